Background: an optimization exercise with open tools, aiming at small area, a short achievable clock period and few clock cycles. Do not read the settings as production practice. At most, simulation tests tie the RTL to the original design; equivalence was not proved. The runs stand in the order in which they began. Some may have run side by side, so a run need not build on the results above it, and the first need not be the original design. The series may have gaps, and a smaller design here may also do less where the tests do not look. For runs 3 to 10, 16 to 20, 23, 34, 36, 44, 48 and 49, only the layout was checked, not whether the RTL still works. Power is estimated from default activity; no workload was simulated.

**design.v**
```verilog
package common_pkg;
    typedef enum logic [3:0] {IF1,D1,IF2,D2,IF3,D3,PUSH1,PUSH2,POP1,POP2,EXE,EXEA,RD,WR} inst_state_e;
    typedef enum logic [5:0]{
        ALU_ADD     = 6'h0A,
        ALU_SUB     = 6'h09,
        ALU_INC     = 6'h1B,
        ALU_DEC     = 6'h18,
        ALU_AND     = 6'h06,
        ALU_OR      = 6'h12,
        ALU_NOT     = 6'h14,
        ALU_XOR     = 6'h16,
        ALU_SHL     = 6'h20,
        ALU_SHR     = 6'h30,
        ALU_SAL     = 6'h24,
        ALU_SAR     = 6'h34,
        ALU_ROL     = 6'h22,
        ALU_ROR     = 6'h32,
        ALU_MOV     = 6'h00
    } alu_op_e;
    typedef enum logic [3:0]{
        R_IR1       = 4'h0,
        R_IR2       = 4'h1,
        R_IR3       = 4'h3,
        R_IV        = 4'h2,
        R_FLAG      = 4'h4,
        R_MEM       = 4'hB,
        R_ADDR      = 4'hC,
        R_ZR        = 4'hF,
        R_IP        = 4'hD,
        R_SP        = 4'hE,
        R_REGA      = 4'h5,
        R_REGB      = 4'h6,
        R_REGC      = 4'h7,
        R_REGD      = 4'h8,
        R_REGE      = 4'h9,
        R_REGF      = 4'hA
    } reg_id_e;
    typedef enum logic [2:0]{
        FLAGT_NOP   = 3'o0,
        FLAGT_C     = 3'o4,
        FLAGT_V     = 3'o5,
        FLAGT_Z     = 3'o6,
        FLAGT_S     = 3'o7
    } flag_type_e;
endpackage
import common_pkg::*;
module instruction_decoder(
    input   logic           i_clk,
    input   logic           i_rst_n,
    input   logic   [15:0]  i_ir1,       
    input   logic   [15:0]  i_ir2,       
    output  common_pkg::inst_state_e    o_state,     
    output  logic           o_err,
    output  common_pkg::alu_op_e        o_alu_op,    
    output  common_pkg::reg_id_e        o_s1_addr,   
    output  common_pkg::reg_id_e        o_s2_addr,   
    output  common_pkg::reg_id_e        o_dest_addr, 
    output  logic           o_mem_wr,    
    output  logic           o_mem_rd,    
    output  common_pkg::reg_id_e        o_addr_reg,
    output  logic           o_reg_w_en,
    input   logic   [3:0]   i_flag_cond,
    output  logic           o_flag_w_en
);
    common_pkg::inst_state_e now_state,next_state;
    logic   [3:0]   inst;
    logic           op_inst,push_inst,pop_inst,call_inst,load_inst,store_inst,ma_inst;
    logic   [3:0]   flag_fld;
    logic           im16_inst;
    common_pkg::alu_op_e        alu_op;
    common_pkg::reg_id_e        ra1,ra2,ra3;
    common_pkg::flag_type_e     flag_type;
    logic           flag_inv;
    logic           flag_dec;
    logic           reg_w_en,mem_rd,mem_wr;
    logic           wb_phase,wb;
    assign  inst        = i_ir1[15:12];
    assign  im16_inst   = i_ir2[15:12] == R_IR3 || i_ir2[11:8] == R_IR3;
    assign  op_inst     = inst[3:2] == 2'b00;
    assign  push_inst   = inst[3:0] == 4'b1101;
    assign  pop_inst    = inst[3:0] == 4'b1100;
    assign  call_inst   = inst[3:0] == 4'b1011;
    assign  load_inst   = inst[3:0] == 4'b1000;
    assign  store_inst  = inst[3:0] == 4'b1001;
    assign  ma_inst     = load_inst | store_inst;
    assign  wb_phase    = now_state == EXE || now_state == EXEA || now_state == WR || now_state == RD || now_state == PUSH1 || now_state == PUSH2 || now_state == POP1 || now_state == POP2;
    assign alu_op       = common_pkg::alu_op_e'(op_inst ? i_ir1[13:8] : {2'b00,i_ir1[11:8]});
    assign ra1          = common_pkg::reg_id_e'(i_ir1[3:0]);
    assign ra2          = common_pkg::reg_id_e'(i_ir2[15:12]);
    assign ra3          = common_pkg::reg_id_e'(i_ir2[11:8]);
    assign  flag_fld    = i_ir1[7:4];
    assign  flag_type   = common_pkg::flag_type_e'(flag_fld[3:1]);
    assign  flag_inv    = flag_fld[0];
    assign  o_state     = now_state;
    always_ff @( posedge i_clk or negedge i_rst_n ) begin
        if(!i_rst_n)begin
            now_state <= IF1;
        end else begin
            now_state <= next_state;
        end
    end
    always_comb begin
        next_state = now_state;
        o_err = 0;
        case(now_state)
            IF1:                    next_state = D1;
            D1: begin
                if(push_inst)       next_state = PUSH1;
                else if(pop_inst)   next_state = POP1;
                else                next_state = IF2;
            end
            IF2:                    next_state = D2;
            D2: begin
                if(im16_inst)       next_state = IF3;
                else if(call_inst)  next_state = PUSH1;
                else if(ma_inst)    next_state = EXEA;
                else                next_state = EXE;
            end
            IF3:                    next_state = D3;
            D3: begin
                if(call_inst)       next_state = PUSH1;
                else if(ma_inst)    next_state = EXEA;
                else                next_state = EXE;
            end
            PUSH1:                  next_state = PUSH2;
            PUSH2: begin
                if(call_inst)       next_state = EXE;
                else                next_state = IF1;
            end
            POP1:                   next_state = POP2;
            POP2:                   next_state = IF1;
            EXE: begin
                                    next_state = IF1;
            end
            EXEA: begin
                if(load_inst)       next_state = RD;
                else                next_state = WR;
            end
            RD:                     next_state = IF1;
            WR:                     next_state = IF1;
            default: begin
                                    next_state = IF1;
                                    o_err = 1;
            end
        endcase
    end
    always_comb begin
        o_alu_op    = ALU_MOV;
        o_s1_addr   = R_ZR;
        o_s2_addr   = R_ZR;
        o_dest_addr = R_ZR;
        o_addr_reg  = R_ZR;
        mem_rd = 0;
        mem_wr = 0;
        case(now_state)
            IF1     :bus_ctrl(ALU_MOV,  R_IR1,  R_MEM,  R_ZR,   R_IP    );
            D1      :bus_ctrl(ALU_INC,  R_IP,   R_IP,   R_ZR,   R_IP    );
            IF2     :bus_ctrl(ALU_MOV,  R_IR2,  R_MEM,  R_ZR,   R_IP    );
            D2      :bus_ctrl(ALU_INC,  R_IP,   R_IP,   R_ZR,   R_IP    );
            IF3     :bus_ctrl(ALU_MOV,  R_IR3,  R_MEM,  R_ZR,   R_IP    );
            D3      :bus_ctrl(ALU_INC,  R_IP,   R_IP,   R_ZR,   R_IP    );
            PUSH1   :bus_ctrl(ALU_DEC,  R_SP,   R_SP,   R_ZR,   R_SP    );
            PUSH2   :bus_ctrl(ALU_MOV,  R_MEM,  ra1,    R_ZR,   R_SP    );
            POP1    :bus_ctrl(ALU_MOV,  ra1,    R_MEM,  R_ZR,   R_SP    );
            POP2    :bus_ctrl(ALU_INC,  R_SP,   R_SP,   R_ZR,   R_SP    );
            EXE     :bus_ctrl(alu_op,   ra1,    ra2,    ra3,    R_ZR    );
            EXEA    :bus_ctrl(alu_op,   R_ADDR, ra2,    ra3,    R_ZR    );
            RD      :bus_ctrl(ALU_MOV,  ra1,    R_MEM,  R_ZR,   R_ADDR  );
            WR      :bus_ctrl(ALU_MOV,  R_MEM,  ra1,    R_ZR,   R_ADDR  );
            default :bus_ctrl(ALU_MOV,  R_ZR,   R_ZR,   R_ZR,   R_ADDR  );
        endcase
    end
    task automatic bus_ctrl(
        input   common_pkg::alu_op_e    i_alu_op,
        input   common_pkg::reg_id_e    i_dest_addr,
        input   common_pkg::reg_id_e    i_s1_addr,
        input   common_pkg::reg_id_e    i_s2_addr,
        input   common_pkg::reg_id_e    addr_reg
    );
        begin
            o_s1_addr   = i_s1_addr;
            o_s2_addr   = i_s2_addr;
            o_dest_addr = i_dest_addr;
            o_addr_reg  = addr_reg;
            if (i_dest_addr == R_MEM) begin
                mem_wr    = 1;
                mem_rd    = 0;
            end
            else if (i_s1_addr == R_MEM || i_s2_addr == R_MEM) begin
                mem_rd    = 1;
            end
            o_alu_op= i_alu_op;
        end
    endtask
    always_comb begin
        case(flag_type)
            FLAGT_C:    flag_dec  = i_flag_cond[3] ^ flag_inv;
            FLAGT_S:    flag_dec  = i_flag_cond[2] ^ flag_inv;
            FLAGT_V:    flag_dec  = i_flag_cond[1] ^ flag_inv;
            FLAGT_Z:    flag_dec  = i_flag_cond[0] ^ flag_inv;
            FLAGT_NOP:  flag_dec  = 1'b0 ^ flag_inv;
            default:    flag_dec  = 1'b0 ^ flag_inv;
        endcase
    end
    assign  wb = wb_phase ? flag_dec : 1'b1;
    assign  o_reg_w_en  = wb;
    assign  o_mem_wr    = wb & mem_wr;
    assign  o_flag_w_en = wb & (now_state==EXE);
    assign  o_mem_rd    = mem_rd;
endmodule
import common_pkg::*;
module ALU (
    input   common_pkg::alu_op_e        i_ctrl,
    input   logic   [15:0]  i_data_a,   i_data_b,
    input   logic           i_carry,
    output  logic   [15:0]  o_data,
    output  logic   [3:0]   o_flag
);
    logic   [16:0]  o_alu;
    logic   flag_s,flag_z,flag_c,flag_v;
    assign o_alu = alu_core(i_ctrl, i_carry, i_data_a, i_data_b);
    assign flag_s = ~o_alu[15];
    assign flag_z = ~(o_alu==0);
    assign flag_c = o_alu[16];
    assign flag_v = 1'b0;
    assign o_flag = {flag_c, flag_s, flag_v, flag_z};
    assign  o_data = o_alu[15:0];
    function [16:0] alu_core(
        input   logic   [5:0]   i_ctrl,
        input   logic           i_carry,
        input   logic   [15:0]  i_data_a,
        input   logic   [15:0]  i_data_b
    );
        begin
            case(i_ctrl)
                ALU_ADD : alu_core = i_data_a + i_data_b;
                ALU_SUB : alu_core = i_data_a - i_data_b;
                ALU_INC : alu_core = i_data_a + 16'h0001;
                ALU_DEC : alu_core = i_data_a - 16'h0001;
                ALU_AND : alu_core = {1'b1,i_data_a & i_data_b};
                ALU_OR  : alu_core = {1'b1,i_data_a | i_data_b};
                ALU_NOT : alu_core = {1'b1,~i_data_a          };
                ALU_XOR : alu_core = {1'b1,i_data_a ^ i_data_b};
                ALU_SHL : alu_core = {1'b0,i_data_a[14:0], 1'b0};          
                ALU_SHR : alu_core = {1'b0,1'b0, i_data_a[15:1]};          
                ALU_SAL : alu_core = {1'b0,i_data_a[14:0], 1'b0};          
                ALU_SAR : alu_core = {1'b0,i_data_a[15], i_data_a[15:1]};  
                ALU_ROL : alu_core = {1'b0,i_data_a[14:0], i_data_a[15]};  
                ALU_ROR : alu_core = {1'b0,i_data_a[0], i_data_a[15:1]};   
                default : alu_core = {1'b0,i_data_a};
            endcase
        end
    endfunction
endmodule
import common_pkg::*;
module register_file(
    input   logic           i_clk,
    input   logic           i_rst_n,
    input   logic           i_reg_w_en,
    input   common_pkg::reg_id_e        i_dest_addr,
    input   common_pkg::reg_id_e        i_s1_addr,
    input   common_pkg::reg_id_e        i_s2_addr,
    input   common_pkg::reg_id_e        i_addr_reg,
    input   logic   [15:0]  i_dest_data,
    output  logic   [15:0]  o_s1_data,
    output  logic   [15:0]  o_s2_data,
    output  logic   [15:0]  o_addr,
    output  logic   [15:0]  o_ir1,
    output  logic   [15:0]  o_ir2,
    input   logic   [3:0]   i_flag_alu,
    input   logic           i_flag_w_en,
    output  logic   [3:0]   o_flag_reg
);
    logic   [15:0]  regfile[15:0];
    assign  o_ir1       = regfile[R_IR1];
    assign  o_ir2       = regfile[R_IR2];
    assign  o_flag_reg  = regfile[R_FLAG];
    logic   [15:0]  s1_val,s2_val,addr_val;
    always_comb begin
        s1_val  = reg_read(i_s1_addr );
        s2_val  = reg_read(i_s2_addr );
        addr_val= reg_read(i_addr_reg);
    end
    assign o_s1_data = s1_val;
    assign o_s2_data = s2_val;
    assign o_addr    = addr_val;
    always_ff @( posedge i_clk) begin
        if(!i_rst_n)begin
            for (int i = 0; i < 16; i++) begin
                regfile[i] <= 16'h0000;
            end
            regfile[R_SP] <= 16'hEFFF;
        end
        else begin
            if(i_reg_w_en && (i_dest_addr != R_FLAG)) regfile[i_dest_addr] <= i_dest_data;
            if(i_flag_w_en) regfile[R_FLAG] <= {12'h000,i_flag_alu};
        end
    end
    function [15:0]  reg_read(
        input   common_pkg::reg_id_e    i_addr
    );
        begin
            case(i_addr)
                R_IR2:  reg_read = regfile[i_addr] & 16'h00FF;
                R_MEM:  reg_read = 16'h0000;
                R_ZR:   reg_read = 16'h0000;
                default:reg_read = regfile[i_addr];
            endcase
        end
    endfunction
endmodule
import common_pkg::*;
module nlp16af(
    input   logic           i_clk,
    input   logic           i_rst_n,
    output  logic           o_wr,
    output  logic           o_rd,
    input   logic   [15:0]  i_bus,
    output  logic   [15:0]  o_bus,
    output  logic   [15:0]  o_address
);
    common_pkg::reg_id_e        s1_addr,s2_addr,dest_addr,addr_reg;
    logic   [15:0]  s1_data,s2_data,dest_data,addr;
    logic   [15:0]  data_a,data_b;
    logic   [15:0]  ir1,ir2;
    logic           carry;
    assign  carry   = flag_reg[3];
    assign  data_a  = s1_addr   == R_MEM ? i_bus    : s1_data;
    assign  data_b  = s2_addr   == R_MEM ? i_bus    : s2_data;
    assign  o_bus   = dest_addr == R_MEM ? dest_data: 16'h0000;
    assign  o_address = addr;
    assign  o_wr = mem_wr;
    assign  o_rd = mem_rd;
    logic   [15:0]  address;
    logic           mem_wr,mem_rd;
    common_pkg::alu_op_e        alu_op;
    logic   [3:0]   flag_alu;
    logic   [3:0]   flag_reg;
    logic           flag_w_en;
    logic           reg_w_en;
    common_pkg::inst_state_e    state;
    logic           err;
    instruction_decoder ID(
        .i_clk      (i_clk      ),
        .i_rst_n    (i_rst_n    ),
        .i_ir1      (ir1        ),
        .i_ir2      (ir2        ),
        .o_state    (state      ),
        .o_err      (err        ),
        .o_alu_op   (alu_op     ),
        .o_s1_addr  (s1_addr    ),
        .o_s2_addr  (s2_addr    ),
        .o_dest_addr(dest_addr  ),
        .o_mem_wr   (mem_wr     ),
        .o_mem_rd   (mem_rd     ),
        .o_addr_reg (addr_reg   ),
        .o_reg_w_en (reg_w_en  ),
        .i_flag_cond(flag_reg   ),
        .o_flag_w_en(flag_w_en  )
    );
    ALU ALU(
        .i_ctrl     (alu_op     ),
        .i_data_a   (data_a     ),
        .i_data_b   (data_b     ),
        .i_carry    (carry      ),
        .o_data     (dest_data  ),
        .o_flag     (flag_alu   )
    );
    register_file reg_file(
        .i_clk      (i_clk      ),
        .i_rst_n    (i_rst_n    ),
        .i_reg_w_en (reg_w_en   ),
        .i_flag_w_en(flag_w_en  ),
        .i_dest_addr(dest_addr  ),
        .i_s1_addr  (s1_addr    ),
        .i_s2_addr  (s2_addr    ),
        .i_addr_reg (addr_reg   ),
        .i_dest_data(dest_data  ),
        .o_s1_data  (s1_data    ),
        .o_s2_data  (s2_data    ),
        .o_addr     (addr       ),
        .o_ir1      (ir1        ),
        .o_ir2      (ir2        ),
        .i_flag_alu (flag_alu   ),
        .o_flag_reg (flag_reg   )
    );
endmodule
```
**run.sh**
```bash
#!/bin/bash
# synth_recipe.tcl (not shown) runs the flow's synth.tcl, then flattens the netlist and writes it again
# the make line also repeats each setting of config.mk as NAME=value (left out here)
make -C /OpenROAD-flow-scripts/flow DESIGN_CONFIG=/design/flow/config.mk WORK_HOME=/design/flow/orfs CLKGATE_MAP_FILE= SYNTH_SCRIPT=/design/flow/synth_recipe.tcl finish
```
**config.mk**
```make
export PLATFORM = sky130hd
export DESIGN_NAME = nlp16af
export DESIGN_NICKNAME = nlp16af
export VERILOG_FILES = /design/flow/design.v
export SDC_FILE = /design/flow/constraint.sdc
export NUM_CORES = 8
export LEC_CHECK = 0
export CAP_MARGIN = 20
export CORE_MARGIN = 2
export CORE_UTILIZATION = 40
export SLEW_MARGIN = 20
```
**constraint.sdc**
```tcl
create_clock -name core_clock -period 12.0 [get_ports {i_clk}]
set_input_delay 2.4000 -clock core_clock [delete_from_list [all_inputs] [get_ports {i_clk}]]
set_output_delay 2.4000 -clock core_clock [all_outputs]
set_load 0.01 [all_outputs]
```
==> results of run 1 <==
## routing by layer
layer  up-vias  GRT usage (%)  part of all wire, %
li1       7743              -                    -
met1      8964           43.9                   38
met2      1384           48.5                   43
met3       297           8.81                   13
met4         0           15.6                  5.4
met5         -              0                    0
## final cells by class
type	instances	area, sq um	share of cell area [%]
Multi-Input combinational cell	1628	10100	49.0
Sequential cell	259	7760	37.5
Timing Repair Buffer	110	966	4.67
Tap cell	607	759	3.67
Clock buffer	32	737	3.56
Clock inverter	20	168	0.811
Inverter	43	161	0.780
## Yosys cell counts, types with 6 or more instances
master                      number  area share [%]
sky130_fd_sc_hd__clkbuf_1      105             2.1
sky130_fd_sc_hd__mux2i_1        50             2.7
sky130_fd_sc_hd__a221oi_1       35             1.6
sky130_fd_sc_hd__nand3_1        42             1.1
sky130_fd_sc_hd__o21a_1          6            0.24
sky130_fd_sc_hd__o21ai_1         8            0.21
sky130_fd_sc_hd__nor2b_1        36             1.2
sky130_fd_sc_hd__mux2_2         19             1.1
sky130_fd_sc_hd__inv_1          37            0.74
sky130_fd_sc_hd__o221ai_1       13            0.61
sky130_fd_sc_hd__a211oi_1       72             2.9
sky130_fd_sc_hd__and3_1         63             2.1
sky130_fd_sc_hd__or3_1          10            0.33
sky130_fd_sc_hd__buf_4          14            0.56
sky130_fd_sc_hd__a211oi_2        6            0.40
sky130_fd_sc_hd__a311oi_1       20            0.93
sky130_fd_sc_hd__mux4_2         14             1.7
sky130_fd_sc_hd__a31oi_1        70             2.3
sky130_fd_sc_hd__xnor2_1        22             1.0
sky130_fd_sc_hd__buf_2          37            0.99
sky130_fd_sc_hd__nand2b_1       15            0.50
sky130_fd_sc_hd__o211ai_1       16            0.64
sky130_fd_sc_hd__nand2_1       329             6.6
sky130_fd_sc_hd__edfxtp_1      255              41
sky130_fd_sc_hd__and2_1         12            0.40
sky130_fd_sc_hd__o22ai_1        23            0.77
sky130_fd_sc_hd__ha_1           40             2.7
sky130_fd_sc_hd__a2111oi_0      12            0.56
sky130_fd_sc_hd__a21oi_1        85             2.3
sky130_fd_sc_hd__nor2_1        307             6.1
sky130_fd_sc_hd__o21ai_0        64             1.7
sky130_fd_sc_hd__a311o_1         7            0.37
sky130_fd_sc_hd__buf_6          15            0.90
sky130_fd_sc_hd__nor4_1          7            0.23
sky130_fd_sc_hd__nor3_1         43             1.1
sky130_fd_sc_hd__a211o_1         8            0.37
sky130_fd_sc_hd__a32oi_1        11            0.51
sky130_fd_sc_hd__a21o_1         13            0.52
sky130_fd_sc_hd__buf_1          12            0.24
sky130_fd_sc_hd__xor2_1          7            0.33
sky130_fd_sc_hd__a22oi_1         6            0.24
sky130_fd_sc_hd__a22o_1          6            0.28
## state kept, by name, indices dropped and copies added, names as in the netlist
signal	cells
reg_file.regfile	255
ID.now_state	4
## worst register-to-register path, stage by stage (launching register included)
cell and delay, ns:
sky130_fd_sc_hd__dfrtp_1 0.94, sky130_fd_sc_hd__inv_2 0.64, sky130_fd_sc_hd__mux2_2 0.51, sky130_fd_sc_hd__a32oi_4 0.57, sky130_fd_sc_hd__buf_4 0.67, sky130_fd_sc_hd__mux2_2 0.45, sky130_fd_sc_hd__o221ai_1 0.15, sky130_fd_sc_hd__o21ai_0 0.25
sky130_fd_sc_hd__a32oi_1 0.59, sky130_fd_sc_hd__inv_1 0.23, sky130_fd_sc_hd__ha_1 0.43, sky130_fd_sc_hd__nand2_1 0.15, sky130_fd_sc_hd__nand3_1 0.11, sky130_fd_sc_hd__o21ai_0 0.08, sky130_fd_sc_hd__nand2_1 0.08, sky130_fd_sc_hd__o221ai_1 0.11
sky130_fd_sc_hd__a221oi_1 0.25, sky130_fd_sc_hd__mux2i_1 0.15, sky130_fd_sc_hd__a211o_1 0.34, sky130_fd_sc_hd__a211oi_1 0.58, sky130_fd_sc_hd__and4_1 0.35, sky130_fd_sc_hd__a31oi_1 0.11
## worst max-delay path by stage
stage / end / from / cells after the start
after floorplan: o_bus[13] / i_bus[4] / 19
after global placement: o_bus[15] / i_bus[4] / 19
after detailed placement: o_bus[15] / i_bus[4] / 19
after CTS: o_bus[15] / i_bus[4] / 19
after global routing: o_bus[13] / ID.now_state[3] / 16
final: o_bus[14] / ID.now_state[3] / 17
## layout by cell type (no fill, tap or decap), drive strengths merged, types with 59 or more instances in the layout
master,count
nand2,329
nor2,308
edfxtp,255
a21oi,87
a211oi,79
o21ai,75
a31oi,70
and3,63
buf,59
## cells by family after synthesis
group | count (synthesis)
AO/OA/AOI/OAI | 547
XOR/XNOR | 29
adder cells (fa/ha/maj) | 42
buffers and inverters | 226
flip-flops | 259
multiplexers | 84
other | 1
AND/OR/NAND/NOR | 913
## through the flow
stage,setup WS (ns),cells
6_report,1.42,2699
5_1_grt,1.10,2699
4_1_cts,1.58,2699
3_5_place_dp,1.63,2647
3_3_place_gp,1.70,2647
2_1_floorplan,3.07,2113
==> flow_results.xml, run 1 <==
<?xml version="1.0" encoding="UTF-8"?>
<metrics>
  <group name="global_routing">
    <metric name="groute.usage.overall" unit="%">32.6</metric>
    <metric name="number_of_global_route_vias_before_repair" unit="">17200</metric>
    <metric name="grt.overflow.total" unit="">0</metric>
    <metric name="initial_antenna_violation_count" unit="">1</metric>
    <metric name="grt_max_degree" unit="">89</metric>
    <metric name="global_route_wire_length_before_repair" unit="microns">116000</metric>
  </group>
  <group name="routing">
    <metric name="dr_total_vias" unit="">18400</metric>
    <metric name="routed_wire_length_per_instance" unit="microns">29.7</metric>
    <metric name="routed_via_density" unit="">6.81</metric>
    <metric name="post_route_antenna_net_violation_count" unit="">0</metric>
    <metric name="postRouteWirelength" unit="microns">80100</metric>
    <metric name="detailedRoute.firstPassIterationCount" unit="">8</metric>
    <metric name="drt_drc_violations_left" unit="">0</metric>
    <metric name="initialDrtViolationCount" unit="">2983</metric>
  </group>
  <group name="final_layout">
    <metric name="layout.cell_area.non_filler" unit="sq mm">0.0207</metric>
    <metric name="finalNetCount" unit="">2130</metric>
    <metric name="area_growth" unit="%">10.4</metric>
    <metric name="post_route_cells_drive_above_1_share" unit="%">9.42</metric>
    <metric name="final_core_utilization" unit="%">44.6</metric>
    <metric name="antenna_cell_count" unit="">0</metric>
    <metric name="fill_cells" unit="">4473</metric>
  </group>
  <group name="timing">
    <metric name="unrepaired_setup_endpoints_after_global_routing" unit="">false</metric>
    <metric name="fin_crit_sh" unit="%">88.2</metric>
    <metric name="report.final.hold_viol_count" unit="">0</metric>
    <metric name="tightest_slew" unit="ns">1.19</metric>
    <metric name="setup_tns" unit="ns">0</metric>
    <metric name="final.hold.worst_slack" unit="ns">0.835</metric>
    <metric name="finClkSkew" unit="ns">0.0115</metric>
    <metric name="drv_slew" unit="">0</metric>
    <metric name="finalWorstPathRequiredPeriod" unit="ns">10.58</metric>
    <metric name="setup_viol_count_final" unit="">0</metric>
    <metric name="maxSlewHeadroom" unit="%">20.5</metric>
    <metric name="timing.fmax" unit="GHz">0.0945</metric>
  </group>
  <group name="floorplan">
    <metric name="start_util" unit="%">40.4</metric>
    <metric name="placement_rows" unit="">79</metric>
    <metric name="design.die.area" unit="sq mm">0.0486</metric>
    <metric name="die_x" unit="microns">220</metric>
    <metric name="die_h" unit="microns">220</metric>
    <metric name="design.portCount" unit="">52</metric>
    <metric name="floorplan.core_area" unit="sq mm">0.0464</metric>
  </group>
  <group name="place">
    <metric name="place.port_buffers" unit="">51</metric>
    <metric name="gp_congestion" unit="">1.01</metric>
    <metric name="detailed_place_hpwl" unit="microns">53300</metric>
    <metric name="placement.cell_area" unit="sq mm">0.0198</metric>
  </group>
  <group name="setup_path">
    <metric name="worstPathMaxFanout" unit="">42</metric>
    <metric name="ws_path_type" unit="">flip-flop to output pin</metric>
    <metric name="cp_cell_sequence" unit="">inv_2 &gt; mux2_2 &gt; a32o_2 &gt; nor3_2 &gt; buf_4 &gt; a32o_1 &gt; inv_1 &gt; ha_1 &gt; fa_1 &gt; o311a_1 &gt; o31ai_1 &gt; a221oi_1 &gt; o21bai_1 &gt; xor2_1 &gt; o21ai_2 &gt; nor2_1 &gt; clkdlybuf4s50_1</metric>
    <metric name="worst_setup_path_start_kind" unit="">flip-flop</metric>
    <metric name="r2r-end" unit="">reg_file.regfile[4][0]</metric>
    <metric name="cp_data_required_time" unit="ns">9.60</metric>
    <metric name="r2r_start" unit="">ID.now_state[3]</metric>
    <metric name="critPathTopFamily" unit="">compound AO/OA/AOI/OAI gates</metric>
    <metric name="timing.reg2reg.worst_path_depth" unit="">21</metric>
    <metric name="path_buf_inv" unit="">4</metric>
    <metric name="worstPathArrival" unit="ns">8.18</metric>
    <metric name="r2r_setup_slk" unit="ns">3.97</metric>
    <metric name="cell_with_the_largest_stage_delay_on_the_worst_path" unit="">sky130_fd_sc_hd__dfrtp_1</metric>
    <metric name="endpoint_kind" unit="">output pin</metric>
    <metric name="crit_path_max_incr_delay" unit="ns">0.94</metric>
  </group>
  <group name="clock_tree">
    <metric name="cts-buffers-inserted" unit="">29</metric>
    <metric name="post_cts.resized_instances" unit="">0</metric>
    <metric name="h-tree-depth" unit="">1</metric>
    <metric name="clock_edge_transition_at_the_registers_on_the_reported_setup_and_hold_paths" unit="ns">0.06</metric>
    <metric name="clkSinkCount" unit="">259</metric>
    <metric name="postCtsSetupRepairBufs" unit="">0</metric>
    <metric name="ctsLongestPathBuffers" unit="">3</metric>
    <metric name="worstSkewPairLatency" unit="ns">0.59</metric>
    <metric name="cts_tree" unit="">yes</metric>
    <metric name="cts.root.buffer_cell" unit="">sky130_fd_sc_hd__clkbuf_16</metric>
    <metric name="ctsHoldBuffers" unit="">0</metric>
  </group>
  <group name="yosys">
    <metric name="post_synth_and_or_nand_nor_area_fraction" unit="%">21.9</metric>
    <metric name="yosys.area_share.adder" unit="%">2.83</metric>
    <metric name="synthesized_area_fraction_occupied_by_xor_and_xnor_cells" unit="%">1.36</metric>
    <metric name="seq_area_frac_synth" unit="%">41.4</metric>
    <metric name="syn-instance-count" unit="">2101</metric>
    <metric name="synth-main-ff-cell" unit="">sky130_fd_sc_hd__edfxtp_1</metric>
    <metric name="largest_family_of_logic_cells_by_synthesized_area" unit="">simple AND/OR/NAND/NOR gates</metric>
    <metric name="synth.avg_cell_area" unit="sq um">8.92</metric>
    <metric name="yosys_reg_bits" unit="">259</metric>
    <metric name="synth.distinct_cells" unit="">101</metric>
    <metric name="synth_mux_area_share" unit="%">5.57</metric>
    <metric name="synth_edf_count" unit="">255</metric>
    <metric name="yosys_warnings" unit="">3</metric>
    <metric name="async_reset_ff_share" unit="%">1.54</metric>
    <metric name="synth.cell_area" unit="sq mm">0.0187</metric>
    <metric name="synth-compound-area-share" unit="%">21.2</metric>
  </group>
  <group name="flow_run">
    <metric name="maxCapViolations" unit="">0</metric>
  </group>
  <group name="min_path">
    <metric name="hold_depth" unit="">2</metric>
    <metric name="min_delay_worst_endpoint" unit="">ID.now_state[0]</metric>
    <metric name="hp-start" unit="">ID.now_state[0]</metric>
    <metric name="hold_class" unit="">flip-flop to flip-flop</metric>
  </group>
  <group name="outcome">
    <metric name="outcome" unit="">timing/DRC/antenna clean</metric>
  </group>
</metrics>
Testbench counts, summed over its fixed seeds: cycles 181,410.
Power of run 1 is left out: the tool's default activity adds up to more than one toggle a clock period on the data nets, which glitch-free logic cannot reach.
==> run 2: changes to the inputs <==
==> design.v (replaced) <==
package common_pkg;
    localparam logic [2:0] ST_F1  = 3'd0;    
    localparam logic [2:0] ST_F2  = 3'd1;    
    localparam logic [2:0] ST_F3  = 3'd2;    
    localparam logic [2:0] ST_RDM = 3'd3;    
    localparam logic [2:0] ST_WR0 = 3'd4;    
    localparam logic [2:0] ST_MR  = 3'd5;    
    localparam logic [2:0] ST_MW  = 3'd6;    
endpackage
module ALU (
    input   logic   [5:0]   i_op,
    input   logic   [15:0]  i_a,
    input   logic   [15:0]  i_b,
    output  logic   [15:0]  o_res,
    output  logic           o_c,
    output  logic           o_s,
    output  logic           o_z
);
    logic op_add, op_sub, op_inc, op_dec, op_and, op_or, op_not, op_xor;
    logic op_shl, op_shr, op_sar, op_rol, op_ror, op_arith, op_logic;
    assign op_add = i_op == 6'h0A;
    assign op_sub = i_op == 6'h09;
    assign op_inc = i_op == 6'h1B;
    assign op_dec = i_op == 6'h18;
    assign op_and = i_op == 6'h06;
    assign op_or  = i_op == 6'h12;
    assign op_not = i_op == 6'h14;
    assign op_xor = i_op == 6'h16;
    assign op_shl = i_op == 6'h20 || i_op == 6'h24;
    assign op_shr = i_op == 6'h30;
    assign op_sar = i_op == 6'h34;
    assign op_rol = i_op == 6'h22;
    assign op_ror = i_op == 6'h32;
    assign op_arith = op_add | op_sub | op_inc | op_dec;
    assign op_logic = op_and | op_or | op_not | op_xor;
    logic [15:0] bx;
    logic [16:0] sum;
    logic        cin;
    assign bx  = ({16{op_add}} & i_b) | ({16{op_sub}} & ~i_b) | {16{op_dec}};
    assign cin = op_sub | op_inc;
    assign sum = {1'b0, i_a} + {1'b0, bx} + {16'b0, cin};
    logic [15:0] res;
    always_comb begin
        if (op_arith)      res = sum[15:0];
        else if (op_and)   res = i_a & i_b;
        else if (op_or)    res = i_a | i_b;
        else if (op_not)   res = ~i_a;
        else if (op_xor)   res = i_a ^ i_b;
        else if (op_shl)   res = {i_a[14:0], 1'b0};
        else if (op_shr)   res = {1'b0, i_a[15:1]};
        else if (op_sar)   res = {i_a[15], i_a[15:1]};
        else if (op_rol)   res = {i_a[14:0], i_a[15]};
        else if (op_ror)   res = {i_a[0], i_a[15:1]};
        else               res = i_a;
    end
    assign o_res = res;
    assign o_c   = op_logic | (op_arith & (sum[16] ^ (op_sub | op_dec)));
    assign o_s   = ~res[15];
    assign o_z   = o_c | (|res);
endmodule
import common_pkg::*;
module nlp16af(
    input   logic           i_clk,
    input   logic           i_rst_n,
    output  logic           o_wr,
    output  logic           o_rd,
    input   logic   [15:0]  i_bus,
    output  logic   [15:0]  o_bus,
    output  logic   [15:0]  o_address
);
    logic           rst;
    assign rst = ~i_rst_n;
    logic   [2:0]   state, nstate;
    logic           s_f1, s_f2, s_f3, s_rdm, s_wr0, s_mr, s_mw, s_fetch;
    assign s_f1    = state == ST_F1;
    assign s_f2    = state == ST_F2;
    assign s_f3    = state == ST_F3;
    assign s_rdm   = state == ST_RDM;
    assign s_wr0   = state == ST_WR0;
    assign s_mr    = state == ST_MR;
    assign s_mw    = state == ST_MW;
    assign s_fetch = s_f1 | s_f2 | s_f3;
    logic   [15:0]  ir1;                 
    logic   [7:0]   ir2f;                
    logic   [7:0]   ir2;                 
    logic   [15:0]  ir3, iv, r_a, r_b, r_c, r_d, r_e, r_f, adr, ip, sp;
    logic           fc, fs, fz;          
    function automatic logic cond_ok(input logic [3:0] cf, input logic c, input logic s, input logic z);
        logic t;
        begin
            case (cf[3:1])
                3'd4:    t = c;
                3'd6:    t = z;
                3'd7:    t = s;
                default: t = 1'b0;
            endcase
            cond_ok = t ^ cf[0];
        end
    endfunction
    logic   [3:0]   opc, ra1;
    logic           is_ld, is_st, is_ldst, is_call, is_pop, is_alu, ra1_mem, cnd;
    logic   [5:0]   aluop;
    assign opc     = ir1[15:12];
    assign ra1     = ir1[3:0];
    assign is_ld   = opc == 4'h8;
    assign is_st   = opc == 4'h9;
    assign is_ldst = is_ld | is_st;
    assign is_call = opc == 4'hB;
    assign is_pop  = opc == 4'hC;
    assign is_alu  = ~(is_ldst | is_call | is_pop | (opc == 4'hD));
    assign ra1_mem = ra1 == 4'hB;
    assign aluop   = (opc[3:2] == 2'b00) ? ir1[13:8] : {2'b00, ir1[11:8]};
    assign cnd     = cond_ok(ir1[7:4], fc, fs, fz);
    logic           b_push, b_pop, b_cnd;
    assign b_push  = i_bus[15:12] == 4'hD;
    assign b_pop   = i_bus[15:12] == 4'hC;
    assign b_cnd   = cond_ok(i_bus[7:4], fc, fs, fz);
    logic           im16_bus, memsrc, last, go;
    assign im16_bus = i_bus[15:12] == 4'h3 || i_bus[11:8] == 4'h3;
    assign memsrc   = s_f2 ? (i_bus[15:12] == 4'hB || i_bus[11:8] == 4'hB)
                           : (ir2f[7:4] == 4'hB || ir2f[3:0] == 4'hB);
    assign last     = (s_f2 & ~im16_bus) | s_f3;
    assign go       = last & cnd;
    always_comb begin
        nstate = ST_F1;
        case (state)
            ST_F1: begin
                if (b_push)       nstate = b_cnd ? ST_MW : ST_F1;
                else if (b_pop)   nstate = b_cnd ? ST_MR : ST_F1;
                else              nstate = ST_F2;
            end
            ST_F2, ST_F3: begin
                if (s_f2 & im16_bus)          nstate = ST_F3;
                else if (!cnd)                nstate = ST_F1;
                else if (is_call)             nstate = ST_MW;
                else if (is_alu & ra1_mem)    nstate = ST_WR0;
                else if (memsrc)              nstate = ST_RDM;
                else if (is_ld)               nstate = ST_MR;
                else if (is_st)               nstate = ST_MW;
                else                          nstate = ST_F1;
            end
            ST_RDM: begin
                if (is_ld)                    nstate = ST_MR;
                else if (is_st)               nstate = ST_MW;
                else if (ra1_mem)             nstate = ST_WR0;
                else                          nstate = ST_F1;
            end
            ST_MW:                            nstate = is_call ? ST_RDM : ST_F1;
            default:                          nstate = ST_F1;
        endcase
    end
    always_ff @(posedge i_clk) begin
        if (rst) state <= ST_F1;
        else     state <= nstate;
    end
    logic   wr_ra1, wr_adr, wr_ir1, flag_we, mem_en, sp_dec, sp_inc;
    assign wr_ra1  = (go & is_alu & ~ra1_mem & ~memsrc) | (s_rdm & ~is_ldst & ~ra1_mem) | (s_mr & ~ra1_mem);
    assign wr_adr  = (go & is_ldst & ~memsrc) | (s_rdm & is_ldst);
    assign wr_ir1  = (go & is_alu & ra1_mem) | (s_rdm & ~is_ldst & ra1_mem);
    assign flag_we = (go & is_alu & (ra1_mem | ~memsrc)) | (s_rdm & ~is_ldst);
    assign mem_en  = (s_mr & ~ra1_mem) | (s_rdm & (is_ldst | ~ra1_mem));
    assign sp_dec  = (s_f1 & b_push & b_cnd) | (go & is_call);
    assign sp_inc  = s_mr & is_pop;
    logic   [3:0]   wdest;
    logic           wen;
    assign wdest = wr_adr ? 4'hC : ra1;
    assign wen   = wr_ra1 | wr_adr;
    logic   [3:0]   fa, fb;
    logic   [5:0]   op;
    always_comb begin
        fa = ir2f[7:4];
        fb = ir2f[3:0];
        op = aluop;
        if (s_f2) begin
            fa = i_bus[15:12];
            fb = i_bus[11:8];
        end else if (s_mr) begin
            fa = 4'hB; fb = 4'hF; op = 6'h00;
        end else if (s_mw) begin
            fa = ra1;  fb = 4'hF; op = 6'h00;
        end else if (s_wr0) begin
            fa = 4'h0; fb = 4'hF; op = 6'h00;
        end
    end
    logic   [15:0]  ip_inc, sp_pm;
    assign ip_inc = ip + 16'h0001;
    assign sp_pm  = sp + (sp_dec ? 16'hFFFF : 16'h0001);
    function automatic logic [15:0] rdreg(
        input logic [3:0]  f,
        input logic [15:0] x_ir1, input logic [7:0] x_ir2, input logic [15:0] x_iv, input logic [15:0] x_ir3,
        input logic [3:0]  x_flag,
        input logic [15:0] x_a, input logic [15:0] x_b, input logic [15:0] x_c,
        input logic [15:0] x_d, input logic [15:0] x_e, input logic [15:0] x_f,
        input logic [15:0] x_mem, input logic [15:0] x_adr, input logic [15:0] x_ip, input logic [15:0] x_sp
    );
        begin
            case (f)
                4'h0:    rdreg = x_ir1;
                4'h1:    rdreg = {8'h00, x_ir2};
                4'h2:    rdreg = x_iv;
                4'h3:    rdreg = x_ir3;
                4'h4:    rdreg = {12'h000, x_flag};
                4'h5:    rdreg = x_a;
                4'h6:    rdreg = x_b;
                4'h7:    rdreg = x_c;
                4'h8:    rdreg = x_d;
                4'h9:    rdreg = x_e;
                4'hA:    rdreg = x_f;
                4'hB:    rdreg = x_mem;
                4'hC:    rdreg = x_adr;
                4'hD:    rdreg = x_ip;
                4'hE:    rdreg = x_sp;
                default: rdreg = 16'h0000;
            endcase
        end
    endfunction
    logic   [7:0]   v_ir2;
    logic   [15:0]  v_ir3, v_mem, v_ip, a, b;
    assign v_ir2 = s_f2 ? i_bus[7:0] : ir2;
    assign v_ir3 = s_f3 ? i_bus : ir3;
    assign v_mem = mem_en ? i_bus : 16'h0000;
    assign v_ip  = (s_f2 | s_f3) ? ip_inc : ip;
    assign a = rdreg(fa, ir1, v_ir2, iv, v_ir3, {fc, fs, 1'b0, fz}, r_a, r_b, r_c, r_d, r_e, r_f, v_mem, adr, v_ip, sp);
    assign b = rdreg(fb, ir1, v_ir2, iv, v_ir3, {fc, fs, 1'b0, fz}, r_a, r_b, r_c, r_d, r_e, r_f, v_mem, adr, v_ip, sp);
    logic   [15:0]  res;
    logic           c_o, s_o, z_o;
    ALU alu (
        .i_op   (op),
        .i_a    (a),
        .i_b    (b),
        .o_res  (res),
        .o_c    (c_o),
        .o_s    (s_o),
        .o_z    (z_o)
    );
    assign o_rd      = s_fetch | s_rdm | (s_mr & ~ra1_mem);
    assign o_wr      = s_wr0 | s_mw | (s_mr & ra1_mem);
    assign o_bus     = a;
    always_comb begin
        if (s_fetch)                                        o_address = ip;
        else if ((s_mr & is_pop) | (s_mw & ~is_st))         o_address = sp;
        else if (s_mr | s_mw)                               o_address = adr;
        else                                                o_address = 16'h0000;
    end
    logic   [15:0]  wd;
    assign wd = rst ? 16'h0000 : res;
    logic   [15:0]  we;
    always_comb begin
        we = 16'h0000;
        if (wen) we[wdest] = 1'b1;
    end
    always_ff @(posedge i_clk) begin
        if (s_f1 | wr_ir1)          ir1  <= s_f1 ? i_bus : res;
        if (s_f2)                   ir2f <= i_bus[15:8];
        if (rst | we[1] | s_f2)     ir2  <= (rst | we[1]) ? wd[7:0] : i_bus[7:0];
        if (rst | we[2])            iv   <= wd;
        if (rst | we[3] | s_f3)     ir3  <= (rst | we[3]) ? wd : i_bus;
        if (rst | we[5])            r_a  <= wd;
        if (rst | we[6])            r_b  <= wd;
        if (rst | we[7])            r_c  <= wd;
        if (rst | we[8])            r_d  <= wd;
        if (rst | we[9])            r_e  <= wd;
        if (rst | we[10])           r_f  <= wd;
        if (rst | we[12])           adr  <= wd;
        if (rst | we[13] | s_fetch) ip   <= (rst | we[13]) ? wd : ip_inc;
        if (rst | sp_dec | sp_inc)  sp   <= rst ? 16'hEFFF : sp_pm;
        if (rst | flag_we)          {fc, fs, fz} <= rst ? 3'b000 : {c_o, s_o, z_o};
    end
endmodule
==> flow_results.xml, run 2 <==
<?xml version="1.0" encoding="UTF-8"?>
<metrics>
  <group name="place">
    <metric name="placedCellCount" unit="">2304</metric>
    <metric name="place.port_buffers" unit="">51</metric>
  </group>
  <group name="setup_path">
    <metric name="worstPathMaxFanout" unit="">15</metric>
    <metric name="cp_data_required_time" unit="ns">12.19</metric>
    <metric name="worstPathArrival" unit="ns">9.68</metric>
    <metric name="worst_setup_path_start_kind" unit="">primary input</metric>
    <metric name="crit_path_max_incr_delay" unit="ns">0.86</metric>
    <metric name="endpoint_kind" unit="">flip-flop</metric>
    <metric name="cp_cell_sequence" unit="">clkdlybuf4s50_1 &gt; o21bai_1 &gt; a31oi_1 &gt; nand2b_1 &gt; nor2_1 &gt; buf_4 &gt; a22o_1 &gt; a221oi_1 &gt; nand3_1 &gt; nor2_1 &gt; mux2i_1 &gt; nand2_1 &gt; fa_1 &gt; fa_1 &gt; a21o_1 &gt; a21oi_1 &gt; nor2b_1 &gt; o41a_1 &gt; a41oi_1 &gt; and2_1 &gt; xor2_1 &gt; o221ai_1 &gt; a21oi_1 &gt; nor2_1</metric>
  </group>
  <group name="yosys">
    <metric name="synth.cell_area" unit="sq mm">0.0169</metric>
    <metric name="syn-instance-count" unit="">1776</metric>
    <metric name="yosys_warnings" unit="">2</metric>
    <metric name="ys_top_cells_by_area" unit="">sky130_fd_sc_hd__edfxtp_1 38%, sky130_fd_sc_hd__ha_1 4.7%, sky130_fd_sc_hd__mux2i_1 3.7%</metric>
    <metric name="synth-main-ff-cell" unit="">sky130_fd_sc_hd__edfxtp_1</metric>
    <metric name="synth.avg_cell_area" unit="sq um">9.51</metric>
    <metric name="seq_area_frac_synth" unit="%">37.9</metric>
    <metric name="netlist_top_cells_count" unit="">211 x sky130_fd_sc_hd__edfxtp_1, 162 x sky130_fd_sc_hd__nand2_1, 151 x sky130_fd_sc_hd__nor2_1</metric>
    <metric name="yosys_reg_bits" unit="">214</metric>
    <metric name="yosysMostFrequentCell" unit="">sky130_fd_sc_hd__edfxtp_1</metric>
    <metric name="yosys.area.top_type" unit="">sky130_fd_sc_hd__edfxtp_1</metric>
  </group>
  <group name="routing">
    <metric name="dr.max_layer_used" unit="">met4</metric>
    <metric name="routed_wire_length_per_instance" unit="microns">37.4</metric>
    <metric name="met3RoutedLength" unit="microns">10500</metric>
    <metric name="initialDrtViolationCount" unit="">2680</metric>
    <metric name="postRouteWirelength" unit="microns">88000</metric>
  </group>
  <group name="final_layout">
    <metric name="antenna_cell_count" unit="">0</metric>
    <metric name="finalNetCount" unit="">1877</metric>
    <metric name="post_route_cells_drive_above_1_share" unit="%">11.5</metric>
  </group>
  <group name="clock_tree">
    <metric name="cts-buffers-inserted" unit="">25</metric>
    <metric name="postCtsSetupRepairBufs" unit="">0</metric>
    <metric name="ctsHoldBuffers" unit="">0</metric>
    <metric name="worstSkewPairLatency" unit="ns">0.57</metric>
    <metric name="cts.root.buffer_cell" unit="">sky130_fd_sc_hd__clkbuf_16</metric>
  </group>
  <group name="floorplan">
    <metric name="design.portCount" unit="">52</metric>
    <metric name="floorplan.core_area" unit="sq mm">0.0419</metric>
    <metric name="design.die.area" unit="sq mm">0.0439</metric>
  </group>
  <group name="outcome">
    <metric name="outcome" unit="">timing/DRC/antenna clean</metric>
  </group>
  <group name="timing">
    <metric name="final.hold.worst_slack" unit="ns">0.847</metric>
    <metric name="fin_crit_sh" unit="%">79.0</metric>
    <metric name="drv_slew" unit="">0</metric>
    <metric name="timing.fmax" unit="GHz">0.105</metric>
    <metric name="finClkSkew" unit="ns">0.0273</metric>
    <metric name="finalWorstPathRequiredPeriod" unit="ns">9.49</metric>
    <metric name="report.final.hold_viol_count" unit="">0</metric>
    <metric name="setup_viol_count_final" unit="">0</metric>
  </group>
  <group name="global_routing">
    <metric name="grt.overflow.total" unit="">0</metric>
  </group>
  <group name="flow_run">
    <metric name="maxCapViolations" unit="">0</metric>
  </group>
  <group name="min_path">
    <metric name="hold_depth" unit="">3</metric>
    <metric name="hold_class" unit="">flip-flop to flip-flop</metric>
  </group>
</metrics>
## run 2: changes by cell type after synthesis, moves of 20 or more
cell,previous run,this run
sky130_fd_sc_hd__a31oi_1,70,21
sky130_fd_sc_hd__inv_1,37,57
sky130_fd_sc_hd__nor2_1,307,151
sky130_fd_sc_hd__ha_1,40,63
sky130_fd_sc_hd__a22oi_1,6,61
sky130_fd_sc_hd__a211oi_1,72,23
sky130_fd_sc_hd__edfxtp_1,255,211
sky130_fd_sc_hd__clkbuf_1,105,71
sky130_fd_sc_hd__nand3_1,42,63
sky130_fd_sc_hd__and3_1,63,30
sky130_fd_sc_hd__nand2_1,329,162
## run 2: stage by stage
| step | util [%] | cell area (sq um) |
|---|---|---|
| after detailed placement | 43.0 | 18000 |
| after CTS | 44.9 | 18800 |
| after global routing | 45.0 | 18800 |
| after global placement | 43.0 | 18000 |
| after floorplan | - | 16900 |
| final | 45.0 | 18800 |
## run 2: worst max-delay path, delay by kind of cell
family | cells | cell delay (ns)
compound gates | 10 | 3.09
xor+xnor | 1 | 0.23
fa+ha+maj | 2 | 0.92
buf+inv | 2 | 1.11
mux | 1 | 0.23
simple gates | 8 | 1.67
## run 2: metal layers
| layer | track usage, % | vias to the layer above |
|---|---|---|
| met4 | 24.3 | 0 |
| li1 | - | 6927 |
| met1 | 53.7 | 8240 |
| met5 | 0 | - |
| met2 | 55.6 | 1291 |
| met3 | 9.89 | 311 |
## run 2: final timing paths
path | start | to
worst max register to register | ir1[0] | r_a[10]
worst min register to register | state[1] | state[1]
worst min-delay path | state[1] | state[1]
worst max-delay path | i_bus[8] | r_a[10]
## run 2: cells by family (layout without fill, tap and decap cells)
| logic type | count (synthesis) | count (layout) | synth area share [%] |
|---|---|---|---|
| and+or+nand+nor | 632 | 632 | 19.1 |
| AOI/OAI and AO/OA | 537 | 537 | 24.6 |
| DFF | 214 | 214 | 37.9 |
| buffers and inverters | 187 | 223 | 5.36 |
| muxes | 84 | 84 | 5.15 |
| adders and majority gates | 66 | 66 | 5.02 |
| xor gates and xnor gates | 56 | 56 | 2.95 |
## run 2: cell type report
cell class / instances / area [sq um]
clock buffer: 30 / 644
clock inverter: 16 / 149
fill: 4028 / 23000
inverter: 59 / 221
multi-input combinational: 1375 / 9720
sequential: 214 / 6400
tap: 539 / 674
timing repair buffer: 118 / 1010
Testbench counts for the RTL of run 2, summed over its fixed seeds: cycles 81,650.
Power of run 2 is not shown: the default activity estimate is doubtful for this run.
==> run 3: changes to the inputs <==
--- a/design.v
+++ b/design.v
@@ -18,5 +18,5 @@
 );
     logic op_add, op_sub, op_inc, op_dec, op_and, op_or, op_not, op_xor;
-    logic op_shl, op_shr, op_sar, op_rol, op_ror, op_arith, op_logic;
+    logic op_shl, op_shr, op_sar, op_rol, op_ror, op_arith, op_logic, op_left, op_right;
     assign op_add = i_op == 6'h0A;
     assign op_sub = i_op == 6'h09;
@@ -34,24 +34,28 @@
     assign op_arith = op_add | op_sub | op_inc | op_dec;
     assign op_logic = op_and | op_or | op_not | op_xor;
-    logic [15:0] bx;
+    assign op_left  = op_shl | op_rol;
+    assign op_right = op_shr | op_sar | op_ror;
+    logic [3:0] t;
+    always_comb begin
+        t = 4'b1100;                                   
+        if (op_add | op_xor) t = 4'b0110;
+        if (op_sub)          t = 4'b1001;
+        if (op_dec | op_not) t = 4'b0011;
+        if (op_and)          t = 4'b1000;
+        if (op_or)           t = 4'b1110;
+        if (op_left | op_right) t = 4'b0000;
+    end
+    logic [15:0] bx, lu, sh, cy;
     logic [16:0] sum;
-    logic        cin;
     assign bx  = ({16{op_add}} & i_b) | ({16{op_sub}} & ~i_b) | {16{op_dec}};
-    assign cin = op_sub | op_inc;
-    assign sum = {1'b0, i_a} + {1'b0, bx} + {16'b0, cin};
+    assign sum = {1'b0, i_a} + {1'b0, bx} + {16'b0, op_sub | op_inc};
+    assign cy  = sum[15:0] ^ i_a ^ bx;
+    always_comb begin
+        for (int i = 0; i < 16; i++) lu[i] = t[{i_a[i], i_b[i]}];
+    end
+    assign sh = ({16{op_left}}  & {i_a[14:0], op_rol & i_a[15]})
+              | ({16{op_right}} & {(op_sar & i_a[15]) | (op_ror & i_a[0]), i_a[15:1]});
     logic [15:0] res;
-    always_comb begin
-        if (op_arith)      res = sum[15:0];
-        else if (op_and)   res = i_a & i_b;
-        else if (op_or)    res = i_a | i_b;
-        else if (op_not)   res = ~i_a;
-        else if (op_xor)   res = i_a ^ i_b;
-        else if (op_shl)   res = {i_a[14:0], 1'b0};
-        else if (op_shr)   res = {1'b0, i_a[15:1]};
-        else if (op_sar)   res = {i_a[15], i_a[15:1]};
-        else if (op_rol)   res = {i_a[14:0], i_a[15]};
-        else if (op_ror)   res = {i_a[0], i_a[15:1]};
-        else               res = i_a;
-    end
+    assign res = lu ^ ({16{op_arith}} & cy) | sh;
     assign o_res = res;
     assign o_c   = op_logic | (op_arith & (sum[16] ^ (op_sub | op_dec)));
--- a/config.mk
+++ b/config.mk
@@ -9,3 +9,4 @@
 export CORE_MARGIN = 2
 export CORE_UTILIZATION = 40
+export SETUP_SLACK_MARGIN = 5
 export SLEW_MARGIN = 20
==> flow_results.xml, run 3 <==
<?xml version="1.0" encoding="UTF-8"?>
<metrics>
  <group name="timing">
    <metric name="finClkSkew" unit="ns">0.0343</metric>
    <metric name="timing.fmax" unit="GHz">0.132</metric>
    <metric name="fin_crit_sh" unit="%">63.1</metric>
    <metric name="drv_slew" unit="">0</metric>
    <metric name="final.hold.worst_slack" unit="ns">0.833</metric>
    <metric name="report.final.hold_viol_count" unit="">0</metric>
    <metric name="finalWorstPathRequiredPeriod" unit="ns">7.58</metric>
  </group>
  <group name="clock_tree">
    <metric name="cts.root.buffer_cell" unit="">sky130_fd_sc_hd__clkbuf_16</metric>
    <metric name="worstSkewPairLatency" unit="ns">0.59</metric>
    <metric name="cts-buffers-inserted" unit="">26</metric>
    <metric name="clkSinkCount" unit="">214</metric>
  </group>
  <group name="floorplan">
    <metric name="design.portCount" unit="">52</metric>
    <metric name="design.die.area" unit="sq mm">0.0448</metric>
    <metric name="die_x" unit="microns">212</metric>
    <metric name="floorplan.core_area" unit="sq mm">0.0428</metric>
    <metric name="placement_rows" unit="">76</metric>
  </group>
  <group name="final_layout">
    <metric name="post_route_cells_drive_above_1_share" unit="%">32.6</metric>
    <metric name="seqCellArea" unit="sq mm">0.00640</metric>
    <metric name="finalNetCount" unit="">2155</metric>
    <metric name="multiInputGateArea" unit="sq mm">0.0119</metric>
    <metric name="fill_cells" unit="">3847</metric>
  </group>
  <group name="setup_path">
    <metric name="path_buf_inv" unit="">4</metric>
    <metric name="cp_cell_sequence" unit="">buf_6 &gt; buf_6 &gt; or4b_4 &gt; and3_4 &gt; buf_4 &gt; nand2_2 &gt; o2bb2ai_1 &gt; o21ai_0 &gt; o2111ai_2 &gt; mux2i_1 &gt; ha_1 &gt; or2_2 &gt; o31a_1 &gt; nand2_1 &gt; xor2_2 &gt; o21ai_1 &gt; a221oi_2 &gt; xnor2_1 &gt; a211o_2 &gt; buf_12 &gt; mux2_4</metric>
    <metric name="worstPathArrival" unit="ns">7.89</metric>
    <metric name="crit_path_max_incr_delay" unit="ns">0.55</metric>
    <metric name="worstPathMaxFanout" unit="">6</metric>
    <metric name="worst_setup_path_start_kind" unit="">primary input</metric>
    <metric name="endpoint_kind" unit="">flip-flop</metric>
    <metric name="cp_data_required_time" unit="ns">12.31</metric>
  </group>
  <group name="yosys">
    <metric name="yosysMostFrequentCell" unit="">sky130_fd_sc_hd__edfxtp_1</metric>
    <metric name="seq_area_frac_synth" unit="%">37.1</metric>
    <metric name="syn-instance-count" unit="">1860</metric>
    <metric name="yosys.area.top_type" unit="">sky130_fd_sc_hd__edfxtp_1</metric>
    <metric name="synth.cell_area" unit="sq mm">0.0173</metric>
    <metric name="ys_top_cells_by_area" unit="">sky130_fd_sc_hd__edfxtp_1 37%, sky130_fd_sc_hd__mux2i_1 4.5%, sky130_fd_sc_hd__nor2_1 3.5%</metric>
    <metric name="yosys_reg_bits" unit="">214</metric>
    <metric name="netlist_top_cells_count" unit="">211 x sky130_fd_sc_hd__edfxtp_1, 162 x sky130_fd_sc_hd__nor2_1, 159 x sky130_fd_sc_hd__nand2_1</metric>
    <metric name="synth.avg_cell_area" unit="sq um">9.28</metric>
    <metric name="yosys_warnings" unit="">2</metric>
    <metric name="synth-main-ff-cell" unit="">sky130_fd_sc_hd__edfxtp_1</metric>
  </group>
  <group name="min_path">
    <metric name="hold_class" unit="">flip-flop to flip-flop</metric>
  </group>
  <group name="global_routing">
    <metric name="grt.overflow.total" unit="">0</metric>
  </group>
  <group name="place">
    <metric name="place.port_buffers" unit="">51</metric>
    <metric name="placement.cell_area" unit="sq mm">0.0186</metric>
  </group>
  <group name="routing">
    <metric name="routed_wire_length_per_instance" unit="microns">39.8</metric>
    <metric name="postRouteWirelength" unit="microns">106000</metric>
    <metric name="initialDrtViolationCount" unit="">3460</metric>
  </group>
  <group name="outcome">
    <metric name="outcome" unit="">timing/DRC/antenna clean</metric>
  </group>
  <group name="flow_run">
    <metric name="maxCapViolations" unit="">0</metric>
  </group>
</metrics>
-- run 3: final timing paths --
check                           cells past startpoint       to  slack, ns      from
worst min-delay path                                2   ip[15]       0.83    ip[15]
worst min register to register                      2   ip[15]       0.83    ip[15]
worst max register to register                     20  ir1[12]       4.82  state[1]
worst max-delay path                               21  ir1[12]       4.42  i_bus[8]
-- run 3: per-stage QoR --
stage	utilization (%)	instances
2_1_floorplan	-	1860
3_3_place_gp	43.4	2380
3_5_place_dp	43.4	2380
4_1_cts	53.4	2624
5_1_grt	55.0	2669
6_report	55.0	2673
-- run 3: layout make-up --
cell class	count	share of cell area, %
multi-input cells	1475	50.4
flip-flops and latches	214	27.2
well taps	546	2.90
inverters	36	0.628
diodes	4	0.0426
clock inverters	15	0.814
repair buffers	350	15.0
clock buffers	33	2.97
-- run 3: worst register-to-register path, delay by kind of cell (launching register included) --
| family | cells | cell delay, ns |
|---|---|---|
| AO/OA/AOI/OAI | 7 | 1.98 |
| XOR/XNOR | 2 | 0.32 |
| adder cells (fa/ha/maj) | 1 | 0.34 |
| buffers and inverters | 3 | 1.07 |
| flip-flops | 1 | 0.31 |
| multiplexers | 3 | 1.39 |
| AND/OR/NAND/NOR | 4 | 1.52 |
-- run 3: cell families (layout without fill, tap and decap cells) --
| logic type | count (synthesis) | in the layout | share of synthesized area (%) |
|---|---|---|---|
| AND/OR/NAND/NOR | 672 | 676 | 19.7 |
| AO/OA/AOI/OAI | 568 | 570 | 24.4 |
| flip-flops | 214 | 214 | 37.1 |
| buffers and inverters | 177 | 434 | 4.94 |
| multiplexers | 117 | 117 | 7.13 |
| XOR/XNOR | 78 | 78 | 4.20 |
| adder cells (fa/ha/maj) | 34 | 34 | 2.59 |
| other | 0 | 4 | 0 |
-- run 3: metal layers --
metal  vias up  track usage [%]  part of all wire, %
li1       7767                -                    -
met1      9474             60.5                   38
met2      1682             63.6                   38
met3       489             17.9                   14
met4         4             32.3                  9.4
met5         -             1.33                0.062
-- run 3: what timing repair did --
item,in CTS,in global routing
hold buffers,0,0
gates resized for setup,400,74
cloned,13,0
buffers inserted,183,45
endpoints found under the setup margin,207,168
pin swaps,107,59
hold endpoints to repair,0,0
Power of run 3 is not shown: the default activity estimate is doubtful for this run.
==> run 4: changes to the inputs <==
--- a/config.mk
+++ b/config.mk
@@ -9,4 +9,3 @@
 export CORE_MARGIN = 2
 export CORE_UTILIZATION = 40
-export SETUP_SLACK_MARGIN = 5
 export SLEW_MARGIN = 20
==> flow_results.xml, run 4 <==
<?xml version="1.0" encoding="UTF-8"?>
<metrics>
  <group name="outcome">
    <metric name="outcome" unit="">timing/DRC/antenna clean</metric>
  </group>
  <group name="clock_tree">
    <metric name="h-tree-depth" unit="">1</metric>
    <metric name="postCtsSetupRepairBufs" unit="">0</metric>
    <metric name="worstSkewPairLatency" unit="ns">0.56</metric>
    <metric name="post_cts.resized_instances" unit="">0</metric>
    <metric name="clock_edge_transition_at_the_registers_on_the_reported_setup_and_hold_paths" unit="ns">0.06</metric>
    <metric name="cts.root.buffer_cell" unit="">sky130_fd_sc_hd__clkbuf_16</metric>
    <metric name="ctsHoldBuffers" unit="">0</metric>
    <metric name="clkSinkCount" unit="">214</metric>
    <metric name="cts-buffers-inserted" unit="">26</metric>
  </group>
  <group name="final_layout">
    <metric name="final_core_utilization" unit="%">45.5</metric>
    <metric name="area_growth" unit="%">12.7</metric>
    <metric name="post_route_cells_drive_above_1_share" unit="%">12.7</metric>
    <metric name="finalNetCount" unit="">1939</metric>
  </group>
  <group name="global_routing">
    <metric name="grt.overflow.total" unit="">0</metric>
    <metric name="number_of_global_route_vias_before_repair" unit="">16100</metric>
    <metric name="global_route_wire_length_before_repair" unit="microns">131000</metric>
  </group>
  <group name="setup_path">
    <metric name="crit_path_max_incr_delay" unit="ns">0.90</metric>
    <metric name="worstPathMaxFanout" unit="">11</metric>
    <metric name="cp_cell_sequence" unit="">clkdlybuf4s50_1 &gt; nor3b_1 &gt; o32ai_4 &gt; and4_1 &gt; and3_1 &gt; a221oi_1 &gt; nand3_1 &gt; nor2_1 &gt; inv_1 &gt; fa_1 &gt; fa_1 &gt; a211oi_1 &gt; o21bai_1 &gt; a21oi_1 &gt; o211ai_1 &gt; a41oi_1 &gt; o21bai_1 &gt; a21oi_1 &gt; mux2i_1 &gt; o211ai_1 &gt; a211oi_1 &gt; o2111ai_1 &gt; nor4_1 &gt; a21oi_1</metric>
    <metric name="endpoint_kind" unit="">flip-flop</metric>
    <metric name="worst_setup_path_start_kind" unit="">primary input</metric>
    <metric name="cp_data_required_time" unit="ns">12.28</metric>
    <metric name="worstPathArrival" unit="ns">10.14</metric>
    <metric name="r2r_setup_slk" unit="ns">3.43</metric>
    <metric name="timing.reg2reg.worst_path_depth" unit="">23</metric>
    <metric name="r2r-end" unit="">fz</metric>
    <metric name="startpoint" unit="">i_bus[14]</metric>
    <metric name="r2r_start" unit="">state[0]</metric>
  </group>
  <group name="timing">
    <metric name="report.final.hold_viol_count" unit="">0</metric>
    <metric name="finClkSkew" unit="ns">0.0151</metric>
    <metric name="drv_slew" unit="">0</metric>
    <metric name="finalWorstPathRequiredPeriod" unit="ns">9.85</metric>
    <metric name="unrepaired_setup_endpoints_after_global_routing" unit="">false</metric>
    <metric name="tightest_slew" unit="ns">1.12</metric>
    <metric name="maxSlewHeadroom" unit="%">24.8</metric>
    <metric name="fin_crit_sh" unit="%">82.1</metric>
    <metric name="timing.fmax" unit="GHz">0.102</metric>
  </group>
  <group name="routing">
    <metric name="postRouteWirelength" unit="microns">96000</metric>
    <metric name="met3RoutedLength" unit="microns">11800</metric>
    <metric name="routed_wire_length_per_instance" unit="microns">39.1</metric>
    <metric name="initialDrtViolationCount" unit="">3013</metric>
    <metric name="dr.max_layer_used" unit="">met4</metric>
    <metric name="wire_length_the_detailed_router_placed_on_met1" unit="microns">39000</metric>
    <metric name="drt_drc_violations_left" unit="">0</metric>
    <metric name="dr_wl_met2" unit="microns">38500</metric>
  </group>
  <group name="min_path">
    <metric name="hold_depth" unit="">2</metric>
    <metric name="hp-start" unit="">ip[15]</metric>
    <metric name="hold_class" unit="">flip-flop to flip-flop</metric>
    <metric name="min_delay_worst_endpoint" unit="">ip[15]</metric>
  </group>
  <group name="yosys">
    <metric name="synth-main-ff-cell" unit="">sky130_fd_sc_hd__edfxtp_1</metric>
    <metric name="synth.cell_area" unit="sq mm">0.0173</metric>
    <metric name="syn-instance-count" unit="">1860</metric>
    <metric name="netlist.area_leader.share" unit="%">36.7</metric>
    <metric name="synth.avg_cell_area" unit="sq um">9.28</metric>
    <metric name="yosys_warnings" unit="">2</metric>
    <metric name="ys_top_cells_by_area" unit="">sky130_fd_sc_hd__edfxtp_1 37%, sky130_fd_sc_hd__mux2i_1 4.5%, sky130_fd_sc_hd__nor2_1 3.5%</metric>
    <metric name="yosys_reg_bits" unit="">214</metric>
    <metric name="seq_area_frac_synth" unit="%">37.1</metric>
    <metric name="netlist_top_cells_count" unit="">211 x sky130_fd_sc_hd__edfxtp_1, 162 x sky130_fd_sc_hd__nor2_1, 159 x sky130_fd_sc_hd__nand2_1</metric>
    <metric name="yosysMostFrequentCell" unit="">sky130_fd_sc_hd__edfxtp_1</metric>
    <metric name="async_reset_ff_share" unit="%">0</metric>
    <metric name="yosys.area.top_type" unit="">sky130_fd_sc_hd__edfxtp_1</metric>
  </group>
  <group name="floorplan">
    <metric name="placement_rows" unit="">76</metric>
    <metric name="floorplan.core_area" unit="sq mm">0.0428</metric>
    <metric name="die_x" unit="microns">212</metric>
    <metric name="die_h" unit="microns">212</metric>
    <metric name="design.portCount" unit="">52</metric>
    <metric name="design.die.area" unit="sq mm">0.0448</metric>
  </group>
  <group name="place">
    <metric name="place.port_buffers" unit="">51</metric>
  </group>
  <group name="flow_run">
    <metric name="maxCapViolations" unit="">0</metric>
  </group>
</metrics>
run 4: cell types whose count changed in the layout (fill, tap and decap cells not counted), sizes merged, moves of 2 or more:
cell,delta
bufbuf,-7
clkinvlp,+2
and3,-2
clkdlybuf4s50,+26
buf,-216
diode,-3
dlygate4sd2,-7
clkdlybuf4s15,-2
dlymetal6s2s,-2
clkbuf,-7
a31o,-2
run 4: area by class of cell:
cell class              count  area, sq um
well taps                 546          683
diodes                      1         2.50
repair buffers            140         1170
inverters                  36          135
fillers                  4152        23300
multi-input cells        1469        10200
clock buffers              28          679
clock inverters            19          229
flip-flops and latches    214         6400
run 4: metrics by stage:
step	hold slack [ns]	setup slack, ns	cells	cell area [sq um]
4_1_cts	0.766	2.52	2452	19500
3_3_place_gp	0.752	2.04	2405	18600
3_5_place_dp	0.745	1.98	2405	18600
2_1_floorplan	0.633	4.12	1860	17300
6_report	0.771	2.15	2453	19500
5_1_grt	0.781	1.86	2452	19500
run 4: cells by family (layout without fill, tap and decap cells):
kind of cell               count (synthesis)  after routing  synth area share [%]
and+or+nand+nor                          672            672                  19.7
AOI/OAI and AO/OA                        568            568                  24.4
DFF                                      214            214                  37.1
buffers and inverters                    177            223                  4.94
muxes                                    117            117                  7.13
xor gates and xnor gates                  78             78                  4.20
adders and majority gates                 34             34                  2.59
other                                      0              1                     0
run 4: worst max path at each step:
stage               to  slack, ns  cells past startpoint
detailed placement  fz       1.98                     24
floorplan           fz       4.12                     25
global route        fz       1.86                     24
global placement    fz       2.04                     25
finish              fz       2.15                     24
CTS                 fz       2.52                     24
run 4: worst max-delay path: cells and delay by family:
kind / cells / cell delay, ns
compound gates: 13 / 3.44
simple gates: 6 / 1.99
buf+inv: 2 / 1.03
fa+ha+maj: 2 / 0.95
mux: 1 / 0.28
run 4: per-layer routing:
metal / track usage (%) / vias to the layer above
met4: 25.4 / 0
met2: 58.6 / 1315
li1: - / 7300
met5: 0 / -
met1: 58.2 / 8784
met3: 12.1 / 256
Power of run 4 is not shown: the default activity estimate is doubtful for this run.
==> run 5: changes to the inputs <==
==> design.v (replaced) <==
package common_pkg;
    localparam logic [3:0] ST_F1  = 4'd0;    
    localparam logic [3:0] ST_F2  = 4'd1;    
    localparam logic [3:0] ST_F3  = 4'd2;    
    localparam logic [3:0] ST_R0  = 4'd3;    
    localparam logic [3:0] ST_XS  = 4'd4;    
    localparam logic [3:0] ST_MLS = 4'd5;    
    localparam logic [3:0] ST_MPP = 4'd6;    
    localparam logic [3:0] ST_CM  = 4'd7;    
    localparam logic [3:0] ST_WR0 = 4'd8;    
endpackage
module carry16 (
    input   logic   [15:0]  i_g,
    input   logic   [15:0]  i_p,
    input   logic           i_cin,
    output  logic   [16:0]  o_c          
);
    logic [15:0] g0, p0, g1, p1, g2, p2, g3, p3, g4, p4;
    assign g0 = {i_g[15:1], i_g[0] | (i_p[0] & i_cin)};
    assign p0 = i_p;
    always_comb begin
        for (int i = 0; i < 16; i++) begin
            if (i[0]) begin g1[i] = g0[i] | (p0[i] & g0[i-1]); p1[i] = p0[i] & p0[i-1]; end
            else      begin g1[i] = g0[i]; p1[i] = p0[i]; end
        end
        for (int i = 0; i < 16; i++) begin
            if (i[1]) begin g2[i] = g1[i] | (p1[i] & g1[{i[3:2], 2'b01}]); p2[i] = p1[i] & p1[{i[3:2], 2'b01}]; end
            else      begin g2[i] = g1[i]; p2[i] = p1[i]; end
        end
        for (int i = 0; i < 16; i++) begin
            if (i[2]) begin g3[i] = g2[i] | (p2[i] & g2[{i[3], 3'b011}]); p3[i] = p2[i] & p2[{i[3], 3'b011}]; end
            else      begin g3[i] = g2[i]; p3[i] = p2[i]; end
        end
        for (int i = 0; i < 16; i++) begin
            if (i[3]) begin g4[i] = g3[i] | (p3[i] & g3[7]); p4[i] = p3[i] & p3[7]; end
            else      begin g4[i] = g3[i]; p4[i] = p3[i]; end
        end
    end
    assign o_c = {g4, i_cin};
endmodule
module ALU (
    input   logic   [15:0]  i_a,
    input   logic   [15:0]  i_b,
    input   logic   [3:0]   i_t,         
    input   logic           i_bpos,      
    input   logic           i_bneg,      
    input   logic           i_cin,       
    input   logic           i_arith,     
    input   logic           i_subdec,    
    input   logic           i_logic,     
    input   logic           i_left,      
    input   logic           i_right,     
    input   logic           i_rol,       
    input   logic           i_msb,       
    input   logic           i_ror,       
    output  logic   [15:0]  o_res,
    output  logic           o_c,
    output  logic           o_s,
    output  logic           o_z
);
    logic [15:0] bx, lu, g, sh, nsum, k;
    logic [16:0] c;
    always_comb begin
        for (int i = 0; i < 16; i++) begin
            bx[i] = i_b[i] ? i_bpos : i_bneg;
            lu[i] = i_t[{i_a[i], i_b[i]}];
        end
    end
    assign g = i_a & bx;
    assign k = i_a | bx;
    carry16 cy (.i_g(g), .i_p(lu), .i_cin(i_cin), .o_c(c));
    assign sh   = ({16{i_left}}  & {i_a[14:0], i_rol & i_a[15]})
                | ({16{i_right}} & {(i_msb & i_a[15]) | (i_ror & i_a[0]), i_a[15:1]});
    assign nsum = lu | sh;
    assign o_res = nsum ^ ({16{i_arith}} & c[15:0]);
    logic zero16, z_arith;
    assign zero16  = (lu[0] == i_cin) && (lu[15:1] == k[14:0]);
    assign z_arith = ~zero16 | (k[15] ^ i_subdec);
    assign o_z = i_arith ? z_arith : (i_logic | (|nsum));
    assign o_c = i_logic | (i_arith & (c[16] ^ i_subdec));
    assign o_s = ~o_res[15];
endmodule
module regsel (
    input   logic   [3:0]   i_f,
    input   logic           i_mem_ok,
    output  logic   [14:0]  o_sel
);
    always_comb begin
        for (int i = 0; i < 15; i++) o_sel[i] = (i_f == i[3:0]);
        o_sel[11] = o_sel[11] & i_mem_ok;
    end
endmodule
module rport (
    input   logic   [14:0]  i_sel,
    input   logic   [15:0]  i_ir1,
    input   logic   [7:0]   i_ir2,
    input   logic   [15:0]  i_iv,
    input   logic   [15:0]  i_ir3,
    input   logic   [3:0]   i_flag,
    input   logic   [15:0]  i_a, i_b, i_c, i_d, i_e, i_f,
    input   logic   [15:0]  i_mem,
    input   logic   [15:0]  i_adr,
    input   logic   [15:0]  i_ip,
    input   logic   [15:0]  i_sp,
    output  logic   [15:0]  o_data
);
    assign o_data = ({16{i_sel[0]}}  & i_ir1)
                  | ({16{i_sel[1]}}  & {8'h00, i_ir2})
                  | ({16{i_sel[2]}}  & i_iv)
                  | ({16{i_sel[3]}}  & i_ir3)
                  | ({16{i_sel[4]}}  & {12'h000, i_flag})
                  | ({16{i_sel[5]}}  & i_a)
                  | ({16{i_sel[6]}}  & i_b)
                  | ({16{i_sel[7]}}  & i_c)
                  | ({16{i_sel[8]}}  & i_d)
                  | ({16{i_sel[9]}}  & i_e)
                  | ({16{i_sel[10]}} & i_f)
                  | ({16{i_sel[11]}} & i_mem)
                  | ({16{i_sel[12]}} & i_adr)
                  | ({16{i_sel[13]}} & i_ip)
                  | ({16{i_sel[14]}} & i_sp);
endmodule
module inc16 (
    input   logic   [15:0]  i_a,
    output  logic   [15:0]  o_s
);
    logic [16:0] c;
    assign c[0] = 1'b1;
    always_comb begin
        for (int i = 0; i < 16; i++) c[i+1] = c[i] & i_a[i];
    end
    assign o_s = i_a ^ c[15:0];
endmodule
module incdec16 (
    input   logic   [15:0]  i_a,
    input   logic           i_dec,
    output  logic   [15:0]  o_s
);
    logic [16:0] c;
    assign c[0] = 1'b1;
    always_comb begin
        for (int i = 0; i < 16; i++) c[i+1] = c[i] & (i_a[i] ^ i_dec);
    end
    assign o_s = i_a ^ c[15:0];
endmodule
import common_pkg::*;
module nlp16af(
    input   logic           i_clk,
    input   logic           i_rst_n,
    output  logic           o_wr,
    output  logic           o_rd,
    input   logic   [15:0]  i_bus,
    output  logic   [15:0]  o_bus,
    output  logic   [15:0]  o_address
);
    logic           rst;
    assign rst = ~i_rst_n;
    logic   [3:0]   state, nstate;
    logic           xq, nxq;             
    logic           nxt, nnxt;           
    logic           mv;                  
    logic   [3:0]   fa, fb, nfa, nfb;    
    logic   [2:0]   asel, nasel;         
    logic           s_f1, s_f2, s_f3, s_r0, s_xs, s_mls, s_mpp, s_cm, s_wr0;
    assign s_f1  = state == ST_F1;
    assign s_f2  = state == ST_F2;
    assign s_f3  = state == ST_F3;
    assign s_r0  = state == ST_R0;
    assign s_xs  = state == ST_XS;
    assign s_mls = state == ST_MLS;
    assign s_mpp = state == ST_MPP;
    assign s_cm  = state == ST_CM;
    assign s_wr0 = state == ST_WR0;
    logic   [15:0]  ir1;                 
    logic   [7:0]   ir2f;                
    logic   [7:0]   ir2;                 
    logic   [15:0]  ir3, iv, r_a, r_b, r_c, r_d, r_e, r_f, adr, ip, sp;
    logic           fc, fs, fz;          
    logic   [15:0]  mdr;                 
    logic   [3:0]   e_ra1;               
    logic           e_ld;                
    function automatic logic cond_ok(input logic [3:0] cf, input logic c, input logic s, input logic z);
        logic t;
        begin
            case (cf[3:1])
                3'd4:    t = c;
                3'd6:    t = z;
                3'd7:    t = s;
                default: t = 1'b0;
            endcase
            cond_ok = t ^ cf[0];
        end
    endfunction
    logic   [3:0]   opc, ra1;
    logic           is_ld, is_st, is_ldst, is_call, is_pop, is_push, is_alu, ra1_mem, ra1_ip, cnd;
    logic   [5:0]   aluop;
    assign opc     = ir1[15:12];
    assign ra1     = ir1[3:0];
    assign is_ld   = opc == 4'h8;
    assign is_st   = opc == 4'h9;
    assign is_ldst = is_ld | is_st;
    assign is_call = opc == 4'hB;
    assign is_pop  = opc == 4'hC;
    assign is_push = opc == 4'hD;
    assign is_alu  = ~(is_ldst | is_call | is_pop | is_push);
    assign ra1_mem = ra1 == 4'hB;
    assign ra1_ip  = ra1 == 4'hD;
    assign aluop   = (opc[3:2] == 2'b00) ? ir1[13:8] : {2'b00, ir1[11:8]};
    assign cnd     = cond_ok(ir1[7:4], fc, fs, fz);
    logic           b_push, b_pop;
    assign b_push = i_bus[15:12] == 4'hD;
    assign b_pop  = i_bus[15:12] == 4'hC;
    logic           im16_bus, memsrc_bus, memsrc_reg, eof, memsrc;
    logic   [3:0]   w2a, w2b;
    assign im16_bus   = i_bus[15:12] == 4'h3 || i_bus[11:8] == 4'h3;
    assign memsrc_bus = i_bus[15:12] == 4'hB || i_bus[11:8] == 4'hB;
    assign memsrc_reg = ir2f[7:4] == 4'hB || ir2f[3:0] == 4'hB;
    assign eof        = (s_f2 & ~im16_bus) | s_f3;    
    assign memsrc     = s_f2 ? memsrc_bus : memsrc_reg;
    assign w2a        = s_f2 ? i_bus[15:12] : ir2f[7:4];
    assign w2b        = s_f2 ? i_bus[11:8]  : ir2f[3:0];
    logic           x_ra1, x_adr, squash, st_xs;
    assign x_ra1  = xq & ~is_ldst & ~ra1_mem;          
    assign x_adr  = xq & is_ldst;                      
    assign squash = s_f1 & xq & ~is_ldst & ra1_ip;     
    assign st_xs  = is_st & (ra1 == 4'h0 || ra1_ip);   
    localparam logic [2:0] A_IP = 3'b001, A_ADR = 3'b010, A_SP = 3'b100, A_0 = 3'b000;
    always_comb begin
        nstate = ST_F1;
        nxq    = 1'b0;
        nnxt   = 1'b0;
        nfa    = 4'hF;
        nfb    = 4'hF;
        case (state)
            ST_F1: begin
                if (xq & ~is_ldst & ra1_ip) begin
                    nstate = ST_F1;
                end else if (xq & is_ldst) begin
                    nstate = ST_MLS; nnxt = 1'b1;
                    if (is_st) nfa = ra1;
                end else if (b_push) begin
                    nstate = ST_MPP; nfa = i_bus[3:0];
                end else if (b_pop) begin
                    nstate = ST_MPP;
                end else begin
                    nstate = ST_F2;
                end
            end
            ST_F2, ST_F3: begin
                if (s_f2 & im16_bus)              nstate = ST_F3;
                else if (!cnd)                    nstate = ST_F1;
                else if (is_call) begin           nstate = ST_CM; nfa = ra1; end
                else if (memsrc & ~(is_alu & ra1_mem)) nstate = ST_R0;
                else begin
                    nstate = (st_xs | (is_alu & ra1_mem)) ? ST_XS : ST_F1;
                    nxq = 1'b1; nfa = w2a; nfb = w2b;
                end
            end
            ST_R0: begin
                nstate = st_xs ? ST_XS : ST_F1;
                nxq = 1'b1; nfa = ir2f[7:4]; nfb = ir2f[3:0];
            end
            ST_CM: begin
                if (memsrc_reg & ~ra1_mem)        nstate = ST_R0;
                else begin
                    nstate = ra1_mem ? ST_XS : ST_F1;
                    nxq = 1'b1; nfa = ir2f[7:4]; nfb = ir2f[3:0];
                end
            end
            ST_XS: begin
                if (is_ldst) begin
                    nstate = ST_MLS;
                    if (is_st) nfa = ra1;
                end else begin
                    nstate = ST_WR0; nfa = 4'h0;
                end
            end
            ST_MLS: begin
                if (nxt & (is_push | is_pop)) begin
                    nstate = ST_MPP;
                    if (is_push) nfa = ra1;
                end else begin
                    nstate = nxt ? ST_F2 : ST_F1;
                end
            end
            default:                              nstate = ST_F1;
        endcase
        case (nstate)
            ST_F1, ST_F2, ST_F3:    nasel = A_IP;
            ST_MLS:                 nasel = A_ADR;
            ST_MPP, ST_CM:          nasel = A_SP;
            default:                nasel = A_0;
        endcase
    end
    always_ff @(posedge i_clk) begin
        if (rst) begin
            state <= ST_F1;
            xq    <= 1'b0;
            nxt   <= 1'b0;
            mv    <= 1'b0;
            fa    <= 4'hF;
            fb    <= 4'hF;
            asel  <= A_IP;
        end else begin
            state <= nstate;
            xq    <= nxq;
            nxt   <= nnxt;
            mv    <= s_r0;
            fa    <= nfa;
            fb    <= nfb;
            asel  <= nasel;
        end
    end
    logic   [14:0]  sel_a, sel_b;
    logic   [15:0]  a, b;
    regsel rsa (.i_f(fa), .i_mem_ok(mv), .o_sel(sel_a));
    regsel rsb (.i_f(fb), .i_mem_ok(mv), .o_sel(sel_b));
    rport  rpa (.i_sel(sel_a), .i_ir1(ir1), .i_ir2(ir2), .i_iv(iv), .i_ir3(ir3), .i_flag({fc, fs, 1'b0, fz}),
                .i_a(r_a), .i_b(r_b), .i_c(r_c), .i_d(r_d), .i_e(r_e), .i_f(r_f),
                .i_mem(mdr), .i_adr(adr), .i_ip(ip), .i_sp(sp), .o_data(a));
    rport  rpb (.i_sel(sel_b), .i_ir1(ir1), .i_ir2(ir2), .i_iv(iv), .i_ir3(ir3), .i_flag({fc, fs, 1'b0, fz}),
                .i_a(r_a), .i_b(r_b), .i_c(r_c), .i_d(r_d), .i_e(r_e), .i_f(r_f),
                .i_mem(mdr), .i_adr(adr), .i_ip(ip), .i_sp(sp), .o_data(b));
    logic   [3:0]   t;
    logic           bpos, bneg, cin, arith, subdec, lgc, left, right, rol, sar, ror;
    always_comb begin
        t = 4'b0000; bpos = 0; bneg = 0; cin = 0; arith = 0; subdec = 0; lgc = 0;
        left = 0; right = 0; rol = 0; sar = 0; ror = 0;
        if (xq) begin
            case (aluop)
                6'h0A: begin t = 4'b0110; bpos = 1; arith = 1; end                               
                6'h09: begin t = 4'b1001; bneg = 1; cin = 1; arith = 1; subdec = 1; end          
                6'h1B: begin t = 4'b1100; cin = 1; arith = 1; end                                
                6'h18: begin t = 4'b0011; bpos = 1; bneg = 1; arith = 1; subdec = 1; end         
                6'h06: begin t = 4'b1000; lgc = 1; end                                           
                6'h12: begin t = 4'b1110; lgc = 1; end                                           
                6'h14: begin t = 4'b0011; lgc = 1; end                                           
                6'h16: begin t = 4'b0110; lgc = 1; end                                           
                6'h20, 6'h24: left = 1;                                                          
                6'h22: begin left = 1; rol = 1; end                                              
                6'h30: right = 1;                                                                
                6'h34: begin right = 1; sar = 1; end                                             
                6'h32: begin right = 1; ror = 1; end                                             
                default: t = 4'b1100;                                                            
            endcase
        end
    end
    logic   [15:0]  res;
    logic           c_o, s_o, z_o;
    ALU alu (
        .i_a(a), .i_b(b), .i_t(t), .i_bpos(bpos), .i_bneg(bneg), .i_cin(cin), .i_arith(arith),
        .i_subdec(subdec), .i_logic(lgc), .i_left(left), .i_right(right), .i_rol(rol),
        .i_msb(sar), .i_ror(ror),
        .o_res(res), .o_c(c_o), .o_s(s_o), .o_z(z_o)
    );
    logic   ld_mls, pop_ok;
    assign ld_mls = s_mls & e_ld & (e_ra1 != 4'hB);
    assign pop_ok = s_mpp & is_pop & cnd;
    assign o_rd   = s_f1 | s_f2 | s_f3 | s_r0 | ld_mls | (s_mpp & is_pop & ~ra1_mem);
    assign o_wr   = s_wr0 | s_cm | (s_mls & ~ld_mls) | (s_mpp & cnd & (is_push | ra1_mem));
    assign o_bus  = a;
    assign o_address = ({16{asel[0]}} & ip) | ({16{asel[1]}} & adr) | ({16{asel[2]}} & sp);
    logic           ldsel, bsel;
    logic   [15:0]  wd;
    assign ldsel = ld_mls | (pop_ok & ~ra1_mem);
    assign bsel  = ldsel | s_f2 | s_f3;
    assign wd    = (res | (i_bus & {16{bsel}})) & {16{~rst}};
    logic   [3:0]   wdest;
    logic           wen;
    assign wdest = x_adr ? 4'hC : (s_mls ? e_ra1 : ra1);
    assign wen   = x_ra1 | x_adr | ldsel;
    logic   [15:0]  we;
    always_comb begin
        we = 16'h0000;
        if (wen) we[wdest] = 1'b1;
    end
    logic           flag_we, sp_dec, sp_inc, ir1_res;
    assign flag_we = xq & ~is_ldst;
    assign ir1_res = s_xs & ~is_ldst;                  
    assign sp_dec  = (s_f1 & b_push & ~squash & ~(xq & is_ldst)) | (s_mls & nxt & is_push)
                   | (eof & cnd & is_call);
    assign sp_inc  = s_mpp & ((is_pop & cnd) | (is_push & ~cnd));
    logic   [15:0]  ip_inc, sp_pm;
    inc16    ipi (.i_a(ip), .o_s(ip_inc));
    incdec16 spi (.i_a(sp), .i_dec(~s_mpp), .o_s(sp_pm));    
    always_ff @(posedge i_clk) begin
        mdr <= i_bus;
        if (s_f1 | ir1_res)                     ir1  <= s_f1 ? i_bus : res;
        if (s_f2)                               ir2f <= i_bus[15:8];
        if (rst | we[1] | s_f2)                 ir2  <= wd[7:0];
        if (rst | we[2])                        iv   <= wd;
        if (rst | we[3] | s_f3)                 ir3  <= wd;
        if (rst | we[5])                        r_a  <= wd;
        if (rst | we[6])                        r_b  <= wd;
        if (rst | we[7])                        r_c  <= wd;
        if (rst | we[8])                        r_d  <= wd;
        if (rst | we[9])                        r_e  <= wd;
        if (rst | we[10])                       r_f  <= wd;
        if (rst | we[12])                       adr  <= wd;
        if (rst | we[13] | s_f1 | s_f2 | s_f3)  ip   <= (rst | we[13]) ? wd : ip_inc;
        if (rst | sp_dec | sp_inc)              sp   <= rst ? 16'hEFFF : sp_pm;
        if (rst | flag_we)                      {fc, fs, fz} <= rst ? 3'b000 : {c_o, s_o, z_o};
        if (x_adr)                              {e_ra1, e_ld} <= {ra1, is_ld};
    end
endmodule
--- a/config.mk
+++ b/config.mk
@@ -9,3 +9,5 @@
 export CORE_MARGIN = 2
 export CORE_UTILIZATION = 40
+export SETUP_SLACK_MARGIN = 4
 export SLEW_MARGIN = 20
+export SYNTH_HIERARCHICAL = 1
==> flow_results.xml, run 5 <==
<?xml version="1.0" encoding="UTF-8"?>
<metrics>
  <group name="timing">
    <metric name="postLayoutSetupSlackWorst" unit="ns">5.84</metric>
    <metric name="finalWorstPathRequiredPeriod" unit="ns">6.16</metric>
    <metric name="unrepaired_setup_endpoints_after_global_routing" unit="">false</metric>
    <metric name="report.final.hold_viol_count" unit="">0</metric>
    <metric name="tightest_slew" unit="ns">1.24</metric>
    <metric name="timing.fmax" unit="GHz">0.162</metric>
    <metric name="fin_crit_sh" unit="%">51.4</metric>
    <metric name="drv_slew" unit="">0</metric>
    <metric name="finClkSkew" unit="ns">0.0160</metric>
    <metric name="maxSlewHeadroom" unit="%">17.3</metric>
  </group>
  <group name="yosys">
    <metric name="seq_area_frac_synth" unit="%">47.3</metric>
    <metric name="yosys.area.top_type" unit="">sky130_fd_sc_hd__edfxtp_1</metric>
    <metric name="synth.avg_cell_area" unit="sq um">11.0</metric>
    <metric name="yosys_reg_bits" unit="">250</metric>
    <metric name="syn-instance-count" unit="">1384</metric>
    <metric name="yosysMostFrequentCell" unit="">sky130_fd_sc_hd__edfxtp_1</metric>
    <metric name="synth-main-ff-cell" unit="">sky130_fd_sc_hd__edfxtp_1</metric>
    <metric name="netlist.area_leader.share" unit="%">42.8</metric>
    <metric name="synth.cell_area" unit="sq mm">0.0152</metric>
    <metric name="ys_top_cells_by_area" unit="">sky130_fd_sc_hd__edfxtp_1 43%, sky130_fd_sc_hd__a22oi_1 5.9%, sky130_fd_sc_hd__dfxtp_1 4.5%</metric>
    <metric name="yosys_warnings" unit="">12</metric>
    <metric name="netlist_top_cells_count" unit="">216 x sky130_fd_sc_hd__edfxtp_1, 120 x sky130_fd_sc_hd__a22oi_1, 114 x sky130_fd_sc_hd__nand2_1</metric>
  </group>
  <group name="clock_tree">
    <metric name="post_cts.resized_instances" unit="">0</metric>
    <metric name="cts-buffers-inserted" unit="">27</metric>
    <metric name="cts.root.buffer_cell" unit="">sky130_fd_sc_hd__clkbuf_16</metric>
    <metric name="clock_edge_transition_at_the_registers_on_the_reported_setup_and_hold_paths" unit="ns">0.06</metric>
    <metric name="ctsHoldBuffers" unit="">0</metric>
    <metric name="postCtsSetupRepairBufs" unit="">0</metric>
    <metric name="clkSinkCount" unit="">250</metric>
    <metric name="h-tree-depth" unit="">1</metric>
    <metric name="worstSkewPairLatency" unit="ns">0.55</metric>
  </group>
  <group name="routing">
    <metric name="initialDrtViolationCount" unit="">2112</metric>
    <metric name="drt_drc_violations_left" unit="">0</metric>
    <metric name="routed_via_density" unit="">6.82</metric>
    <metric name="postRouteWirelength" unit="microns">58200</metric>
    <metric name="routed_wire_length_per_instance" unit="microns">29.9</metric>
  </group>
  <group name="setup_path">
    <metric name="worst_setup_path_start_kind" unit="">flip-flop</metric>
    <metric name="r2r_setup_slk" unit="ns">6.82</metric>
    <metric name="worstPathArrival" unit="ns">3.76</metric>
    <metric name="endpoint_kind" unit="">output pin</metric>
    <metric name="timing.reg2reg.worst_path_depth" unit="">15</metric>
    <metric name="r2r_start" unit="">fb[1]</metric>
    <metric name="r2r-end" unit="">r_c[11]</metric>
    <metric name="cp_data_required_time" unit="ns">9.60</metric>
  </group>
  <group name="place">
    <metric name="placedCellCount" unit="">1899</metric>
    <metric name="place.port_buffers" unit="">51</metric>
    <metric name="placement.cell_area" unit="sq mm">0.0163</metric>
    <metric name="pre_cts_slack" unit="ns">6.62</metric>
  </group>
  <group name="min_path">
    <metric name="min_delay_worst_endpoint" unit="">fb[2]</metric>
    <metric name="hold_class" unit="">flip-flop to flip-flop</metric>
    <metric name="hp-start" unit="">ir2f[2]</metric>
  </group>
  <group name="global_routing">
    <metric name="grt_max_degree" unit="">51</metric>
    <metric name="grt.overflow.total" unit="">0</metric>
    <metric name="number_of_global_route_vias_before_repair" unit="">12700</metric>
  </group>
  <group name="floorplan">
    <metric name="die_x" unit="microns">199</metric>
    <metric name="design.die.area" unit="sq mm">0.0395</metric>
    <metric name="placement_rows" unit="">71</metric>
    <metric name="design.portCount" unit="">52</metric>
    <metric name="floorplan.core_area" unit="sq mm">0.0375</metric>
    <metric name="die_h" unit="microns">199</metric>
  </group>
  <group name="final_layout">
    <metric name="area_growth" unit="%">13.2</metric>
    <metric name="layout.cell_area.non_filler" unit="sq mm">0.0172</metric>
    <metric name="finalNonFillerCells" unit="">1947</metric>
    <metric name="post_route_cells_drive_above_1_share" unit="%">12.3</metric>
    <metric name="finalNetCount" unit="">1454</metric>
    <metric name="antenna_cell_count" unit="">0</metric>
  </group>
  <group name="pwr">
    <metric name="switching_share" unit="%">40.8</metric>
    <metric name="pwr_density_cell" unit="mW/mm^2">213</metric>
    <metric name="leakage_power" unit="uW">0.00614</metric>
  </group>
  <group name="outcome">
    <metric name="outcome" unit="">timing/DRC/antenna clean</metric>
  </group>
  <group name="flow_run">
    <metric name="maxCapViolations" unit="">0</metric>
  </group>
</metrics>
-- run 5: changes by cell type after synthesis, sizes merged, moves of 34 or more --
| cell | change |
|---|---|
| a22oi | +90 |
| a22o | +34 |
| nand3 | -53 |
| mux2i | -59 |
| nand2 | -45 |
| o21ai | -48 |
| a21oi | -80 |
| a222oi | +36 |
| nor2 | -93 |
| a211oi | -51 |
| xnor2 | -34 |
-- run 5: area by class of cell --
type / count / area [sq um]
Sequential cell: 250 / 7170
Timing Repair Buffer: 99 / 866
Multi-Input combinational cell: 992 / 7420
Inverter: 47 / 176
Fill cell: 3452 / 20300
Clock inverter: 17 / 213
Tap cell: 511 / 639
Clock buffer: 31 / 691
-- run 5: per-layer routing --
metal,share of wire (%),GRT usage (%)
met3,14,7.29
met1,39,39.5
met2,43,44.3
met4,4.8,12.7
met5,0,0
-- run 5: worst max-delay path by stage --
stage               startpoint       end  depth (start not counted)
floorplan              ir1[15]    ir3[0]                         10
global placement         fa[3]  o_bus[3]                          6
detailed placement       fa[2]  o_bus[7]                          7
CTS                      fa[3]  o_bus[3]                          6
global route             fa[1]  o_bus[3]                          6
finish                   fa[2]  o_bus[7]                          7
-- run 5: cell families after synthesis --
group,count (synthesis),share of synthesized area [%]
AO/OA/AOI/OAI,429,23.2
XOR/XNOR,43,2.48
adder cells (fa/ha/maj),19,1.57
buffers and inverters,143,4.69
flip-flops,250,47.3
multiplexers,43,4.50
other,1,0.0247
AND/OR/NAND/NOR,456,16.3
-- run 5: stage by stage --
stage | utilization [%] | hold WS, ns
after global routing | 45.8 | 0.592
after floorplan | - | 0.448
after CTS | 45.8 | 0.545
after detailed placement | 43.4 | 0.502
final | 45.8 | 0.547
after global placement | 43.4 | 0.497
-- run 5: critical path: stages (launching register included) --
cell                              delay (ns)
sky130_fd_sc_hd__dfxtp_1                0.49
sky130_fd_sc_hd__nand2b_1               0.21
sky130_fd_sc_hd__nor2_1                 0.77
sky130_fd_sc_hd__buf_4                  0.41
sky130_fd_sc_hd__a22oi_1                0.12
sky130_fd_sc_hd__and3_1                 0.24
sky130_fd_sc_hd__nand4_1                0.33
sky130_fd_sc_hd__clkdlybuf4s50_1        0.62
-- run 5: power groups by stage --
stage / sequential (uW) / clock (uW) / combinational, uW
after floorplan: 1280 / 0 / 863
after global placement: 1400 / 0 / 1330
after detailed placement: 1400 / 0 / 1340
after CTS: 1390 / 868 / 1350
after global routing: 1420 / 903 / 1460
final: 1400 / 864 / 1390
==> run 6: changes to the inputs <==
--- a/config.mk
+++ b/config.mk
@@ -9,5 +9,4 @@
 export CORE_MARGIN = 2
 export CORE_UTILIZATION = 40
-export SETUP_SLACK_MARGIN = 4
 export SLEW_MARGIN = 20
 export SYNTH_HIERARCHICAL = 1
==> flow_results.xml, run 6 <==
<?xml version="1.0" encoding="UTF-8"?>
<metrics>
  <group name="outcome">
    <metric name="outcome" unit="">timing/DRC/antenna clean</metric>
  </group>
  <group name="yosys">
    <metric name="yosys.area_share.adder" unit="%">1.57</metric>
    <metric name="synth.avg_cell_area" unit="sq um">11.0</metric>
    <metric name="largest_family_of_logic_cells_by_synthesized_area" unit="">compound AO/OA/AOI/OAI gates</metric>
    <metric name="synth-compound-area-share" unit="%">23.1</metric>
    <metric name="yosysMostFrequentCell" unit="">sky130_fd_sc_hd__edfxtp_1</metric>
    <metric name="netlist.area_leader.share" unit="%">42.8</metric>
    <metric name="yosys_warnings" unit="">12</metric>
    <metric name="ys_top_cells_by_area" unit="">sky130_fd_sc_hd__edfxtp_1 43%, sky130_fd_sc_hd__a22oi_1 5.9%, sky130_fd_sc_hd__dfxtp_1 4.5%</metric>
    <metric name="seq_area_frac_synth" unit="%">47.3</metric>
    <metric name="synth-main-ff-cell" unit="">sky130_fd_sc_hd__edfxtp_1</metric>
    <metric name="syn-instance-count" unit="">1384</metric>
    <metric name="synth.cell_area" unit="sq mm">0.0152</metric>
    <metric name="netlist_top_cells_count" unit="">216 x sky130_fd_sc_hd__edfxtp_1, 120 x sky130_fd_sc_hd__a22oi_1, 114 x sky130_fd_sc_hd__nand2_1</metric>
    <metric name="yosys.area.top_type" unit="">sky130_fd_sc_hd__edfxtp_1</metric>
    <metric name="synthesized_area_fraction_occupied_by_xor_and_xnor_cells" unit="%">2.48</metric>
    <metric name="synth_mux_area_share" unit="%">4.50</metric>
    <metric name="post_synth_and_or_nand_nor_area_fraction" unit="%">16.3</metric>
    <metric name="yosys_reg_bits" unit="">250</metric>
  </group>
  <group name="clock_tree">
    <metric name="postCtsSetupRepairBufs" unit="">0</metric>
    <metric name="h-tree-depth" unit="">1</metric>
    <metric name="clkSinkCount" unit="">250</metric>
    <metric name="cts-buffers-inserted" unit="">27</metric>
    <metric name="clock_edge_transition_at_the_registers_on_the_reported_setup_and_hold_paths" unit="ns">0.06</metric>
    <metric name="worstSkewPairLatency" unit="ns">0.55</metric>
    <metric name="cts.root.buffer_cell" unit="">sky130_fd_sc_hd__clkbuf_16</metric>
    <metric name="post_cts.resized_instances" unit="">0</metric>
    <metric name="cts_tree" unit="">yes</metric>
    <metric name="ctsHoldBuffers" unit="">0</metric>
  </group>
  <group name="final_layout">
    <metric name="antenna_cell_count" unit="">0</metric>
    <metric name="fill_cells" unit="">3452</metric>
    <metric name="multiInputGateArea" unit="sq mm">0.00742</metric>
    <metric name="finalNetCount" unit="">1454</metric>
    <metric name="finalNonFillerCells" unit="">1947</metric>
    <metric name="seqCellArea" unit="sq mm">0.00717</metric>
    <metric name="post_route_cells_drive_above_1_share" unit="%">12.3</metric>
    <metric name="area_growth" unit="%">13.2</metric>
  </group>
  <group name="timing">
    <metric name="finClkSkew" unit="ns">0.0160</metric>
    <metric name="report.final.hold_viol_count" unit="">0</metric>
    <metric name="unrepaired_setup_endpoints_after_global_routing" unit="">false</metric>
    <metric name="finalWorstPathRequiredPeriod" unit="ns">6.16</metric>
    <metric name="final.hold.worst_slack" unit="ns">0.547</metric>
    <metric name="tightest_slew" unit="ns">1.24</metric>
    <metric name="maxSlewHeadroom" unit="%">17.3</metric>
    <metric name="drv_slew" unit="">0</metric>
    <metric name="timing.fmax" unit="GHz">0.162</metric>
    <metric name="fin_crit_sh" unit="%">51.4</metric>
    <metric name="postLayoutSetupSlackWorst" unit="ns">5.84</metric>
  </group>
  <group name="pwr">
    <metric name="leakage_power" unit="uW">0.00614</metric>
    <metric name="pwr_density_cell" unit="mW/mm^2">213</metric>
    <metric name="switching_share" unit="%">40.8</metric>
  </group>
  <group name="routing">
    <metric name="routed_wire_length_per_instance" unit="microns">29.9</metric>
    <metric name="dr_total_vias" unit="">13300</metric>
    <metric name="postRouteWirelength" unit="microns">58200</metric>
    <metric name="routed_via_density" unit="">6.82</metric>
    <metric name="initialDrtViolationCount" unit="">2112</metric>
  </group>
  <group name="global_routing">
    <metric name="number_of_global_route_vias_before_repair" unit="">12700</metric>
    <metric name="grt.overflow.total" unit="">0</metric>
    <metric name="grt_max_degree" unit="">51</metric>
  </group>
  <group name="setup_path">
    <metric name="endpoint_kind" unit="">output pin</metric>
    <metric name="cp_data_required_time" unit="ns">9.60</metric>
    <metric name="worstPathArrival" unit="ns">3.76</metric>
  </group>
  <group name="floorplan">
    <metric name="design.die.area" unit="sq mm">0.0395</metric>
    <metric name="design.portCount" unit="">52</metric>
    <metric name="placement_rows" unit="">71</metric>
    <metric name="die_x" unit="microns">199</metric>
  </group>
  <group name="min_path">
    <metric name="hold_class" unit="">flip-flop to flip-flop</metric>
  </group>
  <group name="place">
    <metric name="pre_cts_slack" unit="ns">6.62</metric>
    <metric name="placedCellCount" unit="">1899</metric>
    <metric name="place.port_buffers" unit="">51</metric>
  </group>
  <group name="flow_run">
    <metric name="maxCapViolations" unit="">0</metric>
  </group>
</metrics>
[run 6: cell counts after synthesis]
No cell type changed its count.
[run 6: power groups by stage]
stage,sequential [uW],combinational [uW],clock (uW)
6_report,1400,1390,864
5_1_grt,1420,1460,903
4_1_cts,1390,1350,868
3_5_place_dp,1400,1340,0
3_3_place_gp,1400,1330,0
2_1_floorplan,1280,863,0
[run 6: layout make-up]
type / count / share of cell area, %
Clock inverter: 17 / 1.24
Sequential cell: 250 / 41.7
Inverter: 47 / 1.03
Clock buffer: 31 / 4.02
Tap cell: 511 / 3.72
Multi-Input combinational cell: 992 / 43.2
Timing Repair Buffer: 99 / 5.04
[run 6: cells by family after synthesis]
group	count (synthesis)
simple gates	456
fa+ha+maj	19
other cells	1
flops	250
mux	43
compound gates	429
xor+xnor	43
buf+inv	143
[run 6: worst max-delay path: stages (launching register included)]
cell and delay [ns]:
sky130_fd_sc_hd__dfxtp_1 0.49, sky130_fd_sc_hd__nand2b_1 0.21, sky130_fd_sc_hd__nor2_1 0.77, sky130_fd_sc_hd__buf_4 0.41, sky130_fd_sc_hd__a22oi_1 0.12, sky130_fd_sc_hd__and3_1 0.24, sky130_fd_sc_hd__nand4_1 0.33, sky130_fd_sc_hd__clkdlybuf4s50_1 0.62
[run 6: final timing paths]
kind / end / start / slack, ns / cells past startpoint
worst max-delay path: o_bus[7] / fa[2] / 5.84 / 7
worst min-delay path: fb[2] / ir2f[2] / 0.55 / 2
worst min register to register: fb[2] / ir2f[2] / 0.55 / 2
worst max register to register: r_c[11] / fb[1] / 6.82 / 15
[run 6: stage by stage]
stage	total power, uW	util [%]	instance area [sq um]
4_1_cts	3600	45.8	17200
5_1_grt	3790	45.8	17200
2_1_floorplan	2140	-	15200
3_5_place_dp	2740	43.4	16300
6_report	3650	45.8	17200
3_3_place_gp	2730	43.4	16300
[run 6: per-layer routing]
metal  share of wire, %  global-route usage [%]  vias to the layer above  wire length [microns]
met4                4.8                    12.7                        0                   2770
li1                   -                       -                     5605                      -
met3                 14                    7.29                      220                   7890
met1                 39                    39.5                     6392                  22500
met5                  0                       0                        -                      0
met2                 43                    44.3                     1054                  25000
[run 6: Yosys stat by module (local to each module, per instance)]
module    cells inside  flops+latches  cell area, sq um
nlp16af            715            250             10000
carry16             54              0               309
inc16               16              0               188
regsel              22              0               114
ALU                176              0              1420
incdec16            61              0               455
rport              159              0              1270
==> run 7: changes to the inputs <==
--- a/design.v
+++ b/design.v
@@ -160,4 +160,6 @@
     logic           nxt, nnxt;           
     logic           mv;                  
+    logic           ejd;                 
+    logic           cmx, ncmx;           
     logic   [3:0]   fa, fb, nfa, nfb;    
     logic   [2:0]   asel, nasel;         
@@ -208,7 +210,18 @@
     assign aluop   = (opc[3:2] == 2'b00) ? ir1[13:8] : {2'b00, ir1[11:8]};
     assign cnd     = cond_ok(ir1[7:4], fc, fs, fz);
-    logic           b_push, b_pop;
+    logic           is_mov;
+    always_comb begin
+        case (aluop)
+            6'h0A, 6'h09, 6'h1B, 6'h18, 6'h06, 6'h12, 6'h14, 6'h16,
+            6'h20, 6'h24, 6'h22, 6'h30, 6'h34, 6'h32: is_mov = 1'b0;
+            default:                                 is_mov = 1'b1;
+        endcase
+    end
+    logic           ej;
+    assign ej = s_f3 & cnd & is_alu & ra1_ip & is_mov & (ir2f[7:4] == 4'h3);
+    logic           b_push, b_pop, b_skip;
     assign b_push = i_bus[15:12] == 4'hD;
     assign b_pop  = i_bus[15:12] == 4'hC;
+    assign b_skip = ~xq & ~cond_ok(i_bus[7:4], fc, fs, fz);
     logic           im16_bus, memsrc_bus, memsrc_reg, eof, memsrc;
     logic   [3:0]   w2a, w2b;
@@ -221,7 +234,7 @@
     assign w2b        = s_f2 ? i_bus[11:8]  : ir2f[3:0];
     logic           x_ra1, x_adr, squash, st_xs;
-    assign x_ra1  = xq & ~is_ldst & ~ra1_mem;          
+    assign x_ra1  = xq & ~is_ldst & ~ra1_mem & ~ejd;   
     assign x_adr  = xq & is_ldst;                      
-    assign squash = s_f1 & xq & ~is_ldst & ra1_ip;     
+    assign squash = s_f1 & xq & ~is_ldst & ra1_ip & ~ejd;    
     assign st_xs  = is_st & (ra1 == 4'h0 || ra1_ip);   
     localparam logic [2:0] A_IP = 3'b001, A_ADR = 3'b010, A_SP = 3'b100, A_0 = 3'b000;
@@ -229,4 +242,5 @@
         nstate = ST_F1;
         nxq    = 1'b0;
+        ncmx   = 1'b0;
         nnxt   = 1'b0;
         nfa    = 4'hF;
@@ -234,9 +248,11 @@
         case (state)
             ST_F1: begin
-                if (xq & ~is_ldst & ra1_ip) begin
+                if (xq & ~is_ldst & ra1_ip & ~ejd) begin
                     nstate = ST_F1;
                 end else if (xq & is_ldst) begin
                     nstate = ST_MLS; nnxt = 1'b1;
                     if (is_st) nfa = ra1;
+                end else if ((b_push | b_pop) & b_skip) begin
+                    nstate = ST_F1;
                 end else if (b_push) begin
                     nstate = ST_MPP; nfa = i_bus[3:0];
@@ -250,5 +266,10 @@
                 if (s_f2 & im16_bus)              nstate = ST_F3;
                 else if (!cnd)                    nstate = ST_F1;
-                else if (is_call) begin           nstate = ST_CM; nfa = ra1; end
+                else if (is_call) begin
+                    nstate = ST_CM; nfa = ra1;
+                    if (is_mov & ~ra1_mem & (w2a != 4'hB)) begin
+                        ncmx = 1'b1; nxq = 1'b1; nfb = w2a;
+                    end
+                end
                 else if (memsrc & ~(is_alu & ra1_mem)) nstate = ST_R0;
                 else begin
@@ -262,5 +283,6 @@
             end
             ST_CM: begin
-                if (memsrc_reg & ~ra1_mem)        nstate = ST_R0;
+                if (cmx)                          nstate = ST_F1;
+                else if (memsrc_reg & ~ra1_mem)   nstate = ST_R0;
                 else begin
                     nstate = ra1_mem ? ST_XS : ST_F1;
@@ -277,9 +299,9 @@
             end
             ST_MLS: begin
-                if (nxt & (is_push | is_pop)) begin
+                if (nxt & (is_push | is_pop) & cnd) begin
                     nstate = ST_MPP;
                     if (is_push) nfa = ra1;
                 end else begin
-                    nstate = nxt ? ST_F2 : ST_F1;
+                    nstate = (nxt & ~(is_push | is_pop)) ? ST_F2 : ST_F1;
                 end
             end
@@ -299,4 +321,6 @@
             nxt   <= 1'b0;
             mv    <= 1'b0;
+            ejd   <= 1'b0;
+            cmx   <= 1'b0;
             fa    <= 4'hF;
             fb    <= 4'hF;
@@ -307,4 +331,6 @@
             nxt   <= nnxt;
             mv    <= s_r0;
+            ejd   <= ej;
+            cmx   <= ncmx;
             fa    <= nfa;
             fb    <= nfb;
@@ -342,5 +368,5 @@
                 6'h34: begin right = 1; sar = 1; end                                             
                 6'h32: begin right = 1; ror = 1; end                                             
-                default: t = 4'b1100;                                                            
+                default: t = cmx ? 4'b1010 : 4'b1100;                                            
             endcase
         end
@@ -378,5 +404,5 @@
     assign flag_we = xq & ~is_ldst;
     assign ir1_res = s_xs & ~is_ldst;                  
-    assign sp_dec  = (s_f1 & b_push & ~squash & ~(xq & is_ldst)) | (s_mls & nxt & is_push)
+    assign sp_dec  = (s_f1 & b_push & ~(b_skip) & ~squash & ~(xq & is_ldst)) | (s_mls & nxt & is_push & cnd)
                    | (eof & cnd & is_call);
     assign sp_inc  = s_mpp & ((is_pop & cnd) | (is_push & ~cnd));
@@ -398,5 +424,5 @@
         if (rst | we[10])                       r_f  <= wd;
         if (rst | we[12])                       adr  <= wd;
-        if (rst | we[13] | s_f1 | s_f2 | s_f3)  ip   <= (rst | we[13]) ? wd : ip_inc;
+        if (rst | we[13] | s_f1 | s_f2 | s_f3)  ip   <= (rst | we[13] | ej) ? wd : ip_inc;
         if (rst | sp_dec | sp_inc)              sp   <= rst ? 16'hEFFF : sp_pm;
         if (rst | flag_we)                      {fc, fs, fz} <= rst ? 3'b000 : {c_o, s_o, z_o};
==> flow_results.xml, run 7 <==
<?xml version="1.0" encoding="UTF-8"?>
<metrics>
  <group name="yosys">
    <metric name="yosys.area.top_type" unit="">sky130_fd_sc_hd__edfxtp_1</metric>
    <metric name="synth-main-ff-cell" unit="">sky130_fd_sc_hd__edfxtp_1</metric>
    <metric name="yosys_warnings" unit="">12</metric>
    <metric name="seq_area_frac_synth" unit="%">45.8</metric>
    <metric name="syn-instance-count" unit="">1438</metric>
    <metric name="yosys_reg_bits" unit="">252</metric>
    <metric name="synthesized_area_fraction_occupied_by_xor_and_xnor_cells" unit="%">2.56</metric>
    <metric name="largest_family_of_logic_cells_by_synthesized_area" unit="">compound AO/OA/AOI/OAI gates</metric>
    <metric name="yosysMostFrequentCell" unit="">sky130_fd_sc_hd__edfxtp_1</metric>
    <metric name="yosys.area_share.adder" unit="%">1.51</metric>
    <metric name="netlist_top_cells_count" unit="">216 x sky130_fd_sc_hd__edfxtp_1, 120 x sky130_fd_sc_hd__a22oi_1, 94 x sky130_fd_sc_hd__nor2_1</metric>
    <metric name="synth.cell_area" unit="sq mm">0.0157</metric>
    <metric name="post_synth_and_or_nand_nor_area_fraction" unit="%">15.8</metric>
  </group>
  <group name="global_routing">
    <metric name="global_route.usage.met1" unit="%">40.6</metric>
    <metric name="grtUsageMet2" unit="%">45.6</metric>
    <metric name="grt_max_degree" unit="">54</metric>
    <metric name="number_of_global_route_vias_before_repair" unit="">13300</metric>
    <metric name="grt_busiest_layer" unit="">met2</metric>
  </group>
  <group name="final_layout">
    <metric name="final_core_utilization" unit="%">45.8</metric>
    <metric name="post_route_cells_drive_above_1_share" unit="%">14.5</metric>
    <metric name="antenna_cell_count" unit="">0</metric>
    <metric name="finalNonFillerCells" unit="">2002</metric>
    <metric name="finalNetCount" unit="">1498</metric>
    <metric name="area_growth" unit="%">12.8</metric>
    <metric name="fill_cells" unit="">3649</metric>
  </group>
  <group name="setup_path">
    <metric name="r2r_start" unit="">ir1[8]</metric>
    <metric name="r2r_setup_slk" unit="ns">5.99</metric>
    <metric name="worstPathArrival" unit="ns">3.82</metric>
    <metric name="crit_path_max_incr_delay" unit="ns">1.04</metric>
    <metric name="cp-endpoint" unit="">o_bus[5]</metric>
    <metric name="r2r-end" unit="">ip[11]</metric>
    <metric name="cp_num_cells" unit="">6</metric>
    <metric name="startpoint" unit="">fa[0]</metric>
    <metric name="timing.reg2reg.worst_path_depth" unit="">19</metric>
    <metric name="cell_with_the_largest_stage_delay_on_the_worst_path" unit="">sky130_fd_sc_hd__nor2_2</metric>
    <metric name="critPathTopFamily" unit="">simple AND/OR/NAND/NOR gates</metric>
    <metric name="path_buf_inv" unit="">1</metric>
    <metric name="cp_data_required_time" unit="ns">9.60</metric>
  </group>
  <group name="place">
    <metric name="place.port_buffers" unit="">51</metric>
    <metric name="placedCellCount" unit="">1947</metric>
    <metric name="placement.cell_area" unit="sq mm">0.0168</metric>
    <metric name="pre_cts_slack" unit="ns">6.16</metric>
  </group>
  <group name="timing">
    <metric name="unrepaired_setup_endpoints_after_global_routing" unit="">false</metric>
    <metric name="finClkSkew" unit="ns">0.0289</metric>
    <metric name="fin_crit_sh" unit="%">51.8</metric>
    <metric name="timing.fmax" unit="GHz">0.161</metric>
    <metric name="postLayoutSetupSlackWorst" unit="ns">5.78</metric>
    <metric name="report.final.hold_viol_count" unit="">0</metric>
    <metric name="tightest_slew" unit="ns">1.31</metric>
    <metric name="finalWorstPathRequiredPeriod" unit="ns">6.22</metric>
    <metric name="final.hold.worst_slack" unit="ns">0.614</metric>
  </group>
  <group name="routing">
    <metric name="routed_wire_length_per_instance" unit="microns">30.5</metric>
    <metric name="postRouteWirelength" unit="microns">61100</metric>
  </group>
  <group name="pwr">
    <metric name="pwr_density_cell" unit="mW/mm^2">213</metric>
    <metric name="post-layout-total-power" unit="uW">3780</metric>
    <metric name="leakage_power" unit="uW">0.00619</metric>
    <metric name="switching_share" unit="%">40.6</metric>
  </group>
  <group name="outcome">
    <metric name="outcome" unit="">timing/DRC/antenna clean</metric>
  </group>
  <group name="clock_tree">
    <metric name="post_cts.resized_instances" unit="">0</metric>
    <metric name="postCtsSetupRepairBufs" unit="">0</metric>
    <metric name="worstSkewPairLatency" unit="ns">0.57</metric>
    <metric name="cts_tree" unit="">yes</metric>
    <metric name="cts-buffers-inserted" unit="">29</metric>
    <metric name="ctsHoldBuffers" unit="">0</metric>
    <metric name="clkSinkCount" unit="">252</metric>
  </group>
  <group name="floorplan">
    <metric name="placement_rows" unit="">72</metric>
    <metric name="die_x" unit="microns">202</metric>
    <metric name="design.die.area" unit="sq mm">0.0409</metric>
  </group>
  <group name="flow_run">
    <metric name="maxCapViolations" unit="">0</metric>
  </group>
  <group name="min_path">
    <metric name="hp-start" unit="">ir2f[2]</metric>
    <metric name="hold_class" unit="">flip-flop to flip-flop</metric>
  </group>
</metrics>
-- run 7: cell types whose count changed after synthesis, moves of 6 or more --
cell / delta
sky130_fd_sc_hd__and2_1: -14
sky130_fd_sc_hd__o21ai_0: +11
sky130_fd_sc_hd__mux2i_1: +6
sky130_fd_sc_hd__inv_1: +6
sky130_fd_sc_hd__a21o_1: -14
sky130_fd_sc_hd__nand2_1: -33
sky130_fd_sc_hd__mux2_4: +10
sky130_fd_sc_hd__a31oi_1: +18
sky130_fd_sc_hd__nor2_1: +21
sky130_fd_sc_hd__a22o_1: -15
sky130_fd_sc_hd__mux2_2: +18
-- run 7: power by group through the flow --
| stage | combinational (uW) | sequential, uW | clock (uW) |
|---|---|---|---|
| floorplan | 916 | 1290 | 0 |
| global placement | 1390 | 1440 | 0 |
| detailed placement | 1390 | 1440 | 0 |
| CTS | 1390 | 1420 | 917 |
| global route | 1510 | 1450 | 954 |
| finish | 1430 | 1430 | 914 |
-- run 7: per-layer routing --
metal | share of wire [%] | vias to the layer above
met3 | 12 | 205
met1 | 40 | 6897
met4 | 4.4 | 0
met5 | 0 | -
met2 | 44 | 989
li1 | - | 5840
-- run 7: cell type report --
type | count | area, sq um | area share [%]
Clock buffer | 38 | 805 | 4.53
Sequential cell | 252 | 7210 | 40.6
Multi-Input combinational cell | 1033 | 7910 | 44.5
Inverter | 52 | 200 | 1.13
Tap cell | 518 | 648 | 3.65
Clock inverter | 16 | 169 | 0.951
Timing Repair Buffer | 93 | 821 | 4.62
-- run 7: worst register-to-register path: stages (launching register included) --
cell                       delay (ns)
sky130_fd_sc_hd__edfxtp_1        0.49
sky130_fd_sc_hd__inv_1           0.13
sky130_fd_sc_hd__ha_1            0.27
sky130_fd_sc_hd__nor2b_1         0.28
sky130_fd_sc_hd__nand2_1         0.15
sky130_fd_sc_hd__and2_1          0.18
sky130_fd_sc_hd__or2_2           0.31
sky130_fd_sc_hd__nor2b_1         0.13
sky130_fd_sc_hd__o31a_1          0.53
sky130_fd_sc_hd__mux4_2          0.63
sky130_fd_sc_hd__a21o_1          0.22
sky130_fd_sc_hd__a21oi_2         0.15
sky130_fd_sc_hd__a21oi_1         0.10
sky130_fd_sc_hd__o21ai_0         0.48
sky130_fd_sc_hd__a21oi_1         0.13
sky130_fd_sc_hd__nand2_1         0.11
sky130_fd_sc_hd__xor2_1          0.35
sky130_fd_sc_hd__o21ai_0         0.13
sky130_fd_sc_hd__a31oi_1         0.83
sky130_fd_sc_hd__mux2_4          0.29
==> run 8: changes to the inputs <==
--- a/design.v
+++ b/design.v
@@ -54,4 +54,5 @@
     input   logic           i_msb,       
     input   logic           i_ror,       
+    input   logic           i_zero,      
     output  logic   [15:0]  o_res,
     output  logic           o_c,
@@ -73,5 +74,5 @@
                 | ({16{i_right}} & {(i_msb & i_a[15]) | (i_ror & i_a[0]), i_a[15:1]});
     assign nsum = lu | sh;
-    assign o_res = nsum ^ ({16{i_arith}} & c[15:0]);
+    assign o_res = (nsum & {16{~i_zero}}) ^ ({16{i_arith & ~i_zero}} & c[15:0]);
     logic zero16, z_arith;
     assign zero16  = (lu[0] == i_cin) && (lu[15:1] == k[14:0]);
@@ -162,5 +163,10 @@
     logic           ejd;                 
     logic           cmx, ncmx;           
-    logic   [3:0]   fa, fb, nfa, nfb;    
+    logic   [3:0]   nfa, nfb;            
+    logic   [14:0]  sel_a, sel_b;        
+    logic   [14:0]  nsel_a, nsel_b;
+    logic           rd_q, nrd;           
+    logic           wr_q, nwr;           
+    logic           wrc_q, nwrc;         
     logic   [2:0]   asel, nasel;         
     logic           s_f1, s_f2, s_f3, s_r0, s_xs, s_mls, s_mpp, s_cm, s_wr0;
@@ -308,4 +314,26 @@
             default:                              nstate = ST_F1;
         endcase
+        nrd  = 1'b0;
+        nwr  = 1'b0;
+        nwrc = 1'b0;
+        case (nstate)
+            ST_F1, ST_F2, ST_F3, ST_R0: nrd = 1'b1;
+            ST_WR0, ST_CM:              nwr = 1'b1;
+            ST_MLS: begin                
+                nrd = is_ld & ~ra1_mem;
+                nwr = ~(is_ld & ~ra1_mem);
+            end
+            ST_MPP: begin
+                nwrc = 1'b1;
+                if (s_f1) begin          
+                    nrd = b_pop & (i_bus[3:0] != 4'hB);
+                    nwr = b_push | (i_bus[3:0] == 4'hB);
+                end else begin           
+                    nrd = is_pop & ~ra1_mem;
+                    nwr = is_push | ra1_mem;
+                end
+            end
+            default: ;
+        endcase
         case (nstate)
             ST_F1, ST_F2, ST_F3:    nasel = A_IP;
@@ -323,6 +351,9 @@
             ejd   <= 1'b0;
             cmx   <= 1'b0;
-            fa    <= 4'hF;
-            fb    <= 4'hF;
+            sel_a <= 15'h0;
+            sel_b <= 15'h0;
+            rd_q  <= 1'b1;
+            wr_q  <= 1'b0;
+            wrc_q <= 1'b0;
             asel  <= A_IP;
         end else begin
@@ -333,13 +364,15 @@
             ejd   <= ej;
             cmx   <= ncmx;
-            fa    <= nfa;
-            fb    <= nfb;
+            sel_a <= nsel_a;
+            sel_b <= nsel_b;
+            rd_q  <= nrd;
+            wr_q  <= nwr;
+            wrc_q <= nwrc;
             asel  <= nasel;
         end
     end
-    logic   [14:0]  sel_a, sel_b;
     logic   [15:0]  a, b;
-    regsel rsa (.i_f(fa), .i_mem_ok(mv), .o_sel(sel_a));
-    regsel rsb (.i_f(fb), .i_mem_ok(mv), .o_sel(sel_b));
+    regsel rsa (.i_f(nfa), .i_mem_ok(s_r0), .o_sel(nsel_a));
+    regsel rsb (.i_f(nfb), .i_mem_ok(s_r0), .o_sel(nsel_b));
     rport  rpa (.i_sel(sel_a), .i_ir1(ir1), .i_ir2(ir2), .i_iv(iv), .i_ir3(ir3), .i_flag({fc, fs, 1'b0, fz}),
                 .i_a(r_a), .i_b(r_b), .i_c(r_c), .i_d(r_d), .i_e(r_e), .i_f(r_f),
@@ -377,5 +410,5 @@
         .i_a(a), .i_b(b), .i_t(t), .i_bpos(bpos), .i_bneg(bneg), .i_cin(cin), .i_arith(arith),
         .i_subdec(subdec), .i_logic(lgc), .i_left(left), .i_right(right), .i_rol(rol),
-        .i_msb(sar), .i_ror(ror),
+        .i_msb(sar), .i_ror(ror), .i_zero(rst),
         .o_res(res), .o_c(c_o), .o_s(s_o), .o_z(z_o)
     );
@@ -383,6 +416,6 @@
     assign ld_mls = s_mls & e_ld & (e_ra1 != 4'hB);
     assign pop_ok = s_mpp & is_pop & cnd;
-    assign o_rd   = s_f1 | s_f2 | s_f3 | s_r0 | ld_mls | (s_mpp & is_pop & ~ra1_mem);
-    assign o_wr   = s_wr0 | s_cm | (s_mls & ~ld_mls) | (s_mpp & cnd & (is_push | ra1_mem));
+    assign o_rd   = rd_q;
+    assign o_wr   = wr_q & (~wrc_q | cnd);
     assign o_bus  = a;
     assign o_address = ({16{asel[0]}} & ip) | ({16{asel[1]}} & adr) | ({16{asel[2]}} & sp);
@@ -390,6 +423,6 @@
     logic   [15:0]  wd;
     assign ldsel = ld_mls | (pop_ok & ~ra1_mem);
-    assign bsel  = ldsel | s_f2 | s_f3;
-    assign wd    = (res | (i_bus & {16{bsel}})) & {16{~rst}};
+    assign bsel  = (ldsel | s_f2 | s_f3) & ~rst;
+    assign wd    = res | (i_bus & {16{bsel}});       
     logic   [3:0]   wdest;
     logic           wen;
==> flow_results.xml, run 8 <==
<?xml version="1.0" encoding="UTF-8"?>
<metrics>
  <group name="place">
    <metric name="pre_cts_slack" unit="ns">6.15</metric>
    <metric name="place.port_buffers" unit="">51</metric>
    <metric name="detailed_place_hpwl" unit="microns">43100</metric>
  </group>
  <group name="clock_tree">
    <metric name="clkSinkCount" unit="">276</metric>
    <metric name="ctsHoldBuffers" unit="">0</metric>
    <metric name="cts_tree" unit="">yes</metric>
    <metric name="postCtsSetupRepairBufs" unit="">0</metric>
    <metric name="cts-buffers-inserted" unit="">30</metric>
    <metric name="clock_edge_transition_at_the_registers_on_the_reported_setup_and_hold_paths" unit="ns">0.06</metric>
    <metric name="post_cts.resized_instances" unit="">0</metric>
    <metric name="worstSkewPairLatency" unit="ns">0.59</metric>
  </group>
  <group name="pwr">
    <metric name="leakage_power" unit="uW">0.00649</metric>
    <metric name="pwr_density_cell" unit="mW/mm^2">212</metric>
    <metric name="clkPwrFrac" unit="%">25.3</metric>
    <metric name="switching_share" unit="%">39.9</metric>
  </group>
  <group name="floorplan">
    <metric name="placement_rows" unit="">73</metric>
    <metric name="floorplan.core_area" unit="sq mm">0.0400</metric>
    <metric name="die_x" unit="microns">206</metric>
    <metric name="design.die.area" unit="sq mm">0.0424</metric>
  </group>
  <group name="yosys">
    <metric name="synth-main-ff-cell" unit="">sky130_fd_sc_hd__edfxtp_1</metric>
    <metric name="seq_area_frac_synth" unit="%">47.2</metric>
    <metric name="yosys_reg_bits" unit="">276</metric>
    <metric name="synth.cell_area" unit="sq mm">0.0163</metric>
    <metric name="yosysMostFrequentCell" unit="">sky130_fd_sc_hd__edfxtp_1</metric>
    <metric name="yosys_warnings" unit="">12</metric>
    <metric name="synth.distinct_cells" unit="">99</metric>
    <metric name="ys_top_cells_by_area" unit="">sky130_fd_sc_hd__edfxtp_1 40%, sky130_fd_sc_hd__dfxtp_1 7.4%, sky130_fd_sc_hd__a22oi_1 5.8%</metric>
    <metric name="syn-instance-count" unit="">1496</metric>
    <metric name="netlist_top_cells_count" unit="">216 x sky130_fd_sc_hd__edfxtp_1, 125 x sky130_fd_sc_hd__a22oi_1, 113 x sky130_fd_sc_hd__nand2_1</metric>
    <metric name="yosys.area.top_type" unit="">sky130_fd_sc_hd__edfxtp_1</metric>
    <metric name="async_reset_ff_share" unit="%">0</metric>
  </group>
  <group name="setup_path">
    <metric name="cell_with_the_largest_stage_delay_on_the_worst_path" unit="">sky130_fd_sc_hd__nor2_1</metric>
    <metric name="worstPathArrival" unit="ns">6.24</metric>
    <metric name="crit_path_max_incr_delay" unit="ns">0.70</metric>
    <metric name="r2r-end" unit="">ip[9]</metric>
    <metric name="timing.reg2reg.worst_path_depth" unit="">17</metric>
    <metric name="cp_data_required_time" unit="ns">12.46</metric>
    <metric name="path_buf_inv" unit="">0</metric>
    <metric name="r2r_start" unit="">ir1[14]</metric>
    <metric name="r2r_setup_slk" unit="ns">6.22</metric>
    <metric name="critPathTopFamily" unit="">compound AO/OA/AOI/OAI gates</metric>
  </group>
  <group name="timing">
    <metric name="unrepaired_setup_endpoints_after_global_routing" unit="">false</metric>
    <metric name="postLayoutSetupSlackWorst" unit="ns">6.22</metric>
    <metric name="finClkSkew" unit="ns">0.0219</metric>
    <metric name="tightest_slew" unit="ns">1.25</metric>
    <metric name="finalWorstPathRequiredPeriod" unit="ns">5.78</metric>
    <metric name="fin_crit_sh" unit="%">48.2</metric>
    <metric name="setup_viol_count_final" unit="">0</metric>
    <metric name="report.final.hold_viol_count" unit="">0</metric>
    <metric name="maxSlewHeadroom" unit="%">16.7</metric>
    <metric name="timing.fmax" unit="GHz">0.173</metric>
  </group>
  <group name="final_layout">
    <metric name="antenna_cell_count" unit="">0</metric>
    <metric name="fill_cells" unit="">3738</metric>
    <metric name="area_growth" unit="%">11.5</metric>
    <metric name="post_route_cells_drive_above_1_share" unit="%">12.1</metric>
    <metric name="finalNetCount" unit="">1545</metric>
  </group>
  <group name="min_path">
    <metric name="hold_depth" unit="">2</metric>
    <metric name="hp-start" unit="">ip[6]</metric>
    <metric name="min_delay_worst_endpoint" unit="">ip[6]</metric>
    <metric name="hold_class" unit="">flip-flop to flip-flop</metric>
  </group>
  <group name="routing">
    <metric name="dr_total_vias" unit="">14000</metric>
    <metric name="postRouteWirelength" unit="microns">64000</metric>
    <metric name="routed_wire_length_per_instance" unit="microns">31.1</metric>
    <metric name="post_route_antenna_net_violation_count" unit="">0</metric>
  </group>
  <group name="global_routing">
    <metric name="grt_busiest_layer" unit="">met2</metric>
    <metric name="grtUsageMet2" unit="%">48.8</metric>
    <metric name="global_route.usage.met1" unit="%">37.9</metric>
    <metric name="grt_max_degree" unit="">70</metric>
    <metric name="number_of_global_route_vias_before_repair" unit="">13500</metric>
  </group>
  <group name="outcome">
    <metric name="outcome" unit="">timing/DRC/antenna clean</metric>
  </group>
  <group name="flow_run">
    <metric name="maxCapViolations" unit="">0</metric>
  </group>
</metrics>
run 8: logic make-up (layout without fill, tap and decap cells):
kind of cell	after synthesis	in the layout	share of synthesized area, %
other	1	2	0.0230
xor gates and xnor gates	42	42	2.26
muxes	65	65	5.73
adders and majority gates	19	19	1.46
and+or+nand+nor	517	517	17.3
DFF	276	276	47.2
buffers and inverters	152	187	4.78
AOI/OAI and AO/OA	424	424	21.3
run 8: power groups by stage:
stage | combinational (uW) | sequential, uW | clock [uW]
finish | 1370 | 1510 | 973
floorplan | 898 | 1360 | 0
global route | 1450 | 1520 | 1010
CTS | 1330 | 1490 | 975
detailed placement | 1320 | 1510 | 0
global placement | 1330 | 1510 | 0
run 8: per-module statistics from Yosys, one instance, submodules excluded:
module / cells / copies in the design / flip-flops and latches
ALU: 193 / 1 / 0
rport: 159 / 2 / 0
nlp16af: 810 / 1 / 276
regsel: 22 / 2 / 0
incdec16: 61 / 1 / 0
carry16: 54 / 1 / 0
inc16: 16 / 1 / 0
run 8: worst max-delay path by stage:
stage	start	to	slack [ns]	depth (start not counted)
after floorplan	i_bus[6]	sel_a[1]	7.41	10
after global routing	ir1[14]	ip[15]	6.02	17
after global placement	ir1[14]	ip[9]	6.19	17
after detailed placement	i_bus[6]	sel_a[2]	6.15	11
after CTS	ir1[14]	ip[9]	6.27	17
final	ir1[14]	ip[9]	6.22	17
run 8: per-stage QoR:
| stage | instances | hold WS [ns] | util (%) | total power (uW) | cell area (sq um) |
|---|---|---|---|---|---|
| after global routing | 2057 | 0.798 | 45.4 | 3980 | 18200 |
| after detailed placement | 2000 | 0.756 | 42.8 | 2840 | 17100 |
| after CTS | 2056 | 0.772 | 45.4 | 3800 | 18200 |
| final | 2057 | 0.771 | 45.4 | 3850 | 18200 |
| after global placement | 2000 | 0.739 | 42.8 | 2830 | 17100 |
| after floorplan | 1497 | 0.488 | - | 2250 | 16300 |
run 8: layout make-up:
class	instances	area [sq um]	share of cell area, %
timing repair buffer	81	738	4.06
tap	525	657	3.61
inverter	50	188	1.03
sequential	276	7690	42.3
multi-input combinational	1069	7880	43.3
clock inverter	14	181	0.998
clock buffer	42	846	4.65
run 8: metal layers:
| layer | vias up | share of wire (%) |
|---|---|---|
| met2 | 955 | 46 |
| met3 | 185 | 12 |
| met4 | 0 | 4.7 |
| met5 | - | 0 |
| li1 | 5940 | - |
| met1 | 6917 | 38 |
==> run 9: changes to the inputs <==
--- a/config.mk
+++ b/config.mk
@@ -6,7 +6,7 @@
 export NUM_CORES = 8
 export LEC_CHECK = 0
-export CAP_MARGIN = 20
+export CAP_MARGIN = 85
 export CORE_MARGIN = 2
 export CORE_UTILIZATION = 40
-export SLEW_MARGIN = 20
+export SLEW_MARGIN = 85
 export SYNTH_HIERARCHICAL = 1
==> flow_results.xml, run 9 <==
<?xml version="1.0" encoding="UTF-8"?>
<metrics>
  <group name="outcome">
    <metric name="outcome" unit="">timing/DRC/antenna clean</metric>
  </group>
  <group name="yosys">
    <metric name="async_reset_ff_share" unit="%">0</metric>
    <metric name="seq_area_frac_synth" unit="%">47.2</metric>
    <metric name="yosys.area.top_type" unit="">sky130_fd_sc_hd__edfxtp_1</metric>
    <metric name="ys_top_cells_by_area" unit="">sky130_fd_sc_hd__edfxtp_1 40%, sky130_fd_sc_hd__dfxtp_1 7.4%, sky130_fd_sc_hd__a22oi_1 5.8%</metric>
    <metric name="netlist_top_cells_count" unit="">216 x sky130_fd_sc_hd__edfxtp_1, 125 x sky130_fd_sc_hd__a22oi_1, 113 x sky130_fd_sc_hd__nand2_1</metric>
    <metric name="synth.cell_area" unit="sq mm">0.0163</metric>
    <metric name="yosysMostFrequentCell" unit="">sky130_fd_sc_hd__edfxtp_1</metric>
    <metric name="synth.distinct_cells" unit="">99</metric>
    <metric name="synth-main-ff-cell" unit="">sky130_fd_sc_hd__edfxtp_1</metric>
    <metric name="yosys_reg_bits" unit="">276</metric>
    <metric name="syn-instance-count" unit="">1496</metric>
    <metric name="yosys_warnings" unit="">12</metric>
  </group>
  <group name="clock_tree">
    <metric name="clkSinkCount" unit="">276</metric>
    <metric name="cts-buffers-inserted" unit="">29</metric>
    <metric name="cts_tree" unit="">yes</metric>
    <metric name="worstSkewPairLatency" unit="ns">0.61</metric>
    <metric name="clock_edge_transition_at_the_registers_on_the_reported_setup_and_hold_paths" unit="ns">0.06</metric>
  </group>
  <group name="routing">
    <metric name="dr_wl_met2" unit="microns">31900</metric>
    <metric name="met3RoutedLength" unit="microns">8220</metric>
    <metric name="dr.max_layer_used" unit="">met5</metric>
    <metric name="post_route_antenna_net_violation_count" unit="">0</metric>
    <metric name="wire_length_the_detailed_router_placed_on_met1" unit="microns">25700</metric>
    <metric name="routed_wire_length_per_instance" unit="microns">27.8</metric>
    <metric name="postRouteWirelength" unit="microns">70000</metric>
    <metric name="dr_total_vias" unit="">16200</metric>
  </group>
  <group name="min_path">
    <metric name="hold_class" unit="">flip-flop to flip-flop</metric>
  </group>
  <group name="pwr">
    <metric name="power.group.top" unit="">combinational cells</metric>
    <metric name="post-layout-total-power" unit="uW">4720</metric>
    <metric name="switching_share" unit="%">41.2</metric>
    <metric name="leakage_power" unit="uW">0.00876</metric>
    <metric name="clkPwrFrac" unit="%">18.9</metric>
    <metric name="power_combinational" unit="uW">2440</metric>
    <metric name="pwr_density_cell" unit="mW/mm^2">196</metric>
    <metric name="sequentialPower" unit="uW">1390</metric>
    <metric name="p_clk" unit="uW">891</metric>
  </group>
  <group name="floorplan">
    <metric name="design.die.area" unit="sq mm">0.0424</metric>
    <metric name="placement_rows" unit="">73</metric>
    <metric name="floorplan.core_area" unit="sq mm">0.0400</metric>
    <metric name="die_x" unit="microns">206</metric>
  </group>
  <group name="final_layout">
    <metric name="final_common_cell" unit="">sky130_fd_sc_hd__edfxtp_1</metric>
    <metric name="post_route_cells_drive_above_1_share" unit="%">35.3</metric>
    <metric name="finalNetCount" unit="">2005</metric>
    <metric name="area_growth" unit="%">47.5</metric>
  </group>
  <group name="global_routing">
    <metric name="global_route.usage.met1" unit="%">40.0</metric>
    <metric name="grtUsageMet2" unit="%">51.6</metric>
    <metric name="grt_busiest_layer" unit="">met2</metric>
    <metric name="number_of_global_route_vias_before_repair" unit="">15900</metric>
    <metric name="grt_max_degree" unit="">30</metric>
  </group>
  <group name="setup_path">
    <metric name="r2r-end" unit="">sp[3]</metric>
    <metric name="cell_with_the_largest_stage_delay_on_the_worst_path" unit="">sky130_fd_sc_hd__clkdlybuf4s50_1</metric>
    <metric name="cp-endpoint" unit="">sp[3]</metric>
    <metric name="timing.reg2reg.worst_path_depth" unit="">27</metric>
    <metric name="r2r_start" unit="">fz</metric>
    <metric name="worstPathArrival" unit="ns">12.15</metric>
    <metric name="startpoint" unit="">i_bus[5]</metric>
    <metric name="crit_path_max_incr_delay" unit="ns">0.57</metric>
    <metric name="cp_data_required_time" unit="ns">12.36</metric>
    <metric name="r2r_setup_slk" unit="ns">1.76</metric>
  </group>
  <group name="flow_run">
    <metric name="maxCapViolations" unit="">0</metric>
  </group>
  <group name="timing">
    <metric name="final.hold.worst_slack" unit="ns">0.675</metric>
    <metric name="finalWorstPathRequiredPeriod" unit="ns">11.78</metric>
    <metric name="report.final.hold_viol_count" unit="">0</metric>
    <metric name="unrepaired_setup_endpoints_after_global_routing" unit="">false</metric>
    <metric name="setup_viol_count_final" unit="">0</metric>
    <metric name="setup_tns" unit="ns">0</metric>
    <metric name="fin_crit_sh" unit="%">98.2</metric>
    <metric name="timing.fmax" unit="GHz">0.0849</metric>
    <metric name="finClkSkew" unit="ns">0.0191</metric>
  </group>
  <group name="place">
    <metric name="place.port_buffers" unit="">51</metric>
    <metric name="detailed_place_hpwl" unit="microns">51800</metric>
  </group>
</metrics>
run 9: per-module statistics from Yosys (local to each module, per instance):
module	flip-flops and latches	copies in the design	cells	area, sq um
ALU	0	1	193	1460
incdec16	0	1	61	455
nlp16af	276	1	810	11100
carry16	0	1	54	309
inc16	0	1	16	188
regsel	0	2	22	114
rport	0	2	159	1270
run 9: worst min path at each step:
stage / slack [ns] / end / cells past startpoint / from
floorplan: 0.49 / e_ra1[0] / 0 / ir1[0]
global placement: 0.74 / ip[1] / 2 / ip[1]
detailed placement: 0.67 / sp[13] / 2 / sp[13]
CTS: 0.68 / sp[13] / 2 / sp[13]
global route: 0.71 / sp[0] / 2 / sp[0]
finish: 0.67 / sp[13] / 2 / sp[13]
run 9: logic make-up (layout without fill, tap and decap cells):
family,Yosys count,after routing,share of synthesized area (%)
AO/OA/AOI/OAI,424,424,21.3
other,1,3,0.0230
multiplexers,65,65,5.73
flip-flops,276,276,47.2
adder cells (fa/ha/maj),19,19,1.46
AND/OR/NAND/NOR,517,517,17.3
buffers and inverters,152,646,4.78
XOR/XNOR,42,42,2.26
run 9: worst max-delay path: cells and delay by family:
family | cells | cell delay (ns)
AND/OR/NAND/NOR | 3 | 0.34
AO/OA/AOI/OAI | 3 | 0.48
multiplexers | 1 | 0.36
buffers and inverters | 21 | 8.55
run 9: what timing repair did:
item / 4_1_cts / 5_1_grt
setup endpoints to repair: 0 / 37
buffers inserted: 0 / 0
resized for setup: 0 / 5
run 9: through the flow:
| stage | std cells | utilization, % | cell area, sq um | worst slack, ns |
|---|---|---|---|---|
| 2_1_floorplan | 1497 | - | 16300 | 7.41 |
| 3_3_place_gp | 2000 | 42.8 | 17100 | 6.19 |
| 3_5_place_dp | 2405 | 55.1 | 22000 | 2.60 |
| 4_1_cts | 2459 | 57.4 | 23000 | 2.54 |
| 5_1_grt | 2517 | 60.1 | 24000 | 0.117 |
| 6_report | 2517 | 60.1 | 24000 | 0.217 |
run 9: layout make-up:
| cell class | count | area (sq um) |
|---|---|---|
| fillers | 3129 | 16000 |
| multi-input cells | 1069 | 10400 |
| flip-flops and latches | 276 | 7800 |
| repair buffers | 542 | 4040 |
| clock buffers | 36 | 752 |
| well taps | 525 | 657 |
| inverters | 50 | 209 |
| clock inverters | 18 | 156 |
| diodes | 1 | 2.50 |
==> run 10: changes to the inputs <==
--- a/config.mk
+++ b/config.mk
@@ -6,7 +6,7 @@
 export NUM_CORES = 8
 export LEC_CHECK = 0
-export CAP_MARGIN = 85
+export CAP_MARGIN = 60
 export CORE_MARGIN = 2
 export CORE_UTILIZATION = 40
-export SLEW_MARGIN = 85
+export SLEW_MARGIN = 60
 export SYNTH_HIERARCHICAL = 1
==> flow_results.xml, run 10 <==
<?xml version="1.0" encoding="UTF-8"?>
<metrics>
  <group name="clock_tree">
    <metric name="clock_edge_transition_at_the_registers_on_the_reported_setup_and_hold_paths" unit="ns">0.07</metric>
    <metric name="postCtsSetupRepairBufs" unit="">0</metric>
    <metric name="clkSinkCount" unit="">276</metric>
    <metric name="worstSkewPairLatency" unit="ns">0.59</metric>
    <metric name="h-tree-depth" unit="">1</metric>
    <metric name="cts-buffers-inserted" unit="">29</metric>
  </group>
  <group name="routing">
    <metric name="dr_wl_met2" unit="microns">29100</metric>
    <metric name="postRouteWirelength" unit="microns">63900</metric>
    <metric name="routed_wire_length_per_instance" unit="microns">30.9</metric>
    <metric name="dr.max_layer_used" unit="">met4</metric>
    <metric name="post_route_antenna_net_violation_count" unit="">0</metric>
    <metric name="dr_total_vias" unit="">14000</metric>
    <metric name="wire_length_the_detailed_router_placed_on_met1" unit="microns">24700</metric>
    <metric name="met3RoutedLength" unit="microns">7230</metric>
  </group>
  <group name="yosys">
    <metric name="netlist_top_cells_count" unit="">216 x sky130_fd_sc_hd__edfxtp_1, 125 x sky130_fd_sc_hd__a22oi_1, 113 x sky130_fd_sc_hd__nand2_1</metric>
    <metric name="syn-instance-count" unit="">1496</metric>
    <metric name="synthesized_area_fraction_occupied_by_xor_and_xnor_cells" unit="%">2.26</metric>
    <metric name="yosys_reg_bits" unit="">276</metric>
    <metric name="synth-main-ff-cell" unit="">sky130_fd_sc_hd__edfxtp_1</metric>
    <metric name="synth_mux_area_share" unit="%">5.73</metric>
    <metric name="post_synth_and_or_nand_nor_area_fraction" unit="%">17.3</metric>
    <metric name="largest_family_of_logic_cells_by_synthesized_area" unit="">compound AO/OA/AOI/OAI gates</metric>
    <metric name="yosys.area_share.adder" unit="%">1.46</metric>
    <metric name="yosys_warnings" unit="">12</metric>
    <metric name="synth.cell_area" unit="sq mm">0.0163</metric>
    <metric name="ys_top_cells_by_area" unit="">sky130_fd_sc_hd__edfxtp_1 40%, sky130_fd_sc_hd__dfxtp_1 7.4%, sky130_fd_sc_hd__a22oi_1 5.8%</metric>
    <metric name="async_reset_ff_share" unit="%">0</metric>
    <metric name="synth-compound-area-share" unit="%">21.3</metric>
    <metric name="yosys.area.top_type" unit="">sky130_fd_sc_hd__edfxtp_1</metric>
  </group>
  <group name="timing">
    <metric name="final.hold.worst_slack" unit="ns">0.774</metric>
    <metric name="unrepaired_setup_endpoints_after_global_routing" unit="">false</metric>
    <metric name="finalWorstPathRequiredPeriod" unit="ns">5.47</metric>
    <metric name="report.final.hold_viol_count" unit="">0</metric>
    <metric name="finClkSkew" unit="ns">0.0227</metric>
    <metric name="setup_viol_count_final" unit="">0</metric>
    <metric name="fin_crit_sh" unit="%">45.6</metric>
    <metric name="setup_tns" unit="ns">0</metric>
    <metric name="timing.fmax" unit="GHz">0.183</metric>
  </group>
  <group name="floorplan">
    <metric name="placement_rows" unit="">73</metric>
    <metric name="design.die.area" unit="sq mm">0.0424</metric>
    <metric name="die_x" unit="microns">206</metric>
    <metric name="floorplan.core_area" unit="sq mm">0.0400</metric>
  </group>
  <group name="global_routing">
    <metric name="grt_busiest_layer" unit="">met2</metric>
    <metric name="grtUsageMet2" unit="%">48.1</metric>
    <metric name="grt_max_degree" unit="">70</metric>
    <metric name="groute.usage.overall" unit="%">30.1</metric>
    <metric name="number_of_global_route_vias_before_repair" unit="">13400</metric>
  </group>
  <group name="pwr">
    <metric name="pwr_density_cell" unit="mW/mm^2">210</metric>
    <metric name="switching_share" unit="%">40.4</metric>
    <metric name="clkPwrFrac" unit="%">24.2</metric>
    <metric name="leakage_power" unit="uW">0.00655</metric>
    <metric name="power.group.top" unit="">sequential cells</metric>
    <metric name="sequentialPower" unit="uW">1500</metric>
    <metric name="post-layout-total-power" unit="uW">3870</metric>
    <metric name="p_clk" unit="uW">937</metric>
  </group>
  <group name="final_layout">
    <metric name="final_common_cell" unit="">sky130_fd_sc_hd__edfxtp_1</metric>
    <metric name="area_growth" unit="%">13.2</metric>
    <metric name="finalNetCount" unit="">1556</metric>
  </group>
  <group name="setup_path">
    <metric name="r2r-end" unit="">ip[15]</metric>
    <metric name="r2r_setup_slk" unit="ns">6.53</metric>
    <metric name="worstPathArrival" unit="ns">5.93</metric>
    <metric name="cp_data_required_time" unit="ns">12.46</metric>
    <metric name="r2r_start" unit="">ir1[13]</metric>
    <metric name="timing.reg2reg.worst_path_depth" unit="">19</metric>
    <metric name="startpoint" unit="">ir1[13]</metric>
  </group>
  <group name="min_path">
    <metric name="hold_depth" unit="">2</metric>
    <metric name="min_delay_worst_endpoint" unit="">ip[4]</metric>
    <metric name="hp-start" unit="">ip[4]</metric>
  </group>
  <group name="flow_run">
    <metric name="maxCapViolations" unit="">0</metric>
  </group>
  <group name="outcome">
    <metric name="outcome" unit="">timing/DRC/antenna clean</metric>
  </group>
  <group name="place">
    <metric name="detailed_place_hpwl" unit="microns">43600</metric>
  </group>
</metrics>
## run 10: layout make-up
class	count	area [sq um]	area share, %
Antenna cell	1	2.50	0.0136
Clock buffer	33	751	4.07
Clock inverter	21	230	1.25
Inverter	50	188	1.02
Multi-Input combinational cell	1069	8050	43.7
Sequential cell	276	7740	42.0
Tap cell	525	657	3.56
Timing Repair Buffer	93	822	4.46
## run 10: per-stage QoR
| stage | setup slack (ns) | util [%] | instances | cell area (sq um) |
|---|---|---|---|---|
| 5_1_grt | 6.26 | 46.1 | 2068 | 18400 |
| 2_1_floorplan | 7.41 | - | 1497 | 16300 |
| 3_3_place_gp | 6.19 | 42.8 | 2000 | 17100 |
| 6_report | 6.53 | 46.1 | 2068 | 18400 |
| 4_1_cts | 6.38 | 45.9 | 2064 | 18400 |
| 3_5_place_dp | 6.24 | 43.4 | 2010 | 17400 |
## run 10: worst max-delay path, cell delays in order (launching register included)
cell and delay (ns):
sky130_fd_sc_hd__edfxtp_1 0.54, sky130_fd_sc_hd__buf_6 0.22, sky130_fd_sc_hd__nor4b_1 0.32, sky130_fd_sc_hd__buf_4 0.20, sky130_fd_sc_hd__nand2_1 0.07, sky130_fd_sc_hd__and2_1 0.20
sky130_fd_sc_hd__o32a_1 0.21, sky130_fd_sc_hd__a221oi_1 0.34, sky130_fd_sc_hd__nor2_2 0.19, sky130_fd_sc_hd__mux4_1 0.65, sky130_fd_sc_hd__a21o_1 0.24, sky130_fd_sc_hd__a21oi_2 0.16
sky130_fd_sc_hd__a21oi_1 0.12, sky130_fd_sc_hd__o21ai_0 0.44, sky130_fd_sc_hd__a31oi_1 0.18, sky130_fd_sc_hd__nand2_1 0.12, sky130_fd_sc_hd__xor2_1 0.16, sky130_fd_sc_hd__nor2b_1 0.44
sky130_fd_sc_hd__a21o_1 0.33, sky130_fd_sc_hd__mux2_2 0.21
## run 10: kinds of logic (layout without fill, tap and decap cells)
logic type	Yosys count	after routing
DFF	276	276
other	1	3
and+or+nand+nor	517	517
buffers and inverters	152	197
xor gates and xnor gates	42	42
muxes	65	65
AOI/OAI and AO/OA	424	424
adders and majority gates	19	19
## run 10: how the worst max path moves through the flow
stage	end	slack, ns	cells after the start
global placement	ip[9]	6.19	17
detailed placement	sel_a[2]	6.24	11
global route	ip[15]	6.26	19
finish	ip[15]	6.53	19
floorplan	sel_a[1]	7.41	10
CTS	ip[9]	6.38	18
==> run 11: changes to the inputs <==
--- a/design.v
+++ b/design.v
@@ -250,6 +250,16 @@
         ncmx   = 1'b0;
         nnxt   = 1'b0;
-        nfa    = 4'hF;
-        nfb    = 4'hF;
+        nfa    = ir2f[7:4];
+        nfb    = ir2f[3:0];
+        case (state)
+            ST_F1:          nfa = (xq & is_ldst) ? ra1 : i_bus[3:0];
+            ST_F2, ST_F3: begin
+                nfa = is_call ? ra1 : w2a;
+                nfb = (is_call & is_mov & ~ra1_mem) ? w2a : w2b;
+            end
+            ST_XS:          nfa = is_ldst ? ra1 : 4'h0;
+            ST_MLS:         nfa = ra1;
+            default: ;
+        endcase
         case (state)
             ST_F1: begin
@@ -258,10 +268,7 @@
                 end else if (xq & is_ldst) begin
                     nstate = ST_MLS; nnxt = 1'b1;
-                    if (is_st) nfa = ra1;
                 end else if ((b_push | b_pop) & b_skip) begin
                     nstate = ST_F1;
-                end else if (b_push) begin
-                    nstate = ST_MPP; nfa = i_bus[3:0];
-                end else if (b_pop) begin
+                end else if (b_push | b_pop) begin
                     nstate = ST_MPP;
                 end else begin
@@ -273,7 +280,7 @@
                 else if (!cnd)                    nstate = ST_F1;
                 else if (is_call) begin
-                    nstate = ST_CM; nfa = ra1;
+                    nstate = ST_CM;
                     if (is_mov & ~ra1_mem & (w2a != 4'hB)) begin
-                        ncmx = 1'b1; nxq = 1'b1; nfb = w2a;
+                        ncmx = 1'b1; nxq = 1'b1;
                     end
                 end
@@ -281,10 +288,10 @@
                 else begin
                     nstate = (st_xs | (is_alu & ra1_mem)) ? ST_XS : ST_F1;
-                    nxq = 1'b1; nfa = w2a; nfb = w2b;
+                    nxq = 1'b1;
                 end
             end
             ST_R0: begin
                 nstate = st_xs ? ST_XS : ST_F1;
-                nxq = 1'b1; nfa = ir2f[7:4]; nfb = ir2f[3:0];
+                nxq = 1'b1;
             end
             ST_CM: begin
@@ -293,22 +300,11 @@
                 else begin
                     nstate = ra1_mem ? ST_XS : ST_F1;
-                    nxq = 1'b1; nfa = ir2f[7:4]; nfb = ir2f[3:0];
-                end
-            end
-            ST_XS: begin
-                if (is_ldst) begin
-                    nstate = ST_MLS;
-                    if (is_st) nfa = ra1;
-                end else begin
-                    nstate = ST_WR0; nfa = 4'h0;
+                    nxq = 1'b1;
                 end
             end
+            ST_XS:                                nstate = is_ldst ? ST_MLS : ST_WR0;
             ST_MLS: begin
-                if (nxt & (is_push | is_pop) & cnd) begin
-                    nstate = ST_MPP;
-                    if (is_push) nfa = ra1;
-                end else begin
-                    nstate = (nxt & ~(is_push | is_pop)) ? ST_F2 : ST_F1;
-                end
+                if (nxt & (is_push | is_pop) & cnd) nstate = ST_MPP;
+                else                              nstate = (nxt & ~(is_push | is_pop)) ? ST_F2 : ST_F1;
             end
             default:                              nstate = ST_F1;
@@ -381,28 +377,34 @@
                 .i_a(r_a), .i_b(r_b), .i_c(r_c), .i_d(r_d), .i_e(r_e), .i_f(r_f),
                 .i_mem(mdr), .i_adr(adr), .i_ip(ip), .i_sp(sp), .o_data(b));
-    logic   [3:0]   t;
+    logic   [3:0]   t, nt;
     logic           bpos, bneg, cin, arith, subdec, lgc, left, right, rol, sar, ror;
+    logic           nbpos, nbneg, ncin, narith, nsubdec, nlgc, nleft, nright, nrol, nsar, nror;
     always_comb begin
-        t = 4'b0000; bpos = 0; bneg = 0; cin = 0; arith = 0; subdec = 0; lgc = 0;
-        left = 0; right = 0; rol = 0; sar = 0; ror = 0;
-        if (xq) begin
+        nt = 4'b0000; nbpos = 0; nbneg = 0; ncin = 0; narith = 0; nsubdec = 0; nlgc = 0;
+        nleft = 0; nright = 0; nrol = 0; nsar = 0; nror = 0;
+        if (nxq) begin
             case (aluop)
-                6'h0A: begin t = 4'b0110; bpos = 1; arith = 1; end                               
-                6'h09: begin t = 4'b1001; bneg = 1; cin = 1; arith = 1; subdec = 1; end          
-                6'h1B: begin t = 4'b1100; cin = 1; arith = 1; end                                
-                6'h18: begin t = 4'b0011; bpos = 1; bneg = 1; arith = 1; subdec = 1; end         
-                6'h06: begin t = 4'b1000; lgc = 1; end                                           
-                6'h12: begin t = 4'b1110; lgc = 1; end                                           
-                6'h14: begin t = 4'b0011; lgc = 1; end                                           
-                6'h16: begin t = 4'b0110; lgc = 1; end                                           
-                6'h20, 6'h24: left = 1;                                                          
-                6'h22: begin left = 1; rol = 1; end                                              
-                6'h30: right = 1;                                                                
-                6'h34: begin right = 1; sar = 1; end                                             
-                6'h32: begin right = 1; ror = 1; end                                             
-                default: t = cmx ? 4'b1010 : 4'b1100;                                            
+                6'h0A: begin nt = 4'b0110; nbpos = 1; narith = 1; end                                
+                6'h09: begin nt = 4'b1001; nbneg = 1; ncin = 1; narith = 1; nsubdec = 1; end         
+                6'h1B: begin nt = 4'b1100; ncin = 1; narith = 1; end                                 
+                6'h18: begin nt = 4'b0011; nbpos = 1; nbneg = 1; narith = 1; nsubdec = 1; end        
+                6'h06: begin nt = 4'b1000; nlgc = 1; end                                             
+                6'h12: begin nt = 4'b1110; nlgc = 1; end                                             
+                6'h14: begin nt = 4'b0011; nlgc = 1; end                                             
+                6'h16: begin nt = 4'b0110; nlgc = 1; end                                             
+                6'h20, 6'h24: nleft = 1;                                                             
+                6'h22: begin nleft = 1; nrol = 1; end                                                
+                6'h30: nright = 1;                                                                   
+                6'h34: begin nright = 1; nsar = 1; end                                               
+                6'h32: begin nright = 1; nror = 1; end                                               
+                default: nt = ncmx ? 4'b1010 : 4'b1100;                                              
             endcase
         end
     end
+    always_ff @(posedge i_clk) begin
+        if (rst) {t, bpos, bneg, cin, arith, subdec, lgc, left, right, rol, sar, ror} <= '0;
+        else     {t, bpos, bneg, cin, arith, subdec, lgc, left, right, rol, sar, ror} <=
+                 {nt, nbpos, nbneg, ncin, narith, nsubdec, nlgc, nleft, nright, nrol, nsar, nror};
+    end
     logic   [15:0]  res;
     logic           c_o, s_o, z_o;
--- a/config.mk
+++ b/config.mk
@@ -6,7 +6,7 @@
 export NUM_CORES = 8
 export LEC_CHECK = 0
-export CAP_MARGIN = 60
+export CAP_MARGIN = 20
 export CORE_MARGIN = 2
 export CORE_UTILIZATION = 40
-export SLEW_MARGIN = 60
+export SLEW_MARGIN = 20
 export SYNTH_HIERARCHICAL = 1
==> flow_results.xml, run 11 <==
<?xml version="1.0" encoding="UTF-8"?>
<metrics>
  <group name="setup_path">
    <metric name="r2r_start" unit="">sel_b[10]</metric>
    <metric name="worstPathArrival" unit="ns">3.15</metric>
    <metric name="critPathTopFamily" unit="">compound AO/OA/AOI/OAI gates</metric>
    <metric name="crit_path_max_incr_delay" unit="ns">0.67</metric>
    <metric name="timing.reg2reg.worst_path_depth" unit="">14</metric>
    <metric name="cp_num_cells" unit="">4</metric>
    <metric name="r2r-end" unit="">ip[15]</metric>
    <metric name="cp_cell_sequence" unit="">a22o_1 &gt; a221oi_1 &gt; nand4_1 &gt; clkdlybuf4s50_1</metric>
    <metric name="cp_data_required_time" unit="ns">9.60</metric>
    <metric name="path_buf_inv" unit="">1</metric>
    <metric name="endpoint_kind" unit="">output pin</metric>
    <metric name="cp-endpoint" unit="">o_bus[4]</metric>
    <metric name="r2r_setup_slk" unit="ns">6.96</metric>
    <metric name="cell_with_the_largest_stage_delay_on_the_worst_path" unit="">sky130_fd_sc_hd__dfxtp_1</metric>
    <metric name="startpoint" unit="">sel_a[13]</metric>
  </group>
  <group name="final_layout">
    <metric name="area_growth" unit="%">11.5</metric>
    <metric name="finalNetCount" unit="">1538</metric>
    <metric name="finalNonFillerCells" unit="">2059</metric>
    <metric name="seqCellArea" unit="sq mm">0.00797</metric>
    <metric name="final_common_cell" unit="">sky130_fd_sc_hd__edfxtp_1</metric>
    <metric name="antenna_cell_count" unit="">0</metric>
    <metric name="multiInputGateArea" unit="sq mm">0.00764</metric>
  </group>
  <group name="global_routing">
    <metric name="groute.usage.overall" unit="%">26.8</metric>
    <metric name="global_route_wire_length_before_repair" unit="microns">84300</metric>
    <metric name="number_of_global_route_vias_before_repair" unit="">13000</metric>
    <metric name="grt_max_degree" unit="">69</metric>
  </group>
  <group name="place">
    <metric name="placedCellCount" unit="">1996</metric>
    <metric name="detailed_place_hpwl" unit="microns">40800</metric>
  </group>
  <group name="yosys">
    <metric name="ys_top_cells_by_area" unit="">sky130_fd_sc_hd__edfxtp_1 40%, sky130_fd_sc_hd__dfxtp_1 9.0%, sky130_fd_sc_hd__a22oi_1 5.5%</metric>
    <metric name="synth.cell_area" unit="sq mm">0.0164</metric>
    <metric name="synth.distinct_cells" unit="">94</metric>
    <metric name="synth-main-ff-cell" unit="">sky130_fd_sc_hd__edfxtp_1</metric>
    <metric name="yosys_warnings" unit="">12</metric>
    <metric name="netlist_top_cells_count" unit="">216 x sky130_fd_sc_hd__edfxtp_1, 123 x sky130_fd_sc_hd__nand2_1, 120 x sky130_fd_sc_hd__a22oi_1</metric>
    <metric name="syn-instance-count" unit="">1487</metric>
    <metric name="seq_area_frac_synth" unit="%">48.7</metric>
    <metric name="yosys_reg_bits" unit="">290</metric>
    <metric name="async_reset_ff_share" unit="%">0</metric>
    <metric name="synth.avg_cell_area" unit="sq um">11.0</metric>
    <metric name="yosys.area.top_type" unit="">sky130_fd_sc_hd__edfxtp_1</metric>
  </group>
  <group name="floorplan">
    <metric name="floorplan.core_area" unit="sq mm">0.0406</metric>
    <metric name="design.die.area" unit="sq mm">0.0426</metric>
    <metric name="die_x" unit="microns">206</metric>
    <metric name="placement_rows" unit="">74</metric>
  </group>
  <group name="clock_tree">
    <metric name="postCtsSetupRepairBufs" unit="">0</metric>
    <metric name="cts-buffers-inserted" unit="">34</metric>
    <metric name="ctsLongestPathBuffers" unit="">3</metric>
    <metric name="clkSinkCount" unit="">290</metric>
    <metric name="worstSkewPairLatency" unit="ns">0.53</metric>
    <metric name="h-tree-depth" unit="">2</metric>
    <metric name="clock_edge_transition_at_the_registers_on_the_reported_setup_and_hold_paths" unit="ns">0.06</metric>
    <metric name="cts.root.buffer_cell" unit="">sky130_fd_sc_hd__clkbuf_16</metric>
  </group>
  <group name="timing">
    <metric name="fin_crit_sh" unit="%">46.2</metric>
    <metric name="setup_viol_count_final" unit="">0</metric>
    <metric name="timing.fmax" unit="GHz">0.180</metric>
    <metric name="setup_tns" unit="ns">0</metric>
    <metric name="finClkSkew" unit="ns">0.0219</metric>
    <metric name="final.hold.worst_slack" unit="ns">0.765</metric>
    <metric name="report.final.hold_viol_count" unit="">0</metric>
    <metric name="finalWorstPathRequiredPeriod" unit="ns">5.55</metric>
    <metric name="unrepaired_setup_endpoints_after_global_routing" unit="">false</metric>
  </group>
  <group name="routing">
    <metric name="routed_wire_length_per_instance" unit="microns">27.9</metric>
    <metric name="dr_total_vias" unit="">13700</metric>
    <metric name="drt_drc_violations_left" unit="">0</metric>
    <metric name="postRouteWirelength" unit="microns">57400</metric>
    <metric name="post_route_antenna_net_violation_count" unit="">0</metric>
  </group>
  <group name="pwr">
    <metric name="leakage_power" unit="uW">0.00665</metric>
    <metric name="pwr_density_cell" unit="mW/mm^2">217</metric>
    <metric name="post-layout-total-power" unit="uW">3960</metric>
  </group>
  <group name="flow_run">
    <metric name="maxCapViolations" unit="">0</metric>
  </group>
  <group name="outcome">
    <metric name="outcome" unit="">timing/DRC/antenna clean</metric>
  </group>
</metrics>
==> run 11: cell type report <==
class / instances / area share (%)
clock buffer: 41 / 5.03
clock inverter: 21 / 0.932
tap: 532 / 3.65
sequential: 290 / 43.6
multi-input combinational: 1042 / 41.8
timing repair buffer: 74 / 3.71
inverter: 59 / 1.21
==> run 11: logic make-up (layout without fill, tap and decap cells) <==
| logic type | Yosys count | after routing | share of synthesized area [%] |
|---|---|---|---|
| other cells | 1 | 2 | 0.0229 |
| flops | 290 | 290 | 48.7 |
| mux | 59 | 59 | 5.34 |
| compound gates | 409 | 409 | 20.6 |
| fa+ha+maj | 20 | 20 | 1.51 |
| buf+inv | 156 | 195 | 4.82 |
| xor+xnor | 42 | 42 | 2.25 |
| simple gates | 510 | 510 | 16.8 |
==> run 11: per-module statistics from Yosys (local to each module, per instance) <==
module	cell area (sq um)	copies in the design	flops+latches
regsel	114	2	0
incdec16	455	1	0
inc16	188	1	0
carry16	309	1	0
ALU	1460	1	0
nlp16af	11200	1	290
rport	1270	2	0
==> run 11: worst min-delay path by stage <==
stage	start	to	depth (start not counted)
detailed placement	sp[15]	sp[15]	2
floorplan	ir1[1]	e_ra1[1]	0
global route	sp[15]	sp[15]	2
finish	ip[4]	ip[4]	2
CTS	ir1[1]	e_ra1[1]	0
global placement	ip[4]	ip[4]	2
==> run 11: power by group <==
group | internal [uW] | leakage, uW | switching (uW) | total (uW)
clock | 593 | 0.000542 | 427 | 1020
combinational | 516 | 0.00330 | 831 | 1350
sequential | 1300 | 0.00280 | 294 | 1590
==> run 11: metal layers <==
metal / global-route usage (%) / up-vias / routed length, microns
met4: 12.6 / 0 / 2730
met3: 4.30 / 159 / 5410
met5: 0 / - / 0
li1: - / 5859 / -
met1: 35.1 / 6766 / 22500
met2: 43.6 / 888 / 26900
==> run 11: worst reg2reg max path: cells and delay by family, from the launching register on <==
kind	cells	cell delay, ns
AO/OA/AOI/OAI	7	1.69
flip-flops	1	0.99
XOR/XNOR	1	0.33
multiplexers	2	0.99
AND/OR/NAND/NOR	4	0.94
==> run 11: per-stage QoR <==
step                      setup WS, ns  cell area, sq um  util [%]
after CTS                         6.55             18300      44.9
after global placement            6.64             17200      42.2
after global routing              6.44             18300      44.9
after detailed placement          6.63             17200      42.2
after floorplan                   7.44             16400         -
final                             6.45             18300      44.9
Testbench counts for the RTL of run 11, summed over its fixed seeds: cycles 83,608.
==> run 12: changes to the inputs <==
--- a/config.mk
+++ b/config.mk
@@ -6,7 +6,7 @@
 export NUM_CORES = 8
 export LEC_CHECK = 0
-export CAP_MARGIN = 20
+export CAP_MARGIN = 70
 export CORE_MARGIN = 2
 export CORE_UTILIZATION = 40
-export SLEW_MARGIN = 20
+export SLEW_MARGIN = 70
 export SYNTH_HIERARCHICAL = 1
==> flow_results.xml, run 12 <==
<?xml version="1.0" encoding="UTF-8"?>
<metrics>
  <group name="outcome">
    <metric name="outcome" unit="">timing/DRC/antenna clean</metric>
  </group>
  <group name="yosys">
    <metric name="seq_area_frac_synth" unit="%">48.7</metric>
    <metric name="yosys_warnings" unit="">12</metric>
    <metric name="ys_top_cells_by_area" unit="">sky130_fd_sc_hd__edfxtp_1 40%, sky130_fd_sc_hd__dfxtp_1 9.0%, sky130_fd_sc_hd__a22oi_1 5.5%</metric>
    <metric name="syn-instance-count" unit="">1487</metric>
    <metric name="synth_edf_count" unit="">216</metric>
    <metric name="yosys.area.top_type" unit="">sky130_fd_sc_hd__edfxtp_1</metric>
    <metric name="yosys_reg_bits" unit="">290</metric>
    <metric name="synth.cell_area" unit="sq mm">0.0164</metric>
    <metric name="synth-main-ff-cell" unit="">sky130_fd_sc_hd__edfxtp_1</metric>
    <metric name="netlist_top_cells_count" unit="">216 x sky130_fd_sc_hd__edfxtp_1, 123 x sky130_fd_sc_hd__nand2_1, 120 x sky130_fd_sc_hd__a22oi_1</metric>
    <metric name="synth.avg_cell_area" unit="sq um">11.0</metric>
    <metric name="synth.distinct_cells" unit="">94</metric>
    <metric name="async_reset_ff_share" unit="%">0</metric>
  </group>
  <group name="pwr">
    <metric name="switching_share" unit="%">39.5</metric>
    <metric name="proportion_of_power_drawn_by_flip_flops_and_latches" unit="%">38.9</metric>
    <metric name="post-layout-total-power" unit="uW">4020</metric>
    <metric name="clkPwrFrac" unit="%">24.5</metric>
    <metric name="cellInternalPower" unit="uW">2430</metric>
    <metric name="leakage_power" unit="uW">0.00682</metric>
    <metric name="pwr_density_cell" unit="mW/mm^2">214</metric>
    <metric name="comb_power_share" unit="%">36.6</metric>
    <metric name="power.net_switching" unit="uW">1590</metric>
    <metric name="max-vdd-ir-drop" unit="mV">0.107</metric>
  </group>
  <group name="clock_tree">
    <metric name="h-tree-depth" unit="">2</metric>
    <metric name="clock_edge_transition_at_the_registers_on_the_reported_setup_and_hold_paths" unit="ns">0.06</metric>
    <metric name="cts.root.buffer_cell" unit="">sky130_fd_sc_hd__clkbuf_16</metric>
    <metric name="postCtsSetupRepairBufs" unit="">0</metric>
    <metric name="clkSinkCount" unit="">290</metric>
    <metric name="cts-buffers-inserted" unit="">34</metric>
    <metric name="ctsLongestPathBuffers" unit="">3</metric>
    <metric name="worstSkewPairLatency" unit="ns">0.55</metric>
  </group>
  <group name="place">
    <metric name="pre_cts_slack" unit="ns">7.08</metric>
    <metric name="detailed_place_hpwl" unit="microns">41100</metric>
    <metric name="place.port_buffers" unit="">51</metric>
    <metric name="gp_congestion" unit="">0.973</metric>
    <metric name="placedCellCount" unit="">2023</metric>
    <metric name="placement.cell_area" unit="sq mm">0.0175</metric>
  </group>
  <group name="timing">
    <metric name="unrepaired_setup_endpoints_after_global_routing" unit="">false</metric>
    <metric name="setup_viol_count_final" unit="">0</metric>
    <metric name="setup_tns" unit="ns">0</metric>
    <metric name="report.final.hold_viol_count" unit="">0</metric>
    <metric name="finClkSkew" unit="ns">0.0193</metric>
    <metric name="fin_crit_sh" unit="%">43.7</metric>
    <metric name="finalWorstPathRequiredPeriod" unit="ns">5.24</metric>
    <metric name="postLayoutSetupSlackWorst" unit="ns">6.76</metric>
    <metric name="timing.fmax" unit="GHz">0.191</metric>
  </group>
  <group name="floorplan">
    <metric name="die_x" unit="microns">206</metric>
    <metric name="floorplan.core_area" unit="sq mm">0.0406</metric>
    <metric name="design.die.area" unit="sq mm">0.0426</metric>
    <metric name="placement_rows" unit="">74</metric>
  </group>
  <group name="final_layout">
    <metric name="finalNonFillerCells" unit="">2095</metric>
    <metric name="finalNetCount" unit="">1576</metric>
    <metric name="antenna_cell_count" unit="">0</metric>
    <metric name="final_common_cell" unit="">sky130_fd_sc_hd__edfxtp_1</metric>
    <metric name="layout.cell_area.non_filler" unit="sq mm">0.0187</metric>
    <metric name="area_growth" unit="%">14.5</metric>
  </group>
  <group name="routing">
    <metric name="post_route_antenna_net_violation_count" unit="">0</metric>
    <metric name="dr_total_vias" unit="">13800</metric>
    <metric name="postRouteWirelength" unit="microns">57600</metric>
    <metric name="routed_wire_length_per_instance" unit="microns">27.5</metric>
    <metric name="drt_drc_violations_left" unit="">0</metric>
  </group>
  <group name="global_routing">
    <metric name="number_of_global_route_vias_before_repair" unit="">13100</metric>
    <metric name="groute.usage.overall" unit="%">27.1</metric>
    <metric name="global_route_wire_length_before_repair" unit="microns">84500</metric>
    <metric name="grt_max_degree" unit="">69</metric>
  </group>
  <group name="setup_path">
    <metric name="cp_data_required_time" unit="ns">9.60</metric>
    <metric name="worstPathMaxFanout" unit="">5</metric>
    <metric name="worstPathArrival" unit="ns">2.84</metric>
    <metric name="endpoint_kind" unit="">output pin</metric>
  </group>
  <group name="flow_run">
    <metric name="maxCapViolations" unit="">0</metric>
  </group>
</metrics>
-- run 12: cell counts after synthesis --
No cell type changed its count.
-- run 12: cells by family after synthesis --
group,share of synthesized area (%)
flip-flops,48.7
multiplexers,5.34
other,0.0229
AO/OA/AOI/OAI,20.6
buffers and inverters,4.82
AND/OR/NAND/NOR,16.8
XOR/XNOR,2.25
adder cells (fa/ha/maj),1.51
-- run 12: worst max-delay path, cell delays in order (launching register included) --
cell and delay (ns):
sky130_fd_sc_hd__edfxtp_1 0.53, sky130_fd_sc_hd__or4bb_1 0.57, sky130_fd_sc_hd__o22a_1 0.27, sky130_fd_sc_hd__nand3_1 0.22, sky130_fd_sc_hd__o21a_1 0.15, sky130_fd_sc_hd__clkdlybuf4s50_1 0.55
-- run 12: power by group through the flow --
stage / registers [uW] / logic (uW) / clock network, uW
final: 1560 / 1470 / 986
after global routing: 1570 / 1570 / 1040
after CTS: 1560 / 1400 / 995
after detailed placement: 1580 / 1400 / 0
after global placement: 1590 / 1310 / 0
after floorplan: 1410 / 908 / 0
-- run 12: per-layer routing --
layer | part of all wire, % | track usage (%)
met2 | 47 | 44.0
met4 | 4.7 | 12.6
met5 | 0 | 0
met3 | 9.0 | 4.57
met1 | 39 | 35.2
-- run 12: cell type report --
| cell class | instances | area, sq um |
|---|---|---|
| clock buffer | 45 | 913 |
| fill | 3729 | 21900 |
| tap | 532 | 666 |
| clock inverter | 15 | 130 |
| sequential | 290 | 8070 |
| multi-input combinational | 1042 | 7820 |
| timing repair buffer | 112 | 921 |
| inverter | 59 | 221 |
-- run 12: stage by stage --
step           util, %  hold slack (ns)
6_report          46.1            0.739
5_1_grt           46.1            0.742
4_1_cts           45.7            0.776
3_5_place_dp      43.1            0.754
3_3_place_gp      42.2            0.751
2_1_floorplan        -            0.567
-- run 12: Yosys stat by module, one instance, submodules excluded --
module    times used  cells  cell area (sq um)
ALU                1    193               1460
carry16            1     54                309
inc16              1     16                188
incdec16           1     61                455
nlp16af            1    801              11200
regsel             2     22                114
rport              2    159               1270
-- run 12: path summary, 6_finish.rpt --
path	start	endpoint	slack, ns	cells past startpoint
worst min-delay path	ir1[0]	e_ra1[0]	0.74	1
worst max register to register	sel_b[3]	ip[15]	7.54	15
worst min register to register	ir1[0]	e_ra1[0]	0.74	1
worst max-delay path	ir1[5]	o_wr	6.76	5
==> run 13: changes to the inputs <==
==> flow/run.sh (new file) <==
#!/bin/bash
# Layout flow: the standard flow, with a faster buffer on each port.
set -o pipefail
export BUFFER_PORTS_ARGS="-buffer_cell sky130_fd_sc_hd__buf_4"
bash standard.sh > standard.log 2>&1
==> standard.sh (new file) <==
#!/bin/bash
# synth_recipe.tcl (not shown) runs the flow's synth.tcl, then flattens the netlist and writes it again
# the make line also repeats each setting of config.mk as NAME=value (left out here)
make -C /OpenROAD-flow-scripts/flow DESIGN_CONFIG=/design/flow/config.mk WORK_HOME=/design/flow/orfs CLKGATE_MAP_FILE= SYNTH_SCRIPT=/design/flow/synth_recipe.tcl "${@:-finish}"
--- a/config.mk
+++ b/config.mk
@@ -6,7 +6,7 @@
 export NUM_CORES = 8
 export LEC_CHECK = 0
-export CAP_MARGIN = 70
+export CAP_MARGIN = 60
 export CORE_MARGIN = 2
 export CORE_UTILIZATION = 40
-export SLEW_MARGIN = 70
+export SLEW_MARGIN = 60
 export SYNTH_HIERARCHICAL = 1
removed: run.sh
==> flow_results.xml, run 13 <==
<?xml version="1.0" encoding="UTF-8"?>
<metrics>
  <group name="flow_run">
    <metric name="maxCapViolations" unit="">0</metric>
  </group>
  <group name="routing">
    <metric name="postRouteWirelength" unit="microns">59300</metric>
    <metric name="routed_wire_length_per_instance" unit="microns">28.6</metric>
    <metric name="drt_drc_violations_left" unit="">0</metric>
    <metric name="dr_total_vias" unit="">13700</metric>
    <metric name="post_route_antenna_net_violation_count" unit="">0</metric>
  </group>
  <group name="yosys">
    <metric name="yosys_reg_bits" unit="">290</metric>
    <metric name="synth-main-ff-cell" unit="">sky130_fd_sc_hd__edfxtp_1</metric>
    <metric name="synth.avg_cell_area" unit="sq um">11.0</metric>
    <metric name="synth_edf_count" unit="">216</metric>
    <metric name="yosys_warnings" unit="">12</metric>
    <metric name="yosys.area_share.adder" unit="%">1.51</metric>
    <metric name="synth.distinct_cells" unit="">94</metric>
    <metric name="post_synth_and_or_nand_nor_area_fraction" unit="%">16.8</metric>
    <metric name="seq_area_frac_synth" unit="%">48.7</metric>
    <metric name="synthesized_area_fraction_occupied_by_xor_and_xnor_cells" unit="%">2.25</metric>
    <metric name="ys_top_cells_by_area" unit="">sky130_fd_sc_hd__edfxtp_1 40%, sky130_fd_sc_hd__dfxtp_1 9.0%, sky130_fd_sc_hd__a22oi_1 5.5%</metric>
    <metric name="synth_mux_area_share" unit="%">5.34</metric>
    <metric name="synth.cell_area" unit="sq mm">0.0164</metric>
    <metric name="async_reset_ff_share" unit="%">0</metric>
    <metric name="syn-instance-count" unit="">1487</metric>
    <metric name="yosys.area.top_type" unit="">sky130_fd_sc_hd__edfxtp_1</metric>
    <metric name="netlist_top_cells_count" unit="">216 x sky130_fd_sc_hd__edfxtp_1, 123 x sky130_fd_sc_hd__nand2_1, 120 x sky130_fd_sc_hd__a22oi_1</metric>
  </group>
  <group name="clock_tree">
    <metric name="cts_tree" unit="">yes</metric>
    <metric name="ctsLongestPathBuffers" unit="">3</metric>
    <metric name="clock_edge_transition_at_the_registers_on_the_reported_setup_and_hold_paths" unit="ns">0.06</metric>
    <metric name="worstSkewPairLatency" unit="ns">0.54</metric>
    <metric name="clkSinkCount" unit="">290</metric>
    <metric name="cts-buffers-inserted" unit="">34</metric>
    <metric name="postCtsSetupRepairBufs" unit="">0</metric>
    <metric name="h-tree-depth" unit="">2</metric>
  </group>
  <group name="global_routing">
    <metric name="global_route_wire_length_before_repair" unit="microns">85600</metric>
    <metric name="grt_max_degree" unit="">69</metric>
    <metric name="groute.usage.overall" unit="%">27.7</metric>
    <metric name="number_of_global_route_vias_before_repair" unit="">13000</metric>
  </group>
  <group name="setup_path">
    <metric name="cell_with_the_largest_stage_delay_on_the_worst_path" unit="">sky130_fd_sc_hd__or4bb_1</metric>
    <metric name="worstPathArrival" unit="ns">2.44</metric>
    <metric name="path_buf_inv" unit="">1</metric>
    <metric name="critPathTopFamily" unit="">simple AND/OR/NAND/NOR gates</metric>
    <metric name="endpoint_kind" unit="">output pin</metric>
    <metric name="r2r_setup_slk" unit="ns">7.72</metric>
    <metric name="crit_path_max_incr_delay" unit="ns">0.56</metric>
    <metric name="worstPathMaxFanout" unit="">8</metric>
  </group>
  <group name="timing">
    <metric name="timing.fmax" unit="GHz">0.207</metric>
    <metric name="setup_viol_count_final" unit="">0</metric>
    <metric name="setup_tns" unit="ns">0</metric>
    <metric name="unrepaired_setup_endpoints_after_global_routing" unit="">false</metric>
    <metric name="finalWorstPathRequiredPeriod" unit="ns">4.84</metric>
    <metric name="report.final.hold_viol_count" unit="">0</metric>
    <metric name="fin_crit_sh" unit="%">40.4</metric>
    <metric name="final.hold.worst_slack" unit="ns">0.723</metric>
  </group>
  <group name="pwr">
    <metric name="cellInternalPower" unit="uW">2440</metric>
    <metric name="clkPwrFrac" unit="%">26.1</metric>
    <metric name="switching_share" unit="%">38.8</metric>
    <metric name="pwr_density_cell" unit="mW/mm^2">216</metric>
    <metric name="power.net_switching" unit="uW">1550</metric>
    <metric name="leakage_power" unit="uW">0.00682</metric>
  </group>
  <group name="floorplan">
    <metric name="placement_rows" unit="">74</metric>
    <metric name="floorplan.core_area" unit="sq mm">0.0406</metric>
    <metric name="design.die.area" unit="sq mm">0.0426</metric>
  </group>
  <group name="final_layout">
    <metric name="antenna_cell_count" unit="">0</metric>
    <metric name="layout.cell_area.non_filler" unit="sq mm">0.0184</metric>
    <metric name="finalNetCount" unit="">1553</metric>
    <metric name="fill_cells" unit="">3727</metric>
    <metric name="area_growth" unit="%">12.4</metric>
    <metric name="final_core_utilization" unit="%">45.3</metric>
  </group>
  <group name="place">
    <metric name="detailed_place_hpwl" unit="microns">40500</metric>
    <metric name="gp_congestion" unit="">0.915</metric>
    <metric name="place.port_buffers" unit="">51</metric>
    <metric name="placement.cell_area" unit="sq mm">0.0172</metric>
  </group>
  <group name="outcome">
    <metric name="outcome" unit="">timing/DRC/antenna clean</metric>
  </group>
</metrics>
==> run 13: worst paths after layout <==
check,start,endpoint,cells past startpoint
setup / recovery,ir1[4],o_wr,5
hold / removal,ir1[12],rol,2
setup reg to reg,sel_b[14],ip[10],15
hold reg to reg,ir1[12],rol,2
==> run 13: area by class of cell <==
type | count | area, sq um | area share, %
clock buffer | 53 | 1030 | 5.58
sequential | 290 | 8010 | 43.5
timing repair buffer | 89 | 681 | 3.70
tap | 532 | 666 | 3.62
inverter | 59 | 221 | 1.20
clock inverter | 7 | 85.1 | 0.462
multi-input combinational | 1042 | 7710 | 41.9
==> run 13: power by group through the flow <==
stage	combinational, uW	sequential (uW)	clock, uW
6_report	1380	1560	1040
3_5_place_dp	1350	1570	0
4_1_cts	1350	1550	1040
5_1_grt	1490	1570	1090
2_1_floorplan	908	1410	0
3_3_place_gp	1300	1580	0
==> run 13: Yosys stat by module (local to each module, per instance) <==
| module | cells inside | times used |
|---|---|---|
| nlp16af | 801 | 1 |
| carry16 | 54 | 1 |
| ALU | 193 | 1 |
| regsel | 22 | 2 |
| inc16 | 16 | 1 |
| incdec16 | 61 | 1 |
| rport | 159 | 2 |
==> run 13: cell families after synthesis <==
logic type / after synthesis
buffers and inverters: 156
other: 1
flip-flops: 290
multiplexers: 59
adder cells (fa/ha/maj): 20
AND/OR/NAND/NOR: 510
AO/OA/AOI/OAI: 409
XOR/XNOR: 42
==> run 13: worst min-delay path, cell delays in order (launching register included) <==
cell	delay, ns
sky130_fd_sc_hd__edfxtp_1	0.32
sky130_fd_sc_hd__buf_4	0.25
sky130_fd_sc_hd__nor4_1	0.10
==> run 13: stage by stage <==
stage | cells | worst slack (ns)
after detailed placement | 2009 | 7.38
after floorplan | 1488 | 7.44
final | 2072 | 7.16
after global placement | 2000 | 6.91
after global routing | 2072 | 7.08
after CTS | 2069 | 7.12
==> run 13: per-layer routing <==
metal	vias to the layer above	part of all wire, %	track usage (%)	wire (microns)
met2	921	45	42.2	26500
li1	5897	-	-	-
met5	-	0	0	0
met1	6698	39	37.2	23000
met3	191	11	5.20	6330
met4	0	5.8	15.1	3460
==> run 14: changes to the inputs <==
==> run.sh (new file) <==
#!/bin/bash
# synth_recipe.tcl (not shown) runs the flow's synth.tcl, then flattens the netlist and writes it again
# the make line also repeats each setting of config.mk as NAME=value (left out here)
make -C /OpenROAD-flow-scripts/flow DESIGN_CONFIG=/design/flow/config.mk WORK_HOME=/design/flow/orfs CLKGATE_MAP_FILE= SYNTH_SCRIPT=/design/flow/synth_recipe.tcl finish
removed: flow/run.sh
removed: standard.sh
==> flow_results.xml, run 14 <==
<?xml version="1.0" encoding="UTF-8"?>
<metrics>
  <group name="outcome">
    <metric name="outcome" unit="">timing/DRC/antenna clean</metric>
  </group>
  <group name="floorplan">
    <metric name="floorplan.core_area" unit="sq mm">0.0406</metric>
    <metric name="design.die.area" unit="sq mm">0.0426</metric>
    <metric name="placement_rows" unit="">74</metric>
    <metric name="start_util" unit="%">40.3</metric>
  </group>
  <group name="final_layout">
    <metric name="finalNetCount" unit="">1543</metric>
    <metric name="post_route_cells_drive_above_1_share" unit="%">14.5</metric>
    <metric name="area_growth" unit="%">12.6</metric>
    <metric name="most-common-layout-cells" unit="">216 x sky130_fd_sc_hd__edfxtp_1, 122 x sky130_fd_sc_hd__nand2_1, 120 x sky130_fd_sc_hd__a22oi_1</metric>
    <metric name="antenna_cell_count" unit="">0</metric>
    <metric name="final_common_cell" unit="">sky130_fd_sc_hd__edfxtp_1</metric>
  </group>
  <group name="clock_tree">
    <metric name="cts.root.buffer_cell" unit="">sky130_fd_sc_hd__clkbuf_16</metric>
    <metric name="clkSinkCount" unit="">290</metric>
    <metric name="ctsLongestPathBuffers" unit="">3</metric>
    <metric name="post_cts.resized_instances" unit="">0</metric>
    <metric name="cts_tree" unit="">yes</metric>
    <metric name="h-tree-depth" unit="">1</metric>
    <metric name="postCtsSetupRepairBufs" unit="">0</metric>
    <metric name="worstSkewPairLatency" unit="ns">0.58</metric>
    <metric name="cts-buffers-inserted" unit="">31</metric>
    <metric name="clock_edge_transition_at_the_registers_on_the_reported_setup_and_hold_paths" unit="ns">0.06</metric>
  </group>
  <group name="global_routing">
    <metric name="groute.usage.overall" unit="%">26.9</metric>
    <metric name="global_route_wire_length_before_repair" unit="microns">84900</metric>
    <metric name="number_of_global_route_vias_before_repair" unit="">12900</metric>
    <metric name="grt_max_degree" unit="">69</metric>
    <metric name="grt.overflow.total" unit="">0</metric>
    <metric name="initial_antenna_violation_count" unit="">0</metric>
  </group>
  <group name="timing">
    <metric name="setup_viol_count_final" unit="">0</metric>
    <metric name="timing.fmax" unit="GHz">0.189</metric>
    <metric name="postLayoutSetupSlackWorst" unit="ns">6.70</metric>
    <metric name="setup_tns" unit="ns">0</metric>
    <metric name="unrepaired_setup_endpoints_after_global_routing" unit="">false</metric>
    <metric name="finalWorstPathRequiredPeriod" unit="ns">5.30</metric>
    <metric name="fin_crit_sh" unit="%">44.2</metric>
    <metric name="report.final.hold_viol_count" unit="">0</metric>
  </group>
  <group name="yosys">
    <metric name="ys_top_cells_by_area" unit="">sky130_fd_sc_hd__edfxtp_1 40%, sky130_fd_sc_hd__dfxtp_1 9.0%, sky130_fd_sc_hd__a22oi_1 5.5%</metric>
    <metric name="yosys_reg_bits" unit="">290</metric>
    <metric name="seq_area_frac_synth" unit="%">48.7</metric>
    <metric name="async_reset_ff_share" unit="%">0</metric>
    <metric name="netlist_top_cells_count" unit="">216 x sky130_fd_sc_hd__edfxtp_1, 123 x sky130_fd_sc_hd__nand2_1, 120 x sky130_fd_sc_hd__a22oi_1</metric>
    <metric name="yosysMostFrequentCell" unit="">sky130_fd_sc_hd__edfxtp_1</metric>
    <metric name="yosys.area.top_type" unit="">sky130_fd_sc_hd__edfxtp_1</metric>
    <metric name="netlist.area_leader.share" unit="%">39.6</metric>
    <metric name="syn-instance-count" unit="">1487</metric>
    <metric name="synth-main-ff-cell" unit="">sky130_fd_sc_hd__edfxtp_1</metric>
    <metric name="synth.avg_cell_area" unit="sq um">11.0</metric>
    <metric name="synth.distinct_cells" unit="">94</metric>
    <metric name="synth_edf_count" unit="">216</metric>
    <metric name="synth.cell_area" unit="sq mm">0.0164</metric>
    <metric name="yosys_warnings" unit="">12</metric>
  </group>
  <group name="routing">
    <metric name="routed_wire_length_per_instance" unit="microns">27.9</metric>
    <metric name="initialDrtViolationCount" unit="">2200</metric>
    <metric name="postRouteWirelength" unit="microns">57500</metric>
    <metric name="drt_drc_violations_left" unit="">0</metric>
    <metric name="post_route_antenna_net_violation_count" unit="">0</metric>
    <metric name="dr_total_vias" unit="">13600</metric>
    <metric name="detailedRoute.firstPassIterationCount" unit="">7</metric>
  </group>
  <group name="setup_path">
    <metric name="cell_with_the_largest_stage_delay_on_the_worst_path" unit="">sky130_fd_sc_hd__clkdlybuf4s50_1</metric>
    <metric name="endpoint_kind" unit="">output pin</metric>
    <metric name="crit_path_max_incr_delay" unit="ns">0.62</metric>
    <metric name="worstPathArrival" unit="ns">2.90</metric>
    <metric name="worstPathMaxFanout" unit="">16</metric>
    <metric name="ws_path_type" unit="">flip-flop to output pin</metric>
  </group>
  <group name="pwr">
    <metric name="post-layout-total-power" unit="uW">3980</metric>
    <metric name="pwr_density_cell" unit="mW/mm^2">216</metric>
    <metric name="leakage_power" unit="uW">0.00670</metric>
  </group>
  <group name="place">
    <metric name="place.port_buffers" unit="">51</metric>
    <metric name="pre_cts_slack" unit="ns">6.89</metric>
    <metric name="detailed_place_hpwl" unit="microns">40900</metric>
    <metric name="gp_congestion" unit="">0.973</metric>
  </group>
  <group name="flow_run">
    <metric name="maxCapViolations" unit="">0</metric>
  </group>
</metrics>
## run 14: through the flow
step	hold WS (ns)	instance area (sq um)	std cells	util [%]
6_report	0.781	18400	2063	45.3
5_1_grt	0.807	18400	2063	45.3
4_1_cts	0.772	18400	2062	45.2
3_5_place_dp	0.753	17300	2004	42.6
3_3_place_gp	0.751	17200	1996	42.2
2_1_floorplan	0.567	16400	1488	-
## run 14: critical path: cells and delay by family (launching register included)
family,cells,cell delay (ns)
AO/OA/AOI/OAI,2,0.73
buffers and inverters,1,0.62
flip-flops,1,0.48
AND/OR/NAND/NOR,1,0.48
## run 14: cell type report
cell class | count | area, sq um
clock buffer | 43 | 882
clock inverter | 15 | 178
fill | 3723 | 22200
inverter | 59 | 221
multi-input combinational | 1042 | 7730
sequential | 290 | 8010
tap | 532 | 666
timing repair buffer | 82 | 741
## run 14: metal layers
| metal | part of all wire [%] | vias to the layer above | GRT usage, % | wire length (microns) |
|---|---|---|---|---|
| met5 | 0 | - | 0 | 0 |
| met4 | 4.9 | 0 | 12.1 | 2800 |
| met3 | 8.6 | 149 | 3.77 | 4930 |
| met2 | 47 | 825 | 44.0 | 27100 |
| met1 | 39 | 6778 | 35.4 | 22700 |
| li1 | - | 5870 | - | - |
## run 14: path summary, 6_finish.rpt
kind | start | to | slack, ns | cells after the start
worst max-delay path | sel_a[13] | o_bus[4] | 6.70 | 4
worst min-delay path | ip[7] | ip[7] | 0.78 | 2
worst max register to register | sel_a[3] | ip[15] | 7.27 | 14
worst min register to register | ip[7] | ip[7] | 0.78 | 2
## run 14: cell families after synthesis
group,count (synthesis),synth area share (%)
AO/OA/AOI/OAI,409,20.6
flip-flops,290,48.7
adder cells (fa/ha/maj),20,1.51
XOR/XNOR,42,2.25
other,1,0.0229
buffers and inverters,156,4.82
multiplexers,59,5.34
AND/OR/NAND/NOR,510,16.8
## run 14: report_power, final
group	internal (uW)	switching, uW
Combinational	533	864
Sequential	1300	280
Clock	596	403
Total	2430	1550
## run 14: modules after synthesis, one instance, submodules excluded
module | area, sq um | flip-flops and latches
ALU | 1460 | 0
carry16 | 309 | 0
inc16 | 188 | 0
incdec16 | 455 | 0
nlp16af | 11200 | 290
regsel | 114 | 0
rport | 1270 | 0
==> run 15: changes to the inputs <==
==> flow/run.sh (new file) <==
#!/bin/bash
# Layout flow: the standard flow, with a faster buffer on each port and timing repair
# aiming at a 4.5 ns period.
set -o pipefail
export BUFFER_PORTS_ARGS="-buffer_cell sky130_fd_sc_hd__buf_4"
export SETUP_SLACK_MARGIN=7.5
bash standard.sh > standard.log 2>&1
==> standard.sh (new file) <==
#!/bin/bash
# synth_recipe.tcl (not shown) runs the flow's synth.tcl, then flattens the netlist and writes it again
# the make line also repeats each setting of config.mk as NAME=value (left out here)
make -C /OpenROAD-flow-scripts/flow DESIGN_CONFIG=/design/flow/config.mk WORK_HOME=/design/flow/orfs CLKGATE_MAP_FILE= SYNTH_SCRIPT=/design/flow/synth_recipe.tcl "${@:-finish}"
removed: run.sh
==> flow_results.xml, run 15 <==
<?xml version="1.0" encoding="UTF-8"?>
<metrics>
  <group name="outcome">
    <metric name="outcome" unit="">timing/DRC/antenna clean</metric>
  </group>
  <group name="setup_path">
    <metric name="path_buf_inv" unit="">1</metric>
    <metric name="r2r_start" unit="">fc</metric>
    <metric name="worstPathMaxFanout" unit="">5</metric>
    <metric name="r2r-end" unit="">ip[13]</metric>
    <metric name="timing.reg2reg.worst_path_depth" unit="">15</metric>
    <metric name="crit_path_max_incr_delay" unit="ns">0.54</metric>
    <metric name="cell_with_the_largest_stage_delay_on_the_worst_path" unit="">sky130_fd_sc_hd__or4bb_1</metric>
    <metric name="endpoint_kind" unit="">output pin</metric>
    <metric name="r2r_setup_slk" unit="ns">7.68</metric>
  </group>
  <group name="global_routing">
    <metric name="grt_max_degree" unit="">69</metric>
    <metric name="grt.overflow.total" unit="">0</metric>
    <metric name="global_route_wire_length_before_repair" unit="microns">86300</metric>
    <metric name="groute.usage.overall" unit="%">27.7</metric>
  </group>
  <group name="pwr">
    <metric name="post-layout-total-power" unit="uW">4200</metric>
    <metric name="pwr_density_cell" unit="mW/mm^2">223</metric>
  </group>
  <group name="clock_tree">
    <metric name="clock_edge_transition_at_the_registers_on_the_reported_setup_and_hold_paths" unit="ns">0.06</metric>
    <metric name="cts-buffers-inserted" unit="">34</metric>
    <metric name="cts.root.buffer_cell" unit="">sky130_fd_sc_hd__clkbuf_16</metric>
    <metric name="h-tree-depth" unit="">2</metric>
    <metric name="ctsLongestPathBuffers" unit="">3</metric>
    <metric name="cts_tree" unit="">yes</metric>
    <metric name="clkSinkCount" unit="">290</metric>
  </group>
  <group name="floorplan">
    <metric name="floorplan.core_area" unit="sq mm">0.0406</metric>
    <metric name="placement_rows" unit="">74</metric>
    <metric name="design.die.area" unit="sq mm">0.0426</metric>
  </group>
  <group name="final_layout">
    <metric name="final_core_utilization" unit="%">46.4</metric>
    <metric name="fill_cells" unit="">3712</metric>
    <metric name="layout.cell_area.non_filler" unit="sq mm">0.0188</metric>
    <metric name="post_route_cells_drive_above_1_share" unit="%">21.2</metric>
    <metric name="final_common_cell" unit="">sky130_fd_sc_hd__edfxtp_1</metric>
    <metric name="most-common-layout-cells" unit="">216 x sky130_fd_sc_hd__edfxtp_1, 122 x sky130_fd_sc_hd__nand2_1, 120 x sky130_fd_sc_hd__a22oi_1</metric>
    <metric name="antenna_cell_count" unit="">0</metric>
    <metric name="finalNetCount" unit="">1580</metric>
    <metric name="area_growth" unit="%">15.1</metric>
    <metric name="finalNonFillerCells" unit="">2101</metric>
  </group>
  <group name="flow_run">
    <metric name="maxCapViolations" unit="">0</metric>
  </group>
  <group name="routing">
    <metric name="drt_drc_violations_left" unit="">0</metric>
    <metric name="dr_total_vias" unit="">13800</metric>
    <metric name="routed_wire_length_per_instance" unit="microns">28.3</metric>
    <metric name="initialDrtViolationCount" unit="">1874</metric>
    <metric name="postRouteWirelength" unit="microns">59500</metric>
    <metric name="detailedRoute.firstPassIterationCount" unit="">6</metric>
  </group>
  <group name="yosys">
    <metric name="yosysMostFrequentCell" unit="">sky130_fd_sc_hd__edfxtp_1</metric>
    <metric name="async_reset_ff_share" unit="%">0</metric>
    <metric name="yosys_warnings" unit="">12</metric>
    <metric name="synth.cell_area" unit="sq mm">0.0164</metric>
    <metric name="ys_top_cells_by_area" unit="">sky130_fd_sc_hd__edfxtp_1 40%, sky130_fd_sc_hd__dfxtp_1 9.0%, sky130_fd_sc_hd__a22oi_1 5.5%</metric>
    <metric name="synth.distinct_cells" unit="">94</metric>
    <metric name="synth_edf_count" unit="">216</metric>
    <metric name="syn-instance-count" unit="">1487</metric>
    <metric name="yosys_reg_bits" unit="">290</metric>
    <metric name="netlist_top_cells_count" unit="">216 x sky130_fd_sc_hd__edfxtp_1, 123 x sky130_fd_sc_hd__nand2_1, 120 x sky130_fd_sc_hd__a22oi_1</metric>
    <metric name="yosys.area.top_type" unit="">sky130_fd_sc_hd__edfxtp_1</metric>
    <metric name="synth-main-ff-cell" unit="">sky130_fd_sc_hd__edfxtp_1</metric>
  </group>
  <group name="place">
    <metric name="pre_cts_slack" unit="ns">7.42</metric>
    <metric name="detailed_place_hpwl" unit="microns">40600</metric>
    <metric name="place.port_buffers" unit="">51</metric>
    <metric name="gp_congestion" unit="">0.920</metric>
    <metric name="placement.cell_area" unit="sq mm">0.0172</metric>
    <metric name="placedCellCount" unit="">2003</metric>
  </group>
  <group name="timing">
    <metric name="unrepaired_setup_endpoints_after_global_routing" unit="">true</metric>
    <metric name="final.hold.worst_slack" unit="ns">0.707</metric>
    <metric name="report.final.hold_viol_count" unit="">0</metric>
    <metric name="setup_tns" unit="ns">0</metric>
    <metric name="setup_viol_count_final" unit="">0</metric>
    <metric name="timing.fmax" unit="GHz">0.215</metric>
    <metric name="postLayoutSetupSlackWorst" unit="ns">7.36</metric>
  </group>
  <group name="min_path">
    <metric name="min_delay_worst_endpoint" unit="">rol</metric>
    <metric name="hp-start" unit="">ir1[12]</metric>
    <metric name="hold_depth" unit="">2</metric>
  </group>
</metrics>
-- run 15: cell counts after synthesis --
No cell type changed its count.
-- run 15: power by group --
part	internal [uW]	switching, uW	leakage [uW]	total (uW)
combinational	581	919	0.00366	1500
sequential	1300	261	0.00282	1560
clock	706	431	0.000619	1140
total	2590	1610	0.00710	4200
-- run 15: cell type report --
class / count / area (sq um) / area share (%)
inverter: 59 / 221 / 1.18
clock inverter: 19 / 225 / 1.19
multi-input combinational: 1042 / 7830 / 41.5
clock buffer: 43 / 1010 / 5.36
sequential: 290 / 8030 / 42.6
tap: 532 / 666 / 3.53
timing repair buffer: 116 / 870 / 4.61
-- run 15: what timing repair did --
action                                 in CTS  in global routing
endpoints found under the hold margin       0                  0
pin swaps                                   6                  6
setup buffers                              27                  8
resized for setup                          14                 17
cloned                                      0                  0
setup endpoints to repair                  17                 25
-- run 15: logic make-up (layout without fill, tap and decap cells) --
logic type,after synthesis,in the layout,synth area share (%)
adder cells (fa/ha/maj),20,20,1.51
buffers and inverters,156,237,4.82
multiplexers,59,59,5.34
other,1,2,0.0229
XOR/XNOR,42,42,2.25
AO/OA/AOI/OAI,409,409,20.6
AND/OR/NAND/NOR,510,510,16.8
flip-flops,290,290,48.7
-- run 15: tightest hold or removal path: stages (launching register included) --
cell and delay, ns:
sky130_fd_sc_hd__edfxtp_1 0.32, sky130_fd_sc_hd__buf_4 0.25, sky130_fd_sc_hd__nor4_1 0.09
-- run 15: per-module statistics from Yosys, one instance, submodules excluded --
module,cell area (sq um),cells inside,copies in the design
rport,1270,159,2
inc16,188,16,1
incdec16,455,61,1
carry16,309,54,1
nlp16af,11200,801,1
regsel,114,22,2
ALU,1460,193,1
-- run 15: routing by layer --
metal	GRT usage, %	part of all wire, %	vias up
li1	-	-	5952
met3	5.63	10	205
met2	43.9	45	891
met1	35.5	38	6786
met4	15.3	6.7	0
met5	0	0	-
-- run 15: how the worst max path moves through the flow --
| stage | from | endpoint | cells past startpoint |
|---|---|---|---|
| floorplan | i_bus[5] | sp[0] | 6 |
| global placement | i_rst_n | sp[12] | 4 |
| detailed placement | i_bus[5] | sp[11] | 7 |
| CTS | ir1[5] | o_wr | 5 |
| global route | ir1[4] | o_wr | 5 |
| finish | ir1[4] | o_wr | 5 |
==> run 16: changes to the inputs <==
--- a/design.v
+++ b/design.v
@@ -215,5 +215,14 @@
     assign ra1_ip  = ra1 == 4'hD;
     assign aluop   = (opc[3:2] == 2'b00) ? ir1[13:8] : {2'b00, ir1[11:8]};
-    assign cnd     = cond_ok(ir1[7:4], fc, fs, fz);
+    logic           cc_c, cc_z, cc_s, cc_inv;
+    always_ff @(posedge i_clk) begin
+        if (s_f1) begin
+            cc_c   <= i_bus[7:5] == 3'd4;
+            cc_z   <= i_bus[7:5] == 3'd6;
+            cc_s   <= i_bus[7:5] == 3'd7;
+            cc_inv <= i_bus[4];
+        end
+    end
+    assign cnd     = ((cc_c & fc) | (cc_z & fz) | (cc_s & fs)) ^ cc_inv;
     logic           is_mov;
     always_comb begin
==> flow/run.sh (replaced) <==
#!/bin/bash
# Layout flow: the standard flow, with a faster buffer on each port.
set -o pipefail
export BUFFER_PORTS_ARGS="-buffer_cell sky130_fd_sc_hd__buf_4"
bash standard.sh > standard.log 2>&1
==> flow_results.xml, run 16 <==
<?xml version="1.0" encoding="UTF-8"?>
<metrics>
  <group name="timing">
    <metric name="setup_viol_count_final" unit="">0</metric>
    <metric name="timing.fmax" unit="GHz">0.205</metric>
    <metric name="final.hold.worst_slack" unit="ns">0.754</metric>
    <metric name="setup_tns" unit="ns">0</metric>
    <metric name="postLayoutSetupSlackWorst" unit="ns">7.13</metric>
    <metric name="report.final.hold_viol_count" unit="">0</metric>
    <metric name="unrepaired_setup_endpoints_after_global_routing" unit="">false</metric>
  </group>
  <group name="clock_tree">
    <metric name="post_cts.resized_instances" unit="">0</metric>
    <metric name="clkSinkCount" unit="">294</metric>
    <metric name="h-tree-depth" unit="">2</metric>
    <metric name="clock_edge_transition_at_the_registers_on_the_reported_setup_and_hold_paths" unit="ns">0.06</metric>
    <metric name="postCtsSetupRepairBufs" unit="">0</metric>
    <metric name="cts_tree" unit="">yes</metric>
    <metric name="cts-buffers-inserted" unit="">34</metric>
  </group>
  <group name="yosys">
    <metric name="yosysMostFrequentCell" unit="">sky130_fd_sc_hd__edfxtp_1</metric>
    <metric name="synth-main-ff-cell" unit="">sky130_fd_sc_hd__edfxtp_1</metric>
    <metric name="yosys_warnings" unit="">12</metric>
    <metric name="yosys.area_share.adder" unit="%">1.58</metric>
    <metric name="synth_edf_count" unit="">220</metric>
    <metric name="ys_top_cells_by_area" unit="">sky130_fd_sc_hd__edfxtp_1 40%, sky130_fd_sc_hd__dfxtp_1 9.0%, sky130_fd_sc_hd__a22oi_1 5.6%</metric>
    <metric name="post_synth_and_or_nand_nor_area_fraction" unit="%">16.8</metric>
    <metric name="synth.distinct_cells" unit="">92</metric>
    <metric name="syn-instance-count" unit="">1483</metric>
    <metric name="synth.cell_area" unit="sq mm">0.0164</metric>
    <metric name="synth_mux_area_share" unit="%">5.32</metric>
    <metric name="netlist_top_cells_count" unit="">220 x sky130_fd_sc_hd__edfxtp_1, 125 x sky130_fd_sc_hd__nand2_1, 123 x sky130_fd_sc_hd__a22oi_1</metric>
    <metric name="yosys.area.top_type" unit="">sky130_fd_sc_hd__edfxtp_1</metric>
  </group>
  <group name="pwr">
    <metric name="cellInternalPower" unit="uW">2140</metric>
    <metric name="switching_share" unit="%">35.2</metric>
    <metric name="proportion_of_power_drawn_by_flip_flops_and_latches" unit="%">42.6</metric>
    <metric name="comb_power_share" unit="%">26.7</metric>
    <metric name="clkPwrFrac" unit="%">30.7</metric>
    <metric name="power.net_switching" unit="uW">1160</metric>
  </group>
  <group name="final_layout">
    <metric name="finalNetCount" unit="">1558</metric>
    <metric name="final_common_cell" unit="">sky130_fd_sc_hd__edfxtp_1</metric>
    <metric name="most-common-layout-cells" unit="">220 x sky130_fd_sc_hd__edfxtp_1, 124 x sky130_fd_sc_hd__nand2_1, 123 x sky130_fd_sc_hd__a22oi_1</metric>
    <metric name="post_route_cells_drive_above_1_share" unit="%">16.7</metric>
    <metric name="finalNonFillerCells" unit="">2075</metric>
    <metric name="final_core_utilization" unit="%">45.3</metric>
    <metric name="antenna_cell_count" unit="">0</metric>
    <metric name="fill_cells" unit="">3763</metric>
  </group>
  <group name="routing">
    <metric name="drt_drc_violations_left" unit="">0</metric>
    <metric name="postRouteWirelength" unit="microns">63200</metric>
    <metric name="met3RoutedLength" unit="microns">7880</metric>
    <metric name="dr.max_layer_used" unit="">met4</metric>
    <metric name="dr_total_vias" unit="">14000</metric>
    <metric name="wire_length_the_detailed_router_placed_on_met1" unit="microns">23200</metric>
    <metric name="dr_wl_met2" unit="microns">27900</metric>
    <metric name="detailedRoute.firstPassIterationCount" unit="">14</metric>
    <metric name="initialDrtViolationCount" unit="">2184</metric>
  </group>
  <group name="setup_path">
    <metric name="path_buf_inv" unit="">1</metric>
    <metric name="worstPathMaxFanout" unit="">16</metric>
    <metric name="endpoint_kind" unit="">output pin</metric>
    <metric name="startpoint" unit="">sel_a[2]</metric>
    <metric name="crit_path_max_incr_delay" unit="ns">0.52</metric>
    <metric name="cell_with_the_largest_stage_delay_on_the_worst_path" unit="">sky130_fd_sc_hd__dfxtp_2</metric>
  </group>
  <group name="global_routing">
    <metric name="global_route_wire_length_before_repair" unit="microns">90400</metric>
    <metric name="grt.overflow.total" unit="">0</metric>
    <metric name="groute.usage.overall" unit="%">29.6</metric>
  </group>
  <group name="floorplan">
    <metric name="design.die.area" unit="sq mm">0.0427</metric>
    <metric name="floorplan.core_area" unit="sq mm">0.0406</metric>
    <metric name="placement_rows" unit="">74</metric>
    <metric name="start_util" unit="%">40.4</metric>
  </group>
  <group name="min_path">
    <metric name="hp-start" unit="">lgc</metric>
  </group>
  <group name="place">
    <metric name="pre_cts_slack" unit="ns">7.62</metric>
    <metric name="detailed_place_hpwl" unit="microns">40800</metric>
    <metric name="gp_congestion" unit="">0.960</metric>
    <metric name="placedCellCount" unit="">2014</metric>
    <metric name="place.port_buffers" unit="">51</metric>
  </group>
  <group name="outcome">
    <metric name="outcome" unit="">timing/DRC/antenna clean</metric>
  </group>
  <group name="flow_run">
    <metric name="maxCapViolations" unit="">0</metric>
  </group>
</metrics>
## run 16: metal layers
metal / GRT usage [%] / up-vias
met1: 38.2 / 6713
met2: 45.6 / 1102
met4: 17.3 / 0
met3: 6.55 / 255
met5: 0 / -
li1: - / 5888
## run 16: worst paths after layout
kind	end	slack (ns)	depth (start not counted)
setup / recovery	o_bus[1]	7.13	4
setup reg to reg	ip[15]	7.58	16
hold / removal	fc	0.75	2
hold reg to reg	fc	0.75	2
## run 16: final cells by class
type / count / area, sq um / share of cell area [%]
Timing Repair Buffer: 95 / 698 / 3.79
Clock inverter: 9 / 97.6 / 0.530
Clock buffer: 50 / 972 / 5.28
Sequential cell: 294 / 8120 / 44.2
Multi-Input combinational cell: 1041 / 7630 / 41.4
Tap cell: 532 / 666 / 3.62
Inverter: 54 / 215 / 1.17
## run 16: kinds of logic after synthesis
family,after synthesis
flops,294
other cells,1
buf+inv,149
simple gates,510
fa+ha+maj,21
compound gates,407
mux,59
xor+xnor,42
## run 16: modules after synthesis, one instance, submodules excluded
module	area [sq um]	cells inside	times used
ALU	1460	193	1
regsel	114	22	2
carry16	309	54	1
inc16	188	16	1
incdec16	455	61	1
rport	1270	159	2
nlp16af	11200	797	1
## run 16: power groups by stage
stage / combinational [uW] / sequential, uW / clock [uW]
after floorplan: 553 / 1330 / 0
after global placement: 835 / 1420 / 0
after detailed placement: 856 / 1420 / 0
after CTS: 861 / 1400 / 1020
after global routing: 934 / 1420 / 1060
final: 881 / 1410 / 1020
## run 16: per-stage QoR
stage | total power [uW] | area [sq um]
after CTS | 3280 | 18400
after floorplan | 1880 | 16400
final | 3310 | 18400
after global placement | 2250 | 17200
after global routing | 3410 | 18400
after detailed placement | 2280 | 17300
## run 16: worst min-delay path, stage by stage, from the launching register on
cell and delay (ns):
sky130_fd_sc_hd__dfxtp_1 0.42, sky130_fd_sc_hd__a21o_1 0.11, sky130_fd_sc_hd__and2_1 0.12
==> run 17: changes to the inputs <==
==> flow/run.sh (replaced) <==
#!/bin/bash
# Layout flow: the standard flow, with a faster buffer on each port and timing repair
# aiming at a 4 ns period.
set -o pipefail
export BUFFER_PORTS_ARGS="-buffer_cell sky130_fd_sc_hd__buf_4"
export SETUP_SLACK_MARGIN=8
bash standard.sh > standard.log 2>&1
==> flow_results.xml, run 17 <==
<?xml version="1.0" encoding="UTF-8"?>
<metrics>
  <group name="outcome">
    <metric name="outcome" unit="">timing/DRC/antenna clean</metric>
  </group>
  <group name="pwr">
    <metric name="clkPwrFrac" unit="%">30.4</metric>
    <metric name="pwr_density_cell" unit="mW/mm^2">177</metric>
    <metric name="power.net_switching" unit="uW">1230</metric>
    <metric name="max-vdd-ir-drop" unit="mV">0.106</metric>
    <metric name="comb_power_share" unit="%">31.4</metric>
    <metric name="cellInternalPower" unit="uW">2370</metric>
    <metric name="proportion_of_power_drawn_by_flip_flops_and_latches" unit="%">38.2</metric>
    <metric name="switching_share" unit="%">34.2</metric>
  </group>
  <group name="setup_path">
    <metric name="timing.reg2reg.worst_path_depth" unit="">18</metric>
    <metric name="path_buf_inv" unit="">1</metric>
    <metric name="worstPathMaxFanout" unit="">8</metric>
    <metric name="r2r-end" unit="">ip[15]</metric>
    <metric name="cell_with_the_largest_stage_delay_on_the_worst_path" unit="">sky130_fd_sc_hd__dfxtp_1</metric>
    <metric name="cp-endpoint" unit="">o_bus[3]</metric>
    <metric name="crit_path_max_incr_delay" unit="ns">0.66</metric>
    <metric name="cp_num_cells" unit="">4</metric>
    <metric name="startpoint" unit="">sel_a[1]</metric>
    <metric name="endpoint_kind" unit="">output pin</metric>
  </group>
  <group name="yosys">
    <metric name="yosys.area.top_type" unit="">sky130_fd_sc_hd__edfxtp_1</metric>
    <metric name="yosys_warnings" unit="">12</metric>
    <metric name="ys_top_cells_by_area" unit="">sky130_fd_sc_hd__edfxtp_1 40%, sky130_fd_sc_hd__dfxtp_1 9.0%, sky130_fd_sc_hd__a22oi_1 5.6%</metric>
    <metric name="synth-main-ff-cell" unit="">sky130_fd_sc_hd__edfxtp_1</metric>
    <metric name="synth_edf_count" unit="">220</metric>
    <metric name="netlist_top_cells_count" unit="">220 x sky130_fd_sc_hd__edfxtp_1, 125 x sky130_fd_sc_hd__nand2_1, 123 x sky130_fd_sc_hd__a22oi_1</metric>
    <metric name="synth.distinct_cells" unit="">92</metric>
    <metric name="yosysMostFrequentCell" unit="">sky130_fd_sc_hd__edfxtp_1</metric>
    <metric name="synth.cell_area" unit="sq mm">0.0164</metric>
  </group>
  <group name="final_layout">
    <metric name="final_core_utilization" unit="%">50.1</metric>
    <metric name="fill_cells" unit="">3557</metric>
    <metric name="finalNonFillerCells" unit="">2212</metric>
    <metric name="seqCellArea" unit="sq mm">0.00816</metric>
    <metric name="antenna_cell_count" unit="">0</metric>
    <metric name="final_common_cell" unit="">sky130_fd_sc_hd__edfxtp_1</metric>
    <metric name="multiInputGateArea" unit="sq mm">0.00809</metric>
    <metric name="layout.cell_area.non_filler" unit="sq mm">0.0203</metric>
    <metric name="post_route_cells_drive_above_1_share" unit="%">28.3</metric>
    <metric name="finalNetCount" unit="">1691</metric>
  </group>
  <group name="clock_tree">
    <metric name="clock_edge_transition_at_the_registers_on_the_reported_setup_and_hold_paths" unit="ns">0.06</metric>
    <metric name="cts-buffers-inserted" unit="">35</metric>
    <metric name="clkSinkCount" unit="">294</metric>
    <metric name="h-tree-depth" unit="">2</metric>
    <metric name="cts_tree" unit="">yes</metric>
    <metric name="ctsLongestPathBuffers" unit="">3</metric>
  </group>
  <group name="timing">
    <metric name="report.final.hold_viol_count" unit="">0</metric>
    <metric name="finClkSkew" unit="ns">0.0255</metric>
    <metric name="postLayoutSetupSlackWorst" unit="ns">7.61</metric>
    <metric name="unrepaired_setup_endpoints_after_global_routing" unit="">true</metric>
    <metric name="timing.fmax" unit="GHz">0.228</metric>
    <metric name="setup_tns" unit="ns">0</metric>
    <metric name="final.hold.worst_slack" unit="ns">0.758</metric>
  </group>
  <group name="routing">
    <metric name="detailedRoute.firstPassIterationCount" unit="">9</metric>
    <metric name="initialDrtViolationCount" unit="">2371</metric>
    <metric name="drt_drc_violations_left" unit="">0</metric>
    <metric name="dr_total_vias" unit="">14600</metric>
    <metric name="routed_wire_length_per_instance" unit="microns">29.9</metric>
    <metric name="postRouteWirelength" unit="microns">66100</metric>
  </group>
  <group name="floorplan">
    <metric name="design.portCount" unit="">52</metric>
    <metric name="start_util" unit="%">40.4</metric>
    <metric name="floorplan.core_area" unit="sq mm">0.0406</metric>
    <metric name="design.die.area" unit="sq mm">0.0427</metric>
    <metric name="placement_rows" unit="">74</metric>
  </group>
  <group name="place">
    <metric name="gp_congestion" unit="">0.976</metric>
    <metric name="detailed_place_hpwl" unit="microns">40400</metric>
    <metric name="placement.cell_area" unit="sq mm">0.0173</metric>
    <metric name="placedCellCount" unit="">2016</metric>
    <metric name="place.port_buffers" unit="">51</metric>
  </group>
  <group name="global_routing">
    <metric name="global_route_wire_length_before_repair" unit="microns">93200</metric>
    <metric name="grt.overflow.total" unit="">0</metric>
    <metric name="groute.usage.overall" unit="%">30.4</metric>
    <metric name="grt_max_degree" unit="">67</metric>
  </group>
</metrics>
-- run 17: worst min path at each step --
stage	start	endpoint	slack, ns	cells after the start
6_report	lgc	fc	0.76	2
5_1_grt	ir1[0]	e_ra1[0]	0.77	0
4_1_cts	lgc	fc	0.74	2
3_5_place_dp	lgc	fc	0.73	2
3_3_place_gp	lgc	fc	0.72	2
2_1_floorplan	ir1[1]	e_ra1[1]	0.54	0
-- run 17: final cells by class --
cell class | count | share of cell area [%]
clock buffer | 48 | 4.96
clock inverter | 16 | 0.873
inverter | 54 | 1.06
multi-input combinational | 1043 | 39.8
sequential | 294 | 40.1
tap | 532 | 3.27
timing repair buffer | 225 | 9.98
-- run 17: kinds of logic (layout without fill, tap and decap cells) --
group / Yosys count / in the layout / synth area share [%]
and+or+nand+nor: 510 / 510 / 16.8
AOI/OAI and AO/OA: 407 / 409 / 20.2
DFF: 294 / 294 / 49.2
buffers and inverters: 149 / 343 / 4.59
muxes: 59 / 59 / 5.32
xor gates and xnor gates: 42 / 42 / 2.24
adders and majority gates: 21 / 21 / 1.58
other: 1 / 2 / 0.0228
-- run 17: per-layer routing --
layer	global-route usage, %	vias up	part of all wire, %
li1	-	6158	-
met1	39.3	6956	36
met2	45.8	1210	43
met3	7.25	311	13
met4	19.3	0	8.1
met5	0	-	0
-- run 17: power by group through the flow --
stage	combinational, uW	clock (uW)	sequential, uW
6_report	1130	1090	1380
3_5_place_dp	843	0	1420
3_3_place_gp	820	0	1420
4_1_cts	1050	1100	1370
5_1_grt	1190	1140	1380
2_1_floorplan	553	0	1330
-- run 17: timing repair --
item | in CTS | in global routing
cloned | 2 | 3
hold buffers | 0 | 0
endpoints found under the setup margin | 48 | 137
resized for setup | 120 | 80
buffers inserted | 89 | 37
pin swaps | 46 | 42
-- run 17: tightest hold or removal path, cell delays in order (launching register included) --
cell and delay, ns:
sky130_fd_sc_hd__dfxtp_1 0.42, sky130_fd_sc_hd__a21o_1 0.12, sky130_fd_sc_hd__and2_1 0.12
-- run 17: per-module statistics from Yosys, one instance, submodules excluded --
| module | cells | flops+latches | area [sq um] | copies in the design |
|---|---|---|---|---|
| nlp16af | 797 | 294 | 11200 | 1 |
| ALU | 193 | 0 | 1460 | 1 |
| rport | 159 | 0 | 1270 | 2 |
| incdec16 | 61 | 0 | 455 | 1 |
| carry16 | 54 | 0 | 309 | 1 |
| inc16 | 16 | 0 | 188 | 1 |
| regsel | 22 | 0 | 114 | 2 |
==> run 18: changes to the inputs <==
--- a/design.v
+++ b/design.v
@@ -145,4 +145,40 @@
     assign o_s = i_a ^ c[15:0];
 endmodule
+module rport_p (
+    input   logic   [14:0]  i_sel,
+    input   logic   [15:0]  i_ir1,
+    input   logic   [7:0]   i_ir2,
+    input   logic   [15:0]  i_iv,
+    input   logic   [15:0]  i_ir3,
+    input   logic   [3:0]   i_flag,
+    input   logic   [15:0]  i_a, i_b, i_c, i_d, i_e, i_f,
+    input   logic   [15:0]  i_mem,
+    input   logic   [15:0]  i_adr,
+    input   logic   [15:0]  i_ip,
+    input   logic   [15:0]  i_sp,
+    output  logic   [15:0]  o_n0, o_n1, o_n2, o_n3
+);
+    assign o_n0 = ~(({16{i_sel[0]}}  & i_ir1)
+                  | ({16{i_sel[1]}}  & {8'h00, i_ir2})
+                  | ({16{i_sel[2]}}  & i_iv)
+                  | ({16{i_sel[3]}}  & i_ir3));
+    assign o_n1 = ~(({16{i_sel[4]}}  & {12'h000, i_flag})
+                  | ({16{i_sel[5]}}  & i_a)
+                  | ({16{i_sel[6]}}  & i_b)
+                  | ({16{i_sel[7]}}  & i_c));
+    assign o_n2 = ~(({16{i_sel[8]}}  & i_d)
+                  | ({16{i_sel[9]}}  & i_e)
+                  | ({16{i_sel[10]}} & i_f)
+                  | ({16{i_sel[11]}} & i_mem));
+    assign o_n3 = ~(({16{i_sel[12]}} & i_adr)
+                  | ({16{i_sel[13]}} & i_ip)
+                  | ({16{i_sel[14]}} & i_sp));
+endmodule
+module rport_f (
+    input   logic   [15:0]  i_n0, i_n1, i_n2, i_n3,
+    output  logic   [15:0]  o_data
+);
+    assign o_data = ~(i_n0 & i_n1 & i_n2 & i_n3);
+endmodule
 import common_pkg::*;
 module nlp16af(
@@ -380,7 +416,10 @@
     regsel rsa (.i_f(nfa), .i_mem_ok(s_r0), .o_sel(nsel_a));
     regsel rsb (.i_f(nfb), .i_mem_ok(s_r0), .o_sel(nsel_b));
-    rport  rpa (.i_sel(sel_a), .i_ir1(ir1), .i_ir2(ir2), .i_iv(iv), .i_ir3(ir3), .i_flag({fc, fs, 1'b0, fz}),
+    logic   [15:0]  pa0, pa1, pa2, pa3, a_bus;
+    rport_p rpa (.i_sel(sel_a), .i_ir1(ir1), .i_ir2(ir2), .i_iv(iv), .i_ir3(ir3), .i_flag({fc, fs, 1'b0, fz}),
                 .i_a(r_a), .i_b(r_b), .i_c(r_c), .i_d(r_d), .i_e(r_e), .i_f(r_f),
-                .i_mem(mdr), .i_adr(adr), .i_ip(ip), .i_sp(sp), .o_data(a));
+                .i_mem(mdr), .i_adr(adr), .i_ip(ip), .i_sp(sp), .o_n0(pa0), .o_n1(pa1), .o_n2(pa2), .o_n3(pa3));
+    rport_f rfa (.i_n0(pa0), .i_n1(pa1), .i_n2(pa2), .i_n3(pa3), .o_data(a));
+    rport_f rfo (.i_n0(pa0), .i_n1(pa1), .i_n2(pa2), .i_n3(pa3), .o_data(a_bus));
     rport  rpb (.i_sel(sel_b), .i_ir1(ir1), .i_ir2(ir2), .i_iv(iv), .i_ir3(ir3), .i_flag({fc, fs, 1'b0, fz}),
                 .i_a(r_a), .i_b(r_b), .i_c(r_c), .i_d(r_d), .i_e(r_e), .i_f(r_f),
@@ -429,5 +468,5 @@
     assign o_rd   = rd_q;
     assign o_wr   = wr_q & (~wrc_q | cnd);
-    assign o_bus  = a;
+    assign o_bus  = a_bus;
     assign o_address = ({16{asel[0]}} & ip) | ({16{asel[1]}} & adr) | ({16{asel[2]}} & sp);
     logic           ldsel, bsel;
==> flow/run.sh (replaced) <==
#!/bin/bash
# Layout flow: the standard flow, with a faster buffer on each port and timing repair
# aiming at a 5 ns period.
set -o pipefail
export BUFFER_PORTS_ARGS="-buffer_cell sky130_fd_sc_hd__buf_4"
export SETUP_SLACK_MARGIN=7
bash standard.sh > standard.log 2>&1
==> flow_results.xml, run 18 <==
<?xml version="1.0" encoding="UTF-8"?>
<metrics>
  <group name="routing">
    <metric name="dr.max_layer_used" unit="">met4</metric>
    <metric name="drt_drc_violations_left" unit="">0</metric>
    <metric name="detailedRoute.firstPassIterationCount" unit="">13</metric>
    <metric name="dr_total_vias" unit="">14000</metric>
    <metric name="initialDrtViolationCount" unit="">2656</metric>
    <metric name="postRouteWirelength" unit="microns">64100</metric>
    <metric name="wire_length_the_detailed_router_placed_on_met1" unit="microns">23600</metric>
    <metric name="met3RoutedLength" unit="microns">8920</metric>
  </group>
  <group name="place">
    <metric name="placement.cell_area" unit="sq mm">0.0173</metric>
    <metric name="gp_congestion" unit="">0.950</metric>
    <metric name="place.port_buffers" unit="">51</metric>
    <metric name="detailed_place_hpwl" unit="microns">41400</metric>
  </group>
  <group name="pwr">
    <metric name="pwr_density_cell" unit="mW/mm^2">176</metric>
    <metric name="power.group.top" unit="">sequential cells</metric>
    <metric name="power_combinational" unit="uW">902</metric>
    <metric name="p_clk" unit="uW">926</metric>
    <metric name="comb_power_share" unit="%">27.9</metric>
    <metric name="cellInternalPower" unit="uW">2100</metric>
    <metric name="switching_share" unit="%">35.2</metric>
    <metric name="sequentialPower" unit="uW">1410</metric>
    <metric name="clkPwrFrac" unit="%">28.6</metric>
  </group>
  <group name="final_layout">
    <metric name="post_route_cells_drive_above_1_share" unit="%">17.0</metric>
    <metric name="final_core_utilization" unit="%">45.1</metric>
    <metric name="finalNetCount" unit="">1547</metric>
    <metric name="fill_cells" unit="">3765</metric>
    <metric name="layout.cell_area.non_filler" unit="sq mm">0.0184</metric>
    <metric name="final_common_cell" unit="">sky130_fd_sc_hd__edfxtp_1</metric>
  </group>
  <group name="outcome">
    <metric name="outcome" unit="">timing/DRC/antenna clean</metric>
  </group>
  <group name="timing">
    <metric name="unrepaired_setup_endpoints_after_global_routing" unit="">false</metric>
    <metric name="final.hold.worst_slack" unit="ns">0.747</metric>
    <metric name="report.final.hold_viol_count" unit="">0</metric>
    <metric name="timing.fmax" unit="GHz">0.207</metric>
    <metric name="setup_tns" unit="ns">0</metric>
    <metric name="finClkSkew" unit="ns">0.00912</metric>
    <metric name="tightest_slew" unit="ns">0.712</metric>
  </group>
  <group name="global_routing">
    <metric name="groute.usage.overall" unit="%">29.6</metric>
    <metric name="met3_usage" unit="%">6.83</metric>
    <metric name="grt_busiest_layer" unit="">met2</metric>
    <metric name="global_route.usage.met1" unit="%">39.9</metric>
    <metric name="global_route_wire_length_before_repair" unit="microns">90600</metric>
    <metric name="grt.overflow.total" unit="">0</metric>
  </group>
  <group name="floorplan">
    <metric name="placement_rows" unit="">74</metric>
    <metric name="floorplan.core_area" unit="sq mm">0.0407</metric>
    <metric name="design.die.area" unit="sq mm">0.0427</metric>
    <metric name="design.portCount" unit="">52</metric>
    <metric name="start_util" unit="%">40.4</metric>
  </group>
  <group name="yosys">
    <metric name="synth_edf_count" unit="">220</metric>
    <metric name="yosysMostFrequentCell" unit="">sky130_fd_sc_hd__edfxtp_1</metric>
    <metric name="netlist_top_cells_count" unit="">220 x sky130_fd_sc_hd__edfxtp_1, 125 x sky130_fd_sc_hd__nand2_1, 87 x sky130_fd_sc_hd__nor2_1</metric>
    <metric name="yosys_warnings" unit="">12</metric>
    <metric name="synth.cell_area" unit="sq mm">0.0164</metric>
    <metric name="synth.distinct_cells" unit="">94</metric>
    <metric name="ys_top_cells_by_area" unit="">sky130_fd_sc_hd__edfxtp_1 40%, sky130_fd_sc_hd__dfxtp_1 9.0%, sky130_fd_sc_hd__a222oi_1 4.0%</metric>
    <metric name="synth-main-ff-cell" unit="">sky130_fd_sc_hd__edfxtp_1</metric>
  </group>
  <group name="setup_path">
    <metric name="r2r-end" unit="">ip[15]</metric>
    <metric name="endpoint_kind" unit="">output pin</metric>
    <metric name="timing.reg2reg.worst_path_depth" unit="">14</metric>
    <metric name="ws_path_type" unit="">flip-flop to output pin</metric>
    <metric name="worstPathMaxFanout" unit="">4</metric>
  </group>
  <group name="clock_tree">
    <metric name="cts-buffers-inserted" unit="">31</metric>
    <metric name="worstSkewPairLatency" unit="ns">0.58</metric>
    <metric name="clkSinkCount" unit="">294</metric>
    <metric name="clock_edge_transition_at_the_registers_on_the_reported_setup_and_hold_paths" unit="ns">0.06</metric>
    <metric name="ctsHoldBuffers" unit="">0</metric>
    <metric name="postCtsSetupRepairBufs" unit="">0</metric>
    <metric name="h-tree-depth" unit="">1</metric>
    <metric name="ctsLongestPathBuffers" unit="">3</metric>
    <metric name="post_cts.resized_instances" unit="">0</metric>
    <metric name="cts_tree" unit="">yes</metric>
  </group>
  <group name="min_path">
    <metric name="hold_depth" unit="">2</metric>
    <metric name="min_delay_worst_endpoint" unit="">fc</metric>
  </group>
</metrics>
## run 18: cell count changes after synthesis, moves of 8 or more
cell	before	now
sky130_fd_sc_hd__a222oi_1	41	65
sky130_fd_sc_hd__nand3_1	39	31
sky130_fd_sc_hd__nand4_1	28	52
sky130_fd_sc_hd__a221oi_1	19	31
sky130_fd_sc_hd__a22oi_1	123	63
sky130_fd_sc_hd__and3_1	47	31
## run 18: Yosys stat by module (local to each module, per instance)
module	cell area, sq um	flops+latches	cells inside
inc16	188	0	16
regsel	114	0	22
rport	1270	0	159
ALU	1460	0	193
nlp16af	11200	294	797
rport_f	100	0	16
incdec16	455	0	61
carry16	309	0	54
rport_p	1090	0	113
## run 18: cell type report
cell class / instances / area, sq um / share of cell area, %
Multi-Input combinational cell: 1029 / 7650 / 41.7
Clock inverter: 11 / 86.3 / 0.470
Sequential cell: 294 / 8120 / 44.2
Tap cell: 532 / 666 / 3.63
Timing Repair Buffer: 99 / 722 / 3.93
Inverter: 54 / 216 / 1.18
Antenna cell: 1 / 2.50 / 0.0136
Clock buffer: 46 / 892 / 4.86
## run 18: worst max-delay path, stage by stage, from the launching register on
cell and delay (ns):
sky130_fd_sc_hd__edfxtp_1 0.53, sky130_fd_sc_hd__a222oi_1 0.37, sky130_fd_sc_hd__buf_1 0.22, sky130_fd_sc_hd__xor2_1 0.36
sky130_fd_sc_hd__a21boi_0 0.20, sky130_fd_sc_hd__buf_4 0.18
## run 18: worst max path at each step
stage,startpoint,endpoint,slack [ns]
final,fc,o_wr,7.16
after global routing,fc,o_wr,7.07
after floorplan,i_bus[5],sp[0],7.93
after global placement,i_rst_n,ip[7],6.48
after CTS,fc,o_wr,7.15
after detailed placement,i_rst_n,ip[7],7.13
## run 18: kinds of logic after synthesis
kind of cell | count (synthesis) | synth area share (%)
AO/OA/AOI/OAI | 395 | 20.3
XOR/XNOR | 42 | 2.24
adder cells (fa/ha/maj) | 21 | 1.58
buffers and inverters | 147 | 4.57
flip-flops | 294 | 49.2
multiplexers | 59 | 5.31
other | 1 | 0.0228
AND/OR/NAND/NOR | 510 | 16.8
## run 18: stage by stage
step / cells / setup WS [ns]
after global placement: 1996 / 6.48
after detailed placement: 2007 / 7.13
after global routing: 2065 / 7.07
after floorplan: 1470 / 7.93
after CTS: 2064 / 7.15
final: 2066 / 7.16
==> run 19: changes to the inputs <==
==> flow/run.sh (replaced) <==
#!/bin/bash
# Layout flow: the standard flow, with a faster buffer on each port.
set -o pipefail
export BUFFER_PORTS_ARGS="-buffer_cell sky130_fd_sc_hd__buf_4"
bash standard.sh > standard.log 2>&1
==> flow_results.xml, run 19 <==
<?xml version="1.0" encoding="UTF-8"?>
<metrics>
  <group name="global_routing">
    <metric name="grt.overflow.total" unit="">0</metric>
    <metric name="met3_usage" unit="%">6.83</metric>
    <metric name="groute.usage.overall" unit="%">29.6</metric>
    <metric name="global_route_wire_length_before_repair" unit="microns">90600</metric>
    <metric name="initial_antenna_violation_count" unit="">0</metric>
    <metric name="grt_busiest_layer" unit="">met2</metric>
    <metric name="global_route.usage.met1" unit="%">39.9</metric>
  </group>
  <group name="clock_tree">
    <metric name="ctsHoldBuffers" unit="">0</metric>
    <metric name="clock_edge_transition_at_the_registers_on_the_reported_setup_and_hold_paths" unit="ns">0.06</metric>
    <metric name="cts.root.buffer_cell" unit="">sky130_fd_sc_hd__clkbuf_16</metric>
    <metric name="cts-buffers-inserted" unit="">31</metric>
    <metric name="ctsLongestPathBuffers" unit="">3</metric>
    <metric name="worstSkewPairLatency" unit="ns">0.58</metric>
    <metric name="cts_tree" unit="">yes</metric>
    <metric name="post_cts.resized_instances" unit="">0</metric>
    <metric name="postCtsSetupRepairBufs" unit="">0</metric>
    <metric name="h-tree-depth" unit="">1</metric>
    <metric name="clkSinkCount" unit="">294</metric>
  </group>
  <group name="yosys">
    <metric name="synth.distinct_cells" unit="">94</metric>
    <metric name="async_reset_ff_share" unit="%">0</metric>
    <metric name="yosysMostFrequentCell" unit="">sky130_fd_sc_hd__edfxtp_1</metric>
    <metric name="synth_edf_count" unit="">220</metric>
    <metric name="synth.cell_area" unit="sq mm">0.0164</metric>
    <metric name="ys_top_cells_by_area" unit="">sky130_fd_sc_hd__edfxtp_1 40%, sky130_fd_sc_hd__dfxtp_1 9.0%, sky130_fd_sc_hd__a222oi_1 4.0%</metric>
    <metric name="yosys_warnings" unit="">12</metric>
    <metric name="synth-main-ff-cell" unit="">sky130_fd_sc_hd__edfxtp_1</metric>
    <metric name="netlist_top_cells_count" unit="">220 x sky130_fd_sc_hd__edfxtp_1, 125 x sky130_fd_sc_hd__nand2_1, 87 x sky130_fd_sc_hd__nor2_1</metric>
    <metric name="syn-instance-count" unit="">1469</metric>
  </group>
  <group name="timing">
    <metric name="finalWorstPathRequiredPeriod" unit="ns">4.84</metric>
    <metric name="timing.fmax" unit="GHz">0.207</metric>
    <metric name="finClkSkew" unit="ns">0.00912</metric>
    <metric name="tightest_slew" unit="ns">0.712</metric>
    <metric name="report.final.hold_viol_count" unit="">0</metric>
    <metric name="postLayoutSetupSlackWorst" unit="ns">7.16</metric>
    <metric name="setup_tns" unit="ns">0</metric>
    <metric name="unrepaired_setup_endpoints_after_global_routing" unit="">false</metric>
    <metric name="final.hold.worst_slack" unit="ns">0.747</metric>
  </group>
  <group name="final_layout">
    <metric name="fill_cells" unit="">3765</metric>
    <metric name="multiInputGateArea" unit="sq mm">0.00765</metric>
    <metric name="final_core_utilization" unit="%">45.1</metric>
    <metric name="final_common_cell" unit="">sky130_fd_sc_hd__edfxtp_1</metric>
    <metric name="seqCellArea" unit="sq mm">0.00812</metric>
    <metric name="finalNetCount" unit="">1547</metric>
    <metric name="post_route_cells_drive_above_1_share" unit="%">17.0</metric>
    <metric name="layout.cell_area.non_filler" unit="sq mm">0.0184</metric>
  </group>
  <group name="routing">
    <metric name="initialDrtViolationCount" unit="">2656</metric>
    <metric name="detailedRoute.firstPassIterationCount" unit="">13</metric>
    <metric name="drt_drc_violations_left" unit="">0</metric>
    <metric name="dr_total_vias" unit="">14000</metric>
    <metric name="postRouteWirelength" unit="microns">64100</metric>
  </group>
  <group name="place">
    <metric name="detailed_place_hpwl" unit="microns">41400</metric>
    <metric name="pre_cts_slack" unit="ns">7.13</metric>
    <metric name="place.port_buffers" unit="">51</metric>
    <metric name="placement.cell_area" unit="sq mm">0.0173</metric>
    <metric name="gp_congestion" unit="">0.950</metric>
  </group>
  <group name="setup_path">
    <metric name="cell_with_the_largest_stage_delay_on_the_worst_path" unit="">sky130_fd_sc_hd__edfxtp_1</metric>
    <metric name="crit_path_max_incr_delay" unit="ns">0.53</metric>
    <metric name="endpoint_kind" unit="">output pin</metric>
    <metric name="critPathTopFamily" unit="">compound AO/OA/AOI/OAI gates</metric>
    <metric name="ws_path_type" unit="">flip-flop to output pin</metric>
    <metric name="cp_cell_sequence" unit="">a222oi_1 &gt; buf_1 &gt; xor2_1 &gt; a21boi_0 &gt; buf_4</metric>
    <metric name="path_buf_inv" unit="">2</metric>
    <metric name="worstPathMaxFanout" unit="">4</metric>
  </group>
  <group name="floorplan">
    <metric name="floorplan.core_area" unit="sq mm">0.0407</metric>
    <metric name="start_util" unit="%">40.4</metric>
    <metric name="die_x" unit="microns">207</metric>
    <metric name="placement_rows" unit="">74</metric>
    <metric name="design.portCount" unit="">52</metric>
    <metric name="design.die.area" unit="sq mm">0.0427</metric>
  </group>
  <group name="outcome">
    <metric name="outcome" unit="">timing/DRC/antenna clean</metric>
  </group>
  <group name="pwr">
    <metric name="pwr_density_cell" unit="mW/mm^2">176</metric>
  </group>
</metrics>
==> run 19: cell counts in the layout (fill, tap and decap cells not counted) <==
Identical to the previous run, type by type.
==> run 19: path summary, 6_finish.rpt <==
kind                               start  slack, ns  depth (start not counted)      to
worst max-delay path                  fc       7.16                          5    o_wr
worst min-delay path                 lgc       0.75                          2      fc
worst max register to register  sel_a[8]       7.37                         14  ip[15]
worst min register to register       lgc       0.75                          2      fc
==> run 19: through the flow <==
step	cells	power, uW
after floorplan	1470	1890
after global placement	1996	2270
after detailed placement	2007	2290
after CTS	2064	3210
after global routing	2065	3330
final	2066	3230
==> run 19: layer usage <==
layer	wire length, microns	share of wire, %
met4	3800	5.9
met1	23600	37
met3	8920	14
met2	27800	43
met5	0	0
==> run 19: worst register-to-register path, stage by stage, from the launching register on <==
cell and delay [ns]:
sky130_fd_sc_hd__dfxtp_2 0.53, sky130_fd_sc_hd__a22o_2 0.34, sky130_fd_sc_hd__a221oi_1 0.35, sky130_fd_sc_hd__nand4_1 0.50, sky130_fd_sc_hd__mux4_1 0.52, sky130_fd_sc_hd__a21o_1 0.24
sky130_fd_sc_hd__a21oi_2 0.17, sky130_fd_sc_hd__a21oi_1 0.13, sky130_fd_sc_hd__o21ai_0 0.40, sky130_fd_sc_hd__a31oi_1 0.16, sky130_fd_sc_hd__nand2_1 0.11, sky130_fd_sc_hd__xor2_1 0.24
sky130_fd_sc_hd__nor2b_1 0.33, sky130_fd_sc_hd__a21o_1 0.30, sky130_fd_sc_hd__mux2_2 0.21
==> run 19: logic make-up (layout without fill, tap and decap cells) <==
kind of cell	Yosys count	count (layout)	synth area share (%)
adders and majority gates	21	21	1.58
other	1	3	0.0228
and+or+nand+nor	510	510	16.8
buffers and inverters	147	210	4.57
xor gates and xnor gates	42	42	2.24
muxes	59	59	5.31
AOI/OAI and AO/OA	395	395	20.3
DFF	294	294	49.2
==> run 19: cell type report <==
cell class / count / share of cell area (%)
flip-flops and latches: 294 / 44.2
multi-input cells: 1029 / 41.7
clock buffers: 46 / 4.86
repair buffers: 99 / 3.93
well taps: 532 / 3.63
inverters: 54 / 1.18
clock inverters: 11 / 0.470
diodes: 1 / 0.0136
==> run 19: where the power goes <==
| part | switching [uW] | internal [uW] |
|---|---|---|
| registers | 167 | 1240 |
| logic | 577 | 325 |
| clock network | 394 | 532 |
| total | 1140 | 2100 |
==> run 20: changes to the inputs <==
--- a/design.v
+++ b/design.v
@@ -54,5 +54,4 @@
     input   logic           i_msb,       
     input   logic           i_ror,       
-    input   logic           i_zero,      
     output  logic   [15:0]  o_res,
     output  logic           o_c,
@@ -70,9 +69,9 @@
     assign g = i_a & bx;
     assign k = i_a | bx;
-    carry16 cy (.i_g(g), .i_p(lu), .i_cin(i_cin), .o_c(c));
+    carry16 cy (.i_g(g), .i_p(k), .i_cin(i_cin), .o_c(c));
     assign sh   = ({16{i_left}}  & {i_a[14:0], i_rol & i_a[15]})
                 | ({16{i_right}} & {(i_msb & i_a[15]) | (i_ror & i_a[0]), i_a[15:1]});
     assign nsum = lu | sh;
-    assign o_res = (nsum & {16{~i_zero}}) ^ ({16{i_arith & ~i_zero}} & c[15:0]);
+    assign o_res = nsum ^ ({16{i_arith}} & c[15:0]);
     logic zero16, z_arith;
     assign zero16  = (lu[0] == i_cin) && (lu[15:1] == k[14:0]);
@@ -92,34 +91,4 @@
     end
 endmodule
-module rport (
-    input   logic   [14:0]  i_sel,
-    input   logic   [15:0]  i_ir1,
-    input   logic   [7:0]   i_ir2,
-    input   logic   [15:0]  i_iv,
-    input   logic   [15:0]  i_ir3,
-    input   logic   [3:0]   i_flag,
-    input   logic   [15:0]  i_a, i_b, i_c, i_d, i_e, i_f,
-    input   logic   [15:0]  i_mem,
-    input   logic   [15:0]  i_adr,
-    input   logic   [15:0]  i_ip,
-    input   logic   [15:0]  i_sp,
-    output  logic   [15:0]  o_data
-);
-    assign o_data = ({16{i_sel[0]}}  & i_ir1)
-                  | ({16{i_sel[1]}}  & {8'h00, i_ir2})
-                  | ({16{i_sel[2]}}  & i_iv)
-                  | ({16{i_sel[3]}}  & i_ir3)
-                  | ({16{i_sel[4]}}  & {12'h000, i_flag})
-                  | ({16{i_sel[5]}}  & i_a)
-                  | ({16{i_sel[6]}}  & i_b)
-                  | ({16{i_sel[7]}}  & i_c)
-                  | ({16{i_sel[8]}}  & i_d)
-                  | ({16{i_sel[9]}}  & i_e)
-                  | ({16{i_sel[10]}} & i_f)
-                  | ({16{i_sel[11]}} & i_mem)
-                  | ({16{i_sel[12]}} & i_adr)
-                  | ({16{i_sel[13]}} & i_ip)
-                  | ({16{i_sel[14]}} & i_sp);
-endmodule
 module inc16 (
     input   logic   [15:0]  i_a,
@@ -422,7 +391,9 @@
     rport_f rfa (.i_n0(pa0), .i_n1(pa1), .i_n2(pa2), .i_n3(pa3), .o_data(a));
     rport_f rfo (.i_n0(pa0), .i_n1(pa1), .i_n2(pa2), .i_n3(pa3), .o_data(a_bus));
-    rport  rpb (.i_sel(sel_b), .i_ir1(ir1), .i_ir2(ir2), .i_iv(iv), .i_ir3(ir3), .i_flag({fc, fs, 1'b0, fz}),
+    logic   [15:0]  pb0, pb1, pb2, pb3;
+    rport_p rpb (.i_sel(sel_b), .i_ir1(ir1), .i_ir2(ir2), .i_iv(iv), .i_ir3(ir3), .i_flag({fc, fs, 1'b0, fz}),
                 .i_a(r_a), .i_b(r_b), .i_c(r_c), .i_d(r_d), .i_e(r_e), .i_f(r_f),
-                .i_mem(mdr), .i_adr(adr), .i_ip(ip), .i_sp(sp), .o_data(b));
+                .i_mem(mdr), .i_adr(adr), .i_ip(ip), .i_sp(sp), .o_n0(pb0), .o_n1(pb1), .o_n2(pb2), .o_n3(pb3));
+    rport_f rfb (.i_n0(pb0), .i_n1(pb1), .i_n2(pb2), .i_n3(pb3), .o_data(b));
     logic   [3:0]   t, nt;
     logic           bpos, bneg, cin, arith, subdec, lgc, left, right, rol, sar, ror;
@@ -457,8 +428,14 @@
     logic   [15:0]  res;
     logic           c_o, s_o, z_o;
+    logic   [3:0]   t_r;
+    logic           arith_r, left_r, right_r;
+    assign t_r     = t & {4{~rst}};
+    assign arith_r = arith & ~rst;
+    assign left_r  = left & ~rst;
+    assign right_r = right & ~rst;
     ALU alu (
-        .i_a(a), .i_b(b), .i_t(t), .i_bpos(bpos), .i_bneg(bneg), .i_cin(cin), .i_arith(arith),
-        .i_subdec(subdec), .i_logic(lgc), .i_left(left), .i_right(right), .i_rol(rol),
-        .i_msb(sar), .i_ror(ror), .i_zero(rst),
+        .i_a(a), .i_b(b), .i_t(t_r), .i_bpos(bpos), .i_bneg(bneg), .i_cin(cin), .i_arith(arith_r),
+        .i_subdec(subdec), .i_logic(lgc), .i_left(left_r), .i_right(right_r), .i_rol(rol),
+        .i_msb(sar), .i_ror(ror),
         .o_res(res), .o_c(c_o), .o_s(s_o), .o_z(z_o)
     );
==> flow_results.xml, run 20 <==
<?xml version="1.0" encoding="UTF-8"?>
<metrics>
  <group name="outcome">
    <metric name="outcome" unit="">timing/DRC/antenna clean</metric>
  </group>
  <group name="min_path">
    <metric name="hold_class" unit="">flip-flop to flip-flop</metric>
    <metric name="hold_depth" unit="">2</metric>
  </group>
  <group name="place">
    <metric name="gp_congestion" unit="">0.913</metric>
    <metric name="detailed_place_hpwl" unit="microns">39500</metric>
    <metric name="place.port_buffers" unit="">51</metric>
    <metric name="placedCellCount" unit="">1949</metric>
    <metric name="placement.cell_area" unit="sq mm">0.0172</metric>
  </group>
  <group name="yosys">
    <metric name="yosys_warnings" unit="">12</metric>
    <metric name="async_reset_ff_share" unit="%">0</metric>
    <metric name="ys_top_cells_by_area" unit="">sky130_fd_sc_hd__edfxtp_1 40%, sky130_fd_sc_hd__dfxtp_1 9.1%, sky130_fd_sc_hd__a222oi_1 5.5%</metric>
    <metric name="synth.cell_area" unit="sq mm">0.0164</metric>
    <metric name="synth_edf_count" unit="">220</metric>
    <metric name="netlist_top_cells_count" unit="">220 x sky130_fd_sc_hd__edfxtp_1, 97 x sky130_fd_sc_hd__nand2_1, 90 x sky130_fd_sc_hd__a222oi_1</metric>
    <metric name="syn-instance-count" unit="">1427</metric>
    <metric name="synth-main-ff-cell" unit="">sky130_fd_sc_hd__edfxtp_1</metric>
    <metric name="yosysMostFrequentCell" unit="">sky130_fd_sc_hd__edfxtp_1</metric>
    <metric name="synth.distinct_cells" unit="">88</metric>
  </group>
  <group name="setup_path">
    <metric name="endpoint_kind" unit="">flip-flop</metric>
    <metric name="crit_path_max_incr_delay" unit="ns">0.61</metric>
    <metric name="critPathTopFamily" unit="">simple AND/OR/NAND/NOR gates</metric>
    <metric name="ws_path_type" unit="">primary input to flip-flop</metric>
    <metric name="timing.reg2reg.worst_path_depth" unit="">14</metric>
    <metric name="path_buf_inv" unit="">1</metric>
    <metric name="cp_num_cells" unit="">8</metric>
    <metric name="cell_with_the_largest_stage_delay_on_the_worst_path" unit="">sky130_fd_sc_hd__mux4_2</metric>
    <metric name="worstPathMaxFanout" unit="">76</metric>
    <metric name="cp_cell_sequence" unit="">clkbuf_8 &gt; and2_1 &gt; mux4_2 &gt; and3_1 &gt; or4_1 &gt; nor4_1 &gt; a41oi_1 &gt; and2_1</metric>
  </group>
  <group name="timing">
    <metric name="final.hold.worst_slack" unit="ns">0.690</metric>
    <metric name="setup_tns" unit="ns">0</metric>
    <metric name="timing.fmax" unit="GHz">0.206</metric>
    <metric name="report.final.hold_viol_count" unit="">0</metric>
    <metric name="fin_crit_sh" unit="%">40.4</metric>
  </group>
  <group name="clock_tree">
    <metric name="ctsHoldBuffers" unit="">0</metric>
    <metric name="ctsLongestPathBuffers" unit="">3</metric>
    <metric name="cts_tree" unit="">yes</metric>
    <metric name="worstSkewPairLatency" unit="ns">0.54</metric>
    <metric name="post_cts.resized_instances" unit="">0</metric>
    <metric name="clock_edge_transition_at_the_registers_on_the_reported_setup_and_hold_paths" unit="ns">0.05</metric>
    <metric name="clkSinkCount" unit="">294</metric>
    <metric name="h-tree-depth" unit="">2</metric>
    <metric name="cts-buffers-inserted" unit="">35</metric>
    <metric name="postCtsSetupRepairBufs" unit="">0</metric>
  </group>
  <group name="final_layout">
    <metric name="final_common_cell" unit="">sky130_fd_sc_hd__edfxtp_1</metric>
    <metric name="fill_cells" unit="">3719</metric>
    <metric name="antenna_cell_count" unit="">0</metric>
    <metric name="post_route_cells_drive_above_1_share" unit="%">19.6</metric>
    <metric name="finalNonFillerCells" unit="">2020</metric>
    <metric name="final_core_utilization" unit="%">45.4</metric>
    <metric name="area_growth" unit="%">12.8</metric>
    <metric name="layout.cell_area.non_filler" unit="sq mm">0.0184</metric>
  </group>
  <group name="global_routing">
    <metric name="initial_antenna_violation_count" unit="">1</metric>
    <metric name="groute.usage.overall" unit="%">25.9</metric>
    <metric name="grt.overflow.total" unit="">0</metric>
    <metric name="global_route_wire_length_before_repair" unit="microns">80900</metric>
  </group>
  <group name="floorplan">
    <metric name="floorplan.core_area" unit="sq mm">0.0406</metric>
    <metric name="placement_rows" unit="">74</metric>
    <metric name="design.portCount" unit="">52</metric>
    <metric name="design.die.area" unit="sq mm">0.0425</metric>
    <metric name="start_util" unit="%">40.3</metric>
    <metric name="die_x" unit="microns">206</metric>
  </group>
  <group name="pwr">
    <metric name="proportion_of_power_drawn_by_flip_flops_and_latches" unit="%">39.6</metric>
    <metric name="switching_share" unit="%">37.5</metric>
    <metric name="pwr_density_cell" unit="mW/mm^2">208</metric>
    <metric name="clkPwrFrac" unit="%">28.3</metric>
    <metric name="cellInternalPower" unit="uW">2400</metric>
  </group>
  <group name="flow_run">
    <metric name="maxCapViolations" unit="">0</metric>
  </group>
  <group name="routing">
    <metric name="drt_drc_violations_left" unit="">0</metric>
    <metric name="detailedRoute.firstPassIterationCount" unit="">9</metric>
    <metric name="dr_total_vias" unit="">13200</metric>
    <metric name="initialDrtViolationCount" unit="">1891</metric>
  </group>
</metrics>
run 20: final timing paths:
path                start      to  slack [ns]
setup / recovery  i_rst_n      fz        7.16
hold / removal        lgc      fc        0.69
setup reg to reg   ir1[0]  ip[15]        7.70
hold reg to reg       lgc      fc        0.69
run 20: logic make-up after synthesis:
kind of cell	Yosys count	share of synthesized area, %
muxes	75	6.23
adders and majority gates	21	1.59
AOI/OAI and AO/OA	371	19.6
other	1	0.0229
buffers and inverters	142	4.39
and+or+nand+nor	476	16.2
DFF	294	49.4
xor gates and xnor gates	47	2.52
run 20: Yosys stat by module, one instance, submodules excluded:
module	cell area (sq um)	cells
ALU	1450	190
carry16	309	54
inc16	188	16
incdec16	455	61
nlp16af	11300	788
regsel	114	22
rport_f	100	16
rport_p	1090	113
run 20: power groups by stage:
stage | clock (uW) | sequential [uW] | combinational (uW)
after floorplan | 0 | 1400 | 835
after global placement | 0 | 1520 | 1180
after detailed placement | 0 | 1530 | 1200
after CTS | 1100 | 1510 | 1210
after global routing | 1130 | 1540 | 1320
final | 1090 | 1520 | 1230
run 20: tightest hold or removal path, stage by stage, from the launching register on:
cell and delay, ns:
sky130_fd_sc_hd__dfxtp_1 0.37, sky130_fd_sc_hd__a21o_1 0.10, sky130_fd_sc_hd__and2_1 0.11
run 20: metal layers:
layer / global-route usage, % / up-vias / wire length, microns
met3: 5.46 / 112 / 5320
met2: 40.5 / 731 / 25400
met4: 10.1 / 0 / 1970
met1: 35.3 / 6537 / 22900
met5: 0 / - / 0
li1: - / 5810 / -
run 20: final cells by class:
cell class	count	area [sq um]	area share (%)
Clock buffer	44	941	5.10
Clock inverter	20	218	1.18
Inverter	54	208	1.13
Multi-Input combinational cell	992	7660	41.5
Sequential cell	294	8130	44.1
Tap cell	532	666	3.61
Timing Repair Buffer	84	627	3.40
run 20: stage by stage:
step,setup WS (ns),power [uW]
2_1_floorplan,7.13,2230
5_1_grt,7.09,4000
3_3_place_gp,6.68,2710
3_5_place_dp,6.71,2740
4_1_cts,7.25,3820
6_report,7.16,3840
==> run 21: changes to the inputs <==
--- a/design.v
+++ b/design.v
@@ -54,4 +54,5 @@
     input   logic           i_msb,       
     input   logic           i_ror,       
+    input   logic           i_zero,      
     output  logic   [15:0]  o_res,
     output  logic           o_c,
@@ -73,5 +74,5 @@
                 | ({16{i_right}} & {(i_msb & i_a[15]) | (i_ror & i_a[0]), i_a[15:1]});
     assign nsum = lu | sh;
-    assign o_res = nsum ^ ({16{i_arith}} & c[15:0]);
+    assign o_res = (nsum & {16{~i_zero}}) ^ ({16{i_arith & ~i_zero}} & c[15:0]);
     logic zero16, z_arith;
     assign zero16  = (lu[0] == i_cin) && (lu[15:1] == k[14:0]);
@@ -428,14 +429,8 @@
     logic   [15:0]  res;
     logic           c_o, s_o, z_o;
-    logic   [3:0]   t_r;
-    logic           arith_r, left_r, right_r;
-    assign t_r     = t & {4{~rst}};
-    assign arith_r = arith & ~rst;
-    assign left_r  = left & ~rst;
-    assign right_r = right & ~rst;
     ALU alu (
-        .i_a(a), .i_b(b), .i_t(t_r), .i_bpos(bpos), .i_bneg(bneg), .i_cin(cin), .i_arith(arith_r),
-        .i_subdec(subdec), .i_logic(lgc), .i_left(left_r), .i_right(right_r), .i_rol(rol),
-        .i_msb(sar), .i_ror(ror),
+        .i_a(a), .i_b(b), .i_t(t), .i_bpos(bpos), .i_bneg(bneg), .i_cin(cin), .i_arith(arith),
+        .i_subdec(subdec), .i_logic(lgc), .i_left(left), .i_right(right), .i_rol(rol),
+        .i_msb(sar), .i_ror(ror), .i_zero(rst),
         .o_res(res), .o_c(c_o), .o_s(s_o), .o_z(z_o)
     );
--- a/config.mk
+++ b/config.mk
@@ -8,5 +8,5 @@
 export CAP_MARGIN = 60
 export CORE_MARGIN = 2
-export CORE_UTILIZATION = 40
+export CORE_UTILIZATION = 65
 export SLEW_MARGIN = 60
 export SYNTH_HIERARCHICAL = 1
==> flow_results.xml, run 21 <==
<?xml version="1.0" encoding="UTF-8"?>
<metrics>
  <group name="outcome">
    <metric name="outcome" unit="">timing/DRC/antenna clean</metric>
  </group>
  <group name="routing">
    <metric name="dr_wl_met2" unit="microns">25300</metric>
    <metric name="dr_total_vias" unit="">14100</metric>
    <metric name="wire_length_the_detailed_router_placed_on_met1" unit="microns">20400</metric>
  </group>
  <group name="setup_path">
    <metric name="worstPathMaxFanout" unit="">4</metric>
    <metric name="ws_path_type" unit="">flip-flop to output pin</metric>
    <metric name="r2r-end" unit="">ip[15]</metric>
    <metric name="cp_cell_sequence" unit="">a222oi_1 &gt; xor2_1 &gt; a21boi_0 &gt; buf_4</metric>
    <metric name="cell_with_the_largest_stage_delay_on_the_worst_path" unit="">sky130_fd_sc_hd__edfxtp_1</metric>
    <metric name="startpoint" unit="">fc</metric>
    <metric name="r2r_setup_slk" unit="ns">7.33</metric>
    <metric name="r2r_start" unit="">ir1[0]</metric>
    <metric name="path_buf_inv" unit="">1</metric>
    <metric name="timing.reg2reg.worst_path_depth" unit="">15</metric>
    <metric name="critPathTopFamily" unit="">compound AO/OA/AOI/OAI gates</metric>
  </group>
  <group name="clock_tree">
    <metric name="clock_edge_transition_at_the_registers_on_the_reported_setup_and_hold_paths" unit="ns">0.07</metric>
    <metric name="h-tree-depth" unit="">1</metric>
    <metric name="ctsLongestPathBuffers" unit="">3</metric>
    <metric name="ctsHoldBuffers" unit="">0</metric>
    <metric name="postCtsSetupRepairBufs" unit="">0</metric>
    <metric name="cts_tree" unit="">yes</metric>
  </group>
  <group name="min_path">
    <metric name="hold_class" unit="">flip-flop to flip-flop</metric>
    <metric name="hold_depth" unit="">2</metric>
    <metric name="min_delay_worst_endpoint" unit="">sp[15]</metric>
    <metric name="hp-start" unit="">sp[15]</metric>
  </group>
  <group name="final_layout">
    <metric name="final_common_cell" unit="">sky130_fd_sc_hd__edfxtp_1</metric>
    <metric name="seqCellArea" unit="sq mm">0.00813</metric>
    <metric name="final_core_utilization" unit="%">72.3</metric>
    <metric name="post_route_cells_drive_above_1_share" unit="%">17.7</metric>
    <metric name="multiInputGateArea" unit="sq mm">0.00764</metric>
    <metric name="antenna_cell_count" unit="">0</metric>
  </group>
  <group name="global_routing">
    <metric name="grt.overflow.total" unit="">0</metric>
    <metric name="initial_antenna_violation_count" unit="">0</metric>
  </group>
  <group name="place">
    <metric name="place.port_buffers" unit="">51</metric>
    <metric name="detailed_place_hpwl" unit="microns">38600</metric>
  </group>
  <group name="timing">
    <metric name="report.final.hold_viol_count" unit="">0</metric>
    <metric name="setup_tns" unit="ns">0</metric>
  </group>
  <group name="pwr">
    <metric name="post-layout-total-power" unit="uW">3300</metric>
    <metric name="pwr_density_cell" unit="mW/mm^2">183</metric>
    <metric name="clkPwrFrac" unit="%">29.7</metric>
    <metric name="switching_share" unit="%">35.1</metric>
  </group>
  <group name="yosys">
    <metric name="async_reset_ff_share" unit="%">0</metric>
    <metric name="netlist_top_cells_count" unit="">220 x sky130_fd_sc_hd__edfxtp_1, 137 x sky130_fd_sc_hd__nand2_1, 89 x sky130_fd_sc_hd__a222oi_1, 89 x sky130_fd_sc_hd__nor2_1, 74 x sky130_fd_sc_hd__dfxtp_1</metric>
    <metric name="yosysMostFrequentCell" unit="">sky130_fd_sc_hd__edfxtp_1</metric>
    <metric name="ys_top_cells_by_area" unit="">sky130_fd_sc_hd__edfxtp_1 40%, sky130_fd_sc_hd__dfxtp_1 9.0%, sky130_fd_sc_hd__a222oi_1 5.4%</metric>
    <metric name="synth.cell_area" unit="sq mm">0.0164</metric>
    <metric name="syn-instance-count" unit="">1452</metric>
  </group>
  <group name="floorplan">
    <metric name="floorplan.core_area" unit="sq mm">0.0250</metric>
  </group>
  <group name="flow_run">
    <metric name="maxCapViolations" unit="">0</metric>
  </group>
</metrics>
run 21: cell count changes in the layout (fill, tap and decap cells not counted), moves of 6 or more:
| cell | delta |
|---|---|
| sky130_fd_sc_hd__mux2_4 | +9 |
| sky130_fd_sc_hd__and2_1 | -7 |
| sky130_fd_sc_hd__buf_1 | -7 |
| sky130_fd_sc_hd__nor2_1 | +6 |
| sky130_fd_sc_hd__clkinv_2 | -6 |
| sky130_fd_sc_hd__xor2_1 | -17 |
| sky130_fd_sc_hd__mux2_2 | -26 |
| sky130_fd_sc_hd__xnor2_1 | +13 |
| sky130_fd_sc_hd__a21o_1 | +6 |
| sky130_fd_sc_hd__nand2_1 | +38 |
| sky130_fd_sc_hd__or3_1 | +7 |
| sky130_fd_sc_hd__nor2b_1 | +6 |
| sky130_fd_sc_hd__clkbuf_16 | -6 |
| sky130_fd_sc_hd__nor3_1 | -6 |
run 21: worst max-delay path by stage:
stage,end,slack (ns),cells after the start
2_1_floorplan,sp[0],7.93,6
3_3_place_gp,ip[1],6.62,5
3_5_place_dp,ip[1],7.52,6
4_1_cts,o_wr,7.20,4
5_1_grt,ip[15],7.14,15
6_report,o_wr,7.19,4
run 21: routing by layer:
metal | vias to the layer above | global-route usage [%]
li1 | 5849 | -
met1 | 6664 | 58.2
met2 | 1284 | 66.0
met3 | 276 | 12.1
met4 | 0 | 25.8
met5 | - | 0
run 21: cell families after synthesis:
kind of cell | synth area share [%]
fa+ha+maj | 1.59
simple gates | 16.5
buf+inv | 4.59
other cells | 0.0229
flops | 49.3
xor+xnor | 2.30
compound gates | 20.4
mux | 5.29
run 21: stage by stage:
step | instances | setup WS (ns) | cell area [sq um]
3_3_place_gp | 1762 | 6.62 | 16800
6_report | 1826 | 7.19 | 18100
4_1_cts | 1823 | 7.20 | 18000
3_5_place_dp | 1767 | 7.52 | 17000
5_1_grt | 1826 | 7.14 | 18100
2_1_floorplan | 1453 | 7.93 | 16400
run 21: power by group through the flow:
stage,logic [uW],registers (uW),clock network (uW)
after floorplan,587,1330,0
after global placement,832,1420,0
after detailed placement,854,1430,0
after CTS,859,1410,983
after global routing,949,1430,1020
final,894,1420,982
run 21: area by class of cell:
| type | instances | share of cell area [%] |
|---|---|---|
| clock buffers | 37 | 4.36 |
| flip-flops and latches | 294 | 45.0 |
| well taps | 330 | 2.29 |
| multi-input cells | 1012 | 42.3 |
| clock inverters | 19 | 1.43 |
| inverters | 56 | 1.24 |
| repair buffers | 78 | 3.32 |
Testbench counts for the RTL of run 21, summed over its fixed seeds: cycles 83,608.
==> run 22: changes to the inputs <==
--- a/config.mk
+++ b/config.mk
@@ -6,7 +6,7 @@
 export NUM_CORES = 8
 export LEC_CHECK = 0
-export CAP_MARGIN = 60
+export CAP_MARGIN = 20
 export CORE_MARGIN = 2
-export CORE_UTILIZATION = 65
-export SLEW_MARGIN = 60
+export CORE_UTILIZATION = 40
+export SLEW_MARGIN = 20
 export SYNTH_HIERARCHICAL = 1
==> flow_results.xml, run 22 <==
<?xml version="1.0" encoding="UTF-8"?>
<metrics>
  <group name="routing">
    <metric name="detailedRoute.firstPassIterationCount" unit="">9</metric>
    <metric name="postRouteWirelength" unit="microns">63100</metric>
    <metric name="post_route_antenna_net_violation_count" unit="">0</metric>
    <metric name="routed_wire_length_per_instance" unit="microns">31.0</metric>
    <metric name="dr_total_vias" unit="">13800</metric>
    <metric name="drt_drc_violations_left" unit="">0</metric>
  </group>
  <group name="timing">
    <metric name="setup_viol_count_final" unit="">0</metric>
    <metric name="maxSlewHeadroom" unit="%">15.1</metric>
    <metric name="unrepaired_setup_endpoints_after_global_routing" unit="">false</metric>
    <metric name="drv_slew" unit="">0</metric>
    <metric name="setup_tns" unit="ns">0</metric>
    <metric name="report.final.hold_viol_count" unit="">0</metric>
    <metric name="timing.fmax" unit="GHz">0.203</metric>
    <metric name="finalWorstPathRequiredPeriod" unit="ns">4.91</metric>
    <metric name="fin_crit_sh" unit="%">41.0</metric>
    <metric name="postLayoutSetupSlackWorst" unit="ns">7.09</metric>
  </group>
  <group name="place">
    <metric name="placedCellCount" unit="">1971</metric>
    <metric name="pre_cts_slack" unit="ns">7.33</metric>
    <metric name="place.port_buffers" unit="">51</metric>
    <metric name="gp_congestion" unit="">0.949</metric>
    <metric name="detailed_place_hpwl" unit="microns">41500</metric>
  </group>
  <group name="flow_run">
    <metric name="maxCapViolations" unit="">0</metric>
  </group>
  <group name="clock_tree">
    <metric name="cts.root.buffer_cell" unit="">sky130_fd_sc_hd__clkbuf_16</metric>
    <metric name="worstSkewPairLatency" unit="ns">0.56</metric>
    <metric name="h-tree-depth" unit="">2</metric>
    <metric name="ctsHoldBuffers" unit="">0</metric>
    <metric name="cts_tree" unit="">yes</metric>
    <metric name="clock_edge_transition_at_the_registers_on_the_reported_setup_and_hold_paths" unit="ns">0.06</metric>
    <metric name="ctsLongestPathBuffers" unit="">3</metric>
    <metric name="postCtsSetupRepairBufs" unit="">0</metric>
  </group>
  <group name="global_routing">
    <metric name="grt.overflow.total" unit="">0</metric>
    <metric name="initial_antenna_violation_count" unit="">0</metric>
    <metric name="grt_max_degree" unit="">67</metric>
    <metric name="number_of_global_route_vias_before_repair" unit="">13400</metric>
    <metric name="groute.usage.overall" unit="%">29.4</metric>
  </group>
  <group name="floorplan">
    <metric name="placement_rows" unit="">74</metric>
    <metric name="start_util" unit="%">40.3</metric>
    <metric name="design.die.area" unit="sq mm">0.0426</metric>
    <metric name="die_h" unit="microns">206</metric>
    <metric name="floorplan.core_area" unit="sq mm">0.0406</metric>
  </group>
  <group name="final_layout">
    <metric name="post_route_cells_drive_above_1_share" unit="%">15.0</metric>
    <metric name="final_common_cell" unit="">sky130_fd_sc_hd__edfxtp_1</metric>
    <metric name="finalNonFillerCells" unit="">2033</metric>
    <metric name="antenna_cell_count" unit="">0</metric>
    <metric name="finalNetCount" unit="">1513</metric>
    <metric name="area_growth" unit="%">11.0</metric>
    <metric name="final_core_utilization" unit="%">44.8</metric>
  </group>
  <group name="yosys">
    <metric name="ys_top_cells_by_area" unit="">sky130_fd_sc_hd__edfxtp_1 40%, sky130_fd_sc_hd__dfxtp_1 9.0%, sky130_fd_sc_hd__a222oi_1 5.4%</metric>
    <metric name="synth.distinct_cells" unit="">91</metric>
    <metric name="yosys.area.top_type" unit="">sky130_fd_sc_hd__edfxtp_1</metric>
    <metric name="syn-instance-count" unit="">1452</metric>
    <metric name="synth.cell_area" unit="sq mm">0.0164</metric>
    <metric name="synth.avg_cell_area" unit="sq um">11.3</metric>
    <metric name="yosys_reg_bits" unit="">294</metric>
    <metric name="netlist_top_cells_count" unit="">220 x sky130_fd_sc_hd__edfxtp_1, 137 x sky130_fd_sc_hd__nand2_1, 89 x sky130_fd_sc_hd__a222oi_1, 89 x sky130_fd_sc_hd__nor2_1, 74 x sky130_fd_sc_hd__dfxtp_1</metric>
    <metric name="yosysMostFrequentCell" unit="">sky130_fd_sc_hd__edfxtp_1</metric>
    <metric name="synth-main-ff-cell" unit="">sky130_fd_sc_hd__edfxtp_1</metric>
    <metric name="async_reset_ff_share" unit="%">0</metric>
  </group>
  <group name="outcome">
    <metric name="outcome" unit="">timing/DRC/antenna clean</metric>
  </group>
  <group name="setup_path">
    <metric name="cell_with_the_largest_stage_delay_on_the_worst_path" unit="">sky130_fd_sc_hd__dfxtp_1</metric>
    <metric name="critPathTopFamily" unit="">flip-flops</metric>
    <metric name="cp_data_required_time" unit="ns">9.60</metric>
    <metric name="crit_path_max_incr_delay" unit="ns">0.72</metric>
    <metric name="path_buf_inv" unit="">1</metric>
    <metric name="cp_cell_sequence" unit="">a222oi_1 &gt; nand4_1 &gt; buf_4</metric>
    <metric name="worst_setup_path_start_kind" unit="">flip-flop</metric>
    <metric name="worstPathMaxFanout" unit="">16</metric>
    <metric name="ws_path_type" unit="">flip-flop to output pin</metric>
  </group>
  <group name="pwr">
    <metric name="pwr_density_cell" unit="mW/mm^2">183</metric>
    <metric name="leakage_power" unit="uW">0.00687</metric>
  </group>
  <group name="min_path">
    <metric name="hold_class" unit="">flip-flop to flip-flop</metric>
  </group>
</metrics>
run 22: cells by family after synthesis:
kind of cell | count (synthesis) | share of synthesized area [%]
muxes | 59 | 5.29
other | 1 | 0.0229
DFF | 294 | 49.3
xor gates and xnor gates | 43 | 2.30
buffers and inverters | 147 | 4.59
AOI/OAI and AO/OA | 382 | 20.4
and+or+nand+nor | 505 | 16.5
adders and majority gates | 21 | 1.59
run 22: path summary, 6_finish.rpt:
kind	startpoint	to	slack (ns)	depth (start not counted)
hold reg to reg	lgc	fc	0.75	2
setup / recovery	sel_a[13]	o_bus[6]	7.09	3
hold / removal	lgc	fc	0.75	2
setup reg to reg	sel_b[5]	ip[13]	7.36	15
run 22: through the flow:
step	total power, uW	area (sq um)
after floorplan	1910	16400
after global placement	2290	17100
after detailed placement	2300	17100
after CTS	3310	18200
after global routing	3440	18200
final	3330	18200
run 22: per-layer routing:
metal / vias to the layer above / GRT usage [%] / share of wire, %
li1: 5852 / - / -
met2: 999 / 45.1 / 44
met1: 6747 / 39.2 / 38
met5: - / 0 / 0
met3: 211 / 6.26 / 13
met4: 0 / 14.6 / 5.4
run 22: per-module statistics from Yosys, one instance, submodules excluded, excerpt:
module / flops+latches / cells inside / copies in the design
nlp16af: 294 / 797 / 1
carry16: 0 / 54 / 1
ALU: 0 / 206 / 1
incdec16: 0 / 61 / 1
rport_f: 0 / 16 / 3
rport_p: 0 / 113 / 2
run 22: power breakdown:
group,internal (uW),switching [uW]
sequential,1240,187
combinational,320,565
clock,590,430
total,2150,1180
run 22: cell type report:
class	count	area, sq um
tap	532	666
clock inverter	10	96.3
sequential	294	8090
timing repair buffer	77	582
fill	3743	22400
clock buffer	52	980
inverter	56	223
multi-input combinational	1012	7570
run 22: worst min-delay path, cell delays in order (launching register included):
cell,delay [ns]
sky130_fd_sc_hd__dfxtp_1,0.37
sky130_fd_sc_hd__a21o_1,0.13
sky130_fd_sc_hd__and2_1,0.14
==> run 23: changes to the inputs <==
--- a/design.v
+++ b/design.v
@@ -174,5 +174,6 @@
     logic           rd_q, nrd;           
     logic           wr_q, nwr;           
-    logic           wrc_q, nwrc;         
+    logic           nwrc;                
+    logic   [6:0]   wcq, nwc;            
     logic   [2:0]   asel, nasel;         
     logic           s_f1, s_f2, s_f3, s_r0, s_xs, s_mls, s_mpp, s_cm, s_wr0;
@@ -347,4 +348,17 @@
             default: ;
         endcase
+        begin
+            logic [3:0] cf;
+            cf  = s_f1 ? i_bus[7:4] : ir1[7:4];
+            nwc = 7'h0;
+            if (nwr & nwrc) begin
+                case (cf[3:1])
+                    3'd4:    nwc[0 + cf[0]] = 1'b1;
+                    3'd6:    nwc[2 + cf[0]] = 1'b1;
+                    3'd7:    nwc[4 + cf[0]] = 1'b1;
+                    default: nwc[6]         = cf[0];
+                endcase
+            end
+        end
         case (nstate)
             ST_F1, ST_F2, ST_F3:    nasel = A_IP;
@@ -366,5 +380,5 @@
             rd_q  <= 1'b1;
             wr_q  <= 1'b0;
-            wrc_q <= 1'b0;
+            wcq   <= 7'h0;
             asel  <= A_IP;
         end else begin
@@ -378,6 +392,6 @@
             sel_b <= nsel_b;
             rd_q  <= nrd;
-            wr_q  <= nwr;
-            wrc_q <= nwrc;
+            wr_q  <= nwr & ~nwrc;
+            wcq   <= nwc;
             asel  <= nasel;
         end
@@ -439,5 +453,6 @@
     assign pop_ok = s_mpp & is_pop & cnd;
     assign o_rd   = rd_q;
-    assign o_wr   = wr_q & (~wrc_q | cnd);
+    assign o_wr   = wr_q | (wcq[0] & fc) | (wcq[1] & ~fc) | (wcq[2] & fz) | (wcq[3] & ~fz)
+                  | (wcq[4] & fs) | (wcq[5] & ~fs) | wcq[6];
     assign o_bus  = a_bus;
     assign o_address = ({16{asel[0]}} & ip) | ({16{asel[1]}} & adr) | ({16{asel[2]}} & sp);
--- a/config.mk
+++ b/config.mk
@@ -6,7 +6,7 @@
 export NUM_CORES = 8
 export LEC_CHECK = 0
-export CAP_MARGIN = 20
+export CAP_MARGIN = 60
 export CORE_MARGIN = 2
 export CORE_UTILIZATION = 40
-export SLEW_MARGIN = 20
+export SLEW_MARGIN = 60
 export SYNTH_HIERARCHICAL = 1
==> flow_results.xml, run 23 <==
<?xml version="1.0" encoding="UTF-8"?>
<metrics>
  <group name="timing">
    <metric name="setup_viol_count_final" unit="">0</metric>
    <metric name="maxSlewHeadroom" unit="%">57.5</metric>
    <metric name="timing.fmax" unit="GHz">0.213</metric>
    <metric name="setup_tns" unit="ns">0</metric>
  </group>
  <group name="yosys">
    <metric name="synth.distinct_cells" unit="">104</metric>
    <metric name="synth.cell_area" unit="sq mm">0.0168</metric>
    <metric name="async_reset_ff_share" unit="%">0</metric>
    <metric name="synth_mux_area_share" unit="%">5.46</metric>
    <metric name="yosys.area_share.adder" unit="%">1.55</metric>
    <metric name="yosys_reg_bits" unit="">300</metric>
    <metric name="yosysMostFrequentCell" unit="">sky130_fd_sc_hd__edfxtp_1</metric>
    <metric name="largest_family_of_logic_cells_by_synthesized_area" unit="">compound AO/OA/AOI/OAI gates</metric>
    <metric name="netlist_top_cells_count" unit="">220 x sky130_fd_sc_hd__edfxtp_1, 137 x sky130_fd_sc_hd__nand2_1, 95 x sky130_fd_sc_hd__nor2_1</metric>
    <metric name="syn-instance-count" unit="">1483</metric>
    <metric name="yosys.area.top_type" unit="">sky130_fd_sc_hd__edfxtp_1</metric>
  </group>
  <group name="setup_path">
    <metric name="path_buf_inv" unit="">1</metric>
    <metric name="cp_data_required_time" unit="ns">9.60</metric>
    <metric name="worstPathMaxFanout" unit="">9</metric>
    <metric name="critPathTopFamily" unit="">compound AO/OA/AOI/OAI gates</metric>
    <metric name="crit_path_max_incr_delay" unit="ns">0.58</metric>
    <metric name="r2r_start" unit="">ir1[1]</metric>
    <metric name="cp_cell_sequence" unit="">a22o_1 &gt; a221oi_1 &gt; nand4_1 &gt; buf_4</metric>
  </group>
  <group name="clock_tree">
    <metric name="h-tree-depth" unit="">2</metric>
    <metric name="cts.root.buffer_cell" unit="">sky130_fd_sc_hd__clkbuf_16</metric>
    <metric name="ctsHoldBuffers" unit="">0</metric>
    <metric name="ctsLongestPathBuffers" unit="">3</metric>
  </group>
  <group name="pwr">
    <metric name="leakage_power" unit="uW">0.00710</metric>
    <metric name="proportion_of_power_drawn_by_flip_flops_and_latches" unit="%">41.1</metric>
    <metric name="power.group.top" unit="">sequential cells</metric>
    <metric name="sequentialPower" unit="uW">1470</metric>
    <metric name="cellInternalPower" unit="uW">2280</metric>
    <metric name="comb_power_share" unit="%">28.3</metric>
  </group>
  <group name="place">
    <metric name="placement.cell_area" unit="sq mm">0.0176</metric>
    <metric name="place.port_buffers" unit="">51</metric>
    <metric name="gp_congestion" unit="">0.930</metric>
  </group>
  <group name="final_layout">
    <metric name="final_common_cell" unit="">sky130_fd_sc_hd__edfxtp_1</metric>
    <metric name="fill_cells" unit="">3903</metric>
    <metric name="post_route_cells_drive_above_1_share" unit="%">19.0</metric>
    <metric name="finalNetCount" unit="">1551</metric>
  </group>
  <group name="global_routing">
    <metric name="grt_max_degree" unit="">69</metric>
  </group>
  <group name="outcome">
    <metric name="outcome" unit="">timing/DRC/antenna clean</metric>
  </group>
  <group name="routing">
    <metric name="drt_drc_violations_left" unit="">0</metric>
    <metric name="postRouteWirelength" unit="microns">61700</metric>
    <metric name="dr_total_vias" unit="">14000</metric>
    <metric name="post_route_antenna_net_violation_count" unit="">0</metric>
  </group>
  <group name="min_path">
    <metric name="hold_class" unit="">flip-flop to flip-flop</metric>
    <metric name="hp-start" unit="">ir1[12]</metric>
  </group>
  <group name="floorplan">
    <metric name="die_h" unit="microns">209</metric>
    <metric name="design.die.area" unit="sq mm">0.0437</metric>
  </group>
</metrics>
==> run 23: cell count changes in the layout (fill, tap and decap cells not counted), moves of 5 or more <==
cell,change
sky130_fd_sc_hd__a21oi_1,+6
sky130_fd_sc_hd__a31oi_2,+5
sky130_fd_sc_hd__and4b_1,+5
sky130_fd_sc_hd__dfxtp_1,-28
sky130_fd_sc_hd__dfxtp_2,+34
sky130_fd_sc_hd__nor2_1,+5
sky130_fd_sc_hd__o21ai_0,-6
sky130_fd_sc_hd__o31ai_2,+5
==> run 23: final timing paths <==
check                   to  slack [ns]  cells past startpoint
hold / removal        left        0.72                      2
setup reg to reg    ip[11]        7.68                     15
hold reg to reg       left        0.72                      2
setup / recovery  o_bus[1]        7.31                      4
==> run 23: cell type report <==
class / instances / area (sq um) / area share (%)
sequential: 300 / 8250 / 43.8
multi-input combinational: 1038 / 7920 / 42.0
clock buffer: 50 / 970 / 5.15
tap: 539 / 674 / 3.58
timing repair buffer: 85 / 628 / 3.33
inverter: 53 / 211 / 1.12
clock inverter: 14 / 190 / 1.01
==> run 23: metal layers <==
| layer | routed length [microns] | global-route usage (%) | share of wire, % | up-vias |
|---|---|---|---|---|
| met5 | 0 | 0 | 0 | - |
| li1 | - | - | - | 6005 |
| met1 | 24100 | 37.6 | 39 | 6806 |
| met2 | 27100 | 42.8 | 44 | 967 |
| met4 | 3310 | 13.5 | 5.4 | 0 |
| met3 | 7170 | 5.55 | 12 | 196 |
==> run 23: logic make-up (layout without fill, tap and decap cells) <==
| family | Yosys count | after routing |
|---|---|---|
| fa+ha+maj | 21 | 21 |
| simple gates | 520 | 520 |
| mux | 64 | 64 |
| xor+xnor | 44 | 44 |
| compound gates | 387 | 387 |
| buf+inv | 146 | 202 |
| flops | 300 | 300 |
| other cells | 1 | 2 |
==> run 23: Yosys stat by module, one instance, submodules excluded <==
module    flip-flops and latches  cell area, sq um  cells
ALU                            0              1510    206
carry16                        0               309     54
inc16                          0               188     16
incdec16                       0               455     61
nlp16af                      300             11600    828
regsel                         0               114     22
rport_f                        0               100     16
rport_p                        0              1090    113
==> run 23: through the flow <==
step                      hold slack [ns]  total power, uW  utilization (%)  instances  setup slack (ns)
after floorplan                     0.560             2030                -       1484              7.92
after global placement              0.715             2430             42.0       2002              7.39
after detailed placement            0.674             2470             42.3       2011              7.57
after CTS                           0.712             3550             45.1       2075              7.34
after global routing                0.721             3700             45.2       2079              7.23
final                               0.720             3580             45.2       2079              7.31
==> run 24: changes to the inputs <==
--- a/design.v
+++ b/design.v
@@ -174,6 +174,5 @@
     logic           rd_q, nrd;           
     logic           wr_q, nwr;           
-    logic           nwrc;                
-    logic   [6:0]   wcq, nwc;            
+    logic           wrc_q, nwrc;         
     logic   [2:0]   asel, nasel;         
     logic           s_f1, s_f2, s_f3, s_r0, s_xs, s_mls, s_mpp, s_cm, s_wr0;
@@ -348,17 +347,4 @@
             default: ;
         endcase
-        begin
-            logic [3:0] cf;
-            cf  = s_f1 ? i_bus[7:4] : ir1[7:4];
-            nwc = 7'h0;
-            if (nwr & nwrc) begin
-                case (cf[3:1])
-                    3'd4:    nwc[0 + cf[0]] = 1'b1;
-                    3'd6:    nwc[2 + cf[0]] = 1'b1;
-                    3'd7:    nwc[4 + cf[0]] = 1'b1;
-                    default: nwc[6]         = cf[0];
-                endcase
-            end
-        end
         case (nstate)
             ST_F1, ST_F2, ST_F3:    nasel = A_IP;
@@ -380,5 +366,5 @@
             rd_q  <= 1'b1;
             wr_q  <= 1'b0;
-            wcq   <= 7'h0;
+            wrc_q <= 1'b0;
             asel  <= A_IP;
         end else begin
@@ -392,6 +378,6 @@
             sel_b <= nsel_b;
             rd_q  <= nrd;
-            wr_q  <= nwr & ~nwrc;
-            wcq   <= nwc;
+            wr_q  <= nwr;
+            wrc_q <= nwrc;
             asel  <= nasel;
         end
@@ -453,6 +439,5 @@
     assign pop_ok = s_mpp & is_pop & cnd;
     assign o_rd   = rd_q;
-    assign o_wr   = wr_q | (wcq[0] & fc) | (wcq[1] & ~fc) | (wcq[2] & fz) | (wcq[3] & ~fz)
-                  | (wcq[4] & fs) | (wcq[5] & ~fs) | wcq[6];
+    assign o_wr   = wr_q & (~wrc_q | cnd);
     assign o_bus  = a_bus;
     assign o_address = ({16{asel[0]}} & ip) | ({16{asel[1]}} & adr) | ({16{asel[2]}} & sp);
==> flow_results.xml, run 24 <==
<?xml version="1.0" encoding="UTF-8"?>
<metrics>
  <group name="outcome">
    <metric name="outcome" unit="">timing/DRC/antenna clean</metric>
  </group>
  <group name="pwr">
    <metric name="cellInternalPower" unit="uW">2170</metric>
    <metric name="comb_power_share" unit="%">27.1</metric>
    <metric name="proportion_of_power_drawn_by_flip_flops_and_latches" unit="%">42.1</metric>
    <metric name="post-layout-total-power" unit="uW">3360</metric>
    <metric name="switching_share" unit="%">35.4</metric>
  </group>
  <group name="global_routing">
    <metric name="grt_busiest_layer" unit="">met2</metric>
    <metric name="grt_max_degree" unit="">67</metric>
    <metric name="global_route.usage.met1" unit="%">39.5</metric>
  </group>
  <group name="routing">
    <metric name="postRouteWirelength" unit="microns">62900</metric>
    <metric name="dr_total_vias" unit="">13800</metric>
    <metric name="drt_drc_violations_left" unit="">0</metric>
  </group>
  <group name="yosys">
    <metric name="async_reset_ff_share" unit="%">0</metric>
    <metric name="syn-instance-count" unit="">1452</metric>
    <metric name="yosysMostFrequentCell" unit="">sky130_fd_sc_hd__edfxtp_1</metric>
    <metric name="synth.distinct_cells" unit="">91</metric>
    <metric name="synth.cell_area" unit="sq mm">0.0164</metric>
    <metric name="yosys_reg_bits" unit="">294</metric>
    <metric name="netlist_top_cells_count" unit="">220 x sky130_fd_sc_hd__edfxtp_1, 137 x sky130_fd_sc_hd__nand2_1, 89 x sky130_fd_sc_hd__a222oi_1, 89 x sky130_fd_sc_hd__nor2_1, 74 x sky130_fd_sc_hd__dfxtp_1</metric>
  </group>
  <group name="final_layout">
    <metric name="final_common_cell" unit="">sky130_fd_sc_hd__edfxtp_1</metric>
    <metric name="finalNetCount" unit="">1522</metric>
    <metric name="finalNonFillerCells" unit="">2043</metric>
    <metric name="post_route_cells_drive_above_1_share" unit="%">17.7</metric>
  </group>
  <group name="place">
    <metric name="place.port_buffers" unit="">51</metric>
    <metric name="gp_congestion" unit="">0.949</metric>
    <metric name="placedCellCount" unit="">1977</metric>
  </group>
  <group name="floorplan">
    <metric name="start_util" unit="%">40.3</metric>
    <metric name="die_h" unit="microns">206</metric>
    <metric name="design.die.area" unit="sq mm">0.0426</metric>
  </group>
  <group name="timing">
    <metric name="setup_viol_count_final" unit="">0</metric>
    <metric name="setup_tns" unit="ns">0</metric>
    <metric name="maxSlewHeadroom" unit="%">55.9</metric>
    <metric name="timing.fmax" unit="GHz">0.209</metric>
  </group>
  <group name="clock_tree">
    <metric name="ctsHoldBuffers" unit="">0</metric>
    <metric name="h-tree-depth" unit="">2</metric>
    <metric name="cts.root.buffer_cell" unit="">sky130_fd_sc_hd__clkbuf_16</metric>
    <metric name="ctsLongestPathBuffers" unit="">3</metric>
  </group>
  <group name="min_path">
    <metric name="hold_depth" unit="">2</metric>
    <metric name="min_delay_worst_endpoint" unit="">fc</metric>
    <metric name="hold_class" unit="">flip-flop to flip-flop</metric>
    <metric name="hp-start" unit="">lgc</metric>
  </group>
  <group name="setup_path">
    <metric name="r2r-end" unit="">ip[13]</metric>
    <metric name="r2r_start" unit="">ir1[1]</metric>
    <metric name="ws_path_type" unit="">flip-flop to output pin</metric>
    <metric name="cp-endpoint" unit="">o_wr</metric>
    <metric name="r2r_setup_slk" unit="ns">7.65</metric>
    <metric name="timing.reg2reg.worst_path_depth" unit="">15</metric>
    <metric name="cp_data_required_time" unit="ns">9.60</metric>
    <metric name="worstPathMaxFanout" unit="">4</metric>
  </group>
</metrics>
## run 24: cell types whose count changed after synthesis, sizes merged, moves of 6 or more
| cell | before | now |
|---|---|---|
| nor2 | 95 | 89 |
| dfxtp | 80 | 74 |
| o21ai | 30 | 38 |
| buf | 52 | 46 |
| o31ai | 7 | 0 |
## run 24: per-layer routing
| layer | vias up | share of wire (%) |
|---|---|---|
| met2 | 951 | 44 |
| met4 | 0 | 5.4 |
| met1 | 6759 | 39 |
| li1 | 5884 | - |
| met5 | - | 0 |
| met3 | 223 | 12 |
## run 24: area by class of cell
cell class / instances / area (sq um)
Antenna cell: 1 / 2.50
Tap cell: 532 / 666
Clock buffer: 44 / 940
Timing Repair Buffer: 86 / 644
Fill cell: 3742 / 22200
Clock inverter: 18 / 156
Multi-Input combinational cell: 1012 / 7640
Sequential cell: 294 / 8130
Inverter: 56 / 223
## run 24: metrics by stage
| step | util, % | hold WS (ns) | instance area (sq um) | worst slack (ns) |
|---|---|---|---|---|
| 4_1_cts | 45.2 | 0.729 | 18400 | 7.07 |
| 3_5_place_dp | 42.5 | 0.705 | 17300 | 7.60 |
| 5_1_grt | 45.3 | 0.765 | 18400 | 7.12 |
| 6_report | 45.3 | 0.744 | 18400 | 7.22 |
| 3_3_place_gp | 42.1 | 0.720 | 17100 | 7.35 |
| 2_1_floorplan | - | 0.538 | 16400 | 7.93 |
## run 24: critical path: stages, from the launching register on
cell	delay, ns
sky130_fd_sc_hd__edfxtp_1	0.55
sky130_fd_sc_hd__a222oi_1	0.51
sky130_fd_sc_hd__xor2_1	0.44
sky130_fd_sc_hd__a21boi_0	0.17
sky130_fd_sc_hd__buf_4	0.17
## run 24: logic make-up (layout without fill, tap and decap cells)
| family | Yosys count | after routing | share of synthesized area [%] |
|---|---|---|---|
| AND/OR/NAND/NOR | 505 | 505 | 16.5 |
| AO/OA/AOI/OAI | 382 | 382 | 20.4 |
| buffers and inverters | 147 | 204 | 4.59 |
| flip-flops | 294 | 294 | 49.3 |
| other | 1 | 3 | 0.0229 |
| adder cells (fa/ha/maj) | 21 | 21 | 1.59 |
| XOR/XNOR | 43 | 43 | 2.30 |
| multiplexers | 59 | 59 | 5.29 |
## run 24: power by group through the flow
stage	Combinational (uW)	Clock [uW]	Sequential [uW]
detailed placement	890	0	1430
CTS	894	1040	1410
global placement	865	0	1430
floorplan	587	0	1330
global route	972	1080	1420
finish	913	1030	1420
Testbench counts for the RTL of run 24, summed over its fixed seeds: cycles 83,608.
==> run 25: changes to the inputs <==
--- a/config.mk
+++ b/config.mk
@@ -9,4 +9,6 @@
 export CORE_MARGIN = 2
 export CORE_UTILIZATION = 40
+export CTS_CLUSTER_DIAMETER = 150
+export CTS_CLUSTER_SIZE = 30
 export SLEW_MARGIN = 60
 export SYNTH_HIERARCHICAL = 1
==> flow_results.xml, run 25 <==
<?xml version="1.0" encoding="UTF-8"?>
<metrics>
  <group name="yosys">
    <metric name="seq_area_frac_synth" unit="%">49.3</metric>
    <metric name="yosys_reg_bits" unit="">294</metric>
    <metric name="syn-instance-count" unit="">1452</metric>
    <metric name="yosysMostFrequentCell" unit="">sky130_fd_sc_hd__edfxtp_1</metric>
    <metric name="netlist.area_leader.share" unit="%">40.3</metric>
    <metric name="netlist_top_cells_count" unit="">220 x sky130_fd_sc_hd__edfxtp_1, 137 x sky130_fd_sc_hd__nand2_1, 89 x sky130_fd_sc_hd__a222oi_1, 89 x sky130_fd_sc_hd__nor2_1, 74 x sky130_fd_sc_hd__dfxtp_1</metric>
    <metric name="synth.cell_area" unit="sq mm">0.0164</metric>
    <metric name="synth.distinct_cells" unit="">91</metric>
    <metric name="async_reset_ff_share" unit="%">0</metric>
    <metric name="ys_top_cells_by_area" unit="">sky130_fd_sc_hd__edfxtp_1 40%, sky130_fd_sc_hd__dfxtp_1 9.0%, sky130_fd_sc_hd__a222oi_1 5.4%</metric>
  </group>
  <group name="pwr">
    <metric name="max-vdd-ir-drop" unit="mV">0.0953</metric>
    <metric name="leakage_power" unit="uW">0.00659</metric>
  </group>
  <group name="place">
    <metric name="placedCellCount" unit="">1977</metric>
    <metric name="placement.cell_area" unit="sq mm">0.0173</metric>
    <metric name="detailed_place_hpwl" unit="microns">41600</metric>
    <metric name="place.port_buffers" unit="">51</metric>
    <metric name="gp_congestion" unit="">0.949</metric>
  </group>
  <group name="floorplan">
    <metric name="die_h" unit="microns">206</metric>
    <metric name="floorplan.core_area" unit="sq mm">0.0406</metric>
    <metric name="start_util" unit="%">40.3</metric>
    <metric name="design.die.area" unit="sq mm">0.0426</metric>
  </group>
  <group name="final_layout">
    <metric name="final_core_utilization" unit="%">43.4</metric>
    <metric name="post_route_cells_drive_above_1_share" unit="%">15.7</metric>
    <metric name="fill_cells" unit="">3817</metric>
    <metric name="finalNonFillerCells" unit="">2000</metric>
    <metric name="layout.cell_area.non_filler" unit="sq mm">0.0177</metric>
    <metric name="antenna_cell_count" unit="">0</metric>
    <metric name="finalNetCount" unit="">1500</metric>
    <metric name="final_common_cell" unit="">sky130_fd_sc_hd__edfxtp_1</metric>
    <metric name="multiInputGateArea" unit="sq mm">0.00764</metric>
    <metric name="seqCellArea" unit="sq mm">0.00813</metric>
  </group>
  <group name="timing">
    <metric name="timing.fmax" unit="GHz">0.207</metric>
    <metric name="setup_viol_count_final" unit="">0</metric>
    <metric name="maxSlewHeadroom" unit="%">56.1</metric>
    <metric name="setup_tns" unit="ns">0</metric>
  </group>
  <group name="clock_tree">
    <metric name="ctsHoldBuffers" unit="">0</metric>
    <metric name="ctsLongestPathBuffers" unit="">3</metric>
    <metric name="cts.root.buffer_cell" unit="">sky130_fd_sc_hd__clkbuf_16</metric>
    <metric name="h-tree-depth" unit="">1</metric>
  </group>
  <group name="setup_path">
    <metric name="ws_path_type" unit="">flip-flop to output pin</metric>
    <metric name="cp_data_required_time" unit="ns">9.60</metric>
    <metric name="endpoint_kind" unit="">output pin</metric>
  </group>
  <group name="routing">
    <metric name="postRouteWirelength" unit="microns">62600</metric>
    <metric name="dr_total_vias" unit="">13700</metric>
    <metric name="drt_drc_violations_left" unit="">0</metric>
    <metric name="routed_wire_length_per_instance" unit="microns">31.3</metric>
  </group>
  <group name="outcome">
    <metric name="outcome" unit="">timing/DRC/antenna clean</metric>
  </group>
  <group name="min_path">
    <metric name="hold_class" unit="">flip-flop to flip-flop</metric>
  </group>
  <group name="global_routing">
    <metric name="grt_max_degree" unit="">67</metric>
  </group>
</metrics>
## run 25: cell counts after synthesis
No cell type changed its count.
## run 25: metal layers
| layer | global-route usage [%] | part of all wire, % | vias to the layer above |
|---|---|---|---|
| li1 | - | - | 5805 |
| met3 | 4.71 | 12 | 183 |
| met5 | 0 | 0 | - |
| met1 | 39.6 | 39 | 6754 |
| met4 | 12.4 | 4.8 | 0 |
| met2 | 45.5 | 44 | 991 |
## run 25: path summary, 6_finish.rpt
path         startpoint  endpoint  slack (ns)  cells after the start
max                  fc      o_wr        7.16                      4
min                 lgc        fc        0.75                      2
max reg2reg      ir1[1]    ip[13]        7.59                     15
min reg2reg         lgc        fc        0.75                      2
## run 25: cell type report
class                   count  share of cell area [%]
repair buffers             85                    3.58
clock inverters             2                  0.0992
well taps                 532                    3.77
clock buffers              19                    1.97
inverters                  56                    1.26
flip-flops and latches    294                    46.1
multi-input cells        1012                    43.3
## run 25: modules after synthesis, one instance, submodules excluded
| module | area (sq um) | cells inside |
|---|---|---|
| ALU | 1510 | 206 |
| carry16 | 309 | 54 |
| inc16 | 188 | 16 |
| incdec16 | 455 | 61 |
| nlp16af | 11200 | 797 |
| regsel | 114 | 22 |
| rport_f | 100 | 16 |
| rport_p | 1090 | 113 |
## run 25: cell families after synthesis
group                    Yosys count  synth area share (%)
flip-flops                       294                  49.3
buffers and inverters            147                  4.59
XOR/XNOR                          43                  2.30
AND/OR/NAND/NOR                  505                  16.5
multiplexers                      59                  5.29
AO/OA/AOI/OAI                    382                  20.4
adder cells (fa/ha/maj)           21                  1.59
other                              1                0.0229
## run 25: per-stage QoR
step,worst slack (ns),hold slack (ns),power (uW)
4_1_cts,7.08,0.746,2840
3_5_place_dp,7.60,0.705,2320
6_report,7.16,0.754,2870
5_1_grt,7.14,0.784,2960
2_1_floorplan,7.93,0.538,1910
3_3_place_gp,7.35,0.720,2290
## run 25: worst max-delay path, stage by stage, from the launching register on
cell	delay, ns
sky130_fd_sc_hd__edfxtp_1	0.57
sky130_fd_sc_hd__a222oi_1	0.52
sky130_fd_sc_hd__xor2_1	0.49
sky130_fd_sc_hd__a21boi_0	0.18
sky130_fd_sc_hd__buf_4	0.17
## run 25: power breakdown
group | leakage [uW] | switching (uW) | internal [uW] | total [uW]
sequential | 0.00286 | 176 | 1240 | 1410
clock | 0.000176 | 335 | 209 | 544
combinational | 0.00356 | 580 | 331 | 911
==> run 26: changes to the inputs <==
--- a/design.v
+++ b/design.v
@@ -166,5 +166,4 @@
     logic           xq, nxq;             
     logic           nxt, nnxt;           
-    logic           mv;                  
     logic           ejd;                 
     logic           cmx, ncmx;           
@@ -358,10 +357,4 @@
             state <= ST_F1;
             xq    <= 1'b0;
-            nxt   <= 1'b0;
-            mv    <= 1'b0;
-            ejd   <= 1'b0;
-            cmx   <= 1'b0;
-            sel_a <= 15'h0;
-            sel_b <= 15'h0;
             rd_q  <= 1'b1;
             wr_q  <= 1'b0;
@@ -371,10 +364,4 @@
             state <= nstate;
             xq    <= nxq;
-            nxt   <= nnxt;
-            mv    <= s_r0;
-            ejd   <= ej;
-            cmx   <= ncmx;
-            sel_a <= nsel_a;
-            sel_b <= nsel_b;
             rd_q  <= nrd;
             wr_q  <= nwr;
@@ -383,4 +370,11 @@
         end
     end
+    always_ff @(posedge i_clk) begin
+        nxt   <= nnxt;
+        ejd   <= ej;
+        cmx   <= ncmx;
+        sel_a <= nsel_a;
+        sel_b <= nsel_b;
+    end
     logic   [15:0]  a, b;
     regsel rsa (.i_f(nfa), .i_mem_ok(s_r0), .o_sel(nsel_a));
@@ -423,7 +417,6 @@
     end
     always_ff @(posedge i_clk) begin
-        if (rst) {t, bpos, bneg, cin, arith, subdec, lgc, left, right, rol, sar, ror} <= '0;
-        else     {t, bpos, bneg, cin, arith, subdec, lgc, left, right, rol, sar, ror} <=
-                 {nt, nbpos, nbneg, ncin, narith, nsubdec, nlgc, nleft, nright, nrol, nsar, nror};
+        {t, bpos, bneg, cin, arith, subdec, lgc, left, right, rol, sar, ror} <=
+            {nt, nbpos, nbneg, ncin, narith, nsubdec, nlgc, nleft, nright, nrol, nsar, nror};
     end
     logic   [15:0]  res;
--- a/config.mk
+++ b/config.mk
@@ -9,6 +9,4 @@
 export CORE_MARGIN = 2
 export CORE_UTILIZATION = 40
-export CTS_CLUSTER_DIAMETER = 150
-export CTS_CLUSTER_SIZE = 30
 export SLEW_MARGIN = 60
 export SYNTH_HIERARCHICAL = 1
==> flow_results.xml, run 26 <==
<?xml version="1.0" encoding="UTF-8"?>
<metrics>
  <group name="outcome">
    <metric name="outcome" unit="">timing/DRC/antenna clean</metric>
  </group>
  <group name="yosys">
    <metric name="synth.distinct_cells" unit="">96</metric>
    <metric name="syn-instance-count" unit="">1408</metric>
    <metric name="async_reset_ff_share" unit="%">0</metric>
    <metric name="yosys_reg_bits" unit="">294</metric>
    <metric name="largest_family_of_logic_cells_by_synthesized_area" unit="">compound AO/OA/AOI/OAI gates</metric>
    <metric name="yosysMostFrequentCell" unit="">sky130_fd_sc_hd__edfxtp_1</metric>
    <metric name="yosys.area_share.adder" unit="%">1.54</metric>
    <metric name="synth.cell_area" unit="sq mm">0.0163</metric>
  </group>
  <group name="pwr">
    <metric name="power.net_switching" unit="uW">2150</metric>
    <metric name="post-layout-total-power" unit="uW">4920</metric>
    <metric name="switching_share" unit="%">43.7</metric>
    <metric name="clkPwrFrac" unit="%">19.7</metric>
    <metric name="comb_power_share" unit="%">44.6</metric>
    <metric name="leakage_power" unit="uW">0.00684</metric>
    <metric name="proportion_of_power_drawn_by_flip_flops_and_latches" unit="%">35.7</metric>
    <metric name="cellInternalPower" unit="uW">2770</metric>
  </group>
  <group name="clock_tree">
    <metric name="ctsHoldBuffers" unit="">0</metric>
    <metric name="cts.root.buffer_cell" unit="">sky130_fd_sc_hd__clkbuf_16</metric>
    <metric name="ctsLongestPathBuffers" unit="">3</metric>
  </group>
  <group name="global_routing">
    <metric name="grt_max_degree" unit="">37</metric>
  </group>
  <group name="place">
    <metric name="pre_cts_slack" unit="ns">7.41</metric>
    <metric name="place.port_buffers" unit="">51</metric>
    <metric name="gp_congestion" unit="">0.922</metric>
    <metric name="placedCellCount" unit="">1935</metric>
  </group>
  <group name="timing">
    <metric name="postLayoutSetupSlackWorst" unit="ns">7.07</metric>
    <metric name="maxSlewHeadroom" unit="%">56.1</metric>
    <metric name="setup_tns" unit="ns">0</metric>
  </group>
  <group name="final_layout">
    <metric name="antenna_cell_count" unit="">0</metric>
    <metric name="post_route_cells_drive_above_1_share" unit="%">19.2</metric>
    <metric name="final_common_cell" unit="">sky130_fd_sc_hd__edfxtp_1</metric>
    <metric name="seqCellArea" unit="sq mm">0.00814</metric>
    <metric name="finalNonFillerCells" unit="">1993</metric>
    <metric name="finalNetCount" unit="">1484</metric>
  </group>
  <group name="floorplan">
    <metric name="die_h" unit="microns">206</metric>
    <metric name="start_util" unit="%">40.8</metric>
    <metric name="floorplan.core_area" unit="sq mm">0.0399</metric>
    <metric name="design.die.area" unit="sq mm">0.0423</metric>
  </group>
  <group name="routing">
    <metric name="postRouteWirelength" unit="microns">62000</metric>
    <metric name="drt_drc_violations_left" unit="">0</metric>
    <metric name="routed_wire_length_per_instance" unit="microns">31.1</metric>
  </group>
  <group name="setup_path">
    <metric name="cp_cell_sequence" unit="">a222oi_1 &gt; buf_1 &gt; buf_1 &gt; xor2_2 &gt; a21boi_0 &gt; buf_4</metric>
    <metric name="cp_data_required_time" unit="ns">9.60</metric>
    <metric name="endpoint_kind" unit="">output pin</metric>
    <metric name="ws_path_type" unit="">flip-flop to output pin</metric>
    <metric name="cp_num_cells" unit="">6</metric>
    <metric name="cell_with_the_largest_stage_delay_on_the_worst_path" unit="">sky130_fd_sc_hd__edfxtp_1</metric>
    <metric name="critPathTopFamily" unit="">compound AO/OA/AOI/OAI gates</metric>
  </group>
  <group name="min_path">
    <metric name="hold_depth" unit="">2</metric>
  </group>
</metrics>
## run 26: cell count changes after synthesis, moves of 5 or more
cell | before | now
sky130_fd_sc_hd__a21o_1 | 31 | 26
sky130_fd_sc_hd__a21oi_1 | 31 | 26
sky130_fd_sc_hd__and2_1 | 37 | 8
sky130_fd_sc_hd__and3_1 | 13 | 8
sky130_fd_sc_hd__nand2_1 | 137 | 123
sky130_fd_sc_hd__nor2_1 | 89 | 79
sky130_fd_sc_hd__o21ai_0 | 37 | 23
sky130_fd_sc_hd__o22a_1 | 5 | 11
sky130_fd_sc_hd__o31ai_1 | 0 | 12
## run 26: power by group through the flow
stage	logic, uW	clock network (uW)	registers [uW]
floorplan	1390	0	1540
global placement	2040	0	1760
detailed placement	2110	0	1760
CTS	2120	975	1740
global route	2330	1010	1770
finish	2200	969	1760
## run 26: worst register-to-register path, delay by kind of cell, from the launching register on
family | cells | cell delay, ns
AO/OA/AOI/OAI | 8 | 1.85
XOR/XNOR | 1 | 0.43
flip-flops | 1 | 0.63
multiplexers | 2 | 0.64
AND/OR/NAND/NOR | 4 | 1.03
## run 26: kinds of logic after synthesis
| family | Yosys count |
|---|---|
| other cells | 1 |
| flops | 294 |
| compound gates | 390 |
| mux | 59 |
| xor+xnor | 45 |
| simple gates | 455 |
| buf+inv | 144 |
| fa+ha+maj | 20 |
## run 26: cell type report
class | count | share of cell area [%]
timing repair buffer | 98 | 3.89
sequential | 294 | 44.4
inverter | 52 | 1.07
multi-input combinational | 971 | 41.5
clock buffer | 44 | 4.89
tap | 525 | 3.59
clock inverter | 9 | 0.649
## run 26: routing by layer
metal / track usage (%) / up-vias / share of wire (%) / wire, microns
met4: 12.1 / 0 / 4.2 / 2590
met3: 7.48 / 178 / 14 / 8450
met5: 0 / - / 0 / 0
met2: 43.8 / 1017 / 44 / 27200
met1: 39.0 / 6695 / 38 / 23800
li1: - / 5816 / - / -
## run 26: stage by stage
| stage | cell area, sq um | hold slack [ns] |
|---|---|---|
| 2_1_floorplan | 16300 | 0.560 |
| 3_3_place_gp | 17000 | 0.712 |
| 3_5_place_dp | 17200 | 0.720 |
| 4_1_cts | 18200 | 0.738 |
| 5_1_grt | 18300 | 0.773 |
| 6_report | 18300 | 0.745 |
## run 26: worst paths after layout
path | startpoint | to | slack (ns)
min | ip[4] | ip[4] | 0.74
max | fc | o_wr | 7.07
min reg2reg | ip[4] | ip[4] | 0.74
max reg2reg | ir1[2] | ip[15] | 7.31
Testbench counts for the RTL of run 26, summed over its fixed seeds: cycles 83,608.
==> run 27: changes to the inputs <==
--- a/config.mk
+++ b/config.mk
@@ -9,4 +9,5 @@
 export CORE_MARGIN = 2
 export CORE_UTILIZATION = 40
+export CTS_BUF_LIST = sky130_fd_sc_hd__clkbuf_4 sky130_fd_sc_hd__clkbuf_8
 export SLEW_MARGIN = 60
 export SYNTH_HIERARCHICAL = 1
==> flow_results.xml, run 27 <==
<?xml version="1.0" encoding="UTF-8"?>
<metrics>
  <group name="setup_path">
    <metric name="r2r_setup_slk" unit="ns">7.32</metric>
    <metric name="cp_data_required_time" unit="ns">9.60</metric>
    <metric name="worstPathArrival" unit="ns">2.55</metric>
    <metric name="r2r_start" unit="">ir1[2]</metric>
    <metric name="ws_path_type" unit="">flip-flop to output pin</metric>
    <metric name="startpoint" unit="">fc</metric>
    <metric name="r2r-end" unit="">ip[15]</metric>
    <metric name="cp_cell_sequence" unit="">a222oi_1 &gt; buf_1 &gt; buf_1 &gt; xor2_2 &gt; a21boi_0 &gt; buf_4</metric>
    <metric name="worst_path_most_repeated_cell" unit="">sky130_fd_sc_hd__buf_1</metric>
    <metric name="cp-endpoint" unit="">o_wr</metric>
    <metric name="cell_with_the_largest_stage_delay_on_the_worst_path" unit="">sky130_fd_sc_hd__edfxtp_1</metric>
    <metric name="endpoint_kind" unit="">output pin</metric>
  </group>
  <group name="yosys">
    <metric name="synth.cell_area" unit="sq mm">0.0163</metric>
    <metric name="synth.avg_cell_area" unit="sq um">11.6</metric>
    <metric name="synth.distinct_cells" unit="">96</metric>
    <metric name="yosysMostFrequentCell" unit="">sky130_fd_sc_hd__edfxtp_1</metric>
    <metric name="yosys.area_share.adder" unit="%">1.54</metric>
    <metric name="async_reset_ff_share" unit="%">0</metric>
    <metric name="syn-instance-count" unit="">1408</metric>
    <metric name="largest_family_of_logic_cells_by_synthesized_area" unit="">compound AO/OA/AOI/OAI gates</metric>
    <metric name="post_synth_and_or_nand_nor_area_fraction" unit="%">15.2</metric>
    <metric name="ys_top_cells_by_area" unit="">sky130_fd_sc_hd__edfxtp_1 41%, sky130_fd_sc_hd__dfxtp_1 9.1%, sky130_fd_sc_hd__a222oi_1 5.5%</metric>
    <metric name="yosys.area.top_type" unit="">sky130_fd_sc_hd__edfxtp_1</metric>
    <metric name="netlist_top_cells_count" unit="">220 x sky130_fd_sc_hd__edfxtp_1, 123 x sky130_fd_sc_hd__nand2_1, 89 x sky130_fd_sc_hd__a222oi_1</metric>
    <metric name="yosys_reg_bits" unit="">294</metric>
    <metric name="netlist.area_leader.share" unit="%">40.6</metric>
    <metric name="synth_edf_count" unit="">220</metric>
  </group>
  <group name="timing">
    <metric name="unrepaired_setup_endpoints_after_global_routing" unit="">false</metric>
    <metric name="fin_crit_sh" unit="%">41.2</metric>
    <metric name="setup_viol_count_final" unit="">0</metric>
    <metric name="finClkSkew" unit="ns">0.0343</metric>
    <metric name="final.hold.worst_slack" unit="ns">0.741</metric>
    <metric name="maxSlewHeadroom" unit="%">56.7</metric>
    <metric name="setup_tns" unit="ns">0</metric>
  </group>
  <group name="global_routing">
    <metric name="grt_max_degree" unit="">37</metric>
    <metric name="initial_antenna_violation_count" unit="">1</metric>
    <metric name="grt_busiest_layer" unit="">met2</metric>
    <metric name="grtUsageMet2" unit="%">43.9</metric>
    <metric name="met3_usage" unit="%">7.36</metric>
    <metric name="global_route.usage.met1" unit="%">39.5</metric>
  </group>
  <group name="clock_tree">
    <metric name="ctsLongestPathBuffers" unit="">3</metric>
    <metric name="clock_edge_transition_at_the_registers_on_the_reported_setup_and_hold_paths" unit="ns">0.06</metric>
    <metric name="clkSinkCount" unit="">294</metric>
    <metric name="cts_tree" unit="">yes</metric>
    <metric name="cts.root.buffer_cell" unit="">sky130_fd_sc_hd__clkbuf_8</metric>
    <metric name="ctsHoldBuffers" unit="">0</metric>
  </group>
  <group name="pwr">
    <metric name="power.net_switching" unit="uW">2170</metric>
    <metric name="clkPwrFrac" unit="%">18.6</metric>
    <metric name="switching_share" unit="%">44.8</metric>
    <metric name="proportion_of_power_drawn_by_flip_flops_and_latches" unit="%">36.3</metric>
    <metric name="cellInternalPower" unit="uW">2680</metric>
    <metric name="leakage_power" unit="uW">0.00685</metric>
    <metric name="post-layout-total-power" unit="uW">4850</metric>
    <metric name="comb_power_share" unit="%">45.1</metric>
  </group>
  <group name="floorplan">
    <metric name="design.die.area" unit="sq mm">0.0423</metric>
    <metric name="die_h" unit="microns">206</metric>
    <metric name="start_util" unit="%">40.8</metric>
    <metric name="floorplan.core_area" unit="sq mm">0.0399</metric>
    <metric name="placement_rows" unit="">73</metric>
  </group>
  <group name="final_layout">
    <metric name="final_common_cell" unit="">sky130_fd_sc_hd__edfxtp_1</metric>
    <metric name="post_route_cells_drive_above_1_share" unit="%">21.1</metric>
    <metric name="finalNetCount" unit="">1500</metric>
  </group>
  <group name="place">
    <metric name="detailed_place_hpwl" unit="microns">41100</metric>
    <metric name="gp_congestion" unit="">0.922</metric>
    <metric name="place.port_buffers" unit="">51</metric>
  </group>
  <group name="routing">
    <metric name="drt_drc_violations_left" unit="">0</metric>
    <metric name="routed_wire_length_per_instance" unit="microns">30.7</metric>
    <metric name="postRouteWirelength" unit="microns">62200</metric>
    <metric name="post_route_antenna_net_violation_count" unit="">0</metric>
  </group>
  <group name="outcome">
    <metric name="outcome" unit="">timing/DRC/antenna clean</metric>
  </group>
  <group name="flow_run">
    <metric name="maxCapViolations" unit="">0</metric>
  </group>
</metrics>
run 27: cell counts after synthesis:
Identical to the previous run, type by type.
run 27: Yosys stat by module, one instance, submodules excluded:
module | cells inside | times used | flops+latches
nlp16af | 753 | 1 | 294
rport_p | 113 | 2 | 0
rport_f | 16 | 3 | 0
inc16 | 16 | 1 | 0
incdec16 | 61 | 1 | 0
regsel | 22 | 2 | 0
carry16 | 54 | 1 | 0
ALU | 206 | 1 | 0
run 27: worst max-delay path, delay by kind of cell, from the launching register on:
| kind | cells | cell delay (ns) |
|---|---|---|
| compound gates | 2 | 0.56 |
| xor+xnor | 1 | 0.37 |
| buf+inv | 3 | 0.54 |
| flops | 1 | 0.52 |
run 27: stage by stage:
step	setup WS (ns)	std cells	utilization [%]	area (sq um)
final	7.05	2027	45.7	18300
after global routing	6.93	2026	45.7	18300
after CTS	7.04	2023	45.6	18200
after detailed placement	7.41	1935	43.1	17200
after global placement	6.85	1920	42.7	17000
after floorplan	7.55	1409	-	16300
run 27: cells by family after synthesis:
logic type,after synthesis
adder cells (fa/ha/maj),20
AND/OR/NAND/NOR,455
flip-flops,294
XOR/XNOR,45
AO/OA/AOI/OAI,390
buffers and inverters,144
other,1
multiplexers,59
run 27: routing by layer:
layer	up-vias	routed length [microns]	share of wire [%]
li1	5865	-	-
met5	-	0	0
met4	0	2840	4.6
met2	1060	27100	44
met1	6791	24000	39
met3	213	8240	13
run 27: area by class of cell:
class                           instances  area (sq um)
Multi-Input combinational cell        971          7580
Timing Repair Buffer                   96           689
Antenna cell                            1          2.50
Inverter                               52           196
Clock buffer                           71           871
Fill cell                            3637         21700
Sequential cell                       294          8140
Tap cell                              525           657
Clock inverter                         17           124
run 27: worst min path at each step:
stage	from	endpoint	cells after the start
2_1_floorplan	ir1[1]	e_ra1[1]	0
3_5_place_dp	ip[4]	ip[4]	2
3_3_place_gp	ip[3]	ip[3]	2
5_1_grt	ip[4]	ip[4]	2
6_report	ip[4]	ip[4]	2
4_1_cts	ip[4]	ip[4]	2
run 27: power by group through the flow:
stage	Combinational (uW)	Clock [uW]	Sequential, uW
after global placement	2040	0	1760
after floorplan	1390	0	1540
after global routing	2310	956	1770
after detailed placement	2110	0	1760
after CTS	2120	910	1740
final	2190	902	1760
==> run 28: changes to the inputs <==
--- a/config.mk
+++ b/config.mk
@@ -9,5 +9,6 @@
 export CORE_MARGIN = 2
 export CORE_UTILIZATION = 40
-export CTS_BUF_LIST = sky130_fd_sc_hd__clkbuf_4 sky130_fd_sc_hd__clkbuf_8
+export CTS_CLUSTER_DIAMETER = 150
+export CTS_CLUSTER_SIZE = 20
 export SLEW_MARGIN = 60
 export SYNTH_HIERARCHICAL = 1
==> flow_results.xml, run 28 <==
<?xml version="1.0" encoding="UTF-8"?>
<metrics>
  <group name="setup_path">
    <metric name="worstPathArrival" unit="ns">2.49</metric>
    <metric name="cell_with_the_largest_stage_delay_on_the_worst_path" unit="">sky130_fd_sc_hd__edfxtp_1</metric>
    <metric name="cp_data_required_time" unit="ns">9.60</metric>
    <metric name="r2r_start" unit="">ir1[2]</metric>
    <metric name="worst_setup_path_start_kind" unit="">flip-flop</metric>
    <metric name="cp_cell_sequence" unit="">a222oi_1 &gt; buf_1 &gt; buf_1 &gt; xor2_2 &gt; a21boi_0 &gt; buf_4</metric>
    <metric name="endpoint_kind" unit="">output pin</metric>
    <metric name="worst_path_most_repeated_cell" unit="">sky130_fd_sc_hd__buf_1</metric>
    <metric name="startpoint" unit="">fc</metric>
    <metric name="ws_path_type" unit="">flip-flop to output pin</metric>
  </group>
  <group name="pwr">
    <metric name="cellInternalPower" unit="uW">2480</metric>
    <metric name="switching_share" unit="%">45.8</metric>
    <metric name="proportion_of_power_drawn_by_flip_flops_and_latches" unit="%">38.4</metric>
    <metric name="power.net_switching" unit="uW">2090</metric>
    <metric name="clkPwrFrac" unit="%">13.9</metric>
    <metric name="comb_power_share" unit="%">47.8</metric>
    <metric name="leakage_power" unit="uW">0.00657</metric>
    <metric name="max-vdd-ir-drop" unit="mV">0.124</metric>
  </group>
  <group name="final_layout">
    <metric name="fill_cells" unit="">3661</metric>
    <metric name="finalNetCount" unit="">1472</metric>
    <metric name="antenna_cell_count" unit="">0</metric>
    <metric name="final_common_cell" unit="">sky130_fd_sc_hd__edfxtp_1</metric>
    <metric name="layout.cell_area.non_filler" unit="sq mm">0.0178</metric>
  </group>
  <group name="routing">
    <metric name="post_route_antenna_net_violation_count" unit="">0</metric>
    <metric name="postRouteWirelength" unit="microns">61700</metric>
    <metric name="dr.max_layer_used" unit="">met4</metric>
    <metric name="routed_via_density" unit="">6.96</metric>
    <metric name="routed_wire_length_per_instance" unit="microns">31.4</metric>
    <metric name="drt_drc_violations_left" unit="">0</metric>
    <metric name="dr_wl_met2" unit="microns">27000</metric>
    <metric name="met3RoutedLength" unit="microns">8240</metric>
  </group>
  <group name="place">
    <metric name="detailed_place_hpwl" unit="microns">41100</metric>
    <metric name="place.port_buffers" unit="">51</metric>
    <metric name="placement.cell_area" unit="sq mm">0.0172</metric>
    <metric name="gp_congestion" unit="">0.922</metric>
  </group>
  <group name="yosys">
    <metric name="yosys.area.top_type" unit="">sky130_fd_sc_hd__edfxtp_1</metric>
    <metric name="synth.avg_cell_area" unit="sq um">11.6</metric>
    <metric name="synth_edf_count" unit="">220</metric>
    <metric name="synth.distinct_cells" unit="">96</metric>
    <metric name="netlist.area_leader.share" unit="%">40.6</metric>
    <metric name="syn-instance-count" unit="">1408</metric>
    <metric name="ys_top_cells_by_area" unit="">sky130_fd_sc_hd__edfxtp_1 41%, sky130_fd_sc_hd__dfxtp_1 9.1%, sky130_fd_sc_hd__a222oi_1 5.5%</metric>
    <metric name="yosys_reg_bits" unit="">294</metric>
    <metric name="yosysMostFrequentCell" unit="">sky130_fd_sc_hd__edfxtp_1</metric>
    <metric name="synth.cell_area" unit="sq mm">0.0163</metric>
    <metric name="async_reset_ff_share" unit="%">0</metric>
  </group>
  <group name="timing">
    <metric name="setup_tns" unit="ns">0</metric>
    <metric name="setup_viol_count_final" unit="">0</metric>
    <metric name="final.hold.worst_slack" unit="ns">0.749</metric>
    <metric name="tightest_slew" unit="ns">0.660</metric>
    <metric name="fin_crit_sh" unit="%">40.8</metric>
    <metric name="finClkSkew" unit="ns">0.0198</metric>
    <metric name="timing.fmax" unit="GHz">0.204</metric>
    <metric name="maxSlewHeadroom" unit="%">56.0</metric>
    <metric name="unrepaired_setup_endpoints_after_global_routing" unit="">false</metric>
  </group>
  <group name="clock_tree">
    <metric name="cts.root.buffer_cell" unit="">sky130_fd_sc_hd__clkbuf_16</metric>
    <metric name="clkSinkCount" unit="">294</metric>
    <metric name="ctsHoldBuffers" unit="">0</metric>
    <metric name="post_cts.resized_instances" unit="">0</metric>
    <metric name="clock_edge_transition_at_the_registers_on_the_reported_setup_and_hold_paths" unit="ns">0.09</metric>
    <metric name="cts_tree" unit="">yes</metric>
    <metric name="ctsLongestPathBuffers" unit="">3</metric>
  </group>
  <group name="flow_run">
    <metric name="maxCapViolations" unit="">0</metric>
  </group>
  <group name="outcome">
    <metric name="outcome" unit="">timing/DRC/antenna clean</metric>
  </group>
  <group name="floorplan">
    <metric name="die_h" unit="microns">206</metric>
    <metric name="start_util" unit="%">40.8</metric>
    <metric name="design.die.area" unit="sq mm">0.0423</metric>
    <metric name="placement_rows" unit="">73</metric>
    <metric name="floorplan.core_area" unit="sq mm">0.0399</metric>
  </group>
  <group name="min_path">
    <metric name="hp-start" unit="">ip[4]</metric>
  </group>
  <group name="global_routing">
    <metric name="initial_antenna_violation_count" unit="">1</metric>
  </group>
</metrics>
[run 28: final cells by class]
| cell class | count | area [sq um] | share of cell area [%] |
|---|---|---|---|
| Clock buffer | 28 | 509 | 2.86 |
| Sequential cell | 294 | 8130 | 45.7 |
| Multi-Input combinational cell | 971 | 7580 | 42.6 |
| Timing Repair Buffer | 97 | 704 | 3.96 |
| Inverter | 52 | 196 | 1.10 |
| Tap cell | 525 | 657 | 3.69 |
| Clock inverter | 1 | 8.76 | 0.0492 |
[run 28: power groups by stage]
stage          logic (uW)  registers (uW)  clock network [uW]
6_report             2180            1760                 634
5_1_grt              2310            1760                 669
4_1_cts              2120            1740                 639
3_5_place_dp         2110            1760                   0
3_3_place_gp         2040            1760                   0
2_1_floorplan        1390            1540                   0
[run 28: per-layer routing]
layer	global-route usage (%)	up-vias
li1	-	5784
met4	11.2	0
met1	40.1	6684
met5	0	-
met3	5.84	176
met2	43.7	1061
[run 28: through the flow]
step           instances  setup WS, ns  util, %  total power (uW)
6_report            1968          7.11     44.6              4570
5_1_grt             1968          6.94     44.6              4750
4_1_cts             1964          7.11     44.4              4490
3_5_place_dp        1935          7.41     43.1              3870
3_3_place_gp        1920          6.85     42.7              3800
2_1_floorplan       1409          7.55        -              2930
[run 28: cells by family after synthesis]
family	count (synthesis)	share of synthesized area [%]
AO/OA/AOI/OAI	390	21.2
buffers and inverters	144	4.57
adder cells (fa/ha/maj)	20	1.54
flip-flops	294	49.7
multiplexers	59	5.34
AND/OR/NAND/NOR	455	15.2
other	1	0.0230
XOR/XNOR	45	2.42
[run 28: worst paths after layout]
check	cells past startpoint	slack, ns	to
setup reg to reg	15	7.29	ip[15]
hold reg to reg	2	0.75	ip[4]
setup / recovery	6	7.11	o_wr
hold / removal	2	0.75	ip[4]
[run 28: critical path, delay by kind of cell (launching register included)]
| kind | cells | cell delay, ns |
|---|---|---|
| xor+xnor | 1 | 0.37 |
| compound gates | 2 | 0.55 |
| buf+inv | 3 | 0.54 |
| flops | 1 | 0.52 |
[run 28: per-module statistics from Yosys (local to each module, per instance)]
module    flops+latches  times used  area, sq um
nlp16af             294           1        11100
ALU                   0           1         1510
rport_p               0           2         1090
incdec16              0           1          455
carry16               0           1          309
inc16                 0           1          188
regsel                0           2          114
rport_f               0           3          100
==> run 29: changes to the inputs <==
--- a/config.mk
+++ b/config.mk
@@ -10,5 +10,5 @@
 export CORE_UTILIZATION = 40
 export CTS_CLUSTER_DIAMETER = 150
-export CTS_CLUSTER_SIZE = 20
+export CTS_CLUSTER_SIZE = 25
 export SLEW_MARGIN = 60
 export SYNTH_HIERARCHICAL = 1
==> flow_results.xml, run 29 <==
<?xml version="1.0" encoding="UTF-8"?>
<metrics>
  <group name="clock_tree">
    <metric name="post_cts.resized_instances" unit="">0</metric>
    <metric name="clock_edge_transition_at_the_registers_on_the_reported_setup_and_hold_paths" unit="ns">0.11</metric>
    <metric name="cts_tree" unit="">yes</metric>
    <metric name="ctsHoldBuffers" unit="">0</metric>
    <metric name="ctsLongestPathBuffers" unit="">3</metric>
    <metric name="clkSinkCount" unit="">294</metric>
    <metric name="cts.root.buffer_cell" unit="">sky130_fd_sc_hd__clkbuf_16</metric>
  </group>
  <group name="place">
    <metric name="detailed_place_hpwl" unit="microns">41100</metric>
    <metric name="gp_congestion" unit="">0.922</metric>
    <metric name="place.port_buffers" unit="">51</metric>
  </group>
  <group name="setup_path">
    <metric name="cp_data_required_time" unit="ns">9.60</metric>
    <metric name="worst_path_most_repeated_cell" unit="">sky130_fd_sc_hd__buf_1</metric>
    <metric name="timing.reg2reg.worst_path_depth" unit="">15</metric>
    <metric name="cell_with_the_largest_stage_delay_on_the_worst_path" unit="">sky130_fd_sc_hd__edfxtp_1</metric>
    <metric name="worstPathMaxFanout" unit="">6</metric>
    <metric name="path_buf_inv" unit="">3</metric>
    <metric name="ws_path_type" unit="">flip-flop to output pin</metric>
    <metric name="critPathTopFamily" unit="">compound AO/OA/AOI/OAI gates</metric>
    <metric name="worst_setup_path_start_kind" unit="">flip-flop</metric>
    <metric name="r2r-end" unit="">ip[15]</metric>
    <metric name="cp_cell_sequence" unit="">a222oi_1 &gt; buf_1 &gt; buf_1 &gt; xor2_2 &gt; a21boi_0 &gt; buf_4</metric>
    <metric name="worstPathArrival" unit="ns">2.46</metric>
    <metric name="endpoint_kind" unit="">output pin</metric>
    <metric name="r2r_setup_slk" unit="ns">7.23</metric>
  </group>
  <group name="yosys">
    <metric name="synth_edf_count" unit="">220</metric>
    <metric name="synth.distinct_cells" unit="">96</metric>
    <metric name="syn-instance-count" unit="">1408</metric>
    <metric name="yosys_reg_bits" unit="">294</metric>
    <metric name="synth.cell_area" unit="sq mm">0.0163</metric>
    <metric name="synth.avg_cell_area" unit="sq um">11.6</metric>
    <metric name="ys_top_cells_by_area" unit="">sky130_fd_sc_hd__edfxtp_1 41%, sky130_fd_sc_hd__dfxtp_1 9.1%, sky130_fd_sc_hd__a222oi_1 5.5%</metric>
    <metric name="yosysMostFrequentCell" unit="">sky130_fd_sc_hd__edfxtp_1</metric>
    <metric name="async_reset_ff_share" unit="%">0</metric>
    <metric name="yosys.area.top_type" unit="">sky130_fd_sc_hd__edfxtp_1</metric>
  </group>
  <group name="global_routing">
    <metric name="met3_usage" unit="%">6.92</metric>
    <metric name="grtUsageMet2" unit="%">43.5</metric>
    <metric name="initial_antenna_violation_count" unit="">1</metric>
    <metric name="grt_busiest_layer" unit="">met2</metric>
    <metric name="global_route.usage.met1" unit="%">39.3</metric>
  </group>
  <group name="timing">
    <metric name="setup_viol_count_final" unit="">0</metric>
    <metric name="fin_crit_sh" unit="%">40.5</metric>
    <metric name="drv_slew" unit="">0</metric>
    <metric name="finClkSkew" unit="ns">0.0186</metric>
    <metric name="tightest_slew" unit="ns">0.649</metric>
    <metric name="unrepaired_setup_endpoints_after_global_routing" unit="">false</metric>
    <metric name="report.final.hold_viol_count" unit="">0</metric>
    <metric name="timing.fmax" unit="GHz">0.206</metric>
    <metric name="setup_tns" unit="ns">0</metric>
    <metric name="maxSlewHeadroom" unit="%">56.4</metric>
  </group>
  <group name="outcome">
    <metric name="outcome" unit="">timing/DRC/antenna clean</metric>
  </group>
  <group name="floorplan">
    <metric name="floorplan.core_area" unit="sq mm">0.0399</metric>
    <metric name="die_h" unit="microns">206</metric>
    <metric name="placement_rows" unit="">73</metric>
    <metric name="design.die.area" unit="sq mm">0.0423</metric>
    <metric name="start_util" unit="%">40.8</metric>
  </group>
  <group name="min_path">
    <metric name="hold_depth" unit="">2</metric>
    <metric name="hp-start" unit="">ip[3]</metric>
    <metric name="min_delay_worst_endpoint" unit="">ip[3]</metric>
  </group>
  <group name="final_layout">
    <metric name="seqCellArea" unit="sq mm">0.00814</metric>
    <metric name="final_common_cell" unit="">sky130_fd_sc_hd__edfxtp_1</metric>
    <metric name="antenna_cell_count" unit="">0</metric>
    <metric name="finalNetCount" unit="">1468</metric>
    <metric name="fill_cells" unit="">3674</metric>
    <metric name="multiInputGateArea" unit="sq mm">0.00758</metric>
  </group>
  <group name="flow_run">
    <metric name="maxCapViolations" unit="">0</metric>
  </group>
  <group name="pwr">
    <metric name="max-vdd-ir-drop" unit="mV">0.165</metric>
    <metric name="leakage_power" unit="uW">0.00651</metric>
  </group>
  <group name="routing">
    <metric name="routed_via_density" unit="">6.92</metric>
    <metric name="routed_wire_length_per_instance" unit="microns">31.3</metric>
    <metric name="post_route_antenna_net_violation_count" unit="">0</metric>
    <metric name="drt_drc_violations_left" unit="">0</metric>
  </group>
</metrics>
run 29: cell counts after synthesis:
Identical to the previous run, type by type.
run 29: Yosys stat by module, one instance, submodules excluded:
module    area, sq um  flip-flops and latches
nlp16af         11100                     294
incdec16          455                       0
carry16           309                       0
regsel            114                       0
rport_f           100                       0
ALU              1510                       0
inc16             188                       0
rport_p          1090                       0
run 29: per-layer routing:
| layer | vias to the layer above | share of wire [%] |
|---|---|---|
| met4 | 0 | 4.6 |
| li1 | 5771 | - |
| met2 | 953 | 43 |
| met3 | 192 | 13 |
| met5 | - | 0 |
| met1 | 6677 | 39 |
run 29: worst max-delay path by stage:
stage               depth (start not counted)     start     end
finish                                      6        fc    o_wr
global route                               15    ir1[2]  ip[15]
CTS                                         6        fc    o_wr
detailed placement                          6   i_rst_n   ip[0]
global placement                            5   i_rst_n   ip[1]
floorplan                                   6  i_bus[6]   sp[0]
run 29: layout make-up:
cell class,instances,area share (%)
flip-flops and latches,294,46.0
multi-input cells,971,42.9
repair buffers,96,3.90
clock buffers,24,2.31
well taps,525,3.72
inverters,52,1.11
clock inverters,1,0.0495
run 29: report_power, final:
group	total [uW]	switching [uW]	leakage, uW	internal, uW
clock	562	322	0.000200	239
sequential	1760	363	0.00286	1390
combinational	2190	1400	0.00346	795
run 29: kinds of logic (layout without fill, tap and decap cells):
kind of cell | count (synthesis) | in the layout | share of synthesized area, %
adders and majority gates | 20 | 20 | 1.54
and+or+nand+nor | 455 | 455 | 15.2
other | 1 | 2 | 0.0230
muxes | 59 | 59 | 5.34
buffers and inverters | 144 | 173 | 4.57
xor gates and xnor gates | 45 | 45 | 2.42
AOI/OAI and AO/OA | 390 | 390 | 21.2
DFF | 294 | 294 | 49.7
run 29: worst reg2reg max path, delay by kind of cell, from the launching register on:
| family | cells | cell delay (ns) |
|---|---|---|
| AOI/OAI and AO/OA | 8 | 1.84 |
| xor gates and xnor gates | 1 | 0.45 |
| DFF | 1 | 0.63 |
| muxes | 2 | 0.65 |
| and+or+nand+nor | 4 | 1.07 |
run 29: stage by stage:
step                setup WS [ns]  area [sq um]  util (%)  instances  power [uW]
global placement             6.85         17000      42.7       1920        3800
CTS                          7.10         17600      44.2       1960        4420
detailed placement           7.41         17200      43.1       1935        3870
finish                       7.14         17700      44.3       1963        4510
floorplan                    7.55         16300         -       1409        2930
global route                 6.93         17700      44.3       1963        4690
==> run 30: changes to the inputs <==
--- a/config.mk
+++ b/config.mk
@@ -11,4 +11,5 @@
 export CTS_CLUSTER_DIAMETER = 150
 export CTS_CLUSTER_SIZE = 25
+export PLACE_DENSITY = 0.8
 export SLEW_MARGIN = 60
 export SYNTH_HIERARCHICAL = 1
==> flow_results.xml, run 30 <==
<?xml version="1.0" encoding="UTF-8"?>
<metrics>
  <group name="clock_tree">
    <metric name="ctsHoldBuffers" unit="">0</metric>
    <metric name="cts_tree" unit="">yes</metric>
    <metric name="cts-buffers-inserted" unit="">15</metric>
    <metric name="cts.root.buffer_cell" unit="">sky130_fd_sc_hd__clkbuf_16</metric>
    <metric name="postCtsSetupRepairBufs" unit="">0</metric>
    <metric name="post_cts.resized_instances" unit="">0</metric>
    <metric name="ctsLongestPathBuffers" unit="">3</metric>
    <metric name="clkSinkCount" unit="">294</metric>
    <metric name="clock_edge_transition_at_the_registers_on_the_reported_setup_and_hold_paths" unit="ns">0.10</metric>
  </group>
  <group name="yosys">
    <metric name="synth-main-ff-cell" unit="">sky130_fd_sc_hd__edfxtp_1</metric>
    <metric name="seq_area_frac_synth" unit="%">49.7</metric>
    <metric name="yosys_reg_bits" unit="">294</metric>
    <metric name="syn-instance-count" unit="">1408</metric>
    <metric name="yosys_warnings" unit="">12</metric>
    <metric name="ys_top_cells_by_area" unit="">sky130_fd_sc_hd__edfxtp_1 41%, sky130_fd_sc_hd__dfxtp_1 9.1%, sky130_fd_sc_hd__a222oi_1 5.5%</metric>
    <metric name="synth.distinct_cells" unit="">96</metric>
    <metric name="synth.cell_area" unit="sq mm">0.0163</metric>
    <metric name="yosysMostFrequentCell" unit="">sky130_fd_sc_hd__edfxtp_1</metric>
    <metric name="async_reset_ff_share" unit="%">0</metric>
    <metric name="synth_edf_count" unit="">220</metric>
    <metric name="synth.avg_cell_area" unit="sq um">11.6</metric>
    <metric name="yosys.area.top_type" unit="">sky130_fd_sc_hd__edfxtp_1</metric>
  </group>
  <group name="setup_path">
    <metric name="worst_setup_path_start_kind" unit="">flip-flop</metric>
    <metric name="cp_cell_sequence" unit="">a222oi_1 &gt; buf_1 &gt; xor2_2 &gt; a21boi_0 &gt; buf_4</metric>
    <metric name="worstPathMaxFanout" unit="">6</metric>
    <metric name="crit_path_max_incr_delay" unit="ns">0.52</metric>
    <metric name="cp_data_required_time" unit="ns">9.60</metric>
    <metric name="cell_with_the_largest_stage_delay_on_the_worst_path" unit="">sky130_fd_sc_hd__a222oi_1</metric>
    <metric name="endpoint_kind" unit="">output pin</metric>
    <metric name="ws_path_type" unit="">flip-flop to output pin</metric>
    <metric name="worstPathArrival" unit="ns">2.48</metric>
  </group>
  <group name="min_path">
    <metric name="hold_class" unit="">flip-flop to flip-flop</metric>
  </group>
  <group name="routing">
    <metric name="drt_drc_violations_left" unit="">0</metric>
    <metric name="routed_wire_length_per_instance" unit="microns">30.0</metric>
    <metric name="post_route_antenna_net_violation_count" unit="">0</metric>
    <metric name="dr_total_vias" unit="">14000</metric>
    <metric name="routed_via_density" unit="">7.16</metric>
  </group>
  <group name="floorplan">
    <metric name="floorplan.core_area" unit="sq mm">0.0399</metric>
    <metric name="start_util" unit="%">40.8</metric>
    <metric name="design.die.area" unit="sq mm">0.0423</metric>
    <metric name="design.portCount" unit="">52</metric>
    <metric name="die_h" unit="microns">206</metric>
    <metric name="placement_rows" unit="">73</metric>
  </group>
  <group name="pwr">
    <metric name="pwr_density_cell" unit="mW/mm^2">253</metric>
    <metric name="max-vdd-ir-drop" unit="mV">0.170</metric>
    <metric name="leakage_power" unit="uW">0.00649</metric>
  </group>
  <group name="global_routing">
    <metric name="number_of_global_route_vias_before_repair" unit="">13300</metric>
    <metric name="initial_antenna_violation_count" unit="">1</metric>
  </group>
  <group name="final_layout">
    <metric name="final_common_cell" unit="">sky130_fd_sc_hd__edfxtp_1</metric>
    <metric name="layout.cell_area.non_filler" unit="sq mm">0.0177</metric>
    <metric name="fill_cells" unit="">3545</metric>
    <metric name="finalNetCount" unit="">1460</metric>
    <metric name="finalNonFillerCells" unit="">1956</metric>
  </group>
  <group name="timing">
    <metric name="finalWorstPathRequiredPeriod" unit="ns">4.88</metric>
    <metric name="unrepaired_setup_endpoints_after_global_routing" unit="">false</metric>
    <metric name="drv_slew" unit="">0</metric>
    <metric name="tightest_slew" unit="ns">0.660</metric>
    <metric name="setup_tns" unit="ns">0</metric>
    <metric name="timing.fmax" unit="GHz">0.205</metric>
    <metric name="fin_crit_sh" unit="%">40.7</metric>
    <metric name="report.final.hold_viol_count" unit="">0</metric>
    <metric name="finClkSkew" unit="ns">0.0164</metric>
    <metric name="setup_viol_count_final" unit="">0</metric>
    <metric name="maxSlewHeadroom" unit="%">56.0</metric>
  </group>
  <group name="place">
    <metric name="place.port_buffers" unit="">51</metric>
    <metric name="placedCellCount" unit="">1924</metric>
    <metric name="placement.cell_area" unit="sq mm">0.0172</metric>
    <metric name="detailed_place_hpwl" unit="microns">39100</metric>
    <metric name="gp_congestion" unit="">0.949</metric>
  </group>
  <group name="outcome">
    <metric name="outcome" unit="">timing/DRC/antenna clean</metric>
  </group>
  <group name="flow_run">
    <metric name="maxCapViolations" unit="">0</metric>
  </group>
</metrics>
run 30: cell counts after synthesis:
Identical to the previous run, type by type.
run 30: worst paths after layout:
path | slack (ns) | depth (start not counted) | end | start
setup reg to reg | 7.40 | 16 | ip[15] | sel_b[8]
hold / removal | 0.71 | 2 | lgc | ir1[11]
setup / recovery | 7.12 | 5 | o_wr | fc
hold reg to reg | 0.71 | 2 | lgc | ir1[11]
run 30: per-layer routing:
layer / vias up / routed length (microns) / GRT usage, % / share of wire (%)
li1: 5737 / - / - / -
met1: 6570 / 19700 / 33.0 / 33
met2: 1303 / 25000 / 41.0 / 43
met3: 395 / 9400 / 9.44 / 16
met4: 2 / 4660 / 17.1 / 7.9
met5: - / 8 / 0.357 / 0.014
run 30: stage by stage:
stage                     utilization (%)  hold WS [ns]  setup slack, ns  total power (uW)
after floorplan                         -         0.560             7.55              2930
after global placement               42.6         0.671             7.46              3710
after detailed placement             43.0         0.701             7.62              3790
after CTS                            44.1         0.731             7.12              4340
after global routing                 44.2         0.741             7.05              4620
final                                44.2         0.714             7.12              4480
run 30: kinds of logic (layout without fill, tap and decap cells):
group	after synthesis	after routing	synth area share, %
AOI/OAI and AO/OA	390	390	21.2
xor gates and xnor gates	45	45	2.42
adders and majority gates	20	20	1.54
buffers and inverters	144	165	4.57
DFF	294	294	49.7
muxes	59	59	5.34
other	1	3	0.0230
and+or+nand+nor	455	455	15.2
run 30: power by group:
part | switching, uW | leakage [uW] | internal [uW] | total, uW
Combinational | 1340 | 0.00344 | 787 | 2130
Sequential | 399 | 0.00286 | 1390 | 1790
Clock | 316 | 0.000200 | 239 | 555
Total | 2060 | 0.00649 | 2420 | 4480
run 30: final cells by class:
type | instances | area [sq um] | area share, %
diodes | 1 | 2.50 | 0.0142
clock buffers | 24 | 409 | 2.32
clock inverters | 1 | 8.76 | 0.0496
inverters | 52 | 196 | 1.11
multi-input cells | 971 | 7610 | 43.1
flip-flops and latches | 294 | 8130 | 46.0
well taps | 525 | 657 | 3.72
repair buffers | 88 | 649 | 3.68
run 30: per-module statistics from Yosys, one instance, submodules excluded:
module	flops+latches	copies in the design	cells
inc16	0	1	16
nlp16af	294	1	753
incdec16	0	1	61
ALU	0	1	206
carry16	0	1	54
rport_p	0	2	113
rport_f	0	3	16
regsel	0	2	22
run 30: critical path, delay by kind of cell (launching register included):
family / cells / cell delay (ns)
XOR/XNOR: 1 / 0.41
buffers and inverters: 2 / 0.36
AO/OA/AOI/OAI: 2 / 0.71
flip-flops: 1 / 0.49
==> run 31: changes to the inputs <==
==> flow/run.sh (replaced) <==
#!/bin/bash
# Layout flow: the standard flow, with a faster buffer on each port and timing repair
# aiming at a 4.3 ns period.
set -o pipefail
export BUFFER_PORTS_ARGS="-buffer_cell sky130_fd_sc_hd__buf_4"
export SETUP_SLACK_MARGIN=7.7
bash standard.sh > standard.log 2>&1
--- a/config.mk
+++ b/config.mk
@@ -11,5 +11,4 @@
 export CTS_CLUSTER_DIAMETER = 150
 export CTS_CLUSTER_SIZE = 25
-export PLACE_DENSITY = 0.8
 export SLEW_MARGIN = 60
 export SYNTH_HIERARCHICAL = 1
==> flow_results.xml, run 31 <==
<?xml version="1.0" encoding="UTF-8"?>
<metrics>
  <group name="yosys">
    <metric name="synth-main-ff-cell" unit="">sky130_fd_sc_hd__edfxtp_1</metric>
    <metric name="seq_area_frac_synth" unit="%">49.7</metric>
    <metric name="netlist_top_cells_count" unit="">220 x sky130_fd_sc_hd__edfxtp_1, 123 x sky130_fd_sc_hd__nand2_1, 89 x sky130_fd_sc_hd__a222oi_1</metric>
    <metric name="async_reset_ff_share" unit="%">0</metric>
    <metric name="yosysMostFrequentCell" unit="">sky130_fd_sc_hd__edfxtp_1</metric>
    <metric name="ys_top_cells_by_area" unit="">sky130_fd_sc_hd__edfxtp_1 41%, sky130_fd_sc_hd__dfxtp_1 9.1%, sky130_fd_sc_hd__a222oi_1 5.5%</metric>
    <metric name="yosys.area.top_type" unit="">sky130_fd_sc_hd__edfxtp_1</metric>
    <metric name="synth.cell_area" unit="sq mm">0.0163</metric>
    <metric name="yosys_reg_bits" unit="">294</metric>
    <metric name="syn-instance-count" unit="">1408</metric>
    <metric name="synth.distinct_cells" unit="">96</metric>
    <metric name="synth_edf_count" unit="">220</metric>
    <metric name="synth.avg_cell_area" unit="sq um">11.6</metric>
    <metric name="yosys_warnings" unit="">12</metric>
  </group>
  <group name="clock_tree">
    <metric name="cts-buffers-inserted" unit="">15</metric>
    <metric name="clkSinkCount" unit="">294</metric>
    <metric name="cts.root.buffer_cell" unit="">sky130_fd_sc_hd__clkbuf_16</metric>
    <metric name="cts_tree" unit="">yes</metric>
    <metric name="ctsLongestPathBuffers" unit="">3</metric>
    <metric name="ctsHoldBuffers" unit="">0</metric>
  </group>
  <group name="floorplan">
    <metric name="placement_rows" unit="">73</metric>
    <metric name="floorplan.core_area" unit="sq mm">0.0399</metric>
    <metric name="die_h" unit="microns">206</metric>
    <metric name="start_util" unit="%">40.8</metric>
    <metric name="design.die.area" unit="sq mm">0.0423</metric>
  </group>
  <group name="final_layout">
    <metric name="layout.cell_area.non_filler" unit="sq mm">0.0189</metric>
    <metric name="final_common_cell" unit="">sky130_fd_sc_hd__edfxtp_1</metric>
    <metric name="final_core_utilization" unit="%">47.4</metric>
    <metric name="finalNetCount" unit="">1578</metric>
  </group>
  <group name="timing">
    <metric name="unrepaired_setup_endpoints_after_global_routing" unit="">true</metric>
    <metric name="tightest_slew" unit="ns">0.669</metric>
    <metric name="maxSlewHeadroom" unit="%">55.4</metric>
    <metric name="report.final.hold_viol_count" unit="">0</metric>
    <metric name="timing.fmax" unit="GHz">0.219</metric>
    <metric name="fin_crit_sh" unit="%">38.0</metric>
    <metric name="setup_tns" unit="ns">0</metric>
    <metric name="setup_viol_count_final" unit="">0</metric>
    <metric name="drv_slew" unit="">0</metric>
  </group>
  <group name="place">
    <metric name="placement.cell_area" unit="sq mm">0.0173</metric>
    <metric name="detailed_place_hpwl" unit="microns">41500</metric>
    <metric name="gp_congestion" unit="">0.939</metric>
    <metric name="place.port_buffers" unit="">51</metric>
  </group>
  <group name="setup_path">
    <metric name="timing.reg2reg.worst_path_depth" unit="">16</metric>
    <metric name="endpoint_kind" unit="">output pin</metric>
    <metric name="ws_path_type" unit="">flip-flop to output pin</metric>
    <metric name="worstPathMaxFanout" unit="">5</metric>
    <metric name="r2r_start" unit="">ip[0]</metric>
    <metric name="r2r_setup_slk" unit="ns">7.68</metric>
    <metric name="worstPathArrival" unit="ns">2.16</metric>
    <metric name="startpoint" unit="">sel_a[12]</metric>
    <metric name="worst_setup_path_start_kind" unit="">flip-flop</metric>
    <metric name="cp_data_required_time" unit="ns">9.60</metric>
    <metric name="cp-endpoint" unit="">o_bus[15]</metric>
    <metric name="r2r-end" unit="">ip[15]</metric>
  </group>
  <group name="flow_run">
    <metric name="maxCapViolations" unit="">0</metric>
  </group>
  <group name="routing">
    <metric name="drt_drc_violations_left" unit="">0</metric>
    <metric name="detailedRoute.firstPassIterationCount" unit="">9</metric>
    <metric name="post_route_antenna_net_violation_count" unit="">0</metric>
    <metric name="routed_wire_length_per_instance" unit="microns">30.9</metric>
    <metric name="dr_total_vias" unit="">14100</metric>
    <metric name="routed_via_density" unit="">6.81</metric>
  </group>
  <group name="outcome">
    <metric name="outcome" unit="">timing/DRC/antenna clean</metric>
  </group>
  <group name="min_path">
    <metric name="hp-start" unit="">ir1[2]</metric>
    <metric name="hold_class" unit="">flip-flop to flip-flop</metric>
    <metric name="min_delay_worst_endpoint" unit="">e_ra1[2]</metric>
    <metric name="hold_depth" unit="">1</metric>
  </group>
  <group name="global_routing">
    <metric name="number_of_global_route_vias_before_repair" unit="">13100</metric>
    <metric name="groute.usage.overall" unit="%">29.8</metric>
    <metric name="initial_antenna_violation_count" unit="">1</metric>
  </group>
  <group name="pwr">
    <metric name="max-vdd-ir-drop" unit="mV">0.124</metric>
    <metric name="pwr_density_cell" unit="mW/mm^2">259</metric>
  </group>
</metrics>
## run 31: changes by cell type in the layout (fill, tap and decap cells not counted), moves of 4 or more
cell and delta:
sky130_fd_sc_hd__buf_2 +4, sky130_fd_sc_hd__dfxtp_4 +12, sky130_fd_sc_hd__a221oi_1 -11, sky130_fd_sc_hd__buf_4 +92
sky130_fd_sc_hd__dfxtp_2 -15, sky130_fd_sc_hd__buf_12 +9, sky130_fd_sc_hd__a221oi_2 +9, sky130_fd_sc_hd__buf_6 +12
## run 31: power by group
part	internal [uW]	switching [uW]	total, uW
registers	1400	301	1700
logic	1050	1590	2640
clock network	239	325	564
## run 31: cell families after synthesis
logic type,Yosys count,share of synthesized area [%]
mux,59,5.34
flops,294,49.7
compound gates,390,21.2
fa+ha+maj,20,1.54
xor+xnor,45,2.42
buf+inv,144,4.57
other cells,1,0.0230
simple gates,455,15.2
## run 31: per-stage QoR
step / worst slack (ns) / cells / total power, uW / hold WS [ns]
2_1_floorplan: 7.63 / 1409 / 2930 / 0.560
3_3_place_gp: 6.90 / 1921 / 3790 / 0.723
3_5_place_dp: 7.46 / 1936 / 3860 / 0.727
4_1_cts: 7.51 / 2039 / 4630 / 0.705
5_1_grt: 7.46 / 2073 / 5070 / 0.736
6_report: 7.44 / 2074 / 4900 / 0.743
## run 31: area by class of cell
type	count	area, sq um
Clock buffer	24	409
Timing Repair Buffer	206	1680
Antenna cell	1	2.50
Clock inverter	1	8.76
Multi-Input combinational cell	971	7790
Tap cell	525	657
Inverter	52	195
Sequential cell	294	8160
Fill cell	3592	21000
## run 31: routing by layer
metal	part of all wire, %	wire length, microns	track usage (%)	vias to the layer above
met5	0	0	0	-
met4	4.3	2780	12.3	0
met3	14	8840	8.57	190
met2	44	28500	46.0	1007
met1	37	24000	39.1	6942
li1	-	-	-	5986
## run 31: critical path: stages (launching register included)
cell and delay (ns):
sky130_fd_sc_hd__dfxtp_4 0.42, sky130_fd_sc_hd__buf_8 0.17, sky130_fd_sc_hd__a222oi_1 0.49, sky130_fd_sc_hd__nand4_1 0.33, sky130_fd_sc_hd__buf_4 0.25
## run 31: what timing repair did
action | CTS | global route
pin swaps | 35 | 39
setup buffers | 78 | 33
endpoints found under the setup margin | 36 | 60
gates resized for setup | 40 | 30
## run 31: Yosys stat by module, one instance, submodules excluded
module,cells,times used
nlp16af,753,1
ALU,206,1
rport_p,113,2
incdec16,61,1
carry16,54,1
inc16,16,1
regsel,22,2
rport_f,16,3
==> run 32: changes to the inputs <==
==> flow/run.sh (replaced) <==
#!/bin/bash
# Layout flow: the standard flow, with a faster buffer on each port and timing repair
# aiming at a 4.0 ns period.
set -o pipefail
export BUFFER_PORTS_ARGS="-buffer_cell sky130_fd_sc_hd__buf_4"
export SETUP_SLACK_MARGIN=8.0
bash standard.sh > standard.log 2>&1
==> flow_results.xml, run 32 <==
<?xml version="1.0" encoding="UTF-8"?>
<metrics>
  <group name="setup_path">
    <metric name="path_buf_inv" unit="">1</metric>
    <metric name="worstPathArrival" unit="ns">2.14</metric>
    <metric name="endpoint_kind" unit="">output pin</metric>
    <metric name="cp_cell_sequence" unit="">a222oi_1 &gt; nand4_1 &gt; buf_4</metric>
    <metric name="crit_path_max_incr_delay" unit="ns">0.51</metric>
    <metric name="cp_data_required_time" unit="ns">9.60</metric>
    <metric name="ws_path_type" unit="">flip-flop to output pin</metric>
    <metric name="cell_with_the_largest_stage_delay_on_the_worst_path" unit="">sky130_fd_sc_hd__edfxtp_1</metric>
    <metric name="worstPathMaxFanout" unit="">2</metric>
    <metric name="worst_setup_path_start_kind" unit="">flip-flop</metric>
  </group>
  <group name="final_layout">
    <metric name="finalNonFillerCells" unit="">2095</metric>
    <metric name="finalNetCount" unit="">1598</metric>
    <metric name="seqCellArea" unit="sq mm">0.00817</metric>
    <metric name="final_common_cell" unit="">sky130_fd_sc_hd__edfxtp_1</metric>
    <metric name="multiInputGateArea" unit="sq mm">0.00818</metric>
  </group>
  <group name="clock_tree">
    <metric name="clkSinkCount" unit="">294</metric>
    <metric name="ctsLongestPathBuffers" unit="">3</metric>
    <metric name="cts_tree" unit="">yes</metric>
    <metric name="cts.root.buffer_cell" unit="">sky130_fd_sc_hd__clkbuf_16</metric>
    <metric name="ctsHoldBuffers" unit="">0</metric>
  </group>
  <group name="routing">
    <metric name="wire_length_the_detailed_router_placed_on_met1" unit="microns">24300</metric>
    <metric name="detailedRoute.firstPassIterationCount" unit="">10</metric>
    <metric name="met3RoutedLength" unit="microns">8750</metric>
    <metric name="routed_wire_length_per_instance" unit="microns">31.4</metric>
    <metric name="drt_drc_violations_left" unit="">0</metric>
  </group>
  <group name="yosys">
    <metric name="synth.avg_cell_area" unit="sq um">11.6</metric>
    <metric name="synth.cell_area" unit="sq mm">0.0163</metric>
    <metric name="yosysMostFrequentCell" unit="">sky130_fd_sc_hd__edfxtp_1</metric>
    <metric name="yosys_reg_bits" unit="">294</metric>
    <metric name="ys_top_cells_by_area" unit="">sky130_fd_sc_hd__edfxtp_1 41%, sky130_fd_sc_hd__dfxtp_1 9.1%, sky130_fd_sc_hd__a222oi_1 5.5%</metric>
    <metric name="syn-instance-count" unit="">1408</metric>
    <metric name="synth_edf_count" unit="">220</metric>
    <metric name="yosys_warnings" unit="">12</metric>
    <metric name="netlist_top_cells_count" unit="">220 x sky130_fd_sc_hd__edfxtp_1, 123 x sky130_fd_sc_hd__nand2_1, 89 x sky130_fd_sc_hd__a222oi_1</metric>
    <metric name="async_reset_ff_share" unit="%">0</metric>
    <metric name="synth-main-ff-cell" unit="">sky130_fd_sc_hd__edfxtp_1</metric>
    <metric name="yosys.area.top_type" unit="">sky130_fd_sc_hd__edfxtp_1</metric>
    <metric name="synth.distinct_cells" unit="">96</metric>
  </group>
  <group name="floorplan">
    <metric name="die_x" unit="microns">206</metric>
    <metric name="die_h" unit="microns">206</metric>
    <metric name="design.die.area" unit="sq mm">0.0423</metric>
    <metric name="placement_rows" unit="">73</metric>
    <metric name="floorplan.core_area" unit="sq mm">0.0399</metric>
    <metric name="start_util" unit="%">40.8</metric>
  </group>
  <group name="pwr">
    <metric name="post-layout-total-power" unit="uW">4980</metric>
    <metric name="pwr_density_cell" unit="mW/mm^2">255</metric>
    <metric name="comb_power_share" unit="%">54.3</metric>
    <metric name="clkPwrFrac" unit="%">11.4</metric>
    <metric name="cellInternalPower" unit="uW">2740</metric>
    <metric name="proportion_of_power_drawn_by_flip_flops_and_latches" unit="%">34.3</metric>
    <metric name="power.net_switching" unit="uW">2240</metric>
    <metric name="switching_share" unit="%">45.0</metric>
  </group>
  <group name="min_path">
    <metric name="hold_class" unit="">flip-flop to flip-flop</metric>
  </group>
  <group name="timing">
    <metric name="maxSlewHeadroom" unit="%">49.7</metric>
    <metric name="timing.fmax" unit="GHz">0.220</metric>
    <metric name="fin_crit_sh" unit="%">37.8</metric>
    <metric name="tightest_slew" unit="ns">0.754</metric>
    <metric name="postLayoutSetupSlackWorst" unit="ns">7.46</metric>
    <metric name="report.final.hold_viol_count" unit="">0</metric>
    <metric name="setup_viol_count_final" unit="">0</metric>
    <metric name="drv_slew" unit="">0</metric>
    <metric name="unrepaired_setup_endpoints_after_global_routing" unit="">true</metric>
    <metric name="setup_tns" unit="ns">0</metric>
  </group>
  <group name="flow_run">
    <metric name="maxCapViolations" unit="">0</metric>
  </group>
  <group name="place">
    <metric name="pre_cts_slack" unit="ns">7.45</metric>
    <metric name="detailed_place_hpwl" unit="microns">41000</metric>
    <metric name="place.port_buffers" unit="">51</metric>
  </group>
  <group name="outcome">
    <metric name="outcome" unit="">timing/DRC/antenna clean</metric>
  </group>
  <group name="global_routing">
    <metric name="number_of_global_route_vias_before_repair" unit="">13300</metric>
    <metric name="grt_max_degree" unit="">37</metric>
    <metric name="initial_antenna_violation_count" unit="">1</metric>
  </group>
</metrics>
## run 32: cell types whose count changed in the layout (fill, tap and decap cells not counted), sizes merged
cell	delta
buf	+20
diode	+1
## run 32: kinds of logic (layout without fill, tap and decap cells)
| group | after synthesis | count (layout) | synth area share (%) |
|---|---|---|---|
| other cells | 1 | 4 | 0.0230 |
| xor+xnor | 45 | 45 | 2.42 |
| mux | 59 | 59 | 5.34 |
| flops | 294 | 294 | 49.7 |
| fa+ha+maj | 20 | 20 | 1.54 |
| compound gates | 390 | 390 | 21.2 |
| simple gates | 455 | 455 | 15.2 |
| buf+inv | 144 | 303 | 4.57 |
## run 32: layout make-up
class / count / share of cell area (%)
Antenna cell: 2 / 0.0256
Tap cell: 525 / 3.36
Multi-Input combinational cell: 971 / 41.9
Clock inverter: 1 / 0.0448
Sequential cell: 294 / 41.8
Timing Repair Buffer: 226 / 9.80
Inverter: 52 / 1.02
Clock buffer: 24 / 2.09
## run 32: path summary, 6_finish.rpt
check / startpoint / endpoint / slack [ns] / depth (start not counted)
worst min register to register: ir1[0] / e_ra1[0] / 0.72 / 1
worst max-delay path: sp[14] / o_bus[14] / 7.46 / 3
worst min-delay path: ir1[0] / e_ra1[0] / 0.72 / 1
worst max register to register: sel_a[0] / ip[10] / 7.89 / 24
## run 32: power by group through the flow
stage,logic (uW),clock network (uW),registers (uW)
after floorplan,1400,0,1540
after global placement,2030,0,1770
after detailed placement,2080,0,1780
after CTS,2440,564,1680
after global routing,2850,600,1720
final,2710,566,1710
## run 32: per-stage QoR
stage                     instance area [sq um]  hold slack (ns)
after global placement                    17100            0.723
after detailed placement                  17300            0.728
after global routing                      19500            0.745
final                                     19500            0.723
after CTS                                 18600            0.699
after floorplan                           16300            0.560
## run 32: layer usage
layer,global-route usage (%),up-vias
li1,-,6021
met3,7.71,206
met1,38.8,7104
met2,46.6,1081
met4,15.4,0
met5,0,-
## run 32: modules after synthesis, one instance, submodules excluded
module    cells  flops+latches  times used  cell area, sq um
nlp16af     753            294           1             11100
ALU         206              0           1              1510
incdec16     61              0           1               455
regsel       22              0           2               114
inc16        16              0           1               188
rport_p     113              0           2              1090
carry16      54              0           1               309
rport_f      16              0           3               100
## run 32: timing repair
| action | in CTS | in global routing |
|---|---|---|
| resized for setup | 93 | 109 |
| setup endpoints to repair | 63 | 149 |
| setup buffers | 82 | 52 |
| pin swaps | 48 | 49 |
==> run 33: changes to the inputs <==
==> flow/run.sh (replaced) <==
#!/bin/bash
# Layout flow: the standard flow, with a faster buffer on each port and timing repair
# aiming at a 4.6 ns period.
set -o pipefail
export BUFFER_PORTS_ARGS="-buffer_cell sky130_fd_sc_hd__buf_4"
export SETUP_SLACK_MARGIN=7.4
bash standard.sh > standard.log 2>&1
==> flow_results.xml, run 33 <==
<?xml version="1.0" encoding="UTF-8"?>
<metrics>
  <group name="setup_path">
    <metric name="timing.reg2reg.worst_path_depth" unit="">16</metric>
    <metric name="cp_data_required_time" unit="ns">9.60</metric>
    <metric name="ws_path_type" unit="">flip-flop to output pin</metric>
    <metric name="worstPathMaxFanout" unit="">16</metric>
    <metric name="worst_setup_path_start_kind" unit="">flip-flop</metric>
    <metric name="endpoint_kind" unit="">output pin</metric>
    <metric name="worstPathArrival" unit="ns">2.18</metric>
  </group>
  <group name="timing">
    <metric name="drv_slew" unit="">0</metric>
    <metric name="timing.fmax" unit="GHz">0.218</metric>
    <metric name="report.final.hold_viol_count" unit="">0</metric>
    <metric name="unrepaired_setup_endpoints_after_global_routing" unit="">false</metric>
    <metric name="fin_crit_sh" unit="%">38.2</metric>
    <metric name="tightest_slew" unit="ns">0.662</metric>
    <metric name="setup_tns" unit="ns">0</metric>
    <metric name="postLayoutSetupSlackWorst" unit="ns">7.42</metric>
    <metric name="setup_viol_count_final" unit="">0</metric>
    <metric name="maxSlewHeadroom" unit="%">55.9</metric>
  </group>
  <group name="yosys">
    <metric name="netlist_top_cells_count" unit="">220 x sky130_fd_sc_hd__edfxtp_1, 123 x sky130_fd_sc_hd__nand2_1, 89 x sky130_fd_sc_hd__a222oi_1</metric>
    <metric name="synth_edf_count" unit="">220</metric>
    <metric name="synth-main-ff-cell" unit="">sky130_fd_sc_hd__edfxtp_1</metric>
    <metric name="yosysMostFrequentCell" unit="">sky130_fd_sc_hd__edfxtp_1</metric>
    <metric name="synth.avg_cell_area" unit="sq um">11.6</metric>
    <metric name="yosys.area_share.adder" unit="%">1.54</metric>
    <metric name="synthesized_area_fraction_occupied_by_xor_and_xnor_cells" unit="%">2.42</metric>
    <metric name="yosys.area.top_type" unit="">sky130_fd_sc_hd__edfxtp_1</metric>
    <metric name="yosys_reg_bits" unit="">294</metric>
    <metric name="synth_mux_area_share" unit="%">5.34</metric>
    <metric name="post_synth_and_or_nand_nor_area_fraction" unit="%">15.2</metric>
    <metric name="synth.cell_area" unit="sq mm">0.0163</metric>
    <metric name="syn-instance-count" unit="">1408</metric>
    <metric name="synth.distinct_cells" unit="">96</metric>
    <metric name="ys_top_cells_by_area" unit="">sky130_fd_sc_hd__edfxtp_1 41%, sky130_fd_sc_hd__dfxtp_1 9.1%, sky130_fd_sc_hd__a222oi_1 5.5%</metric>
    <metric name="largest_family_of_logic_cells_by_synthesized_area" unit="">compound AO/OA/AOI/OAI gates</metric>
    <metric name="yosys_warnings" unit="">12</metric>
    <metric name="synth-compound-area-share" unit="%">21.2</metric>
    <metric name="async_reset_ff_share" unit="%">0</metric>
  </group>
  <group name="final_layout">
    <metric name="antenna_cell_count" unit="">0</metric>
    <metric name="seqCellArea" unit="sq mm">0.00814</metric>
    <metric name="final_core_utilization" unit="%">44.6</metric>
    <metric name="final_common_cell" unit="">sky130_fd_sc_hd__edfxtp_1</metric>
    <metric name="finalNetCount" unit="">1485</metric>
  </group>
  <group name="floorplan">
    <metric name="placement_rows" unit="">73</metric>
    <metric name="die_x" unit="microns">206</metric>
    <metric name="floorplan.core_area" unit="sq mm">0.0399</metric>
    <metric name="start_util" unit="%">40.8</metric>
    <metric name="die_h" unit="microns">206</metric>
  </group>
  <group name="global_routing">
    <metric name="number_of_global_route_vias_before_repair" unit="">12800</metric>
    <metric name="initial_antenna_violation_count" unit="">1</metric>
    <metric name="global_route_wire_length_before_repair" unit="microns">87100</metric>
    <metric name="grt_busiest_layer" unit="">met2</metric>
    <metric name="grt_max_degree" unit="">37</metric>
    <metric name="met3_usage" unit="%">6.86</metric>
    <metric name="grtUsageMet2" unit="%">43.7</metric>
  </group>
  <group name="min_path">
    <metric name="hold_class" unit="">flip-flop to flip-flop</metric>
    <metric name="hold_depth" unit="">1</metric>
  </group>
  <group name="clock_tree">
    <metric name="clkSinkCount" unit="">294</metric>
    <metric name="ctsLongestPathBuffers" unit="">3</metric>
    <metric name="cts_tree" unit="">yes</metric>
    <metric name="cts-buffers-inserted" unit="">15</metric>
    <metric name="cts.root.buffer_cell" unit="">sky130_fd_sc_hd__clkbuf_16</metric>
  </group>
  <group name="routing">
    <metric name="detailedRoute.firstPassIterationCount" unit="">10</metric>
    <metric name="postRouteWirelength" unit="microns">61700</metric>
    <metric name="drt_drc_violations_left" unit="">0</metric>
  </group>
  <group name="pwr">
    <metric name="pwr_density_cell" unit="mW/mm^2">258</metric>
    <metric name="post-layout-total-power" unit="uW">4590</metric>
  </group>
  <group name="place">
    <metric name="pre_cts_slack" unit="ns">7.41</metric>
    <metric name="detailed_place_hpwl" unit="microns">41100</metric>
    <metric name="place.port_buffers" unit="">51</metric>
    <metric name="gp_congestion" unit="">0.922</metric>
  </group>
  <group name="flow_run">
    <metric name="maxCapViolations" unit="">0</metric>
  </group>
  <group name="outcome">
    <metric name="outcome" unit="">timing/DRC/antenna clean</metric>
  </group>
</metrics>
[run 33: cell counts after synthesis]
No cell type changed its count.
[run 33: where the power goes]
part           switching, uW  internal (uW)
sequential               345           1390
combinational           1430            856
clock                    325            239
[run 33: worst max-delay path, stage by stage, from the launching register on]
cell and delay, ns:
sky130_fd_sc_hd__dfxtp_2 0.50, sky130_fd_sc_hd__a222oi_1 0.57, sky130_fd_sc_hd__nand4_1 0.34, sky130_fd_sc_hd__buf_4 0.25
[run 33: final timing paths]
path	end	slack, ns	start
max	o_bus[8]	7.42	sel_a[0]
min	e_ra1[3]	0.75	ir1[3]
max reg2reg	ip[15]	7.61	ip[0]
min reg2reg	e_ra1[3]	0.75	ir1[3]
[run 33: area by class of cell]
class,count,share of cell area (%)
repair buffers,113,4.59
clock buffers,24,2.30
well taps,525,3.69
multi-input cells,971,42.6
flip-flops and latches,294,45.7
clock inverters,1,0.0491
inverters,52,1.10
[run 33: metrics by stage]
stage / instances / instance area [sq um]
2_1_floorplan: 1409 / 16300
3_3_place_gp: 1920 / 17000
3_5_place_dp: 1935 / 17200
4_1_cts: 1963 / 17700
5_1_grt: 1980 / 17800
6_report: 1980 / 17800
[run 33: cell families after synthesis]
kind of cell	after synthesis
mux	59
fa+ha+maj	20
buf+inv	144
xor+xnor	45
other cells	1
simple gates	455
compound gates	390
flops	294
[run 33: layer usage]
layer | share of wire (%) | vias to the layer above
met2 | 44 | 964
li1 | - | 5807
met3 | 13 | 178
met5 | 0 | -
met4 | 4.3 | 0
met1 | 38 | 6664
[run 33: modules after synthesis, one instance, submodules excluded]
module | flip-flops and latches | cells | area, sq um
nlp16af | 294 | 753 | 11100
inc16 | 0 | 16 | 188
rport_p | 0 | 113 | 1090
ALU | 0 | 206 | 1510
incdec16 | 0 | 61 | 455
carry16 | 0 | 54 | 309
regsel | 0 | 22 | 114
rport_f | 0 | 16 | 100
[run 33: repair_timing]
item | in CTS | in global routing
pin swaps | 0 | 5
setup buffers | 3 | 15
hold buffers | 0 | 0
resized for setup | 1 | 2
setup endpoints to repair | 2 | 42
==> run 34: changes to the inputs <==
--- a/design.v
+++ b/design.v
@@ -116,5 +116,6 @@
 endmodule
 module rport_p (
-    input   logic   [14:0]  i_sel,
+    input   logic   [14:0]  i_sel,       
+    input   logic   [14:0]  i_selh,      
     input   logic   [15:0]  i_ir1,
     input   logic   [7:0]   i_ir2,
@@ -129,19 +130,23 @@
     output  logic   [15:0]  o_n0, o_n1, o_n2, o_n3
 );
-    assign o_n0 = ~(({16{i_sel[0]}}  & i_ir1)
-                  | ({16{i_sel[1]}}  & {8'h00, i_ir2})
-                  | ({16{i_sel[2]}}  & i_iv)
-                  | ({16{i_sel[3]}}  & i_ir3));
-    assign o_n1 = ~(({16{i_sel[4]}}  & {12'h000, i_flag})
-                  | ({16{i_sel[5]}}  & i_a)
-                  | ({16{i_sel[6]}}  & i_b)
-                  | ({16{i_sel[7]}}  & i_c));
-    assign o_n2 = ~(({16{i_sel[8]}}  & i_d)
-                  | ({16{i_sel[9]}}  & i_e)
-                  | ({16{i_sel[10]}} & i_f)
-                  | ({16{i_sel[11]}} & i_mem));
-    assign o_n3 = ~(({16{i_sel[12]}} & i_adr)
-                  | ({16{i_sel[13]}} & i_ip)
-                  | ({16{i_sel[14]}} & i_sp));
+    logic [15:0] s [0:14];
+    always_comb begin
+        for (int k = 0; k < 15; k++) s[k] = {{8{i_selh[k]}}, {8{i_sel[k]}}};
+    end
+    assign o_n0 = ~((s[0]  & i_ir1)
+                  | (s[1]  & {8'h00, i_ir2})
+                  | (s[2]  & i_iv)
+                  | (s[3]  & i_ir3));
+    assign o_n1 = ~((s[4]  & {12'h000, i_flag})
+                  | (s[5]  & i_a)
+                  | (s[6]  & i_b)
+                  | (s[7]  & i_c));
+    assign o_n2 = ~((s[8]  & i_d)
+                  | (s[9]  & i_e)
+                  | (s[10] & i_f)
+                  | (s[11] & i_mem));
+    assign o_n3 = ~((s[12] & i_adr)
+                  | (s[13] & i_ip)
+                  | (s[14] & i_sp));
 endmodule
 module rport_f (
@@ -151,4 +156,12 @@
     assign o_data = ~(i_n0 & i_n1 & i_n2 & i_n3);
 endmodule
+module owr (
+    input   logic   i_wr, i_wrc,
+    input   logic   i_c, i_z, i_s, i_inv,
+    input   logic   i_fc, i_fz, i_fs,
+    output  logic   o_wr
+);
+    assign o_wr = i_wr & (~i_wrc | (((i_c & i_fc) | (i_z & i_fz) | (i_s & i_fs)) ^ i_inv));
+endmodule
 import common_pkg::*;
 module nlp16af(
@@ -171,4 +184,5 @@
     logic   [14:0]  sel_a, sel_b;        
     logic   [14:0]  nsel_a, nsel_b;
+    logic   [14:0]  sel_ah, nsel_ah;     
     logic           rd_q, nrd;           
     logic           wr_q, nwr;           
@@ -375,11 +389,13 @@
         cmx   <= ncmx;
         sel_a <= nsel_a;
+        sel_ah <= nsel_ah;
         sel_b <= nsel_b;
     end
     logic   [15:0]  a, b;
     regsel rsa (.i_f(nfa), .i_mem_ok(s_r0), .o_sel(nsel_a));
+    regsel rsh (.i_f(nfa), .i_mem_ok(s_r0), .o_sel(nsel_ah));
     regsel rsb (.i_f(nfb), .i_mem_ok(s_r0), .o_sel(nsel_b));
     logic   [15:0]  pa0, pa1, pa2, pa3, a_bus;
-    rport_p rpa (.i_sel(sel_a), .i_ir1(ir1), .i_ir2(ir2), .i_iv(iv), .i_ir3(ir3), .i_flag({fc, fs, 1'b0, fz}),
+    rport_p rpa (.i_sel(sel_a), .i_selh(sel_ah), .i_ir1(ir1), .i_ir2(ir2), .i_iv(iv), .i_ir3(ir3), .i_flag({fc, fs, 1'b0, fz}),
                 .i_a(r_a), .i_b(r_b), .i_c(r_c), .i_d(r_d), .i_e(r_e), .i_f(r_f),
                 .i_mem(mdr), .i_adr(adr), .i_ip(ip), .i_sp(sp), .o_n0(pa0), .o_n1(pa1), .o_n2(pa2), .o_n3(pa3));
@@ -387,5 +403,5 @@
     rport_f rfo (.i_n0(pa0), .i_n1(pa1), .i_n2(pa2), .i_n3(pa3), .o_data(a_bus));
     logic   [15:0]  pb0, pb1, pb2, pb3;
-    rport_p rpb (.i_sel(sel_b), .i_ir1(ir1), .i_ir2(ir2), .i_iv(iv), .i_ir3(ir3), .i_flag({fc, fs, 1'b0, fz}),
+    rport_p rpb (.i_sel(sel_b), .i_selh(sel_b), .i_ir1(ir1), .i_ir2(ir2), .i_iv(iv), .i_ir3(ir3), .i_flag({fc, fs, 1'b0, fz}),
                 .i_a(r_a), .i_b(r_b), .i_c(r_c), .i_d(r_d), .i_e(r_e), .i_f(r_f),
                 .i_mem(mdr), .i_adr(adr), .i_ip(ip), .i_sp(sp), .o_n0(pb0), .o_n1(pb1), .o_n2(pb2), .o_n3(pb3));
@@ -432,5 +448,6 @@
     assign pop_ok = s_mpp & is_pop & cnd;
     assign o_rd   = rd_q;
-    assign o_wr   = wr_q & (~wrc_q | cnd);
+    owr owr_u (.i_wr(wr_q), .i_wrc(wrc_q), .i_c(cc_c), .i_z(cc_z), .i_s(cc_s), .i_inv(cc_inv),
+               .i_fc(fc), .i_fz(fz), .i_fs(fs), .o_wr(o_wr));
     assign o_bus  = a_bus;
     assign o_address = ({16{asel[0]}} & ip) | ({16{asel[1]}} & adr) | ({16{asel[2]}} & sp);
==> flow_results.xml, run 34 <==
<?xml version="1.0" encoding="UTF-8"?>
<metrics>
  <group name="outcome">
    <metric name="outcome" unit="">timing/DRC/antenna clean</metric>
  </group>
  <group name="clock_tree">
    <metric name="worstSkewPairLatency" unit="ns">0.53</metric>
    <metric name="cts-buffers-inserted" unit="">16</metric>
    <metric name="h-tree-depth" unit="">1</metric>
    <metric name="postCtsSetupRepairBufs" unit="">0</metric>
    <metric name="clock_edge_transition_at_the_registers_on_the_reported_setup_and_hold_paths" unit="ns">0.10</metric>
    <metric name="post_cts.resized_instances" unit="">0</metric>
    <metric name="cts.root.buffer_cell" unit="">sky130_fd_sc_hd__clkbuf_16</metric>
    <metric name="cts_tree" unit="">yes</metric>
    <metric name="ctsLongestPathBuffers" unit="">3</metric>
    <metric name="clkSinkCount" unit="">307</metric>
    <metric name="ctsHoldBuffers" unit="">0</metric>
  </group>
  <group name="routing">
    <metric name="initialDrtViolationCount" unit="">1898</metric>
    <metric name="routed_via_density" unit="">6.58</metric>
    <metric name="drt_drc_violations_left" unit="">0</metric>
    <metric name="post_route_antenna_net_violation_count" unit="">0</metric>
    <metric name="detailedRoute.firstPassIterationCount" unit="">10</metric>
    <metric name="dr_total_vias" unit="">13300</metric>
    <metric name="postRouteWirelength" unit="microns">59500</metric>
    <metric name="routed_wire_length_per_instance" unit="microns">29.4</metric>
  </group>
  <group name="pwr">
    <metric name="leakage_power" unit="uW">0.00680</metric>
    <metric name="proportion_of_power_drawn_by_flip_flops_and_latches" unit="%">40.8</metric>
    <metric name="pwr_density_cell" unit="mW/mm^2">254</metric>
    <metric name="power.net_switching" unit="uW">2070</metric>
    <metric name="switching_share" unit="%">44.7</metric>
    <metric name="clkPwrFrac" unit="%">13.5</metric>
    <metric name="max-vdd-ir-drop" unit="mV">0.144</metric>
    <metric name="cellInternalPower" unit="uW">2550</metric>
    <metric name="comb_power_share" unit="%">45.8</metric>
  </group>
  <group name="place">
    <metric name="pre_cts_slack" unit="ns">7.51</metric>
    <metric name="detailed_place_hpwl" unit="microns">43200</metric>
    <metric name="gp_congestion" unit="">0.970</metric>
    <metric name="place.port_buffers" unit="">51</metric>
  </group>
  <group name="setup_path">
    <metric name="worstPathMaxFanout" unit="">10</metric>
    <metric name="worstPathArrival" unit="ns">2.15</metric>
    <metric name="worst_setup_path_start_kind" unit="">flip-flop</metric>
    <metric name="ws_path_type" unit="">flip-flop to output pin</metric>
    <metric name="cp_data_required_time" unit="ns">9.60</metric>
    <metric name="endpoint_kind" unit="">output pin</metric>
  </group>
  <group name="timing">
    <metric name="tightest_slew" unit="ns">0.616</metric>
    <metric name="drv_slew" unit="">0</metric>
    <metric name="unrepaired_setup_endpoints_after_global_routing" unit="">false</metric>
    <metric name="final.hold.worst_slack" unit="ns">0.683</metric>
    <metric name="fin_crit_sh" unit="%">37.9</metric>
    <metric name="finClkSkew" unit="ns">0.0276</metric>
    <metric name="maxSlewHeadroom" unit="%">58.9</metric>
    <metric name="finalWorstPathRequiredPeriod" unit="ns">4.55</metric>
    <metric name="postLayoutSetupSlackWorst" unit="ns">7.45</metric>
    <metric name="setup_viol_count_final" unit="">0</metric>
    <metric name="setup_tns" unit="ns">0</metric>
    <metric name="timing.fmax" unit="GHz">0.220</metric>
    <metric name="report.final.hold_viol_count" unit="">0</metric>
  </group>
  <group name="final_layout">
    <metric name="final_core_utilization" unit="%">44.4</metric>
    <metric name="most-common-layout-cells" unit="">220 x sky130_fd_sc_hd__edfxtp_1, 142 x sky130_fd_sc_hd__nand2_1, 101 x sky130_fd_sc_hd__nor2_1</metric>
    <metric name="final_common_cell" unit="">sky130_fd_sc_hd__edfxtp_1</metric>
    <metric name="post_route_cells_drive_above_1_share" unit="%">18.1</metric>
    <metric name="area_growth" unit="%">9.55</metric>
    <metric name="finalNetCount" unit="">1518</metric>
    <metric name="antenna_cell_count" unit="">0</metric>
  </group>
  <group name="global_routing">
    <metric name="grt.overflow.total" unit="">0</metric>
    <metric name="global_route_wire_length_before_repair" unit="microns">85300</metric>
    <metric name="groute.usage.overall" unit="%">26.6</metric>
    <metric name="number_of_global_route_vias_before_repair" unit="">12600</metric>
    <metric name="initial_antenna_violation_count" unit="">0</metric>
    <metric name="grt_max_degree" unit="">37</metric>
  </group>
  <group name="floorplan">
    <metric name="placement_rows" unit="">74</metric>
    <metric name="floorplan.core_area" unit="sq mm">0.0408</metric>
    <metric name="start_util" unit="%">40.6</metric>
    <metric name="die_x" unit="microns">208</metric>
    <metric name="design.portCount" unit="">52</metric>
    <metric name="die_h" unit="microns">208</metric>
    <metric name="design.die.area" unit="sq mm">0.0431</metric>
  </group>
  <group name="yosys">
    <metric name="syn-instance-count" unit="">1448</metric>
    <metric name="synth.cell_area" unit="sq mm">0.0166</metric>
    <metric name="yosys_warnings" unit="">14</metric>
    <metric name="synth.avg_cell_area" unit="sq um">11.4</metric>
  </group>
  <group name="min_path">
    <metric name="hold_class" unit="">flip-flop to flip-flop</metric>
  </group>
  <group name="flow_run">
    <metric name="maxCapViolations" unit="">0</metric>
  </group>
</metrics>
## run 34: power groups by stage
stage	Sequential (uW)	Clock, uW	Combinational [uW]
5_1_grt	1900	663	2260
6_report	1880	621	2120
2_1_floorplan	1620	0	1400
3_3_place_gp	1870	0	2020
4_1_cts	1860	628	2060
3_5_place_dp	1890	0	2050
## run 34: final timing paths
path              slack (ns)  cells after the start  startpoint        to
setup / recovery        7.45                      4      ir1[3]  o_bus[3]
hold / removal          0.68                      2          xq       nxt
setup reg to reg        7.64                     15      ir1[1]    ip[15]
hold reg to reg         0.68                      2          xq       nxt
## run 34: worst max-delay path, stage by stage (launching register included)
cell,delay (ns)
sky130_fd_sc_hd__edfxtp_1,0.62
sky130_fd_sc_hd__a22o_1,0.33
sky130_fd_sc_hd__a221oi_2,0.22
sky130_fd_sc_hd__nand4_1,0.25
sky130_fd_sc_hd__buf_4,0.22
## run 34: cell type report
class	count	area, sq um
Multi-Input combinational cell	1004	7690
Timing Repair Buffer	102	743
Clock buffer	27	463
Inverter	49	184
Tap cell	532	666
Sequential cell	307	8380
Clock inverter	1	20.0
Fill cell	3795	22700
## run 34: routing by layer
layer	global-route usage, %	routed length, microns
met5	0	0
met4	7.88	1730
met1	37.0	24800
met3	5.39	6180
met2	42.0	26800
## run 34: per-stage QoR
stage / std cells / instance area, sq um / power (uW)
floorplan: 1449 / 16600 / 3030
global placement: 1975 / 17400 / 3890
detailed placement: 1984 / 17600 / 3930
CTS: 2012 / 18000 / 4550
global route: 2022 / 18100 / 4820
finish: 2022 / 18100 / 4620
==> run 35: changes to the inputs <==
==> design.v: back to that of run 26 <==
--- a/config.mk
+++ b/config.mk
@@ -6,9 +6,9 @@
 export NUM_CORES = 8
 export LEC_CHECK = 0
-export CAP_MARGIN = 60
+export CAP_MARGIN = 40
 export CORE_MARGIN = 2
 export CORE_UTILIZATION = 40
 export CTS_CLUSTER_DIAMETER = 150
 export CTS_CLUSTER_SIZE = 25
-export SLEW_MARGIN = 60
+export SLEW_MARGIN = 40
 export SYNTH_HIERARCHICAL = 1
==> flow_results.xml, run 35 <==
<?xml version="1.0" encoding="UTF-8"?>
<metrics>
  <group name="setup_path">
    <metric name="r2r_start" unit="">ip[0]</metric>
    <metric name="r2r_setup_slk" unit="ns">7.60</metric>
    <metric name="timing.reg2reg.worst_path_depth" unit="">16</metric>
    <metric name="cp_data_required_time" unit="ns">9.60</metric>
    <metric name="cp-endpoint" unit="">o_bus[15]</metric>
    <metric name="cp_cell_sequence" unit="">a22o_2 &gt; a221oi_1 &gt; nand4_1 &gt; buf_4</metric>
    <metric name="worstPathMaxFanout" unit="">16</metric>
    <metric name="worst_setup_path_start_kind" unit="">flip-flop</metric>
    <metric name="endpoint_kind" unit="">output pin</metric>
    <metric name="startpoint" unit="">sel_a[8]</metric>
    <metric name="cell_with_the_largest_stage_delay_on_the_worst_path" unit="">sky130_fd_sc_hd__dfxtp_4</metric>
    <metric name="worstPathArrival" unit="ns">2.17</metric>
    <metric name="crit_path_max_incr_delay" unit="ns">0.48</metric>
    <metric name="r2r-end" unit="">ip[15]</metric>
  </group>
  <group name="final_layout">
    <metric name="finalNetCount" unit="">1478</metric>
    <metric name="antenna_cell_count" unit="">0</metric>
    <metric name="most-common-layout-cells" unit="">220 x sky130_fd_sc_hd__edfxtp_1, 122 x sky130_fd_sc_hd__nand2_1, 104 x sky130_fd_sc_hd__buf_4</metric>
    <metric name="final_core_utilization" unit="%">44.5</metric>
    <metric name="final_common_cell" unit="">sky130_fd_sc_hd__edfxtp_1</metric>
    <metric name="area_growth" unit="%">9.10</metric>
    <metric name="post_route_cells_drive_above_1_share" unit="%">17.7</metric>
  </group>
  <group name="routing">
    <metric name="post_route_antenna_net_violation_count" unit="">0</metric>
    <metric name="initialDrtViolationCount" unit="">2614</metric>
    <metric name="postRouteWirelength" unit="microns">61900</metric>
    <metric name="drt_drc_violations_left" unit="">0</metric>
    <metric name="detailedRoute.firstPassIterationCount" unit="">10</metric>
    <metric name="dr_total_vias" unit="">13700</metric>
    <metric name="routed_via_density" unit="">6.93</metric>
  </group>
  <group name="yosys">
    <metric name="yosys_warnings" unit="">12</metric>
    <metric name="synth.avg_cell_area" unit="sq um">11.6</metric>
    <metric name="syn-instance-count" unit="">1408</metric>
    <metric name="synth.cell_area" unit="sq mm">0.0163</metric>
    <metric name="yosysMostFrequentCell" unit="">sky130_fd_sc_hd__edfxtp_1</metric>
  </group>
  <group name="timing">
    <metric name="maxSlewHeadroom" unit="%">46.1</metric>
    <metric name="setup_tns" unit="ns">0</metric>
    <metric name="fin_crit_sh" unit="%">38.1</metric>
    <metric name="tightest_slew" unit="ns">0.807</metric>
    <metric name="report.final.hold_viol_count" unit="">0</metric>
    <metric name="setup_viol_count_final" unit="">0</metric>
    <metric name="finalWorstPathRequiredPeriod" unit="ns">4.57</metric>
    <metric name="drv_slew" unit="">0</metric>
    <metric name="unrepaired_setup_endpoints_after_global_routing" unit="">false</metric>
    <metric name="finClkSkew" unit="ns">0.0343</metric>
    <metric name="timing.fmax" unit="GHz">0.219</metric>
    <metric name="postLayoutSetupSlackWorst" unit="ns">7.43</metric>
  </group>
  <group name="place">
    <metric name="gp_congestion" unit="">0.922</metric>
    <metric name="pre_cts_slack" unit="ns">7.21</metric>
    <metric name="place.port_buffers" unit="">51</metric>
    <metric name="detailed_place_hpwl" unit="microns">40900</metric>
  </group>
  <group name="floorplan">
    <metric name="die_x" unit="microns">206</metric>
    <metric name="design.die.area" unit="sq mm">0.0423</metric>
    <metric name="start_util" unit="%">40.8</metric>
    <metric name="floorplan.core_area" unit="sq mm">0.0399</metric>
    <metric name="placement_rows" unit="">73</metric>
    <metric name="die_h" unit="microns">206</metric>
  </group>
  <group name="clock_tree">
    <metric name="ctsLongestPathBuffers" unit="">3</metric>
    <metric name="cts-buffers-inserted" unit="">15</metric>
    <metric name="clkSinkCount" unit="">294</metric>
    <metric name="worstSkewPairLatency" unit="ns">0.53</metric>
    <metric name="h-tree-depth" unit="">1</metric>
    <metric name="clock_edge_transition_at_the_registers_on_the_reported_setup_and_hold_paths" unit="ns">0.10</metric>
    <metric name="cts.root.buffer_cell" unit="">sky130_fd_sc_hd__clkbuf_16</metric>
  </group>
  <group name="pwr">
    <metric name="leakage_power" unit="uW">0.00660</metric>
    <metric name="max-vdd-ir-drop" unit="mV">0.170</metric>
    <metric name="pwr_density_cell" unit="mW/mm^2">259</metric>
  </group>
  <group name="global_routing">
    <metric name="grt.overflow.total" unit="">0</metric>
    <metric name="initial_antenna_violation_count" unit="">1</metric>
    <metric name="grt_max_degree" unit="">37</metric>
    <metric name="groute.usage.overall" unit="%">28.9</metric>
  </group>
  <group name="min_path">
    <metric name="hold_class" unit="">flip-flop to flip-flop</metric>
  </group>
  <group name="outcome">
    <metric name="outcome" unit="">timing/DRC/antenna clean</metric>
  </group>
</metrics>
==> run 35: cells by family after synthesis <==
kind of cell | count (synthesis) | synth area share [%]
xor gates and xnor gates | 45 | 2.42
adders and majority gates | 20 | 1.54
muxes | 59 | 5.34
buffers and inverters | 144 | 4.57
AOI/OAI and AO/OA | 390 | 21.2
DFF | 294 | 49.7
and+or+nand+nor | 455 | 15.2
other | 1 | 0.0230
==> run 35: metrics by stage <==
stage	cell area (sq um)	power [uW]	hold slack, ns	cells
floorplan	16300	2930	0.560	1409
global placement	17000	3800	0.712	1920
detailed placement	17100	3830	0.720	1921
CTS	17600	4410	0.755	1951
global route	17800	4770	0.766	1974
finish	17800	4590	0.753	1974
==> run 35: final cells by class <==
cell class / instances / area [sq um]
clock buffers: 24 / 409
clock inverters: 2 / 17.5
fillers: 3647 / 22200
inverters: 52 / 195
multi-input cells: 971 / 7550
flip-flops and latches: 294 / 8120
well taps: 525 / 657
repair buffers: 106 / 807
==> run 35: per-layer routing <==
layer / track usage [%] / wire length, microns / up-vias
met2: 44.6 / 27200 / 986
met1: 40.0 / 23800 / 6699
li1: - / - / 5791
met3: 6.24 / 8220 / 199
met4: 10.1 / 2630 / 0
met5: 0 / 0 / -
==> run 35: critical path, delay by kind of cell (launching register included) <==
| family | cells | cell delay (ns) |
|---|---|---|
| buffers and inverters | 1 | 0.26 |
| AOI/OAI and AO/OA | 2 | 0.56 |
| and+or+nand+nor | 1 | 0.34 |
| DFF | 1 | 0.48 |
==> run 35: repair_timing <==
item,in CTS,in global routing
pin swaps,1,7
gates resized for setup,2,4
hold buffers,0,0
endpoints found under the hold margin,0,0
buffers inserted,4,22
setup endpoints to repair,3,67
==> run 35: how the worst min path moves through the flow <==
stage,endpoint,depth (start not counted),startpoint
after CTS,ip[3],2,ip[3]
final,ror,2,ir1[13]
after global routing,e_ra1[3],1,ir1[3]
after detailed placement,ip[4],2,ip[4]
after floorplan,e_ra1[1],0,ir1[1]
after global placement,ip[3],2,ip[3]
==> run 35: Yosys stat by module, one instance, submodules excluded <==
module    flops+latches  area, sq um  cells inside
carry16               0          309            54
nlp16af             294        11100           753
rport_p               0         1090           113
inc16                 0          188            16
ALU                   0         1510           206
incdec16              0          455            61
rport_f               0          100            16
regsel                0          114            22
==> run 35: power breakdown <==
part,leakage (uW),switching [uW],internal [uW]
sequential,0.00285,343,1390
clock,0.000204,330,241
combinational,0.00354,1440,851
total,0.00660,2110,2480
Testbench counts for the RTL of run 35, summed over its fixed seeds: cycles 83,608.
==> run 36: changes to the inputs <==
==> design.v: back to that of run 34 <==
==> flow/run.sh (replaced) <==
#!/bin/bash
# Layout flow: the standard flow, with a faster buffer on each port and timing repair
# aiming at a 4.3 ns period.
set -o pipefail
export BUFFER_PORTS_ARGS="-buffer_cell sky130_fd_sc_hd__buf_4"
export SETUP_SLACK_MARGIN=7.7
bash standard.sh > standard.log 2>&1
--- a/config.mk
+++ b/config.mk
@@ -6,9 +6,9 @@
 export NUM_CORES = 8
 export LEC_CHECK = 0
-export CAP_MARGIN = 40
+export CAP_MARGIN = 60
 export CORE_MARGIN = 2
 export CORE_UTILIZATION = 40
 export CTS_CLUSTER_DIAMETER = 150
 export CTS_CLUSTER_SIZE = 25
-export SLEW_MARGIN = 40
+export SLEW_MARGIN = 60
 export SYNTH_HIERARCHICAL = 1
==> flow_results.xml, run 36 <==
<?xml version="1.0" encoding="UTF-8"?>
<metrics>
  <group name="outcome">
    <metric name="outcome" unit="">timing/DRC/antenna clean</metric>
  </group>
  <group name="global_routing">
    <metric name="number_of_global_route_vias_before_repair" unit="">13100</metric>
    <metric name="grt.overflow.total" unit="">0</metric>
    <metric name="groute.usage.overall" unit="%">27.5</metric>
    <metric name="global_route_wire_length_before_repair" unit="microns">88100</metric>
    <metric name="initial_antenna_violation_count" unit="">1</metric>
    <metric name="grt_max_degree" unit="">37</metric>
  </group>
  <group name="timing">
    <metric name="tightest_slew" unit="ns">0.608</metric>
    <metric name="setup_tns" unit="ns">0</metric>
    <metric name="finalWorstPathRequiredPeriod" unit="ns">4.41</metric>
    <metric name="final.hold.worst_slack" unit="ns">0.672</metric>
    <metric name="finClkSkew" unit="ns">0.0425</metric>
    <metric name="timing.fmax" unit="GHz">0.227</metric>
    <metric name="setup_viol_count_final" unit="">0</metric>
    <metric name="unrepaired_setup_endpoints_after_global_routing" unit="">true</metric>
    <metric name="drv_slew" unit="">0</metric>
    <metric name="fin_crit_sh" unit="%">36.8</metric>
    <metric name="report.final.hold_viol_count" unit="">0</metric>
    <metric name="maxSlewHeadroom" unit="%">59.5</metric>
  </group>
  <group name="floorplan">
    <metric name="placement_rows" unit="">74</metric>
    <metric name="start_util" unit="%">40.6</metric>
    <metric name="die_h" unit="microns">208</metric>
    <metric name="die_x" unit="microns">208</metric>
    <metric name="design.die.area" unit="sq mm">0.0431</metric>
    <metric name="design.portCount" unit="">52</metric>
    <metric name="floorplan.core_area" unit="sq mm">0.0408</metric>
  </group>
  <group name="routing">
    <metric name="routed_via_density" unit="">6.66</metric>
    <metric name="detailedRoute.firstPassIterationCount" unit="">13</metric>
    <metric name="drt_drc_violations_left" unit="">0</metric>
    <metric name="post_route_antenna_net_violation_count" unit="">0</metric>
    <metric name="dr_total_vias" unit="">13900</metric>
    <metric name="routed_wire_length_per_instance" unit="microns">29.7</metric>
    <metric name="postRouteWirelength" unit="microns">61900</metric>
    <metric name="initialDrtViolationCount" unit="">2385</metric>
  </group>
  <group name="setup_path">
    <metric name="r2r_start" unit="">ip[0]</metric>
    <metric name="r2r-end" unit="">ip[15]</metric>
    <metric name="cell_with_the_largest_stage_delay_on_the_worst_path" unit="">sky130_fd_sc_hd__edfxtp_1</metric>
    <metric name="r2r_setup_slk" unit="ns">7.80</metric>
    <metric name="timing.reg2reg.worst_path_depth" unit="">16</metric>
    <metric name="worst_setup_path_start_kind" unit="">flip-flop</metric>
    <metric name="worstPathMaxFanout" unit="">2</metric>
    <metric name="endpoint_kind" unit="">output pin</metric>
    <metric name="cp_data_required_time" unit="ns">9.60</metric>
    <metric name="crit_path_max_incr_delay" unit="ns">0.50</metric>
    <metric name="worstPathArrival" unit="ns">2.01</metric>
    <metric name="cp_cell_sequence" unit="">a222oi_1 &gt; nand4_1 &gt; buf_4</metric>
    <metric name="ws_path_type" unit="">flip-flop to output pin</metric>
  </group>
  <group name="final_layout">
    <metric name="antenna_cell_count" unit="">0</metric>
    <metric name="post_route_cells_drive_above_1_share" unit="%">22.7</metric>
    <metric name="most-common-layout-cells" unit="">220 x sky130_fd_sc_hd__edfxtp_1, 144 x sky130_fd_sc_hd__buf_4, 143 x sky130_fd_sc_hd__nand2_1</metric>
    <metric name="finalNetCount" unit="">1579</metric>
    <metric name="area_growth" unit="%">12.5</metric>
    <metric name="final_common_cell" unit="">sky130_fd_sc_hd__edfxtp_1</metric>
    <metric name="final_core_utilization" unit="%">45.6</metric>
  </group>
  <group name="yosys">
    <metric name="synth.cell_area" unit="sq mm">0.0166</metric>
    <metric name="yosys_warnings" unit="">14</metric>
    <metric name="syn-instance-count" unit="">1448</metric>
    <metric name="synth.avg_cell_area" unit="sq um">11.4</metric>
  </group>
  <group name="pwr">
    <metric name="max-vdd-ir-drop" unit="mV">0.142</metric>
    <metric name="leakage_power" unit="uW">0.00708</metric>
    <metric name="pwr_density_cell" unit="mW/mm^2">254</metric>
    <metric name="post-layout-total-power" unit="uW">4740</metric>
  </group>
  <group name="min_path">
    <metric name="min_delay_worst_endpoint" unit="">nxt</metric>
    <metric name="hold_class" unit="">flip-flop to flip-flop</metric>
    <metric name="hp-start" unit="">xq</metric>
    <metric name="hold_depth" unit="">2</metric>
  </group>
  <group name="clock_tree">
    <metric name="ctsLongestPathBuffers" unit="">3</metric>
    <metric name="cts-buffers-inserted" unit="">16</metric>
    <metric name="cts.root.buffer_cell" unit="">sky130_fd_sc_hd__clkbuf_16</metric>
    <metric name="clkSinkCount" unit="">307</metric>
    <metric name="ctsHoldBuffers" unit="">0</metric>
    <metric name="worstSkewPairLatency" unit="ns">0.55</metric>
    <metric name="cts_tree" unit="">yes</metric>
    <metric name="clock_edge_transition_at_the_registers_on_the_reported_setup_and_hold_paths" unit="ns">0.11</metric>
    <metric name="h-tree-depth" unit="">1</metric>
  </group>
  <group name="place">
    <metric name="gp_congestion" unit="">0.976</metric>
    <metric name="detailed_place_hpwl" unit="microns">42900</metric>
    <metric name="place.port_buffers" unit="">51</metric>
  </group>
  <group name="flow_run">
    <metric name="maxCapViolations" unit="">0</metric>
  </group>
</metrics>
-- run 36: area by class of cell --
cell class,instances,area (sq um)
sequential,307,8400
clock buffer,26,438
timing repair buffer,163,1220
multi-input combinational,1004,7690
fill,3736,22200
clock inverter,2,36.3
inverter,49,184
tap,532,666
-- run 36: stage by stage --
stage	instance area, sq um	cells	setup WS (ns)
2_1_floorplan	16600	1449	7.81
3_3_place_gp	17400	1974	7.07
3_5_place_dp	17600	1988	7.48
4_1_cts	18400	2055	7.60
5_1_grt	18600	2083	7.57
6_report	18600	2083	7.59
-- run 36: how the worst max path moves through the flow --
stage | from | endpoint | depth (start not counted) | slack [ns]
after detailed placement | i_bus[10] | bpos | 8 | 7.48
after global routing | adr[6] | o_bus[6] | 4 | 7.57
after global placement | i_rst_n | ip[5] | 5 | 7.07
after CTS | fc | o_wr | 4 | 7.60
after floorplan | i_bus[12] | arith | 8 | 7.81
final | ir1[15] | o_bus[15] | 3 | 7.59
-- run 36: power by group --
| group | internal (uW) | total, uW | switching [uW] | leakage [uW] |
|---|---|---|---|---|
| Sequential | 1470 | 1850 | 380 | 0.00297 |
| Clock | 261 | 619 | 358 | 0.000226 |
| Combinational | 888 | 2270 | 1390 | 0.00388 |
| Total | 2620 | 4740 | 2120 | 0.00708 |
-- run 36: critical path: cells and delay by family, from the launching register on --
family	cells	cell delay, ns
flip-flops	1	0.50
AO/OA/AOI/OAI	1	0.47
AND/OR/NAND/NOR	1	0.26
buffers and inverters	1	0.23
-- run 36: repair_timing --
item,4_1_cts,5_1_grt
pin swaps,21,27
setup buffers,39,24
hold endpoints to repair,0,0
setup endpoints to repair,18,46
gates resized for setup,19,12
-- run 36: per-layer routing --
layer / wire length (microns) / global-route usage, % / vias to the layer above / part of all wire, %
met5: 0 / 0 / - / 0
met2: 27000 / 42.0 / 1001 / 44
met1: 24600 / 38.1 / 6750 / 40
li1: - / - / 5964 / -
met3: 7810 / 6.31 / 168 / 13
met4: 2540 / 10.3 / 0 / 4.1
==> run 37: changes to the inputs <==
==> design.v: back to that of run 26 <==
==> flow/run.sh (replaced) <==
#!/bin/bash
# Layout flow: the standard flow, with a faster buffer on each port and timing repair
# aiming at a 4.6 ns period.
set -o pipefail
export BUFFER_PORTS_ARGS="-buffer_cell sky130_fd_sc_hd__buf_4"
export SETUP_SLACK_MARGIN=7.4
bash standard.sh > standard.log 2>&1
--- a/config.mk
+++ b/config.mk
@@ -6,9 +6,9 @@
 export NUM_CORES = 8
 export LEC_CHECK = 0
-export CAP_MARGIN = 60
+export CAP_MARGIN = 40
 export CORE_MARGIN = 2
 export CORE_UTILIZATION = 40
 export CTS_CLUSTER_DIAMETER = 150
-export CTS_CLUSTER_SIZE = 25
-export SLEW_MARGIN = 60
+export CTS_CLUSTER_SIZE = 28
+export SLEW_MARGIN = 40
 export SYNTH_HIERARCHICAL = 1
==> flow_results.xml, run 37 <==
<?xml version="1.0" encoding="UTF-8"?>
<metrics>
  <group name="timing">
    <metric name="setup_tns" unit="ns">0</metric>
    <metric name="timing.fmax" unit="GHz">0.220</metric>
    <metric name="finalWorstPathRequiredPeriod" unit="ns">4.55</metric>
    <metric name="setup_viol_count_final" unit="">0</metric>
    <metric name="tightest_slew" unit="ns">0.810</metric>
    <metric name="finClkSkew" unit="ns">0.0238</metric>
    <metric name="drv_slew" unit="">0</metric>
    <metric name="unrepaired_setup_endpoints_after_global_routing" unit="">true</metric>
    <metric name="maxSlewHeadroom" unit="%">46.0</metric>
    <metric name="final.hold.worst_slack" unit="ns">0.739</metric>
  </group>
  <group name="final_layout">
    <metric name="antenna_cell_count" unit="">0</metric>
    <metric name="layout.cell_area.non_filler" unit="sq mm">0.0177</metric>
    <metric name="final_common_cell" unit="">sky130_fd_sc_hd__edfxtp_1</metric>
    <metric name="fill_cells" unit="">3637</metric>
    <metric name="finalNetCount" unit="">1474</metric>
    <metric name="post_route_cells_drive_above_1_share" unit="%">17.5</metric>
    <metric name="area_growth" unit="%">8.94</metric>
    <metric name="most-common-layout-cells" unit="">220 x sky130_fd_sc_hd__edfxtp_1, 122 x sky130_fd_sc_hd__nand2_1, 101 x sky130_fd_sc_hd__buf_4</metric>
    <metric name="finalNonFillerCells" unit="">1969</metric>
  </group>
  <group name="routing">
    <metric name="routed_via_density" unit="">6.92</metric>
    <metric name="dr_wl_met2" unit="microns">27200</metric>
    <metric name="met3RoutedLength" unit="microns">8370</metric>
    <metric name="initialDrtViolationCount" unit="">2418</metric>
    <metric name="routed_wire_length_per_instance" unit="microns">31.4</metric>
    <metric name="dr.max_layer_used" unit="">met4</metric>
    <metric name="postRouteWirelength" unit="microns">61800</metric>
    <metric name="detailedRoute.firstPassIterationCount" unit="">13</metric>
    <metric name="dr_total_vias" unit="">13600</metric>
    <metric name="post_route_antenna_net_violation_count" unit="">0</metric>
    <metric name="drt_drc_violations_left" unit="">0</metric>
  </group>
  <group name="floorplan">
    <metric name="floorplan.core_area" unit="sq mm">0.0399</metric>
    <metric name="die_h" unit="microns">206</metric>
    <metric name="die_x" unit="microns">206</metric>
    <metric name="placement_rows" unit="">73</metric>
    <metric name="design.die.area" unit="sq mm">0.0423</metric>
    <metric name="design.portCount" unit="">52</metric>
  </group>
  <group name="clock_tree">
    <metric name="clkSinkCount" unit="">294</metric>
    <metric name="h-tree-depth" unit="">1</metric>
    <metric name="cts-buffers-inserted" unit="">14</metric>
    <metric name="cts_tree" unit="">yes</metric>
    <metric name="ctsLongestPathBuffers" unit="">3</metric>
    <metric name="ctsHoldBuffers" unit="">0</metric>
    <metric name="clock_edge_transition_at_the_registers_on_the_reported_setup_and_hold_paths" unit="ns">0.10</metric>
    <metric name="worstSkewPairLatency" unit="ns">0.53</metric>
    <metric name="cts.root.buffer_cell" unit="">sky130_fd_sc_hd__clkbuf_16</metric>
  </group>
  <group name="place">
    <metric name="placedCellCount" unit="">1921</metric>
    <metric name="placement.cell_area" unit="sq mm">0.0171</metric>
    <metric name="detailed_place_hpwl" unit="microns">40900</metric>
    <metric name="place.port_buffers" unit="">51</metric>
    <metric name="gp_congestion" unit="">0.922</metric>
  </group>
  <group name="flow_run">
    <metric name="maxCapViolations" unit="">0</metric>
  </group>
  <group name="global_routing">
    <metric name="groute.usage.overall" unit="%">28.8</metric>
    <metric name="initial_antenna_violation_count" unit="">1</metric>
    <metric name="grt.overflow.total" unit="">0</metric>
    <metric name="grt_max_degree" unit="">37</metric>
  </group>
  <group name="setup_path">
    <metric name="worstPathArrival" unit="ns">2.15</metric>
    <metric name="endpoint_kind" unit="">output pin</metric>
    <metric name="worstPathMaxFanout" unit="">16</metric>
    <metric name="worst_setup_path_start_kind" unit="">flip-flop</metric>
  </group>
  <group name="pwr">
    <metric name="proportion_of_power_drawn_by_flip_flops_and_latches" unit="%">38.0</metric>
    <metric name="comb_power_share" unit="%">49.5</metric>
    <metric name="pwr_density_cell" unit="mW/mm^2">258</metric>
    <metric name="clkPwrFrac" unit="%">12.5</metric>
    <metric name="cellInternalPower" unit="uW">2470</metric>
    <metric name="max-vdd-ir-drop" unit="mV">0.166</metric>
  </group>
  <group name="yosys">
    <metric name="synthesized_area_fraction_occupied_by_xor_and_xnor_cells" unit="%">2.42</metric>
    <metric name="syn-instance-count" unit="">1408</metric>
    <metric name="synth.cell_area" unit="sq mm">0.0163</metric>
    <metric name="yosys_warnings" unit="">12</metric>
  </group>
  <group name="outcome">
    <metric name="outcome" unit="">timing/DRC/antenna clean</metric>
  </group>
  <group name="min_path">
    <metric name="hold_class" unit="">flip-flop to flip-flop</metric>
  </group>
</metrics>
## run 37: area by class of cell
| cell class | instances | area (sq um) | area share [%] |
|---|---|---|---|
| Clock buffer | 23 | 405 | 2.29 |
| Clock inverter | 1 | 16.3 | 0.0918 |
| Inverter | 52 | 195 | 1.10 |
| Multi-Input combinational cell | 971 | 7550 | 42.6 |
| Sequential cell | 294 | 8120 | 45.8 |
| Tap cell | 525 | 657 | 3.71 |
| Timing Repair Buffer | 103 | 785 | 4.43 |
## run 37: power by group through the flow
stage | clock, uW | combinational (uW) | sequential [uW]
final | 571 | 2270 | 1740
after global routing | 605 | 2400 | 1740
after CTS | 573 | 2100 | 1730
after detailed placement | 0 | 2050 | 1780
after global placement | 0 | 2040 | 1760
after floorplan | 0 | 1390 | 1540
## run 37: per-module statistics from Yosys (local to each module, per instance)
module / area, sq um / cells
ALU: 1510 / 206
nlp16af: 11100 / 753
rport_f: 100 / 16
inc16: 188 / 16
carry16: 309 / 54
regsel: 114 / 22
incdec16: 455 / 61
rport_p: 1090 / 113
## run 37: per-stage QoR
stage / total power [uW] / setup slack, ns / utilization, %
floorplan: 2930 / 7.55 / -
global placement: 3800 / 6.85 / 42.7
detailed placement: 3830 / 7.21 / 42.8
CTS: 4410 / 7.44 / 44.0
global route: 4750 / 7.35 / 44.4
finish: 4570 / 7.45 / 44.4
## run 37: metal layers
layer	vias up	track usage, %
li1	5784	-
met1	6642	40.0
met2	1028	44.4
met3	178	5.83
met4	0	10.4
met5	-	0
## run 37: path summary, 6_finish.rpt
kind,end,slack [ns],cells after the start,from
setup / recovery,o_bus[8],7.45,3,sel_a[12]
hold / removal,e_ra1[3],0.74,1,ir1[3]
hold reg to reg,e_ra1[3],0.74,1,ir1[3]
setup reg to reg,ip[15],7.63,16,ip[0]
## run 37: kinds of logic (layout without fill, tap and decap cells)
family                   after synthesis  after routing
flip-flops                           294            294
AND/OR/NAND/NOR                      455            455
AO/OA/AOI/OAI                        390            390
adder cells (fa/ha/maj)               20             20
buffers and inverters                144            179
XOR/XNOR                              45             45
other                                  1              2
multiplexers                          59             59
## run 37: repair_timing
action,CTS,global route
gates resized for setup,2,4
setup endpoints to repair,4,63
setup buffers,5,18
pin swaps,1,6
## run 37: worst max-delay path, stage by stage, from the launching register on
cell and delay, ns:
sky130_fd_sc_hd__dfxtp_2 0.51, sky130_fd_sc_hd__a222oi_1 0.56, sky130_fd_sc_hd__nand4_1 0.31, sky130_fd_sc_hd__buf_4 0.24
Testbench counts for the RTL of run 37, summed over its fixed seeds: cycles 83,608.
==> run 38: changes to the inputs <==
==> flow/run.sh (replaced) <==
#!/bin/bash
# Layout flow: the standard flow, with a faster buffer on each port and timing repair
# aiming at a 4.4 ns period.
set -o pipefail
export BUFFER_PORTS_ARGS="-buffer_cell sky130_fd_sc_hd__buf_4"
export SETUP_SLACK_MARGIN=7.6
bash standard.sh > standard.log 2>&1
--- a/config.mk
+++ b/config.mk
@@ -10,5 +10,5 @@
 export CORE_UTILIZATION = 40
 export CTS_CLUSTER_DIAMETER = 150
-export CTS_CLUSTER_SIZE = 28
+export CTS_CLUSTER_SIZE = 25
 export SLEW_MARGIN = 40
 export SYNTH_HIERARCHICAL = 1
==> flow_results.xml, run 38 <==
<?xml version="1.0" encoding="UTF-8"?>
<metrics>
  <group name="pwr">
    <metric name="cellInternalPower" unit="uW">2550</metric>
    <metric name="pwr_density_cell" unit="mW/mm^2">257</metric>
    <metric name="post-layout-total-power" unit="uW">4720</metric>
    <metric name="max-vdd-ir-drop" unit="mV">0.169</metric>
    <metric name="proportion_of_power_drawn_by_flip_flops_and_latches" unit="%">36.4</metric>
    <metric name="clkPwrFrac" unit="%">11.9</metric>
  </group>
  <group name="place">
    <metric name="gp_congestion" unit="">0.992</metric>
    <metric name="placement.cell_area" unit="sq mm">0.0171</metric>
    <metric name="placedCellCount" unit="">1916</metric>
    <metric name="pre_cts_slack" unit="ns">7.42</metric>
    <metric name="place.port_buffers" unit="">51</metric>
  </group>
  <group name="final_layout">
    <metric name="layout.cell_area.non_filler" unit="sq mm">0.0184</metric>
    <metric name="finalNonFillerCells" unit="">2025</metric>
    <metric name="fill_cells" unit="">3617</metric>
    <metric name="post_route_cells_drive_above_1_share" unit="%">21.7</metric>
    <metric name="finalNetCount" unit="">1529</metric>
    <metric name="most-common-layout-cells" unit="">220 x sky130_fd_sc_hd__edfxtp_1, 136 x sky130_fd_sc_hd__buf_4, 122 x sky130_fd_sc_hd__nand2_1</metric>
    <metric name="area_growth" unit="%">12.9</metric>
    <metric name="final_common_cell" unit="">sky130_fd_sc_hd__edfxtp_1</metric>
    <metric name="final_core_utilization" unit="%">46.0</metric>
  </group>
  <group name="floorplan">
    <metric name="die_x" unit="microns">206</metric>
    <metric name="placement_rows" unit="">73</metric>
    <metric name="die_h" unit="microns">206</metric>
    <metric name="design.die.area" unit="sq mm">0.0423</metric>
  </group>
  <group name="clock_tree">
    <metric name="clkSinkCount" unit="">294</metric>
    <metric name="cts-buffers-inserted" unit="">15</metric>
    <metric name="h-tree-depth" unit="">1</metric>
    <metric name="ctsHoldBuffers" unit="">0</metric>
    <metric name="ctsLongestPathBuffers" unit="">3</metric>
    <metric name="clock_edge_transition_at_the_registers_on_the_reported_setup_and_hold_paths" unit="ns">0.10</metric>
    <metric name="worstSkewPairLatency" unit="ns">0.52</metric>
    <metric name="cts.root.buffer_cell" unit="">sky130_fd_sc_hd__clkbuf_16</metric>
  </group>
  <group name="timing">
    <metric name="setup_tns" unit="ns">0</metric>
    <metric name="postLayoutSetupSlackWorst" unit="ns">7.46</metric>
    <metric name="maxSlewHeadroom" unit="%">44.4</metric>
    <metric name="setup_viol_count_final" unit="">0</metric>
    <metric name="unrepaired_setup_endpoints_after_global_routing" unit="">true</metric>
    <metric name="timing.fmax" unit="GHz">0.220</metric>
    <metric name="finClkSkew" unit="ns">0.0241</metric>
    <metric name="finalWorstPathRequiredPeriod" unit="ns">4.54</metric>
    <metric name="tightest_slew" unit="ns">0.825</metric>
    <metric name="report.final.hold_viol_count" unit="">0</metric>
    <metric name="final.hold.worst_slack" unit="ns">0.712</metric>
  </group>
  <group name="routing">
    <metric name="postRouteWirelength" unit="microns">65400</metric>
    <metric name="dr_total_vias" unit="">14300</metric>
    <metric name="drt_drc_violations_left" unit="">0</metric>
    <metric name="post_route_antenna_net_violation_count" unit="">0</metric>
    <metric name="routed_via_density" unit="">7.05</metric>
    <metric name="initialDrtViolationCount" unit="">2867</metric>
    <metric name="detailedRoute.firstPassIterationCount" unit="">9</metric>
  </group>
  <group name="setup_path">
    <metric name="worst_setup_path_start_kind" unit="">flip-flop</metric>
    <metric name="cell_with_the_largest_stage_delay_on_the_worst_path" unit="">sky130_fd_sc_hd__edfxtp_1</metric>
    <metric name="critPathTopFamily" unit="">flip-flops</metric>
    <metric name="crit_path_max_incr_delay" unit="ns">0.53</metric>
    <metric name="worstPathArrival" unit="ns">2.14</metric>
    <metric name="r2r_start" unit="">ip[0]</metric>
    <metric name="r2r-end" unit="">ip[15]</metric>
    <metric name="worstPathMaxFanout" unit="">4</metric>
    <metric name="path_buf_inv" unit="">1</metric>
    <metric name="timing.reg2reg.worst_path_depth" unit="">17</metric>
    <metric name="r2r_setup_slk" unit="ns">7.65</metric>
    <metric name="endpoint_kind" unit="">output pin</metric>
  </group>
  <group name="min_path">
    <metric name="min_delay_worst_endpoint" unit="">e_ra1[2]</metric>
    <metric name="hold_class" unit="">flip-flop to flip-flop</metric>
    <metric name="hp-start" unit="">ir1[2]</metric>
  </group>
  <group name="global_routing">
    <metric name="grt_max_degree" unit="">37</metric>
    <metric name="initial_antenna_violation_count" unit="">1</metric>
  </group>
  <group name="yosys">
    <metric name="synth.cell_area" unit="sq mm">0.0163</metric>
    <metric name="syn-instance-count" unit="">1408</metric>
  </group>
  <group name="outcome">
    <metric name="outcome" unit="">timing/DRC/antenna clean</metric>
  </group>
  <group name="flow_run">
    <metric name="maxCapViolations" unit="">0</metric>
  </group>
</metrics>
[run 38: power groups by stage]
stage / combinational [uW] / clock (uW) / sequential (uW)
floorplan: 1390 / 0 / 1540
global route: 2550 / 599 / 1730
CTS: 2180 / 563 / 1720
finish: 2440 / 564 / 1720
global placement: 2000 / 0 / 1810
detailed placement: 2010 / 0 / 1830
[run 38: final cells by class]
cell class              instances  area (sq um)  area share [%]
clock buffers                  23           405            2.21
diodes                          2          5.00          0.0272
multi-input cells             971          7640            41.6
well taps                     525           657            3.57
flip-flops and latches        294          8150            44.4
repair buffers                157          1320            7.16
inverters                      52           195            1.06
clock inverters                 1          8.76          0.0477
[run 38: worst max path at each step]
stage	startpoint	endpoint	slack [ns]	cells after the start
after global placement	i_rst_n	ip[11]	7.36	6
after global routing	sel_a[0]	o_bus[15]	7.45	4
final	sp[14]	o_bus[14]	7.46	3
after detailed placement	i_bus[12]	sp[1]	7.42	7
after CTS	fs	o_wr	7.49	5
after floorplan	i_bus[6]	sp[0]	7.61	6
[run 38: what timing repair did]
action | CTS | global route
setup buffers | 38 | 44
setup endpoints to repair | 19 | 45
pin swaps | 15 | 30
resized for setup | 14 | 28
[run 38: cells by family after synthesis]
kind of cell | Yosys count
AOI/OAI and AO/OA | 390
xor gates and xnor gates | 45
and+or+nand+nor | 455
buffers and inverters | 144
other | 1
muxes | 59
DFF | 294
adders and majority gates | 20
[run 38: worst reg2reg max path, stage by stage (launching register included)]
cell and delay [ns]:
sky130_fd_sc_hd__edfxtp_1 0.41, sky130_fd_sc_hd__buf_4 0.16, sky130_fd_sc_hd__ha_1 0.19, sky130_fd_sc_hd__ha_1 0.22, sky130_fd_sc_hd__ha_1 0.23, sky130_fd_sc_hd__ha_1 0.24
sky130_fd_sc_hd__ha_1 0.22, sky130_fd_sc_hd__ha_1 0.21, sky130_fd_sc_hd__ha_1 0.23, sky130_fd_sc_hd__ha_1 0.22, sky130_fd_sc_hd__ha_1 0.22, sky130_fd_sc_hd__ha_1 0.21
sky130_fd_sc_hd__ha_1 0.25, sky130_fd_sc_hd__ha_1 0.22, sky130_fd_sc_hd__ha_1 0.21, sky130_fd_sc_hd__ha_1 0.23, sky130_fd_sc_hd__xor2_1 0.18, sky130_fd_sc_hd__mux2_2 0.27
[run 38: routing by layer]
metal	vias up	track usage (%)	share of wire, %
li1	5887	-	-
met1	6944	39.7	37
met2	1182	45.7	43
met3	265	7.73	13
met4	0	15.0	6.6
met5	-	0	0
==> run 39: changes to the inputs <==
==> flow/run.sh (replaced) <==
#!/bin/bash
# Layout flow: the standard flow, with a faster buffer on each port and timing repair
# aiming at a 4.35 ns period.
set -o pipefail
export BUFFER_PORTS_ARGS="-buffer_cell sky130_fd_sc_hd__buf_4"
export SETUP_SLACK_MARGIN=7.65
bash standard.sh > standard.log 2>&1
==> flow_results.xml, run 39 <==
<?xml version="1.0" encoding="UTF-8"?>
<metrics>
  <group name="routing">
    <metric name="drt_drc_violations_left" unit="">0</metric>
    <metric name="postRouteWirelength" unit="microns">65000</metric>
    <metric name="dr_total_vias" unit="">14200</metric>
    <metric name="initialDrtViolationCount" unit="">2499</metric>
  </group>
  <group name="global_routing">
    <metric name="grt_max_degree" unit="">37</metric>
  </group>
  <group name="setup_path">
    <metric name="startpoint" unit="">sp[14]</metric>
    <metric name="worst_setup_path_start_kind" unit="">flip-flop</metric>
    <metric name="r2r_start" unit="">ip[0]</metric>
    <metric name="endpoint_kind" unit="">output pin</metric>
    <metric name="cp-endpoint" unit="">o_bus[14]</metric>
    <metric name="crit_path_max_incr_delay" unit="ns">0.55</metric>
    <metric name="worstPathMaxFanout" unit="">6</metric>
    <metric name="r2r_setup_slk" unit="ns">7.63</metric>
    <metric name="timing.reg2reg.worst_path_depth" unit="">16</metric>
  </group>
  <group name="final_layout">
    <metric name="layout.comb_gates.multi_input" unit="">971</metric>
    <metric name="clock_buffer_count" unit="">24</metric>
    <metric name="post_route_cells_drive_above_1_share" unit="%">23.5</metric>
    <metric name="finalNetCount" unit="">1559</metric>
    <metric name="area_growth" unit="%">15.0</metric>
    <metric name="seq_share" unit="%">43.5</metric>
    <metric name="biggestCellCategory" unit="">sequential cells</metric>
    <metric name="most-common-layout-cells" unit="">220 x sky130_fd_sc_hd__edfxtp_1, 157 x sky130_fd_sc_hd__buf_4, 122 x sky130_fd_sc_hd__nand2_1</metric>
    <metric name="clkCellAreaFrac" unit="%">2.28</metric>
    <metric name="nonclk_inv_count" unit="">52</metric>
    <metric name="buffers" unit="">187</metric>
  </group>
  <group name="yosys">
    <metric name="syn-instance-count" unit="">1408</metric>
    <metric name="synth.cell_area" unit="sq mm">0.0163</metric>
  </group>
  <group name="clock_tree">
    <metric name="ctsHoldBuffers" unit="">0</metric>
    <metric name="ctsLongestPathBuffers" unit="">3</metric>
    <metric name="worstSkewPairLatency" unit="ns">0.52</metric>
    <metric name="h-tree-depth" unit="">1</metric>
    <metric name="cts-buffers-inserted" unit="">15</metric>
  </group>
  <group name="timing">
    <metric name="finalWorstPathRequiredPeriod" unit="ns">4.56</metric>
    <metric name="maxSlewHeadroom" unit="%">42.2</metric>
    <metric name="timing.fmax" unit="GHz">0.219</metric>
    <metric name="unrepaired_setup_endpoints_after_global_routing" unit="">true</metric>
    <metric name="setup_viol_count_final" unit="">0</metric>
    <metric name="finClkSkew" unit="ns">0.0360</metric>
    <metric name="setup_tns" unit="ns">0</metric>
    <metric name="tightest_slew" unit="ns">0.867</metric>
  </group>
  <group name="flow_run">
    <metric name="maxCapViolations" unit="">0</metric>
  </group>
  <group name="place">
    <metric name="placedCellCount" unit="">1922</metric>
  </group>
  <group name="min_path">
    <metric name="hold_class" unit="">flip-flop to flip-flop</metric>
  </group>
  <group name="floorplan">
    <metric name="tap_cells" unit="">525</metric>
    <metric name="die_h" unit="microns">206</metric>
    <metric name="die_x" unit="microns">206</metric>
  </group>
  <group name="pwr">
    <metric name="pwr_density_cell" unit="mW/mm^2">258</metric>
    <metric name="max-vdd-ir-drop" unit="mV">0.148</metric>
  </group>
  <group name="outcome">
    <metric name="outcome" unit="">timing/DRC/antenna clean</metric>
  </group>
</metrics>
[run 39: cell counts after synthesis]
No cell type changed its count.
[run 39: worst min-delay path by stage]
| stage | from | to | slack, ns | cells after the start |
|---|---|---|---|---|
| after floorplan | ir1[1] | e_ra1[1] | 0.56 | 0 |
| after global placement | ip[4] | ip[4] | 0.72 | 2 |
| after detailed placement | ip[4] | ip[4] | 0.73 | 2 |
| after CTS | ir1[3] | e_ra1[3] | 0.73 | 1 |
| after global routing | ir1[0] | e_ra1[0] | 0.75 | 1 |
| final | ir1[0] | e_ra1[0] | 0.75 | 1 |
[run 39: layer usage]
layer | GRT usage, % | share of wire, % | up-vias
li1 | - | - | 5957
met1 | 39.6 | 37 | 6902
met2 | 45.5 | 44 | 1101
met3 | 8.00 | 14 | 219
met4 | 14.2 | 5.2 | 0
met5 | 0 | 0 | -
[run 39: per-stage QoR]
step	util (%)	worst slack (ns)	total power, uW	hold WS [ns]	instance area (sq um)
after global routing	46.9	7.40	4990	0.748	18700
after global placement	42.7	6.91	3800	0.724	17100
final	46.9	7.44	4830	0.755	18700
after floorplan	-	7.63	2930	0.560	16300
after detailed placement	42.9	7.15	3840	0.733	17100
after CTS	45.7	7.55	4560	0.733	18300
[run 39: logic make-up after synthesis]
family | Yosys count | share of synthesized area (%)
AOI/OAI and AO/OA | 390 | 21.2
buffers and inverters | 144 | 4.57
DFF | 294 | 49.7
xor gates and xnor gates | 45 | 2.42
adders and majority gates | 20 | 1.54
and+or+nand+nor | 455 | 15.2
other | 1 | 0.0230
muxes | 59 | 5.34
[run 39: Yosys stat by module, one instance, submodules excluded]
module	area, sq um	times used	flops+latches
rport_p	1090	2	0
inc16	188	1	0
rport_f	100	3	0
carry16	309	1	0
incdec16	455	1	0
ALU	1510	1	0
nlp16af	11100	1	294
regsel	114	2	0
[run 39: timing repair]
| item | in CTS | in global routing |
|---|---|---|
| buffers inserted | 65 | 41 |
| endpoints found under the setup margin | 32 | 117 |
| pin swaps | 29 | 33 |
| gates resized for setup | 38 | 27 |
[run 39: power breakdown]
| group | leakage (uW) | internal [uW] | switching, uW |
|---|---|---|---|
| logic | 0.00403 | 1000 | 1580 |
| registers | 0.00286 | 1400 | 286 |
| clock network | 0.000204 | 241 | 321 |
| total | 0.00709 | 2640 | 2190 |
[run 39: worst max-delay path: cells and delay by family (launching register included)]
family                 cells  cell delay (ns)
DFF                        1             0.55
AOI/OAI and AO/OA          1             0.44
and+or+nand+nor            1             0.37
buffers and inverters      1             0.28
==> run 40: changes to the inputs <==
==> flow/run.sh (replaced) <==
#!/bin/bash
# Layout flow: the standard flow, with a faster buffer on each port and timing repair
# aiming at a 4.5 ns period.
set -o pipefail
export BUFFER_PORTS_ARGS="-buffer_cell sky130_fd_sc_hd__buf_4"
export SETUP_SLACK_MARGIN=7.5
bash standard.sh > standard.log 2>&1
==> flow_results.xml, run 40 <==
<?xml version="1.0" encoding="UTF-8"?>
<metrics>
  <group name="outcome">
    <metric name="outcome" unit="">timing/DRC/antenna clean</metric>
  </group>
  <group name="clock_tree">
    <metric name="cts-buffers-inserted" unit="">15</metric>
    <metric name="worstSkewPairLatency" unit="ns">0.53</metric>
    <metric name="ctsHoldBuffers" unit="">0</metric>
    <metric name="h-tree-depth" unit="">1</metric>
    <metric name="ctsLongestPathBuffers" unit="">3</metric>
  </group>
  <group name="global_routing">
    <metric name="number_of_global_route_vias_before_repair" unit="">12700</metric>
    <metric name="met3_usage" unit="%">6.26</metric>
    <metric name="global_route_wire_length_before_repair" unit="microns">87700</metric>
    <metric name="grt_busiest_layer" unit="">met2</metric>
    <metric name="initial_antenna_violation_count" unit="">1</metric>
    <metric name="grtUsageMet2" unit="%">44.8</metric>
    <metric name="groute.usage.overall" unit="%">29.0</metric>
    <metric name="global_route.usage.met1" unit="%">40.0</metric>
    <metric name="grt_max_degree" unit="">37</metric>
  </group>
  <group name="routing">
    <metric name="dr.max_layer_used" unit="">met4</metric>
    <metric name="met3RoutedLength" unit="microns">8320</metric>
    <metric name="dr_wl_met2" unit="microns">27100</metric>
    <metric name="postRouteWirelength" unit="microns">61900</metric>
    <metric name="detailedRoute.firstPassIterationCount" unit="">8</metric>
    <metric name="wire_length_the_detailed_router_placed_on_met1" unit="microns">23800</metric>
    <metric name="initialDrtViolationCount" unit="">2685</metric>
    <metric name="dr_total_vias" unit="">13700</metric>
    <metric name="drt_drc_violations_left" unit="">0</metric>
  </group>
  <group name="final_layout">
    <metric name="finalNetCount" unit="">1484</metric>
    <metric name="final_common_cell" unit="">sky130_fd_sc_hd__edfxtp_1</metric>
    <metric name="area_growth" unit="%">9.64</metric>
    <metric name="post_route_cells_drive_above_1_share" unit="%">18.3</metric>
    <metric name="final_core_utilization" unit="%">44.7</metric>
    <metric name="most-common-layout-cells" unit="">220 x sky130_fd_sc_hd__edfxtp_1, 122 x sky130_fd_sc_hd__nand2_1, 110 x sky130_fd_sc_hd__buf_4</metric>
    <metric name="antenna_cell_count" unit="">0</metric>
  </group>
  <group name="pwr">
    <metric name="max-vdd-ir-drop" unit="mV">0.170</metric>
    <metric name="pwr_density_cell" unit="mW/mm^2">258</metric>
  </group>
  <group name="timing">
    <metric name="setup_tns" unit="ns">0</metric>
    <metric name="maxSlewHeadroom" unit="%">46.0</metric>
    <metric name="timing.fmax" unit="GHz">0.222</metric>
    <metric name="finalWorstPathRequiredPeriod" unit="ns">4.50</metric>
    <metric name="finClkSkew" unit="ns">0.0328</metric>
    <metric name="tightest_slew" unit="ns">0.808</metric>
    <metric name="drv_slew" unit="">0</metric>
    <metric name="unrepaired_setup_endpoints_after_global_routing" unit="">true</metric>
    <metric name="final.hold.worst_slack" unit="ns">0.730</metric>
    <metric name="setup_viol_count_final" unit="">0</metric>
  </group>
  <group name="yosys">
    <metric name="synth.avg_cell_area" unit="sq um">11.6</metric>
    <metric name="netlist.area_leader.share" unit="%">40.6</metric>
    <metric name="yosysMostFrequentCell" unit="">sky130_fd_sc_hd__edfxtp_1</metric>
    <metric name="synth.distinct_cells" unit="">96</metric>
    <metric name="synth.cell_area" unit="sq mm">0.0163</metric>
    <metric name="yosys_warnings" unit="">12</metric>
    <metric name="yosys_reg_bits" unit="">294</metric>
    <metric name="seq_area_frac_synth" unit="%">49.7</metric>
    <metric name="syn-instance-count" unit="">1408</metric>
  </group>
  <group name="floorplan">
    <metric name="design.die.area" unit="sq mm">0.0423</metric>
    <metric name="design.portCount" unit="">52</metric>
    <metric name="die_x" unit="microns">206</metric>
    <metric name="start_util" unit="%">40.8</metric>
    <metric name="die_h" unit="microns">206</metric>
  </group>
  <group name="min_path">
    <metric name="hold_class" unit="">flip-flop to flip-flop</metric>
    <metric name="hp-start" unit="">ir1[3]</metric>
    <metric name="min_delay_worst_endpoint" unit="">e_ra1[3]</metric>
    <metric name="hold_depth" unit="">1</metric>
  </group>
  <group name="setup_path">
    <metric name="ws_path_type" unit="">flip-flop to output pin</metric>
    <metric name="endpoint_kind" unit="">output pin</metric>
    <metric name="worstPathMaxFanout" unit="">16</metric>
    <metric name="crit_path_max_incr_delay" unit="ns">0.54</metric>
    <metric name="r2r_start" unit="">ip[0]</metric>
    <metric name="r2r-end" unit="">ip[15]</metric>
    <metric name="r2r_setup_slk" unit="ns">7.61</metric>
    <metric name="worst_setup_path_start_kind" unit="">flip-flop</metric>
    <metric name="timing.reg2reg.worst_path_depth" unit="">16</metric>
  </group>
  <group name="flow_run">
    <metric name="maxCapViolations" unit="">0</metric>
  </group>
</metrics>
-- run 40: cell counts after synthesis --
No cell type changed its count.
-- run 40: layout make-up --
cell class	count	area (sq um)
Inverter	52	195
Multi-Input combinational cell	971	7570
Timing Repair Buffer	112	852
Sequential cell	294	8130
Clock inverter	2	17.5
Clock buffer	24	409
Fill cell	3645	22100
Tap cell	525	657
-- run 40: timing repair --
item | 4_1_cts | 5_1_grt
buffers inserted | 10 | 22
pin swaps | 2 | 17
gates resized for setup | 6 | 11
setup endpoints to repair | 11 | 69
-- run 40: cell families (layout without fill, tap and decap cells) --
group / Yosys count / in the layout / synth area share [%]
other: 1 / 2 / 0.0230
flip-flops: 294 / 294 / 49.7
buffers and inverters: 144 / 190 / 4.57
multiplexers: 59 / 59 / 5.34
adder cells (fa/ha/maj): 20 / 20 / 1.54
AO/OA/AOI/OAI: 390 / 390 / 21.2
AND/OR/NAND/NOR: 455 / 455 / 15.2
XOR/XNOR: 45 / 45 / 2.42
-- run 40: how the worst max path moves through the flow --
stage / from / to / slack [ns] / cells past startpoint
6_report: sel_a[13] / o_bus[8] / 7.50 / 3
2_1_floorplan: i_bus[6] / sp[0] / 7.55 / 6
3_3_place_gp: i_rst_n / ip[1] / 6.85 / 5
5_1_grt: sel_a[2] / o_bus[15] / 7.42 / 4
4_1_cts: fc / o_wr / 7.43 / 5
3_5_place_dp: i_rst_n / ip[1] / 7.21 / 6
-- run 40: Yosys stat by module, one instance, submodules excluded --
module / cells / copies in the design / cell area (sq um)
inc16: 16 / 1 / 188
nlp16af: 753 / 1 / 11100
ALU: 206 / 1 / 1510
rport_p: 113 / 2 / 1090
incdec16: 61 / 1 / 455
carry16: 54 / 1 / 309
rport_f: 16 / 3 / 100
regsel: 22 / 2 / 114
-- run 40: where the power goes --
group	total, uW	internal [uW]	switching, uW
Sequential	1720	1390	328
Clock	569	241	328
Combinational	2310	862	1450
-- run 40: metrics by stage --
step           cell area (sq um)  worst slack [ns]  std cells  power (uW)
2_1_floorplan              16300              7.55       1409        2930
3_3_place_gp               17000              6.85       1920        3800
3_5_place_dp               17100              7.21       1921        3830
4_1_cts                    17600              7.43       1957        4430
5_1_grt                    17800              7.42       1980        4780
6_report                   17800              7.50       1980        4600
-- run 40: critical path: cells and delay by family, from the launching register on --
| kind | cells | cell delay [ns] |
|---|---|---|
| AOI/OAI and AO/OA | 1 | 0.54 |
| buffers and inverters | 1 | 0.24 |
| DFF | 1 | 0.51 |
| and+or+nand+nor | 1 | 0.29 |
==> run 41: changes to the inputs <==
--- a/design.v
+++ b/design.v
@@ -151,4 +151,12 @@
     assign o_data = ~(i_n0 & i_n1 & i_n2 & i_n3);
 endmodule
+module owr (
+    input   logic   i_wr, i_wrc,
+    input   logic   i_c, i_z, i_s, i_inv,
+    input   logic   i_fc, i_fz, i_fs,
+    output  logic   o_wr
+);
+    assign o_wr = i_wr & (~i_wrc | (((i_c & i_fc) | (i_z & i_fz) | (i_s & i_fs)) ^ i_inv));
+endmodule
 import common_pkg::*;
 module nlp16af(
@@ -432,5 +440,6 @@
     assign pop_ok = s_mpp & is_pop & cnd;
     assign o_rd   = rd_q;
-    assign o_wr   = wr_q & (~wrc_q | cnd);
+    owr owr_u (.i_wr(wr_q), .i_wrc(wrc_q), .i_c(cc_c), .i_z(cc_z), .i_s(cc_s), .i_inv(cc_inv),
+               .i_fc(fc), .i_fz(fz), .i_fs(fs), .o_wr(o_wr));
     assign o_bus  = a_bus;
     assign o_address = ({16{asel[0]}} & ip) | ({16{asel[1]}} & adr) | ({16{asel[2]}} & sp);
==> flow_results.xml, run 41 <==
<?xml version="1.0" encoding="UTF-8"?>
<metrics>
  <group name="routing">
    <metric name="detailedRoute.firstPassIterationCount" unit="">13</metric>
    <metric name="drt_drc_violations_left" unit="">0</metric>
    <metric name="initialDrtViolationCount" unit="">2584</metric>
    <metric name="dr_total_vias" unit="">13600</metric>
    <metric name="routed_via_density" unit="">6.91</metric>
    <metric name="postRouteWirelength" unit="microns">61500</metric>
    <metric name="routed_wire_length_per_instance" unit="microns">31.2</metric>
  </group>
  <group name="setup_path">
    <metric name="crit_path_max_incr_delay" unit="ns">0.82</metric>
    <metric name="path_buf_inv" unit="">2</metric>
    <metric name="endpoint_kind" unit="">output pin</metric>
    <metric name="ws_path_type" unit="">flip-flop to output pin</metric>
    <metric name="worst_setup_path_start_kind" unit="">flip-flop</metric>
    <metric name="worstPathMaxFanout" unit="">16</metric>
    <metric name="critPathTopFamily" unit="">compound AO/OA/AOI/OAI gates</metric>
  </group>
  <group name="clock_tree">
    <metric name="worstSkewPairLatency" unit="ns">0.54</metric>
    <metric name="cts-buffers-inserted" unit="">15</metric>
    <metric name="ctsLongestPathBuffers" unit="">3</metric>
    <metric name="h-tree-depth" unit="">1</metric>
  </group>
  <group name="floorplan">
    <metric name="design.portCount" unit="">52</metric>
    <metric name="die_x" unit="microns">206</metric>
    <metric name="start_util" unit="%">40.7</metric>
    <metric name="design.die.area" unit="sq mm">0.0423</metric>
    <metric name="placement_rows" unit="">73</metric>
    <metric name="die_h" unit="microns">206</metric>
    <metric name="floorplan.core_area" unit="sq mm">0.0399</metric>
  </group>
  <group name="final_layout">
    <metric name="area_growth" unit="%">8.35</metric>
    <metric name="layout.cell_area.non_filler" unit="sq mm">0.0176</metric>
    <metric name="most-common-layout-cells" unit="">220 x sky130_fd_sc_hd__edfxtp_1, 139 x sky130_fd_sc_hd__nand2_1, 93 x sky130_fd_sc_hd__a222oi_1</metric>
    <metric name="final_common_cell" unit="">sky130_fd_sc_hd__edfxtp_1</metric>
    <metric name="post_route_cells_drive_above_1_share" unit="%">17.7</metric>
    <metric name="final_core_utilization" unit="%">44.1</metric>
    <metric name="antenna_cell_count" unit="">0</metric>
    <metric name="finalNetCount" unit="">1475</metric>
  </group>
  <group name="pwr">
    <metric name="comb_power_share" unit="%">46.5</metric>
    <metric name="post-layout-total-power" unit="uW">4400</metric>
    <metric name="power.net_switching" unit="uW">1990</metric>
    <metric name="cellInternalPower" unit="uW">2410</metric>
    <metric name="leakage_power" unit="uW">0.00667</metric>
    <metric name="proportion_of_power_drawn_by_flip_flops_and_latches" unit="%">40.3</metric>
    <metric name="pwr_density_cell" unit="mW/mm^2">250</metric>
    <metric name="max-vdd-ir-drop" unit="mV">0.132</metric>
    <metric name="switching_share" unit="%">45.3</metric>
    <metric name="clkPwrFrac" unit="%">13.2</metric>
  </group>
  <group name="yosys">
    <metric name="netlist.area_leader.share" unit="%">40.6</metric>
    <metric name="syn-instance-count" unit="">1417</metric>
    <metric name="yosys_warnings" unit="">12</metric>
    <metric name="synth.avg_cell_area" unit="sq um">11.5</metric>
    <metric name="seq_area_frac_synth" unit="%">49.7</metric>
    <metric name="synth.distinct_cells" unit="">96</metric>
    <metric name="synth_edf_count" unit="">220</metric>
    <metric name="yosys_reg_bits" unit="">294</metric>
    <metric name="synth.cell_area" unit="sq mm">0.0163</metric>
    <metric name="yosysMostFrequentCell" unit="">sky130_fd_sc_hd__edfxtp_1</metric>
  </group>
  <group name="timing">
    <metric name="postLayoutSetupSlackWorst" unit="ns">7.46</metric>
    <metric name="unrepaired_setup_endpoints_after_global_routing" unit="">true</metric>
    <metric name="finalWorstPathRequiredPeriod" unit="ns">4.54</metric>
    <metric name="drv_slew" unit="">0</metric>
    <metric name="maxSlewHeadroom" unit="%">39.4</metric>
    <metric name="timing.fmax" unit="GHz">0.220</metric>
    <metric name="setup_viol_count_final" unit="">0</metric>
    <metric name="tightest_slew" unit="ns">0.908</metric>
    <metric name="setup_tns" unit="ns">0</metric>
    <metric name="finClkSkew" unit="ns">0.0294</metric>
  </group>
  <group name="place">
    <metric name="pre_cts_slack" unit="ns">7.44</metric>
    <metric name="placement.cell_area" unit="sq mm">0.0170</metric>
  </group>
  <group name="outcome">
    <metric name="outcome" unit="">timing/DRC/antenna clean</metric>
  </group>
  <group name="min_path">
    <metric name="hold_class" unit="">flip-flop to flip-flop</metric>
  </group>
  <group name="global_routing">
    <metric name="groute.usage.overall" unit="%">28.5</metric>
    <metric name="number_of_global_route_vias_before_repair" unit="">12600</metric>
    <metric name="global_route_wire_length_before_repair" unit="microns">86500</metric>
    <metric name="grt_max_degree" unit="">39</metric>
  </group>
</metrics>
-- run 41: Yosys stat by module (local to each module, per instance), excerpt --
module | area [sq um] | flops+latches | times used | cells inside
ALU | 1510 | 0 | 1 | 206
incdec16 | 455 | 0 | 1 | 61
nlp16af | 11100 | 294 | 1 | 759
regsel | 114 | 0 | 2 | 22
rport_f | 100 | 0 | 3 | 16
rport_p | 1090 | 0 | 2 | 113
-- run 41: repair_timing --
action	in CTS	in global routing
buffers inserted	10	10
cloned	0	0
gates resized for setup	5	12
pin swaps	1	15
endpoints found under the setup margin	7	16
hold buffers	0	0
-- run 41: layout make-up --
cell class | count | area, sq um
fillers | 3723 | 22300
flip-flops and latches | 294 | 8140
multi-input cells | 976 | 7470
repair buffers | 93 | 702
well taps | 525 | 657
clock buffers | 24 | 409
inverters | 57 | 226
clock inverters | 2 | 17.5
-- run 41: cell families (layout without fill, tap and decap cells) --
group / after synthesis / count (layout) / share of synthesized area, %
compound gates: 374 / 374 / 20.3
xor+xnor: 46 / 46 / 2.52
fa+ha+maj: 20 / 20 / 1.54
buf+inv: 148 / 176 / 4.80
flops: 294 / 294 / 49.7
mux: 58 / 58 / 5.27
other cells: 1 / 2 / 0.0231
simple gates: 476 / 476 / 15.8
-- run 41: worst paths after layout --
kind	startpoint	endpoint	slack (ns)	depth (start not counted)
worst min register to register	lgc	fc	0.73	2
worst max register to register	ir1[1]	ip[13]	7.60	16
worst max-delay path	asel[1]	o_address[9]	7.46	3
worst min-delay path	lgc	fc	0.73	2
-- run 41: routing by layer --
| layer | vias up | track usage [%] | wire length (microns) |
|---|---|---|---|
| met2 | 1071 | 44.1 | 26700 |
| met3 | 219 | 7.25 | 8550 |
| met5 | - | 0.833 | 0 |
| met4 | 0 | 13.8 | 3780 |
| met1 | 6617 | 37.1 | 22500 |
| li1 | 5711 | - | - |
-- run 41: power groups by stage --
stage	clock network, uW	registers [uW]	logic (uW)
final	580	1770	2040
after global routing	617	1780	2170
after CTS	582	1740	1970
after detailed placement	0	1800	1900
after global placement	0	1790	1890
after floorplan	0	1530	1350
-- run 41: stage by stage --
stage	hold slack (ns)	std cells
4_1_cts	0.720	1961
6_report	0.731	1971
3_5_place_dp	0.702	1925
3_3_place_gp	0.717	1925
5_1_grt	0.724	1971
2_1_floorplan	0.566	1418
Testbench counts for the RTL of run 41, summed over its fixed seeds: cycles 83,608.
==> run 42: changes to the inputs <==
--- a/config.mk
+++ b/config.mk
@@ -6,9 +6,9 @@
 export NUM_CORES = 8
 export LEC_CHECK = 0
-export CAP_MARGIN = 40
+export CAP_MARGIN = 30
 export CORE_MARGIN = 2
 export CORE_UTILIZATION = 40
 export CTS_CLUSTER_DIAMETER = 150
 export CTS_CLUSTER_SIZE = 25
-export SLEW_MARGIN = 40
+export SLEW_MARGIN = 30
 export SYNTH_HIERARCHICAL = 1
==> flow_results.xml, run 42 <==
<?xml version="1.0" encoding="UTF-8"?>
<metrics>
  <group name="yosys">
    <metric name="synth.cell_area" unit="sq mm">0.0163</metric>
    <metric name="yosys.area_share.adder" unit="%">1.54</metric>
    <metric name="largest_family_of_logic_cells_by_synthesized_area" unit="">compound AO/OA/AOI/OAI gates</metric>
    <metric name="yosys_reg_bits" unit="">294</metric>
    <metric name="syn-instance-count" unit="">1417</metric>
    <metric name="synth.distinct_cells" unit="">96</metric>
    <metric name="yosys_warnings" unit="">12</metric>
    <metric name="netlist.area_leader.share" unit="%">40.6</metric>
    <metric name="yosysMostFrequentCell" unit="">sky130_fd_sc_hd__edfxtp_1</metric>
    <metric name="synthesized_area_fraction_occupied_by_xor_and_xnor_cells" unit="%">2.52</metric>
    <metric name="synth.avg_cell_area" unit="sq um">11.5</metric>
    <metric name="synth_edf_count" unit="">220</metric>
    <metric name="synth-compound-area-share" unit="%">20.3</metric>
    <metric name="synth_mux_area_share" unit="%">5.27</metric>
    <metric name="post_synth_and_or_nand_nor_area_fraction" unit="%">15.8</metric>
  </group>
  <group name="timing">
    <metric name="timing.fmax" unit="GHz">0.220</metric>
    <metric name="finClkSkew" unit="ns">0.0209</metric>
    <metric name="drv_slew" unit="">0</metric>
    <metric name="maxSlewHeadroom" unit="%">29.4</metric>
    <metric name="unrepaired_setup_endpoints_after_global_routing" unit="">true</metric>
    <metric name="finalWorstPathRequiredPeriod" unit="ns">4.54</metric>
    <metric name="setup_viol_count_final" unit="">0</metric>
    <metric name="tightest_slew" unit="ns">1.06</metric>
    <metric name="setup_tns" unit="ns">0</metric>
  </group>
  <group name="pwr">
    <metric name="pwr_density_cell" unit="mW/mm^2">250</metric>
    <metric name="max-vdd-ir-drop" unit="mV">0.127</metric>
    <metric name="leakage_power" unit="uW">0.00668</metric>
  </group>
  <group name="routing">
    <metric name="post_route_antenna_net_violation_count" unit="">0</metric>
    <metric name="dr_total_vias" unit="">13700</metric>
    <metric name="routed_via_density" unit="">6.93</metric>
    <metric name="routed_wire_length_per_instance" unit="microns">31.3</metric>
    <metric name="detailedRoute.firstPassIterationCount" unit="">10</metric>
    <metric name="drt_drc_violations_left" unit="">0</metric>
    <metric name="initialDrtViolationCount" unit="">2721</metric>
    <metric name="postRouteWirelength" unit="microns">61700</metric>
  </group>
  <group name="global_routing">
    <metric name="global_route_wire_length_before_repair" unit="microns">87000</metric>
    <metric name="grt_max_degree" unit="">39</metric>
    <metric name="number_of_global_route_vias_before_repair" unit="">12700</metric>
  </group>
  <group name="min_path">
    <metric name="min_delay_worst_endpoint" unit="">e_ra1[3]</metric>
    <metric name="hold_class" unit="">flip-flop to flip-flop</metric>
    <metric name="hold_depth" unit="">1</metric>
    <metric name="hp-start" unit="">ir1[3]</metric>
  </group>
  <group name="final_layout">
    <metric name="finalNetCount" unit="">1477</metric>
    <metric name="final_common_cell" unit="">sky130_fd_sc_hd__edfxtp_1</metric>
    <metric name="antenna_cell_count" unit="">0</metric>
    <metric name="layout.cell_area.non_filler" unit="sq mm">0.0176</metric>
    <metric name="post_route_cells_drive_above_1_share" unit="%">17.7</metric>
    <metric name="area_growth" unit="%">8.36</metric>
    <metric name="most-common-layout-cells" unit="">220 x sky130_fd_sc_hd__edfxtp_1, 139 x sky130_fd_sc_hd__nand2_1, 94 x sky130_fd_sc_hd__buf_4</metric>
    <metric name="final_core_utilization" unit="%">44.1</metric>
  </group>
  <group name="clock_tree">
    <metric name="ctsLongestPathBuffers" unit="">3</metric>
    <metric name="worstSkewPairLatency" unit="ns">0.53</metric>
    <metric name="ctsHoldBuffers" unit="">0</metric>
    <metric name="clkSinkCount" unit="">294</metric>
    <metric name="h-tree-depth" unit="">1</metric>
  </group>
  <group name="setup_path">
    <metric name="startpoint" unit="">sel_a[13]</metric>
    <metric name="endpoint_kind" unit="">output pin</metric>
    <metric name="ws_path_type" unit="">flip-flop to output pin</metric>
    <metric name="timing.reg2reg.worst_path_depth" unit="">16</metric>
    <metric name="r2r_start" unit="">ip[0]</metric>
    <metric name="r2r_setup_slk" unit="ns">7.58</metric>
    <metric name="r2r-end" unit="">ip[15]</metric>
  </group>
  <group name="flow_run">
    <metric name="maxCapViolations" unit="">0</metric>
  </group>
  <group name="place">
    <metric name="placement.cell_area" unit="sq mm">0.0170</metric>
    <metric name="place.port_buffers" unit="">51</metric>
  </group>
  <group name="floorplan">
    <metric name="die_x" unit="microns">206</metric>
    <metric name="placement_rows" unit="">73</metric>
    <metric name="start_util" unit="%">40.7</metric>
    <metric name="floorplan.core_area" unit="sq mm">0.0399</metric>
    <metric name="die_h" unit="microns">206</metric>
  </group>
  <group name="outcome">
    <metric name="outcome" unit="">timing/DRC/antenna clean</metric>
  </group>
</metrics>
## run 42: report_power, final
part           total (uW)  switching [uW]  leakage (uW)  internal, uW
Combinational        2060            1280       0.00361           780
Sequential           1780             385       0.00286          1390
Clock                 571             332      0.000207           240
Total                4410            1990       0.00668          2410
## run 42: kinds of logic (layout without fill, tap and decap cells)
group | Yosys count | count (layout)
AND/OR/NAND/NOR | 476 | 476
AO/OA/AOI/OAI | 374 | 374
flip-flops | 294 | 294
buffers and inverters | 148 | 178
multiplexers | 58 | 58
XOR/XNOR | 46 | 46
adder cells (fa/ha/maj) | 20 | 20
other | 1 | 2
## run 42: worst max path at each step
stage / endpoint / depth (start not counted)
2_1_floorplan: ip[0] / 9
3_3_place_gp: sp[10] / 6
3_5_place_dp: sp[10] / 6
4_1_cts: o_bus[3] / 4
5_1_grt: ip[15] / 16
6_report: o_bus[3] / 3
## run 42: layer usage
layer  track usage, %  up-vias  wire (microns)
met1             37.5     6642           22800
met2             44.1     1063           26800
met5                0        -              13
met3             7.10      225            8330
li1                 -     5732               -
met4             14.6        2            3800
## run 42: cell type report
cell class / instances / area, sq um
Clock buffer: 23 / 405
Clock inverter: 3 / 18.8
Fill cell: 3704 / 22300
Inverter: 57 / 226
Multi-Input combinational cell: 976 / 7460
Sequential cell: 294 / 8130
Tap cell: 525 / 657
Timing Repair Buffer: 95 / 717
## run 42: repair_timing
action / 4_1_cts / 5_1_grt
gates resized for setup: 11 / 14
cloned: 0 / 0
setup endpoints to repair: 16 / 42
pin swaps: 1 / 13
hold endpoints to repair: 0 / 0
buffers inserted: 10 / 12
## run 42: per-module statistics from Yosys (local to each module, per instance)
module,area (sq um),flip-flops and latches,cells,copies in the design
rport_f,100,0,16,3
owr,26.3,0,3,1
regsel,114,0,22,2
carry16,309,0,54,1
incdec16,455,0,61,1
nlp16af,11100,294,759,1
inc16,188,0,16,1
ALU,1510,0,206,1
rport_p,1090,0,113,2
## run 42: metrics by stage
step                      setup WS, ns  std cells  total power [uW]  hold slack, ns
after CTS                         7.48       1961              4290           0.704
after global placement            7.48       1925              3670           0.717
after global routing              7.40       1973              4570           0.716
after detailed placement          7.44       1925              3700           0.702
final                             7.46       1973              4410           0.717
after floorplan                   7.71       1418              2880           0.566
## run 42: critical path: stages (launching register included)
cell and delay (ns):
sky130_fd_sc_hd__dfxtp_2 0.52, sky130_fd_sc_hd__a222oi_1 0.53, sky130_fd_sc_hd__nand4_1 0.31, sky130_fd_sc_hd__buf_4 0.24
==> run 43: changes to the inputs <==
--- a/config.mk
+++ b/config.mk
@@ -6,9 +6,9 @@
 export NUM_CORES = 8
 export LEC_CHECK = 0
-export CAP_MARGIN = 30
+export CAP_MARGIN = 50
 export CORE_MARGIN = 2
 export CORE_UTILIZATION = 40
 export CTS_CLUSTER_DIAMETER = 150
 export CTS_CLUSTER_SIZE = 25
-export SLEW_MARGIN = 30
+export SLEW_MARGIN = 50
 export SYNTH_HIERARCHICAL = 1
==> flow_results.xml, run 43 <==
<?xml version="1.0" encoding="UTF-8"?>
<metrics>
  <group name="outcome">
    <metric name="outcome" unit="">timing/DRC/antenna clean</metric>
  </group>
  <group name="setup_path">
    <metric name="r2r_setup_slk" unit="ns">7.59</metric>
    <metric name="cp_cell_sequence" unit="">a222oi_1 &gt; nand4_1 &gt; buf_4</metric>
    <metric name="crit_path_max_incr_delay" unit="ns">0.54</metric>
    <metric name="endpoint_kind" unit="">output pin</metric>
    <metric name="ws_path_type" unit="">flip-flop to output pin</metric>
    <metric name="path_buf_inv" unit="">1</metric>
    <metric name="cell_with_the_largest_stage_delay_on_the_worst_path" unit="">sky130_fd_sc_hd__a222oi_1</metric>
    <metric name="worst_setup_path_start_kind" unit="">flip-flop</metric>
    <metric name="critPathTopFamily" unit="">compound AO/OA/AOI/OAI gates</metric>
  </group>
  <group name="place">
    <metric name="placedCellCount" unit="">1925</metric>
    <metric name="place.port_buffers" unit="">51</metric>
    <metric name="gp_congestion" unit="">0.967</metric>
    <metric name="placement.cell_area" unit="sq mm">0.0170</metric>
  </group>
  <group name="timing">
    <metric name="unrepaired_setup_endpoints_after_global_routing" unit="">true</metric>
    <metric name="maxSlewHeadroom" unit="%">47.9</metric>
    <metric name="drv_slew" unit="">0</metric>
    <metric name="finClkSkew" unit="ns">0.0207</metric>
    <metric name="tightest_slew" unit="ns">0.781</metric>
    <metric name="setup_tns" unit="ns">0</metric>
    <metric name="setup_viol_count_final" unit="">0</metric>
    <metric name="timing.fmax" unit="GHz">0.219</metric>
    <metric name="fin_crit_sh" unit="%">38.0</metric>
    <metric name="finalWorstPathRequiredPeriod" unit="ns">4.56</metric>
  </group>
  <group name="floorplan">
    <metric name="placement_rows" unit="">73</metric>
    <metric name="start_util" unit="%">40.7</metric>
    <metric name="floorplan.core_area" unit="sq mm">0.0399</metric>
    <metric name="die_h" unit="microns">206</metric>
  </group>
  <group name="routing">
    <metric name="dr_total_vias" unit="">13600</metric>
    <metric name="routed_via_density" unit="">6.88</metric>
    <metric name="drt_drc_violations_left" unit="">0</metric>
    <metric name="detailedRoute.firstPassIterationCount" unit="">8</metric>
    <metric name="postRouteWirelength" unit="microns">61500</metric>
    <metric name="routed_wire_length_per_instance" unit="microns">31.1</metric>
    <metric name="initialDrtViolationCount" unit="">2600</metric>
    <metric name="post_route_antenna_net_violation_count" unit="">0</metric>
  </group>
  <group name="global_routing">
    <metric name="initial_antenna_violation_count" unit="">0</metric>
    <metric name="grt_max_degree" unit="">39</metric>
    <metric name="global_route_wire_length_before_repair" unit="microns">86700</metric>
    <metric name="number_of_global_route_vias_before_repair" unit="">12700</metric>
  </group>
  <group name="clock_tree">
    <metric name="ctsHoldBuffers" unit="">0</metric>
    <metric name="h-tree-depth" unit="">1</metric>
    <metric name="ctsLongestPathBuffers" unit="">3</metric>
    <metric name="post_cts.resized_instances" unit="">6</metric>
    <metric name="postCtsSetupRepairBufs" unit="">10</metric>
    <metric name="clkSinkCount" unit="">294</metric>
    <metric name="worstSkewPairLatency" unit="ns">0.53</metric>
  </group>
  <group name="final_layout">
    <metric name="post_route_cells_drive_above_1_share" unit="%">18.3</metric>
    <metric name="layout.cell_area.non_filler" unit="sq mm">0.0177</metric>
    <metric name="area_growth" unit="%">8.75</metric>
    <metric name="fill_cells" unit="">3705</metric>
    <metric name="most-common-layout-cells" unit="">220 x sky130_fd_sc_hd__edfxtp_1, 139 x sky130_fd_sc_hd__nand2_1, 100 x sky130_fd_sc_hd__buf_4</metric>
    <metric name="finalNonFillerCells" unit="">1980</metric>
    <metric name="final_common_cell" unit="">sky130_fd_sc_hd__edfxtp_1</metric>
    <metric name="finalNetCount" unit="">1485</metric>
  </group>
  <group name="yosys">
    <metric name="synth.cell_area" unit="sq mm">0.0163</metric>
    <metric name="yosys_reg_bits" unit="">294</metric>
    <metric name="synth_edf_count" unit="">220</metric>
    <metric name="syn-instance-count" unit="">1417</metric>
    <metric name="synth.avg_cell_area" unit="sq um">11.5</metric>
    <metric name="netlist.area_leader.share" unit="%">40.6</metric>
    <metric name="yosys_warnings" unit="">12</metric>
    <metric name="synth.distinct_cells" unit="">96</metric>
    <metric name="yosys.area.top_type" unit="">sky130_fd_sc_hd__edfxtp_1</metric>
    <metric name="ys_top_cells_by_area" unit="">sky130_fd_sc_hd__edfxtp_1 41%, sky130_fd_sc_hd__dfxtp_1 9.1%, sky130_fd_sc_hd__a222oi_1 5.7%</metric>
    <metric name="yosysMostFrequentCell" unit="">sky130_fd_sc_hd__edfxtp_1</metric>
  </group>
  <group name="pwr">
    <metric name="max-vdd-ir-drop" unit="mV">0.131</metric>
    <metric name="leakage_power" unit="uW">0.00671</metric>
    <metric name="pwr_density_cell" unit="mW/mm^2">249</metric>
  </group>
  <group name="flow_run">
    <metric name="maxCapViolations" unit="">0</metric>
  </group>
  <group name="min_path">
    <metric name="hold_class" unit="">flip-flop to flip-flop</metric>
  </group>
</metrics>
## run 43: final cells by class
| class | instances | area (sq um) | area share (%) |
|---|---|---|---|
| timing repair buffer | 103 | 778 | 4.40 |
| antenna | 1 | 2.50 | 0.0141 |
| sequential | 294 | 8140 | 46.0 |
| multi-input combinational | 976 | 7460 | 42.2 |
| inverter | 57 | 226 | 1.28 |
| clock inverter | 2 | 17.5 | 0.0990 |
| clock buffer | 22 | 402 | 2.27 |
| tap | 525 | 657 | 3.71 |
## run 43: kinds of logic (layout without fill, tap and decap cells)
kind of cell	count (synthesis)	in the layout	synth area share (%)
buffers and inverters	148	184	4.80
other	1	3	0.0231
XOR/XNOR	46	46	2.52
AND/OR/NAND/NOR	476	476	15.8
multiplexers	58	58	5.27
adder cells (fa/ha/maj)	20	20	1.54
flip-flops	294	294	49.7
AO/OA/AOI/OAI	374	374	20.3
## run 43: power breakdown
group	internal (uW)	leakage, uW	switching [uW]
combinational	786	0.00365	1290
sequential	1390	0.00286	369
clock	238	0.000202	338
## run 43: final timing paths
path | cells after the start | start | end
setup / recovery | 3 | sel_a[13] | o_bus[3]
hold / removal | 1 | ir1[3] | e_ra1[3]
setup reg to reg | 16 | ir1[0] | ip[13]
hold reg to reg | 1 | ir1[3] | e_ra1[3]
## run 43: layer usage
layer / share of wire [%] / global-route usage, % / routed length, microns / vias up
li1: - / - / - / 5738
met1: 37 / 37.1 / 22700 / 6601
met2: 44 / 43.2 / 26900 / 1079
met3: 14 / 7.98 / 8440 / 200
met4: 5.8 / 15.4 / 3550 / 0
met5: 0 / 0.833 / 0 / -
## run 43: metrics by stage
step           hold WS [ns]  setup slack [ns]  util, %  total power, uW
6_report              0.723              7.44     44.3             4410
5_1_grt               0.719              7.41     44.3             4580
4_1_cts               0.705              7.47     43.8             4290
3_5_place_dp          0.695              7.60     42.5             3700
3_3_place_gp          0.717              7.48     42.4             3670
2_1_floorplan         0.566              7.71        -             2880
## run 43: Yosys stat by module (local to each module, per instance)
| module | cells | area [sq um] | flops+latches | times used |
|---|---|---|---|---|
| regsel | 22 | 114 | 0 | 2 |
| rport_p | 113 | 1090 | 0 | 2 |
| carry16 | 54 | 309 | 0 | 1 |
| inc16 | 16 | 188 | 0 | 1 |
| owr | 3 | 26.3 | 0 | 1 |
| rport_f | 16 | 100 | 0 | 3 |
| nlp16af | 759 | 11100 | 294 | 1 |
| ALU | 206 | 1510 | 0 | 1 |
| incdec16 | 61 | 455 | 0 | 1 |
==> run 44: changes to the inputs <==
--- a/design.v
+++ b/design.v
@@ -127,27 +127,27 @@
     input   logic   [15:0]  i_ip,
     input   logic   [15:0]  i_sp,
-    output  logic   [15:0]  o_n0, o_n1, o_n2, o_n3
+    output  logic   [15:0]  o_n0, o_n1, o_n2, o_n3, o_n4
 );
     assign o_n0 = ~(({16{i_sel[0]}}  & i_ir1)
-                  | ({16{i_sel[1]}}  & {8'h00, i_ir2})
                   | ({16{i_sel[2]}}  & i_iv)
                   | ({16{i_sel[3]}}  & i_ir3));
-    assign o_n1 = ~(({16{i_sel[4]}}  & {12'h000, i_flag})
-                  | ({16{i_sel[5]}}  & i_a)
-                  | ({16{i_sel[6]}}  & i_b)
-                  | ({16{i_sel[7]}}  & i_c));
-    assign o_n2 = ~(({16{i_sel[8]}}  & i_d)
-                  | ({16{i_sel[9]}}  & i_e)
+    assign o_n1 = ~(({16{i_sel[1]}}  & {8'h00, i_ir2})
+                  | ({16{i_sel[4]}}  & {12'h000, i_flag})
+                  | ({16{i_sel[5]}}  & i_a));
+    assign o_n2 = ~(({16{i_sel[6]}}  & i_b)
+                  | ({16{i_sel[7]}}  & i_c)
+                  | ({16{i_sel[8]}}  & i_d));
+    assign o_n3 = ~(({16{i_sel[9]}}  & i_e)
                   | ({16{i_sel[10]}} & i_f)
                   | ({16{i_sel[11]}} & i_mem));
-    assign o_n3 = ~(({16{i_sel[12]}} & i_adr)
+    assign o_n4 = ~(({16{i_sel[12]}} & i_adr)
                   | ({16{i_sel[13]}} & i_ip)
                   | ({16{i_sel[14]}} & i_sp));
 endmodule
 module rport_f (
-    input   logic   [15:0]  i_n0, i_n1, i_n2, i_n3,
+    input   logic   [15:0]  i_n0, i_n1, i_n2, i_n3, i_n4,
     output  logic   [15:0]  o_data
 );
-    assign o_data = ~(i_n0 & i_n1 & i_n2 & i_n3);
+    assign o_data = ~(i_n0 & i_n1 & i_n2 & i_n3 & i_n4);
 endmodule
 module owr (
@@ -388,15 +388,15 @@
     regsel rsa (.i_f(nfa), .i_mem_ok(s_r0), .o_sel(nsel_a));
     regsel rsb (.i_f(nfb), .i_mem_ok(s_r0), .o_sel(nsel_b));
-    logic   [15:0]  pa0, pa1, pa2, pa3, a_bus;
+    logic   [15:0]  pa0, pa1, pa2, pa3, pa4, a_bus;
     rport_p rpa (.i_sel(sel_a), .i_ir1(ir1), .i_ir2(ir2), .i_iv(iv), .i_ir3(ir3), .i_flag({fc, fs, 1'b0, fz}),
                 .i_a(r_a), .i_b(r_b), .i_c(r_c), .i_d(r_d), .i_e(r_e), .i_f(r_f),
-                .i_mem(mdr), .i_adr(adr), .i_ip(ip), .i_sp(sp), .o_n0(pa0), .o_n1(pa1), .o_n2(pa2), .o_n3(pa3));
-    rport_f rfa (.i_n0(pa0), .i_n1(pa1), .i_n2(pa2), .i_n3(pa3), .o_data(a));
-    rport_f rfo (.i_n0(pa0), .i_n1(pa1), .i_n2(pa2), .i_n3(pa3), .o_data(a_bus));
-    logic   [15:0]  pb0, pb1, pb2, pb3;
+                .i_mem(mdr), .i_adr(adr), .i_ip(ip), .i_sp(sp), .o_n0(pa0), .o_n1(pa1), .o_n2(pa2), .o_n3(pa3), .o_n4(pa4));
+    rport_f rfa (.i_n0(pa0), .i_n1(pa1), .i_n2(pa2), .i_n3(pa3), .i_n4(pa4), .o_data(a));
+    rport_f rfo (.i_n0(pa0), .i_n1(pa1), .i_n2(pa2), .i_n3(pa3), .i_n4(pa4), .o_data(a_bus));
+    logic   [15:0]  pb0, pb1, pb2, pb3, pb4;
     rport_p rpb (.i_sel(sel_b), .i_ir1(ir1), .i_ir2(ir2), .i_iv(iv), .i_ir3(ir3), .i_flag({fc, fs, 1'b0, fz}),
                 .i_a(r_a), .i_b(r_b), .i_c(r_c), .i_d(r_d), .i_e(r_e), .i_f(r_f),
-                .i_mem(mdr), .i_adr(adr), .i_ip(ip), .i_sp(sp), .o_n0(pb0), .o_n1(pb1), .o_n2(pb2), .o_n3(pb3));
-    rport_f rfb (.i_n0(pb0), .i_n1(pb1), .i_n2(pb2), .i_n3(pb3), .o_data(b));
+                .i_mem(mdr), .i_adr(adr), .i_ip(ip), .i_sp(sp), .o_n0(pb0), .o_n1(pb1), .o_n2(pb2), .o_n3(pb3), .o_n4(pb4));
+    rport_f rfb (.i_n0(pb0), .i_n1(pb1), .i_n2(pb2), .i_n3(pb3), .i_n4(pb4), .o_data(b));
     logic   [3:0]   t, nt;
     logic           bpos, bneg, cin, arith, subdec, lgc, left, right, rol, sar, ror;
--- a/config.mk
+++ b/config.mk
@@ -6,9 +6,9 @@
 export NUM_CORES = 8
 export LEC_CHECK = 0
-export CAP_MARGIN = 50
+export CAP_MARGIN = 40
 export CORE_MARGIN = 2
 export CORE_UTILIZATION = 40
 export CTS_CLUSTER_DIAMETER = 150
 export CTS_CLUSTER_SIZE = 25
-export SLEW_MARGIN = 50
+export SLEW_MARGIN = 40
 export SYNTH_HIERARCHICAL = 1
==> flow_results.xml, run 44 <==
<?xml version="1.0" encoding="UTF-8"?>
<metrics>
  <group name="timing">
    <metric name="finClkSkew" unit="ns">0.0396</metric>
    <metric name="drv_slew" unit="">0</metric>
    <metric name="postLayoutSetupSlackWorst" unit="ns">7.43</metric>
    <metric name="tightest_slew" unit="ns">0.937</metric>
    <metric name="final.hold.worst_slack" unit="ns">0.668</metric>
    <metric name="finalWorstPathRequiredPeriod" unit="ns">4.57</metric>
    <metric name="maxSlewHeadroom" unit="%">37.4</metric>
    <metric name="unrepaired_setup_endpoints_after_global_routing" unit="">true</metric>
    <metric name="timing.fmax" unit="GHz">0.219</metric>
  </group>
  <group name="yosys">
    <metric name="netlist.area_leader.share" unit="%">41.1</metric>
    <metric name="ys_top_cells_by_area" unit="">sky130_fd_sc_hd__edfxtp_1 41%, sky130_fd_sc_hd__a222oi_1 9.8%, sky130_fd_sc_hd__dfxtp_1 9.2%</metric>
    <metric name="synth.cell_area" unit="sq mm">0.0161</metric>
    <metric name="yosys_reg_bits" unit="">294</metric>
    <metric name="syn-instance-count" unit="">1429</metric>
    <metric name="synth.distinct_cells" unit="">93</metric>
    <metric name="yosysMostFrequentCell" unit="">sky130_fd_sc_hd__edfxtp_1</metric>
    <metric name="synth_edf_count" unit="">220</metric>
    <metric name="yosys.area.top_type" unit="">sky130_fd_sc_hd__edfxtp_1</metric>
  </group>
  <group name="global_routing">
    <metric name="grt_busiest_layer" unit="">met2</metric>
    <metric name="grtUsageMet2" unit="%">44.0</metric>
    <metric name="number_of_global_route_vias_before_repair" unit="">12700</metric>
    <metric name="grt_max_degree" unit="">39</metric>
    <metric name="initial_antenna_violation_count" unit="">0</metric>
    <metric name="global_route.usage.met1" unit="%">39.4</metric>
    <metric name="met3_usage" unit="%">5.13</metric>
  </group>
  <group name="setup_path">
    <metric name="r2r_setup_slk" unit="ns">7.71</metric>
    <metric name="startpoint" unit="">asel[0]</metric>
    <metric name="ws_path_type" unit="">flip-flop to output pin</metric>
    <metric name="endpoint_kind" unit="">output pin</metric>
    <metric name="cp-endpoint" unit="">o_address[14]</metric>
    <metric name="r2r_start" unit="">ip[0]</metric>
    <metric name="worst_setup_path_start_kind" unit="">flip-flop</metric>
  </group>
  <group name="pwr">
    <metric name="leakage_power" unit="uW">0.00670</metric>
    <metric name="power.net_switching" unit="uW">2010</metric>
    <metric name="cellInternalPower" unit="uW">2460</metric>
    <metric name="max-vdd-ir-drop" unit="mV">0.0926</metric>
    <metric name="comb_power_share" unit="%">48.8</metric>
    <metric name="pwr_density_cell" unit="mW/mm^2">254</metric>
    <metric name="proportion_of_power_drawn_by_flip_flops_and_latches" unit="%">37.8</metric>
  </group>
  <group name="routing">
    <metric name="routed_via_density" unit="">6.93</metric>
    <metric name="dr_total_vias" unit="">13900</metric>
    <metric name="drt_drc_violations_left" unit="">0</metric>
    <metric name="post_route_antenna_net_violation_count" unit="">0</metric>
    <metric name="initialDrtViolationCount" unit="">3032</metric>
    <metric name="routed_wire_length_per_instance" unit="microns">30.3</metric>
    <metric name="detailedRoute.firstPassIterationCount" unit="">11</metric>
  </group>
  <group name="min_path">
    <metric name="hold_depth" unit="">2</metric>
    <metric name="hold_class" unit="">flip-flop to flip-flop</metric>
  </group>
  <group name="final_layout">
    <metric name="seqCellArea" unit="sq mm">0.00813</metric>
    <metric name="area_growth" unit="%">9.72</metric>
    <metric name="final_common_cell" unit="">sky130_fd_sc_hd__edfxtp_1</metric>
    <metric name="post_route_cells_drive_above_1_share" unit="%">15.5</metric>
    <metric name="antenna_cell_count" unit="">0</metric>
    <metric name="fill_cells" unit="">3695</metric>
    <metric name="finalNetCount" unit="">1513</metric>
    <metric name="most-common-layout-cells" unit="">220 x sky130_fd_sc_hd__edfxtp_1, 157 x sky130_fd_sc_hd__a222oi_1, 155 x sky130_fd_sc_hd__nand2_1</metric>
    <metric name="layout.cell_area.non_filler" unit="sq mm">0.0176</metric>
  </group>
  <group name="clock_tree">
    <metric name="ctsHoldBuffers" unit="">0</metric>
    <metric name="clkSinkCount" unit="">294</metric>
    <metric name="ctsLongestPathBuffers" unit="">3</metric>
    <metric name="worstSkewPairLatency" unit="ns">0.54</metric>
  </group>
  <group name="place">
    <metric name="placement.cell_area" unit="sq mm">0.0168</metric>
    <metric name="place.port_buffers" unit="">51</metric>
    <metric name="pre_cts_slack" unit="ns">7.43</metric>
    <metric name="gp_congestion" unit="">0.932</metric>
  </group>
  <group name="outcome">
    <metric name="outcome" unit="">timing/DRC/antenna clean</metric>
  </group>
  <group name="floorplan">
    <metric name="floorplan.core_area" unit="sq mm">0.0396</metric>
    <metric name="placement_rows" unit="">73</metric>
    <metric name="start_util" unit="%">40.5</metric>
    <metric name="die_h" unit="microns">204</metric>
  </group>
  <group name="flow_run">
    <metric name="maxCapViolations" unit="">0</metric>
  </group>
</metrics>
## run 44: cell families (layout without fill, tap and decap cells)
group	count (synthesis)	count (layout)	share of synthesized area [%]
simple gates	540	540	17.9
compound gates	334	334	17.7
flops	294	294	50.4
buf+inv	136	190	4.55
mux	58	58	5.34
xor+xnor	46	46	2.56
fa+ha+maj	20	20	1.56
other cells	1	2	0.0234
## run 44: final cells by class
cell class                 instances  share of cell area, %
sequential                       294                   46.1
multi-input combinational       1000                   41.5
timing repair buffer             107                   4.73
tap                              525                   3.73
clock buffer                      25                   2.52
inverter                          57                   1.29
clock inverter                     1                 0.0497
## run 44: power by group through the flow
stage	Sequential (uW)	Clock [uW]	Combinational, uW
floorplan	1540	0	1360
global route	1700	633	2310
global placement	1740	0	1960
finish	1690	596	2180
CTS	1670	597	2090
detailed placement	1760	0	1980
## run 44: through the flow
step                      std cells  util [%]  total power, uW
after floorplan                1430         -             2890
after global placement         1954      42.4             3710
after detailed placement       1954      42.5             3730
after CTS                      2003      44.2             4360
after global routing           2009      44.4             4640
final                          2009      44.4             4470
## run 44: Yosys stat by module, one instance, submodules excluded
module | area (sq um) | flip-flops and latches | copies in the design
nlp16af | 11100 | 294 | 1
rport_f | 180 | 0 | 3
owr | 26.3 | 0 | 1
regsel | 114 | 0 | 2
carry16 | 309 | 0 | 1
rport_p | 865 | 0 | 2
inc16 | 188 | 0 | 1
ALU | 1510 | 0 | 1
incdec16 | 455 | 0 | 1
## run 44: layer usage
layer | share of wire [%] | vias to the layer above
met5 | 0 | -
met4 | 4.2 | 0
met3 | 13 | 167
met2 | 45 | 1082
met1 | 38 | 6854
li1 | - | 5824
## run 44: repair_timing
item | CTS | global route
pin swaps | 3 | 11
endpoints found under the setup margin | 18 | 30
hold endpoints to repair | 0 | 0
setup buffers | 23 | 4
gates resized for setup | 14 | 16
## run 44: worst max-delay path, stage by stage (launching register included)
cell and delay, ns:
sky130_fd_sc_hd__dfxtp_2 0.34, sky130_fd_sc_hd__buf_12 0.13, sky130_fd_sc_hd__buf_4 0.19, sky130_fd_sc_hd__a222oi_1 0.70, sky130_fd_sc_hd__inv_1 0.10, sky130_fd_sc_hd__buf_4 0.17
==> run 45: changes to the inputs <==
==> design.v: back to that of run 41 <==
--- a/config.mk
+++ b/config.mk
@@ -13,2 +13,3 @@
 export SLEW_MARGIN = 40
 export SYNTH_HIERARCHICAL = 1
+export TNS_END_PERCENT = 0
==> flow_results.xml, run 45 <==
<?xml version="1.0" encoding="UTF-8"?>
<metrics>
  <group name="outcome">
    <metric name="outcome" unit="">timing/DRC/antenna clean</metric>
  </group>
  <group name="final_layout">
    <metric name="biggestCellCategory" unit="">sequential cells</metric>
    <metric name="antenna_cell_count" unit="">0</metric>
    <metric name="fill_cells" unit="">3729</metric>
    <metric name="clock_buffer_count" unit="">24</metric>
    <metric name="seqCellArea" unit="sq mm">0.00813</metric>
    <metric name="bufAreaShareNonClock" unit="%">3.56</metric>
    <metric name="layout.comb_gates.multi_input" unit="">976</metric>
    <metric name="seq_share" unit="%">46.4</metric>
    <metric name="buffers" unit="">83</metric>
    <metric name="post_route_cells_drive_above_1_share" unit="%">16.7</metric>
    <metric name="nonclk_inv_count" unit="">57</metric>
    <metric name="finalNetCount" unit="">1465</metric>
    <metric name="clkCellAreaFrac" unit="%">2.44</metric>
    <metric name="area_growth" unit="%">7.65</metric>
    <metric name="final_common_cell" unit="">sky130_fd_sc_hd__edfxtp_1</metric>
    <metric name="multi_input_area_share" unit="%">42.5</metric>
  </group>
  <group name="setup_path">
    <metric name="cp-endpoint" unit="">o_bus[3]</metric>
    <metric name="r2r_setup_slk" unit="ns">7.57</metric>
    <metric name="startpoint" unit="">fc</metric>
    <metric name="endpoint_kind" unit="">output pin</metric>
    <metric name="r2r_start" unit="">ip[0]</metric>
    <metric name="worst_setup_path_start_kind" unit="">flip-flop</metric>
    <metric name="ws_path_type" unit="">flip-flop to output pin</metric>
  </group>
  <group name="floorplan">
    <metric name="tap_cells" unit="">525</metric>
    <metric name="placement_rows" unit="">73</metric>
    <metric name="floorplan.core_area" unit="sq mm">0.0399</metric>
    <metric name="start_util" unit="%">40.7</metric>
    <metric name="die_h" unit="microns">206</metric>
  </group>
  <group name="timing">
    <metric name="unrepaired_setup_endpoints_after_global_routing" unit="">true</metric>
    <metric name="finClkSkew" unit="ns">0.0316</metric>
    <metric name="maxSlewHeadroom" unit="%">40.4</metric>
    <metric name="timing.fmax" unit="GHz">0.220</metric>
    <metric name="finalWorstPathRequiredPeriod" unit="ns">4.55</metric>
    <metric name="drv_slew" unit="">0</metric>
    <metric name="fin_crit_sh" unit="%">37.9</metric>
    <metric name="postLayoutSetupSlackWorst" unit="ns">7.45</metric>
    <metric name="final.hold.worst_slack" unit="ns">0.744</metric>
    <metric name="tightest_slew" unit="ns">0.893</metric>
  </group>
  <group name="yosys">
    <metric name="ys_top_cells_by_area" unit="">sky130_fd_sc_hd__edfxtp_1 41%, sky130_fd_sc_hd__dfxtp_1 9.1%, sky130_fd_sc_hd__a222oi_1 5.7%</metric>
    <metric name="synth.distinct_cells" unit="">96</metric>
    <metric name="yosysMostFrequentCell" unit="">sky130_fd_sc_hd__edfxtp_1</metric>
    <metric name="async_reset_ff_share" unit="%">0</metric>
    <metric name="syn-instance-count" unit="">1417</metric>
    <metric name="yosys_reg_bits" unit="">294</metric>
    <metric name="synth.cell_area" unit="sq mm">0.0163</metric>
    <metric name="netlist.area_leader.share" unit="%">40.6</metric>
    <metric name="yosys.area.top_type" unit="">sky130_fd_sc_hd__edfxtp_1</metric>
  </group>
  <group name="pwr">
    <metric name="leakage_power" unit="uW">0.00661</metric>
    <metric name="max-vdd-ir-drop" unit="mV">0.127</metric>
    <metric name="pwr_density_cell" unit="mW/mm^2">249</metric>
  </group>
  <group name="min_path">
    <metric name="hold_class" unit="">flip-flop to flip-flop</metric>
    <metric name="hold_depth" unit="">2</metric>
  </group>
  <group name="routing">
    <metric name="dr_total_vias" unit="">13500</metric>
    <metric name="initialDrtViolationCount" unit="">2736</metric>
    <metric name="routed_via_density" unit="">6.87</metric>
    <metric name="detailedRoute.firstPassIterationCount" unit="">9</metric>
    <metric name="drt_drc_violations_left" unit="">0</metric>
  </group>
  <group name="clock_tree">
    <metric name="ctsHoldBuffers" unit="">0</metric>
    <metric name="clkSinkCount" unit="">294</metric>
    <metric name="cts_tree" unit="">yes</metric>
    <metric name="ctsLongestPathBuffers" unit="">3</metric>
    <metric name="worstSkewPairLatency" unit="ns">0.54</metric>
    <metric name="post_cts.resized_instances" unit="">0</metric>
    <metric name="postCtsSetupRepairBufs" unit="">1</metric>
  </group>
  <group name="place">
    <metric name="place.port_buffers" unit="">51</metric>
    <metric name="pre_cts_slack" unit="ns">7.44</metric>
    <metric name="gp_congestion" unit="">0.967</metric>
  </group>
  <group name="global_routing">
    <metric name="grt_max_degree" unit="">39</metric>
    <metric name="initial_antenna_violation_count" unit="">0</metric>
  </group>
  <group name="flow_run">
    <metric name="maxCapViolations" unit="">0</metric>
  </group>
</metrics>
[run 45: changes by cell type after synthesis, moves of 10 or more]
cell / delta
sky130_fd_sc_hd__nand3_1: -48
sky130_fd_sc_hd__nand4_1: +48
sky130_fd_sc_hd__a221oi_2: +26
sky130_fd_sc_hd__a221oi_1: +30
sky130_fd_sc_hd__a22o_1: +46
sky130_fd_sc_hd__nand2_1: -16
sky130_fd_sc_hd__a222oi_1: -64
sky130_fd_sc_hd__a22o_2: +10
sky130_fd_sc_hd__and3_1: -48
[run 45: metal layers]
layer / GRT usage [%] / share of wire (%) / up-vias
li1: - / - / 5706
met1: 36.8 / 37 / 6536
met2: 43.8 / 43 / 1034
met3: 7.44 / 13 / 198
met4: 13.1 / 5.9 / 2
met5: 0.833 / 0.076 / -
[run 45: power by group]
part           internal [uW]  total [uW]  switching (uW)
registers               1390        1780             389
logic                    749        2000            1250
clock network            241         580             339
[run 45: critical path, stage by stage (launching register included)]
cell and delay (ns):
sky130_fd_sc_hd__edfxtp_1 0.38, sky130_fd_sc_hd__buf_4 0.18, sky130_fd_sc_hd__a22o_1 0.21, sky130_fd_sc_hd__a221oi_1 0.31, sky130_fd_sc_hd__nand4_1 0.30, sky130_fd_sc_hd__buf_4 0.24
[run 45: Yosys stat by module (local to each module, per instance)]
module    flip-flops and latches  cells  area, sq um
inc16                          0     16          188
regsel                         0     22          114
owr                            0      3         26.3
rport_p                        0    113         1090
carry16                        0     54          309
incdec16                       0     61          455
ALU                            0    206         1510
rport_f                        0     16          100
nlp16af                      294    759        11100
[run 45: cells by family (layout without fill, tap and decap cells)]
| group | count (synthesis) | in the layout | share of synthesized area (%) |
|---|---|---|---|
| and+or+nand+nor | 476 | 476 | 15.8 |
| AOI/OAI and AO/OA | 374 | 374 | 20.3 |
| DFF | 294 | 294 | 49.7 |
| buffers and inverters | 148 | 166 | 4.80 |
| muxes | 58 | 58 | 5.27 |
| xor gates and xnor gates | 46 | 46 | 2.52 |
| adders and majority gates | 20 | 20 | 1.54 |
| other | 1 | 2 | 0.0231 |
[run 45: metrics by stage]
| step | total power (uW) | area, sq um | cells | utilization (%) |
|---|---|---|---|---|
| after floorplan | 2880 | 16300 | 1418 | - |
| after global placement | 3670 | 16900 | 1925 | 42.4 |
| after detailed placement | 3700 | 17000 | 1925 | 42.5 |
| after CTS | 4270 | 17400 | 1952 | 43.6 |
| after global routing | 4530 | 17500 | 1961 | 43.9 |
| final | 4360 | 17500 | 1961 | 43.9 |
Testbench counts for the RTL of run 45, summed over its fixed seeds: cycles 83,608.
==> run 46: changes to the inputs <==
==> flow/run.sh (replaced) <==
#!/bin/bash
# Layout flow: the standard flow, with a faster buffer on each port and timing repair
# aiming at a 4.3 ns period.
set -o pipefail
export BUFFER_PORTS_ARGS="-buffer_cell sky130_fd_sc_hd__buf_4"
export SETUP_SLACK_MARGIN=7.7
bash standard.sh > standard.log 2>&1
==> flow_results.xml, run 46 <==
<?xml version="1.0" encoding="UTF-8"?>
<metrics>
  <group name="clock_tree">
    <metric name="cts_tree" unit="">yes</metric>
    <metric name="worstSkewPairLatency" unit="ns">0.53</metric>
    <metric name="clock_edge_transition_at_the_registers_on_the_reported_setup_and_hold_paths" unit="ns">0.10</metric>
    <metric name="cts.root.buffer_cell" unit="">sky130_fd_sc_hd__clkbuf_16</metric>
    <metric name="ctsHoldBuffers" unit="">0</metric>
    <metric name="clkSinkCount" unit="">294</metric>
    <metric name="ctsLongestPathBuffers" unit="">3</metric>
  </group>
  <group name="place">
    <metric name="placedCellCount" unit="">1925</metric>
    <metric name="gp_congestion" unit="">0.967</metric>
    <metric name="place.port_buffers" unit="">51</metric>
    <metric name="pre_cts_slack" unit="ns">7.44</metric>
  </group>
  <group name="timing">
    <metric name="tightest_slew" unit="ns">0.899</metric>
    <metric name="unrepaired_setup_endpoints_after_global_routing" unit="">true</metric>
    <metric name="fin_crit_sh" unit="%">37.6</metric>
    <metric name="maxSlewHeadroom" unit="%">40.0</metric>
    <metric name="postLayoutSetupSlackWorst" unit="ns">7.49</metric>
    <metric name="drv_slew" unit="">0</metric>
    <metric name="finalWorstPathRequiredPeriod" unit="ns">4.51</metric>
    <metric name="setup_viol_count_final" unit="">0</metric>
    <metric name="finClkSkew" unit="ns">0.0295</metric>
    <metric name="timing.fmax" unit="GHz">0.222</metric>
  </group>
  <group name="yosys">
    <metric name="synth.distinct_cells" unit="">96</metric>
    <metric name="yosysMostFrequentCell" unit="">sky130_fd_sc_hd__edfxtp_1</metric>
    <metric name="yosys_reg_bits" unit="">294</metric>
    <metric name="netlist.area_leader.share" unit="%">40.6</metric>
    <metric name="ys_top_cells_by_area" unit="">sky130_fd_sc_hd__edfxtp_1 41%, sky130_fd_sc_hd__dfxtp_1 9.1%, sky130_fd_sc_hd__a222oi_1 5.7%</metric>
    <metric name="yosys.area.top_type" unit="">sky130_fd_sc_hd__edfxtp_1</metric>
    <metric name="syn-instance-count" unit="">1417</metric>
    <metric name="async_reset_ff_share" unit="%">0</metric>
    <metric name="synth.cell_area" unit="sq mm">0.0163</metric>
  </group>
  <group name="pwr">
    <metric name="leakage_power" unit="uW">0.00670</metric>
    <metric name="power.net_switching" unit="uW">2000</metric>
    <metric name="switching_share" unit="%">45.2</metric>
    <metric name="post-layout-total-power" unit="uW">4410</metric>
    <metric name="max-vdd-ir-drop" unit="mV">0.131</metric>
    <metric name="pwr_density_cell" unit="mW/mm^2">250</metric>
    <metric name="comb_power_share" unit="%">46.9</metric>
    <metric name="proportion_of_power_drawn_by_flip_flops_and_latches" unit="%">40.0</metric>
    <metric name="clkPwrFrac" unit="%">13.1</metric>
    <metric name="cellInternalPower" unit="uW">2420</metric>
  </group>
  <group name="outcome">
    <metric name="outcome" unit="">timing/DRC/antenna clean</metric>
  </group>
  <group name="final_layout">
    <metric name="final_common_cell" unit="">sky130_fd_sc_hd__edfxtp_1</metric>
    <metric name="final_core_utilization" unit="%">44.3</metric>
    <metric name="area_growth" unit="%">8.62</metric>
    <metric name="post_route_cells_drive_above_1_share" unit="%">18.0</metric>
    <metric name="fill_cells" unit="">3727</metric>
    <metric name="seqCellArea" unit="sq mm">0.00814</metric>
    <metric name="finalNonFillerCells" unit="">1978</metric>
    <metric name="finalNetCount" unit="">1481</metric>
  </group>
  <group name="setup_path">
    <metric name="worst_setup_path_start_kind" unit="">flip-flop</metric>
    <metric name="ws_path_type" unit="">flip-flop to output pin</metric>
    <metric name="endpoint_kind" unit="">output pin</metric>
    <metric name="worstPathArrival" unit="ns">2.11</metric>
  </group>
  <group name="global_routing">
    <metric name="grt.overflow.total" unit="">0</metric>
    <metric name="grt_max_degree" unit="">39</metric>
    <metric name="initial_antenna_violation_count" unit="">0</metric>
  </group>
  <group name="routing">
    <metric name="dr_total_vias" unit="">13700</metric>
    <metric name="initialDrtViolationCount" unit="">2762</metric>
    <metric name="drt_drc_violations_left" unit="">0</metric>
    <metric name="routed_via_density" unit="">6.91</metric>
    <metric name="post_route_antenna_net_violation_count" unit="">0</metric>
    <metric name="detailedRoute.firstPassIterationCount" unit="">12</metric>
  </group>
  <group name="floorplan">
    <metric name="floorplan.core_area" unit="sq mm">0.0399</metric>
    <metric name="design.die.area" unit="sq mm">0.0423</metric>
    <metric name="start_util" unit="%">40.7</metric>
    <metric name="placement_rows" unit="">73</metric>
    <metric name="design.portCount" unit="">52</metric>
    <metric name="die_x" unit="microns">206</metric>
    <metric name="die_h" unit="microns">206</metric>
  </group>
  <group name="min_path">
    <metric name="hold_class" unit="">flip-flop to flip-flop</metric>
  </group>
  <group name="flow_run">
    <metric name="maxCapViolations" unit="">0</metric>
  </group>
</metrics>
==> run 46: final cells by class <==
class	instances	area share, %
Sequential cell	294	46.1
Multi-Input combinational cell	976	42.3
Timing Repair Buffer	99	4.25
Tap cell	525	3.72
Clock buffer	24	2.32
Inverter	57	1.28
Clock inverter	2	0.0992
Antenna cell	1	0.0142
==> run 46: cell families after synthesis <==
kind of cell    Yosys count  share of synthesized area, %
simple gates            476                          15.8
compound gates          374                          20.3
flops                   294                          49.7
buf+inv                 148                          4.80
mux                      58                          5.27
xor+xnor                 46                          2.52
fa+ha+maj                20                          1.54
other cells               1                        0.0231
==> run 46: worst paths after layout <==
kind	depth (start not counted)	from	end	slack (ns)
max	3	sel_a[13]	o_bus[3]	7.49
min	1	ir1[3]	e_ra1[3]	0.73
max reg2reg	16	ip[0]	ip[15]	7.62
min reg2reg	1	ir1[3]	e_ra1[3]	0.73
==> run 46: power groups by stage <==
stage	Sequential, uW	Clock (uW)	Combinational, uW
3_3_place_gp	1790	0	1890
5_1_grt	1770	617	2200
3_5_place_dp	1800	0	1900
4_1_cts	1740	582	1980
2_1_floorplan	1530	0	1350
6_report	1760	578	2070
==> run 46: metal layers <==
metal  GRT usage, %  routed length [microns]
met1           37.1                    22600
met2           43.9                    27100
met3           7.30                     8450
met4           14.3                     3470
met5          0.833                        0
==> run 46: what timing repair did <==
action | CTS | global route
resized for setup | 4 | 12
buffers inserted | 11 | 15
pin swaps | 1 | 15
setup endpoints to repair | 23 | 57
==> run 46: worst max-delay path: stages, from the launching register on <==
cell	delay (ns)
sky130_fd_sc_hd__dfxtp_2	0.52
sky130_fd_sc_hd__a222oi_1	0.51
sky130_fd_sc_hd__nand4_1	0.31
sky130_fd_sc_hd__buf_4	0.24
==> run 46: per-module statistics from Yosys, one instance, submodules excluded <==
module	flip-flops and latches	cell area, sq um	cells inside
rport_f	0	100	16
nlp16af	294	11100	759
regsel	0	114	22
incdec16	0	455	61
carry16	0	309	54
inc16	0	188	16
ALU	0	1510	206
rport_p	0	1090	113
owr	0	26.3	3
==> run 46: per-stage QoR <==
step           instance area, sq um  hold WS, ns
2_1_floorplan                 16300        0.566
3_3_place_gp                  16900        0.717
3_5_place_dp                  17000        0.702
4_1_cts                       17500        0.720
5_1_grt                       17700        0.724
6_report                      17700        0.727
==> run 47: changes to the inputs <==
==> flow/run.sh (replaced) <==
#!/bin/bash
# Layout flow: the standard flow, with a faster buffer on each port and timing repair
# aiming at a 4.5 ns period.
set -o pipefail
export BUFFER_PORTS_ARGS="-buffer_cell sky130_fd_sc_hd__buf_4"
export SETUP_SLACK_MARGIN=7.5
bash standard.sh > standard.log 2>&1
--- a/config.mk
+++ b/config.mk
@@ -9,7 +9,6 @@
 export CORE_MARGIN = 2
 export CORE_UTILIZATION = 40
-export CTS_CLUSTER_DIAMETER = 150
+export CTS_CLUSTER_DIAMETER = 60
 export CTS_CLUSTER_SIZE = 25
 export SLEW_MARGIN = 40
 export SYNTH_HIERARCHICAL = 1
-export TNS_END_PERCENT = 0
==> flow_results.xml, run 47 <==
<?xml version="1.0" encoding="UTF-8"?>
<metrics>
  <group name="final_layout">
    <metric name="layout.cell_area.non_filler" unit="sq mm">0.0182</metric>
    <metric name="fill_cells" unit="">3664</metric>
    <metric name="finalNetCount" unit="">1496</metric>
    <metric name="post_route_cells_drive_above_1_share" unit="%">20.1</metric>
    <metric name="final_common_cell" unit="">sky130_fd_sc_hd__edfxtp_1</metric>
    <metric name="most-common-layout-cells" unit="">220 x sky130_fd_sc_hd__edfxtp_1, 139 x sky130_fd_sc_hd__nand2_1, 98 x sky130_fd_sc_hd__buf_4</metric>
    <metric name="antenna_cell_count" unit="">0</metric>
    <metric name="area_growth" unit="%">12.0</metric>
  </group>
  <group name="clock_tree">
    <metric name="cts.root.buffer_cell" unit="">sky130_fd_sc_hd__clkbuf_16</metric>
    <metric name="clock_edge_transition_at_the_registers_on_the_reported_setup_and_hold_paths" unit="ns">0.08</metric>
    <metric name="ctsLongestPathBuffers" unit="">3</metric>
    <metric name="cts-buffers-inserted" unit="">27</metric>
  </group>
  <group name="global_routing">
    <metric name="grt.overflow.total" unit="">0</metric>
    <metric name="groute.usage.overall" unit="%">28.6</metric>
    <metric name="grt_max_degree" unit="">39</metric>
  </group>
  <group name="yosys">
    <metric name="synthesized_area_fraction_occupied_by_xor_and_xnor_cells" unit="%">2.52</metric>
    <metric name="yosys.area_share.adder" unit="%">1.54</metric>
    <metric name="synth.cell_area" unit="sq mm">0.0163</metric>
    <metric name="async_reset_ff_share" unit="%">0</metric>
    <metric name="netlist.area_leader.share" unit="%">40.6</metric>
    <metric name="synth.distinct_cells" unit="">96</metric>
    <metric name="syn-instance-count" unit="">1417</metric>
    <metric name="largest_family_of_logic_cells_by_synthesized_area" unit="">compound AO/OA/AOI/OAI gates</metric>
    <metric name="yosys_reg_bits" unit="">294</metric>
    <metric name="post_synth_and_or_nand_nor_area_fraction" unit="%">15.8</metric>
    <metric name="ys_top_cells_by_area" unit="">sky130_fd_sc_hd__edfxtp_1 41%, sky130_fd_sc_hd__dfxtp_1 9.1%, sky130_fd_sc_hd__a222oi_1 5.7%</metric>
    <metric name="synth-compound-area-share" unit="%">20.3</metric>
    <metric name="synth_mux_area_share" unit="%">5.27</metric>
    <metric name="yosys.area.top_type" unit="">sky130_fd_sc_hd__edfxtp_1</metric>
  </group>
  <group name="timing">
    <metric name="timing.fmax" unit="GHz">0.221</metric>
    <metric name="postLayoutSetupSlackWorst" unit="ns">7.47</metric>
    <metric name="final.hold.worst_slack" unit="ns">0.711</metric>
    <metric name="drv_slew" unit="">0</metric>
    <metric name="fin_crit_sh" unit="%">37.7</metric>
    <metric name="maxSlewHeadroom" unit="%">38.2</metric>
    <metric name="unrepaired_setup_endpoints_after_global_routing" unit="">true</metric>
    <metric name="setup_viol_count_final" unit="">0</metric>
    <metric name="report.final.hold_viol_count" unit="">0</metric>
    <metric name="finClkSkew" unit="ns">0.0132</metric>
    <metric name="tightest_slew" unit="ns">0.926</metric>
  </group>
  <group name="routing">
    <metric name="post_route_antenna_net_violation_count" unit="">0</metric>
    <metric name="drt_drc_violations_left" unit="">0</metric>
    <metric name="initialDrtViolationCount" unit="">2663</metric>
    <metric name="routed_via_density" unit="">6.84</metric>
    <metric name="dr_total_vias" unit="">13700</metric>
  </group>
  <group name="outcome">
    <metric name="outcome" unit="">timing/DRC/antenna clean</metric>
  </group>
  <group name="floorplan">
    <metric name="placement_rows" unit="">73</metric>
    <metric name="design.die.area" unit="sq mm">0.0423</metric>
    <metric name="floorplan.core_area" unit="sq mm">0.0399</metric>
    <metric name="design.portCount" unit="">52</metric>
    <metric name="start_util" unit="%">40.7</metric>
    <metric name="die_x" unit="microns">206</metric>
    <metric name="die_h" unit="microns">206</metric>
  </group>
  <group name="setup_path">
    <metric name="critPathTopFamily" unit="">flip-flops</metric>
    <metric name="worstPathMaxFanout" unit="">16</metric>
    <metric name="cp_cell_sequence" unit="">a222oi_1 &gt; nand4_1 &gt; buf_4</metric>
    <metric name="worst_setup_path_start_kind" unit="">flip-flop</metric>
    <metric name="timing.reg2reg.worst_path_depth" unit="">16</metric>
    <metric name="crit_path_max_incr_delay" unit="ns">0.53</metric>
    <metric name="path_buf_inv" unit="">1</metric>
    <metric name="worstPathArrival" unit="ns">2.13</metric>
    <metric name="endpoint_kind" unit="">output pin</metric>
    <metric name="ws_path_type" unit="">flip-flop to output pin</metric>
    <metric name="cell_with_the_largest_stage_delay_on_the_worst_path" unit="">sky130_fd_sc_hd__dfxtp_2</metric>
  </group>
  <group name="place">
    <metric name="place.port_buffers" unit="">51</metric>
    <metric name="gp_congestion" unit="">0.967</metric>
    <metric name="placement.cell_area" unit="sq mm">0.0170</metric>
  </group>
  <group name="min_path">
    <metric name="hold_class" unit="">flip-flop to flip-flop</metric>
    <metric name="hold_depth" unit="">1</metric>
  </group>
  <group name="pwr">
    <metric name="pwr_density_cell" unit="mW/mm^2">261</metric>
  </group>
  <group name="flow_run">
    <metric name="maxCapViolations" unit="">0</metric>
  </group>
</metrics>
run 47: cell counts after synthesis:
No cell type changed its count.
run 47: final timing paths:
path	start	endpoint	slack, ns
min	ir1[3]	e_ra1[3]	0.71
min reg2reg	ir1[3]	e_ra1[3]	0.71
max	sel_a[14]	o_bus[3]	7.47
max reg2reg	ip[0]	ip[15]	7.68
run 47: power breakdown:
group          total, uW  internal (uW)  switching, uW
combinational       2090            796           1290
sequential          1770           1390            372
clock                900            460            440
run 47: modules after synthesis (local to each module, per instance):
module    copies in the design  cells
rport_p                      2    113
inc16                        1     16
owr                          1      3
ALU                          1    206
carry16                      1     54
incdec16                     1     61
rport_f                      3     16
regsel                       2     22
nlp16af                      1    759
run 47: area by class of cell:
class | count | area, sq um | area share, %
flip-flops and latches | 294 | 8140 | 44.7
repair buffers | 102 | 798 | 4.38
inverters | 57 | 226 | 1.24
clock buffers | 28 | 679 | 3.73
multi-input cells | 976 | 7470 | 41.0
clock inverters | 22 | 248 | 1.36
well taps | 525 | 657 | 3.61
run 47: repair_timing:
item | CTS | global route
gates resized for setup | 6 | 17
endpoints found under the setup margin | 12 | 19
hold buffers | 0 | 0
buffers inserted | 11 | 18
pin swaps | 4 | 22
run 47: cell families after synthesis:
group / Yosys count
other: 1
buffers and inverters: 148
AO/OA/AOI/OAI: 374
multiplexers: 58
XOR/XNOR: 46
AND/OR/NAND/NOR: 476
flip-flops: 294
adder cells (fa/ha/maj): 20
run 47: per-layer routing:
| metal | GRT usage, % | wire length (microns) | part of all wire, % | vias up |
|---|---|---|---|---|
| met5 | 0.952 | 50 | 0.081 | - |
| met4 | 14.6 | 3530 | 5.7 | 2 |
| met3 | 7.41 | 8160 | 13 | 204 |
| met2 | 43.8 | 26800 | 44 | 1021 |
| met1 | 37.1 | 23000 | 37 | 6690 |
| li1 | - | - | - | 5782 |
run 47: stage by stage:
stage                     cells  util, %  total power, uW
after floorplan            1418        -             2880
after global placement     1925     42.4             3670
after detailed placement   1925     42.5             3700
after CTS                  1986     45.1             4630
after global routing       2004     45.7             4930
final                      2004     45.7             4750
==> run 48: too many edits to list; what changed since run 47 <==
design.v: 488 -> 613 lines; modules unchanged: 6
  regsel_a: new, 39 lines
  rport_a: new, 35 lines, not shown
  rport_p: edited, 30 -> 30 lines
  rport_f: edited, 6 -> 6 lines
  nlp16af: edited, 327 -> 368 lines, shown in part
  code outside the modules changed too, not shown
==> module regsel_a as of run 48 <==
module regsel_a (
    input   logic   [3:0]   i_f,
    input   logic   [2:0]   i_mode,
    input   logic           i_ldhz,
    output  logic   [18:0]  o_sel
);
    always_comb begin
        o_sel = 19'h0;
        for (int i = 0; i < 15; i++) o_sel[i] = (i_f == i[3:0]);
        o_sel[11] = 1'b0;
        case (i_mode)
            M_F2: begin
                o_sel[16] = o_sel[1];  o_sel[1]  = 1'b0;
                o_sel[17] = o_sel[13]; o_sel[13] = 1'b0;
            end
            M_F3: begin
                o_sel[15] = o_sel[3];  o_sel[3]  = 1'b0;
                o_sel[17] = o_sel[13]; o_sel[13] = 1'b0;
            end
            M_R0: begin
                o_sel[15] = (i_f == 4'hB);
            end
            M_PF1: begin
                o_sel[15] = o_sel[0];  o_sel[0]  = 1'b0;
                o_sel[17] = o_sel[13]; o_sel[13] = 1'b0;
                o_sel[18] = o_sel[14]; o_sel[14] = 1'b0;
            end
            M_PML: begin
                o_sel[18] = o_sel[14]; o_sel[14] = 1'b0;
                if (i_ldhz) begin    
                    o_sel = 19'h0;
                    o_sel[15] = (i_f != 4'h1);
                    o_sel[16] = (i_f == 4'h1);
                end
            end
            default: ;
        endcase
    end
endmodule
==> module rport_p as of run 48 <==
module rport_p (
    input   logic   [14:0]  i_sel,
    input   logic   [15:0]  i_ir1,
    input   logic   [7:0]   i_ir2,
    input   logic   [15:0]  i_iv,
    input   logic   [15:0]  i_ir3,
    input   logic   [3:0]   i_flag,
    input   logic   [15:0]  i_a, i_b, i_c, i_d, i_e, i_f,
    input   logic   [15:0]  i_mem,
    input   logic   [15:0]  i_adr,
    input   logic   [15:0]  i_ip,
    input   logic   [15:0]  i_sp,
    output  logic   [15:0]  o_n0, o_n1, o_n2, o_n3, o_n4
);
    assign o_n0 = ~(({16{i_sel[0]}}  & i_ir1)
                  | ({16{i_sel[2]}}  & i_iv)
                  | ({16{i_sel[3]}}  & i_ir3));
    assign o_n1 = ~(({16{i_sel[1]}}  & {8'h00, i_ir2})
                  | ({16{i_sel[4]}}  & {12'h000, i_flag})
                  | ({16{i_sel[5]}}  & i_a));
    assign o_n2 = ~(({16{i_sel[6]}}  & i_b)
                  | ({16{i_sel[7]}}  & i_c)
                  | ({16{i_sel[8]}}  & i_d));
    assign o_n3 = ~(({16{i_sel[9]}}  & i_e)
                  | ({16{i_sel[10]}} & i_f)
                  | ({16{i_sel[11]}} & i_mem));
    assign o_n4 = ~(({16{i_sel[12]}} & i_adr)
                  | ({16{i_sel[13]}} & i_ip)
                  | ({16{i_sel[14]}} & i_sp));
endmodule
==> module rport_f as of run 48 <==
module rport_f (
    input   logic   [15:0]  i_n0, i_n1, i_n2, i_n3, i_n4,
    output  logic   [15:0]  o_data
);
    assign o_data = ~(i_n0 & i_n1 & i_n2 & i_n3 & i_n4);
endmodule
==> module nlp16af, changes in run 48, first 45 of 259 lines <==
@@ -15,12 +15,16 @@
     logic           ejd;                 
     logic           cmx, ncmx;           
-    logic   [3:0]   nfa, nfb;            
-    logic   [14:0]  sel_a, sel_b;        
-    logic   [14:0]  nsel_a, nsel_b;
+    logic   [18:0]  sel_a, nsel_a;       
+    logic   [3:0]   nfa;                 
+    logic   [2:0]   nma;
+    logic           nldhz;
+    logic   [14:0]  sel_b, nsel_b;       
+    logic   [3:0]   nfb;
+    logic           nmokb;
     logic           rd_q, nrd;           
     logic           wr_q, nwr;           
     logic           wrc_q, nwrc;         
     logic   [2:0]   asel, nasel;         
-    logic           s_f1, s_f2, s_f3, s_r0, s_xs, s_mls, s_mpp, s_cm, s_wr0;
+    logic           s_f1, s_f2, s_f3, s_r0, s_xs, s_mls, s_mpp, s_cm;
     assign s_f1  = state == ST_F1;
     assign s_f2  = state == ST_F2;
@@ -31,5 +35,4 @@
     assign s_mpp = state == ST_MPP;
     assign s_cm  = state == ST_CM;
-    assign s_wr0 = state == ST_WR0;
     logic   [15:0]  ir1;                 
     logic   [7:0]   ir2f;                
@@ -38,4 +41,5 @@
     logic           fc, fs, fz;          
     logic   [15:0]  mdr;                 
+    logic   [15:0]  paq;                 
     logic   [3:0]   e_ra1;               
     logic           e_ld;                
@@ -52,4 +56,9 @@
         end
     endfunction
+    function automatic logic wreg(input logic [3:0] r);
+        begin
+            wreg = ~(r == 4'h0 || r == 4'h4 || r == 4'hB || r == 4'hD || r == 4'hE || r == 4'hF);
+        end
+    endfunction
     logic   [3:0]   opc, ra1;
     logic           is_ld, is_st, is_ldst, is_call, is_pop, is_push, is_alu, ra1_mem, ra1_ip, cnd;
@@ -87,10 +96,12 @@
     logic           ej;
==> flow/run.sh (replaced) <==
#!/bin/bash
# Layout flow: the standard flow, with a faster buffer on each port.
set -o pipefail
export BUFFER_PORTS_ARGS="-buffer_cell sky130_fd_sc_hd__buf_4"
bash standard.sh > standard.log 2>&1
--- a/config.mk
+++ b/config.mk
@@ -9,5 +9,5 @@
 export CORE_MARGIN = 2
 export CORE_UTILIZATION = 40
-export CTS_CLUSTER_DIAMETER = 60
+export CTS_CLUSTER_DIAMETER = 150
 export CTS_CLUSTER_SIZE = 25
 export SLEW_MARGIN = 40
==> flow_results.xml, run 48 <==
<?xml version="1.0" encoding="UTF-8"?>
<metrics>
  <group name="setup_path">
    <metric name="r2r-end" unit="">ip[15]</metric>
    <metric name="cell_with_the_largest_stage_delay_on_the_worst_path" unit="">sky130_fd_sc_hd__o41ai_1</metric>
    <metric name="ws_path_type" unit="">primary input to flip-flop</metric>
    <metric name="critPathTopFamily" unit="">compound AO/OA/AOI/OAI gates</metric>
    <metric name="r2r_setup_slk" unit="ns">7.36</metric>
    <metric name="worst_setup_path_start_kind" unit="">primary input</metric>
    <metric name="endpoint_kind" unit="">flip-flop</metric>
    <metric name="r2r_start" unit="">ir1[0]</metric>
    <metric name="worstPathArrival" unit="ns">5.73</metric>
    <metric name="timing.reg2reg.worst_path_depth" unit="">15</metric>
    <metric name="cp_cell_sequence" unit="">buf_4 &gt; a311oi_1 &gt; a31oi_1 &gt; o41ai_1 &gt; a21oi_1 &gt; o21ai_0 &gt; a21o_1 &gt; nand4_1 &gt; or4_1 &gt; a21oi_1 &gt; and2_1</metric>
    <metric name="path_buf_inv" unit="">1</metric>
    <metric name="crit_path_max_incr_delay" unit="ns">0.78</metric>
    <metric name="worstPathMaxFanout" unit="">8</metric>
  </group>
  <group name="timing">
    <metric name="finClkSkew" unit="ns">0.0352</metric>
    <metric name="timing.fmax" unit="GHz">0.190</metric>
    <metric name="maxSlewHeadroom" unit="%">35.7</metric>
    <metric name="fin_crit_sh" unit="%">43.8</metric>
    <metric name="report.final.hold_viol_count" unit="">0</metric>
    <metric name="tightest_slew" unit="ns">0.965</metric>
    <metric name="setup_viol_count_final" unit="">0</metric>
    <metric name="unrepaired_setup_endpoints_after_global_routing" unit="">false</metric>
    <metric name="postLayoutSetupSlackWorst" unit="ns">6.75</metric>
    <metric name="drv_slew" unit="">0</metric>
  </group>
  <group name="final_layout">
    <metric name="largest_register" unit="">sel_a</metric>
    <metric name="seqCellArea" unit="sq mm">0.00848</metric>
    <metric name="antenna_cell_count" unit="">0</metric>
    <metric name="area_growth" unit="%">6.96</metric>
    <metric name="post_route_cells_drive_above_1_share" unit="%">12.5</metric>
    <metric name="finalNetCount" unit="">1738</metric>
    <metric name="multiInputGateArea" unit="sq mm">0.00876</metric>
  </group>
  <group name="routing">
    <metric name="routed_via_density" unit="">6.87</metric>
    <metric name="post_route_antenna_net_violation_count" unit="">0</metric>
    <metric name="initialDrtViolationCount" unit="">3140</metric>
    <metric name="dr_total_vias" unit="">15800</metric>
  </group>
  <group name="outcome">
    <metric name="outcome" unit="">timing/DRC/antenna clean</metric>
  </group>
  <group name="pwr">
    <metric name="comb_power_share" unit="%">40.7</metric>
    <metric name="switching_share" unit="%">43.8</metric>
    <metric name="clkPwrFrac" unit="%">15.4</metric>
    <metric name="p_clk" unit="uW">630</metric>
    <metric name="power.net_switching" unit="uW">1790</metric>
    <metric name="sequentialPower" unit="uW">1800</metric>
    <metric name="proportion_of_power_drawn_by_flip_flops_and_latches" unit="%">43.9</metric>
    <metric name="power.group.top" unit="">sequential cells</metric>
    <metric name="power_combinational" unit="uW">1670</metric>
    <metric name="cellInternalPower" unit="uW">2300</metric>
  </group>
  <group name="floorplan">
    <metric name="die_x" unit="microns">216</metric>
    <metric name="design.portCount" unit="">52</metric>
    <metric name="placement_rows" unit="">77</metric>
    <metric name="start_util" unit="%">40.6</metric>
    <metric name="design.die.area" unit="sq mm">0.0467</metric>
    <metric name="die_h" unit="microns">216</metric>
  </group>
  <group name="flow_run">
    <metric name="maxCapViolations" unit="">0</metric>
  </group>
  <group name="place">
    <metric name="gp_congestion" unit="">0.935</metric>
    <metric name="place.port_buffers" unit="">51</metric>
  </group>
  <group name="min_path">
    <metric name="min_delay_worst_endpoint" unit="">paq[7]</metric>
    <metric name="hp-start" unit="">r_d[7]</metric>
    <metric name="hold_depth" unit="">2</metric>
  </group>
  <group name="global_routing">
    <metric name="global_route_wire_length_before_repair" unit="microns">100000</metric>
    <metric name="grt.overflow.total" unit="">0</metric>
    <metric name="groute.usage.overall" unit="%">28.6</metric>
    <metric name="grt_max_degree" unit="">56</metric>
  </group>
  <group name="clock_tree">
    <metric name="postCtsSetupRepairBufs" unit="">0</metric>
    <metric name="ctsHoldBuffers" unit="">0</metric>
    <metric name="cts.root.buffer_cell" unit="">sky130_fd_sc_hd__clkbuf_16</metric>
    <metric name="ctsLongestPathBuffers" unit="">3</metric>
    <metric name="post_cts.resized_instances" unit="">0</metric>
    <metric name="cts-buffers-inserted" unit="">16</metric>
    <metric name="clock_edge_transition_at_the_registers_on_the_reported_setup_and_hold_paths" unit="ns">0.11</metric>
  </group>
  <group name="yosys">
    <metric name="syn-instance-count" unit="">1701</metric>
    <metric name="synth.cell_area" unit="sq mm">0.0180</metric>
  </group>
</metrics>
run 48: routing by layer:
layer	track usage, %	vias up	wire, microns	share of wire (%)
met5	0	-	0	0
met4	14.4	0	3850	5.6
met3	6.58	268	8750	13
met2	43.4	1295	29500	43
met1	38.4	7610	26600	39
li1	-	6631	-	-
run 48: area by class of cell:
type | count | area share (%)
multi-input combinational | 1238 | 45.5
sequential | 313 | 44.1
tap | 592 | 3.85
timing repair buffer | 76 | 2.98
clock buffer | 27 | 2.41
inverter | 53 | 1.10
clock inverter | 1 | 0.0845
run 48: worst register-to-register path, stage by stage, from the launching register on:
cell                       delay [ns]
sky130_fd_sc_hd__edfxtp_1        0.74
sky130_fd_sc_hd__a222oi_1        0.48
sky130_fd_sc_hd__and3_1          0.23
sky130_fd_sc_hd__nand3_1         0.26
sky130_fd_sc_hd__mux2i_1         0.41
sky130_fd_sc_hd__nand2_1         0.11
sky130_fd_sc_hd__a21o_2          0.25
sky130_fd_sc_hd__nand4_1         0.14
sky130_fd_sc_hd__a21oi_1         0.14
sky130_fd_sc_hd__o21ai_0         0.44
sky130_fd_sc_hd__a31oi_1         0.16
sky130_fd_sc_hd__nand2_1         0.11
sky130_fd_sc_hd__xor2_1          0.15
sky130_fd_sc_hd__nor2b_1         0.37
sky130_fd_sc_hd__a21o_1          0.32
sky130_fd_sc_hd__mux2_2          0.22
run 48: worst max path at each step:
| stage | end | from | cells after the start |
|---|---|---|---|
| after floorplan | sp[0] | i_bus[15] | 5 |
| after global placement | sel_a[0] | i_bus[0] | 11 |
| after detailed placement | sel_a[0] | i_bus[0] | 11 |
| after CTS | sel_a[0] | i_bus[0] | 11 |
| after global routing | sel_a[0] | i_bus[3] | 11 |
| final | sel_a[0] | i_bus[0] | 11 |
run 48: per-stage QoR:
| stage | util, % | instance area, sq um | std cells | hold WS (ns) | power (uW) |
|---|---|---|---|---|---|
| floorplan | - | 18000 | 1714 | 0.471 | 2750 |
| global placement | 42.1 | 18700 | 2270 | 0.524 | 3390 |
| detailed placement | 42.2 | 18700 | 2270 | 0.518 | 3390 |
| CTS | 43.3 | 19200 | 2298 | 0.534 | 4020 |
| global route | 43.4 | 19200 | 2300 | 0.560 | 4250 |
| finish | 43.4 | 19200 | 2300 | 0.538 | 4100 |
==> run 49: changes to the inputs <==
==> flow/run.sh (replaced) <==
#!/bin/bash
# Layout flow: the standard flow, with a faster buffer on each port and timing repair
# aiming at a 4.5 ns period.
set -o pipefail
export BUFFER_PORTS_ARGS="-buffer_cell sky130_fd_sc_hd__buf_4"
export SETUP_SLACK_MARGIN=7.5
bash standard.sh > standard.log 2>&1
==> flow_results.xml, run 49 <==
<?xml version="1.0" encoding="UTF-8"?>
<metrics>
  <group name="floorplan">
    <metric name="start_util" unit="%">40.6</metric>
    <metric name="die_h" unit="microns">216</metric>
    <metric name="die_x" unit="microns">216</metric>
    <metric name="floorplan.core_area" unit="sq mm">0.0443</metric>
    <metric name="placement_rows" unit="">77</metric>
    <metric name="design.die.area" unit="sq mm">0.0467</metric>
    <metric name="design.portCount" unit="">52</metric>
  </group>
  <group name="yosys">
    <metric name="synth.avg_cell_area" unit="sq um">10.6</metric>
    <metric name="yosys_warnings" unit="">13</metric>
    <metric name="synth.cell_area" unit="sq mm">0.0180</metric>
    <metric name="syn-instance-count" unit="">1701</metric>
  </group>
  <group name="min_path">
    <metric name="hold_class" unit="">flip-flop to flip-flop</metric>
    <metric name="min_delay_worst_endpoint" unit="">paq[8]</metric>
    <metric name="hp-start" unit="">ir3[8]</metric>
    <metric name="hold_depth" unit="">2</metric>
  </group>
  <group name="routing">
    <metric name="post_route_antenna_net_violation_count" unit="">0</metric>
    <metric name="initialDrtViolationCount" unit="">3319</metric>
    <metric name="dr_total_vias" unit="">16000</metric>
    <metric name="drt_drc_violations_left" unit="">0</metric>
    <metric name="detailedRoute.firstPassIterationCount" unit="">13</metric>
    <metric name="routed_via_density" unit="">6.83</metric>
    <metric name="postRouteWirelength" unit="microns">71700</metric>
    <metric name="routed_wire_length_per_instance" unit="microns">30.7</metric>
  </group>
  <group name="final_layout">
    <metric name="final_common_cell" unit="">sky130_fd_sc_hd__edfxtp_1</metric>
    <metric name="finalNetCount" unit="">1774</metric>
    <metric name="most-common-layout-cells" unit="">220 x sky130_fd_sc_hd__edfxtp_1, 187 x sky130_fd_sc_hd__nand2_1, 102 x sky130_fd_sc_hd__nor2_1</metric>
    <metric name="antenna_cell_count" unit="">0</metric>
    <metric name="fill_cells" unit="">4181</metric>
    <metric name="final_core_utilization" unit="%">44.6</metric>
    <metric name="largest_register" unit="">sel_a</metric>
    <metric name="largest_register_ff_count" unit="">18</metric>
    <metric name="layout.cell_area.non_filler" unit="sq mm">0.0198</metric>
    <metric name="post_route_cells_drive_above_1_share" unit="%">15.7</metric>
    <metric name="area_growth" unit="%">9.95</metric>
  </group>
  <group name="global_routing">
    <metric name="grt.overflow.total" unit="">0</metric>
    <metric name="groute.usage.overall" unit="%">29.7</metric>
    <metric name="initial_antenna_violation_count" unit="">0</metric>
    <metric name="number_of_global_route_vias_before_repair" unit="">15400</metric>
    <metric name="global_route_wire_length_before_repair" unit="microns">103000</metric>
    <metric name="grt_max_degree" unit="">55</metric>
  </group>
  <group name="clock_tree">
    <metric name="worstSkewPairLatency" unit="ns">0.54</metric>
    <metric name="cts.root.buffer_cell" unit="">sky130_fd_sc_hd__clkbuf_16</metric>
    <metric name="cts-buffers-inserted" unit="">16</metric>
    <metric name="ctsLongestPathBuffers" unit="">3</metric>
    <metric name="cts_tree" unit="">yes</metric>
    <metric name="clkSinkCount" unit="">313</metric>
    <metric name="h-tree-depth" unit="">1</metric>
    <metric name="clock_edge_transition_at_the_registers_on_the_reported_setup_and_hold_paths" unit="ns">0.10</metric>
  </group>
  <group name="timing">
    <metric name="drv_slew" unit="">0</metric>
    <metric name="fin_crit_sh" unit="%">37.2</metric>
    <metric name="timing.fmax" unit="GHz">0.224</metric>
    <metric name="tightest_slew" unit="ns">0.864</metric>
    <metric name="maxSlewHeadroom" unit="%">41.9</metric>
    <metric name="setup_viol_count_final" unit="">0</metric>
    <metric name="postLayoutSetupSlackWorst" unit="ns">7.53</metric>
    <metric name="final.hold.worst_slack" unit="ns">0.541</metric>
    <metric name="unrepaired_setup_endpoints_after_global_routing" unit="">true</metric>
    <metric name="report.final.hold_viol_count" unit="">0</metric>
    <metric name="setup_tns" unit="ns">0</metric>
    <metric name="finalWorstPathRequiredPeriod" unit="ns">4.47</metric>
    <metric name="finClkSkew" unit="ns">0.0258</metric>
  </group>
  <group name="setup_path">
    <metric name="timing.reg2reg.worst_path_depth" unit="">11</metric>
    <metric name="ws_path_type" unit="">primary input to flip-flop</metric>
    <metric name="cp_data_required_time" unit="ns">12.48</metric>
    <metric name="worst_setup_path_start_kind" unit="">primary input</metric>
    <metric name="r2r_start" unit="">ir1[14]</metric>
    <metric name="endpoint_kind" unit="">flip-flop</metric>
    <metric name="worstPathMaxFanout" unit="">8</metric>
    <metric name="worstPathArrival" unit="ns">4.95</metric>
    <metric name="r2r_setup_slk" unit="ns">7.69</metric>
    <metric name="r2r-end" unit="">r_b[4]</metric>
  </group>
  <group name="place">
    <metric name="gp_congestion" unit="">0.948</metric>
    <metric name="placement.cell_area" unit="sq mm">0.0190</metric>
    <metric name="place.port_buffers" unit="">51</metric>
    <metric name="detailed_place_hpwl" unit="microns">47900</metric>
    <metric name="pre_cts_slack" unit="ns">6.70</metric>
  </group>
  <group name="pwr">
    <metric name="leakage_power" unit="uW">0.00736</metric>
    <metric name="pwr_density_cell" unit="mW/mm^2">214</metric>
    <metric name="max-vdd-ir-drop" unit="mV">0.103</metric>
  </group>
  <group name="flow_run">
    <metric name="maxCapViolations" unit="">0</metric>
  </group>
  <group name="outcome">
    <metric name="outcome" unit="">timing/DRC/antenna clean</metric>
  </group>
</metrics>
-- run 49: worst max-delay path by stage --
stage | endpoint | from | cells past startpoint
finish | sel_a[0] | i_bus[10] | 9
floorplan | sel_a[0] | i_bus[15] | 13
detailed placement | sel_a[0] | i_bus[12] | 12
CTS | sel_a[0] | i_bus[12] | 13
global placement | paq[8] | i_bus[14] | 9
global route | rd_q | i_bus[3] | 10
-- run 49: power by group --
group / leakage [uW] / internal (uW) / switching (uW) / total, uW
Combinational: 0.00413 / 660 / 1190 / 1850
Sequential: 0.00300 / 1450 / 311 / 1760
Clock: 0.000223 / 260 / 365 / 624
Total: 0.00736 / 2360 / 1870 / 4230
-- run 49: repair_timing --
action	CTS	global route
endpoints found under the setup margin	36	56
resized for setup	16	22
hold buffers	0	0
setup buffers	6	17
cloned	0	1
pin swaps	6	15
-- run 49: layout make-up --
type / instances / area [sq um] / area share [%]
Multi-Input combinational cell: 1239 / 8950 / 45.2
Sequential cell: 313 / 8480 / 42.9
Timing Repair Buffer: 111 / 925 / 4.67
Tap cell: 592 / 741 / 3.74
Clock buffer: 26 / 438 / 2.21
Inverter: 53 / 215 / 1.09
Clock inverter: 2 / 32.5 / 0.164
-- run 49: worst max-delay path: stages --
cell	delay [ns]
sky130_fd_sc_hd__buf_4	0.17
sky130_fd_sc_hd__or4bb_1	0.56
sky130_fd_sc_hd__a21oi_4	0.36
sky130_fd_sc_hd__a31oi_1	0.22
sky130_fd_sc_hd__a21oi_4	0.26
sky130_fd_sc_hd__nand2_2	0.19
sky130_fd_sc_hd__or4_4	0.55
sky130_fd_sc_hd__a21oi_2	0.11
sky130_fd_sc_hd__and2_1	0.12
-- run 49: through the flow --
step	total power, uW	std cells
3_3_place_gp	3420	2276
4_1_cts	4070	2317
2_1_floorplan	2770	1714
6_report	4230	2336
5_1_grt	4380	2336
3_5_place_dp	3440	2283
-- run 49: routing by layer --
metal | track usage (%) | vias to the layer above | routed length, microns
met3 | 9.28 | 277 | 10200
met1 | 38.6 | 7624 | 26700
met2 | 44.7 | 1328 | 30800
li1 | - | 6719 | -
met5 | 2.08 | - | 68
met4 | 14.6 | 2 | 3980
==> run 50: changes to the inputs <==
==> design.v: back to that of run 41 <==
==> flow/run.sh (replaced) <==
#!/bin/bash
# Layout flow: the standard flow, with a faster buffer on each port and timing repair
# aiming at a 4.4 ns period, without gate cloning.
set -o pipefail
export BUFFER_PORTS_ARGS="-buffer_cell sky130_fd_sc_hd__buf_4"
export SETUP_SLACK_MARGIN=7.6
export SKIP_GATE_CLONING=1
bash standard.sh > standard.log 2>&1
==> flow_results.xml, run 50 <==
<?xml version="1.0" encoding="UTF-8"?>
<metrics>
  <group name="place">
    <metric name="detailed_place_hpwl" unit="microns">39900</metric>
    <metric name="placement.cell_area" unit="sq mm">0.0170</metric>
    <metric name="place.port_buffers" unit="">51</metric>
    <metric name="placedCellCount" unit="">1925</metric>
    <metric name="pre_cts_slack" unit="ns">7.44</metric>
  </group>
  <group name="setup_path">
    <metric name="r2r_setup_slk" unit="ns">7.61</metric>
    <metric name="timing.reg2reg.worst_path_depth" unit="">16</metric>
    <metric name="cp_data_required_time" unit="ns">9.60</metric>
    <metric name="crit_path_max_incr_delay" unit="ns">0.43</metric>
    <metric name="startpoint" unit="">fc</metric>
    <metric name="critPathTopFamily" unit="">flip-flops</metric>
    <metric name="worstPathArrival" unit="ns">2.07</metric>
    <metric name="cp_num_cells" unit="">5</metric>
    <metric name="path_buf_inv" unit="">2</metric>
    <metric name="ws_path_type" unit="">flip-flop to output pin</metric>
    <metric name="r2r-end" unit="">ip[15]</metric>
    <metric name="worstPathMaxFanout" unit="">2</metric>
    <metric name="endpoint_kind" unit="">output pin</metric>
    <metric name="cell_with_the_largest_stage_delay_on_the_worst_path" unit="">sky130_fd_sc_hd__edfxtp_1</metric>
    <metric name="worst_setup_path_start_kind" unit="">flip-flop</metric>
    <metric name="cp_cell_sequence" unit="">buf_6 &gt; a22o_1 &gt; a221oi_2 &gt; nand4_1 &gt; buf_4</metric>
  </group>
  <group name="routing">
    <metric name="dr_total_vias" unit="">13700</metric>
    <metric name="detailedRoute.firstPassIterationCount" unit="">14</metric>
    <metric name="initialDrtViolationCount" unit="">2641</metric>
    <metric name="drt_drc_violations_left" unit="">0</metric>
    <metric name="postRouteWirelength" unit="microns">62100</metric>
    <metric name="routed_via_density" unit="">6.80</metric>
  </group>
  <group name="clock_tree">
    <metric name="clock_edge_transition_at_the_registers_on_the_reported_setup_and_hold_paths" unit="ns">0.11</metric>
    <metric name="ctsLongestPathBuffers" unit="">3</metric>
    <metric name="clkSinkCount" unit="">294</metric>
    <metric name="cts_tree" unit="">yes</metric>
    <metric name="h-tree-depth" unit="">1</metric>
    <metric name="cts.root.buffer_cell" unit="">sky130_fd_sc_hd__clkbuf_16</metric>
  </group>
  <group name="global_routing">
    <metric name="global_route_wire_length_before_repair" unit="microns">86900</metric>
    <metric name="grt.overflow.total" unit="">0</metric>
    <metric name="grt_max_degree" unit="">39</metric>
    <metric name="number_of_global_route_vias_before_repair" unit="">12700</metric>
    <metric name="groute.usage.overall" unit="%">28.7</metric>
    <metric name="initial_antenna_violation_count" unit="">1</metric>
  </group>
  <group name="floorplan">
    <metric name="die_x" unit="microns">206</metric>
    <metric name="placement_rows" unit="">73</metric>
    <metric name="design.die.area" unit="sq mm">0.0423</metric>
    <metric name="start_util" unit="%">40.7</metric>
    <metric name="floorplan.core_area" unit="sq mm">0.0399</metric>
    <metric name="design.portCount" unit="">52</metric>
    <metric name="die_h" unit="microns">206</metric>
  </group>
  <group name="final_layout">
    <metric name="area_growth" unit="%">11.0</metric>
    <metric name="final_common_cell" unit="">sky130_fd_sc_hd__edfxtp_1</metric>
    <metric name="finalNonFillerCells" unit="">2009</metric>
    <metric name="final_core_utilization" unit="%">45.2</metric>
    <metric name="post_route_cells_drive_above_1_share" unit="%">20.1</metric>
    <metric name="multiInputGateArea" unit="sq mm">0.00752</metric>
    <metric name="layout.cell_area.non_filler" unit="sq mm">0.0180</metric>
    <metric name="most-common-layout-cells" unit="">220 x sky130_fd_sc_hd__edfxtp_1, 139 x sky130_fd_sc_hd__nand2_1, 119 x sky130_fd_sc_hd__buf_4</metric>
    <metric name="fill_cells" unit="">3695</metric>
  </group>
  <group name="timing">
    <metric name="tightest_slew" unit="ns">0.912</metric>
    <metric name="finalWorstPathRequiredPeriod" unit="ns">4.47</metric>
    <metric name="maxSlewHeadroom" unit="%">39.1</metric>
    <metric name="drv_slew" unit="">0</metric>
    <metric name="postLayoutSetupSlackWorst" unit="ns">7.53</metric>
    <metric name="report.final.hold_viol_count" unit="">0</metric>
    <metric name="setup_tns" unit="ns">0</metric>
    <metric name="fin_crit_sh" unit="%">37.3</metric>
  </group>
  <group name="yosys">
    <metric name="synth.avg_cell_area" unit="sq um">11.5</metric>
    <metric name="yosys_warnings" unit="">12</metric>
    <metric name="synth.cell_area" unit="sq mm">0.0163</metric>
    <metric name="syn-instance-count" unit="">1417</metric>
  </group>
  <group name="pwr">
    <metric name="pwr_density_cell" unit="mW/mm^2">250</metric>
    <metric name="leakage_power" unit="uW">0.00687</metric>
  </group>
  <group name="flow_run">
    <metric name="maxCapViolations" unit="">0</metric>
  </group>
  <group name="outcome">
    <metric name="outcome" unit="">timing/DRC/antenna clean</metric>
  </group>
</metrics>
-- run 50: worst min path at each step --
stage	from	end	cells after the start
detailed placement	lgc	fc	2
global placement	lgc	fc	2
finish	ir1[3]	e_ra1[3]	1
global route	ir1[3]	e_ra1[3]	1
floorplan	ir1[1]	e_ra1[1]	0
CTS	ir1[3]	e_ra1[3]	1
-- run 50: layout make-up --
| type | instances | share of cell area (%) |
|---|---|---|
| diodes | 1 | 0.0139 |
| clock buffers | 24 | 2.27 |
| clock inverters | 2 | 0.0971 |
| inverters | 57 | 1.26 |
| multi-input cells | 976 | 41.7 |
| flip-flops and latches | 294 | 45.2 |
| well taps | 525 | 3.64 |
| repair buffers | 130 | 5.89 |
-- run 50: where the power goes --
part           internal, uW  switching [uW]
registers              1390             351
clock network           241             340
logic                   848            1330
total                  2480            2020
-- run 50: Yosys stat by module (local to each module, per instance), excerpt --
module | copies in the design | area, sq um | cells inside | flip-flops and latches
ALU | 1 | 1510 | 206 | 0
carry16 | 1 | 309 | 54 | 0
owr | 1 | 26.3 | 3 | 0
regsel | 2 | 114 | 22 | 0
rport_f | 3 | 100 | 16 | 0
rport_p | 2 | 1090 | 113 | 0
-- run 50: cells by family (layout without fill, tap and decap cells) --
group           after synthesis  after routing  share of synthesized area [%]
fa+ha+maj                    20             20                           1.54
other cells                   1              3                         0.0231
simple gates                476            476                           15.8
flops                       294            294                           49.7
compound gates              374            374                           20.3
xor+xnor                     46             46                           2.52
mux                          58             58                           5.27
buf+inv                     148            213                           4.80
-- run 50: timing repair --
action,4_1_cts,5_1_grt
gates resized for setup,17,18
pin swaps,7,24
hold endpoints to repair,0,0
hold buffers,0,0
cloned,0,0
setup buffers,29,28
endpoints found under the setup margin,17,42
-- run 50: per-layer routing --
layer / up-vias / track usage, % / wire length [microns] / part of all wire [%]
met5: - / 0 / 0 / 0
met4: 0 / 14.8 / 3910 / 6.3
met3: 210 / 7.41 / 8630 / 14
met2: 1056 / 44.1 / 26900 / 43
met1: 6587 / 37.3 / 22700 / 37
li1: 5799 / - / - / -
-- run 50: stage by stage --
stage / hold slack [ns] / power [uW]
floorplan: 0.566 / 2880
global placement: 0.717 / 3670
detailed placement: 0.702 / 3700
CTS: 0.720 / 4350
global route: 0.723 / 4670
finish: 0.725 / 4500
Testbench counts for the RTL of run 50, summed over its fixed seeds: cycles 83,608.
==> run 51: changes to the inputs <==
==> flow/run.sh (replaced) <==
#!/bin/bash
# Layout flow: the standard flow, with a faster buffer on each port and timing repair
# aiming at a 4.4 ns period by sizing, pin swapping and buffering only.
set -o pipefail
export BUFFER_PORTS_ARGS="-buffer_cell sky130_fd_sc_hd__buf_4"
export SETUP_SLACK_MARGIN=7.6
export SETUP_MOVE_SEQUENCE="unbuffer,sizeup,swap,buffer"
bash standard.sh > standard.log 2>&1
==> flow_results.xml, run 51 <==
<?xml version="1.0" encoding="UTF-8"?>
<metrics>
  <group name="place">
    <metric name="detailed_place_hpwl" unit="microns">39900</metric>
    <metric name="placement.cell_area" unit="sq mm">0.0170</metric>
    <metric name="place.port_buffers" unit="">51</metric>
  </group>
  <group name="yosys">
    <metric name="yosys_warnings" unit="">12</metric>
    <metric name="synth_edf_count" unit="">220</metric>
    <metric name="synth.cell_area" unit="sq mm">0.0163</metric>
    <metric name="synth.avg_cell_area" unit="sq um">11.5</metric>
    <metric name="synth.distinct_cells" unit="">96</metric>
    <metric name="syn-instance-count" unit="">1417</metric>
  </group>
  <group name="global_routing">
    <metric name="grt_max_degree" unit="">39</metric>
    <metric name="global_route_wire_length_before_repair" unit="microns">86900</metric>
    <metric name="groute.usage.overall" unit="%">28.7</metric>
    <metric name="number_of_global_route_vias_before_repair" unit="">12700</metric>
    <metric name="grt.overflow.total" unit="">0</metric>
    <metric name="initial_antenna_violation_count" unit="">0</metric>
  </group>
  <group name="setup_path">
    <metric name="worstPathMaxFanout" unit="">16</metric>
    <metric name="r2r-end" unit="">ip[15]</metric>
    <metric name="worst_setup_path_start_kind" unit="">flip-flop</metric>
    <metric name="ws_path_type" unit="">flip-flop to output pin</metric>
    <metric name="worstPathArrival" unit="ns">2.08</metric>
    <metric name="cp_data_required_time" unit="ns">9.60</metric>
    <metric name="timing.reg2reg.worst_path_depth" unit="">16</metric>
    <metric name="r2r_setup_slk" unit="ns">7.62</metric>
    <metric name="endpoint_kind" unit="">output pin</metric>
    <metric name="startpoint" unit="">sel_a[14]</metric>
  </group>
  <group name="timing">
    <metric name="fin_crit_sh" unit="%">37.3</metric>
    <metric name="tightest_slew" unit="ns">0.904</metric>
    <metric name="maxSlewHeadroom" unit="%">39.7</metric>
    <metric name="setup_viol_count_final" unit="">0</metric>
    <metric name="report.final.hold_viol_count" unit="">0</metric>
    <metric name="drv_slew" unit="">0</metric>
    <metric name="setup_tns" unit="ns">0</metric>
    <metric name="finalWorstPathRequiredPeriod" unit="ns">4.48</metric>
  </group>
  <group name="floorplan">
    <metric name="placement_rows" unit="">73</metric>
    <metric name="die_h" unit="microns">206</metric>
    <metric name="die_x" unit="microns">206</metric>
    <metric name="design.die.area" unit="sq mm">0.0423</metric>
    <metric name="start_util" unit="%">40.7</metric>
    <metric name="floorplan.core_area" unit="sq mm">0.0399</metric>
    <metric name="design.portCount" unit="">52</metric>
  </group>
  <group name="final_layout">
    <metric name="fill_cells" unit="">3698</metric>
    <metric name="area_growth" unit="%">10.8</metric>
    <metric name="final_core_utilization" unit="%">45.2</metric>
    <metric name="final_common_cell" unit="">sky130_fd_sc_hd__edfxtp_1</metric>
    <metric name="layout.cell_area.non_filler" unit="sq mm">0.0180</metric>
    <metric name="post_route_cells_drive_above_1_share" unit="%">19.9</metric>
    <metric name="multiInputGateArea" unit="sq mm">0.00752</metric>
    <metric name="most-common-layout-cells" unit="">220 x sky130_fd_sc_hd__edfxtp_1, 139 x sky130_fd_sc_hd__nand2_1, 117 x sky130_fd_sc_hd__buf_4</metric>
  </group>
  <group name="pwr">
    <metric name="power.net_switching" unit="uW">2010</metric>
    <metric name="max-vdd-ir-drop" unit="mV">0.127</metric>
    <metric name="cellInternalPower" unit="uW">2480</metric>
    <metric name="switching_share" unit="%">44.8</metric>
    <metric name="leakage_power" unit="uW">0.00686</metric>
    <metric name="clkPwrFrac" unit="%">12.9</metric>
    <metric name="proportion_of_power_drawn_by_flip_flops_and_latches" unit="%">38.8</metric>
  </group>
  <group name="clock_tree">
    <metric name="ctsLongestPathBuffers" unit="">3</metric>
    <metric name="clock_edge_transition_at_the_registers_on_the_reported_setup_and_hold_paths" unit="ns">0.10</metric>
    <metric name="h-tree-depth" unit="">1</metric>
    <metric name="cts_tree" unit="">yes</metric>
    <metric name="clkSinkCount" unit="">294</metric>
    <metric name="cts.root.buffer_cell" unit="">sky130_fd_sc_hd__clkbuf_16</metric>
  </group>
  <group name="routing">
    <metric name="routed_via_density" unit="">6.85</metric>
    <metric name="dr_total_vias" unit="">13700</metric>
    <metric name="initialDrtViolationCount" unit="">2717</metric>
    <metric name="drt_drc_violations_left" unit="">0</metric>
    <metric name="post_route_antenna_net_violation_count" unit="">0</metric>
    <metric name="detailedRoute.firstPassIterationCount" unit="">12</metric>
  </group>
  <group name="outcome">
    <metric name="outcome" unit="">timing/DRC/antenna clean</metric>
  </group>
  <group name="min_path">
    <metric name="hp-start" unit="">ir1[3]</metric>
    <metric name="min_delay_worst_endpoint" unit="">e_ra1[3]</metric>
    <metric name="hold_depth" unit="">1</metric>
  </group>
</metrics>
## run 51: changes by cell type in the layout (fill, tap and decap cells not counted), sizes merged
cell / change
buf: -2
clkbuf: -1
## run 51: area by class of cell
class | count | area share, %
diodes | 1 | 0.0139
clock buffers | 24 | 2.27
clock inverters | 2 | 0.0972
inverters | 57 | 1.26
multi-input cells | 976 | 41.7
flip-flops and latches | 294 | 45.2
well taps | 525 | 3.64
repair buffers | 127 | 5.79
## run 51: per-layer routing
layer	part of all wire, %	vias to the layer above	global-route usage, %
met4	6.2	2	14.8
met5	0.11	-	0
met2	43	1099	44.1
met1	37	6641	37.3
met3	14	212	7.41
li1	-	5785	-
## run 51: through the flow
step	setup slack (ns)	power [uW]	std cells	hold WS, ns
2_1_floorplan	7.71	2880	1418	0.566
3_3_place_gp	7.48	3670	1925	0.717
3_5_place_dp	7.44	3700	1925	0.702
4_1_cts	7.56	4350	1980	0.720
5_1_grt	7.49	4670	2005	0.723
6_report	7.52	4490	2006	0.724
## run 51: power by group through the flow
stage	Combinational [uW]	Sequential, uW	Clock (uW)
2_1_floorplan	1350	1530	0
3_3_place_gp	1890	1790	0
3_5_place_dp	1900	1800	0
4_1_cts	2050	1720	582
5_1_grt	2300	1750	616
6_report	2170	1750	578
## run 51: per-module statistics from Yosys (local to each module, per instance)
module,cells inside,flops+latches
inc16,16,0
incdec16,61,0
rport_p,113,0
ALU,206,0
carry16,54,0
rport_f,16,0
regsel,22,0
nlp16af,759,294
owr,3,0
## run 51: kinds of logic after synthesis
kind of cell | Yosys count | share of synthesized area [%]
AO/OA/AOI/OAI | 374 | 20.3
XOR/XNOR | 46 | 2.52
adder cells (fa/ha/maj) | 20 | 1.54
buffers and inverters | 148 | 4.80
flip-flops | 294 | 49.7
multiplexers | 58 | 5.27
other | 1 | 0.0231
AND/OR/NAND/NOR | 476 | 15.8
## run 51: critical path, cell delays in order, from the launching register on
cell and delay (ns):
sky130_fd_sc_hd__dfxtp_2 0.52, sky130_fd_sc_hd__a222oi_1 0.48, sky130_fd_sc_hd__nand4_1 0.31, sky130_fd_sc_hd__buf_4 0.24
## run 51: timing repair
action	CTS	global route
resized for setup	17	18
endpoints found under the setup margin	17	42
buffers inserted	29	25
pin swaps	7	23
hold buffers	0	0

[afterwards: timing with drivers on the ports]
Ports are ideal in the flow. The routed layouts listed here were re-timed in OpenROAD. Step 1 assumes that a clkbuf_16 drives the clock port and a buf_2 every other input. Step 2 also shifts input and output timing later by t, the mid clock arrival at the registers, as if the neighbouring blocks saw the same clock. Slacks: no drivers / after step 1 / after step 2; pairs: no drivers / after step 1.
| run | t (ns) | setup WS [ns] | hold WS [ns] | clock arrival spread, ns | worst slew at a driven data input, ns |
|---|---|---|---|---|---|
| run 1 | 0.642 | 1.418 / 1.359 / 1.500 | 0.835 / 0.835 / 0.835 | 0.012 / 0.012 | 0.05 |
| run 2 | 0.613 | 2.515 / 2.545 / 1.931 | 0.847 / 0.847 / 0.847 | 0.027 / 0.027 | 0.04 |
| run 3 | 0.624 | 4.423 / 4.445 / 3.821 | 0.833 / 0.833 / 0.833 | 0.034 / 0.034 | 0.06 |
| run 4 | 0.609 | 2.149 / 2.168 / 1.560 | 0.771 / 0.771 / 0.771 | 0.015 / 0.015 | 0.06 |
| run 5 | 0.594 | 5.837 / 5.786 / 6.380 | 0.547 / 0.547 / 0.547 | 0.016 / 0.016 | 0.04 |
| run 6 | 0.594 | 5.837 / 5.786 / 6.380 | 0.547 / 0.547 / 0.547 | 0.016 / 0.016 | 0.04 |
| run 7 | 0.609 | 5.778 / 5.730 / 5.991 | 0.614 / 0.614 / 0.614 | 0.029 / 0.029 | 0.03 |
| run 8 | 0.628 | 6.219 / 6.219 / 5.811 | 0.771 / 0.771 / 0.771 | 0.023 / 0.022 | 0.07 |
| run 9 | 0.649 | 0.217 / 0.247 / -0.402 | 0.675 / 0.675 / 0.675 | 0.019 / 0.019 | 0.10 |
| run 10 | 0.631 | 6.531 / 6.531 / 6.077 | 0.774 / 0.774 / 0.774 | 0.023 / 0.023 | 0.08 |
| run 11 | 0.577 | 6.453 / 6.399 / 6.614 | 0.765 / 0.765 / 0.765 | 0.022 / 0.022 | 0.04 |
| run 12 | 0.597 | 6.758 / 6.703 / 6.986 | 0.739 / 0.739 / 0.739 | 0.019 / 0.019 | 0.04 |
| run 13 | 0.587 | 7.157 / 7.107 / 7.247 | 0.723 / 0.723 / 0.723 | 0.014 / 0.014 | 0.06 |
| run 14 | 0.625 | 6.696 / 6.645 / 6.855 | 0.781 / 0.781 / 0.781 | 0.020 / 0.021 | 0.03 |
| run 15 | 0.588 | 7.359 / 7.304 / 7.288 | 0.707 / 0.707 / 0.707 | 0.033 / 0.034 | 0.06 |
| run 16 | 0.572 | 7.130 / 7.078 / 7.545 | 0.754 / 0.754 / 0.754 | 0.023 / 0.023 | 0.04 |
| run 17 | 0.573 | 7.609 / 7.552 / 7.435 | 0.758 / 0.758 / 0.758 | 0.025 / 0.026 | 0.05 |
| run 18 | 0.627 | 7.163 / 7.109 / 6.989 | 0.747 / 0.747 / 0.747 | 0.009 / 0.009 | 0.05 |
| run 19 | 0.627 | 7.163 / 7.109 / 6.989 | 0.747 / 0.747 / 0.747 | 0.009 / 0.009 | 0.05 |
| run 20 | 0.585 | 7.155 / 7.180 / 6.594 | 0.690 / 0.690 / 0.690 | 0.021 / 0.021 | 0.04 |
| run 21 | 0.614 | 7.194 / 7.144 / 7.333 | 0.771 / 0.771 / 0.771 | 0.012 / 0.012 | 0.04 |
| run 22 | 0.599 | 7.086 / 7.033 / 7.343 | 0.749 / 0.749 / 0.749 | 0.019 / 0.019 | 0.04 |
| run 23 | 0.619 | 7.314 / 7.258 / 7.526 | 0.720 / 0.720 / 0.720 | 0.020 / 0.020 | 0.05 |
| run 24 | 0.593 | 7.222 / 7.166 / 7.515 | 0.744 / 0.744 / 0.744 | 0.026 / 0.027 | 0.05 |
| run 25 | 0.571 | 7.158 / 7.102 / 7.527 | 0.754 / 0.754 / 0.754 | 0.035 / 0.035 | 0.05 |
| run 26 | 0.615 | 7.074 / 7.023 / 7.311 | 0.745 / 0.745 / 0.745 | 0.008 / 0.009 | 0.03 |
| run 27 | 0.632 | 7.051 / 7.005 / 7.321 | 0.741 / 0.741 / 0.741 | 0.034 / 0.034 | 0.03 |
| run 28 | 0.563 | 7.108 / 7.058 / 7.285 | 0.749 / 0.749 / 0.749 | 0.019 / 0.020 | 0.03 |
| run 29 | 0.552 | 7.142 / 7.089 / 7.232 | 0.758 / 0.758 / 0.758 | 0.019 / 0.019 | 0.03 |
| run 30 | 0.550 | 7.121 / 7.073 / 7.405 | 0.714 / 0.714 / 0.714 | 0.016 / 0.017 | 0.12 |
| run 31 | 0.555 | 7.437 / 7.383 / 7.401 | 0.743 / 0.743 / 0.743 | 0.019 / 0.019 | 0.04 |
| run 32 | 0.555 | 7.462 / 7.410 / 7.588 | 0.723 / 0.723 / 0.723 | 0.024 / 0.024 | 0.04 |
| run 33 | 0.552 | 7.419 / 7.366 / 7.324 | 0.747 / 0.747 / 0.747 | 0.022 / 0.022 | 0.03 |
| run 34 | 0.567 | 7.450 / 7.396 / 7.481 | 0.683 / 0.683 / 0.683 | 0.027 / 0.027 | 0.04 |
| run 35 | 0.562 | 7.425 / 7.373 / 7.176 | 0.753 / 0.753 / 0.753 | 0.035 / 0.034 | 0.03 |
| run 36 | 0.588 | 7.588 / 7.532 / 7.437 | 0.672 / 0.672 / 0.672 | 0.042 / 0.042 | 0.04 |
| run 37 | 0.566 | 7.445 / 7.397 / 7.126 | 0.739 / 0.739 / 0.739 | 0.024 / 0.024 | 0.04 |
| run 38 | 0.567 | 7.456 / 7.401 / 7.341 | 0.712 / 0.712 / 0.712 | 0.024 / 0.024 | 0.07 |
| run 39 | 0.557 | 7.439 / 7.387 / 7.363 | 0.755 / 0.755 / 0.755 | 0.036 / 0.036 | 0.04 |
| run 40 | 0.562 | 7.503 / 7.451 / 7.141 | 0.730 / 0.730 / 0.730 | 0.033 / 0.033 | 0.04 |
| run 41 | 0.579 | 7.460 / 7.402 / 7.602 | 0.731 / 0.731 / 0.731 | 0.030 / 0.030 | 0.03 |
| run 42 | 0.579 | 7.458 / 7.395 / 7.448 | 0.717 / 0.717 / 0.717 | 0.021 / 0.021 | 0.04 |
| run 43 | 0.581 | 7.443 / 7.382 / 7.585 | 0.723 / 0.723 / 0.723 | 0.021 / 0.021 | 0.04 |
| run 44 | 0.573 | 7.426 / 7.371 / 7.437 | 0.668 / 0.668 / 0.668 | 0.039 / 0.040 | 0.04 |
| run 45 | 0.575 | 7.449 / 7.395 / 7.574 | 0.744 / 0.744 / 0.744 | 0.032 / 0.032 | 0.04 |
| run 46 | 0.574 | 7.491 / 7.435 / 7.594 | 0.727 / 0.727 / 0.727 | 0.030 / 0.030 | 0.04 |
| run 47 | 0.615 | 7.472 / 7.418 / 7.594 | 0.711 / 0.711 / 0.711 | 0.013 / 0.014 | 0.04 |
| run 48 | 0.581 | 6.748 / 6.778 / 6.197 | 0.538 / 0.538 / 0.538 | 0.036 / 0.035 | 0.05 |
| run 49 | 0.578 | 7.533 / 7.506 / 6.982 | 0.541 / 0.541 / 0.541 | 0.026 / 0.026 | 0.05 |
| run 50 | 0.574 | 7.528 / 7.474 / 7.605 | 0.725 / 0.725 / 0.725 | 0.026 / 0.026 | 0.04 |
| run 51 | 0.573 | 7.525 / 7.470 / 7.588 | 0.724 / 0.724 / 0.724 | 0.028 / 0.027 | 0.04 |
With both steps, setup timing fails in run 9, where it was met with ideal ports. The setup slack of run 9, which loses most, moves by +0.030 ns with the drivers and by -0.619 ns with both steps.
